This is an optimization exercise on Yosys and OpenROAD, whose aim is small area, a short achievable clock period and few clock cycles per item, not a production implementation. RTL that was checked went through simulation tests only; none was proved equivalent to the original. The runs stand in the order in which they began. Some may have run side by side, so a run need not build on the results above it, and the first need not be the original design. Not every run is shown, and edits may drop behaviour that the tests do not exercise. No functional check of the RTL was part of runs 9 to 12, 16, 17, 21 to 23, 25, 26, 31, 32, 34, 37, 38, 41, 42 and 44. Power figures rest on the tool's default switching activity, not on a simulated workload.

===== flow/config.mk =====
export PLATFORM = sky130hd
export DESIGN_NAME = fpm
export DESIGN_NICKNAME = fpm
export VERILOG_FILES = /design/flow/design.v
export SDC_FILE = /design/flow/constraint.sdc
export NUM_CORES = 4
export LEC_CHECK = 0
export CAP_MARGIN = 20
export CORE_MARGIN = 2
export CORE_UTILIZATION = 40
export SLEW_MARGIN = 20

===== flow/constraint.sdc =====
create_clock -name core_clock -period 9.0 [get_ports {clk}]
set_input_delay 1.8000 -clock core_clock [delete_from_list [all_inputs] [get_ports {clk}]]
set_output_delay 1.8000 -clock core_clock [all_outputs]
set_load 0.01 [all_outputs]

===== flow/design.v =====
`timescale 1ns / 1ps
module fpm(
  input clk,
  input rst,
  input [31:0] number_in,
  input number_a_valid,
  output number_a_ready,
  input number_b_valid,
  output number_b_ready,
  output [31:0] number_out,
  output result_valid
);
  reg reg_a_ready, reg_b_ready;
  reg a_sign, b_sign, z_sign;
  reg signed [9:0] a_exp, b_exp, z_exp;
  reg [23:0] a_mant, b_mant, z_mant;
  reg [47:0] product;
  reg reg_done;
  reg [31:0] result;
  reg [2:0] state;
  parameter READ_A = 0,
            READ_B = 1,
            DECODE = 2,
            MULTIPLY = 3,
            NORMALIZE = 4,
            ROUND = 5,
            PACK = 6,
            OUTPUT = 7;
  assign number_a_ready = reg_a_ready;
  assign number_b_ready = reg_b_ready;
  assign result_valid = reg_done;
  assign number_out = result;
  always@(posedge clk)
  begin
    case (state)
      READ_A: begin
        reg_a_ready <= 1;
        if (number_a_valid && reg_a_ready) begin
          reg_done <= 0;
          result <= 0;
          a_sign <= number_in[31];
          a_exp <= number_in[30:23] - 127;
          a_mant <= {1'b0, number_in[22:0]};
          reg_a_ready <= 0;
          state <= READ_B;
        end
      end
      READ_B: begin
        reg_b_ready <= 1;
        if (number_b_valid && reg_b_ready) begin
          b_sign <= number_in[31];
          b_exp <= number_in[30:23] - 127;
          b_mant <= {1'b0, number_in[22:0]};
          reg_b_ready <= 0;
          state <= DECODE;
        end
      end
      DECODE: begin
        if ((a_exp == 128 && a_mant != 0) || (b_exp == 128 && b_mant != 0)) begin
          z_sign <= 0;
          z_exp <= 255;
          z_mant[22] <= 1;
          z_mant[21:0] <= 0;
          state <= OUTPUT;
        end else if (a_exp == 128) begin
          z_sign <= a_sign ^ b_sign;
          z_exp <= 255;
          if ((b_exp == -127) && (b_mant == 0)) begin
            z_mant[22] <= 1;
            z_mant[21:0] <= 0;
          end else begin
            z_mant <= 0;
          end
          state <= OUTPUT;
        end else if (b_exp == 128) begin
          z_sign <= a_sign ^ b_sign;
          z_exp <= 255;
          if ((a_exp == -127) && (a_mant == 0)) begin
            z_mant[22] <= 1;
            z_mant[21:0] <= 0;
          end else begin
            z_mant <= 0;
          end
          state <= OUTPUT;
        end else if (((a_exp == -127) && (a_mant == 0)) || ((b_exp == -127) && (b_mant == 0))) begin
          z_sign <= a_sign ^ b_sign;
          z_exp <= 0;
          z_mant <= 0;
          state <= OUTPUT;
        end else begin
          if (a_exp == -127) begin
            a_exp <= -126;
          end else begin
            a_mant[23] <= 1;
          end
          if (b_exp == -127) begin
            b_exp <= -126;
          end else begin
            b_mant[23] <= 1;
          end
          state <= MULTIPLY;
        end
      end
      MULTIPLY: begin
        z_sign <= a_sign ^ b_sign;
        z_exp <= a_exp + b_exp + 1;
        product <= a_mant * b_mant;
        state <= NORMALIZE;
      end
      NORMALIZE: begin
        if (z_exp < -150) begin
          product <= {47'b0, |product};
          z_exp <= -126;
          state <= NORMALIZE;
        end else if (z_exp < -126) begin
          product <= {1'b0, product[47:2], product[1] | product[0]};
          z_exp <= z_exp + 1;
          state <= NORMALIZE;
        end else if (product[47] == 0 && z_exp > -126) begin
          product <= product << 1;
          z_exp <= z_exp - 1;
          state <= NORMALIZE;
        end else begin
          state <= ROUND;
        end
      end
      ROUND: begin
        if (product[23] && (product[24] | product[22:0] != 0)) begin
          z_mant <= product[47:24] + 1;  
          if (product[47:24] == 24'hffffff) begin
            z_exp <= z_exp + 1;
          end
        end else begin
          z_mant <= product[47:24];  
        end
        state <= PACK;
      end
      PACK: begin
        if (z_exp > 127) begin  
          z_mant <= 0;
          z_exp <= 255;
        end else if (z_exp < -126) begin  
          z_mant <= 0;
          z_exp <= 0;
        end else if (z_mant[23] == 0 && z_exp == -126) begin  
          z_exp <= 0;
        end else begin  
          z_exp <= z_exp + 127;
        end
        state <= OUTPUT;
      end
      OUTPUT: begin
        reg_done <= 1;
        result[31] <= z_sign;
        result[30:23] <= z_exp;
        result[22:0] <= z_mant[22:0];
        state <= READ_A;
      end
    endcase
    if (rst == 0) begin
      reg_a_ready <= 0;
      reg_b_ready <= 0;
      reg_done <= 0;
      result <= 0;
      state <= READ_A;
    end
  end
endmodule

===== flow/run.sh =====
#!/bin/bash
# synth_recipe.tcl (not shown) runs the flow's synth.tcl, then flattens the netlist and writes it again
# the make line also repeats each setting of config.mk as NAME=value (left out here)
make -C /OpenROAD-flow-scripts/flow DESIGN_CONFIG=/design/flow/config.mk WORK_HOME=/design/flow/orfs CLKGATE_MAP_FILE= SYNTH_SCRIPT=/design/flow/synth_recipe.tcl finish

==> run notes, run 1 <==
- Worst r2r path cells: 23
- Setup tns final: 0 ns
- Gr ovfl total: 0
- Final #Nets: ~3700
- First-pass GRT wire length: roughly 120 mm
- Slew HR: 0.229
- I/O Buffers: 70
- Average wire per standard cell: 19.2 um
- # setup viols final: 0
- Worst Setup Path Type: flop to flop
- Minimum clock period: approximately 8 ns
- Initial antenna violation count: 1
- HP Class: flop to flop
- Startpoint type of the worst setup path: flop
- Hold depth: 1
- Fin. max-slew vios: 0
- CP Max Fanout: 25
- Hold-fix buffers, CTS: 0
- Area growth syn-to-layout: 8.14%
- Ys flop type: edfxtp_1
- Post-CTS setup buffers: 0
- Period utilization: 0.885
- Synth top cells by count: inv_1, fa_1, nand2_1, and2_1, ha_1
- Die Y: 269 um
- Vias in the first global route: roughly 21000
- Status: timing/DRC/antenna clean
- Mapped Cells: ~3000
- Final wirelength: 75.3 mm
- Crit-path most repeated cell: fa_1
- DRC Markers: 0
- WP depth: 23
- Final WS setup: a little over 1 ns
- Buffer and inverter count on the worst path: 5
- Diodes inserted: 0
- ANT nets after route: 0
- Arrival @ worst endpoint: 8.20 ns
- Synth Warn #: 1
- DR iter-0 viols: between 1000 and 1500
- Row count: 97
- CP delay by family, top: adder cells
- Critical Path RT: between 9 and 10 ns
- CP max stage delay: roughly 1.1 ns
- Post-synthesis cell area: ~0.028 mm^2
- TritonRoute pass-1 iters: 5
- Htree depth: 4
- Worst slew pin tran: around 1.2 ns
- Clk Latency, worst-skew pair: between 0.5 and 0.6 ns
- TritonCTS Buffers: 17
- Clock root buffer: clkbuf_16
- RSZ-0062 raised after global routing: no
- Max-cap violations: 0
- Finished Cell Area: slightly above 0.03 mm^2
- EDFF count, synth: between 150 and 200
- Post-Place Cell Area: 0.0296 mm^2
- Place WS: between 1 and 1.5 ns
- # resized after CTS: 0
- Register area share after synthesis: 0.189
- Die W: between 200 and 300 um
- Vias: 20575
- Final Wtd Congestion: approximately 0.89
- Top-area cell type share of the netlist area: 0.344
- Initial Util: 0.402
- Critical path cell sequence: nand2_1 -> fa_1 -> fa_1 -> inv_1 -> fa_1 -> inv_1 -> fa_1 -> inv_1 -> fa_1 -> fa_1 -> inv_1 -> fa_1 -> inv_1 -> ha_1 -> o21ai_0 -> nor2_1 -> a2111oi_2 -> o221ai_1 -> nor3_1 -> o21ai_0 -> a21oi_1 -> xor2_1 -> o22ai_1
- Distinct cells, synth: slightly above 70
- GRT Util Overall: 0.216
- Crit. End Element: flop
- Die area: roughly 0.072 mm^2
- Core Footprint: around 0.070 mm^2
- Share of layout cells above drive strength 1: 0.0311
- Fmax: approximately 130 MHz
- Pin count of the biggest net entering global routing: 49
- TritonCTS clock tree: built
- Synth async-reset ratio: 0
- Slowest cell on crit path: edfxtp_1
- Worst-path clk slew: around 0.10 ns
- #FFs+latches synth: 189
- Vias per inst: about 5.2
- Final setup skew: 0.0207 ns
- Post-synth top area cell: fa_1
- Synth area leaders: fa_1, edfxtp_1, ha_1
- Avg Inst Size Synth: between 9 and 10 um^2
- Post-DP HPWL: 58.1 mm
- I/O pin count: about 70
- Clock Tree Buf Depth: 2
- Final hold viol count: 0
- Clock sink count: between 150 and 200
- Top-count cell post-synth: inv_1
-- logic make-up after synthesis --
logic type	share of synthesized area
mux	0.0136
flops	0.189
xor+xnor	0.0246
simple gates	0.167
buf+inv	0.100
compound gates	0.0776
fa+ha+maj	0.428
-- layout by cell type, fill, tap and decap left out, types with 10 or more instances in the layout --
master	netlist	routed
a21oi_1	89	88
clkdlybuf4s50_1	0	70
nor2_1	93	93
nor4_1	29	29
a21o_1	21	21
buf_4	1	39
nand3_1	42	42
fa_1	483	483
nand2_1	412	412
and2_1	286	287
o21ai_0	58	56
inv_1	579	579
nand4_1	16	16
clkbuf_16	0	17
o31ai_1	10	10
nor3_1	16	16
and3_1	17	17
ha_1	188	188
a22o_1	25	25
xnor2_1	39	39
dfxtp_1	38	38
a21boi_0	11	11
mux2i_1	37	37
edfxtp_1	151	151
o22ai_1	31	31
xor2_1	40	40
-- state kept, by name, summed over array words and instances (netlist names) --
register	count
state	3
b_mant	24
reg_b_ready	1
a_sign	1
z_exp	10
product	48
a_exp	9
result	32
b_exp	9
b_sign	1
reg_done	1
z_mant	24
z_sign	1
a_mant	24
reg_a_ready	1
-- final timing paths --
| check | from | slack (ns) | endpoint |
|---|---|---|---|
| worst min register to register | z_mant[21] | 0.46 | result[21] |
| worst max register to register | b_mant[9] | 1.03 | product[35] |
| worst min-delay path | z_mant[21] | 0.46 | result[21] |
| worst max-delay path | b_mant[9] | 1.03 | product[35] |
-- worst register-to-register path: stages (launching register included) --
cell and delay [ns]:
edfxtp_1 1.12, nand2_1 0.20, fa_1 0.55, fa_1 0.55, inv_1 0.05, fa_1 0.51
inv_1 0.06, fa_1 0.54, inv_1 0.07, fa_1 0.45, fa_1 0.49, inv_1 0.05
fa_1 0.47, inv_1 0.04, ha_1 0.37, o21ai_0 0.27, nor2_1 0.10, a2111oi_2 0.42
o221ai_1 0.28, nor3_1 0.34, o21ai_0 0.24, a21oi_1 0.22, xor2_1 0.19, o22ai_1 0.11
-- final cells by class --
| class | instances | area [um^2] |
|---|---|---|
| fillers | 6783 | 39400 |
| multi-input cells | 2074 | 20000 |
| flip-flops and latches | 189 | 5300 |
| inverters | 579 | 2170 |
| well taps | 940 | 1180 |
| repair buffers | 112 | 1080 |
| clock buffers | 17 | 425 |
| clock inverters | 15 | 221 |
-- per-layer routing --
| layer | wire [um] | up-vias | share of wire | GRT usage |
|---|---|---|---|---|
| met4 | 1780 | 2 | 0.024 | 0.0563 |
| met1 | 33000 | 10552 | 0.44 | 0.289 |
| met2 | 36800 | 575 | 0.49 | 0.367 |
| met3 | 3730 | 112 | 0.050 | 0.0321 |
| li1 | - | 9334 | - | - |
| met5 | 9 | - | 0.00012 | 0 |
-- stage by stage --
stage	instances	util	hold WS, ns
after detailed placement	3891	0.425	0.441
final	3926	0.435	0.456
after floorplan	3005	-	0.436
after CTS	3923	0.434	0.462
after global routing	3926	0.435	0.477
after global placement	3891	0.425	0.439
Testbench counts, summed over its fixed seeds: cycles 33,241, items 3,200.
Power of run 1 is not shown: the default activity estimate is doubtful for this run.
==> run 2, diff against run 1 <==
==> flow/design.v (replaced) <==
`timescale 1ns / 1ps
module fpm(
  input clk,
  input rst,
  input [31:0] number_in,
  input number_a_valid,
  output number_a_ready,
  input number_b_valid,
  output number_b_ready,
  output [31:0] number_out,
  output result_valid
);
  reg phase;             
  reg v1;                
  reg v2;                
  reg [31:0] ra;
  reg [23:0] s1_hi;      
  reg [11:0] s1_lo;      
  reg [11:0] bhi;        
  reg [9:0]  s1_e;       
  reg        s1_s, s1_nan, s1_inf, s1_zero;
  reg [47:0] r;          
  reg [9:0]  e;          
  reg        s2_s, s2_nan, s2_inf, s2_zero, sub;
  wire a_fire = number_a_valid & ~phase;
  wire b_fire;
  wire [7:0]  ea = ra[30:23];
  wire [7:0]  eb = number_in[30:23];
  wire        ha = |ea;
  wire        hb = |eb;
  wire [23:0] ma = {ha, ra[22:0]};
  wire a_zero = ~ha & ~|ra[22:0];
  wire b_zero = ~hb & ~|number_in[22:0];
  wire a_infn = &ea;
  wire b_infn = &eb;
  wire a_nan  = a_infn & |ra[22:0];
  wire b_nan  = b_infn & |number_in[22:0];
  wire a_inf  = a_infn & ~|ra[22:0];
  wire b_inf  = b_infn & ~|number_in[22:0];
  wire [11:0] mm  = phase ? number_in[11:0] : bhi;
  wire [23:0] acc = phase ? 24'd0 : s1_hi;
  wire [35:0] x   = ma * mm + acc;
  wire fast_ok = r[47] ? (e != 10'd0 && !e[9]) : (r[46] && !e[9] && e > 10'd1);
  wire special = s2_nan | s2_inf | s2_zero;
  wire busy    = v2 & ~special & ~sub & ~fast_ok;
  assign b_fire = number_b_valid & phase & ~busy;
  assign number_a_ready = ~phase;
  assign number_b_ready = phase & ~busy;
  assign result_valid   = v2 & ~busy;
  always @(posedge clk) begin
    if (a_fire)
      ra <= number_in;
    if (b_fire) begin
      s1_hi <= x[35:12];
      s1_lo <= x[11:0];
      bhi <= {hb, number_in[22:12]};
      s1_e <= {2'b00, ea | {7'd0, ~ha}} + {2'b00, eb | {7'd0, ~hb}} - 10'd126;
      s1_nan <= a_nan | b_nan | (a_inf & b_zero) | (b_inf & a_zero);
      s1_s <= (ra[31] ^ number_in[31]) & ~(a_nan | b_nan);
      s1_inf <= a_inf | b_inf;
      s1_zero <= a_zero | b_zero;
    end
    if (v1) begin
      r <= {x, s1_lo};
      e <= s1_e;
      s2_s <= s1_s;
      s2_nan <= s1_nan;
      s2_inf <= s1_inf & ~s1_nan;
      s2_zero <= s1_zero & ~s1_nan & ~s1_inf;
      sub <= 1'b0;
    end else if (busy) begin
      if (e[9] || e == 10'd0) begin
        if (e[9] && e < 10'd994) begin  
          r <= {47'd0, |r};
          e <= 10'd1;
        end else begin
          r <= {1'b0, r[47:2], r[1] | r[0]};
          e <= e + 10'd1;
        end
      end else if (e == 10'd1) begin
        sub <= 1'b1;
      end else begin
        r <= {r[46:0], 1'b0};
        e <= e - 10'd1;
      end
    end
    if (rst == 0) begin
      phase <= 1'b0;
      v1 <= 1'b0;
      v2 <= 1'b0;
    end else begin
      if (a_fire) phase <= 1'b1;
      else if (b_fire) phase <= 1'b0;
      v1 <= b_fire;
      v2 <= v1 | busy;
    end
  end
  wire        hi   = r[47] | sub;
  wire [22:0] mant = hi ? r[46:24] : r[45:23];
  wire        g    = hi ? r[23] : r[22];
  wire        st   = hi ? |r[22:0] : |r[21:0];
  wire [9:0]  fe   = r[47] ? e : (sub ? 10'd0 : e - 10'd1);
  wire        inc  = g & (st | mant[0]);
  wire [32:0] rnd  = {fe, mant} + {32'd0, inc};
  wire        ovf  = rnd[32:23] >= 10'd255;
  assign number_out = s2_nan  ? {s2_s, 31'h7fc00000} :
                      s2_zero ? {s2_s, 31'd0} :
                      (s2_inf | ovf) ? {s2_s, 8'hff, 23'd0} :
                      {s2_s, rnd[30:0]};
endmodule
==> run 2 against run 1 <==
Against the previous run: hold slack lost 0.037 ns; count of clock-buffer cells in the layout is the same; clock skew shrank 0.011 ns; wire length shrank 34%; setup slack lost 0.19 ns; sequential cell count shrank 29; non-clock buffer count shrank 26; utilization grew 0.58 points; synthesized cell count shrank 29%; still clean; via count shrank 27%; final area shrank 30%; sequential share of layout area grew 5.1 points.
==> run notes, run 2 <==
- Top-area cell type share of the netlist area: 0.250
- Diodes inserted: 0
- Startpoint type of the worst setup path: input pin
- Synth Warn #: 1
- Place WS: 0.461 ns
- I/O pin count: a little over 70
- Die Y: 225 um
- Gr ovfl total: 0
- Worst hold slack: between 0.4 and 0.5 ns
- Synth async-reset ratio: 0
- Post-synthesis cell area: slightly below 0.02 mm^2
- Area growth syn-to-layout: 8.31%
- # fillers: between 4000 and 5000
- Final wirelength: ~50 mm
- Hold_sp: s1_s
- Max-cap violations: 0
- Largest registers: r x48, ra x32, s1_hi x24
- Post-CTS setup buffers: 0
- Register Area: around 0.0048 mm^2
- ANT nets after route: 0
- Mapped Cells: ~2100
- Minimum clock period: roughly 8.2 ns
- Biggest register: r
- Post-DP HPWL: approximately 38 mm
- RSZ-0062 raised after global routing: no
- Post-synth top area cell: fa_1
- Die W: around 220 um
- Core Footprint: ~0.048 mm^2
- CP Max Fanout: 24
- Final setup skew: between 0.009 and 0.01 ns
- Clk Latency, worst-skew pair: around 0.45 ns
- TritonCTS Buffers: 17
- Critical path cell sequence: clkdlybuf4s50_1 -> mux2_2 -> nand2_1 -> fa_1 -> fa_1 -> fa_1 -> inv_1 -> fa_1 -> inv_1 -> fa_1 -> inv_1 -> ha_1 -> a21oi_1 -> o21ai_0 -> or3b_2 -> o21ai_0 -> nand4_1 -> a21oi_1 -> o21ai_0 -> a211oi_1
- TritonCTS clock tree: built
- Final #Nets: about 2500
- Ys flop type: edfxtp_1
- First-pass GRT wire length: around 81 mm
- Max reg flops: between 40 and 50
- Clock Tree Buf Depth: 2
- Vias per inst: roughly 5.5
- Worst slew pin tran: roughly 0.94 ns
- TritonRoute pass-1 iters: 5
- Synth top cells by count: inv_1, nand2_1, fa_1, edfxtp_1, and2_1
- EDFF count, synth: approximately 160
- Worst Setup Path Type: input pin to flop
- Htree depth: 4
- Slew HR: 0.370
- Clock root buffer: clkbuf_16
- Leading cell type in the layout, fill and taps excluded: inv_1
- Vias: roughly 15000
- Register area share after synthesis: 0.244
- Final hold viol count: 0
- Final WS setup: around 0.84 ns
- Top-count cell post-synth: inv_1
- Fin. max-slew vios: 0
- Fmax: 123 MHz
- CP max stage delay: between 0.6 and 0.7 ns
- GRT Util Overall: 0.203
- Initial Util: 0.407
- HP Class: flop to flop
- Crit. End Element: flop
- Area of the multi-input gates: around 0.013 mm^2
- DRC Markers: 0
- Arrival @ worst endpoint: roughly 8.4 ns
- Period utilization: 0.907
- Critical Path RT: slightly above 9 ns
- Row count: 80
- #FFs+latches synth: 160
- Slowest cell on crit path: clkdlybuf4s50_1
- Distinct cells, synth: 86
- # setup viols final: 0
- Final Wtd Congestion: about 0.87
- Setup tns final: 0 ns
- Clock sink count: 160
- Vias in the first global route: around 15000
- I/O Buffers: 70
- # resized after CTS: 0
- Die area: a little over 0.05 mm^2
- Avg Inst Size Synth: about 9.1 um^2
- CP startpoint: number_in[3]
- Share of layout cells above drive strength 1: 0.0411
- Crit-path most repeated cell: fa_1
- Status: timing/DRC/antenna clean
- DR iter-0 viols: ~1100
- Reg-to-Reg Start: phase
- Pin count of the biggest net entering global routing: 84
- Initial antenna violation count: 2
- Worst-path clk slew: ~0.070 ns
- Hold-fix buffers, CTS: 0
- Commonest non-fill, non-tap cells in the layout: inv_1, nand2_1, fa_1
- Average wire per standard cell: around 18 um
- Synth area leaders: fa_1, edfxtp_1, ha_1
[run 2: logic make-up after synthesis]
logic type	count (synthesis)	synth area share
and+or+nand+nor	727	0.191
muxes	14	0.00795
AOI/OAI and AO/OA	348	0.116
DFF	160	0.244
adders and majority gates	345	0.315
xor gates and xnor gates	74	0.0336
buffers and inverters	465	0.0928
[run 2: path summary, 6_finish.rpt]
path / endpoint / slack, ns / depth (start not counted)
worst min-delay path: s2_s / 0.42 / 0
worst max register to register: r[43] / 1.44 / 21
worst min register to register: s2_s / 0.42 / 0
worst max-delay path: r[43] / 0.84 / 20
[run 2: final cells by class]
type	instances	area share
clock buffers	17	0.0201
clock inverters	15	0.00604
inverters	331	0.0588
multi-input cells	1508	0.614
flip-flops and latches	160	0.226
well taps	615	0.0364
repair buffers	86	0.0394
[run 2: worst max-delay path: cells and delay by family]
family | cells | cell delay, ns
buffers and inverters | 4 | 0.78
AND/OR/NAND/NOR | 3 | 0.93
multiplexers | 1 | 0.53
adder cells (fa/ha/maj) | 6 | 2.90
AO/OA/AOI/OAI | 6 | 1.50
[run 2: per-layer routing]
metal / track usage / vias up / wire length (um)
li1: - / 6972 / -
met1: 0.261 / 7559 / 21200
met2: 0.351 / 357 / 25300
met3: 0.0307 / 87 / 2120
met4: 0.0617 / 2 / 1310
met5: 0 / - / 13
[run 2: stage by stage]
step                instance area [um^2]  utilization  cells
floorplan                          19500            -   2133
global placement                   20600        0.429   2699
detailed placement                 20600        0.429   2699
CTS                                21100        0.440   2731
global route                       21100        0.441   2732
finish                             21100        0.441   2732
Testbench counts for the RTL of run 2, summed over its fixed seeds: cycles 6,416, items 3,200.
Power of run 2 is not shown: the default activity estimate is doubtful for this run.
==> run 3, diff against run 2 <==
--- a/flow/config.mk
+++ b/flow/config.mk
@@ -9,3 +9,4 @@
 export CORE_MARGIN = 2
 export CORE_UTILIZATION = 40
+export SETUP_SLACK_MARGIN = 2
 export SLEW_MARGIN = 20
==> run 3 against run 2 <==
Against the previous run: hold slack got worse by 0.0026 ns; final area increased by 3.3%; utilization increased by 1.5 points.
==> run notes, run 3 <==
- Crit. End Element: flop
- Max reg flops: 48
- Final setup skew: around 0.014 ns
- # setup viols final: 0
- Period utilization: 0.765
- EDFF count, synth: 156
- Row count: 80
- DR iter-0 viols: around 1200
- Post-synthesis cell area: 0.0195 mm^2
- Top-area cell type share of the netlist area: 0.250
- Vias: 15573
- Largest registers: r x48, ra x32, s1_hi x24
- Clock root buffer: clkbuf_16
- Share of layout cells above drive strength 1: 0.0817
- Worst slew pin tran: approximately 0.98 ns
- Setup tns final: 0 ns
- ANT nets after route: 0
- TritonRoute pass-1 iters: 5
- CP startpoint: number_in[8]
- Hold depth: 0
- Post-synth top area cell: fa_1
- Critical Path RT: between 9 and 10 ns
- Biggest register: r
- Status: timing/DRC/antenna clean
- Worst-path clk slew: 0.07 ns
- Max-cap violations: 0
- Startpoint type of the worst setup path: input pin
- Minimum clock period: around 6.9 ns
- Die W: 225 um
- TritonCTS Buffers: 17
- Clk Latency, worst-skew pair: 0.46 ns
- Initial Util: 0.407
- CP Max Fanout: 7
- First-pass GRT wire length: approximately 87 mm
- CP Capture Point: s1_hi[23]
- Ys flop type: edfxtp_1
- Average wire per standard cell: between 15 and 20 um
- Clock sink count: 160
- GRT Util Overall: 0.221
- Pin count of the biggest net entering global routing: 64
- Die area: between 0.05 and 0.06 mm^2
- I/O Buffers: 70
- Synth Warn #: 1
- Register area share after synthesis: 0.244
- Fmax: approximately 150 MHz
- Fin. max-slew vios: 0
- Final Wtd Congestion: 0.888
- Synth top cells by count: inv_1, nand2_1, fa_1, edfxtp_1, and2_1
- Vias in the first global route: between 15000 and 20000
- RSZ-0062 raised after global routing: no
- Vias per inst: about 5.6
- Mapped Cells: between 2000 and 2500
- Leading cell type in the layout, fill and taps excluded: inv_1
- Area growth syn-to-layout: 11.9%
- TritonCTS clock tree: built
- Htree depth: 4
- HP Class: flop to flop
- Arrival @ worst endpoint: between 7 and 8 ns
- Gr ovfl total: 0
- Clock Tree Buf Depth: 2
- Top-count cell post-synth: inv_1
- Worst Setup Path Type: input pin to flop
- I/O pin count: between 70 and 80
- Avg Inst Size Synth: around 9.1 um^2
- Commonest non-fill, non-tap cells in the layout: inv_1, nand2_1, fa_1
- Post-DP HPWL: 38.0 mm
- #FFs+latches synth: 160
- Slew HR: 0.347
- Final hold viol count: 0
- Synth async-reset ratio: 0
- Worst r2r path cells: 21
- Distinct cells, synth: 86
- Die Y: between 200 and 250 um
- DRC Markers: 0
- Critical R2R Capture: s1_hi[23]
- Initial antenna violation count: 0
- Final #Nets: 2522
- Core Footprint: around 0.048 mm^2
- Synth area leaders: fa_1, edfxtp_1, ha_1
- Final wirelength: 55.1 mm
- R2R Setup Slk: approximately 2.6 ns
- Reg-to-Reg Start: phase
-- run 3: worst min-delay path by stage --
stage          slack, ns  startpoint   end
3_3_place_gp        0.41        s1_s  s2_s
3_5_place_dp        0.42        s1_s  s2_s
4_1_cts             0.42        s1_s  s2_s
2_1_floorplan       0.40        s1_s  s2_s
5_1_grt             0.42        s1_s  s2_s
6_report            0.42        s1_s  s2_s
-- run 3: what timing repair did --
item / CTS / global route
gates resized for setup: 62 / 62
pin swaps: 4 / 12
hold buffers: 0 / 0
setup endpoints to repair: 47 / 47
setup buffers: 14 / 3
cloned: 23 / 0
-- run 3: through the flow --
step / setup slack [ns] / utilization / area, um^2 / hold WS [ns] / std cells
5_1_grt: 1.98 / 0.456 / 21800 / 0.420 / 2768
2_1_floorplan: 1.98 / - / 19600 / 0.400 / 2133
6_report: 2.12 / 0.456 / 21800 / 0.417 / 2769
4_1_cts: 1.98 / 0.452 / 21700 / 0.419 / 2764
3_3_place_gp: 0.841 / 0.430 / 20600 / 0.406 / 2696
3_5_place_dp: 0.761 / 0.430 / 20600 / 0.421 / 2696
-- run 3: final cells by class --
type                       count  area, um^2
antenna                        1        2.50
clock buffer                  17         425
timing repair buffer         100         910
tap                          615         769
sequential                   160        4770
inverter                     331        1240
multi-input combinational   1531       13600
clock inverter                14         110
fill                        4559       26100
-- run 3: kinds of logic (layout without fill, tap and decap cells) --
kind of cell    count (synthesis)  count (layout)  synth area share
simple gates                  727             727             0.191
buf+inv                       465             462            0.0928
compound gates                348             348             0.116
fa+ha+maj                     345             345             0.315
flops                         160             160             0.244
xor+xnor                       74              74            0.0336
mux                            14              37           0.00795
other cells                     0               1                 0
-- run 3: routing by layer --
| metal | vias up | GRT usage | part of all wire |
|---|---|---|---|
| met5 | - | 0 | 0 |
| met4 | 0 | 0.0590 | 0.028 |
| met3 | 110 | 0.0504 | 0.066 |
| met2 | 490 | 0.366 | 0.48 |
| met1 | 7877 | 0.292 | 0.43 |
| li1 | 7096 | - | - |
-- run 3: worst max-delay path: stages --
cell and delay [ns]:
clkbuf_4 0.16, mux2_4 0.27, buf_4 0.17, nand2_1 0.08
fa_1 0.52, inv_1 0.05, fa_1 0.56, fa_1 0.44
fa_1 0.55, inv_1 0.05, fa_1 0.47, inv_1 0.06
ha_4 0.23, a21o_1 0.20, a21oi_2 0.15, or3b_4 0.40
o21ai_4 0.17, nand4_1 0.11, buf_6 0.16, a21o_1 0.20
a31oi_1 0.17, xor2_1 0.08
Power of run 3 is not shown: the default activity estimate is doubtful for this run.
==> run 4, diff against run 3 <==
--- a/flow/config.mk
+++ b/flow/config.mk
@@ -9,4 +9,4 @@
 export CORE_MARGIN = 2
 export CORE_UTILIZATION = 40
-export SETUP_SLACK_MARGIN = 2
+export SETUP_SLACK_MARGIN = 4
 export SLEW_MARGIN = 20
==> run 4 against run 3 <==
Against the previous run: register-to-register slack lost 0.13 ns; cell count up 4.7%; sequential cell count is the same; hold slack improved by 0.011 ns; die area stayed put; wire length rose by 8.5%; global-route usage rose by 1.6 points; setup slack improved by 0.061 ns; sequential share of layout area decreased by 2.2 points; utilization up 5.0 points; area after synthesis stayed put; critical endpoint unchanged; largest cell class unchanged.
==> run notes, run 4 <==
- Clock sink count: 160
- Die W: around 220 um
- Worst Setup Path Type: input pin to flop
- GRT Util Overall: 0.237
- Synth Warn #: 1
- Place WS: 0.959 ns
- Status: timing/DRC/antenna clean
- Setup tns final: 0 ns
- Pin count of the biggest net entering global routing: 98
- Die Y: 225 um
- Clock Tree Buf Depth: 2
- EDFF count, synth: ~160
- DR iter-0 viols: about 1300
- GRT busiest layer: met2
- Htree depth: 4
- Largest registers: r x48, ra x32, s1_hi x24
- TritonRoute pass-1 iters: 6
- TritonCTS clock tree: built
- Critical Path RT: roughly 9.2 ns
- Vias: around 16000
- Biggest register: r
- First-pass GRT wire length: approximately 93 mm
- Synth async-reset ratio: 0
- Gr ovfl total: 0
- TritonCTS Buffers: 17
- Clk Latency, worst-skew pair: 0.45 ns
- Share of layout cells above drive strength 1: 0.218
- #FFs+latches synth: 160
- Arrival @ worst endpoint: around 7 ns
- Die area: roughly 0.05 mm^2
- Final hold viol count: 0
- # setup viols final: 0
- I/O pin count: 71
- Fmax: around 150 MHz
- Vias per inst: approximately 5.6
- Commonest non-fill, non-tap cells in the layout: inv_1, nand2_1, fa_1
- Slew HR: 0.366
- Final wirelength: between 50 and 60 mm
- Final WS setup: approximately 2.2 ns
- Top-area cell type share of the netlist area: 0.250
- Average wire per standard cell: between 20 and 25 um
- I/O Buffers: 70
- RSZ-0062 raised after global routing: yes
- Startpoint type of the worst setup path: input pin
- Top-count cell post-synth: inv_1
- Register area share after synthesis: 0.244
- Worst slew pin tran: 0.951 ns
- Crit. End Element: flop
- Hold-fix buffers, CTS: 0
- Avg Inst Size Synth: approximately 9.1 um^2
- HP Class: flop to flop
- Final setup skew: 0.0121 ns
- Final Wtd Congestion: 0.871
- Max reg flops: 48
- Final #Nets: 2653
- Initial antenna violation count: 1
- Max-cap violations: 0
- Minimum clock period: between 6 and 7 ns
- CP Max Fanout: 4
- Mapped Cells: about 2100
- Synth area leaders: fa_1, edfxtp_1, ha_1
- Distinct cells, synth: 86
- Synth top cells by count: inv_1, nand2_1, fa_1, edfxtp_1, and2_1
- Met2 Usage GRT: 0.389
- Grt met1 use: 0.314
- Met3 Usage GRT: 0.0512
- Ys flop type: edfxtp_1
- Fin. max-slew vios: 0
- Clock root buffer: clkbuf_16
- Core Footprint: about 0.048 mm^2
- Post-synthesis cell area: slightly below 0.02 mm^2
- Area growth syn-to-layout: 24.3%
- Row count: 80
- Period utilization: 0.758
- Post-DP HPWL: 38.5 mm
- Initial Util: 0.407
- ANT nets after route: 0
- Post-synth top area cell: fa_1
- Vias in the first global route: between 15000 and 20000
- DRC Markers: 0
- Worst-path clk slew: approximately 0.07 ns
- Leading cell type in the layout, fill and taps excluded: inv_1
[run 4: changes by cell type in the layout (fill, tap and decap cells not counted), moves of 15 or more]
cell / delta
and3_1: -17
buf_6: +70
buf_2: +16
a21oi_1: -21
a21oi_2: +15
xnor2_1: -18
and3_4: +17
clkdlybuf4s50_1: -32
buf_4: +71
ha_1: -16
o21ai_0: -18
[run 4: layout make-up]
cell class | instances | area (um^2)
Fill cell | 4272 | 23700
Antenna cell | 2 | 5.00
Timing Repair Buffer | 233 | 2220
Clock inverter | 12 | 163
Multi-Input combinational cell | 1529 | 14700
Inverter | 331 | 1240
Tap cell | 615 | 769
Sequential cell | 160 | 4770
Clock buffer | 17 | 425
[run 4: through the flow]
step / cells / utilization / cell area, um^2 / hold WS (ns)
final: 2899 / 0.506 / 24300 / 0.428
after detailed placement: 2696 / 0.437 / 20900 / 0.426
after floorplan: 2133 / - / 20100 / 0.400
after global placement: 2696 / 0.437 / 20900 / 0.411
after CTS: 2842 / 0.486 / 23300 / 0.436
after global routing: 2897 / 0.506 / 24200 / 0.446
[run 4: repair_timing]
item | 4_1_cts | 5_1_grt
cloned | 21 | 0
buffers inserted | 96 | 54
setup endpoints to repair | 98 | 95
pin swaps | 75 | 61
resized for setup | 391 | 113
[run 4: worst max-delay path, stage by stage]
cell and delay, ns:
buf_8 0.11, mux2_4 0.27, buf_12 0.15, buf_4 0.14, nand2_1 0.07, fa_1 0.44
inv_2 0.08, fa_1 0.40, fa_1 0.47, fa_1 0.54, inv_1 0.05, fa_1 0.51
inv_2 0.05, ha_4 0.21, a21o_1 0.18, a21oi_2 0.16, or3b_4 0.40, o21ai_4 0.16
nand4_1 0.14, buf_6 0.18, a21o_1 0.22, a31oi_1 0.17, xor2_1 0.10
[run 4: path summary, 6_finish.rpt]
path / startpoint / to / slack [ns] / cells after the start
max: number_in[8] / s1_hi[23] / 2.18 / 23
max reg2reg: phase / s1_hi[23] / 2.43 / 23
min reg2reg: s1_s / s2_s / 0.43 / 0
min: s1_s / s2_s / 0.43 / 0
[run 4: cell families after synthesis]
kind of cell,after synthesis,synth area share
simple gates,727,0.191
buf+inv,465,0.0928
compound gates,348,0.116
fa+ha+maj,345,0.315
flops,160,0.244
xor+xnor,74,0.0336
mux,14,0.00795
[run 4: layer usage]
metal  vias to the layer above  wire length [um]  share of wire
met5                         -                 0              0
met1                      8274             24700           0.41
met4                         0              1780          0.030
met2                       597             28500           0.48
met3                       134              4690          0.078
li1                       7348                 -              -
Power of run 4 is left out: the tool's default activity adds up to more than one toggle a clock period on the data nets, which glitch-free logic cannot reach.
==> run 5: too many edits to list; what changed since run 4 <==
flow/design.v: 110 -> 619 lines; modules unchanged: 0
  fpm: edited, 109 -> 610 lines, shown in part
  fpm_fa: new, 4 lines
  fpm_ha: new, 4 lines
==> module fpm, changes in run 5, first 27 of 601 lines <==
@@ -21,5 +21,5 @@
   reg [47:0] r;          
   reg [9:0]  e;          
-  reg        s2_s, s2_nan, s2_inf, s2_zero, sub;
+  reg        s2_s, s2_nan, s2_inf, s2_zero;
   wire a_fire = number_a_valid & ~phase;
   wire b_fire;
@@ -39,8 +39,521 @@
   wire [11:0] mm  = phase ? number_in[11:0] : bhi;
   wire [23:0] acc = phase ? 24'd0 : s1_hi;
-  wire [35:0] x   = ma * mm + acc;
-  wire fast_ok = r[47] ? (e != 10'd0 && !e[9]) : (r[46] && !e[9] && e > 10'd1);
+  wire [287:0] pp = {ma & {24{mm[11]}}, ma & {24{mm[10]}}, ma & {24{mm[9]}},
+                     ma & {24{mm[8]}}, ma & {24{mm[7]}}, ma & {24{mm[6]}},
+                     ma & {24{mm[5]}}, ma & {24{mm[4]}}, ma & {24{mm[3]}},
+                     ma & {24{mm[2]}}, ma & {24{mm[1]}}, ma & {24{mm[0]}}};
+  wire t1, t2;
+  fpm_ha u_t1 (.a(pp[8]), .b(pp[31]), .s(t1), .co(t2));
+  wire t3, t4;
+  fpm_fa u_t3 (.a(pp[9]), .b(pp[32]), .c(pp[55]), .s(t3), .co(t4));
+  wire t5, t6;
+  fpm_ha u_t5 (.a(pp[78]), .b(pp[101]), .s(t5), .co(t6));
+  wire t7, t8;
+  fpm_fa u_t7 (.a(pp[10]), .b(pp[33]), .c(pp[56]), .s(t7), .co(t8));
+  wire t9, t10;
+  fpm_fa u_t9 (.a(pp[79]), .b(pp[102]), .c(pp[125]), .s(t9), .co(t10));
+  wire t11, t12;
==> module fpm_fa as of run 5 <==
module fpm_fa(input a, input b, input c, output s, output co);
  assign s = a ^ b ^ c;
  assign co = (a & b) | (a & c) | (b & c);
endmodule
==> module fpm_ha as of run 5 <==
module fpm_ha(input a, input b, output s, output co);
  assign s = a ^ b;
  assign co = a & b;
endmodule
--- a/flow/config.mk
+++ b/flow/config.mk
@@ -9,4 +9,5 @@
 export CORE_MARGIN = 2
 export CORE_UTILIZATION = 40
-export SETUP_SLACK_MARGIN = 4
+export SETUP_SLACK_MARGIN = 2
 export SLEW_MARGIN = 20
+export SYNTH_HIERARCHICAL = 1
==> run 5 against run 4 <==
Against the previous run: sequential share of layout area is 1.6 points lower; largest cell class unchanged; critical path depth shrank 3; wire length down 19%; clock skew rose by 0.0020 ns; critical path type unchanged.
==> run notes, run 5 <==
- Max reg flops: 48
- Clk Latency, worst-skew pair: approximately 0.45 ns
- Final setup skew: ~0.014 ns
- Post-synth top area cell: fa_1
- Hold_sp: s1_s
- Share of layout cells above drive strength 1: 0.115
- Vias in the first global route: 13584
- TritonCTS clock tree: built
- Ys flop type: dfxtp_1
- Core Footprint: approximately 0.041 mm^2
- Simple-Gate Fraction of Synth Area: 0.241
- Die area: 0.0433 mm^2
- Critical Path RT: a little over 9 ns
- Final #Nets: 2127
- Largest family of logic cells by synthesized area: adder cells
- XOR/XNOR Fraction of Synth Area: 0.0389
- Minimum clock period: 6.86 ns
- Fmax: about 150 MHz
- DR iter-0 viols: between 900 and 1000
- GRT Util Overall: 0.223
- EDFF count, synth: 33
- Final hold viol count: 0
- Final cell count without fillers: 2326
- Area growth syn-to-layout: 17.2%
- Synth Warn #: 7
- Commonest non-fill, non-tap cells in the layout: nor2b_1, fa_1, nand2_1
- Initial Util: 0.407
- Post-Place Cell Area: approximately 0.018 mm^2
- Period utilization: 0.762
- Slew HR: 0.420
- Vias per inst: ~5.6
- CP startpoint: number_in[0]
- Status: timing/DRC/antenna clean
- Arrival @ worst endpoint: between 7 and 8 ns
- Clock root buffer: clkbuf_16
- Pin count of the biggest net entering global routing: 53
- CP Max Fanout: 12
- Htree depth: 4
- Critical R2R Capture: r[40]
- Finished Cell Area: 0.0195 mm^2
- Fin. max-slew vios: 0
- Post-synthesis cell area: about 0.017 mm^2
- Startpoint type of the worst setup path: input pin
- Worst r2r path cells: 19
- Compound-Gate Fraction of Synth Area: 0.112
- TritonCTS Buffers: 17
- Die W: ~210 um
- Crit. End Element: flop
- Synth area leaders: fa_1, dfxtp_1, nor2b_1
- R2R Setup Slk: approximately 2.5 ns
- Inst Count DP: around 2300
- HP Class: flop to flop
- First-pass GRT wire length: about 76 mm
- Worst-path clk slew: 0.07 ns
- Die Y: roughly 210 um
- Hold depth: 0
- Setup tns final: 0 ns
- Top-area cell type share of the netlist area: 0.293
- Row count: 74
- Biggest register: r
- I/O pin count: 71
- Register area share after synthesis: 0.211
- Initial antenna violation count: 0
- #FFs+latches synth: 159
- RSZ-0062 raised after global routing: yes
- ANT nets after route: 0
- Hold Path End: s2_s
- Gr ovfl total: 0
- Final wirelength: 48.4 mm
- Vias: around 13000
- Clock sink count: approximately 160
- Hold-fix buffers, CTS: 0
- Synth async-reset ratio: 0
- TritonRoute pass-1 iters: 5
- Reg-to-Reg Start: phase
- Average wire per standard cell: roughly 21 um
- Post-DP HPWL: around 36 mm
- Leading cell type in the layout, fill and taps excluded: nor2b_1
- Largest registers: r x48, ra x32, s1_hi x24
- Top-count cell post-synth: nor2b_1
- Post-synthesis adder-cell area fraction: 0.343
- # setup viols final: 0
- Worst Setup Path Type: input pin to flop
- Layout Utilization: 0.477
- Post-synthesis mux area share: 0.0155
- Distinct cells, synth: between 70 and 80
- Clock Tree Buf Depth: 2
- I/O Buffers: 70
- Synth top cells by count: nor2b_1, fa_1, nand2_1, dfxtp_1, nor2_1
- Max-cap violations: 0
- Mapped Cells: around 1700
- Worst slew pin tran: slightly below 0.9 ns
- Final Wtd Congestion: 0.873
- Avg Inst Size Synth: 9.53 um^2
- DRC Markers: 0
- Diodes inserted: 0
==> run 5: cell types whose count changed after synthesis, sizes merged, moves of 20 or more <==
cell	change
a21oi	-60
and3	-39
nor2	+47
nor2b	+283
dfxtp	+122
nand2	-137
and2	-126
inv	-289
edfxtp	-123
ha	-35
a31oi	+34
mux2i	+20
o21ai	-26
==> run 5: metal layers <==
layer / GRT usage / up-vias / part of all wire
li1: - / 5948 / -
met1: 0.300 / 6651 / 0.44
met2: 0.366 / 425 / 0.47
met3: 0.0448 / 65 / 0.056
met4: 0.0626 / 0 / 0.026
met5: 0 / - / 0
==> run 5: layout make-up <==
type / count / area [um^2]
fill: 3833 / 21400
multi-input combinational: 1431 / 13100
sequential: 159 / 3520
timing repair buffer: 132 / 1490
tap: 532 / 666
clock buffer: 19 / 464
clock inverter: 13 / 165
inverter: 40 / 150
==> run 5: worst max-delay path, stage by stage <==
cell and delay [ns]:
dlygate4sd2_1 0.29, mux2i_4 0.27, buf_12 0.15, buf_16 0.15, nor2b_1 0.08, fa_1 0.48
fa_1 0.53, fa_1 0.46, fa_1 0.50, fa_1 0.54, ha_2 0.31, and2_1 0.17
o21a_1 0.14, a221oi_4 0.30, o211a_1 0.26, nand3_4 0.12, a31oi_4 0.20, o21ai_0 0.12
xor2_1 0.17, a21o_1 0.16
==> run 5: repair_timing <==
item / CTS / global route
endpoints found under the hold margin: 0 / 0
gates cloned: 5 / 2
endpoints found under the setup margin: 65 / 53
pin swaps: 7 / 24
resized for setup: 63 / 75
setup buffers: 21 / 12
==> run 5: cell families after synthesis <==
family	count (synthesis)
AND/OR/NAND/NOR	745
adder cells (fa/ha/maj)	310
AO/OA/AOI/OAI	275
buffers and inverters	159
flip-flops	159
XOR/XNOR	74
multiplexers	25
==> run 5: worst max-delay path by stage <==
stage / end / slack [ns] / cells past startpoint
floorplan: r[45] / 2.01 / 19
global placement: r[44] / 0.94 / 19
detailed placement: r[44] / 0.81 / 19
CTS: r[47] / 2.00 / 20
global route: number_out[15] / 1.95 / 18
finish: r[40] / 2.14 / 20
==> run 5: through the flow <==
stage / worst slack (ns) / hold slack (ns)
4_1_cts: 2.00 / 0.413
2_1_floorplan: 2.01 / 0.386
5_1_grt: 1.95 / 0.433
3_5_place_dp: 0.806 / 0.398
6_report: 2.14 / 0.417
3_3_place_gp: 0.940 / 0.400
==> run 5: modules after synthesis (local to each module, per instance) <==
| module | copies in the design | flip-flops and latches | cell area [um^2] | cells |
|---|---|---|---|---|
| fpm | 1 | 159 | 11700 | 1494 |
| fpm_fa | 242 | 0 | 20.0 | 1 |
| fpm_ha | 11 | 0 | 12.5 | 1 |
Testbench counts for the RTL of run 5, summed over its fixed seeds: cycles 6,416, items 3,200.
Power of run 5 is left out for the same reason.
==> run 6: too many edits to list; what changed since run 5 <==
flow/design.v: 619 -> 749 lines; modules unchanged: 2
  fpm: edited, 610 -> 740 lines, shown in part
==> module fpm, changes in run 6, first 53 of 1055 lines <==
@@ -11,600 +11,730 @@
 );
   reg phase;             
-  reg v1;                
-  reg v2;                
-  reg [31:0] ra;
-  reg [23:0] s1_hi;      
-  reg [11:0] s1_lo;      
-  reg [11:0] bhi;        
+  reg nrm_a, nrm_b;      
+  reg vx, vy, vz, vw;    
+  reg slow;              
+  reg rv;
+  reg [31:0] ra, rb;
+  reg [4:0]  k;          
+  reg [11:0] ahi;        
+  reg [35:0] ts, tc;     
+  reg        c12, stlo;  
   reg [9:0]  s1_e;       
-  reg        s1_s, s1_nan, s1_inf, s1_zero;
-  reg [47:0] r;          
-  reg [9:0]  e;          
+  reg        s1_s, s1_nan, s1_inf, s1_zero, s1_slow;
+  reg [26:0] r;          
+  reg [9:0]  e;
   reg        s2_s, s2_nan, s2_inf, s2_zero;
-  wire a_fire = number_a_valid & ~phase;
-  wire b_fire;
-  wire [7:0]  ea = ra[30:23];
-  wire [7:0]  eb = number_in[30:23];
-  wire        ha = |ea;
-  wire        hb = |eb;
+  reg [31:0] out;
+  wire [7:0] ea = ra[30:23];
+  wire [7:0] eb = rb[30:23];
+  wire ha = |ea;
+  wire hb = |eb;
   wire [23:0] ma = {ha, ra[22:0]};
-  wire a_zero = ~ha & ~|ra[22:0];
-  wire b_zero = ~hb & ~|number_in[22:0];
-  wire a_infn = &ea;
-  wire b_infn = &eb;
-  wire a_nan  = a_infn & |ra[22:0];
-  wire b_nan  = b_infn & |number_in[22:0];
-  wire a_inf  = a_infn & ~|ra[22:0];
-  wire b_inf  = b_infn & ~|number_in[22:0];
-  wire [11:0] mm  = phase ? number_in[11:0] : bhi;
-  wire [23:0] acc = phase ? 24'd0 : s1_hi;
-  wire [287:0] pp = {ma & {24{mm[11]}}, ma & {24{mm[10]}}, ma & {24{mm[9]}},
-                     ma & {24{mm[8]}}, ma & {24{mm[7]}}, ma & {24{mm[6]}},
-                     ma & {24{mm[5]}}, ma & {24{mm[4]}}, ma & {24{mm[3]}},
-                     ma & {24{mm[2]}}, ma & {24{mm[1]}}, ma & {24{mm[0]}}};
+  wire [23:0] mb = {hb, rb[22:0]};
==> run 6 against run 5 <==
Against the previous run: critical path type is now flop to flop; non-clock buffer count decreased by 48; register-to-register slack improved by 0.95 ns; first-iteration DRC count increased by 5.7%; wire length increased by 11%; maximum frequency increased by 25%; still clean on timing, DRC and antenna; area after synthesis increased by 22%; cell count increased by 15%.
==> run notes, run 6 <==
- Status: timing/DRC/antenna clean
- Setup tns final: 0 ns
- I/O Buffers: 70
- Place WS: 3.44 ns
- Vias in the first global route: ~15000
- Hold-fix buffers, CTS: 0
- Compound-Gate Fraction of Synth Area: 0.0870
- Mapped Cells: about 2000
- Slew HR: 0.246
- Max-cap violations: 0
- Largest registers: ts x36, tc x35
- Final WS setup: ~3.5 ns
- Clock Tree Buf Depth: 3
- Fin. max-slew vios: 0
- Pleak: between 9 and 10 nW
- Commonest non-fill, non-tap cells in the layout: nor2b_1, fa_1, dfxtp_1
- I/O pin count: 71
- Top-area cell type share of the netlist area: 0.270
- GRT Util Overall: 0.207
- Row count: approximately 80
- Final setup skew: approximately 0.014 ns
- DR iter-0 viols: just over 1000
- Core Footprint: about 0.050 mm^2
- Diodes inserted: 0
- Fmax: 182 MHz
- Initial antenna violation count: 0
- DRC Markers: 0
- Area growth syn-to-layout: 12.2%
- TritonRoute pass-1 iters: 5
- Synth Warn #: 7
- Die Y: 229 um
- Die W: between 200 and 250 um
- Distinct cells, synth: 75
- CP Max Fanout: 29
- First-pass GRT wire length: between 80 and 90 mm
- # fillers: approximately 4800
- Clock sink count: 250
- Post-synthesis adder-cell area fraction: 0.320
- Critical Path RT: about 9.4 ns
- Vias: roughly 14000
- Final hold viol count: 0
- Synth async-reset ratio: 0
- Period utilization: 0.612
- Post-synthesis cell area: around 0.020 mm^2
- #FFs+latches synth: 250
- Minimum clock period: ~5.5 ns
- Post-synthesis mux area share: 0.0221
- Crit. End Element: flop
- Leading cell type in the layout, fill and taps excluded: nor2b_1
- TritonCTS Buffers: 34
- XOR/XNOR Fraction of Synth Area: 0.0337
- Worst vdd ir: around 0.14 mV
- Power per cell area: around 350 mW/mm^2
- Worst-path clk slew: roughly 0.06 ns
- ANT nets after route: 0
- TritonCTS clock tree: built
- RSZ-0062 raised after global routing: no
- Die area: 0.0525 mm^2
- Clk Latency, worst-skew pair: about 0.54 ns
- Arrival @ worst endpoint: slightly below 6 ns
- Startpoint type of the worst setup path: flop
- Avg Inst Size Synth: 10.3 um^2
- Synth area leaders: fa_1, dfxtp_1, edfxtp_1
- Ys flop type: dfxtp_1
- Synth top cells by count: nor2b_1, fa_1, dfxtp_1, nand2_1, clkbuf_1
- Final #Nets: about 2400
- Initial Util: 0.405
- Post-synth top area cell: fa_1
- # setup viols final: 0
- Biggest register: ts
- # resized after CTS: 0
- Average wire per standard cell: 20.2 um
- Register area share after synthesis: 0.286
- Clock root buffer: clkbuf_16
- Final wirelength: roughly 54 mm
- HP Class: flop to flop
- Max reg flops: 36
- Gr ovfl total: 0
- Pin count of the biggest net entering global routing: between 50 and 60
- Worst Setup Path Type: flop to flop
- EDFF count, synth: between 70 and 80
- Post-CTS setup buffers: 0
- Share of layout cells above drive strength 1: 0.0665
- Htree depth: 2
- Post-DP HPWL: a little under 40 mm
- Vias per inst: ~5.4
- Top-count cell post-synth: nor2b_1
- Largest family of logic cells by synthesized area: adder cells
- Simple-Gate Fraction of Synth Area: 0.214
- Final Wtd Congestion: approximately 0.86
- Worst slew pin tran: between 1 and 1.5 ns
run 6: cell types whose count changed after synthesis, moves of 18 or more:
cell,before,now
a31oi_1,41,13
and3_1,20,38
dfxtp_1,126,171
edfxtp_1,33,79
fa_1,244,274
inv_1,40,67
mux2_2,2,23
nor2b_1,303,331
o21ai_0,50,68
run 6: per-module statistics from Yosys, one instance, submodules excluded:
module / flops+latches / cells inside
fpm: 250 / 1688
fpm_fa: 0 / 1
fpm_ha: 0 / 1
run 6: path summary, 6_finish.rpt:
path | startpoint | to | slack, ns | depth (start not counted)
min | s2_s | out[31] | 0.34 | 0
max reg2reg | e[0] | out[20] | 3.49 | 16
max | e[0] | out[20] | 3.49 | 16
min reg2reg | s2_s | out[31] | 0.34 | 0
run 6: worst max-delay path, stage by stage (launching register included):
cell      delay (ns)
dfxtp_1         0.56
ha_1            0.23
or4b_4          0.53
o31ai_4         0.23
buf_4           0.35
nand2_1         0.13
a21boi_0        0.21
ha_1            0.32
nand2_1         0.11
nor4_1          0.55
nand3_1         0.35
o41ai_1         0.42
a221oi_1        0.13
and3_1          0.17
a211o_1         0.32
or3_4           0.48
a311oi_1        0.29
run 6: layer usage:
metal | part of all wire | vias up | track usage | wire length [um]
met2 | 0.47 | 420 | 0.340 | 25100
met4 | 0.035 | 0 | 0.0832 | 1880
met1 | 0.45 | 7131 | 0.274 | 24000
li1 | - | 6626 | - | -
met3 | 0.053 | 120 | 0.0340 | 2850
met5 | 0 | - | 0 | 0
run 6: cell families (layout without fill, tap and decap cells):
logic type,Yosys count,count (layout)
buffers and inverters,189,212
flip-flops,250,250
AND/OR/NAND/NOR,797,797
other,1,1
AO/OA/AOI/OAI,264,264
adder cells (fa/ha/maj),355,355
XOR/XNOR,78,78
multiplexers,42,42
run 6: cell type report:
type                            instances  area [um^2]  share of cell area
Multi-Input combinational cell       1537        13900               0.611
Sequential cell                       250         5800               0.255
Clock buffer                           44          950              0.0417
Timing Repair Buffer                   84          841              0.0369
Tap cell                              672          841              0.0369
Inverter                               67          251              0.0111
Clock inverter                         17          178             0.00781
run 6: where the power goes:
group | switching (mW) | internal (mW) | leakage (nW)
combinational | 2.58 | 2.15 | 6.40
clock | 0.527 | 0.833 | 0.551
sequential | 0.354 | 1.58 | 2.17
total | 3.46 | 4.57 | 9.12
run 6: per-stage QoR:
stage | total power [mW] | util | hold WS [ns] | instances | instance area, um^2
global route | 8.78 | 0.455 | 0.343 | 2671 | 22800
global placement | 6.47 | 0.431 | 0.335 | 2607 | 21600
floorplan | 5.30 | - | 0.323 | 1976 | 20300
detailed placement | 6.65 | 0.431 | 0.330 | 2608 | 21600
finish | 8.02 | 0.455 | 0.340 | 2671 | 22800
CTS | 8.04 | 0.453 | 0.343 | 2669 | 22700
Testbench counts for the RTL of run 6, summed over its fixed seeds: cycles 6,440, items 3,200.
## Run 7: large edit since run 6, in outline
flow/design.v: 749 -> 1060 lines; modules unchanged: 1
  fpm: edited, 740 -> 1051 lines, shown in part
  fpm_han: new, 4 lines
  removed: fpm_ha
==> module fpm, changes in run 7, first 44 of 1587 lines <==
@@ -17,11 +17,12 @@
   reg [31:0] ra, rb;
   reg [4:0]  k;          
-  reg [11:0] ahi;        
-  reg [35:0] ts, tc;     
-  reg        c12, stlo;  
+  reg [12:0] mm;         
+  reg [36:0] tsn, tcn;   
+  reg        c13, stlo;  
   reg [9:0]  s1_e;       
   reg        s1_s, s1_nan, s1_inf, s1_zero, s1_slow;
-  reg [26:0] r;          
-  reg [9:0]  e;
+  reg [25:0] sig;        
+  reg [9:0]  e;          
+  reg        le0;        
   reg        s2_s, s2_nan, s2_inf, s2_zero;
   reg [31:0] out;
@@ -51,4 +52,5 @@
   wire go_b = in_sub & ~a_sub & ~a_spec;
   wire normalising = nrm_a | nrm_b;
+  wire vx_next;
   wire a_fire = number_a_valid & ~phase & ~normalising;
   wire b_fire = number_b_valid & phase & ~slow;
@@ -57,613 +59,917 @@
   assign result_valid = rv;
   assign number_out = out;
-  wire [11:0] mm    = vx ? ma[11:0] : ahi;
-  wire [23:0] acc_s = vx ? 24'd0 : ts[35:12];
-  wire [23:0] acc_c = vx ? 24'd0 : tc[35:12];
-  wire [35:0] tree_s, tree_c;
-  wire [287:0] pp;
-  genvar gj;
-  generate
-    for (gj = 0; gj < 12; gj = gj + 1) begin : g_pp
-      assign pp[24*gj +: 24] = mb & {24{mm[gj]}};
-    end
-  endgenerate
-  wire t1, t2;
-  fpm_ha u_t1 (.a(pp[11]), .b(pp[34]), .s(t1), .co(t2));
-  wire t3, t4;
-  fpm_fa u_t3 (.a(pp[12]), .b(pp[35]), .c(pp[58]), .s(t3), .co(t4));
-  wire t5, t6;
-  fpm_fa u_t5 (.a(pp[13]), .b(pp[36]), .c(pp[59]), .s(t5), .co(t6));
==> module fpm_han as of run 7 <==
module fpm_han(input an, input bn, output sn, output con);
  assign sn = ~(an ^ bn);
  assign con = an | bn;
endmodule
--- a/flow/config.mk
+++ b/flow/config.mk
@@ -9,5 +9,5 @@
 export CORE_MARGIN = 2
 export CORE_UTILIZATION = 40
-export SETUP_SLACK_MARGIN = 2
+export SETUP_SLACK_MARGIN = 4
 export SLEW_MARGIN = 20
 export SYNTH_HIERARCHICAL = 1
==> run 7 against run 6 <==
Against the previous run: first-iteration DRC count fell by 2.0%; final area fell by 3.8%; highest routed layer unchanged; die area fell by 3.1%; setup slack improved by 0.99 ns; critical endpoint is now number_a_ready; wire length fell by 4.6%; sequential cell count rose by 2; sequential power barely moved; clock skew rose by 0.020 ns; maximum frequency rose by 22%; utilization fell by 0.56 points.
==> run notes, run 7 <==
- Worst Setup Path Type: flop to output port
- Startpoint type of the worst setup path: flop
- CP startpoint: nrm_a
- Minimum clock period: between 4 and 5 ns
- Synth top cells by count: nand2_1, fa_1, dfxtp_1, inv_1, nor2_1
- Vias per inst: ~5.4
- ANT nets after route: 0
- TritonRoute pass-1 iters: 5
- Distinct cells, synth: about 70
- Hold-fix buffers, CTS: 0
- Gr ovfl total: 0
- #FFs+latches synth: 252
- Final wirelength: 51.4 mm
- Switching part of the total: 0.447
- Clk network pwr share: 0.151
- EDFF count, synth: between 70 and 80
- Post-DP HPWL: about 37 mm
- Die Y: roughly 230 um
- CP delay by family, top: simple AND/OR/NAND/NOR gates
- Vias in the first global route: between 15000 and 20000
- Synth async-reset ratio: 0
- TritonCTS Buffers: 31
- First-pass GRT wire length: just over 80 mm
- Post-route total power: 8.27 mW
- TritonCTS clock tree: built
- I/O Buffers: 70
- Commonest non-fill, non-tap cells in the layout: nand2_1, fa_1, dfxtp_1
- Gate power share: 0.616
- Arrival @ worst endpoint: about 2.7 ns
- Htree depth: 1
- Setup tns final: 0 ns
- CP max stage delay: around 0.64 ns
- Status: timing/DRC/antenna clean
- Area of the multi-input gates: 0.0129 mm^2
- Pin count of the biggest net entering global routing: 62
- Hold_sp: s2_s
- Fmax: ~220 MHz
- Final hold viol count: 0
- # fillers: ~4600
- Register Area: just under 0.006 mm^2
- DR iter-0 viols: 987
- # setup viols final: 0
- Average wire per standard cell: between 15 and 20 um
- Critical Path RT: around 7.2 ns
- Initial antenna violation count: 0
- Largest registers: tcn x36, tsn x36
- Diodes inserted: 0
- Mapped Cells: around 2000
- Initial Util: 0.403
- Internal power: around 4.6 mW
- # resized after CTS: 0
- Share of layout cells above drive strength 1: 0.0780
- Final Wtd Congestion: 0.836
- Pleak: roughly 8.6 nW
- Die W: 226 um
- Clk Latency, worst-skew pair: roughly 0.60 ns
- Avg Inst Size Synth: 9.68 um^2
- Final setup skew: 0.0335 ns
- Synth Warn #: 7
- Vias: approximately 15000
- Post-CTS setup buffers: 0
- GRT Util Overall: 0.207
- CP Max Fanout: 16
- Reg-to-Reg Start: rb[26]
- Worst-path clk slew: roughly 0.06 ns
- HP Class: flop to flop
- RSZ-0062 raised after global routing: no
- Synth area leaders: fa_1, dfxtp_1, edfxtp_1
- Buffer and inverter count on the worst path: 1
- Post-synth top area cell: fa_1
- Sequential Power Share: 0.233
- Die area: between 0.05 and 0.06 mm^2
- Slew HR: 0.250
- Row count: 81
- Fin. max-slew vios: 0
- Inst Count DP: approximately 2700
- Post-synthesis cell area: 0.0196 mm^2
- Period utilization: 0.502
- I/O pin count: 71
- Final cell count without fillers: around 2700
- Max-cap violations: 0
- Top-area cell type share of the netlist area: 0.277
- Clock Tree Buf Depth: 3
- Register area share after synthesis: 0.297
- Psw: 3.70 mW
- Worst slew pin tran: 1.12 ns
- Ys flop type: dfxtp_1
- DRC Markers: 0
- Core Footprint: ~0.049 mm^2
- Crit. End Element: output port
- Leading cell type in the layout, fill and taps excluded: nand2_1
- Area growth syn-to-layout: 11.4%
- Critical path cell sequence: or2_2 -> nor2_1 -> clkdlybuf4s50_1
- Clock root buffer: clkbuf_16
- Worst vdd ir: 0.213 mV
- Power per cell area: ~380 mW/mm^2
- Slowest cell on crit path: clkdlybuf4s50_1
- Top-count cell post-synth: nand2_1
- Final #Nets: 2426
- Clock sink count: 252
run 7: final timing paths:
| check | end | slack [ns] | depth (start not counted) |
|---|---|---|---|
| setup / recovery | number_a_ready | 4.48 | 3 |
| hold / removal | out[31] | 0.34 | 0 |
| setup reg to reg | tcn[27] | 4.91 | 8 |
| hold reg to reg | out[31] | 0.34 | 0 |
run 7: layer usage:
layer | global-route usage | up-vias | share of wire
met4 | 0.0560 | 0 | 0.025
met3 | 0.0376 | 92 | 0.072
met5 | 0 | - | 0
met1 | 0.275 | 7323 | 0.43
met2 | 0.349 | 554 | 0.47
li1 | - | 6707 | -
run 7: Yosys stat by module (local to each module, per instance):
module | cells inside | flip-flops and latches | times used | cell area, um^2
fpm | 1706 | 252 | 1 | 14000
fpm_fa | 1 | 0 | 263 | 20.0
fpm_han | 5 | 0 | 12 | 27.5
run 7: cell families (layout without fill, tap and decap cells):
group	after synthesis	count (layout)	synth area share
compound gates	264	264	0.0831
simple gates	799	799	0.183
fa+ha+maj	352	352	0.328
flops	252	252	0.297
mux	37	37	0.0203
buf+inv	232	266	0.0459
xor+xnor	93	93	0.0419
run 7: final cells by class:
class	instances	share of cell area
Timing Repair Buffer	85	0.0372
Sequential cell	252	0.267
Multi-Input combinational cell	1545	0.590
Tap cell	664	0.0380
Inverter	123	0.0211
Clock inverter	20	0.00789
Clock buffer	38	0.0394
run 7: power groups by stage:
stage | Sequential [mW] | Clock (mW) | Combinational, mW
2_1_floorplan | 1.78 | 0 | 3.88
3_3_place_gp | 1.94 | 0 | 4.94
3_5_place_dp | 1.94 | 0 | 5.10
4_1_cts | 1.92 | 1.28 | 5.12
5_1_grt | 1.96 | 1.31 | 5.84
6_report | 1.93 | 1.25 | 5.10
run 7: per-stage QoR:
stage | area [um^2] | hold slack [ns] | worst slack, ns | util
after CTS | 21900 | 0.345 | 4.47 | 0.449
after floorplan | 19600 | 0.323 | 5.17 | -
final | 21900 | 0.343 | 4.48 | 0.449
after detailed placement | 20800 | 0.329 | 4.51 | 0.428
after global routing | 21900 | 0.362 | 4.34 | 0.449
after global placement | 20800 | 0.334 | 4.62 | 0.428
Testbench counts for the RTL of run 7, summed over its fixed seeds: cycles 6,440, items 3,200.
==> run 8, diff against run 7 <==
--- a/flow/config.mk
+++ b/flow/config.mk
@@ -9,5 +9,5 @@
 export CORE_MARGIN = 2
 export CORE_UTILIZATION = 40
-export SETUP_SLACK_MARGIN = 4
+export SETUP_SLACK_MARGIN = 5
 export SLEW_MARGIN = 20
 export SYNTH_HIERARCHICAL = 1
==> run 8 against run 7 <==
Against the previous run: still clean on timing, DRC and antenna; clock skew decreased by 0.0047 ns; critical path depth fell by 1; total power is essentially flat; largest cell class unchanged.
==> run notes, run 8 <==
- Buffer and inverter count on the worst path: 1
- Post-synthesis cell area: 0.0196 mm^2
- Worst slew pin tran: about 1.0 ns
- Fin. max-slew vios: 0
- Register area share after synthesis: 0.297
- Clock Tree Buf Depth: 3
- Distinct cells, synth: slightly below 70
- Clock root buffer: clkbuf_16
- CP max stage delay: 0.65 ns
- Die area: a little over 0.05 mm^2
- Setup tns final: 0 ns
- Finished Cell Area: between 0.02 and 0.025 mm^2
- Post-DP HPWL: approximately 37 mm
- Mapped Cells: approximately 2000
- Slew HR: 0.328
- Synth Warn #: 7
- Final wirelength: 51.3 mm
- Clock sink count: roughly 250
- DR iter-0 viols: about 1000
- R2R Setup Slk: a little over 5 ns
- Final setup skew: approximately 0.029 ns
- Final hold viol count: 0
- #FFs+latches synth: 252
- Pleak: 8.59 nW
- First-pass GRT wire length: roughly 83 mm
- Synth top cells by count: nand2_1, fa_1, dfxtp_1, inv_1, nor2_1
- Minimum clock period: about 4.0 ns
- TritonCTS Buffers: 31
- EDFF count, synth: between 70 and 80
- Post-synth top area cell: fa_1
- Initial antenna violation count: 0
- I/O Buffers: 70
- Diodes inserted: 0
- Synth async-reset ratio: 0
- Worst Setup Path Type: flop to output port
- Crit. End Element: output port
- Area growth syn-to-layout: 11.7%
- Max-cap violations: 0
- TritonCTS clock tree: built
- Top-count cell post-synth: nand2_1
- CP Max Fanout: 10
- Htree depth: 1
- Post-Place Cell Area: 0.0208 mm^2
- Power per cell area: roughly 380 mW/mm^2
- HP Class: flop to flop
- I/O pin count: about 70
- ANT nets after route: 0
- Gr ovfl total: 0
- Top-area cell type share of the netlist area: 0.277
- Average wire per standard cell: roughly 19 um
- Pin count of the biggest net entering global routing: 62
- Largest registers: tcn x36, tsn x36
- Hold-fix buffers, CTS: 0
- # setup viols final: 0
- Commonest non-fill, non-tap cells in the layout: nand2_1, fa_1, dfxtp_1
- TritonRoute pass-1 iters: 6
- Vias per inst: 5.37
- Critical Path RT: slightly above 7 ns
- Core Footprint: between 0.04 and 0.05 mm^2
- Worst-path clk slew: 0.06 ns
- Worst vdd ir: around 0.21 mV
- Status: timing/DRC/antenna clean
- Initial Util: 0.403
- Row count: a little over 80
- Leading cell type in the layout, fill and taps excluded: nand2_1
- Clk Latency, worst-skew pair: about 0.59 ns
- Fmax: 253 MHz
- Final Wtd Congestion: around 0.84
- Arrival @ worst endpoint: around 2.2 ns
- Critical path cell sequence: nor2b_1 -> clkdlybuf4s50_1
- Synth area leaders: fa_1, dfxtp_1, edfxtp_1
- RSZ-0062 raised after global routing: yes
- Period utilization: 0.440
- Die Y: roughly 230 um
- Vias: ~15000
- Vias in the first global route: approximately 15000
- Slowest cell on crit path: clkdlybuf4s50_1
- Avg Inst Size Synth: 9.68 um^2
- CP delay by family, top: buffers and inverters
- Die W: roughly 230 um
- Final #Nets: ~2400
- Startpoint type of the worst setup path: flop
- Ys flop type: dfxtp_1
- GRT Util Overall: 0.207
- Share of layout cells above drive strength 1: 0.0819
- DRC Markers: 0
- Worst hold slack: between 0.3 and 0.4 ns
==> run 8: cell types whose count changed in the layout (fill, tap and decap cells not counted), moves of 2 or more <==
cell and change:
nor4_4 +2, dfxtp_2 +2, nor4_1 -2, nand2_1 -2, dfxtp_1 -3
==> run 8: modules after synthesis, one instance, submodules excluded <==
module | times used | flops+latches | cells inside | cell area, um^2
fpm_han | 12 | 0 | 5 | 27.5
fpm | 1 | 252 | 1706 | 14000
fpm_fa | 263 | 0 | 1 | 20.0
==> run 8: area by class of cell <==
class	instances	area (um^2)
fillers	4620	26800
multi-input cells	1545	13000
flip-flops and latches	252	5850
clock buffers	38	862
well taps	664	831
repair buffers	85	813
inverters	123	462
clock inverters	20	173
==> run 8: repair_timing <==
| action | 4_1_cts | 5_1_grt |
|---|---|---|
| gates resized for setup | 5 | 10 |
| setup endpoints to repair | 18 | 73 |
| gates cloned | 0 | 0 |
| buffers inserted | 0 | 0 |
==> run 8: logic make-up (layout without fill, tap and decap cells) <==
kind of cell               count (synthesis)  count (layout)  synth area share
adders and majority gates                352             352             0.328
AOI/OAI and AO/OA                        264             264            0.0831
DFF                                      252             252             0.297
and+or+nand+nor                          799             799             0.183
buffers and inverters                    232             266            0.0459
xor gates and xnor gates                  93              93            0.0419
muxes                                     37              37            0.0203
==> run 8: power by group <==
group,leakage [nW],switching (mW),internal (mW),total [mW]
Combinational,5.90,2.84,2.26,5.10
Clock,0.497,0.528,0.716,1.24
Sequential,2.19,0.329,1.60,1.93
==> run 8: layer usage <==
| metal | up-vias | global-route usage | part of all wire |
|---|---|---|---|
| li1 | 6711 | - | - |
| met1 | 7283 | 0.275 | 0.43 |
| met2 | 565 | 0.349 | 0.47 |
| met3 | 91 | 0.0376 | 0.073 |
| met4 | 0 | 0.0560 | 0.025 |
| met5 | - | 0 | 0 |
==> run 8: worst paths after layout <==
path                              from  cells past startpoint        endpoint
worst max-delay path             phase                      2  number_b_ready
worst min-delay path              s2_s                      0         out[31]
worst max register to register  rb[11]                      6         tcn[24]
worst min register to register    s2_s                      0         out[31]
==> run 8: through the flow <==
stage	setup slack [ns]	power [mW]	util	cells
after global routing	4.97	9.12	0.450	2727
after CTS	4.92	8.31	0.449	2727
final	5.04	8.27	0.450	2727
after floorplan	5.17	5.66	-	2029
after global placement	4.62	6.88	0.428	2669
after detailed placement	4.51	7.04	0.428	2669
==> run 9, diff against run 8 <==
--- a/flow/design.v
+++ b/flow/design.v
@@ -16,4 +16,5 @@
   reg slow;              
   reg rv;
+  reg ar_q, br_q;        
   reg [31:0] ra, rb;
   reg [4:0]  k;          
@@ -54,10 +55,15 @@
   wire normalising = nrm_a | nrm_b;
   wire vx_next;
-  wire a_fire = number_a_valid & ~phase & ~normalising;
-  wire b_fire = number_b_valid & phase & ~slow;
-  assign number_a_ready = ~phase & ~normalising;
-  assign number_b_ready = phase & ~slow;
+  wire a_fire = number_a_valid & ar_q;
+  wire b_fire = number_b_valid & br_q;
+  assign number_a_ready = ar_q;
+  assign number_b_ready = br_q;
   assign result_valid = rv;
   assign number_out = out;
+  wire phase_n = a_fire | (phase & ~b_fire);
+  wire nrm_a_n = b_fire ? go_a : (nrm_a & ~ra[22]);
+  wire nrm_b_n = b_fire ? go_b : (nrm_b & ~rb[22]);
+  wire slow_set = vx & ~x_nan & ~x_inf & ~x_zero & (ex[9] | (ex[9:1] == 9'd0));
+  wire slow_n = slow_set | (slow & ~(vw & ~busy & ~vy & ~vz));
   assign vx_next = rst & ((b_fire & ~go_a & ~go_b) | (nrm_a & ra[22]) | (nrm_b & rb[22]));
   wire [23:0] acc_s = ~tsn[36:13] & {24{~vx}};
@@ -1001,8 +1007,12 @@
     c13 <= lo[13];
     stlo <= |lo[12:0];
-    if (vx_next)
-      mm <= nrm_a ? {ra[11:0], 1'b0} : ra[12:0];
-    else
+    if (b_fire)
+      mm <= ra[12:0];
+    else if (vx)
       mm <= {2'b00, ma[23:13]};
+    else if (nrm_a)
+      mm <= {ra[11:0], 1'b0};
+    else
+      mm <= ra[12:0];
     if (!busy) begin
       sig <= sig_z;
@@ -1029,14 +1039,10 @@
       slow <= 1'b0;
       rv <= 1'b0;
+      ar_q <= 1'b1;      
+      br_q <= 1'b0;
     end else begin
-      if (a_fire) phase <= 1'b1;
-      else if (b_fire) phase <= 1'b0;
-      if (b_fire) begin
-        nrm_a <= go_a;
-        nrm_b <= go_b;
-      end else begin
-        if (nrm_a & ra[22]) nrm_a <= 1'b0;
-        if (nrm_b & rb[22]) nrm_b <= 1'b0;
-      end
+      phase <= phase_n;
+      nrm_a <= nrm_a_n;
+      nrm_b <= nrm_b_n;
       vx <= vx_next;
       vy <= vx;
@@ -1044,8 +1050,7 @@
       vw <= vz | busy;
       rv <= vw & ~busy;
-      if (vx & ~x_nan & ~x_inf & ~x_zero & (ex[9] | (ex[9:1] == 9'd0)))
-        slow <= 1'b1;
-      else if (vw & ~busy & ~vy & ~vz)
-        slow <= 1'b0;        
+      slow <= slow_n;
+      ar_q <= ~phase_n & ~nrm_a_n & ~nrm_b_n;
+      br_q <= phase_n & ~slow_n;
     end
   end
==> flow/flow/run.sh (new file) <==
#!/bin/bash
set -euo pipefail
bash standard.sh SETUP_SLACK_MARGIN=6 finish > standard.log 2>&1
==> flow/standard.sh (new file) <==
#!/bin/bash
# synth_recipe.tcl (not shown) runs the flow's synth.tcl, then flattens the netlist and writes it again
# the make line also repeats each setting of config.mk as NAME=value (left out here)
make -C /OpenROAD-flow-scripts/flow DESIGN_CONFIG=/design/flow/config.mk WORK_HOME=/design/flow/orfs CLKGATE_MAP_FILE= SYNTH_SCRIPT=/design/flow/synth_recipe.tcl "${@:-finish}"
removed: flow/run.sh
==> run 9 against run 8 <==
Against the previous run: wire length is 20% higher; critical path depth is 7 higher; sequential share of layout area is 3.8 points lower; register-to-register slack better by 0.19 ns; count of clock-buffer cells in the layout is 1 higher; critical path type is now flop to flop; synthesized cell count is 0.74% lower; utilization is 8.0 points higher; sequential cell count is 2 higher; final area is 18% higher; still clean; combinational power is 42% higher.
==> run notes, run 9 <==
- Setup tns final: 0 ns
- DRC Markers: 0
- Fin. max-slew vios: 0
- Vias per inst: 5.46
- Post-synthesis cell area: 0.0198 mm^2
- Reg-to-Reg Start: rb[25]
- Final wirelength: between 60 and 70 mm
- #FFs+latches synth: 254
- Clk Latency, worst-skew pair: 0.58 ns
- Switching part of the total: 0.427
- Grt met1 use: 0.294
- Pin count of the biggest net entering global routing: 54
- Top-area cell type share of the netlist area: 0.275
- Place WS: approximately 5 ns
- Clock sink count: ~250
- First-pass GRT wire length: between 90 and 100 mm
- Register area share after synthesis: 0.297
- Hold-fix buffers, CTS: 0
- Worst Setup Path Type: flop to flop
- Initial antenna violation count: 0
- Core Footprint: about 0.049 mm^2
- Die Y: roughly 230 um
- Status: timing/DRC/antenna clean
- Area growth syn-to-layout: 30.9%
- Post-DP HPWL: 38.0 mm
- Clock Tree Buf Depth: 3
- Sequential Power Share: 0.188
- Post-route total power: slightly above 10 mW
- Worst hold slack: 0.354 ns
- Mapped Cells: ~2000
- Initial Util: 0.405
- Synth area leaders: fa_1, dfxtp_1, edfxtp_1
- Hold depth: 0
- Synth Warn #: 7
- Gate power share: 0.696
- Period utilization: 0.404
- CP Max Fanout: 8
- Worst r2r path cells: 9
- I/O Buffers: 70
- Finished Cell Area: roughly 0.026 mm^2
- Critical Path RT: around 9.5 ns
- Share of layout cells above drive strength 1: 0.307
- Post-Place Cell Area: about 0.021 mm^2
- ANT nets after route: 0
- I/O pin count: about 70
- Startpoint type of the worst setup path: flop
- Final setup skew: slightly below 0.03 ns
- Final Wtd Congestion: approximately 0.86
- Max-cap violations: 0
- Worst-path clk slew: around 0.060 ns
- R2R Setup Slk: about 5.4 ns
- Leading cell type in the layout, fill and taps excluded: nand2_1
- Vias in the first global route: 16436
- Row count: 81
- Fmax: between 200 and 300 MHz
- Synth top cells by count: nand2_1, fa_1, dfxtp_1, inv_1, nor2_1
- Htree depth: 1
- Met2 Usage GRT: 0.398
- TritonRoute pass-1 iters: 6
- Gr ovfl total: 0
- Internal power: between 5 and 6 mW
- Top-count cell post-synth: nand2_1
- CP startpoint: rb[25]
- Pleak: a little over 10 nW
- Largest registers: tcn x36, tsn x36
- Diodes inserted: 0
- Distinct cells, synth: just under 80
- GRT Util Overall: 0.237
- Post-synth top area cell: fa_1
- Worst vdd ir: roughly 0.27 mV
- Commonest non-fill, non-tap cells in the layout: nand2_1, fa_2, dfxtp_1
- RSZ-0062 raised after global routing: yes
- Vias: around 16000
- Crit. End Element: flop
- Average wire per standard cell: 21.2 um
- Clk network pwr share: 0.116
- Synth async-reset ratio: 0
- TritonCTS Buffers: 29
- HP Class: flop to flop
- Final hold viol count: 0
- Met3 Usage GRT: 0.0486
- DR iter-0 viols: 1246
- Slew HR: 0.408
- Avg Inst Size Synth: between 9 and 10 um^2
- Worst slew pin tran: 0.886 ns
- Power per cell area: around 400 mW/mm^2
- Minimum clock period: roughly 3.6 ns
- Psw: 4.42 mW
- Die area: 0.0512 mm^2
- GRT busiest layer: met2
- Arrival @ worst endpoint: 4.14 ns
- Hold_sp: s2_s
- EDFF count, synth: 79
- Final #Nets: between 2000 and 3000
- Ys flop type: dfxtp_1
- # setup viols final: 0
- Die W: between 200 and 250 um
- Final WS setup: around 5.4 ns
- TritonCTS clock tree: built
- Clock root buffer: clkbuf_16
## run 9: kinds of logic (layout without fill, tap and decap cells)
group | Yosys count | in the layout | share of synthesized area
muxes | 48 | 48 | 0.0288
buffers and inverters | 229 | 444 | 0.0459
adders and majority gates | 352 | 352 | 0.326
and+or+nand+nor | 780 | 786 | 0.176
DFF | 254 | 254 | 0.297
xor gates and xnor gates | 91 | 91 | 0.0403
AOI/OAI and AO/OA | 260 | 260 | 0.0861
## run 9: what timing repair did
action | in CTS | in global routing
endpoints found under the setup margin | 249 | 145
setup buffers | 126 | 26
resized for setup | 328 | 120
pin swaps | 179 | 96
cloned | 19 | 4
## run 9: modules after synthesis, one instance, submodules excluded
module	copies in the design	area, um^2
fpm_han	12	27.5
fpm	1	14200
fpm_fa	263	20.0
## run 9: area by class of cell
cell class                 count  area (um^2)
tap                          664          831
inverter                     130          494
multi-input combinational   1537        14400
sequential                   254         5920
fill                        4129        22900
clock buffer                  39          795
clock inverter                15          155
timing repair buffer         260         3310
## run 9: routing by layer
| layer | up-vias | share of wire |
|---|---|---|
| met2 | 691 | 0.47 |
| met4 | 0 | 0.050 |
| met5 | - | 0 |
| li1 | 7058 | - |
| met3 | 196 | 0.076 |
| met1 | 7890 | 0.40 |
## run 9: power groups by stage
stage	Sequential [mW]	Clock, mW	Combinational [mW]
2_1_floorplan	1.82	0	4.60
3_3_place_gp	1.97	0	5.72
3_5_place_dp	1.97	0	5.88
4_1_cts	1.93	1.21	6.91
5_1_grt	1.98	1.26	7.89
6_report	1.95	1.20	7.22
## run 9: final timing paths
kind              to
max reg2reg  tcn[24]
min reg2reg  out[31]
min          out[31]
max          tcn[24]
## run 9: worst max-delay path, stage by stage (launching register included)
cell and delay, ns:
edfxtp_1 0.45, nor4_4 0.37, nand2_1 0.14, buf_12 0.18, nand2_4 0.07, fa_1 0.44, fa_2 0.36, fa_2 0.53
fa_1 0.45, fa_2 0.55
## run 9: metrics by stage
stage                     utilization  std cells
after floorplan                     -       2014
after global placement          0.438       2669
after detailed placement        0.439       2670
after CTS                       0.515       2869
after global routing            0.530       2899
final                           0.530       2899
==> run 10, diff against run 9 <==
==> flow/run.sh (new file) <==
#!/bin/bash
# synth_recipe.tcl (not shown) runs the flow's synth.tcl, then flattens the netlist and writes it again
# the make line also repeats each setting of config.mk as NAME=value (left out here)
make -C /OpenROAD-flow-scripts/flow DESIGN_CONFIG=/design/flow/config.mk WORK_HOME=/design/flow/orfs CLKGATE_MAP_FILE= SYNTH_SCRIPT=/design/flow/synth_recipe.tcl finish
removed: flow/flow/run.sh
removed: flow/standard.sh
==> run 10 against run 9 <==
Against the previous run: clock power barely moved; cell count fell by 6.1%; maximum frequency down 4.5%; combinational power down 22%; clock skew down 0.011 ns; total power is 15% lower; non-clock buffer count decreased by 170; global-route usage fell by 3.0 points; area after synthesis stayed put; die area did not move; first-iteration DRC count shrank 21%; count of clock-buffer cells in the layout did not move.
==> run notes, run 10 <==
- First-pass GRT wire length: ~83 mm
- Slew HR: 0.308
- Top-area cell type share of the netlist area: 0.275
- Setup tns final: 0 ns
- Htree depth: 1
- Synth top cells by count: nand2_1, fa_1, dfxtp_1, inv_1, nor2_1
- Share of layout cells above drive strength 1: 0.0841
- Internal power: around 5.0 mW
- Clock root buffer: clkbuf_16
- Die W: approximately 230 um
- Status: timing/DRC/antenna clean
- Fmax: 263 MHz
- Synth async-reset ratio: 0
- Synth area leaders: fa_1, dfxtp_1, edfxtp_1
- Power per cell area: 400 mW/mm^2
- Pleak: ~8.7 nW
- Gr ovfl total: 0
- Area growth syn-to-layout: 11.6%
- GRT busiest layer: met2
- Worst-path clk slew: about 0.060 ns
- Sequential Power Share: 0.221
- Period utilization: 0.423
- Crit. End Element: flop
- Commonest non-fill, non-tap cells in the layout: nand2_1, fa_1, dfxtp_1
- Ys flop type: dfxtp_1
- Met3 Usage GRT: 0.0373
- Met2 Usage GRT: 0.352
- Vias in the first global route: roughly 15000
- Initial Util: 0.405
- Die Y: about 230 um
- I/O Buffers: 70
- Switching part of the total: 0.434
- Initial antenna violation count: 0
- TritonRoute pass-1 iters: 5
- Post-DP HPWL: between 30 and 40 mm
- Critical Path RT: 9.44 ns
- TritonCTS clock tree: built
- HP Class: flop to flop
- Final cell count without fillers: approximately 2700
- GRT Util Overall: 0.207
- #FFs+latches synth: about 250
- Top-count cell post-synth: nand2_1
- RSZ-0062 raised after global routing: yes
- Crit-path most repeated cell: fa_1
- Max-cap violations: 0
- Final wirelength: 52.3 mm
- Area of the multi-input gates: about 0.013 mm^2
- Vias per inst: 5.33
- Arrival @ worst endpoint: about 4.3 ns
- Clk Latency, worst-skew pair: 0.58 ns
- Clk network pwr share: 0.139
- Final hold viol count: 0
- DRC Markers: 0
- Largest registers: tcn x36, tsn x36
- Post-route total power: roughly 9 mW
- Worst Setup Path Type: flop to flop
- # setup viols final: 0
- Slowest cell on crit path: fa_1
- TritonCTS Buffers: 29
- Fin. max-slew vios: 0
- ANT nets after route: 0
- Grt met1 use: 0.270
- Vias: 14507
- Final Wtd Congestion: between 0.8 and 0.9
- Row count: 81
- Register area share after synthesis: 0.297
- Post-synthesis cell area: roughly 0.020 mm^2
- Critical path cell sequence: nor4_2 -> nand2_2 -> nand2_1 -> fa_1 -> fa_1 -> fa_1 -> fa_1 -> fa_1
- Inst Count DP: between 2000 and 3000
- Worst vdd ir: 0.296 mV
- Clock Tree Buf Depth: 3
- Avg Inst Size Synth: 9.82 um^2
- Startpoint type of the worst setup path: flop
- Leading cell type in the layout, fill and taps excluded: nand2_1
- Core Footprint: between 0.04 and 0.05 mm^2
- Register Area: a little under 0.006 mm^2
- CP Max Fanout: 14
- I/O pin count: 71
- EDFF count, synth: 79
- Pin count of the biggest net entering global routing: 76
- Distinct cells, synth: approximately 80
- Die area: a little over 0.05 mm^2
- Mapped Cells: about 2000
- # fillers: approximately 4700
- Minimum clock period: around 3.8 ns
- CP max stage delay: ~0.52 ns
- DR iter-0 viols: between 900 and 1000
- Final #Nets: roughly 2400
- Final setup skew: approximately 0.018 ns
- Post-synth top area cell: fa_1
- Psw: ~3.8 mW
- Average wire per standard cell: 19.2 um
- Gate power share: 0.639
- Diodes inserted: 0
- Synth Warn #: 7
- Clock sink count: between 200 and 300
- Worst slew pin tran: a little over 1 ns
==> run 10: cell counts after synthesis <==
No cell type changed its count.
==> run 10: power by group through the flow <==
stage,Combinational (mW),Sequential [mW],Clock [mW]
after floorplan,4.38,1.81,0
after global placement,5.44,1.96,0
after detailed placement,5.66,1.97,0
after CTS,5.68,1.94,1.26
after global routing,6.40,1.99,1.29
final,5.64,1.95,1.23
==> run 10: stage by stage <==
step	instance area (um^2)	setup slack, ns	hold WS, ns	utilization
2_1_floorplan	19800	5.07	0.323	-
3_3_place_gp	21000	4.56	0.332	0.431
3_5_place_dp	21000	4.51	0.330	0.431
4_1_cts	22000	4.99	0.352	0.451
5_1_grt	22100	4.90	0.360	0.452
6_report	22100	5.19	0.350	0.452
==> run 10: final cells by class <==
cell class / instances / share of cell area
clock inverter: 14 / 0.00737
timing repair buffer: 90 / 0.0387
inverter: 130 / 0.0221
sequential: 254 / 0.266
tap: 664 / 0.0376
multi-input combinational: 1531 / 0.590
clock buffer: 39 / 0.0378
==> run 10: final timing paths <==
| kind | from | cells past startpoint | slack (ns) | end |
|---|---|---|---|---|
| worst max-delay path | rb[26] | 8 | 5.19 | tcn[30] |
| worst min-delay path | s2_s | 0 | 0.35 | out[31] |
| worst max register to register | rb[26] | 8 | 5.19 | tcn[30] |
| worst min register to register | s2_s | 0 | 0.35 | out[31] |
==> run 10: routing by layer <==
layer | share of wire | wire length, um
met1 | 0.42 | 22000
met2 | 0.48 | 25200
met3 | 0.070 | 3650
met4 | 0.028 | 1470
met5 | 0 | 0
==> run 10: cell families after synthesis <==
| group | share of synthesized area |
|---|---|
| adder cells (fa/ha/maj) | 0.326 |
| AND/OR/NAND/NOR | 0.176 |
| buffers and inverters | 0.0459 |
| multiplexers | 0.0288 |
| flip-flops | 0.297 |
| XOR/XNOR | 0.0403 |
| AO/OA/AOI/OAI | 0.0861 |
==> run 10: Yosys stat by module (local to each module, per instance) <==
module | flops+latches | cells inside | times used
fpm_fa | 0 | 1 | 263
fpm | 254 | 1691 | 1
fpm_han | 0 | 5 | 12
==> run 10: repair_timing <==
action / 4_1_cts / 5_1_grt
setup buffers: 0 / 0
hold buffers: 0 / 0
gates resized for setup: 1 / 6
gates cloned: 0 / 0
endpoints found under the setup margin: 8 / 37
pin swaps: 0 / 1
==> run 10: critical path: cells and delay by family, from the launching register on <==
kind / cells / cell delay (ns)
adder cells (fa/ha/maj): 5 / 2.35
flip-flops: 1 / 0.43
AND/OR/NAND/NOR: 3 / 0.90
==> run 11, diff against run 10 <==
--- a/flow/design.v
+++ b/flow/design.v
@@ -18,4 +18,5 @@
   reg ar_q, br_q;        
   reg [31:0] ra, rb;
+  reg        hb;         
   reg [4:0]  k;          
   reg [12:0] mm;         
@@ -32,5 +33,5 @@
   wire [7:0] eb = rb[30:23];
   wire ha = |ea;
-  wire hb = |eb;
+  wire hb_e = |eb;
   wire [23:0] ma = {ha, ra[22:0]};
   wire [23:0] mb = {hb, rb[22:0]};
@@ -38,5 +39,5 @@
   wire fb0 = ~|rb[22:0];
   wire a_zero = ~ha & fa0;
-  wire b_zero = ~hb & fb0;
+  wire b_zero = ~hb_e & fb0;
   wire a_max = &ea;
   wire b_max = &eb;
@@ -64,6 +65,7 @@
   wire nrm_a_n = b_fire ? go_a : (nrm_a & ~ra[22]);
   wire nrm_b_n = b_fire ? go_b : (nrm_b & ~rb[22]);
-  wire slow_set = vx & ~x_nan & ~x_inf & ~x_zero & (ex[9] | (ex[9:1] == 9'd0));
-  wire slow_n = slow_set | (slow & ~(vw & ~busy & ~vy & ~vz));
+  wire [8:0] esum_in = {1'b0, ea | {7'd0, ~ha}} + {1'b0, ein | {7'd0, ~|ein}};
+  wire slow_set = b_fire & (go_a | go_b | (esum_in <= 9'd127));
+  wire slow_n = slow_set | (slow & ~(vw & ~busy & ~vx & ~vy & ~vz & ~normalising));
   assign vx_next = rst & ((b_fire & ~go_a & ~go_b) | (nrm_a & ra[22]) | (nrm_b & rb[22]));
   wire [23:0] acc_s = ~tsn[36:13] & {24{~vx}};
@@ -957,5 +959,5 @@
   assign tree_sn = {1'b1, t885, t883, t881, t879, t877, t875, t873, t871, t869, t867, t865, t863, t861, t859, t857, t855, t853, t851, t849, t847, t845, t843, t841, t839, t837, t835, t833, t831, t829, t827, t825, t823, t821, t819, t817, t816};
   assign tree_cn = {1'b1, t335, t884, t882, t880, t878, t876, t874, t872, t870, t868, t866, t864, t862, t860, t858, t856, t854, t852, t850, t848, t846, t844, t842, t840, t838, t836, t834, t832, t830, t828, t826, t824, t822, t820, t818, t3};
-  wire [9:0] ex = {2'b00, ea | {7'd0, ~ha}} + {2'b00, eb | {7'd0, ~hb}} - 10'd126 - {5'd0, k};
+  wire [9:0] ex = {2'b00, ea | {7'd0, ~ha}} + {2'b00, eb | {7'd0, ~hb_e}} - 10'd126 - {5'd0, k};
   wire x_nan = a_nan | b_nan | (a_inf & b_zero) | (b_inf & a_zero);
   wire x_inf = (a_inf | b_inf) & ~x_nan;
@@ -993,4 +995,8 @@
     end
     if (b_fire)
+      hb <= |ein;
+    else if (nrm_b & rb[22])
+      hb <= 1'b1;
+    if (b_fire)
       k <= 5'd0;
     else if (normalising)
==> run 11 against run 10 <==
Against the previous run: utilization shrank 0.20 points; die area grew 1.9%; hold slack gained 0.068 ns; via count grew 2.7%; total power shrank 4.3%; sequential cell count grew 1; sequential share of layout area shrank 0.34 points; global-route usage grew 0.075 points; synthesized cell count grew 2.9%; critical path depth shrank 2; critical endpoint is now tcn[19].
==> run notes, run 11 <==
- Fmax: 265 MHz
- Fin. max-slew vios: 0
- First-pass GRT wire length: between 80 and 90 mm
- Initial antenna violation count: 0
- Slew HR: 0.250
- Die W: about 230 um
- #FFs+latches synth: 255
- # setup viols final: 0
- GRT Util Overall: 0.208
- Startpoint type of the worst setup path: flop
- Final wirelength: 53.8 mm
- RSZ-0062 raised after global routing: no
- Die Y: between 200 and 250 um
- Leading cell type in the layout, fill and taps excluded: nand2_1
- ANT nets after route: 0
- Post-Place Cell Area: ~0.021 mm^2
- Final setup skew: between 0.015 and 0.02 ns
- Pleak: approximately 9 nW
- Clock sink count: 255
- TritonCTS clock tree: built
- Final WS setup: about 5.2 ns
- Area growth syn-to-layout: 11.5%
- CP Capture Point: tcn[19]
- Synth top cells by count: nand2_1, fa_1, dfxtp_1, inv_1, nor2_1
- Critical R2R Capture: tcn[19]
- Max-cap violations: 0
- Share of layout cells above drive strength 1: 0.0812
- Clock root buffer: clkbuf_16
- Worst Setup Path Type: flop to flop
- Final Wtd Congestion: roughly 0.85
- Vias in the first global route: about 16000
- Row count: roughly 80
- Gr ovfl total: 0
- TritonRoute pass-1 iters: 5
- Critical Path RT: about 9.5 ns
- Die area: around 0.052 mm^2
- DR iter-0 viols: around 980
- Average wire per standard cell: between 15 and 20 um
- Ys flop type: dfxtp_1
- Area of the multi-input gates: ~0.013 mm^2
- Largest registers: tcn x36, tsn x36
- CP Max Fanout: 15
- Pin count of the biggest net entering global routing: 64
- Mapped Cells: approximately 2100
- Distinct cells, synth: 84
- Register Area: 0.00591 mm^2
- EDFF count, synth: 80
- Final #Nets: roughly 2500
- Worst slew pin tran: ~1.1 ns
- Vias per inst: 5.37
- Clock Tree Buf Depth: 3
- Minimum clock period: ~3.8 ns
- Commonest non-fill, non-tap cells in the layout: nand2_1, fa_1, dfxtp_1
- Post-route total power: 8.44 mW
- Inst Count DP: 2722
- Avg Inst Size Synth: between 9 and 10 um^2
- Finished Cell Area: about 0.022 mm^2
- I/O pin count: 71
- Post-synth top area cell: fa_1
- Htree depth: 1
- Worst-path clk slew: about 0.060 ns
- Synth async-reset ratio: 0
- # fillers: around 4800
- Clk Latency, worst-skew pair: between 0.5 and 0.6 ns
- HP Class: flop to flop
- Synth Warn #: 7
- Core Footprint: ~0.05 mm^2
- CP startpoint: rb[7]
- DRC Markers: 0
- Final cell count without fillers: ~2800
- Final hold viol count: 0
- Top-count cell post-synth: nand2_1
- Diodes inserted: 0
- Reg-to-Reg Start: rb[7]
- Vias: roughly 15000
- Period utilization: 0.420
- TritonCTS Buffers: 30
- Crit. End Element: flop
- Initial Util: 0.404
- Power per cell area: ~380 mW/mm^2
- Synth area leaders: fa_1, dfxtp_1, edfxtp_1
- Top-area cell type share of the netlist area: 0.271
- Place WS: about 4.3 ns
- Status: timing/DRC/antenna clean
- I/O Buffers: 70
- Worst r2r path cells: 6
- Register area share after synthesis: 0.293
- Worst vdd ir: 0.234 mV
- Worst hold slack: 0.418 ns
- Setup tns final: 0 ns
- Arrival @ worst endpoint: between 4 and 5 ns
- R2R Setup Slk: ~5.2 ns
- Layout Utilization: 0.450
- Post-synthesis cell area: roughly 0.020 mm^2
- Post-DP HPWL: just under 40 mm
[run 11: cell types whose count changed in the layout (fill, tap and decap cells not counted), sizes merged, moves of 6 or more]
cell           before  now
o21a               11    3
xnor2              51   57
ha                 80   88
a211oi              3    9
clkdlybuf4s50      70   62
nor4               28   22
dlymetal6s2s        0    8
nor2              119  132
nand4              25   35
mux2               42   25
or2                28   36
o21ai              51   43
[run 11: logic make-up after synthesis]
kind of cell    after synthesis  share of synthesized area
simple gates                820                      0.186
compound gates              262                     0.0852
buf+inv                     244                     0.0485
mux                          35                     0.0189
fa+ha+maj                   361                      0.326
flops                       255                      0.293
xor+xnor                     96                     0.0430
[run 11: per-layer routing]
layer | share of wire | vias to the layer above | wire length, um | global-route usage
met2 | 0.46 | 492 | 25000 | 0.343
li1 | - | 6867 | - | -
met5 | 0 | - | 0 | 0
met1 | 0.44 | 7441 | 23600 | 0.278
met3 | 0.068 | 103 | 3680 | 0.0412
met4 | 0.027 | 0 | 1470 | 0.0598
[run 11: modules after synthesis, one instance, submodules excluded]
module,flip-flops and latches,copies in the design
fpm,255,1
fpm_fa,0,263
fpm_han,0,12
[run 11: what timing repair did]
item / CTS / global route
pin swaps: 1 / 0
endpoints found under the setup margin: 29 / 5
hold endpoints to repair: 0 / 0
setup buffers: 0 / 0
gates resized for setup: 3 / 13
gates cloned: 1 / 0
hold buffers: 0 / 0
[run 11: layout make-up]
cell class / count / area share
Multi-Input combinational cell: 1575 / 0.593
Sequential cell: 255 / 0.263
Clock buffer: 39 / 0.0385
Timing Repair Buffer: 88 / 0.0384
Tap cell: 672 / 0.0374
Inverter: 133 / 0.0222
Clock inverter: 15 / 0.00802
[run 11: where the power goes]
part           switching (mW)  internal [mW]
sequential              0.350           1.60
clock                   0.513          0.764
combinational            2.91           2.30
[run 11: how the worst min path moves through the flow]
| stage | start | end | slack, ns | cells past startpoint |
|---|---|---|---|---|
| floorplan | s2_s | out[31] | 0.32 | 0 |
| global placement | s2_s | out[31] | 0.39 | 0 |
| detailed placement | s2_s | out[31] | 0.40 | 0 |
| CTS | s2_s | out[31] | 0.42 | 0 |
| global route | s2_s | out[31] | 0.42 | 0 |
| finish | s2_s | out[31] | 0.42 | 0 |
[run 11: critical path, cell delays in order (launching register included)]
cell,delay [ns]
edfxtp_1,0.94
a21oi_1,0.20
fa_1,0.63
fa_1,0.46
fa_1,0.44
fa_1,0.56
fa_1,0.42
==> run 12, diff against run 11 <==
==> flow/flow/run.sh (new file) <==
#!/bin/bash
set -euo pipefail
bash standard.sh SETUP_SLACK_MARGIN=5.5 finish > standard.log 2>&1
==> flow/standard.sh (new file) <==
#!/bin/bash
# synth_recipe.tcl (not shown) runs the flow's synth.tcl, then flattens the netlist and writes it again
# the make line also repeats each setting of config.mk as NAME=value (left out here)
make -C /OpenROAD-flow-scripts/flow DESIGN_CONFIG=/design/flow/config.mk WORK_HOME=/design/flow/orfs CLKGATE_MAP_FILE= SYNTH_SCRIPT=/design/flow/synth_recipe.tcl "${@:-finish}"
removed: flow/run.sh
==> run 12 against run 11 <==
Against the previous run: die area stayed put; non-clock buffer count is 78 higher; total power is 3.4% higher; register-to-register slack improved by 0.32 ns; largest cell class unchanged; global-route usage fell by 0.072 points; final area increased by 4.3%; setup slack improved by 0.29 ns; critical endpoint is now slow; critical path type is now input pin to flop.
==> run notes, run 12 <==
- Status: timing/DRC/antenna clean
- Distinct cells, synth: 84
- Register area share after synthesis: 0.293
- Avg Inst Size Synth: approximately 9.7 um^2
- Die area: around 0.052 mm^2
- Mapped Cells: a little over 2000
- CP Max Fanout: 3
- Slowest cell on crit path: or4_4
- GRT busiest layer: met2
- GRT Util Overall: 0.207
- Diodes inserted: 0
- Crit. End Element: flop
- ANT nets after route: 0
- Post-synthesis cell area: slightly above 0.02 mm^2
- Worst-path clk slew: 0.06 ns
- Clock root buffer: clkbuf_16
- RSZ-0062 raised after global routing: yes
- DRC Markers: 0
- Sequential Power Share: 0.220
- Max-cap violations: 0
- Gate power share: 0.635
- Core Footprint: between 0.04 and 0.05 mm^2
- Initial antenna violation count: 0
- Fmax: between 200 and 300 MHz
- Internal power: 4.87 mW
- HP Class: flop to flop
- Critical Path RT: ~9.5 ns
- Top-area cell type share of the netlist area: 0.271
- Area growth syn-to-layout: 16.2%
- Hold depth: 0
- TritonRoute pass-1 iters: 5
- Gr ovfl total: 0
- Final setup skew: approximately 0.026 ns
- Hold Path End: out[31]
- Critical R2R Capture: tcn[23]
- I/O pin count: roughly 70
- Period utilization: 0.387
- Met2 Usage GRT: 0.345
- Vias in the first global route: around 16000
- Die W: approximately 230 um
- Clk Latency, worst-skew pair: around 0.58 ns
- Crit-path most repeated cell: o21ai_1
- Synth Warn #: 7
- Synth top cells by count: nand2_1, fa_1, dfxtp_1, inv_1, nor2_1
- Final hold viol count: 0
- DR iter-0 viols: about 1100
- Worst Setup Path Type: input pin to flop
- Startpoint type of the worst setup path: input pin
- Leading cell type in the layout, fill and taps excluded: nand2_1
- Hold_sp: s2_s
- Grt met1 use: 0.270
- Final Wtd Congestion: 0.887
- # setup viols final: 0
- CP startpoint: number_in[24]
- I/O Buffers: 70
- Final #Nets: 2558
- Post-DP HPWL: 38.8 mm
- Htree depth: 1
- TritonCTS Buffers: 30
- #FFs+latches synth: around 260
- Final wirelength: approximately 55 mm
- Die Y: between 200 and 250 um
- Clock Tree Buf Depth: 3
- Post-synth top area cell: fa_1
- Fin. max-slew vios: 0
- Arrival @ worst endpoint: roughly 4 ns
- Top-count cell post-synth: nand2_1
- Critical path cell sequence: buf_8 -> or4_4 -> nor2_4 -> or2_4 -> ha_4 -> a21o_1 -> nand2_1 -> nor2_1 -> o21ai_1 -> nand2b_1 -> a21oi_2 -> nor2b_1 -> o21ai_1 -> a221o_1 -> and2_1
- Worst vdd ir: roughly 0.22 mV
- Pin count of the biggest net entering global routing: 64
- Initial Util: 0.404
- First-pass GRT wire length: about 86 mm
- Ys flop type: dfxtp_1
- Minimum clock period: between 3 and 4 ns
- Reg-to-Reg Start: vx
- R2R Setup Slk: 5.54 ns
- Synth area leaders: fa_1, dfxtp_1, edfxtp_1
- Vias per inst: around 5.4
- Clock sink count: 255
- Switching part of the total: 0.442
- Hold-fix buffers, CTS: 0
- TritonCTS clock tree: built
- Worst slew pin tran: around 0.87 ns
- Row count: a little over 80
- Worst r2r path cells: 8
- Pleak: around 9.4 nW
- Met3 Usage GRT: 0.0429
- Setup tns final: 0 ns
- Synth async-reset ratio: 0
- Average wire per standard cell: ~19 um
- Largest registers: tcn x36, tsn x36
- Power per cell area: about 370 mW/mm^2
- Psw: about 3.9 mW
- Vias: roughly 15000
- Slew HR: 0.417
- CP max stage delay: ~0.53 ns
- Share of layout cells above drive strength 1: 0.132
- Commonest non-fill, non-tap cells in the layout: nand2_1, fa_1, dfxtp_1
- EDFF count, synth: 80
- Worst hold slack: just over 0.4 ns
- Clk network pwr share: 0.145
[run 12: repair_timing]
item / 4_1_cts / 5_1_grt
resized for setup: 35 / 54
endpoints found under the hold margin: 0 / 0
setup endpoints to repair: 75 / 58
gates cloned: 1 / 0
setup buffers: 69 / 13
pin swaps: 7 / 19
[run 12: routing by layer]
metal / vias to the layer above / part of all wire
li1: 7006 / -
met1: 7597 / 0.42
met2: 618 / 0.47
met3: 134 / 0.076
met4: 2 / 0.032
met5: - / 0.0012
[run 12: worst max path at each step]
stage	cells after the start	to	slack (ns)
2_1_floorplan	14	slow	5.16
3_3_place_gp	15	slow	4.41
3_5_place_dp	15	slow	4.46
4_1_cts	8	tcn[23]	5.50
5_1_grt	15	slow	5.42
6_report	15	slow	5.51
[run 12: through the flow]
| stage | std cells | worst slack [ns] | instance area (um^2) | power, mW | util |
|---|---|---|---|---|---|
| floorplan | 2073 | 5.16 | 20200 | 5.78 | - |
| global placement | 2718 | 4.41 | 21400 | 7.02 | 0.428 |
| detailed placement | 2718 | 4.46 | 21400 | 7.15 | 0.428 |
| CTS | 2844 | 5.50 | 23200 | 8.57 | 0.464 |
| global route | 2857 | 5.42 | 23400 | 9.47 | 0.469 |
| finish | 2857 | 5.51 | 23400 | 8.73 | 0.469 |
[run 12: modules after synthesis (local to each module, per instance)]
module | cells | cell area (um^2)
fpm | 1750 | 14600
fpm_han | 5 | 27.5
fpm_fa | 1 | 20.0
[run 12: critical path, delay by kind of cell]
family / cells / cell delay [ns]
AO/OA/AOI/OAI: 5 / 0.65
adder cells (fa/ha/maj): 1 / 0.12
buffers and inverters: 1 / 0.10
AND/OR/NAND/NOR: 8 / 1.28
[run 12: cell families (layout without fill, tap and decap cells)]
family	Yosys count	in the layout	share of synthesized area
DFF	255	255	0.293
xor gates and xnor gates	96	97	0.0430
buffers and inverters	244	355	0.0485
AOI/OAI and AO/OA	262	262	0.0852
muxes	35	35	0.0189
and+or+nand+nor	820	820	0.186
adders and majority gates	361	361	0.326
[run 12: layout make-up]
cell class                      instances  area, um^2
Clock buffer                           41         905
Clock inverter                         15         144
Fill cell                            4685       26500
Inverter                              133         499
Multi-Input combinational cell       1575       13500
Sequential cell                       255        5930
Tap cell                              672         841
Timing Repair Buffer                  166        1670
[run 12: power groups by stage]
stage                     logic [mW]  clock network, mW  registers [mW]
after floorplan                 3.99                  0            1.79
after global placement          5.07                  0            1.96
after detailed placement        5.19                  0            1.96
after CTS                       5.37               1.28            1.91
after global routing            6.18               1.33            1.96
final                           5.54               1.26            1.92
==> run 13, diff against run 12 <==
--- a/flow/design.v
+++ b/flow/design.v
@@ -65,6 +65,6 @@
   wire nrm_a_n = b_fire ? go_a : (nrm_a & ~ra[22]);
   wire nrm_b_n = b_fire ? go_b : (nrm_b & ~rb[22]);
-  wire [8:0] esum_in = {1'b0, ea | {7'd0, ~ha}} + {1'b0, ein | {7'd0, ~|ein}};
-  wire slow_set = b_fire & (go_a | go_b | (esum_in <= 9'd127));
+  wire [8:0] esum = {1'b0, ea | {7'd0, ~ha}} + {1'b0, eb | {7'd0, ~hb_e}};
+  wire slow_set = vx & ((k != 5'd0) | (esum <= 9'd127));
   wire slow_n = slow_set | (slow & ~(vw & ~busy & ~vx & ~vy & ~vz & ~normalising));
   assign vx_next = rst & ((b_fire & ~go_a & ~go_b) | (nrm_a & ra[22]) | (nrm_b & rb[22]));
@@ -982,5 +982,5 @@
                       {s2_s, rnd[30:0]};
   always @(posedge clk) begin
-    if (a_fire)
+    if (ar_q)
       ra <= number_in;
     else if (nrm_a) begin
@@ -988,5 +988,5 @@
       if (ra[22]) ra[30:23] <= 8'd1;
     end
-    if (b_fire)
+    if (phase)
       rb <= number_in;
     else if (nrm_b) begin
@@ -994,9 +994,9 @@
       if (rb[22]) rb[30:23] <= 8'd1;
     end
-    if (b_fire)
+    if (phase)
       hb <= |ein;
     else if (nrm_b & rb[22])
       hb <= 1'b1;
-    if (b_fire)
+    if (phase)
       k <= 5'd0;
     else if (normalising)
@@ -1013,7 +1013,5 @@
     c13 <= lo[13];
     stlo <= |lo[12:0];
-    if (b_fire)
-      mm <= ra[12:0];
-    else if (vx)
+    if (vx)
       mm <= {2'b00, ma[23:13]};
     else if (nrm_a)
==> flow/run.sh (new file) <==
#!/bin/bash
# synth_recipe.tcl (not shown) runs the flow's synth.tcl, then flattens the netlist and writes it again
# the make line also repeats each setting of config.mk as NAME=value (left out here)
make -C /OpenROAD-flow-scripts/flow DESIGN_CONFIG=/design/flow/config.mk WORK_HOME=/design/flow/orfs CLKGATE_MAP_FILE= SYNTH_SCRIPT=/design/flow/synth_recipe.tcl finish
--- a/flow/config.mk
+++ b/flow/config.mk
@@ -9,4 +9,5 @@
 export CORE_MARGIN = 2
 export CORE_UTILIZATION = 40
+export CTS_BUF_LIST = sky130_fd_sc_hd__clkbuf_4
 export SETUP_SLACK_MARGIN = 5
 export SLEW_MARGIN = 20
removed: flow/flow/run.sh
removed: flow/standard.sh
==> run 13 against run 12 <==
Against the previous run: still clean on timing, DRC and antenna; clock skew increased by 0.018 ns; count of clock-buffer cells in the layout rose by 69; cell count fell by 1.8%; maximum frequency is 9.4% lower; first-iteration DRC count shrank 6.5%; critical endpoint is now tcn[22]; largest cell class unchanged.
==> run notes, run 13 <==
- Crit-path most repeated cell: fa_1
- Worst slew pin tran: slightly below 1 ns
- Fmax: roughly 260 MHz
- Worst hold slack: between 0.3 and 0.4 ns
- Grt met1 use: 0.277
- Final setup skew: 0.0439 ns
- Met2 Usage GRT: 0.347
- Vias per inst: between 5 and 6
- Hold_sp: s2_s
- Ys flop type: dfxtp_1
- Hold depth: 0
- Compound-Gate Fraction of Synth Area: 0.0844
- CP Max Fanout: 15
- Clock root buffer: clkbuf_4
- Synth Warn #: 7
- Arrival @ worst endpoint: 4.50 ns
- I/O Buffers: 70
- Critical R2R Capture: tcn[22]
- RSZ-0062 raised after global routing: no
- Place WS: 4.73 ns
- Synth area leaders: fa_1, dfxtp_1, edfxtp_1
- Final wirelength: around 56 mm
- Initial Util: 0.402
- Vias in the first global route: roughly 16000
- Vias: 15100
- Pin count of the biggest net entering global routing: 49
- Slowest cell on crit path: edfxtp_1
- R2R Setup Slk: just over 5 ns
- Share of layout cells above drive strength 1: 0.115
- Reg-to-Reg Start: rb[10]
- EDFF count, synth: 80
- Post-Place Cell Area: 0.0213 mm^2
- GRT busiest layer: met2
- Synth top cells by count: nand2_1, fa_1, dfxtp_1, inv_1, nor2_1
- GRT Util Overall: 0.215
- Setup tns final: 0 ns
- ANT nets after route: 0
- TritonCTS clock tree: built
- Die W: 228 um
- Final #Nets: 2470
- Status: timing/DRC/antenna clean
- Core Footprint: 0.0499 mm^2
- Met3 Usage GRT: 0.0568
- Die area: 0.0520 mm^2
- Hold Path End: out[31]
- Distinct cells, synth: 69
- Final Wtd Congestion: ~0.9
- I/O pin count: a little over 70
- Crit. End Element: flop
- Synth async-reset ratio: 0
- Post-synth top area cell: fa_1
- Clock sink count: 255
- CP delay by family, top: adder cells
- TritonCTS Buffers: 72
- CP max stage delay: 0.93 ns
- Post-synthesis cell area: between 0.02 and 0.025 mm^2
- Die Y: 228 um
- Worst Setup Path Type: flop to flop
- Buffer and inverter count on the worst path: 0
- Worst r2r path cells: 6
- XOR/XNOR Fraction of Synth Area: 0.0428
- Commonest non-fill, non-tap cells in the layout: nand2_1, fa_1, dfxtp_1
- Max-cap violations: 0
- Clk Latency, worst-skew pair: around 0.80 ns
- Clock Tree Buf Depth: 3
- Startpoint type of the worst setup path: flop
- Avg Inst Size Synth: 9.97 um^2
- Final hold viol count: 0
- Worst-path clk slew: ~0.060 ns
- Period utilization: 0.427
- First-pass GRT wire length: roughly 90 mm
- Post-synthesis adder-cell area fraction: 0.328
- Mapped Cells: between 2000 and 2500
- Top-count cell post-synth: nand2_1
- Critical Path RT: 9.65 ns
- Row count: ~80
- Largest family of logic cells by synthesized area: adder cells
- DRC Markers: 0
- Critical path cell sequence: a21oi_1 -> fa_1 -> fa_1 -> fa_1 -> fa_1 -> fa_1
- Average wire per standard cell: roughly 20 um
- Largest registers: tcn x36, tsn x36
- Post-DP HPWL: 39.9 mm
- #FFs+latches synth: roughly 260
- Simple-Gate Fraction of Synth Area: 0.158
- Top-area cell type share of the netlist area: 0.272
- HP Class: flop to flop
- TritonRoute pass-1 iters: 6
- # setup viols final: 0
- Htree depth: 3
- Fin. max-slew vios: 0
- Register area share after synthesis: 0.294
- Minimum clock period: between 3 and 4 ns
- DR iter-0 viols: around 1100
- Gr ovfl total: 0
- Leading cell type in the layout, fill and taps excluded: nand2_1
- Final WS setup: approximately 5.2 ns
- Post-synthesis mux area share: 0.0446
- Slew HR: 0.359
- Initial antenna violation count: 2
- Area growth syn-to-layout: 11.3%
- Finished Cell Area: between 0.02 and 0.025 mm^2
run 13: changes by cell type in the layout (fill, tap and decap cells not counted), moves of 9 or more:
cell | before | now
buf_12 | 17 | 0
clkbuf_16 | 32 | 0
a21oi_2 | 22 | 1
mux2_2 | 24 | 59
a22oi_1 | 14 | 2
a21oi_1 | 82 | 106
clkbuf_4 | 0 | 110
nand2_1 | 444 | 373
o21ai_0 | 34 | 54
buf_4 | 67 | 18
buf_6 | 14 | 1
and3_1 | 23 | 10
and2_1 | 21 | 30
mux2i_1 | 10 | 23
run 13: worst max path at each step:
stage            from  slack [ns]  depth (start not counted)       to
2_1_floorplan      vx        5.14                          9  tcn[15]
3_3_place_gp       vx        4.88                          8  tcn[16]
3_5_place_dp       vx        4.73                          8  tcn[22]
4_1_cts        tcn[0]        5.02                         12     e[1]
5_1_grt        tcn[0]        4.99                         12   sig[9]
6_report       rb[10]        5.15                          6  tcn[22]
run 13: per-module statistics from Yosys (local to each module, per instance):
module / flip-flops and latches / copies in the design
fpm: 255 / 1
fpm_fa: 0 / 263
fpm_han: 0 / 12
run 13: routing by layer:
metal | wire (um) | vias to the layer above
li1 | - | 6821
met1 | 23600 | 7459
met2 | 25600 | 674
met3 | 4710 | 146
met4 | 1840 | 0
met5 | 0 | -
run 13: what timing repair did:
item                       in CTS  in global routing
setup endpoints to repair      28                 30
setup buffers                   0                  1
resized for setup               2                  2
hold buffers                    0                  0
run 13: cell families (layout without fill, tap and decap cells):
kind of cell,Yosys count,in the layout
buf+inv,239,355
flops,255,255
compound gates,270,270
other cells,0,6
mux,82,82
simple gates,706,706
fa+ha+maj,362,362
xor+xnor,98,98
run 13: cell type report:
cell class	count	area, um^2
fillers	4827	27500
multi-input cells	1518	13200
flip-flops and latches	255	5910
repair buffers	90	862
well taps	672	841
clock buffers	110	826
inverters	135	507
clock inverters	20	141
diodes	6	15.0
run 13: metrics by stage:
stage | util | cells
global placement | 0.427 | 2669
floorplan | - | 2012
CTS | 0.447 | 2799
global route | 0.448 | 2806
finish | 0.448 | 2806
detailed placement | 0.427 | 2669
run 13: worst reg2reg max path: cells and delay by family (launching register included):
family / cells / cell delay, ns
AO/OA/AOI/OAI: 1 / 0.26
adder cells (fa/ha/maj): 5 / 2.51
flip-flops: 1 / 0.93
Testbench counts for the RTL of run 13, summed over its fixed seeds: cycles 6,440, items 3,200.
Power of run 13 is not shown: the default activity estimate is doubtful for this run.
==> run 14, diff against run 13 <==
==> flow/flow/run.sh (new file) <==
#!/bin/bash
set -euo pipefail
bash standard.sh SETUP_SLACK_MARGIN=5.5 "BUFFER_PORTS_ARGS=-buffer_cell sky130_fd_sc_hd__buf_2" finish > standard.log 2>&1
==> flow/standard.sh (new file) <==
#!/bin/bash
# synth_recipe.tcl (not shown) runs the flow's synth.tcl, then flattens the netlist and writes it again
# the make line also repeats each setting of config.mk as NAME=value (left out here)
make -C /OpenROAD-flow-scripts/flow DESIGN_CONFIG=/design/flow/config.mk WORK_HOME=/design/flow/orfs CLKGATE_MAP_FILE= SYNTH_SCRIPT=/design/flow/synth_recipe.tcl "${@:-finish}"
--- a/flow/config.mk
+++ b/flow/config.mk
@@ -9,5 +9,4 @@
 export CORE_MARGIN = 2
 export CORE_UTILIZATION = 40
-export CTS_BUF_LIST = sky130_fd_sc_hd__clkbuf_4
 export SETUP_SLACK_MARGIN = 5
 export SLEW_MARGIN = 20
removed: flow/run.sh
==> run 14 against run 13 <==
Against the previous run: critical endpoint is now tcn[23]; utilization increased by 0.97 points; via count is 0.15% lower; sequential share of layout area is 0.55 points lower.
==> run notes, run 14 <==
- Status: timing/DRC/antenna clean
- Slowest cell on crit path: dfxtp_4
- Routed wl met3: roughly 4.3 mm
- CP startpoint: vx
- TritonCTS clock tree: built
- Reg-to-Reg Start: vx
- CP Capture Point: tcn[23]
- Period utilization: 0.378
- Max-cap violations: 0
- Area of the multi-input gates: roughly 0.013 mm^2
- Final setup skew: 0.0215 ns
- Synth top cells by count: nand2_1, fa_1, dfxtp_1, inv_1, nor2_1
- Vias in the first global route: roughly 16000
- Leading cell type in the layout, fill and taps excluded: nand2_1
- DR iter-0 viols: between 1000 and 1500
- Final Wtd Congestion: just under 0.9
- Share of layout cells above drive strength 1: 0.146
- ANT nets after route: 0
- Slew HR: 0.324
- Top-count cell post-synth: nand2_1
- Vias per inst: approximately 5.4
- Worst Setup Path Type: flop to flop
- M1 wire length: 23.3 mm
- Gr ovfl total: 0
- Clock Tree Buf Depth: 3
- Max layer used: met4
- Final cell count without fillers: around 2800
- Pin count of the biggest net entering global routing: 47
- Row count: between 80 and 90
- Crit. End Element: flop
- Core Footprint: roughly 0.05 mm^2
- Area growth syn-to-layout: 13.7%
- Fin. max-slew vios: 0
- EDFF count, synth: 80
- Commonest non-fill, non-tap cells in the layout: nand2_1, fa_1, dfxtp_1
- # setup viols final: 0
- Critical path cell sequence: nor2_1 -> a21oi_1 -> fa_1 -> fa_1 -> fa_1 -> fa_1 -> fa_1
- First-pass GRT wire length: ~90 mm
- Register area share after synthesis: 0.294
- Avg Inst Size Synth: 9.97 um^2
- RSZ-0062 raised after global routing: yes
- Post-DP HPWL: slightly below 40 mm
- Synth async-reset ratio: 0
- Distinct cells, synth: just under 70
- Die area: between 0.05 and 0.06 mm^2
- Ys flop type: dfxtp_1
- Critical R2R Capture: tcn[23]
- Inst Count DP: around 2700
- Post-synthesis cell area: between 0.02 and 0.025 mm^2
- Register Area: between 0.005 and 0.006 mm^2
- Diodes inserted: 0
- Die W: ~230 um
- Critical Path RT: between 9 and 10 ns
- Clk Latency, worst-skew pair: about 0.58 ns
- DRC Markers: 0
- Crit-path most repeated cell: fa_1
- HP Class: flop to flop
- CP max stage delay: ~0.56 ns
- Final hold viol count: 0
- CP Max Fanout: 24
- Arrival @ worst endpoint: about 3.8 ns
- Mapped Cells: between 2000 and 2500
- Top-area cell type share of the netlist area: 0.272
- Clock root buffer: clkbuf_16
- Finished Cell Area: approximately 0.023 mm^2
- GRT Util Overall: 0.213
- Synth area leaders: fa_1, dfxtp_1, edfxtp_1
- Minimum clock period: 3.40 ns
- Final wirelength: about 56 mm
- I/O Buffers: 70
- Largest registers: tcn x36, tsn x36
- Initial Util: 0.402
- Die Y: ~230 um
- R2R Setup Slk: between 5 and 6 ns
- TritonRoute pass-1 iters: 7
- Final #Nets: 2488
- Synth Warn #: 7
- Initial antenna violation count: 0
- Worst r2r path cells: 7
- Average wire per standard cell: 19.9 um
- # fillers: 4679
- Post-Place Cell Area: between 0.02 and 0.025 mm^2
- Clock sink count: ~260
- Worst slew pin tran: just over 1 ns
- Vias: 15077
- Setup tns final: 0 ns
- #FFs+latches synth: ~260
- Fmax: 294 MHz
- TritonCTS Buffers: 30
- Startpoint type of the worst setup path: flop
- I/O pin count: 71
- Met2 WL: between 20 and 30 mm
- Worst-path clk slew: about 0.060 ns
- Post-synth top area cell: fa_1
- Htree depth: 1
==> run 14: cell types whose count changed in the layout (fill, tap and decap cells not counted), moves of 7 or more <==
| cell | delta |
|---|---|
| clkbuf_4 | -110 |
| buf_2 | +70 |
| clkdlybuf4s50_1 | -70 |
| buf_4 | +36 |
| clkbuf_16 | +31 |
| buf_12 | +18 |
| clkinv_1 | -7 |
==> run 14: how the worst min path moves through the flow <==
stage / cells past startpoint / endpoint / startpoint
2_1_floorplan: 0 / out[31] / s2_s
3_3_place_gp: 0 / out[31] / s2_s
3_5_place_dp: 0 / out[31] / s2_s
4_1_cts: 0 / out[31] / s2_s
5_1_grt: 0 / out[31] / s2_s
6_report: 0 / out[31] / s2_s
==> run 14: final cells by class <==
cell class,count,share of cell area
multi-input combinational,1519,0.582
inverter,135,0.0222
timing repair buffer,149,0.0526
tap,672,0.0369
clock inverter,15,0.00862
clock buffer,41,0.0383
sequential,255,0.259
==> run 14: what timing repair did <==
item,CTS,global route
gates cloned,0,1
hold buffers,0,0
gates resized for setup,6,12
setup endpoints to repair,80,44
pin swaps,0,1
setup buffers,60,2
==> run 14: stage by stage <==
stage          hold WS (ns)  setup WS (ns)  utilization
2_1_floorplan         0.323           5.54            -
3_3_place_gp          0.330           5.17        0.420
3_5_place_dp          0.337           5.13        0.420
4_1_cts               0.351           5.52        0.456
5_1_grt               0.376           5.48        0.457
6_report              0.350           5.60        0.457
==> run 14: cells by family (layout without fill, tap and decap cells) <==
group,count (synthesis),count (layout),share of synthesized area
and+or+nand+nor,706,707,0.158
buffers and inverters,239,340,0.0477
muxes,82,82,0.0446
adders and majority gates,362,362,0.328
AOI/OAI and AO/OA,270,270,0.0844
xor gates and xnor gates,98,98,0.0428
DFF,255,255,0.294
==> run 14: modules after synthesis, one instance, submodules excluded <==
| module | cell area (um^2) | flip-flops and latches | times used |
|---|---|---|---|
| fpm | 14500 | 255 | 1 |
| fpm_han | 27.5 | 0 | 12 |
| fpm_fa | 20.0 | 0 | 263 |
==> run 14: critical path: cells and delay by family, from the launching register on <==
family          cells  cell delay, ns
flops               1            0.56
simple gates        1            0.11
fa+ha+maj           5            2.36
compound gates      1            0.22
==> run 14: layer usage <==
metal / up-vias / global-route usage
met3: 151 / 0.0419
met2: 651 / 0.355
li1: 6821 / -
met4: 0 / 0.0729
met1: 7454 / 0.278
met5: - / 0
Power of run 14 is not shown: the default activity estimate is doubtful for this run.
==> run 15, diff against run 14 <==
==> flow/flow/run.sh (replaced) <==
#!/bin/bash
set -euo pipefail
bash standard.sh SETUP_SLACK_MARGIN=5.5 "BUFFER_PORTS_ARGS=-buffer_cell sky130_fd_sc_hd__buf_2" "CTS_ARGS=-sink_clustering_enable -repair_clock_nets -dont_use_dummy_load" finish > standard.log 2>&1
==> run 15 against run 14 <==
Against the previous run: final area is 1.3% lower; register-to-register slack worse by 0.02 ns; critical path depth stayed put; global-route usage hardly changed; highest routed layer unchanged; die area stayed put.
==> run notes, run 15 <==
- Status: timing/DRC/antenna clean
- Initial Util: 0.402
- Crit. End Element: flop
- M1 wire length: about 24 mm
- # setup viols final: 0
- Worst slew pin tran: 1.02 ns
- Critical path cell sequence: nor2_1 -> a21oi_1 -> fa_1 -> fa_1 -> fa_1 -> fa_1 -> fa_1
- I/O Buffers: 70
- Vias: 15012
- RSZ-0062 raised after global routing: yes
- Final wirelength: approximately 55 mm
- Max layer used: met4
- TritonCTS clock tree: built
- Fmax: 292 MHz
- Final #Nets: roughly 2500
- Post-synth top area cell: fa_1
- Clk Latency, worst-skew pair: just under 0.6 ns
- Ys flop type: dfxtp_1
- Max-cap violations: 0
- Mapped Cells: slightly above 2000
- Vias in the first global route: around 16000
- I/O pin count: a little over 70
- Core Footprint: about 0.05 mm^2
- Gr ovfl total: 0
- DRC Markers: 0
- HP Class: flop to flop
- CP delay by family, top: adder cells
- Commonest non-fill, non-tap cells in the layout: nand2_1, fa_1, dfxtp_1
- Fin. max-slew vios: 0
- EDFF count, synth: 80
- Die Y: 228 um
- Hold-fix buffers, CTS: 0
- Avg Inst Size Synth: roughly 10 um^2
- Buffer and inverter count on the worst path: 0
- Synth Warn #: 7
- Leading cell type in the layout, fill and taps excluded: nand2_1
- Setup tns final: 0 ns
- ANT nets after route: 0
- Largest registers: tcn x36, tsn x36
- Arrival @ worst endpoint: between 3 and 4 ns
- First-pass GRT wire length: 87.9 mm
- Final setup skew: roughly 0.042 ns
- Crit-path most repeated cell: fa_1
- Synth area leaders: fa_1, dfxtp_1, edfxtp_1
- CP Max Fanout: 24
- Top-area cell type share of the netlist area: 0.272
- Area growth syn-to-layout: 12.2%
- TritonCTS Buffers: 30
- Minimum clock period: approximately 3.4 ns
- Htree depth: 1
- Register area share after synthesis: 0.294
- Met2 WL: 26.1 mm
- Final Wtd Congestion: a little under 0.9
- Average wire per standard cell: approximately 20 um
- Slew HR: 0.317
- Routed wl met3: approximately 3.8 mm
- #FFs+latches synth: 255
- Die W: 228 um
- Post-DP HPWL: roughly 40 mm
- Period utilization: 0.380
- Critical Path RT: approximately 9.4 ns
- Worst-path clk slew: around 0.060 ns
- TritonRoute pass-1 iters: 5
- Row count: 82
- Share of layout cells above drive strength 1: 0.138
- Synth async-reset ratio: 0
- CP max stage delay: about 0.57 ns
- Worst Setup Path Type: flop to flop
- Clock root buffer: clkbuf_16
- DR iter-0 viols: 1157
- Distinct cells, synth: 69
- GRT Util Overall: 0.213
- Die area: 0.0520 mm^2
- Final hold viol count: 0
- Vias per inst: between 5 and 6
- Initial antenna violation count: 0
- Startpoint type of the worst setup path: flop
- Top-count cell post-synth: nand2_1
- Post-synthesis cell area: between 0.02 and 0.025 mm^2
- Synth top cells by count: nand2_1, fa_1, dfxtp_1, inv_1, nor2_1
- Pin count of the biggest net entering global routing: between 40 and 50
- Slowest cell on crit path: dfxtp_4
- Layout Utilization: 0.451
- Diodes inserted: 0
- Clock Tree Buf Depth: 3
- Clock sink count: roughly 260
run 15: cell types whose count changed in the layout (fill, tap and decap cells not counted):
cell,before,now
clkbuf_1,4,0
clkbuf_16,31,30
buf_12,18,19
clkinv_1,1,0
buf_6,6,5
clkbuf_8,6,0
inv_6,2,0
bufinv_16,4,0
clkinvlp_4,1,0
clkinv_2,3,0
inv_4,1,0
buf_4,54,56
clkinv_4,3,0
run 15: cell families after synthesis:
family                     share of synthesized area
muxes                                         0.0446
xor gates and xnor gates                      0.0428
buffers and inverters                         0.0477
adders and majority gates                      0.328
and+or+nand+nor                                0.158
AOI/OAI and AO/OA                             0.0844
DFF                                            0.294
run 15: cell type report:
cell class              count  area, um^2
fillers                  4692       27400
multi-input cells        1519       13300
flip-flops and latches    255        5910
repair buffers            151        1220
well taps                 672         841
clock buffers              30         751
inverters                 135         507
run 15: what timing repair did:
action,in CTS,in global routing
cloned,0,1
gates resized for setup,6,11
buffers inserted,62,2
endpoints found under the setup margin,80,44
endpoints found under the hold margin,0,0
pin swaps,0,1
run 15: worst paths after layout:
path | start | end | slack [ns] | cells past startpoint
worst max-delay path | vx | tcn[20] | 5.58 | 7
worst min-delay path | s2_s | out[31] | 0.35 | 0
worst max register to register | vx | tcn[20] | 5.58 | 7
worst min register to register | s2_s | out[31] | 0.35 | 0
run 15: modules after synthesis, one instance, submodules excluded:
module	cells inside	flip-flops and latches	cell area, um^2	copies in the design
fpm_fa	1	0	20.0	263
fpm	1689	255	14500	1
fpm_han	5	0	27.5	12
run 15: metal layers:
metal / vias to the layer above / track usage
met5: - / 0
met1: 7486 / 0.278
met2: 594 / 0.357
met4: 0 / 0.0674
met3: 135 / 0.0413
li1: 6797 / -
run 15: stage by stage:
stage	std cells	instance area (um^2)	hold slack, ns	setup slack [ns]
final	2762	22500	0.348	5.58
after global routing	2762	22500	0.374	5.48
after CTS	2759	22400	0.349	5.52
after detailed placement	2667	20900	0.337	5.13
after global placement	2667	20900	0.330	5.17
after floorplan	2012	20100	0.323	5.54
Power of run 15 is not shown: the default activity estimate is doubtful for this run.
==> run 16, diff against run 15 <==
--- a/flow/design.v
+++ b/flow/design.v
@@ -12,5 +12,5 @@
 );
   reg phase;             
-  reg nrm_a, nrm_b;      
+  reg nrm_a;             
   reg vx, vy, vz, vw;    
   reg slow;              
@@ -54,19 +54,14 @@
   wire go_a = a_sub & ~in_sub & ~in_spec;
   wire go_b = in_sub & ~a_sub & ~a_spec;
-  wire normalising = nrm_a | nrm_b;
+  wire normalising = nrm_a;
   wire vx_next;
   wire a_fire = number_a_valid & ar_q;
   wire b_fire = number_b_valid & br_q;
+  wire swap = b_fire & go_b;
   assign number_a_ready = ar_q;
   assign number_b_ready = br_q;
   assign result_valid = rv;
   assign number_out = out;
-  wire phase_n = a_fire | (phase & ~b_fire);
-  wire nrm_a_n = b_fire ? go_a : (nrm_a & ~ra[22]);
-  wire nrm_b_n = b_fire ? go_b : (nrm_b & ~rb[22]);
-  wire [8:0] esum = {1'b0, ea | {7'd0, ~ha}} + {1'b0, eb | {7'd0, ~hb_e}};
-  wire slow_set = vx & ((k != 5'd0) | (esum <= 9'd127));
-  wire slow_n = slow_set | (slow & ~(vw & ~busy & ~vx & ~vy & ~vz & ~normalising));
-  assign vx_next = rst & ((b_fire & ~go_a & ~go_b) | (nrm_a & ra[22]) | (nrm_b & rb[22]));
+  assign vx_next = rst & ((b_fire & ~go_a & ~go_b) | (nrm_a & ra[22]));
   wire [23:0] acc_s = ~tsn[36:13] & {24{~vx}};
   wire [23:0] acc_c = ~tcn[36:13] & {24{~vx}};
@@ -981,6 +976,10 @@
                       (s2_inf | ovf) ? {s2_s, 8'hff, 23'd0} :
                       {s2_s, rnd[30:0]};
+  wire phase_n = a_fire | (phase & ~b_fire);
+  wire nrm_a_n = b_fire ? (go_a | go_b) : (nrm_a & ~ra[22]);
+  wire slow_set = vx & ((k != 5'd0) | ex[9] | (ex[9:1] == 9'd0));
+  wire slow_n = slow_set | (slow & ~(vw & ~busy & ~vx & ~vy & ~vz & ~normalising));
   always @(posedge clk) begin
-    if (ar_q)
+    if (ar_q | swap)
       ra <= number_in;
     else if (nrm_a) begin
@@ -988,14 +987,12 @@
       if (ra[22]) ra[30:23] <= 8'd1;
     end
-    if (phase)
+    if (swap)
+      rb <= ra;
+    else if (phase)
       rb <= number_in;
-    else if (nrm_b) begin
-      rb[22:0] <= {rb[21:0], 1'b0};
-      if (rb[22]) rb[30:23] <= 8'd1;
-    end
-    if (phase)
-      hb <= |ein;
-    else if (nrm_b & rb[22])
+    if (swap)
       hb <= 1'b1;
+    else if (phase)
+      hb <= |ein;
     if (phase)
       k <= 5'd0;
@@ -1036,5 +1033,4 @@
       phase <= 1'b0;
       nrm_a <= 1'b0;
-      nrm_b <= 1'b0;
       vx <= 1'b0;
       vy <= 1'b0;
@@ -1048,5 +1044,4 @@
       phase <= phase_n;
       nrm_a <= nrm_a_n;
-      nrm_b <= nrm_b_n;
       vx <= vx_next;
       vy <= vx;
@@ -1055,5 +1050,5 @@
       rv <= vw & ~busy;
       slow <= slow_n;
-      ar_q <= ~phase_n & ~nrm_a_n & ~nrm_b_n;
+      ar_q <= ~phase_n & ~nrm_a_n;
       br_q <= phase_n & ~slow_n;
     end
==> flow/flow/run.sh (replaced) <==
#!/bin/bash
set -euo pipefail
bash standard.sh SETUP_SLACK_MARGIN=5.5 "BUFFER_PORTS_ARGS=-buffer_cell sky130_fd_sc_hd__buf_2" "CTS_ARGS=-sink_clustering_enable -repair_clock_nets -dont_use_dummy_load -buf_list sky130_fd_sc_hd__clkbuf_8 -sink_clustering_size 25" finish > standard.log 2>&1
==> run 16 against run 15 <==
Against the previous run: die area is 1.1% higher; final area is 1.4% higher; sequential share of layout area is 0.48 points lower; synthesized cell count is 5.3% higher; critical path depth is 9 higher; hold slack better by 0.0026 ns; first-iteration DRC count is 5.4% lower; global-route usage is 0.076 points higher; setup slack worse by 0.28 ns.
==> run notes, run 16 <==
- Status: timing/DRC/antenna clean
- I/O pin count: between 70 and 80
- Arrival @ worst endpoint: around 4.2 ns
- Top-area cell type share of the netlist area: 0.268
- # setup viols final: 0
- Commonest non-fill, non-tap cells in the layout: nand2_1, fa_1, dfxtp_1
- CP Max Fanout: 2
- Slew HR: 0.266
- Post-synth top area cell: fa_1
- Clk Latency, worst-skew pair: roughly 0.63 ns
- Critical Path RT: around 9.5 ns
- Mapped Cells: 2119
- ANT nets after route: 0
- GRT Util Overall: 0.214
- Clock sink count: 254
- Post-Place Cell Area: between 0.02 and 0.025 mm^2
- Ys flop type: dfxtp_1
- Final #Nets: between 2000 and 3000
- Die W: ~230 um
- Fin. max-slew vios: 0
- Gr ovfl total: 0
- TritonCTS clock tree: built
- Die area: around 0.053 mm^2
- Final wirelength: between 50 and 60 mm
- Vias in the first global route: about 17000
- Synth top cells by count: nand2_1, fa_1, dfxtp_1, inv_1, nor2_1
- Worst Setup Path Type: flop to flop
- Distinct cells, synth: 75
- DR iter-0 viols: between 1000 and 1500
- Vias per inst: 5.46
- Period utilization: 0.411
- M1 wire length: between 20 and 25 mm
- #FFs+latches synth: roughly 250
- Fmax: roughly 270 MHz
- Htree depth: 2
- Worst slew pin tran: approximately 1.1 ns
- TritonCTS Buffers: 46
- Largest registers: tcn x36, tsn x36
- Average wire per standard cell: 19.4 um
- RSZ-0062 raised after global routing: yes
- Avg Inst Size Synth: about 9.6 um^2
- Setup tns final: 0 ns
- Final setup skew: between 0.07 and 0.08 ns
- Diodes inserted: 0
- DRC Markers: 0
- Final Wtd Congestion: approximately 0.87
- Area growth syn-to-layout: 12.5%
- Met2 WL: 26.3 mm
- Core Footprint: ~0.050 mm^2
- Vias: 15720
- Finished Cell Area: 0.0228 mm^2
- First-pass GRT wire length: 89.3 mm
- TritonRoute pass-1 iters: 7
- Post-synthesis cell area: approximately 0.020 mm^2
- Synth Warn #: 7
- Minimum clock period: approximately 3.7 ns
- Row count: around 80
- Leading cell type in the layout, fill and taps excluded: nand2_1
- Register area share after synthesis: 0.290
- Synth async-reset ratio: 0
- Initial antenna violation count: 0
- Max layer used: met4
- Pin count of the biggest net entering global routing: about 60
- Worst-path clk slew: around 0.06 ns
- Die Y: 229 um
- Startpoint type of the worst setup path: flop
- Clock root buffer: clkbuf_8
- Routed wl met3: between 4 and 5 mm
- Top-count cell post-synth: nand2_1
- HP Class: flop to flop
- Clock Tree Buf Depth: 3
- Max-cap violations: 0
- Post-DP HPWL: between 30 and 40 mm
- I/O Buffers: 70
- Final hold viol count: 0
- Initial Util: 0.405
- Crit. End Element: flop
- EDFF count, synth: 79
- Synth area leaders: fa_1, dfxtp_1, edfxtp_1
- Share of layout cells above drive strength 1: 0.148
==> run 16: cells by family (layout without fill, tap and decap cells) <==
family                   Yosys count  after routing  synth area share
AO/OA/AOI/OAI                    291            291            0.0936
XOR/XNOR                          91             91            0.0393
adder cells (fa/ha/maj)          353            353             0.318
buffers and inverters            247            334            0.0472
flip-flops                       254            254             0.290
multiplexers                      40             40            0.0212
AND/OR/NAND/NOR                  843            843             0.191
==> run 16: layout make-up <==
type / instances / area [um^2]
Tap cell: 672 / 841
Fill cell: 4799 / 27300
Sequential cell: 254 / 5880
Multi-Input combinational cell: 1618 / 13700
Timing Repair Buffer: 155 / 1300
Inverter: 133 / 499
Clock buffer: 46 / 633
==> run 16: per-layer routing <==
| metal | vias to the layer above | global-route usage |
|---|---|---|
| met5 | - | 0 |
| met4 | 0 | 0.0731 |
| met3 | 106 | 0.0418 |
| met2 | 568 | 0.352 |
| met1 | 7832 | 0.281 |
| li1 | 7214 | - |
==> run 16: final timing paths <==
check,to,start,slack [ns],cells past startpoint
setup / recovery,br_q,rb[23],5.30,16
hold reg to reg,out[31],s2_s,0.35,0
setup reg to reg,br_q,rb[23],5.30,16
hold / removal,out[31],s2_s,0.35,0
==> run 16: stage by stage <==
| step | util | instances | setup slack [ns] | hold slack, ns |
|---|---|---|---|---|
| floorplan | - | 2119 | 5.48 | 0.323 |
| global placement | 0.424 | 2765 | 4.68 | 0.334 |
| detailed placement | 0.424 | 2765 | 4.70 | 0.339 |
| CTS | 0.451 | 2870 | 5.32 | 0.352 |
| global route | 0.456 | 2878 | 5.13 | 0.367 |
| finish | 0.456 | 2878 | 5.30 | 0.350 |
==> run 16: repair_timing <==
| item | in CTS | in global routing |
|---|---|---|
| gates resized for setup | 13 | 36 |
| buffers inserted | 59 | 8 |
| hold buffers | 0 | 0 |
| pin swaps | 4 | 10 |
| endpoints found under the setup margin | 123 | 92 |
| endpoints found under the hold margin | 0 | 0 |
==> run 16: Yosys stat by module, one instance, submodules excluded <==
module	times used	cells inside	area (um^2)	flip-flops and latches
fpm_han	12	5	27.5	0
fpm_fa	263	1	20.0	0
fpm	1	1796	14700	254
==> run 16: worst max-delay path, cell delays in order, from the launching register on <==
cell and delay [ns]:
edfxtp_1 0.38, or4_4 0.55, nor2_2 0.09, nor2_1 0.05
ha_2 0.16, fa_1 0.48, inv_1 0.04, ha_2 0.18
fa_2 0.34, a21o_1 0.17, a21oi_2 0.15, o21bai_1 0.10
a21oi_2 0.20, xnor2_2 0.10, o41ai_2 0.27, a21oi_2 0.13
and2_1 0.17
Power of run 16 is not shown: the default activity estimate is doubtful for this run.
==> run 17, diff against run 16 <==
--- a/flow/design.v
+++ b/flow/design.v
@@ -978,5 +978,6 @@
   wire phase_n = a_fire | (phase & ~b_fire);
   wire nrm_a_n = b_fire ? (go_a | go_b) : (nrm_a & ~ra[22]);
-  wire slow_set = vx & ((k != 5'd0) | ex[9] | (ex[9:1] == 9'd0));
+  wire [8:0] esum = {1'b0, ea | {7'd0, ~ha}} + {1'b0, eb | {7'd0, ~hb_e}};
+  wire slow_set = vx & ((k != 5'd0) | (esum <= 9'd127));
   wire slow_n = slow_set | (slow & ~(vw & ~busy & ~vx & ~vy & ~vz & ~normalising));
   always @(posedge clk) begin
==> flow/flow/run.sh (replaced) <==
#!/bin/bash
set -euo pipefail
bash standard.sh SETUP_SLACK_MARGIN=5.5 BUFFER_PORTS_ARGS=-buffer_cell\ sky130_fd_sc_hd__buf_2 CTS_ARGS=-sink_clustering_enable\ -repair_clock_nets\ -dont_use_dummy_load\ -buf_list\ sky130_fd_sc_hd__clkbuf_8\ -sink_clustering_size\ 25 finish > standard.log 2>&1
==> run 17 against run 16 <==
Against the previous run: register-to-register slack better by 0.29 ns; via count down 0.93%; global-route usage down 0.28 points; still clean on timing, DRC and antenna.
==> run notes, run 17 <==
- Status: timing/DRC/antenna clean
- Setup tns final: 0 ns
- Hold-fix buffers, CTS: 0
- Largest registers: tcn x36, tsn x36
- Final wirelength: roughly 56 mm
- Top-area cell type share of the netlist area: 0.270
- Hold depth: 0
- Minimum clock period: 3.43 ns
- Gr ovfl total: 0
- Die Y: 229 um
- Fmax: about 290 MHz
- Top-count cell post-synth: nand2_1
- Vias in the first global route: 16197
- Synth Warn #: 7
- Final setup skew: about 0.047 ns
- Critical R2R Capture: sig[22]
- Clock sink count: 254
- Leading cell type in the layout, fill and taps excluded: nand2_1
- ANT nets after route: 0
- TritonCTS Buffers: 43
- Initial Util: 0.404
- Worst r2r path cells: 14
- First-pass GRT wire length: approximately 90 mm
- Inst Count DP: around 2800
- Diodes inserted: 0
- Die area: 0.0524 mm^2
- Htree depth: 2
- Final Wtd Congestion: 0.880
- Worst-path clk slew: ~0.060 ns
- Clock root buffer: clkbuf_8
- Worst hold slack: ~0.34 ns
- Synth area leaders: fa_1, dfxtp_1, edfxtp_1
- Final hold viol count: 0
- Reg-to-Reg Start: c13
- Startpoint type of the worst setup path: input pin
- TritonCTS clock tree: built
- Vias per inst: between 5 and 6
- Ys flop type: dfxtp_1
- I/O pin count: 71
- Hold Path End: out[31]
- Worst slew pin tran: between 1 and 1.5 ns
- TritonRoute pass-1 iters: 5
- Arrival @ worst endpoint: 3.64 ns
- GRT Util Overall: 0.211
- Fin. max-slew vios: 0
- Die W: about 230 um
- #FFs+latches synth: 254
- Clock Tree Buf Depth: 3
- Mapped Cells: about 2100
- Row count: 82
- Share of layout cells above drive strength 1: 0.148
- Final #Nets: between 2000 and 3000
- Period utilization: 0.382
- Final cell count without fillers: between 2000 and 3000
- Clk Latency, worst-skew pair: roughly 0.58 ns
- Critical Path RT: between 9 and 10 ns
- DRC Markers: 0
- Post-synthesis cell area: 0.0202 mm^2
- DR iter-0 viols: between 900 and 1000
- Hold_sp: s2_s
- HP Class: flop to flop
- # setup viols final: 0
- Crit. End Element: flop
- R2R Setup Slk: ~5.6 ns
- Area growth syn-to-layout: 13.4%
- Commonest non-fill, non-tap cells in the layout: nand2_1, fa_1, dfxtp_1
- Distinct cells, synth: between 60 and 70
- RSZ-0062 raised after global routing: yes
- Vias: roughly 16000
- Synth top cells by count: nand2_1, fa_1, dfxtp_1, inv_1, nor2_1
- Register area share after synthesis: 0.291
- Pin count of the biggest net entering global routing: 44
- Post-synth top area cell: fa_1
- CP Max Fanout: 27
- Worst Setup Path Type: input pin to flop
- Avg Inst Size Synth: roughly 9.5 um^2
- I/O Buffers: 70
- Average wire per standard cell: approximately 19 um
- Slew HR: 0.300
- Core Footprint: 0.0501 mm^2
- Synth async-reset ratio: 0
- Post-DP HPWL: between 30 and 40 mm
- EDFF count, synth: between 70 and 80
- Initial antenna violation count: 0
- Max-cap violations: 0
==> run 17: cell count changes in the layout (fill, tap and decap cells not counted), moves of 6 or more <==
| cell | change |
|---|---|
| a21o_1 | +8 |
| inv_1 | +14 |
| nor2_2 | -13 |
| fa_1 | +6 |
| nor2_1 | +18 |
| o21ai_0 | -10 |
| a211oi_2 | +6 |
| nor3_1 | -7 |
| xnor2_1 | -8 |
| a21oi_1 | +17 |
| nand2_1 | +9 |
| a31oi_1 | -10 |
==> run 17: cells by family (layout without fill, tap and decap cells) <==
kind of cell	count (synthesis)	after routing	synth area share
AOI/OAI and AO/OA	296	296	0.0943
buffers and inverters	252	347	0.0493
adders and majority gates	362	362	0.325
and+or+nand+nor	833	836	0.182
muxes	45	45	0.0238
DFF	254	254	0.291
xor gates and xnor gates	80	80	0.0347
==> run 17: cell type report <==
type	count	area [um^2]
Tap cell	672	841
Inverter	147	552
Fill cell	4807	27100
Multi-Input combinational cell	1619	13600
Clock buffer	43	592
Sequential cell	254	5890
Timing Repair Buffer	157	1410
==> run 17: through the flow <==
| step | utilization | worst slack, ns | instance area, um^2 |
|---|---|---|---|
| final | 0.458 | 5.57 | 22900 |
| after global routing | 0.458 | 5.46 | 22900 |
| after CTS | 0.449 | 5.50 | 22500 |
| after detailed placement | 0.422 | 4.40 | 21100 |
| after global placement | 0.422 | 4.45 | 21100 |
| after floorplan | - | 5.50 | 20300 |
==> run 17: repair_timing <==
item | 4_1_cts | 5_1_grt
cloned | 1 | 4
buffers inserted | 50 | 18
gates resized for setup | 22 | 59
setup endpoints to repair | 144 | 160
hold endpoints to repair | 0 | 0
pin swaps | 4 | 16
==> run 17: Yosys stat by module (local to each module, per instance) <==
module   flops+latches  area (um^2)  times used
fpm_han              0         27.5          12
fpm_fa               0         20.0         263
fpm                254        14600           1
==> run 17: worst max path at each step <==
stage	endpoint	start	slack, ns	cells after the start
final	rb[30]	number_in[23]	5.57	8
after global routing	sig[1]	c13	5.46	14
after CTS	sig[22]	tsn[0]	5.50	13
after detailed placement	ra[23]	number_in[17]	4.40	8
after global placement	ra[23]	number_in[17]	4.45	8
after floorplan	ra[10]	number_in[11]	5.50	7
==> run 17: critical path, cell delays in order <==
cell	delay [ns]
buf_2	0.13
nor4_2	0.34
nand2_1	0.14
nor2_1	0.13
o211ai_1	0.15
buf_4	0.18
or2_4	0.37
nand2b_2	0.40
==> run 17: layer usage <==
layer  part of all wire  up-vias  GRT usage
met5                  0        -          0
met4              0.029        0     0.0629
met3              0.063      109     0.0327
met1               0.42     7726      0.273
li1                   -     7217          -
met2               0.48      522      0.364
Power of run 17 is not shown: the default activity estimate is doubtful for this run.
==> run 18, diff against run 17 <==
==> flow/design.v: back to that of run 13 <==
--- a/flow/config.mk
+++ b/flow/config.mk
@@ -8,5 +8,6 @@
 export CAP_MARGIN = 20
 export CORE_MARGIN = 2
-export CORE_UTILIZATION = 40
+export CORE_UTILIZATION = 65
+export PLACE_DENSITY = 0.75
 export SETUP_SLACK_MARGIN = 5
 export SLEW_MARGIN = 20
==> run 18 against run 17 <==
Against the previous run: still clean on timing, DRC and antenna; via count decreased by 1.9%; global-route usage up 13 points; non-clock buffer count shrank 18; register-to-register slack got worse by 0.06 ns; clock skew grew 0.035 ns; sequential cell count up 1; die area decreased by 38%; critical endpoint is now tcn[12].
==> run notes, run 18 <==
- Status: timing/DRC/antenna clean
- Arrival @ worst endpoint: about 3.9 ns
- Distinct cells, synth: 69
- DRC Markers: 0
- Synth top cells by count: nand2_1, fa_1, dfxtp_1, inv_1, nor2_1
- Crit. End Element: flop
- Vias in the first global route: 16205
- Post-synthesis adder-cell area fraction: 0.328
- Worst r2r path cells: 7
- Critical R2R Capture: tcn[12]
- Fmax: 288 MHz
- Slowest cell on crit path: fa_1
- Worst hold slack: 0.339 ns
- GRT Util Overall: 0.336
- EDFF count, synth: 80
- Synth Warn #: 7
- Clock sink count: between 200 and 300
- Crit-path most repeated cell: fa_1
- Die area: roughly 0.032 mm^2
- CP Capture Point: tcn[12]
- ANT nets after route: 0
- Core Footprint: 0.0305 mm^2
- Post-synth top area cell: fa_1
- Hold-fix buffers, CTS: 0
- Critical Path RT: between 9 and 10 ns
- Hold depth: 0
- HP Class: flop to flop
- Period utilization: 0.386
- Clock Tree Buf Depth: 3
- Final wirelength: around 54 mm
- TritonCTS Buffers: 45
- Fin. max-slew vios: 0
- Final cell count without fillers: 2490
- Vias per inst: between 6 and 7
- Slew HR: 0.303
- Average wire per standard cell: 21.5 um
- Final hold viol count: 0
- Ys flop type: dfxtp_1
- First-pass GRT wire length: 85.7 mm
- Final setup skew: 0.0827 ns
- Top-area cell type share of the netlist area: 0.272
- I/O pin count: 71
- Critical path cell sequence: buf_4 -> a21oi_1 -> fa_1 -> fa_1 -> fa_1 -> fa_1 -> fa_1
- Initial Util: 0.657
- Mapped Cells: roughly 2000
- Area growth syn-to-layout: 9.33%
- Synth async-reset ratio: 0
- XOR/XNOR Fraction of Synth Area: 0.0428
- Compound-Gate Fraction of Synth Area: 0.0844
- Largest registers: tcn x36, tsn x36
- Gr ovfl total: 0
- Final #Nets: roughly 2500
- Die Y: ~180 um
- Post-DP HPWL: roughly 37 mm
- I/O Buffers: 70
- Largest family of logic cells by synthesized area: adder cells
- Simple-Gate Fraction of Synth Area: 0.158
- Worst-path clk slew: around 0.050 ns
- Register area share after synthesis: 0.294
- Max-cap violations: 0
- R2R Setup Slk: 5.53 ns
- Startpoint type of the worst setup path: flop
- Register Area: 0.00592 mm^2
- Vias: approximately 15000
- Pin count of the biggest net entering global routing: between 40 and 50
- Layout Utilization: 0.719
- Minimum clock period: 3.47 ns
- Inst Count DP: between 2000 and 2500
- Reg-to-Reg Start: mm[11]
- # fillers: approximately 2200
- CP max stage delay: between 0.6 and 0.7 ns
- Htree depth: 2
- Die W: ~180 um
- #FFs+latches synth: about 260
- Share of layout cells above drive strength 1: 0.141
- CP Max Fanout: 24
- Worst slew pin tran: between 1 and 1.5 ns
- Top-count cell post-synth: nand2_1
- Synth area leaders: fa_1, dfxtp_1, edfxtp_1
- TritonRoute pass-1 iters: 5
- Leading cell type in the layout, fill and taps excluded: nand2_1
- Row count: 64
- Final Wtd Congestion: a little over 0.9
- RSZ-0062 raised after global routing: yes
- Area of the multi-input gates: 0.0133 mm^2
- CP startpoint: mm[11]
- TritonCTS clock tree: built
- Post-synthesis mux area share: 0.0446
- Worst Setup Path Type: flop to flop
- Commonest non-fill, non-tap cells in the layout: nand2_1, fa_1, dfxtp_1
- DR iter-0 viols: 1388
- # setup viols final: 0
- Initial antenna violation count: 1
- Post-synthesis cell area: 0.0201 mm^2
- Clk Latency, worst-skew pair: about 0.59 ns
- Avg Inst Size Synth: 9.97 um^2
- Clock root buffer: clkbuf_8
- Setup tns final: 0 ns
## run 18: changes by cell type in the layout (fill, tap and decap cells not counted), moves of 7 or more
cell	previous run	this run
buf_12	24	17
a211oi_2	7	0
nor3_1	29	18
inv_1	145	135
mux2_2	23	59
xnor2_1	42	61
o22ai_1	11	1
nor2_1	137	121
nor2b_1	15	8
and2_1	9	30
a21oi_1	94	105
nand2_1	455	373
ha_1	82	89
a21o_1	32	24
## run 18: worst max-delay path: cells and delay by family (launching register included)
family / cells / cell delay (ns)
AO/OA/AOI/OAI: 1 / 0.18
adder cells (fa/ha/maj): 5 / 2.49
flip-flops: 1 / 0.31
buffers and inverters: 1 / 0.35
## run 18: worst min path at each step
stage	from	end	slack [ns]
after detailed placement	s2_s	out[31]	0.33
after floorplan	s2_s	out[31]	0.32
after global placement	s2_s	out[31]	0.33
after global routing	s2_s	out[31]	0.36
final	s2_s	out[31]	0.34
after CTS	s2_s	out[31]	0.34
## run 18: layout make-up
cell class	instances	area share
Tap cell	396	0.0226
Timing Repair Buffer	139	0.0505
Sequential cell	255	0.270
Clock buffer	45	0.0282
Antenna cell	1	0.000114
Inverter	135	0.0231
Multi-Input combinational cell	1519	0.605
## run 18: through the flow
step	worst slack, ns	cell area, um^2
detailed placement	5.09	20600
global placement	5.20	20600
floorplan	5.54	20100
CTS	5.50	21800
finish	5.53	21900
global route	5.47	21900
## run 18: modules after synthesis, one instance, submodules excluded
module   times used  cell area (um^2)  cells
fpm_han          12              27.5      5
fpm_fa          263              20.0      1
fpm               1             14500   1689
## run 18: kinds of logic (layout without fill, tap and decap cells)
kind of cell / count (synthesis) / in the layout
flops: 255 / 255
simple gates: 706 / 707
other cells: 0 / 1
compound gates: 270 / 270
fa+ha+maj: 362 / 362
xor+xnor: 98 / 98
mux: 82 / 82
buf+inv: 239 / 319
## run 18: what timing repair did
item,4_1_cts,5_1_grt
gates resized for setup,10,11
buffers inserted,48,4
pin swaps,0,1
gates cloned,0,1
endpoints found under the setup margin,78,87
## run 18: layer usage
| metal | up-vias | track usage | wire [um] |
|---|---|---|---|
| met1 | 7431 | 0.437 | 20900 |
| met3 | 216 | 0.0592 | 4820 |
| met2 | 843 | 0.549 | 25200 |
| met5 | - | 0.00296 | 0 |
| li1 | 6794 | - | - |
| met4 | 0 | 0.161 | 2770 |
Testbench counts for the RTL of run 18, summed over its fixed seeds: cycles 6,440, items 3,200.
Power of run 18 is not shown: the default activity estimate is doubtful for this run.
==> run 19, diff against run 18 <==
==> flow/flow/run.sh (replaced) <==
#!/bin/bash
set -euo pipefail
bash standard.sh SETUP_SLACK_MARGIN=5.5 "BUFFER_PORTS_ARGS=-buffer_cell sky130_fd_sc_hd__buf_2" "CTS_ARGS=-sink_clustering_enable -repair_clock_nets -dont_use_dummy_load -buf_list sky130_fd_sc_hd__clkbuf_8 -sink_clustering_size 25" finish > standard.log 2>&1
--- a/flow/config.mk
+++ b/flow/config.mk
@@ -8,6 +8,5 @@
 export CAP_MARGIN = 20
 export CORE_MARGIN = 2
-export CORE_UTILIZATION = 65
-export PLACE_DENSITY = 0.75
+export CORE_UTILIZATION = 40
 export SETUP_SLACK_MARGIN = 5
 export SLEW_MARGIN = 20
==> run 19 against run 18 <==
Against the previous run: register-to-register slack better by 0.06 ns; hold slack better by 0.0099 ns; setup slack better by 0.064 ns; maximum frequency up 1.9%; sequential share of layout area down 0.62 points; still clean; critical path depth unchanged; wire length up 3.3%; area after synthesis unchanged; final area up 2.2%.
==> run notes, run 19 <==
- Distinct cells, synth: 69
- Post-synth top area cell: fa_1
- Area growth syn-to-layout: 11.7%
- Final wirelength: approximately 55 mm
- Period utilization: 0.379
- Clock sink count: 255
- Hold-fix buffers, CTS: 0
- Worst Setup Path Type: flop to flop
- Slew HR: 0.331
- Critical Path RT: 9.38 ns
- Slowest cell on crit path: fa_1
- #FFs+latches synth: around 260
- DRC Markers: 0
- Average wire per standard cell: 20.0 um
- CP delay by family, top: adder cells
- RSZ-0062 raised after global routing: no
- Diodes inserted: 0
- Synth top cells by count: nand2_1, fa_1, dfxtp_1, inv_1, nor2_1
- Gr ovfl total: 0
- Leading cell type in the layout, fill and taps excluded: nand2_1
- Vias per inst: approximately 5.4
- Worst-path clk slew: 0.05 ns
- CP Max Fanout: 24
- DR iter-0 viols: roughly 1200
- Fin. max-slew vios: 0
- Final #Nets: about 2500
- Final Wtd Congestion: roughly 0.87
- I/O pin count: 71
- TritonRoute pass-1 iters: 8
- Post-DP HPWL: 38.8 mm
- Avg Inst Size Synth: around 10 um^2
- Largest registers: tcn x36, tsn x36
- TritonCTS Buffers: between 40 and 50
- Minimum clock period: 3.41 ns
- Arrival @ worst endpoint: roughly 3.8 ns
- Max-cap violations: 0
- Share of layout cells above drive strength 1: 0.144
- # setup viols final: 0
- Core Footprint: around 0.05 mm^2
- Register area share after synthesis: 0.294
- Vias in the first global route: roughly 16000
- Die Y: about 230 um
- Commonest non-fill, non-tap cells in the layout: nand2_1, fa_1, dfxtp_1
- Fmax: approximately 290 MHz
- Critical path cell sequence: buf_6 -> nand2_1 -> fa_1 -> fa_1 -> fa_1 -> fa_1 -> fa_1
- Clock Tree Buf Depth: 3
- GRT Util Overall: 0.214
- Clk Latency, worst-skew pair: 0.59 ns
- Crit. End Element: flop
- Initial antenna violation count: 0
- Htree depth: 2
- EDFF count, synth: 80
- HP Class: flop to flop
- Crit-path most repeated cell: fa_1
- Ys flop type: dfxtp_1
- I/O Buffers: 70
- Die W: ~230 um
- Mapped Cells: 2012
- Top-count cell post-synth: nand2_1
- CP max stage delay: slightly below 0.6 ns
- Die area: approximately 0.052 mm^2
- Final setup skew: around 0.074 ns
- # fillers: 4716
- Synth Warn #: 7
- Synth area leaders: fa_1, dfxtp_1, edfxtp_1
- Worst hold slack: between 0.3 and 0.4 ns
- Status: timing/DRC/antenna clean
- ANT nets after route: 0
- Top-area cell type share of the netlist area: 0.272
- Setup tns final: 0 ns
- First-pass GRT wire length: 88.1 mm
- Clock root buffer: clkbuf_8
- TritonCTS clock tree: built
- Synth async-reset ratio: 0
- Worst slew pin tran: between 1 and 1.5 ns
- Buffer and inverter count on the worst path: 1
- Startpoint type of the worst setup path: flop
- Initial Util: 0.402
- Vias: roughly 15000
- Row count: 82
- Post-synthesis cell area: 0.0201 mm^2
- Pin count of the biggest net entering global routing: between 40 and 50
- Final hold viol count: 0
[run 19: cell counts after synthesis]
Identical to the previous run, type by type.
[run 19: worst paths after layout]
kind	end	startpoint	slack, ns	depth (start not counted)
max	tcn[29]	mm[4]	5.59	7
min	out[31]	s2_s	0.35	0
max reg2reg	tcn[29]	mm[4]	5.59	7
min reg2reg	out[31]	s2_s	0.35	0
[run 19: modules after synthesis (local to each module, per instance)]
module / cells / times used / area (um^2)
fpm_fa: 1 / 263 / 20.0
fpm: 1689 / 1 / 14500
fpm_han: 5 / 12 / 27.5
[run 19: area by class of cell]
cell class	instances	area (um^2)	area share
Clock buffer	45	619	0.0276
Sequential cell	255	5910	0.264
Inverter	135	507	0.0226
Timing Repair Buffer	151	1260	0.0562
Multi-Input combinational cell	1519	13300	0.592
Tap cell	672	841	0.0375
[run 19: kinds of logic after synthesis]
| logic type | Yosys count | share of synthesized area |
|---|---|---|
| compound gates | 270 | 0.0844 |
| buf+inv | 239 | 0.0477 |
| simple gates | 706 | 0.158 |
| flops | 255 | 0.294 |
| xor+xnor | 98 | 0.0428 |
| mux | 82 | 0.0446 |
| fa+ha+maj | 362 | 0.328 |
[run 19: worst register-to-register path: cells and delay by family (launching register included)]
| family | cells | cell delay, ns |
|---|---|---|
| fa+ha+maj | 5 | 2.46 |
| flops | 1 | 0.32 |
| buf+inv | 1 | 0.27 |
| simple gates | 1 | 0.17 |
[run 19: stage by stage]
stage | utilization | instances | instance area [um^2] | setup WS (ns)
final | 0.449 | 2777 | 22400 | 5.59
after detailed placement | 0.420 | 2667 | 20900 | 5.13
after global placement | 0.420 | 2667 | 20900 | 5.17
after CTS | 0.447 | 2772 | 22300 | 5.51
after global routing | 0.449 | 2777 | 22400 | 5.49
after floorplan | - | 2012 | 20100 | 5.54
[run 19: metal layers]
metal,track usage,share of wire
met5,0,0
met4,0.0707,0.033
met3,0.0429,0.077
met2,0.356,0.47
met1,0.279,0.42
[run 19: repair_timing]
item / CTS / global route
gates resized for setup: 8 / 17
pin swaps: 0 / 1
buffers inserted: 60 / 4
setup endpoints to repair: 79 / 58
gates cloned: 0 / 1
Power of run 19 is not shown: the default activity estimate is doubtful for this run.
==> run 20, diff against run 19 <==
==> flow/flow/run.sh (replaced) <==
#!/bin/bash
set -euo pipefail
bash standard.sh SETUP_SLACK_MARGIN=5.8 BUFFER_PORTS_ARGS=-buffer_cell\ sky130_fd_sc_hd__buf_2 CTS_ARGS=-sink_clustering_enable\ -repair_clock_nets\ -dont_use_dummy_load\ -buf_list\ sky130_fd_sc_hd__clkbuf_8\ -sink_clustering_size\ 25 finish > standard.log 2>&1
==> run 20 against run 19 <==
Against the previous run: sequential share of layout area down 2.4 points; cell count up 4.0%; wire length up 11%; final area is 11% higher; die area unchanged; critical endpoint is now tcn[19]; maximum frequency rose by 2.4%; via count up 4.5%; critical path depth is 1 higher; setup slack better by 0.080 ns; largest cell class unchanged.
==> run notes, run 20 <==
- Vias in the first global route: ~16000
- Routed wl met3: 5.18 mm
- Row count: 82
- Critical Path RT: 9.47 ns
- Slowest cell on crit path: fa_2
- Fin. max-slew vios: 0
- Final Wtd Congestion: about 0.9
- Final hold viol count: 0
- Distinct cells, synth: between 60 and 70
- Register area share after synthesis: 0.294
- Area growth syn-to-layout: 24.2%
- Initial antenna violation count: 2
- Crit-path most repeated cell: fa_2
- Crit. End Element: flop
- Core Footprint: roughly 0.050 mm^2
- Clock sink count: 255
- Worst hold slack: around 0.36 ns
- I/O pin count: 71
- Worst slew pin tran: 0.699 ns
- #FFs+latches synth: about 260
- Synth Warn #: 7
- Hold depth: 0
- TritonCTS Buffers: 47
- First-pass GRT wire length: a little over 90 mm
- TritonRoute pass-1 iters: 7
- Worst r2r path cells: 8
- Clock Tree Buf Depth: 3
- Buffer and inverter count on the worst path: 2
- Mapped Cells: approximately 2000
- Final setup skew: 0.0695 ns
- Vias per inst: 5.46
- CP max stage delay: between 0.5 and 0.6 ns
- Fmax: between 300 and 400 MHz
- Period utilization: 0.370
- Die W: roughly 230 um
- Status: timing/DRC/antenna clean
- Max-cap violations: 0
- ANT nets after route: 0
- Hold-fix buffers, CTS: 0
- Synth top cells by count: nand2_1, fa_1, dfxtp_1, inv_1, nor2_1
- RSZ-0062 raised after global routing: yes
- GRT Util Overall: 0.225
- Htree depth: 2
- Post-synthesis cell area: approximately 0.020 mm^2
- Ys flop type: dfxtp_1
- I/O Buffers: 70
- Post-synth top area cell: fa_1
- Post-DP HPWL: a little under 40 mm
- Largest registers: tcn x36, tsn x36
- Worst Setup Path Type: flop to flop
- Slew HR: 0.530
- # setup viols final: 0
- CP delay by family, top: adder cells
- Leading cell type in the layout, fill and taps excluded: nand2_1
- Die area: between 0.05 and 0.06 mm^2
- Clk Latency, worst-skew pair: between 0.6 and 0.7 ns
- Startpoint type of the worst setup path: flop
- Worst-path clk slew: about 0.06 ns
- HP Class: flop to flop
- Inst Count DP: between 2000 and 3000
- Share of layout cells above drive strength 1: 0.299
- Final cell count without fillers: between 2000 and 3000
- # fillers: 4476
- M1 wire length: ~25 mm
- WP depth: 8
- Initial Util: 0.402
- Met2 WL: 28.6 mm
- Arrival @ worst endpoint: between 3 and 4 ns
- Average wire per standard cell: 21.3 um
- Avg Inst Size Synth: 9.97 um^2
- DR iter-0 viols: roughly 1200
- DRC Markers: 0
- CP Max Fanout: 13
- Max layer used: met4
- Top-count cell post-synth: nand2_1
- Final #Nets: between 2000 and 3000
- Pin count of the biggest net entering global routing: slightly below 50
- TritonCTS clock tree: built
- Minimum clock period: between 3 and 4 ns
- Gr ovfl total: 0
- Top-area cell type share of the netlist area: 0.272
- Setup tns final: 0 ns
- Vias: 15781
- EDFF count, synth: 80
- Final wirelength: between 60 and 70 mm
- Die Y: roughly 230 um
- Synth area leaders: fa_1, dfxtp_1, edfxtp_1
- Critical path cell sequence: buf_12 -> buf_4 -> a21oi_2 -> fa_1 -> fa_2 -> fa_2 -> fa_2 -> fa_1
- Layout Utilization: 0.500
- Synth async-reset ratio: 0
- Clock root buffer: clkbuf_8
- Commonest non-fill, non-tap cells in the layout: nand2_1, dfxtp_1, fa_2
==> run 20: worst paths after layout <==
path,from,to,slack [ns]
setup reg to reg,rb[6],tcn[19],5.67
hold reg to reg,s2_s,out[31],0.36
setup / recovery,rb[6],tcn[19],5.67
hold / removal,s2_s,out[31],0.36
==> run 20: layer usage <==
layer	GRT usage	vias up
li1	-	7042
met1	0.285	7740
met2	0.364	784
met3	0.0508	215
met4	0.108	0
met5	0	-
==> run 20: worst register-to-register path: cells and delay by family (launching register included) <==
kind | cells | cell delay [ns]
adders and majority gates | 5 | 2.28
DFF | 1 | 0.42
buffers and inverters | 2 | 0.33
AOI/OAI and AO/OA | 1 | 0.13
==> run 20: logic make-up (layout without fill, tap and decap cells) <==
family,Yosys count,after routing,synth area share
muxes,82,82,0.0446
buffers and inverters,239,440,0.0477
AOI/OAI and AO/OA,270,270,0.0844
and+or+nand+nor,706,707,0.158
other,0,2,0
xor gates and xnor gates,98,98,0.0428
DFF,255,255,0.294
adders and majority gates,362,362,0.328
==> run 20: stage by stage <==
| step | cell area (um^2) | setup WS, ns |
|---|---|---|
| 4_1_cts | 23500 | 5.67 |
| 3_5_place_dp | 21100 | 5.05 |
| 3_3_place_gp | 21100 | 5.00 |
| 6_report | 24900 | 5.67 |
| 5_1_grt | 24900 | 5.62 |
| 2_1_floorplan | 20400 | 5.76 |
==> run 20: Yosys stat by module (local to each module, per instance) <==
module | flip-flops and latches | area, um^2 | cells inside
fpm_fa | 0 | 20.0 | 1
fpm | 255 | 14500 | 1689
fpm_han | 0 | 27.5 | 5
==> run 20: timing repair <==
action / CTS / global route
setup buffers: 101 / 60
gates cloned: 7 / 8
setup endpoints to repair: 97 / 92
resized for setup: 106 / 180
pin swaps: 14 / 119
==> run 20: area by class of cell <==
cell class / count / area [um^2] / area share
clock buffer: 47 / 647 / 0.0260
multi-input combinational: 1519 / 14100 / 0.567
antenna: 2 / 5.00 / 0.000201
inverter: 135 / 507 / 0.0203
timing repair buffer: 258 / 2830 / 0.113
tap: 672 / 841 / 0.0338
sequential: 255 / 5960 / 0.239
Power of run 20 is not shown: the default activity estimate is doubtful for this run.
--- run 21: outline of the changes from run 20 ---
flow/design.v: 1069 -> 788 lines; modules unchanged: 2
  fpm: edited, 1060 -> 779 lines, shown in part
==> module fpm, changes in run 21, first 40 of 1480 lines <==
@@ -11,5 +11,5 @@
 );
   reg phase;             
-  reg nrm_a, nrm_b;      
+  reg nrm_a;             
   reg vx, vy, vz, vw;    
   reg slow;              
@@ -19,6 +19,6 @@
   reg        hb;         
   reg [4:0]  k;          
-  reg [12:0] mm;         
-  reg [36:0] tsn, tcn;   
+  reg [6:0]  bone, btwo, bneg;   
+  reg [38:0] tsn, tcn;   
   reg        c13, stlo;  
   reg [9:0]  s1_e;       
@@ -53,909 +53,630 @@
   wire go_a = a_sub & ~in_sub & ~in_spec;
   wire go_b = in_sub & ~a_sub & ~a_spec;
-  wire normalising = nrm_a | nrm_b;
+  wire normalising = nrm_a;
   wire vx_next;
   wire a_fire = number_a_valid & ar_q;
   wire b_fire = number_b_valid & br_q;
+  wire swap = b_fire & go_b;
   assign number_a_ready = ar_q;
   assign number_b_ready = br_q;
   assign result_valid = rv;
   assign number_out = out;
-  wire phase_n = a_fire | (phase & ~b_fire);
-  wire nrm_a_n = b_fire ? go_a : (nrm_a & ~ra[22]);
-  wire nrm_b_n = b_fire ? go_b : (nrm_b & ~rb[22]);
-  wire [8:0] esum = {1'b0, ea | {7'd0, ~ha}} + {1'b0, eb | {7'd0, ~hb_e}};
-  wire slow_set = vx & ((k != 5'd0) | (esum <= 9'd127));
-  wire slow_n = slow_set | (slow & ~(vw & ~busy & ~vx & ~vy & ~vz & ~normalising));
-  assign vx_next = rst & ((b_fire & ~go_a & ~go_b) | (nrm_a & ra[22]) | (nrm_b & rb[22]));
-  wire [23:0] acc_s = ~tsn[36:13] & {24{~vx}};
-  wire [23:0] acc_c = ~tcn[36:13] & {24{~vx}};
-  wire [36:0] tree_sn, tree_cn;
-  wire t1 = ~(mb[0] & mm[0]);
==> flow/flow/run.sh (replaced) <==
#!/bin/bash
set -euo pipefail
bash standard.sh SETUP_SLACK_MARGIN=5.5 BUFFER_PORTS_ARGS=-buffer_cell\ sky130_fd_sc_hd__buf_2 CTS_ARGS=-sink_clustering_enable\ -repair_clock_nets\ -dont_use_dummy_load\ -buf_list\ sky130_fd_sc_hd__clkbuf_8\ -sink_clustering_size\ 25 finish > standard.log 2>&1
==> run 21 against run 20 <==
Against the previous run: clock skew up 0.0041 ns; synthesized cell count rose by 2.8%; setup slack worse by 0.16 ns; still clean on timing, DRC and antenna; register-to-register slack got worse by 0.16 ns; area after synthesis is 0.53% higher; final area decreased by 10%; global-route usage is 1.4 points lower; first-iteration DRC count rose by 8.8%; non-clock buffer count down 135; critical endpoint is now tcn[12].
==> run notes, run 21 <==
- Status: timing/DRC/antenna clean
- Average wire per standard cell: slightly above 20 um
- Minimum clock period: between 3 and 4 ns
- EDFF count, synth: 79
- R2R Setup Slk: roughly 5.5 ns
- Buffer and inverter count on the worst path: 0
- TritonCTS clock tree: built
- Vias: between 15000 and 20000
- Register area share after synthesis: 0.300
- Die Y: roughly 230 um
- Htree depth: 2
- #FFs+latches synth: ~260
- Arrival @ worst endpoint: 3.92 ns
- HP Class: flop to flop
- Period utilization: 0.387
- Ys flop type: dfxtp_1
- Clock root buffer: clkbuf_8
- Crit. End Element: flop
- Post-synth top area cell: dfxtp_1
- Row count: between 80 and 90
- Vias per inst: between 5 and 6
- Worst Setup Path Type: flop to flop
- Leading cell type in the layout, fill and taps excluded: xnor2_1
- Gr ovfl total: 0
- RSZ-0062 raised after global routing: yes
- Layout Utilization: 0.448
- Share of layout cells above drive strength 1: 0.154
- Critical path cell sequence: a22oi_1 -> xnor2_1 -> fa_1 -> fa_1 -> fa_1 -> fa_1
- TritonRoute pass-1 iters: 8
- GRT Util Overall: 0.211
- Synth async-reset ratio: 0
- # setup viols final: 0
- Synth Warn #: 7
- Final hold viol count: 0
- Final #Nets: approximately 2400
- Synth area leaders: dfxtp_1, fa_1, edfxtp_1
- Commonest non-fill, non-tap cells in the layout: xnor2_1, inv_1, dfxtp_1
- Post-synthesis cell area: 0.0202 mm^2
- Top-area cell type share of the netlist area: 0.183
- First-pass GRT wire length: a little under 90 mm
- Synth top cells by count: xnor2_1, inv_1, dfxtp_1, fa_1, a22oi_1
- Worst slew pin tran: 1.12 ns
- Top-count cell post-synth: xnor2_1
- Pin count of the biggest net entering global routing: 67
- I/O Buffers: 70
- Final setup skew: around 0.074 ns
- Mapped Cells: 2068
- Slowest cell on crit path: edfxtp_1
- Largest registers: tcn x37, tsn x37
- CP delay by family, top: adder cells
- Setup tns final: 0 ns
- Slew HR: 0.249
- Clk Latency, worst-skew pair: between 0.6 and 0.7 ns
- Fin. max-slew vios: 0
- Area growth syn-to-layout: 11.1%
- CP max stage delay: ~0.9 ns
- Avg Inst Size Synth: between 9 and 10 um^2
- Clock sink count: roughly 260
- Critical Path RT: approximately 9.4 ns
- Crit-path most repeated cell: fa_1
- TritonCTS Buffers: 47
- CP Max Fanout: 15
- Worst-path clk slew: ~0.06 ns
- I/O pin count: 71
- DRC Markers: 0
- Clock Tree Buf Depth: 3
- Max-cap violations: 0
- Fmax: 287 MHz
- Final wirelength: 56.2 mm
- Initial antenna violation count: 2
- ANT nets after route: 0
- DR iter-0 viols: around 1300
- Vias in the first global route: ~16000
- Initial Util: 0.404
- Core Footprint: 0.0500 mm^2
- Post-DP HPWL: between 30 and 40 mm
- Final Wtd Congestion: ~0.86
- Die W: about 230 um
- Startpoint type of the worst setup path: flop
- Distinct cells, synth: 69
- Die area: 0.0522 mm^2
-- run 21: area by class of cell --
cell class,count,area (um^2)
diodes,2,5.00
clock buffers,47,647
fillers,4712,27600
inverters,197,742
multi-input cells,1491,13100
flip-flops and latches,263,6080
well taps,672,841
repair buffers,123,1020
-- run 21: Yosys stat by module, one instance, submodules excluded --
module   area, um^2  cells
fpm_fa         20.0      1
fpm_han        27.5      5
fpm           16300   1785
-- run 21: per-layer routing --
metal | GRT usage | vias to the layer above | part of all wire
li1 | - | 7196 | -
met1 | 0.283 | 7656 | 0.43
met2 | 0.342 | 600 | 0.46
met3 | 0.0356 | 149 | 0.071
met4 | 0.0770 | 0 | 0.034
met5 | 0 | - | 0
-- run 21: what timing repair did --
item,4_1_cts,5_1_grt
cloned,3,1
buffers inserted,31,13
hold buffers,0,0
endpoints found under the setup margin,172,122
gates resized for setup,21,23
pin swaps,4,1
-- run 21: cell families after synthesis --
group                    after synthesis  share of synthesized area
flip-flops                           263                      0.300
buffers and inverters                319                     0.0601
other                                  1                   0.000186
AND/OR/NAND/NOR                      482                      0.121
XOR/XNOR                             253                      0.110
AO/OA/AOI/OAI                        414                      0.142
adder cells (fa/ha/maj)              271                      0.231
multiplexers                          65                     0.0357
-- run 21: path summary, 6_finish.rpt --
kind | end | start | depth (start not counted)
setup / recovery | tcn[12] | rb[0] | 6
setup reg to reg | tcn[12] | rb[0] | 6
hold / removal | out[31] | s2_s | 0
hold reg to reg | out[31] | s2_s | 0
-- run 21: per-stage QoR --
step                instance area, um^2  hold WS [ns]  cells  setup WS [ns]
finish                            22400         0.365   2795           5.51
global placement                  21000         0.326   2698           4.29
detailed placement                21000         0.329   2698           4.14
CTS                               22100         0.370   2779           5.50
global route                      22400         0.371   2795           5.39
floorplan                         20300         0.323   2069           5.46
-- run 21: worst reg2reg max path, cell delays in order (launching register included) --
cell      delay (ns)
edfxtp_1        0.89
a22oi_1         0.21
xnor2_1         0.24
fa_1            0.48
fa_1            0.44
fa_1            0.51
fa_1            0.53
Power of run 21 is left out: the tool's default activity adds up to more than one toggle a clock period on the data nets, which glitch-free logic cannot reach.
==> run 22, diff against run 21 <==
--- a/flow/design.v
+++ b/flow/design.v
@@ -313,15 +313,15 @@
   wire t233 = ~(~bneg[6]);
   wire t234, t235;
-  fpm_han u_t234 (.an(t28), .bn(t29), .sn(t234), .con(t235));
+  fpm_fa u_t234 (.a(t28), .b(t29), .c(1'b1), .s(t234), .co(t235));
   wire t236, t237;
-  fpm_han u_t236 (.an(t35), .bn(t36), .sn(t236), .con(t237));
+  fpm_fa u_t236 (.a(t35), .b(t36), .c(1'b1), .s(t236), .co(t237));
   wire t238, t239;
   fpm_fa u_t238 (.a(t41), .b(t42), .c(t43), .s(t238), .co(t239));
   wire t240, t241;
-  fpm_han u_t240 (.an(t44), .bn(t45), .sn(t240), .con(t241));
+  fpm_fa u_t240 (.a(t44), .b(t45), .c(1'b1), .s(t240), .co(t241));
   wire t242, t243;
   fpm_fa u_t242 (.a(t49), .b(t50), .c(t51), .s(t242), .co(t243));
   wire t244, t245;
-  fpm_han u_t244 (.an(t52), .bn(t53), .sn(t244), .con(t245));
+  fpm_fa u_t244 (.a(t52), .b(t53), .c(1'b1), .s(t244), .co(t245));
   wire t246, t247;
   fpm_fa u_t246 (.a(t56), .b(t57), .c(t58), .s(t246), .co(t247));
@@ -329,5 +329,5 @@
   fpm_fa u_t248 (.a(t59), .b(t60), .c(t61), .s(t248), .co(t249));
   wire t250, t251;
-  fpm_han u_t250 (.an(t62), .bn(t63), .sn(t250), .con(t251));
+  fpm_fa u_t250 (.a(t62), .b(t63), .c(1'b1), .s(t250), .co(t251));
   wire t252, t253;
   fpm_fa u_t252 (.a(t65), .b(t66), .c(t67), .s(t252), .co(t253));
@@ -335,5 +335,5 @@
   fpm_fa u_t254 (.a(t68), .b(t69), .c(t70), .s(t254), .co(t255));
   wire t256, t257;
-  fpm_han u_t256 (.an(t71), .bn(t72), .sn(t256), .con(t257));
+  fpm_fa u_t256 (.a(t71), .b(t72), .c(1'b1), .s(t256), .co(t257));
   wire t258, t259;
   fpm_fa u_t258 (.a(t73), .b(t74), .c(t75), .s(t258), .co(t259));
@@ -353,5 +353,5 @@
   fpm_fa u_t272 (.a(t94), .b(t95), .c(t96), .s(t272), .co(t273));
   wire t274, t275;
-  fpm_han u_t274 (.an(t97), .bn(t98), .sn(t274), .con(t275));
+  fpm_fa u_t274 (.a(t97), .b(t98), .c(1'b1), .s(t274), .co(t275));
   wire t276, t277;
   fpm_fa u_t276 (.a(t99), .b(t100), .c(t101), .s(t276), .co(t277));
@@ -365,5 +365,5 @@
   fpm_fa u_t284 (.a(t111), .b(t112), .c(t113), .s(t284), .co(t285));
   wire t286, t287;
-  fpm_han u_t286 (.an(t114), .bn(t115), .sn(t286), .con(t287));
+  fpm_fa u_t286 (.a(t114), .b(t115), .c(1'b1), .s(t286), .co(t287));
   wire t288, t289;
   fpm_fa u_t288 (.a(t116), .b(t117), .c(t118), .s(t288), .co(t289));
@@ -377,5 +377,5 @@
   fpm_fa u_t296 (.a(t128), .b(t129), .c(t130), .s(t296), .co(t297));
   wire t298, t299;
-  fpm_han u_t298 (.an(t131), .bn(t132), .sn(t298), .con(t299));
+  fpm_fa u_t298 (.a(t131), .b(t132), .c(1'b1), .s(t298), .co(t299));
   wire t300, t301;
   fpm_fa u_t300 (.a(t133), .b(t134), .c(t135), .s(t300), .co(t301));
@@ -389,5 +389,5 @@
   fpm_fa u_t308 (.a(t145), .b(t146), .c(t147), .s(t308), .co(t309));
   wire t310, t311;
-  fpm_han u_t310 (.an(t148), .bn(t149), .sn(t310), .con(t311));
+  fpm_fa u_t310 (.a(t148), .b(t149), .c(1'b1), .s(t310), .co(t311));
   wire t312, t313;
   fpm_fa u_t312 (.a(t150), .b(t151), .c(t152), .s(t312), .co(t313));
@@ -401,5 +401,5 @@
   fpm_fa u_t320 (.a(t162), .b(t163), .c(t164), .s(t320), .co(t321));
   wire t322, t323;
-  fpm_han u_t322 (.an(t165), .bn(t166), .sn(t322), .con(t323));
+  fpm_fa u_t322 (.a(t165), .b(t166), .c(1'b1), .s(t322), .co(t323));
   wire t324, t325;
   fpm_fa u_t324 (.a(t167), .b(t168), .c(t169), .s(t324), .co(t325));
@@ -413,5 +413,5 @@
   fpm_fa u_t332 (.a(t179), .b(t180), .c(t181), .s(t332), .co(t333));
   wire t334, t335;
-  fpm_han u_t334 (.an(t182), .bn(t183), .sn(t334), .con(t335));
+  fpm_fa u_t334 (.a(t182), .b(t183), .c(1'b1), .s(t334), .co(t335));
   wire t336, t337;
   fpm_fa u_t336 (.a(t184), .b(t185), .c(t186), .s(t336), .co(t337));
@@ -419,23 +419,23 @@
   fpm_fa u_t338 (.a(t187), .b(t188), .c(t189), .s(t338), .co(t339));
   wire t340, t341;
-  fpm_han u_t340 (.an(t190), .bn(t191), .sn(t340), .con(t341));
+  fpm_fa u_t340 (.a(t190), .b(t191), .c(1'b1), .s(t340), .co(t341));
   wire t342, t343;
   fpm_fa u_t342 (.a(t192), .b(t193), .c(t194), .s(t342), .co(t343));
   wire t344, t345;
-  fpm_han u_t344 (.an(t195), .bn(t196), .sn(t344), .con(t345));
+  fpm_fa u_t344 (.a(t195), .b(t196), .c(1'b1), .s(t344), .co(t345));
   wire t346, t347;
   fpm_fa u_t346 (.a(t198), .b(t199), .c(t200), .s(t346), .co(t347));
   wire t348, t349;
-  fpm_han u_t348 (.an(t8), .bn(t9), .sn(t348), .con(t349));
+  fpm_fa u_t348 (.a(t8), .b(t9), .c(1'b1), .s(t348), .co(t349));
   wire t350, t351;
-  fpm_han u_t350 (.an(t13), .bn(t14), .sn(t350), .con(t351));
+  fpm_fa u_t350 (.a(t13), .b(t14), .c(1'b1), .s(t350), .co(t351));
   wire t352, t353;
   fpm_fa u_t352 (.a(t17), .b(t18), .c(t19), .s(t352), .co(t353));
   wire t354, t355;
-  fpm_han u_t354 (.an(t20), .bn(t21), .sn(t354), .con(t355));
+  fpm_fa u_t354 (.a(t20), .b(t21), .c(1'b1), .s(t354), .co(t355));
   wire t356, t357;
   fpm_fa u_t356 (.a(t23), .b(t24), .c(t25), .s(t356), .co(t357));
   wire t358, t359;
-  fpm_han u_t358 (.an(t26), .bn(t27), .sn(t358), .con(t359));
+  fpm_fa u_t358 (.a(t26), .b(t27), .c(1'b1), .s(t358), .co(t359));
   wire t360, t361;
   fpm_fa u_t360 (.a(t234), .b(t30), .c(t31), .s(t360), .co(t361));
@@ -533,13 +533,13 @@
   fpm_fa u_t452 (.a(t209), .b(t210), .c(t211), .s(t452), .co(t453));
   wire t454, t455;
-  fpm_han u_t454 (.an(t212), .bn(t213), .sn(t454), .con(t455));
+  fpm_fa u_t454 (.a(t212), .b(t213), .c(1'b1), .s(t454), .co(t455));
   wire t456, t457;
   fpm_fa u_t456 (.a(t214), .b(t215), .c(t216), .s(t456), .co(t457));
   wire t458, t459;
-  fpm_han u_t458 (.an(t218), .bn(t219), .sn(t458), .con(t459));
+  fpm_fa u_t458 (.a(t218), .b(t219), .c(1'b1), .s(t458), .co(t459));
   wire t460, t461;
-  fpm_han u_t460 (.an(t1), .bn(t2), .sn(t460), .con(t461));
+  fpm_fa u_t460 (.a(t1), .b(t2), .c(1'b1), .s(t460), .co(t461));
   wire t462, t463;
-  fpm_han u_t462 (.an(t5), .bn(t6), .sn(t462), .con(t463));
+  fpm_fa u_t462 (.a(t5), .b(t6), .c(1'b1), .s(t462), .co(t463));
   wire t464, t465;
   fpm_fa u_t464 (.a(t348), .b(t10), .c(t11), .s(t464), .co(t465));
@@ -605,7 +605,7 @@
   fpm_fa u_t524 (.a(t459), .b(t222), .c(t223), .s(t524), .co(t525));
   wire t526, t527;
-  fpm_han u_t526 (.an(t225), .bn(t226), .sn(t526), .con(t527));
+  fpm_fa u_t526 (.a(t225), .b(t226), .c(1'b1), .s(t526), .co(t527));
   wire t528, t529;
-  fpm_han u_t528 (.an(t460), .bn(t3), .sn(t528), .con(t529));
+  fpm_fa u_t528 (.a(t460), .b(t3), .c(1'b1), .s(t528), .co(t529));
   wire t530, t531;
   fpm_fa u_t530 (.a(t461), .b(t462), .c(t7), .s(t530), .co(t531));
@@ -677,5 +677,5 @@
   fpm_fa u_t596 (.a(t527), .b(t228), .c(t229), .s(t596), .co(t597));
   wire t598, t599;
-  fpm_han u_t598 (.an(t230), .bn(t231), .sn(t598), .con(t599));
+  fpm_fa u_t598 (.a(t230), .b(t231), .c(1'b1), .s(t598), .co(t599));
   assign tree_sn = {1'b1, t233, t599, t597, t595, t593, t591, t589, t587, t585, t583, t581, t579, t577, t575, t573, t571, t569, t567, t565, t563, t561, t559, t557, t555, t553, t551, t549, t547, t545, t543, t541, t539, t537, t535, t533, t531, t529, t528};
   assign tree_cn = {1'b1, 1'b1, t232, t598, t596, t594, t592, t590, t588, t586, t584, t582, t580, t578, t576, t574, t572, t570, t568, t566, t564, t562, t560, t558, t556, t554, t552, t550, t548, t546, t544, t542, t540, t538, t536, t534, t532, t530, t4};
@@ -783,6 +783,2 @@
   assign co = (a & b) | (a & c) | (b & c);
 endmodule
-module fpm_han(input an, input bn, output sn, output con);
-  assign sn = ~(an ^ bn);
-  assign con = an | bn;
-endmodule
==> run 22 against run 21 <==
Against the previous run: still clean on timing, DRC and antenna; die area shrank 0.20%; via count shrank 0.73%; register-to-register slack gained 0.06 ns; cell count shrank 1.8%; wire length shrank 0.29%; area after synthesis shrank 0.20%; hold slack lost 0.016 ns; utilization grew 0.12 points; critical path type unchanged; critical endpoint unchanged.
==> run notes, run 22 <==
- Initial Util: 0.404
- # setup viols final: 0
- Die Y: about 230 um
- Pin count of the biggest net entering global routing: between 80 and 90
- I/O Buffers: 70
- Largest family of logic cells by synthesized area: adder cells
- GRT Util Overall: 0.212
- CP Max Fanout: 24
- Post-synthesis cell area: 0.0201 mm^2
- TritonCTS Buffers: 47
- Worst-path clk slew: ~0.060 ns
- Core Footprint: 0.0499 mm^2
- DRC Markers: 0
- Fmax: ~290 MHz
- Compound-Gate Fraction of Synth Area: 0.145
- I/O pin count: just over 70
- Distinct cells, synth: 69
- Max-cap violations: 0
- Mapped Cells: between 1500 and 2000
- Post-DP HPWL: 38.7 mm
- Average wire per standard cell: 20.4 um
- Period utilization: 0.381
- Share of layout cells above drive strength 1: 0.163
- Largest registers: tcn x37, tsn x37
- Fin. max-slew vios: 0
- Minimum clock period: approximately 3.4 ns
- Worst slew pin tran: ~0.98 ns
- Clock Tree Buf Depth: 3
- Simple-Gate Fraction of Synth Area: 0.126
- Row count: 82
- Status: timing/DRC/antenna clean
- Worst Setup Path Type: flop to flop
- First-pass GRT wire length: approximately 88 mm
- Top-area cell type share of the netlist area: 0.192
- Startpoint type of the worst setup path: flop
- Diodes inserted: 0
- Ys flop type: dfxtp_1
- Synth area leaders: fa_1, dfxtp_1, edfxtp_1
- Vias in the first global route: ~16000
- Clk Latency, worst-skew pair: about 0.65 ns
- Post-synth top area cell: fa_1
- Setup tns final: 0 ns
- Synth top cells by count: fa_1, xnor2_1, dfxtp_1, a22oi_1, nor2_1
- Commonest non-fill, non-tap cells in the layout: xnor2_1, fa_1, dfxtp_1
- Post-synthesis mux area share: 0.0387
- Slew HR: 0.345
- Die area: between 0.05 and 0.06 mm^2
- Arrival @ worst endpoint: 3.87 ns
- Clock sink count: 263
- HP Class: flop to flop
- #FFs+latches synth: 263
- TritonRoute pass-1 iters: 6
- Synth Warn #: 7
- Avg Inst Size Synth: between 10 and 15 um^2
- Synth async-reset ratio: 0
- Final Wtd Congestion: 0.867
- Die W: between 200 and 250 um
- Final setup skew: 0.0917 ns
- EDFF count, synth: 79
- Final #Nets: 2383
- DR iter-0 viols: 1182
- Crit. End Element: flop
- Final wirelength: 56.1 mm
- Clock root buffer: clkbuf_8
- XOR/XNOR Fraction of Synth Area: 0.105
- Register area share after synthesis: 0.301
- RSZ-0062 raised after global routing: yes
- Post-synthesis adder-cell area fraction: 0.240
- Htree depth: 2
- Vias per inst: 5.64
- Vias: 15487
- Area growth syn-to-layout: 11.4%
- Gr ovfl total: 0
- Critical Path RT: around 9.5 ns
- ANT nets after route: 0
- Initial antenna violation count: 0
- Final hold viol count: 0
- TritonCTS clock tree: built
==> run 22: per-module statistics from Yosys, one instance, submodules excluded <==
module | area (um^2) | flip-flops and latches | times used | cells
fpm | 16500 | 263 | 1 | 1810
fpm_fa | 20.0 | 0 | 183 | 1
==> run 22: layer usage <==
metal  GRT usage  vias up  part of all wire
li1            -     7121                 -
met1       0.268     7641              0.42
met2       0.351      574              0.47
met3      0.0373      151             0.068
met4       0.101        0             0.046
met5           0        -                 0
==> run 22: kinds of logic (layout without fill, tap and decap cells) <==
kind of cell | after synthesis | in the layout
AOI/OAI and AO/OA | 432 | 432
xor gates and xnor gates | 241 | 241
adders and majority gates | 271 | 271
buffers and inverters | 222 | 275
DFF | 263 | 263
muxes | 71 | 71
other | 1 | 27
and+or+nand+nor | 492 | 494
==> run 22: through the flow <==
| step | hold WS (ns) | setup WS (ns) | std cells | instance area, um^2 | util |
|---|---|---|---|---|---|
| 4_1_cts | 0.351 | 5.47 | 2717 | 22000 | 0.441 |
| 2_1_floorplan | 0.323 | 5.46 | 2019 | 20300 | - |
| 5_1_grt | 0.362 | 5.46 | 2746 | 22400 | 0.450 |
| 6_report | 0.349 | 5.57 | 2746 | 22400 | 0.450 |
| 3_5_place_dp | 0.343 | 4.69 | 2647 | 21000 | 0.422 |
| 3_3_place_gp | 0.333 | 4.78 | 2647 | 21000 | 0.422 |
==> run 22: layout make-up <==
type	count	area, um^2
clock buffers	47	647
fillers	4824	27400
inverters	98	378
multi-input cells	1536	13400
flip-flops and latches	263	6070
well taps	672	841
repair buffers	130	1050
==> run 22: final timing paths <==
| path | start | endpoint | slack, ns | depth (start not counted) |
|---|---|---|---|---|
| max | bone[1] | tcn[12] | 5.57 | 6 |
| min | s2_s | out[31] | 0.35 | 0 |
| max reg2reg | bone[1] | tcn[12] | 5.57 | 6 |
| min reg2reg | s2_s | out[31] | 0.35 | 0 |
==> run 22: what timing repair did <==
item                                    4_1_cts  5_1_grt
pin swaps                                     2        3
resized for setup                            21       28
hold buffers                                  0        0
gates cloned                                  1        2
endpoints found under the setup margin      108      155
setup buffers                                22       27
==> run 22: critical path, stage by stage (launching register included) <==
cell and delay (ns):
dfxtp_2 0.74, a22oi_1 0.22, xnor2_1 0.20, fa_1 0.47
fa_1 0.52, fa_1 0.64, fa_1 0.43
Power of run 22 is not shown: the default activity estimate is doubtful for this run.
--- run 23: outline of the changes from run 22 ---
flow/design.v: 784 -> 1061 lines; modules unchanged: 1
  fpm: edited, 779 -> 1056 lines, shown in part
==> module fpm as of run 23, first 63 of 1056 lines <==
module fpm(
  input clk,
  input rst,
  input [31:0] number_in,
  input number_a_valid,
  output number_a_ready,
  input number_b_valid,
  output number_b_ready,
  output [31:0] number_out,
  output result_valid
);
  reg phase;             
  reg nrm_a;             
  reg vx, vy, vz, vw;    
  reg slow;              
  reg rv;
  reg ar_q, br_q;        
  reg [31:0] ra, rb;
  reg        hb;         
  reg [4:0]  k;          
  reg [12:0] mm;         
  reg [36:0] tsn, tcn;   
  reg        c13, stlo;  
  reg [9:0]  s1_e;       
  reg        s1_s, s1_nan, s1_inf, s1_zero, s1_slow;
  reg [25:0] sig;        
  reg [9:0]  e;          
  reg        le0;        
  reg        s2_s, s2_nan, s2_inf, s2_zero;
  reg [31:0] out;
  wire [7:0] ea = ra[30:23];
  wire [7:0] eb = rb[30:23];
  wire ha = |ea;
  wire hb_e = |eb;
  wire [23:0] ma = {ha, ra[22:0]};
  wire [23:0] mb = {hb, rb[22:0]};
  wire fa0 = ~|ra[22:0];
  wire fb0 = ~|rb[22:0];
  wire a_zero = ~ha & fa0;
  wire b_zero = ~hb_e & fb0;
  wire a_max = &ea;
  wire b_max = &eb;
  wire a_nan = a_max & ~fa0;
  wire b_nan = b_max & ~fb0;
  wire a_inf = a_max & fa0;
  wire b_inf = b_max & fb0;
  wire [7:0] ein = number_in[30:23];
  wire in_f0 = ~|number_in[22:0];
  wire in_sub = ~|ein & ~in_f0;
  wire in_spec = (~|ein & in_f0) | &ein;
  wire a_sub = ~ha & ~fa0;
  wire a_spec = a_zero | a_max;
  wire go_a = a_sub & ~in_sub & ~in_spec;
  wire go_b = in_sub & ~a_sub & ~a_spec;
  wire normalising = nrm_a;
  wire vx_next;
  wire a_fire = number_a_valid & ar_q;
  wire b_fire = number_b_valid & br_q;
  wire swap = b_fire & go_b;
  assign number_a_ready = ar_q;
  assign number_b_ready = br_q;
  assign result_valid = rv;
  assign number_out = out;
==> run 23 against run 22 <==
Against the previous run: global-route usage increased by 0.44 points; synthesized cell count increased by 4.1%; die area about the same; sequential cell count decreased by 9; count of clock-buffer cells in the layout decreased by 1; largest cell class unchanged; cell count increased by 4.2%; final area increased by 2.3%; critical path type is now input pin to flop; still clean.
==> run notes, run 23 <==
- Status: timing/DRC/antenna clean
- First-pass GRT wire length: between 80 and 90 mm
- Final wirelength: between 50 and 60 mm
- Row count: 82
- Vias per inst: approximately 5.4
- Synth top cells by count: nand2_1, fa_1, dfxtp_1, nor2_1
- Hold_sp: s2_s
- Largest family of logic cells by synthesized area: adder cells
- Pin count of the biggest net entering global routing: 44
- Die area: roughly 0.052 mm^2
- Max-cap violations: 0
- HP Class: flop to flop
- Htree depth: 2
- Final hold viol count: 0
- Final setup skew: around 0.046 ns
- Fin. max-slew vios: 0
- Commonest non-fill, non-tap cells in the layout: nand2_1, fa_1, dfxtp_1
- Critical Path RT: roughly 9.3 ns
- Gr ovfl total: 0
- EDFF count, synth: slightly below 80
- Post-synthesis adder-cell area fraction: 0.331
- Synth Warn #: 7
- Startpoint type of the worst setup path: input pin
- Post-synth top area cell: fa_1
- Average wire per standard cell: roughly 20 um
- CP startpoint: number_in[17]
- CP Max Fanout: 34
- Leading cell type in the layout, fill and taps excluded: nand2_1
- Critical path cell sequence: buf_2 -> nor4_1 -> nand4_1 -> o211ai_1 -> nor2_2 -> buf_8 -> nor2_4 -> buf_12 -> mux2_2
- Share of layout cells above drive strength 1: 0.151
- Setup tns final: 0 ns
- Post-synthesis cell area: roughly 0.020 mm^2
- Initial antenna violation count: 1
- R2R Setup Slk: ~5.5 ns
- Post-synthesis mux area share: 0.0239
- Arrival @ worst endpoint: approximately 3.8 ns
- Die W: between 200 and 250 um
- Clk Latency, worst-skew pair: slightly below 0.6 ns
- Minimum clock period: 3.46 ns
- CP max stage delay: ~0.35 ns
- I/O Buffers: 70
- TritonRoute pass-1 iters: 7
- CP Capture Point: ra[11]
- Compound-Gate Fraction of Synth Area: 0.0947
- WP depth: 9
- Slew HR: 0.239
- Critical R2R Capture: tcn[23]
- ANT nets after route: 0
- Clock root buffer: clkbuf_8
- Worst hold slack: around 0.35 ns
- Vias: 15563
- Top-area cell type share of the netlist area: 0.283
- Core Footprint: around 0.05 mm^2
- I/O pin count: 71
- Area growth syn-to-layout: 13.9%
- Largest registers: tcn x36, tsn x36
- Avg Inst Size Synth: roughly 9.7 um^2
- Synth async-reset ratio: 0
- Simple-Gate Fraction of Synth Area: 0.183
- Period utilization: 0.384
- Finished Cell Area: around 0.023 mm^2
- Worst r2r path cells: 7
- Top-count cell post-synth: nand2_1
- Worst Setup Path Type: input pin to flop
- GRT Util Overall: 0.216
- Register area share after synthesis: 0.292
- DRC Markers: 0
- Synth area leaders: fa_1, dfxtp_1, edfxtp_1
- Worst-path clk slew: approximately 0.050 ns
- RSZ-0062 raised after global routing: yes
- CP delay by family, top: simple AND/OR/NAND/NOR gates
- Reg-to-Reg Start: mm[11]
- Slowest cell on crit path: o211ai_1
- XOR/XNOR Fraction of Synth Area: 0.0348
- Ys flop type: dfxtp_1
- # setup viols final: 0
- Vias in the first global route: roughly 17000
- Die Y: approximately 230 um
- Clock Tree Buf Depth: 3
- Distinct cells, synth: 69
- DR iter-0 viols: 980
- Initial Util: 0.403
- Worst slew pin tran: ~1.1 ns
- Post-Place Cell Area: between 0.02 and 0.025 mm^2
- Mapped Cells: around 2100
- Final Wtd Congestion: roughly 0.88
- Crit. End Element: flop
- Final #Nets: ~2600
- TritonCTS clock tree: built
- TritonCTS Buffers: 46
- Post-DP HPWL: slightly below 40 mm
- Buffer and inverter count on the worst path: 3
- Fmax: 289 MHz
- Diodes inserted: 0
- #FFs+latches synth: ~250
- Clock sink count: between 200 and 300
## run 23: layer usage
metal | share of wire | vias to the layer above | GRT usage
li1 | - | 7144 | -
met1 | 0.42 | 7699 | 0.278
met2 | 0.48 | 564 | 0.370
met3 | 0.064 | 156 | 0.0351
met4 | 0.036 | 0 | 0.0741
met5 | 0 | - | 0
## run 23: cell type report
| type | instances | area (um^2) |
|---|---|---|
| Timing Repair Buffer | 157 | 1390 |
| Sequential cell | 254 | 5900 |
| Fill cell | 4727 | 27000 |
| Inverter | 99 | 372 |
| Multi-Input combinational cell | 1633 | 13800 |
| Tap cell | 672 | 841 |
| Clock buffer | 46 | 633 |
## run 23: cell families after synthesis
| kind of cell | Yosys count |
|---|---|
| buffers and inverters | 204 |
| AND/OR/NAND/NOR | 833 |
| multiplexers | 45 |
| AO/OA/AOI/OAI | 296 |
| adder cells (fa/ha/maj) | 362 |
| other | 1 |
| XOR/XNOR | 80 |
| flip-flops | 254 |
## run 23: worst min path at each step
stage               endpoint  slack, ns  cells past startpoint
floorplan            out[31]       0.32                      0
global placement     out[31]       0.33                      0
detailed placement   out[31]       0.34                      0
CTS                  out[31]       0.35                      0
global route         out[31]       0.35                      0
finish               out[31]       0.35                      0
## run 23: Yosys stat by module, one instance, submodules excluded
module | times used | cell area [um^2] | cells inside | flip-flops and latches
fpm_fa | 275 | 20.0 | 1 | 0
fpm | 1 | 14600 | 1800 | 254
## run 23: what timing repair did
| item | 4_1_cts | 5_1_grt |
|---|---|---|
| gates cloned | 3 | 3 |
| setup buffers | 58 | 15 |
| gates resized for setup | 26 | 54 |
| pin swaps | 7 | 14 |
| setup endpoints to repair | 165 | 142 |
| hold buffers | 0 | 0 |
## run 23: metrics by stage
stage               worst slack (ns)  utilization  instances
finish                          5.54        0.459       2861
global route                    5.46        0.459       2861
CTS                             5.48        0.451       2843
detailed placement              4.37        0.422       2736
global placement                4.45        0.422       2736
floorplan                       5.50            -       2086
Power of run 23 is not shown: the default activity estimate is doubtful for this run.
==> run 24, diff against run 23 <==
--- a/flow/design.v
+++ b/flow/design.v
@@ -12,5 +12,5 @@
 );
   reg phase;             
-  reg nrm_a;             
+  reg nrm_a, nrm_b;      
   reg vx, vy, vz, vw;    
   reg slow;              
@@ -54,14 +54,13 @@
   wire go_a = a_sub & ~in_sub & ~in_spec;
   wire go_b = in_sub & ~a_sub & ~a_spec;
-  wire normalising = nrm_a;
+  wire normalising = nrm_a | nrm_b;
   wire vx_next;
   wire a_fire = number_a_valid & ar_q;
   wire b_fire = number_b_valid & br_q;
-  wire swap = b_fire & go_b;
   assign number_a_ready = ar_q;
   assign number_b_ready = br_q;
   assign result_valid = rv;
   assign number_out = out;
-  assign vx_next = rst & ((b_fire & ~go_a & ~go_b) | (nrm_a & ra[22]));
+  assign vx_next = rst & ((b_fire & ~go_a & ~go_b) | (nrm_a & ra[22]) | (nrm_b & rb[22]));
   wire [23:0] acc_s = ~tsn[36:13] & {24{~vx}};
   wire [23:0] acc_c = ~tcn[36:13] & {24{~vx}};
@@ -977,10 +976,11 @@
                       {s2_s, rnd[30:0]};
   wire phase_n = a_fire | (phase & ~b_fire);
-  wire nrm_a_n = b_fire ? (go_a | go_b) : (nrm_a & ~ra[22]);
+  wire nrm_a_n = b_fire ? go_a : (nrm_a & ~ra[22]);
+  wire nrm_b_n = b_fire ? go_b : (nrm_b & ~rb[22]);
   wire [8:0] esum = {1'b0, ea | {7'd0, ~ha}} + {1'b0, eb | {7'd0, ~hb_e}};
   wire slow_set = vx & ((k != 5'd0) | (esum <= 9'd127));
   wire slow_n = slow_set | (slow & ~(vw & ~busy & ~vx & ~vy & ~vz & ~normalising));
   always @(posedge clk) begin
-    if (ar_q | swap)
+    if (ar_q)
       ra <= number_in;
     else if (nrm_a) begin
@@ -988,12 +988,14 @@
       if (ra[22]) ra[30:23] <= 8'd1;
     end
-    if (swap)
-      rb <= ra;
-    else if (phase)
+    if (phase)
       rb <= number_in;
-    if (swap)
-      hb <= 1'b1;
-    else if (phase)
+    else if (nrm_b) begin
+      rb[22:0] <= {rb[21:0], 1'b0};
+      if (rb[22]) rb[30:23] <= 8'd1;
+    end
+    if (phase)
       hb <= |ein;
+    else if (nrm_b & rb[22])
+      hb <= 1'b1;
     if (phase)
       k <= 5'd0;
@@ -1034,4 +1036,5 @@
       phase <= 1'b0;
       nrm_a <= 1'b0;
+      nrm_b <= 1'b0;
       vx <= 1'b0;
       vy <= 1'b0;
@@ -1045,4 +1048,5 @@
       phase <= phase_n;
       nrm_a <= nrm_a_n;
+      nrm_b <= nrm_b_n;
       vx <= vx_next;
       vy <= vx;
@@ -1051,5 +1055,5 @@
       rv <= vw & ~busy;
       slow <= slow_n;
-      ar_q <= ~phase_n & ~nrm_a_n;
+      ar_q <= ~phase_n & ~nrm_a_n & ~nrm_b_n;
       br_q <= phase_n & ~slow_n;
     end
==> run 24 against run 23 <==
Against the previous run: still clean; global-route usage rose by 0.31 points; critical path depth fell by 2; clock skew fell by 0.0016 ns; setup slack improved by 0.038 ns; die area fell by 0.95%; non-clock buffer count rose by 5; utilization fell by 0.084 points; first-iteration DRC count fell by 5.6%; count of clock-buffer cells in the layout did not move; area after synthesis fell by 0.97%; wire length fell by 2.3%; critical endpoint is now tcn[11]; largest cell class unchanged.
==> run notes, run 24 <==
- Slew HR: 0.427
- Hold-fix buffers, CTS: 0
- Final hold viol count: 0
- Finished Cell Area: roughly 0.022 mm^2
- Slowest cell on crit path: fa_1
- #FFs+latches synth: around 260
- I/O pin count: 71
- Share of layout cells above drive strength 1: 0.157
- Row count: 81
- Buffer and inverter count on the worst path: 1
- Period utilization: 0.380
- Clock root buffer: clkbuf_8
- Crit-path most repeated cell: fa_1
- Worst slew pin tran: roughly 0.86 ns
- Startpoint type of the worst setup path: flop
- Pin count of the biggest net entering global routing: 54
- Clk Latency, worst-skew pair: just over 0.6 ns
- TritonCTS Buffers: between 40 and 50
- CP delay by family, top: adder cells
- Critical Path RT: around 9.5 ns
- Diodes inserted: 0
- Synth top cells by count: nand2_1, fa_1, dfxtp_1, nor2_1, a21oi_1
- Die area: slightly above 0.05 mm^2
- Synth Warn #: 7
- Max-cap violations: 0
- Minimum clock period: 3.42 ns
- Synth async-reset ratio: 0
- Die Y: between 200 and 250 um
- Gr ovfl total: 0
- DR iter-0 viols: between 900 and 1000
- EDFF count, synth: 80
- CP Max Fanout: 24
- GRT Util Overall: 0.219
- TritonRoute pass-1 iters: 5
- Avg Inst Size Synth: 10.2 um^2
- Post-DP HPWL: ~39 mm
- Leading cell type in the layout, fill and taps excluded: nand2_1
- Arrival @ worst endpoint: 3.87 ns
- ANT nets after route: 0
- Ys flop type: dfxtp_1
- Fin. max-slew vios: 0
- Initial antenna violation count: 0
- Post-synth top area cell: fa_1
- Final Wtd Congestion: 0.851
- Top-count cell post-synth: nand2_1
- Htree depth: 2
- Final wirelength: about 55 mm
- Synth area leaders: fa_1, dfxtp_1, edfxtp_1
- HP Class: flop to flop
- Area growth syn-to-layout: 12.7%
- Distinct cells, synth: between 60 and 70
- Post-Place Cell Area: ~0.021 mm^2
- DRC Markers: 0
- CP max stage delay: around 0.53 ns
- Setup tns final: 0 ns
- Vias: 14902
- Crit. End Element: flop
- Post-synthesis cell area: around 0.020 mm^2
- Initial Util: 0.406
- Vias in the first global route: roughly 16000
- Clock sink count: around 260
- Largest registers: tcn x36, tsn x36
- Top-area cell type share of the netlist area: 0.286
- Final #Nets: between 2000 and 2500
- TritonCTS clock tree: built
- Commonest non-fill, non-tap cells in the layout: nand2_1, fa_1, dfxtp_1
- I/O Buffers: 70
- Worst-path clk slew: about 0.060 ns
- Status: timing/DRC/antenna clean
- Average wire per standard cell: 20.1 um
- Vias per inst: about 5.4
- Clock Tree Buf Depth: 3
- # setup viols final: 0
- Final setup skew: approximately 0.045 ns
- Mapped Cells: about 2000
- Fmax: approximately 290 MHz
- First-pass GRT wire length: 87.1 mm
- Die W: 227 um
- Critical path cell sequence: buf_6 -> nand2_1 -> fa_1 -> fa_1 -> fa_1 -> fa_1 -> fa_1
- Register area share after synthesis: 0.296
- RSZ-0062 raised after global routing: no
- Core Footprint: roughly 0.049 mm^2
- Worst Setup Path Type: flop to flop
-- run 24: changes by cell type after synthesis, sizes merged, moves of 14 or more --
cell | before | now
nor2 | 141 | 117
a211oi | 16 | 1
mux2 | 24 | 66
xnor2 | 42 | 56
clkbuf | 96 | 80
and2 | 9 | 28
nand2 | 456 | 370
-- run 24: cell type report --
| type | instances | area, um^2 |
|---|---|---|
| clock buffer | 46 | 633 |
| sequential | 255 | 5910 |
| multi-input combinational | 1528 | 13400 |
| timing repair buffer | 162 | 1390 |
| inverter | 91 | 342 |
| fill | 4633 | 26600 |
| tap | 664 | 831 |
-- run 24: timing repair --
action	4_1_cts	5_1_grt
resized for setup	2	24
hold endpoints to repair	0	0
gates cloned	1	0
pin swaps	2	0
endpoints found under the setup margin	75	53
buffers inserted	65	10
-- run 24: cells by family (layout without fill, tap and decap cells) --
group | after synthesis | after routing | synth area share
AND/OR/NAND/NOR | 720 | 721 | 0.165
adder cells (fa/ha/maj) | 362 | 362 | 0.335
AO/OA/AOI/OAI | 255 | 255 | 0.0780
flip-flops | 255 | 255 | 0.296
buffers and inverters | 191 | 299 | 0.0384
XOR/XNOR | 91 | 91 | 0.0400
multiplexers | 87 | 87 | 0.0478
other | 1 | 12 | 0.000188
-- run 24: per-module statistics from Yosys (local to each module, per instance) --
module,times used,area [um^2]
fpm,1,14400
fpm_fa,275,20.0
-- run 24: per-stage QoR --
stage	setup WS [ns]	hold WS, ns	std cells	utilization
finish	5.58	0.420	2746	0.458
global route	5.50	0.439	2746	0.458
global placement	5.17	0.409	2624	0.425
floorplan	5.53	0.323	1973	-
detailed placement	5.10	0.407	2624	0.425
CTS	5.50	0.420	2736	0.454
-- run 24: worst paths after layout --
path | start | to | slack [ns] | depth (start not counted)
min reg2reg | s1_s | s2_s | 0.42 | 0
max | mm[9] | tcn[11] | 5.58 | 7
max reg2reg | mm[9] | tcn[11] | 5.58 | 7
min | s1_s | s2_s | 0.42 | 0
-- run 24: routing by layer --
metal / up-vias / routed length, um / GRT usage
met5: - / 0 / 0
met4: 0 / 1660 / 0.0799
met3: 148 / 3980 / 0.0435
met2: 558 / 26100 / 0.365
met1: 7446 / 23400 / 0.283
li1: 6750 / - / -
Testbench counts for the RTL of run 24, summed over its fixed seeds: cycles 6,440, items 3,200.
Power of run 24 is not shown: the default activity estimate is doubtful for this run.
==> run 25: too many edits to list; what changed since run 24 <==
flow/design.v: 1065 -> 792 lines; modules unchanged: 1
  fpm: edited, 1060 -> 787 lines, not shown
==> run 25 against run 24 <==
Against the previous run: cell count grew 0.11%; utilization shrank 1.9 points; critical endpoint unchanged; non-clock buffer count shrank 77; critical path type unchanged; largest cell class unchanged; still clean; register-to-register slack is essentially flat.
==> run notes, run 25 <==
- Area growth syn-to-layout: 8.35%
- TritonCTS clock tree: built
- Commonest non-fill, non-tap cells in the layout: xnor2_1, fa_1, dfxtp_1
- Synth top cells by count: xnor2_1, dfxtp_1, fa_1, a22oi_1, nor2_1
- Hold depth: 0
- Hold-fix buffers, CTS: 0
- I/O Buffers: 70
- Crit. End Element: flop
- Clk Latency, worst-skew pair: 0.63 ns
- EDFF count, synth: around 80
- Synth area leaders: dfxtp_1, fa_1, edfxtp_1
- Distinct cells, synth: 78
- Clock Tree Buf Depth: 3
- Worst-path clk slew: roughly 0.050 ns
- DRC Markers: 0
- Final Wtd Congestion: 0.902
- Place WS: ~4.9 ns
- Critical path cell sequence: inv_2 -> xnor2_1 -> fa_1 -> fa_1 -> fa_1 -> fa_1
- Synth Warn #: 7
- Initial Util: 0.405
- Fmax: ~290 MHz
- Status: timing/DRC/antenna clean
- DR iter-0 viols: roughly 1100
- First-pass GRT wire length: 89.2 mm
- Reg-to-Reg Start: bneg[2]
- Slowest cell on crit path: inv_2
- RSZ-0062 raised after global routing: yes
- Worst slew pin tran: roughly 0.96 ns
- Die area: ~0.054 mm^2
- Leading cell type in the layout, fill and taps excluded: xnor2_1
- Avg Inst Size Synth: 10.3 um^2
- Hold Path End: out[31]
- Startpoint type of the worst setup path: flop
- Vias in the first global route: between 15000 and 20000
- Clock root buffer: clkbuf_8
- Share of layout cells above drive strength 1: 0.133
- Inst Count DP: between 2000 and 3000
- TritonCTS Buffers: 50
- Arrival @ worst endpoint: 3.86 ns
- Vias per inst: approximately 5.6
- Die W: roughly 230 um
- Crit-path most repeated cell: fa_1
- # setup viols final: 0
- Post-DP HPWL: 40.4 mm
- Initial antenna violation count: 0
- CP Max Fanout: 26
- Pin count of the biggest net entering global routing: between 60 and 70
- Row count: 83
- Clock sink count: roughly 290
- R2R Setup Slk: 5.59 ns
- Final setup skew: 0.0649 ns
- Core Footprint: roughly 0.051 mm^2
- Final cell count without fillers: between 2000 and 3000
- Top-area cell type share of the netlist area: 0.201
- Synth async-reset ratio: 0
- Worst r2r path cells: 6
- Final hold viol count: 0
- Final WS setup: about 5.6 ns
- Post-synthesis cell area: between 0.02 and 0.025 mm^2
- #FFs+latches synth: about 290
- ANT nets after route: 0
- Diodes inserted: 0
- Period utilization: 0.379
- Average wire per standard cell: ~21 um
- GRT Util Overall: 0.211
- Worst Setup Path Type: flop to flop
- Gr ovfl total: 0
- Hold_sp: s2_s
- CP max stage delay: approximately 0.66 ns
- Critical R2R Capture: tcn[11]
- Final #Nets: 2378
- TritonRoute pass-1 iters: 7
- Setup tns final: 0 ns
- Htree depth: 2
- Fin. max-slew vios: 0
- Final wirelength: about 57 mm
- Register area share after synthesis: 0.315
- # fillers: about 5000
- Post-synth top area cell: dfxtp_1
- Die Y: ~230 um
- Max-cap violations: 0
- Ys flop type: dfxtp_1
- Vias: ~15000
- Minimum clock period: ~3.4 ns
- Largest registers: tcn x37, tsn x37
- Slew HR: 0.363
- Critical Path RT: about 9.5 ns
- HP Class: flop to flop
- Mapped Cells: 2029
- Top-count cell post-synth: xnor2_1
- I/O pin count: between 70 and 80
## run 25: logic make-up (layout without fill, tap and decap cells)
logic type / after synthesis / after routing / synth area share
adder cells (fa/ha/maj): 271 / 271 / 0.232
XOR/XNOR: 252 / 252 / 0.106
buffers and inverters: 226 / 239 / 0.0425
flip-flops: 288 / 288 / 0.315
AO/OA/AOI/OAI: 436 / 436 / 0.146
AND/OR/NAND/NOR: 473 / 474 / 0.114
multiplexers: 82 / 82 / 0.0440
other: 1 / 27 / 0.000180
## run 25: layout make-up
type | count | area [um^2] | area share
multi-input combinational | 1542 | 13500 | 0.600
sequential | 288 | 6580 | 0.292
tap | 680 | 851 | 0.0377
clock buffer | 50 | 688 | 0.0305
timing repair buffer | 85 | 495 | 0.0220
inverter | 104 | 400 | 0.0178
## run 25: how the worst max path moves through the flow
stage / startpoint / cells past startpoint / endpoint / slack [ns]
after global placement: tsn[0] / 12 / e[9] / 5.01
final: bneg[2] / 6 / tcn[11] / 5.59
after CTS: tsn[0] / 12 / e[8] / 5.50
after global routing: tcn[0] / 13 / e[9] / 5.47
after floorplan: vx / 9 / tcn[14] / 5.57
after detailed placement: tsn[0] / 12 / e[8] / 4.93
## run 25: through the flow
stage	utilization	area, um^2	hold slack (ns)
global route	0.439	22600	0.349
global placement	0.422	21700	0.335
finish	0.439	22600	0.340
CTS	0.437	22500	0.346
detailed placement	0.422	21700	0.351
floorplan	-	20900	0.323
## run 25: worst max-delay path, delay by kind of cell, from the launching register on
kind,cells,cell delay [ns]
XOR/XNOR,1,0.22
adder cells (fa/ha/maj),4,2.00
buffers and inverters,1,0.66
flip-flops,1,0.33
## run 25: modules after synthesis (local to each module, per instance)
module	cell area [um^2]	times used	cells
fpm	17200	1	1846
fpm_fa	20.0	183	1
## run 25: per-layer routing
| layer | vias up | GRT usage | wire [um] |
|---|---|---|---|
| li1 | 7116 | - | - |
| met1 | 7560 | 0.268 | 23700 |
| met2 | 613 | 0.347 | 26600 |
| met3 | 155 | 0.0390 | 3900 |
| met4 | 0 | 0.101 | 2350 |
| met5 | - | 0 | 0 |
## run 25: what timing repair did
| action | in CTS | in global routing |
|---|---|---|
| cloned | 1 | 0 |
| pin swaps | 1 | 4 |
| endpoints found under the setup margin | 85 | 77 |
| resized for setup | 12 | 29 |
| setup buffers | 1 | 3 |
Power of run 25 is not shown: the default activity estimate is doubtful for this run.
==> run 26, diff against run 25 <==
==> flow/flow/run.sh (replaced) <==
#!/bin/bash
set -euo pipefail
bash standard.sh SETUP_SLACK_MARGIN=5.75 BUFFER_PORTS_ARGS=-buffer_cell\ sky130_fd_sc_hd__buf_2 CTS_ARGS=-sink_clustering_enable\ -repair_clock_nets\ -dont_use_dummy_load\ -buf_list\ sky130_fd_sc_hd__clkbuf_8\ -sink_clustering_size\ 25 finish > standard.log 2>&1
==> run 26 against run 25 <==
Against the previous run: final area increased by 3.3%; global-route usage is 0.35 points higher; first-iteration DRC count up 4.9%; sequential share of layout area is 0.62 points lower; clock skew up 0.023 ns; setup slack improved by 0.11 ns; critical endpoint is now sig[13].
==> run notes, run 26 <==
- Vias: about 16000
- Gr ovfl total: 0
- Final Wtd Congestion: 0.902
- # fillers: a little under 5000
- ANT nets after route: 0
- Vias in the first global route: approximately 16000
- Worst Setup Path Type: flop to flop
- Worst slew pin tran: between 0.9 and 1 ns
- TritonCTS clock tree: built
- Die W: approximately 230 um
- Register Area: between 0.006 and 0.007 mm^2
- GRT Util Overall: 0.215
- EDFF count, synth: around 80
- Arrival @ worst endpoint: 3.85 ns
- Clk Latency, worst-skew pair: ~0.65 ns
- First-pass GRT wire length: 90.3 mm
- Post-synthesis cell area: 0.0208 mm^2
- Setup tns final: 0 ns
- Post-synthesis mux area share: 0.0440
- Post-synthesis adder-cell area fraction: 0.232
- #FFs+latches synth: around 290
- Synth area leaders: dfxtp_1, fa_1, edfxtp_1
- Register area share after synthesis: 0.315
- Initial antenna violation count: 1
- Htree depth: 2
- Critical Path RT: 9.55 ns
- Routed wl met3: 4.55 mm
- Distinct cells, synth: slightly below 80
- Commonest non-fill, non-tap cells in the layout: xnor2_1, fa_1, dfxtp_1
- Final setup skew: ~0.09 ns
- Average wire per standard cell: ~21 um
- Pin count of the biggest net entering global routing: just over 60
- Top-area cell type share of the netlist area: 0.201
- Top-count cell post-synth: xnor2_1
- I/O Buffers: 70
- Worst-path clk slew: ~0.06 ns
- # setup viols final: 0
- Crit. End Element: flop
- Status: timing/DRC/antenna clean
- Die Y: 232 um
- Max layer used: met4
- Synth top cells by count: xnor2_1, dfxtp_1, fa_1, a22oi_1, nor2_1
- Clock Tree Buf Depth: 3
- Initial Util: 0.405
- Leading cell type in the layout, fill and taps excluded: xnor2_1
- Minimum clock period: about 3.3 ns
- Post-synth top area cell: dfxtp_1
- Compound-Gate Fraction of Synth Area: 0.146
- Hold_sp: s2_s
- M1 wire length: around 24 mm
- Reg-to-Reg Start: tsn[0]
- Synth async-reset ratio: 0
- RSZ-0062 raised after global routing: yes
- Final wirelength: between 50 and 60 mm
- Final hold viol count: 0
- Final #Nets: 2412
- Avg Inst Size Synth: around 10 um^2
- CP startpoint: tsn[0]
- Largest family of logic cells by synthesized area: adder cells
- Fin. max-slew vios: 0
- Simple-Gate Fraction of Synth Area: 0.114
- Area of the multi-input gates: about 0.014 mm^2
- Period utilization: 0.367
- Core Footprint: approximately 0.051 mm^2
- I/O pin count: 71
- Clock root buffer: clkbuf_8
- Ys flop type: dfxtp_1
- TritonRoute pass-1 iters: 5
- Max-cap violations: 0
- Clock sink count: ~290
- TritonCTS Buffers: 52
- Die area: about 0.054 mm^2
- Vias per inst: 5.67
- Synth Warn #: 7
- Area growth syn-to-layout: 11.9%
- DRC Markers: 0
- Slew HR: 0.348
- Mapped Cells: a little over 2000
- Post-DP HPWL: ~40 mm
- Share of layout cells above drive strength 1: 0.175
- Fmax: slightly above 300 MHz
- Met2 WL: 27.5 mm
- DR iter-0 viols: about 1200
- CP Max Fanout: 8
- Startpoint type of the worst setup path: flop
- HP Class: flop to flop
- Row count: 83
- XOR/XNOR Fraction of Synth Area: 0.106
- Largest registers: tcn x37, tsn x37
## run 26: cells by family (layout without fill, tap and decap cells)
family | after synthesis | after routing
DFF | 288 | 288
adders and majority gates | 271 | 271
xor gates and xnor gates | 252 | 252
AOI/OAI and AO/OA | 436 | 436
other | 1 | 28
buffers and inverters | 226 | 272
muxes | 82 | 82
and+or+nand+nor | 473 | 475
## run 26: cell type report
cell class / count / area share
sequential: 288 / 0.286
tap: 680 / 0.0365
antenna: 1 / 0.000107
inverter: 104 / 0.0182
multi-input combinational: 1543 / 0.590
clock buffer: 52 / 0.0307
timing repair buffer: 116 / 0.0383
## run 26: final timing paths
kind | endpoint | slack (ns) | cells after the start
min | out[31] | 0.35 | 0
min reg2reg | out[31] | 0.35 | 0
max | sig[13] | 5.70 | 14
max reg2reg | sig[13] | 5.70 | 14
## run 26: stage by stage
step / setup slack [ns] / instance area [um^2] / cells / hold slack [ns] / utilization
2_1_floorplan: 5.76 / 21000 / 2055 / 0.323 / -
5_1_grt: 5.60 / 23300 / 2784 / 0.358 / 0.453
6_report: 5.70 / 23300 / 2784 / 0.348 / 0.453
4_1_cts: 5.67 / 22800 / 2763 / 0.355 / 0.443
3_5_place_dp: 4.93 / 21700 / 2694 / 0.341 / 0.423
3_3_place_gp: 5.00 / 21700 / 2694 / 0.340 / 0.423
## run 26: what timing repair did
action,CTS,global route
setup buffers,13,19
hold buffers,0,0
endpoints found under the setup margin,110,94
gates resized for setup,61,79
pin swaps,6,29
gates cloned,4,1
## run 26: modules after synthesis, one instance, submodules excluded
module / cells / times used / area (um^2)
fpm_fa: 1 / 183 / 20.0
fpm: 1846 / 1 / 17200
## run 26: routing by layer
layer,global-route usage,vias up
li1,-,7181
met1,0.284,7746
met2,0.348,713
met3,0.0344,155
met4,0.0913,0
met5,0,-
## run 26: critical path, stage by stage (launching register included)
cell and delay, ns:
dfxtp_2 0.33, fa_2 0.40, inv_2 0.07, fa_2 0.18
and2b_2 0.24, o31a_1 0.31, o211ai_2 0.29, a2111oi_4 0.11
buf_4 0.17, or3_4 0.35, nand3_4 0.12, buf_6 0.11
buf_12 0.12, mux2_1 0.32, a21oi_1 0.14
Power of run 26 is not shown: the default activity estimate is doubtful for this run.
==> run 27, diff against run 26 <==
==> flow/design.v: back to that of run 24 <==
==> flow/flow/run.sh (replaced) <==
#!/bin/bash
set -euo pipefail
bash standard.sh SETUP_SLACK_MARGIN=5.5 BUFFER_PORTS_ARGS=-buffer_cell\ sky130_fd_sc_hd__buf_2 CTS_ARGS=-sink_clustering_enable\ -repair_clock_nets\ -dont_use_dummy_load\ -buf_list\ sky130_fd_sc_hd__clkbuf_8\ -sink_clustering_size\ 25 finish > standard.log 2>&1
--- a/flow/config.mk
+++ b/flow/config.mk
@@ -12,2 +12,3 @@
 export SLEW_MARGIN = 20
 export SYNTH_HIERARCHICAL = 1
+export TNS_END_PERCENT = 5
==> run 27 against run 26 <==
Against the previous run: still clean; non-clock buffer count up 33; area after synthesis fell by 4.2%; critical path depth shrank 8; die area is 4.2% lower; hold slack improved by 0.073 ns; sequential cell count shrank 33; synthesized cell count decreased by 3.3%; largest cell class unchanged.
==> run notes, run 27 <==
- HP Class: flop to flop
- Clock root buffer: clkbuf_8
- Slowest cell on crit path: edfxtp_1
- Final Wtd Congestion: ~0.85
- Avg Inst Size Synth: a little over 10 um^2
- Met2 WL: 25.9 mm
- Synth area leaders: fa_1, dfxtp_1, edfxtp_1
- Top-count cell post-synth: nand2_1
- Synth async-reset ratio: 0
- Critical path cell sequence: nand2_1 -> fa_1 -> fa_1 -> fa_1 -> fa_1 -> fa_1
- #FFs+latches synth: 255
- CP max stage delay: a little under 0.8 ns
- Crit. End Element: flop
- Startpoint type of the worst setup path: flop
- Gr ovfl total: 0
- ANT nets after route: 0
- Post-DP HPWL: approximately 39 mm
- Final hold viol count: 0
- Row count: between 80 and 90
- Slew HR: 0.428
- Final setup skew: 0.0511 ns
- Status: timing/DRC/antenna clean
- Fin. max-slew vios: 0
- Htree depth: 2
- Pin count of the biggest net entering global routing: 54
- Hold-fix buffers, CTS: 0
- Share of layout cells above drive strength 1: 0.149
- Initial Util: 0.406
- Routed wl met3: 4.26 mm
- # setup viols final: 0
- Clock sink count: between 200 and 300
- Die W: ~230 um
- EDFF count, synth: 80
- I/O Buffers: 70
- Die area: between 0.05 and 0.06 mm^2
- Core Footprint: 0.0491 mm^2
- First-pass GRT wire length: between 80 and 90 mm
- Vias in the first global route: about 16000
- Leading cell type in the layout, fill and taps excluded: nand2_1
- Synth Warn #: 7
- Die Y: 227 um
- Initial antenna violation count: 0
- Final #Nets: roughly 2500
- Commonest non-fill, non-tap cells in the layout: nand2_1, fa_1, dfxtp_1
- TritonRoute pass-1 iters: 5
- Top-area cell type share of the netlist area: 0.286
- Mapped Cells: roughly 2000
- Clk Latency, worst-skew pair: slightly above 0.6 ns
- DR iter-0 viols: about 900
- Setup tns final: 0 ns
- Area growth syn-to-layout: 11.6%
- Clock Tree Buf Depth: 3
- Worst Setup Path Type: flop to flop
- Max-cap violations: 0
- Largest registers: tcn x36, tsn x36
- TritonCTS Buffers: 46
- Worst-path clk slew: around 0.07 ns
- Synth top cells by count: nand2_1, fa_1, dfxtp_1, nor2_1, a21oi_1
- Diodes inserted: 0
- Minimum clock period: ~3.5 ns
- RSZ-0062 raised after global routing: yes
- CP Max Fanout: 15
- TritonCTS clock tree: built
- Vias per inst: between 5 and 6
- DRC Markers: 0
- Register area share after synthesis: 0.296
- Fmax: about 280 MHz
- Worst slew pin tran: 0.856 ns
- M1 wire length: ~23 mm
- I/O pin count: around 70
- GRT Util Overall: 0.219
- Max layer used: met4
- Post-synth top area cell: fa_1
- Final wirelength: ~55 mm
- Arrival @ worst endpoint: 4.01 ns
- Average wire per standard cell: between 20 and 25 um
- Crit-path most repeated cell: fa_1
- Period utilization: 0.394
- Post-synthesis cell area: between 0.015 and 0.02 mm^2
- Distinct cells, synth: 66
- Critical Path RT: 9.47 ns
- Vias: between 10000 and 15000
- Ys flop type: dfxtp_1
run 27: changes by cell type in the layout (fill, tap and decap cells not counted), sizes merged, moves of 21 or more:
cell | before | now
nand2 | 102 | 370
a22o | 24 | 3
dfxtp | 209 | 175
fa | 193 | 285
buf | 114 | 149
a22oi | 147 | 1
nor2 | 138 | 117
xnor2 | 217 | 56
run 27: repair_timing:
action,4_1_cts,5_1_grt
buffers inserted,59,3
resized for setup,1,3
gates cloned,1,0
pin swaps,1,1
endpoints found under the setup margin,75,66
run 27: stage by stage:
step	instance area (um^2)	std cells	util	hold WS [ns]	setup slack [ns]
after floorplan	20000	1973	-	0.323	5.53
after global placement	20900	2624	0.425	0.409	5.17
after detailed placement	20900	2624	0.425	0.407	5.10
after CTS	22200	2730	0.453	0.420	5.42
after global routing	22300	2733	0.454	0.439	5.31
final	22300	2733	0.454	0.420	5.46
run 27: worst max-delay path, delay by kind of cell (launching register included):
kind / cells / cell delay [ns]
AND/OR/NAND/NOR: 1 / 0.17
adder cells (fa/ha/maj): 5 / 2.45
flip-flops: 1 / 0.77
run 27: final timing paths:
check	to	slack, ns	startpoint	depth (start not counted)
max reg2reg	tcn[24]	5.46	rb[21]	6
min	s2_s	0.42	s1_s	0
min reg2reg	s2_s	0.42	s1_s	0
max	tcn[24]	5.46	rb[21]	6
run 27: layout make-up:
class	instances	area [um^2]
Tap cell	664	831
Clock buffer	46	633
Fill cell	4657	26800
Multi-Input combinational cell	1528	13300
Sequential cell	255	5910
Timing Repair Buffer	149	1200
Inverter	91	342
run 27: logic make-up (layout without fill, tap and decap cells):
logic type / Yosys count / after routing / synth area share
simple gates: 720 / 721 / 0.165
fa+ha+maj: 362 / 362 / 0.335
compound gates: 255 / 255 / 0.0780
flops: 255 / 255 / 0.296
buf+inv: 191 / 286 / 0.0384
xor+xnor: 91 / 91 / 0.0400
mux: 87 / 87 / 0.0478
other cells: 1 / 12 / 0.000188
run 27: Yosys stat by module (local to each module, per instance):
| module | cell area [um^2] | times used | cells inside | flip-flops and latches |
|---|---|---|---|---|
| fpm_fa | 20.0 | 275 | 1 | 0 |
| fpm | 14400 | 1 | 1687 | 255 |
run 27: per-layer routing:
metal | track usage | vias to the layer above
met2 | 0.365 | 573
met5 | 0 | -
met3 | 0.0428 | 142
met4 | 0.0795 | 0
li1 | - | 6727
met1 | 0.284 | 7389
Testbench counts for the RTL of run 27, summed over its fixed seeds: cycles 6,440, items 3,200.
Power of run 27 is not shown: the default activity estimate is doubtful for this run.
==> run 28, diff against run 27 <==
==> flow/flow/run.sh (replaced) <==
#!/bin/bash
set -euo pipefail
bash standard.sh SETUP_SLACK_MARGIN=5.5 BUFFER_PORTS_ARGS=-buffer_cell\ sky130_fd_sc_hd__buf_1 CTS_ARGS=-sink_clustering_enable\ -repair_clock_nets\ -dont_use_dummy_load\ -buf_list\ \{sky130_fd_sc_hd__clkbuf_16\ sky130_fd_sc_hd__clkbuf_8\}\ -sink_clustering_size\ 30 finish > standard.log 2>&1
--- a/flow/config.mk
+++ b/flow/config.mk
@@ -12,3 +12,2 @@
 export SLEW_MARGIN = 20
 export SYNTH_HIERARCHICAL = 1
-export TNS_END_PERCENT = 5
==> run 28 against run 27 <==
Against the previous run: area after synthesis unchanged; critical path depth up 1; sequential cell count unchanged; final area up 0.36%; highest routed layer unchanged; synthesized cell count unchanged; via count down 0.51%; die area unchanged; maximum frequency up 4.0%; hold slack worse by 0.0062 ns; non-clock buffer count up 5; setup slack better by 0.14 ns.
==> run notes, run 28 <==
- DR iter-0 viols: 942
- CP delay by family, top: adder cells
- Largest registers: tcn x36, tsn x36
- TritonCTS Buffers: 30
- Clk Latency, worst-skew pair: slightly below 0.6 ns
- Startpoint type of the worst setup path: flop
- Status: timing/DRC/antenna clean
- CP max stage delay: a little under 0.6 ns
- Worst r2r path cells: 7
- Die W: 227 um
- Die area: slightly above 0.05 mm^2
- Synth Warn #: 7
- Top-area cell type share of the netlist area: 0.286
- CP Max Fanout: 24
- Ys flop type: dfxtp_1
- Initial antenna violation count: 2
- Final #Nets: ~2500
- ANT nets after route: 0
- Top-count cell post-synth: nand2_1
- Slowest cell on crit path: fa_1
- GRT Util Overall: 0.214
- Synth area leaders: fa_1, dfxtp_1, edfxtp_1
- Post-synthesis cell area: between 0.015 and 0.02 mm^2
- Vias in the first global route: approximately 16000
- DRC Markers: 0
- Vias per inst: 5.42
- # setup viols final: 0
- CP startpoint: mm[11]
- Gr ovfl total: 0
- Reg-to-Reg Start: mm[11]
- Vias: 14755
- Final setup skew: about 0.035 ns
- Fmax: 294 MHz
- Leading cell type in the layout, fill and taps excluded: nand2_1
- Worst Setup Path Type: flop to flop
- Critical Path RT: between 9 and 10 ns
- Synth top cells by count: nand2_1, fa_1, dfxtp_1, nor2_1, a21oi_1
- Critical R2R Capture: tcn[18]
- Arrival @ worst endpoint: about 3.9 ns
- Final Wtd Congestion: 0.864
- Max-cap violations: 0
- Worst slew pin tran: between 0.7 and 0.8 ns
- I/O Buffers: 70
- # fillers: around 4600
- Clock sink count: approximately 260
- Critical path cell sequence: buf_4 -> a21oi_1 -> fa_1 -> fa_1 -> fa_1 -> fa_1 -> fa_1
- Hold_sp: s1_s
- Avg Inst Size Synth: between 10 and 15 um^2
- Clock root buffer: clkbuf_16
- Die Y: 227 um
- TritonCTS clock tree: built
- RSZ-0062 raised after global routing: no
- WP depth: 7
- R2R Setup Slk: roughly 5.6 ns
- Worst-path clk slew: 0.06 ns
- Htree depth: 1
- Clock Tree Buf Depth: 3
- Crit-path most repeated cell: fa_1
- Period utilization: 0.378
- Post-synth top area cell: fa_1
- Inst Count DP: between 2000 and 3000
- Core Footprint: between 0.04 and 0.05 mm^2
- Initial Util: 0.406
- Slew HR: 0.482
- Hold depth: 0
- First-pass GRT wire length: 85.2 mm
- Buffer and inverter count on the worst path: 1
- Final wirelength: about 54 mm
- EDFF count, synth: 80
- HP Class: flop to flop
- TritonRoute pass-1 iters: 5
- Minimum clock period: 3.41 ns
- Final hold viol count: 0
- Share of layout cells above drive strength 1: 0.110
- Area growth syn-to-layout: 12.0%
- Register area share after synthesis: 0.296
- Synth async-reset ratio: 0
- Final cell count without fillers: ~2700
- #FFs+latches synth: approximately 260
- Post-DP HPWL: 38.5 mm
- Mapped Cells: just under 2000
- Pin count of the biggest net entering global routing: 52
- Commonest non-fill, non-tap cells in the layout: nand2_1, fa_1, dfxtp_1
- Distinct cells, synth: between 60 and 70
- I/O pin count: 71
- Setup tns final: 0 ns
- Row count: 81
- Crit. End Element: flop
- Average wire per standard cell: 19.8 um
- CP Capture Point: tcn[18]
- Fin. max-slew vios: 0
==> run 28: cell counts after synthesis <==
Identical to the previous run, type by type.
==> run 28: logic make-up (layout without fill, tap and decap cells) <==
logic type,after synthesis,in the layout,share of synthesized area
AO/OA/AOI/OAI,255,255,0.0780
XOR/XNOR,91,91,0.0400
adder cells (fa/ha/maj),362,362,0.335
buffers and inverters,191,275,0.0384
flip-flops,255,255,0.296
multiplexers,87,87,0.0478
other,1,14,0.000188
AND/OR/NAND/NOR,720,720,0.165
==> run 28: metal layers <==
| metal | track usage | up-vias | routed length (um) |
|---|---|---|---|
| li1 | - | 6698 | - |
| met1 | 0.273 | 7361 | 22300 |
| met2 | 0.359 | 566 | 25500 |
| met3 | 0.0480 | 130 | 4320 |
| met4 | 0.0744 | 0 | 1780 |
| met5 | 0 | - | 0 |
==> run 28: how the worst min path moves through the flow <==
| stage | endpoint | slack [ns] |
|---|---|---|
| final | s2_s | 0.41 |
| after global routing | out[31] | 0.43 |
| after CTS | s2_s | 0.42 |
| after detailed placement | s2_s | 0.40 |
| after global placement | s2_s | 0.42 |
| after floorplan | out[31] | 0.32 |
==> run 28: through the flow <==
step | cell area, um^2 | setup slack [ns] | hold WS (ns) | utilization
after CTS | 22300 | 5.53 | 0.416 | 0.454
after detailed placement | 20800 | 5.13 | 0.405 | 0.424
final | 22300 | 5.59 | 0.414 | 0.455
after global placement | 20800 | 5.16 | 0.416 | 0.424
after global routing | 22300 | 5.45 | 0.435 | 0.455
after floorplan | 20000 | 5.53 | 0.323 | -
==> run 28: cell type report <==
type                            count  area [um^2]  area share
Antenna cell                        2         5.00    0.000224
Clock buffer                       30          751      0.0336
Inverter                           91          342      0.0153
Multi-Input combinational cell   1527        13300       0.597
Sequential cell                   255         5910       0.265
Tap cell                          664          831      0.0372
Timing Repair Buffer              154         1160      0.0521
==> run 28: per-module statistics from Yosys (local to each module, per instance) <==
module  copies in the design  cells
fpm_fa                   275      1
fpm                        1   1687
==> run 28: timing repair <==
item | in CTS | in global routing
resized for setup | 1 | 11
hold endpoints to repair | 0 | 0
setup endpoints to repair | 65 | 25
hold buffers | 0 | 0
pin swaps | 1 | 0
setup buffers | 62 | 3
Power of run 28 is not shown: the default activity estimate is doubtful for this run.
==> run 29, diff against run 28 <==
==> flow/flow/run.sh (replaced) <==
#!/bin/bash
set -euo pipefail
bash standard.sh SETUP_SLACK_MARGIN=5.5 BUFFER_PORTS_ARGS=-buffer_cell\ sky130_fd_sc_hd__buf_1 CTS_ARGS=-sink_clustering_enable\ -repair_clock_nets\ -dont_use_dummy_load\ -buf_list\ sky130_fd_sc_hd__clkbuf_16\ -sink_clustering_size\ 35\ -sink_clustering_max_diameter\ 80 finish > standard.log 2>&1
==> run 29 against run 28 <==
Against the previous run: register-to-register slack hardly changed; critical endpoint is now tcn[21]; sequential cell count unchanged; area after synthesis unchanged; count of clock-buffer cells in the layout fell by 12; setup slack worse by 0.0048 ns; non-clock buffer count up 3; hold slack got worse by 0.055 ns; wire length about the same; via count fell by 0.47%; first-iteration DRC count grew 3.9%; clock skew is 0.030 ns higher; sequential share of layout area increased by 0.26 points; critical path type unchanged.
==> run notes, run 29 <==
- Avg Inst Size Synth: slightly above 10 um^2
- HP Class: flop to flop
- Startpoint type of the worst setup path: flop
- Inst Count DP: approximately 2600
- DRC Markers: 0
- Minimum clock period: ~3.4 ns
- Layout Utilization: 0.451
- Share of layout cells above drive strength 1: 0.106
- Clk Latency, worst-skew pair: 0.55 ns
- Slew HR: 0.404
- Top-area cell type share of the netlist area: 0.286
- Period utilization: 0.379
- Clock Tree Buf Depth: 3
- Post-DP HPWL: ~39 mm
- Final cell count without fillers: 2713
- Synth area leaders: fa_1, dfxtp_1, edfxtp_1
- I/O pin count: slightly above 70
- Final hold viol count: 0
- Vias per inst: 5.41
- Worst slew pin tran: slightly below 0.9 ns
- Slowest cell on crit path: fa_1
- EDFF count, synth: 80
- Critical path cell sequence: buf_6 -> nand2_1 -> fa_1 -> fa_1 -> fa_1 -> fa_1 -> fa_1
- CP max stage delay: ~0.6 ns
- TritonRoute pass-1 iters: 6
- Die W: 227 um
- Post-synthesis cell area: roughly 0.02 mm^2
- Final #Nets: ~2400
- Register area share after synthesis: 0.296
- Area of the multi-input gates: roughly 0.013 mm^2
- Max-cap violations: 0
- Setup tns final: 0 ns
- Vias in the first global route: approximately 16000
- RSZ-0062 raised after global routing: no
- Met2 WL: roughly 25 mm
- Synth top cells by count: nand2_1, fa_1, dfxtp_1, nor2_1, a21oi_1
- # setup viols final: 0
- TritonCTS Buffers: 18
- Clock root buffer: clkbuf_16
- Pin count of the biggest net entering global routing: 52
- Worst hold slack: between 0.3 and 0.4 ns
- Crit-path most repeated cell: fa_1
- Max layer used: met5
- Mapped Cells: slightly below 2000
- Htree depth: 1
- First-pass GRT wire length: 84.9 mm
- I/O Buffers: 70
- # fillers: 4641
- Final wirelength: between 50 and 60 mm
- Final Wtd Congestion: 0.864
- Gr ovfl total: 0
- CP Max Fanout: 24
- Average wire per standard cell: 19.9 um
- Largest registers: tcn x36, tsn x36
- Vias: ~15000
- Area growth syn-to-layout: 11.0%
- Status: timing/DRC/antenna clean
- CP delay by family, top: adder cells
- Initial antenna violation count: 1
- DR iter-0 viols: 979
- Buffer and inverter count on the worst path: 1
- Post-synth top area cell: fa_1
- Clock sink count: 255
- Leading cell type in the layout, fill and taps excluded: nand2_1
- Top-count cell post-synth: nand2_1
- M1 wire length: 22.4 mm
- Hold-fix buffers, CTS: 0
- Core Footprint: 0.0491 mm^2
- TritonCTS clock tree: built
- #FFs+latches synth: ~260
- Synth async-reset ratio: 0
- Initial Util: 0.406
- Die area: approximately 0.052 mm^2
- Crit. End Element: flop
- Fmax: 293 MHz
- GRT Util Overall: 0.214
- Synth Warn #: 7
- Worst Setup Path Type: flop to flop
- Critical Path RT: 9.37 ns
- Commonest non-fill, non-tap cells in the layout: nand2_1, fa_1, dfxtp_1
- ANT nets after route: 0
- Row count: between 80 and 90
- Arrival @ worst endpoint: ~3.8 ns
- Distinct cells, synth: 66
- Ys flop type: dfxtp_1
- Fin. max-slew vios: 0
- Final setup skew: approximately 0.066 ns
- Register Area: around 0.0059 mm^2
- Die Y: between 200 and 250 um
- Worst-path clk slew: 0.11 ns
- Routed wl met3: roughly 4.3 mm
==> run 29: cell counts after synthesis <==
Identical to the previous run, type by type.
==> run 29: through the flow <==
| stage | area [um^2] | setup slack (ns) |
|---|---|---|
| 3_3_place_gp | 20800 | 5.16 |
| 6_report | 22100 | 5.59 |
| 2_1_floorplan | 20000 | 5.53 |
| 5_1_grt | 22100 | 5.48 |
| 3_5_place_dp | 20800 | 5.13 |
| 4_1_cts | 22000 | 5.52 |
==> run 29: logic make-up after synthesis <==
group,count (synthesis),share of synthesized area
xor gates and xnor gates,91,0.0400
muxes,87,0.0478
buffers and inverters,191,0.0384
adders and majority gates,362,0.335
AOI/OAI and AO/OA,255,0.0780
and+or+nand+nor,720,0.165
other,1,0.000188
DFF,255,0.296
==> run 29: worst paths after layout <==
kind | cells after the start | endpoint | slack, ns | start
worst max-delay path | 7 | tcn[21] | 5.59 | mm[7]
worst min-delay path | 0 | out[31] | 0.36 | s2_s
worst max register to register | 7 | tcn[21] | 5.59 | mm[7]
worst min register to register | 0 | out[31] | 0.36 | s2_s
==> run 29: per-module statistics from Yosys (local to each module, per instance) <==
module | flip-flops and latches | times used | cell area [um^2] | cells
fpm | 255 | 1 | 14400 | 1687
fpm_fa | 0 | 275 | 20.0 | 1
==> run 29: area by class of cell <==
type | count | area share
inverter | 91 | 0.0154
timing repair buffer | 157 | 0.0565
multi-input combinational | 1527 | 0.603
antenna | 1 | 0.000113
clock buffer | 18 | 0.0204
tap | 664 | 0.0376
sequential | 255 | 0.267
==> run 29: what timing repair did <==
| action | 4_1_cts | 5_1_grt |
|---|---|---|
| buffers inserted | 64 | 4 |
| gates resized for setup | 2 | 18 |
| pin swaps | 1 | 0 |
| hold endpoints to repair | 0 | 0 |
| endpoints found under the setup margin | 69 | 35 |
==> run 29: layer usage <==
layer  up-vias  track usage
met3       135       0.0427
li1       6684            -
met5         -       0.0104
met2       574        0.357
met4         2       0.0753
met1      7290        0.275
Power of run 29 is not shown: the default activity estimate is doubtful for this run.
==> run 30, diff against run 29 <==
==> flow/flow/run.sh (replaced) <==
#!/bin/bash
set -euo pipefail
bash standard.sh SETUP_SLACK_MARGIN=5.5 BUFFER_PORTS_ARGS=-buffer_cell\ sky130_fd_sc_hd__buf_1 CTS_ARGS=-sink_clustering_enable\ -repair_clock_nets\ -dont_use_dummy_load\ -buf_list\ sky130_fd_sc_hd__clkbuf_16\ -sink_clustering_size\ 40\ -sink_clustering_max_diameter\ 80 finish > standard.log 2>&1
==> run 30 against run 29 <==
Against the previous run: still clean; clock skew did not move; utilization unchanged; non-clock buffer count stayed put; global-route usage unchanged; wire length is the same; cell count is the same; register-to-register slack barely moved; area after synthesis unchanged; critical path type unchanged.
==> run notes, run 30 <==
- Reg-to-Reg Start: mm[7]
- Arrival @ worst endpoint: approximately 3.8 ns
- Initial Util: 0.406
- Post-synthesis adder-cell area fraction: 0.335
- TritonRoute pass-1 iters: 6
- Worst Setup Path Type: flop to flop
- CP startpoint: mm[7]
- Area growth syn-to-layout: 11.0%
- CP max stage delay: just under 0.6 ns
- Fmax: a little under 300 MHz
- HP Class: flop to flop
- Gr ovfl total: 0
- Worst slew pin tran: about 0.89 ns
- Row count: 81
- Synth Warn #: 7
- Post-synthesis cell area: roughly 0.02 mm^2
- DR iter-0 viols: between 900 and 1000
- GRT Util Overall: 0.214
- Clock sink count: 255
- Buffer and inverter count on the worst path: 1
- RSZ-0062 raised after global routing: no
- Final WS setup: 5.59 ns
- Period utilization: 0.379
- DRC Markers: 0
- Final #Nets: 2448
- Final wirelength: roughly 54 mm
- Clock root buffer: clkbuf_16
- Vias: roughly 15000
- Largest family of logic cells by synthesized area: adder cells
- I/O Buffers: 70
- Synth area leaders: fa_1, dfxtp_1, edfxtp_1
- Commonest non-fill, non-tap cells in the layout: nand2_1, fa_1, dfxtp_1
- Die W: approximately 230 um
- Startpoint type of the worst setup path: flop
- Synth top cells by count: nand2_1, fa_1, dfxtp_1, nor2_1, a21oi_1
- Final setup skew: roughly 0.066 ns
- # fillers: 4641
- Post-Place Cell Area: between 0.02 and 0.025 mm^2
- Htree depth: 1
- Crit-path most repeated cell: fa_1
- Register area share after synthesis: 0.296
- Vias per inst: 5.41
- Setup tns final: 0 ns
- Simple-Gate Fraction of Synth Area: 0.165
- XOR/XNOR Fraction of Synth Area: 0.0400
- Die area: 0.0516 mm^2
- Max-cap violations: 0
- Slowest cell on crit path: fa_1
- Top-count cell post-synth: nand2_1
- # setup viols final: 0
- Hold-fix buffers, CTS: 0
- TritonCTS Buffers: 18
- CP delay by family, top: adder cells
- Status: timing/DRC/antenna clean
- Crit. End Element: flop
- Final hold viol count: 0
- Register Area: around 0.0059 mm^2
- TritonCTS clock tree: built
- Top-area cell type share of the netlist area: 0.286
- Post-synth top area cell: fa_1
- Clock Tree Buf Depth: 3
- CP Max Fanout: 24
- Post-synthesis mux area share: 0.0478
- ANT nets after route: 0
- I/O pin count: between 70 and 80
- Final Wtd Congestion: about 0.86
- Place WS: 5.13 ns
- Finished Cell Area: between 0.02 and 0.025 mm^2
- Vias in the first global route: 15531
- Critical path cell sequence: buf_6 -> nand2_1 -> fa_1 -> fa_1 -> fa_1 -> fa_1 -> fa_1
- Minimum clock period: 3.41 ns
- Leading cell type in the layout, fill and taps excluded: nand2_1
- Clk Latency, worst-skew pair: ~0.55 ns
- Fin. max-slew vios: 0
- Core Footprint: 0.0491 mm^2
- Inst Count DP: 2626
- First-pass GRT wire length: between 80 and 90 mm
- Mapped Cells: 1962
- #FFs+latches synth: about 260
- Pin count of the biggest net entering global routing: 52
- Final cell count without fillers: around 2700
- Worst-path clk slew: around 0.11 ns
- Largest registers: tcn x36, tsn x36
- Die Y: between 200 and 250 um
- Distinct cells, synth: between 60 and 70
- Hold_sp: s2_s
- Post-DP HPWL: approximately 39 mm
- Area of the multi-input gates: 0.0133 mm^2
- Share of layout cells above drive strength 1: 0.106
- Avg Inst Size Synth: 10.2 um^2
- Synth async-reset ratio: 0
- EDFF count, synth: 80
- Compound-Gate Fraction of Synth Area: 0.0780
- Critical Path RT: between 9 and 10 ns
- Ys flop type: dfxtp_1
- Slew HR: 0.404
- Average wire per standard cell: 19.9 um
- Initial antenna violation count: 1
[run 30: cell counts after synthesis]
No cell type changed its count.
[run 30: area by class of cell]
type	instances	area share
diodes	1	0.000113
clock buffers	18	0.0204
inverters	91	0.0154
multi-input cells	1527	0.603
flip-flops and latches	255	0.267
well taps	664	0.0376
repair buffers	157	0.0565
[run 30: cells by family after synthesis]
logic type	after synthesis
and+or+nand+nor	720
adders and majority gates	362
AOI/OAI and AO/OA	255
DFF	255
buffers and inverters	191
xor gates and xnor gates	91
muxes	87
other	1
[run 30: metal layers]
metal,up-vias,GRT usage,wire [um]
li1,6684,-,-
met1,7290,0.275,22400
met2,574,0.357,25300
met3,135,0.0427,4310
met4,2,0.0753,1800
met5,-,0.0104,63
[run 30: worst register-to-register path, cell delays in order (launching register included)]
cell and delay [ns]:
dfxtp_1 0.35, buf_6 0.27, nand2_1 0.15, fa_1 0.59
fa_1 0.46, fa_1 0.43, fa_1 0.57, fa_1 0.43
[run 30: path summary, 6_finish.rpt]
check / to / slack (ns) / cells after the start
setup / recovery: tcn[21] / 5.59 / 7
setup reg to reg: tcn[21] / 5.59 / 7
hold / removal: out[31] / 0.36 / 0
hold reg to reg: out[31] / 0.36 / 0
[run 30: timing repair]
item / in CTS / in global routing
pin swaps: 1 / 0
gates cloned: 0 / 0
setup buffers: 64 / 4
setup endpoints to repair: 69 / 35
resized for setup: 2 / 18
[run 30: stage by stage]
| stage | util | hold slack [ns] |
|---|---|---|
| 3_3_place_gp | 0.424 | 0.416 |
| 3_5_place_dp | 0.424 | 0.405 |
| 6_report | 0.451 | 0.359 |
| 5_1_grt | 0.451 | 0.373 |
| 2_1_floorplan | - | 0.323 |
| 4_1_cts | 0.448 | 0.373 |
[run 30: modules after synthesis, one instance, submodules excluded]
module,copies in the design,cells,flip-flops and latches
fpm,1,1687,255
fpm_fa,275,1,0
Power of run 30 is not shown: the default activity estimate is doubtful for this run.
==> run 31, diff against run 30 <==
--- a/flow/design.v
+++ b/flow/design.v
@@ -957,27 +957,74 @@
   wire x_inf = (a_inf | b_inf) & ~x_nan;
   wire x_zero = (a_zero | b_zero) & ~x_nan & ~x_inf;
-  wire [13:0] lo = {1'b0, ~tsn[12:0]} + {1'b0, ~tcn[12:0]};
+  wire [12:0] lo_a = ~tsn[12:0];
+  wire [12:0] lo_b = ~tcn[12:0];
+  wire [12:0] lo_p = lo_a ^ lo_b;
+  wire [12:0] lo_g = lo_a & lo_b;
+  wire [12:0] lo_k = lo_a | lo_b;
+  wire [13:0] lo_c;
+  assign lo_c[0] = 1'b0;
+  genvar gl;
+  generate
+    for (gl = 0; gl < 13; gl = gl + 1) begin : g_lo
+      assign lo_c[gl+1] = lo_g[gl] | (lo_p[gl] & lo_c[gl]);
+    end
+  endgenerate
+  wire lo_nz = |(lo_p ^ {lo_k[11:0], 1'b0});
   wire [34:0] phn = tsn[34:0] + tcn[34:0] + {34'd0, ~c13};
   wire [34:0] ph = ~phn;   
   wire        p47 = ph[34];
   wire [25:0] sig_z = p47 ? {ph[34:10], stlo | |ph[9:0]} : {ph[33:9], stlo | |ph[8:0]};
-  wire [9:0]  s1_em1 = s1_e - 10'd1;
+  wire [10:0] em1_b;
+  wire [9:0]  s1_em1;
+  assign em1_b[0] = 1'b1;
+  generate
+    for (gl = 0; gl < 10; gl = gl + 1) begin : g_em1
+      assign s1_em1[gl] = s1_e[gl] ^ em1_b[gl];
+      assign em1_b[gl+1] = em1_b[gl] & ~s1_e[gl];
+    end
+  endgenerate
   wire [9:0]  e_z = p47 ? s1_e : s1_em1;
-  wire        le0_z = p47 ? (s1_e[9] | (s1_e == 10'd0)) : (s1_em1[9] | (s1_em1 == 10'd0));
+  wire        le0_z = s1_e[9] | (~|s1_e[8:1] & (~s1_e[0] | ~p47));
   wire busy = vw & ~s2_nan & ~s2_inf & ~s2_zero & le0;
   wire [22:0] mant = sig[24:2];
   wire        inc  = sig[1] & (sig[0] | mant[0]);
   wire [9:0]  fe   = e & {10{sig[25]}};
-  wire [32:0] rnd  = {fe, mant} + {32'd0, inc};
-  wire        ovf  = rnd[32:23] >= 10'd255;
+  wire [32:0] rnd_x = {fe, mant};
+  wire [33:0] rnd_c;
+  wire [32:0] rnd;
+  assign rnd_c[0] = inc;
+  generate
+    for (gl = 0; gl < 33; gl = gl + 1) begin : g_rnd
+      assign rnd[gl] = rnd_x[gl] ^ rnd_c[gl];
+      assign rnd_c[gl+1] = rnd_c[gl] & rnd_x[gl];
+    end
+  endgenerate
+  wire        ovf  = rnd[32] | rnd[31] | &rnd[30:23];
   wire [31:0] res_w = s2_nan  ? {s2_s, 31'h7fc00000} :
                       s2_zero ? {s2_s, 31'd0} :
                       (s2_inf | ovf) ? {s2_s, 8'hff, 23'd0} :
                       {s2_s, rnd[30:0]};
+  wire [10:0] einc_c;
+  wire [9:0]  e_inc;
+  assign einc_c[0] = 1'b1;
+  generate
+    for (gl = 0; gl < 10; gl = gl + 1) begin : g_einc
+      assign e_inc[gl] = e[gl] ^ einc_c[gl];
+      assign einc_c[gl+1] = einc_c[gl] & e[gl];
+    end
+  endgenerate
   wire phase_n = a_fire | (phase & ~b_fire);
   wire nrm_a_n = b_fire ? go_a : (nrm_a & ~ra[22]);
   wire nrm_b_n = b_fire ? go_b : (nrm_b & ~rb[22]);
-  wire [8:0] esum = {1'b0, ea | {7'd0, ~ha}} + {1'b0, eb | {7'd0, ~hb_e}};
-  wire slow_set = vx & ((k != 5'd0) | (esum <= 9'd127));
+  wire [7:0] ea1 = ea | {7'd0, ~ha};
+  wire [7:0] eb1 = eb | {7'd0, ~hb_e};
+  wire [7:0] es_c;
+  assign es_c[0] = 1'b0;
+  generate
+    for (gl = 0; gl < 7; gl = gl + 1) begin : g_es
+      assign es_c[gl+1] = (ea1[gl] & eb1[gl]) | ((ea1[gl] | eb1[gl]) & es_c[gl]);
+    end
+  endgenerate
+  wire slow_set = vx & ((k != 5'd0) | (~ea1[7] & ~eb1[7] & ~es_c[7]));
   wire slow_n = slow_set | (slow & ~(vw & ~busy & ~vx & ~vy & ~vz & ~normalising));
   always @(posedge clk) begin
@@ -1001,5 +1048,5 @@
       k <= 5'd0;
     else if (normalising)
-      k <= k + 5'd1;
+      k <= {k[4] ^ &k[3:0], k[3] ^ &k[2:0], k[2] ^ &k[1:0], k[1] ^ k[0], ~k[0]};
     if (vx) begin
       s1_e <= ex;
@@ -1011,6 +1058,6 @@
     tsn <= tree_sn;
     tcn <= tree_cn;
-    c13 <= lo[13];
-    stlo <= |lo[12:0];
+    c13 <= lo_c[13];
+    stlo <= lo_nz;
     if (vx)
       mm <= {2'b00, ma[23:13]};
@@ -1026,5 +1073,5 @@
     end else begin
       sig <= {1'b0, sig[25:2], sig[1] | sig[0]};
-      e <= e + 10'd1;
+      e <= e_inc;
       le0 <= e[9];
     end
==> flow/flow/run.sh (replaced) <==
#!/bin/bash
set -euo pipefail
bash standard.sh SETUP_SLACK_MARGIN=5.5 BUFFER_PORTS_ARGS=-buffer_cell\ sky130_fd_sc_hd__buf_1 CTS_ARGS=-sink_clustering_enable\ -repair_clock_nets\ -dont_use_dummy_load\ -buf_list\ sky130_fd_sc_hd__clkbuf_16\ -sink_clustering_size\ 35\ -sink_clustering_max_diameter\ 80 finish > standard.log 2>&1
==> run 31 against run 30 <==
Against the previous run: final area grew 0.81%; largest cell class unchanged; utilization up 1.5 points; first-iteration DRC count grew 2.7%; still clean; global-route usage is 0.49 points lower; cell count decreased by 6.7%; area after synthesis fell by 2.6%; critical endpoint is now out[5]; sequential share of layout area decreased by 0.11 points; synthesized cell count down 7.9%; setup slack worse by 2.7 ns; die area decreased by 2.6%; register-to-register slack got worse by 2.7 ns; count of clock-buffer cells in the layout grew 2.
==> run notes, run 31 <==
- Status: timing/DRC/antenna clean
- Vias per inst: between 5 and 6
- Arrival @ worst endpoint: 6.61 ns
- Mapped Cells: between 1500 and 2000
- Worst Setup Path Type: flop to flop
- I/O pin count: roughly 70
- Vias: roughly 14000
- HP Class: flop to flop
- Die area: just over 0.05 mm^2
- Worst-path clk slew: around 0.1 ns
- Vias in the first global route: between 10000 and 15000
- Final wirelength: around 52 mm
- Worst slew pin tran: roughly 1.1 ns
- Fin. max-slew vios: 0
- Crit. End Element: flop
- Initial Util: 0.406
- Post-synth top area cell: fa_1
- Post-Place Cell Area: approximately 0.021 mm^2
- Fmax: between 150 and 200 MHz
- Average wire per standard cell: between 20 and 25 um
- TritonCTS Buffers: 20
- Clock root buffer: clkbuf_16
- Row count: 80
- Hold_sp: s2_s
- Share of layout cells above drive strength 1: 0.139
- GRT Util Overall: 0.209
- Place WS: 2.24 ns
- Crit-path most repeated cell: ha_4
- Setup tns final: 0 ns
- DRC Markers: 0
- Synth top cells by count: nand2_1, fa_1, dfxtp_1, ha_1, nor2_1
- TritonCTS clock tree: built
- Slowest cell on crit path: dfxtp_2
- Post-synthesis cell area: slightly below 0.02 mm^2
- Top-count cell post-synth: nand2_1
- Leading cell type in the layout, fill and taps excluded: nand2_1
- Clock Tree Buf Depth: 3
- Final WS setup: roughly 2.9 ns
- Gr ovfl total: 0
- Post-DP HPWL: approximately 36 mm
- Synth area leaders: fa_1, dfxtp_1, edfxtp_1
- Die Y: roughly 220 um
- Initial antenna violation count: 0
- Avg Inst Size Synth: roughly 11 um^2
- Area growth syn-to-layout: 14.9%
- Startpoint type of the worst setup path: flop
- TritonRoute pass-1 iters: 5
- CP Max Fanout: 12
- Largest registers: tcn x36, tsn x36
- # fillers: 4435
- Critical Path RT: between 9 and 10 ns
- Htree depth: 1
- Final #Nets: 2364
- #FFs+latches synth: 255
- Final hold viol count: 0
- Core Footprint: about 0.048 mm^2
- Ys flop type: dfxtp_1
- Minimum clock period: 6.13 ns
- Commonest non-fill, non-tap cells in the layout: nand2_1, fa_1, dfxtp_1
- DR iter-0 viols: between 1000 and 1500
- ANT nets after route: 0
- Slew HR: 0.251
- Reg-to-Reg Start: sig[2]
- Inst Count DP: approximately 2400
- Final setup skew: ~0.066 ns
- Hold depth: 0
- Hold-fix buffers, CTS: 0
- # setup viols final: 0
- EDFF count, synth: 80
- Top-area cell type share of the netlist area: 0.303
- First-pass GRT wire length: between 80 and 90 mm
- R2R Setup Slk: ~2.9 ns
- Synth async-reset ratio: 0
- Register area share after synthesis: 0.304
- Max-cap violations: 0
- RSZ-0062 raised after global routing: yes
- Clk Latency, worst-skew pair: 0.55 ns
- CP max stage delay: ~0.31 ns
- Period utilization: 0.681
- Finished Cell Area: between 0.02 and 0.025 mm^2
- Hold Path End: out[31]
- Final cell count without fillers: roughly 2500
- Die W: 224 um
- Pin count of the biggest net entering global routing: 65
- Final Wtd Congestion: 0.856
- Worst r2r path cells: 38
- Critical R2R Capture: out[5]
- I/O Buffers: 70
- Synth Warn #: 7
- Clock sink count: between 200 and 300
- Distinct cells, synth: 73
## run 31: critical path: cells and delay by family (launching register included)
family,cells,cell delay [ns]
adder cells (fa/ha/maj),31,4.67
AND/OR/NAND/NOR,4,0.61
flip-flops,1,0.31
AO/OA/AOI/OAI,1,0.15
buffers and inverters,1,0.14
XOR/XNOR,1,0.13
## run 31: stage by stage
stage          hold slack [ns]   util
4_1_cts                  0.369  0.461
3_5_place_dp             0.408  0.431
6_report                 0.371  0.466
5_1_grt                  0.377  0.466
2_1_floorplan            0.323      -
3_3_place_gp             0.407  0.431
## run 31: cells by family (layout without fill, tap and decap cells)
group,Yosys count,after routing,synth area share
AO/OA/AOI/OAI,202,202,0.0703
XOR/XNOR,47,49,0.0216
adder cells (fa/ha/maj),416,416,0.382
buffers and inverters,179,270,0.0359
flip-flops,255,255,0.304
multiplexers,61,61,0.0346
other,1,14,0.000193
AND/OR/NAND/NOR,646,648,0.152
## run 31: how the worst max path moves through the flow
stage               startpoint      end  slack, ns  cells after the start
floorplan               sig[2]   out[0]       2.85                     38
global placement        sig[2]   out[2]       2.35                     37
detailed placement      sig[2]  out[16]       2.24                     37
CTS                     sig[2]   out[5]       2.84                     38
global route            sig[2]  out[10]       2.70                     38
finish                  sig[2]   out[5]       2.87                     38
## run 31: Yosys stat by module (local to each module, per instance)
module	times used	flip-flops and latches
fpm_fa	275	0
fpm	1	255
## run 31: what timing repair did
action / 4_1_cts / 5_1_grt
resized for setup: 15 / 26
gates cloned: 4 / 0
buffers inserted: 70 / 12
hold endpoints to repair: 0 / 0
endpoints found under the setup margin: 115 / 91
pin swaps: 12 / 13
## run 31: metal layers
layer  GRT usage  vias up  wire length (um)  share of wire
li1            -     6189                 -              -
met1       0.284     6779             22600           0.44
met2       0.337      540             23600           0.46
met3      0.0405      118              3780          0.073
met4      0.0664        0              1720          0.033
met5           0        -                 0              0
## run 31: final cells by class
type | instances | area, um^2 | share of cell area
tap | 615 | 769 | 0.0345
antenna | 2 | 5.00 | 0.000224
timing repair buffer | 164 | 1350 | 0.0607
sequential | 255 | 5930 | 0.266
multi-input combinational | 1388 | 13400 | 0.601
inverter | 86 | 328 | 0.0147
clock buffer | 20 | 500 | 0.0224
Power of run 31 is not shown: the default activity estimate is doubtful for this run.
==> run 32, diff against run 31 <==
--- a/flow/design.v
+++ b/flow/design.v
@@ -971,5 +971,16 @@
   endgenerate
   wire lo_nz = |(lo_p ^ {lo_k[11:0], 1'b0});
-  wire [34:0] phn = tsn[34:0] + tcn[34:0] + {34'd0, ~c13};
+  wire [34:0] ph_p = tsn[34:0] ^ tcn[34:0];
+  wire [34:0] ph_g = tsn[34:0] & tcn[34:0];
+  wire [35:0] ph_c;
+  wire [34:0] phn;
+  assign ph_c[0] = ~c13;
+  genvar gp;
+  generate
+    for (gp = 0; gp < 35; gp = gp + 1) begin : g_ph
+      assign phn[gp] = ph_p[gp] ^ ph_c[gp];
+      assign ph_c[gp+1] = ph_g[gp] | (ph_p[gp] & ph_c[gp]);
+    end
+  endgenerate
   wire [34:0] ph = ~phn;   
   wire        p47 = ph[34];
==> run 32 against run 31 <==
Against the previous run: the layout now fails its checks (setup timing); count of clock-buffer cells in the layout is 2 lower; wire length shrank 4.9%; synthesized cell count decreased by 6.7%; sequential cell count did not move; maximum frequency decreased by 54%; die area decreased by 3.4%; final area is essentially flat; clock skew grew 0.013 ns; register-to-register slack worse by 7.3 ns; via count shrank 5.6%; global-route usage is 0.22 points lower; critical endpoint is now le0; highest routed layer unchanged.
==> run notes, run 32 <==
- Period utilization: 1.49
- Diodes inserted: 0
- Post-route total power: around 8.4 mW
- Initial antenna violation count: 0
- Average wire per standard cell: between 20 and 25 um
- I/O Buffers: 70
- HP Class: flop to flop
- Clk network pwr share: 0.089
- Worst Setup Path Type: flop to flop
- Psw: approximately 3.5 mW
- EDFF count, synth: 80
- Share of layout cells above drive strength 1: 0.211
- R2R Setup Slk: -4.40 ns
- Clock root buffer: clkbuf_16
- CP max stage delay: around 0.38 ns
- Top-area cell type share of the netlist area: 0.336
- Synth Warn #: 7
- First-pass GRT wire length: 77.2 mm
- Clock Tree Buf Depth: 3
- Reg-to-Reg Start: tsn[0]
- Setup tns final: -160.65 ns
- Area growth syn-to-layout: 19.1%
- Violated Checks: setup timing
- Final Wtd Congestion: roughly 0.84
- Fmax: between 70 and 80 MHz
- GRT Util Overall: 0.206
- Die W: around 220 um
- Largest registers: tcn x36, tsn x36
- Startpoint type of the worst setup path: flop
- Worst hold slack: approximately 0.35 ns
- Critical R2R Capture: le0
- Vias: between 10000 and 15000
- Row count: a little under 80
- Avg Inst Size Synth: roughly 11 um^2
- Pin count of the biggest net entering global routing: 52
- Status: complete, but fails checks
- Worst r2r path cells: 42
- Pleak: approximately 8.6 nW
- Power per cell area: 375 mW/mm^2
- DRC Markers: 0
- Worst slew pin tran: 0.751 ns
- Crit-path most repeated cell: fa_2
- Minimum clock period: between 10 and 15 ns
- DR iter-0 viols: roughly 840
- Synth area leaders: fa_1, dfxtp_1, edfxtp_1
- Vias in the first global route: 14174
- Sequential Power Share: 0.234
- Internal power: between 4 and 5 mW
- Leading cell type in the layout, fill and taps excluded: nand2_1
- CP startpoint: tsn[0]
- Final #Nets: 2286
- Post-synth top area cell: fa_1
- Hold-fix buffers, CTS: 0
- Die area: approximately 0.049 mm^2
- Register area share after synthesis: 0.315
- TritonCTS Buffers: 18
- I/O pin count: between 70 and 80
- Post-synthesis cell area: 0.0187 mm^2
- Critical Path RT: between 9 and 10 ns
- RSZ-0062 raised after global routing: yes
- Top-count cell post-synth: nand2_1
- Ys flop type: dfxtp_1
- Clock sink count: roughly 260
- Vias per inst: around 5.3
- Worst vdd ir: ~0.21 mV
- Arrival @ worst endpoint: 13.77 ns
- Slowest cell on crit path: fa_2
- CP Capture Point: le0
- # setup viols final: 37
- Slew HR: 0.496
- Final setup skew: approximately 0.08 ns
- Core Footprint: about 0.046 mm^2
- Switching part of the total: 0.423
- #FFs+latches synth: between 200 and 300
- CP Max Fanout: 21
- Final WS setup: -4.40 ns
- Htree depth: 1
- Max-cap violations: 0
- Clk Latency, worst-skew pair: 0.55 ns
- Gate power share: 0.677
- Gr ovfl total: 0
- Mapped Cells: 1686
- Worst-path clk slew: about 0.090 ns
- ANT nets after route: 0
- Final hold viol count: 0
- Commonest non-fill, non-tap cells in the layout: nand2_1, fa_1, dfxtp_1
- Synth async-reset ratio: 0
- Fin. max-slew vios: 0
- TritonCTS clock tree: built
- Crit. End Element: flop
- Synth top cells by count: nand2_1, fa_1, dfxtp_1, inv_1, ha_1
- Die Y: 220 um
- Distinct cells, synth: 59
- TritonRoute pass-1 iters: 5
- Post-DP HPWL: between 30 and 40 mm
- Initial Util: 0.404
- Final wirelength: approximately 49 mm
-- run 32: modules after synthesis, one instance, submodules excluded --
| module | flip-flops and latches | cell area, um^2 | cells inside | times used |
|---|---|---|---|---|
| fpm | 255 | 13200 | 1411 | 1 |
| fpm_fa | 0 | 20.0 | 1 | 275 |
-- run 32: layout make-up --
| cell class | instances | area, um^2 |
|---|---|---|
| fillers | 4177 | 24000 |
| clock buffers | 18 | 450 |
| multi-input cells | 1237 | 12900 |
| flip-flops and latches | 255 | 5930 |
| well taps | 607 | 759 |
| repair buffers | 208 | 1830 |
| inverters | 118 | 443 |
-- run 32: per-layer routing --
layer  track usage  wire length, um
met1         0.272            20700
met2         0.342            22900
met3        0.0452             3840
met4        0.0626             1740
met5             0                0
-- run 32: stage by stage --
| step | setup WS (ns) | utilization | instances | area (um^2) |
|---|---|---|---|---|
| finish | -4.40 | 0.481 | 2443 | 22300 |
| global route | -4.73 | 0.481 | 2443 | 22300 |
| CTS | -4.43 | 0.469 | 2421 | 21800 |
| detailed placement | -4.52 | 0.438 | 2325 | 20300 |
| global placement | -4.29 | 0.438 | 2325 | 20300 |
| floorplan | -4.01 | - | 1697 | 19400 |
-- run 32: repair_timing --
item	4_1_cts	5_1_grt
resized for setup	56	78
cloned	3	3
hold endpoints to repair	0	0
pin swaps	5	9
setup buffers	75	18
endpoints found under the setup margin	118	106
-- run 32: kinds of logic after synthesis --
logic type               count (synthesis)  synth area share
adder cells (fa/ha/maj)                412             0.401
AND/OR/NAND/NOR                        565             0.136
buffers and inverters                  206            0.0417
other                                    1          0.000200
multiplexers                            79            0.0451
AO/OA/AOI/OAI                          143            0.0483
XOR/XNOR                                25            0.0121
flip-flops                             255             0.315
-- run 32: critical path: cells and delay by family (launching register included) --
family                     cells  cell delay, ns
AOI/OAI and AO/OA              2            0.19
xor gates and xnor gates       2            0.32
adders and majority gates     34           11.90
buffers and inverters          3            0.36
DFF                            1            0.33
and+or+nand+nor                1            0.15
-- run 32: power by group through the flow --
stage	Clock, mW	Combinational (mW)	Sequential, mW
floorplan	0	3.47	1.88
global placement	0	4.85	2.02
CTS	0.768	5.35	1.96
global route	0.802	6.35	1.99
finish	0.748	5.66	1.95
detailed placement	0	5.00	2.02
-- run 32: how the worst min path moves through the flow --
stage / from / to / slack, ns / depth (start not counted)
floorplan: s2_s / out[31] / 0.32 / 0
finish: s2_s / out[31] / 0.35 / 0
detailed placement: s2_s / out[31] / 0.34 / 0
global route: s2_s / out[31] / 0.37 / 0
CTS: s2_s / out[31] / 0.36 / 0
global placement: s2_s / out[31] / 0.32 / 0
==> run 33, diff against run 32 <==
--- a/flow/design.v
+++ b/flow/design.v
@@ -971,58 +971,148 @@
   endgenerate
   wire lo_nz = |(lo_p ^ {lo_k[11:0], 1'b0});
-  wire [34:0] ph_p = tsn[34:0] ^ tcn[34:0];
-  wire [34:0] ph_g = tsn[34:0] & tcn[34:0];
-  wire [35:0] ph_c;
-  wire [34:0] phn;
-  assign ph_c[0] = ~c13;
-  genvar gp;
-  generate
-    for (gp = 0; gp < 35; gp = gp + 1) begin : g_ph
-      assign phn[gp] = ph_p[gp] ^ ph_c[gp];
-      assign ph_c[gp+1] = ph_g[gp] | (ph_p[gp] & ph_c[gp]);
-    end
-  endgenerate
+  wire [34:0] phn = tsn[34:0] + tcn[34:0] + {34'd0, ~c13};
   wire [34:0] ph = ~phn;   
   wire        p47 = ph[34];
   wire [25:0] sig_z = p47 ? {ph[34:10], stlo | |ph[9:0]} : {ph[33:9], stlo | |ph[8:0]};
-  wire [10:0] em1_b;
-  wire [9:0]  s1_em1;
-  assign em1_b[0] = 1'b1;
-  generate
-    for (gl = 0; gl < 10; gl = gl + 1) begin : g_em1
-      assign s1_em1[gl] = s1_e[gl] ^ em1_b[gl];
-      assign em1_b[gl+1] = em1_b[gl] & ~s1_e[gl];
-    end
-  endgenerate
+  wire [9:0]  s1_ez;   
+  wire s1_ez_0_1 = ~s1_e[1] & ~s1_e[0];
+  wire s1_ez_0_3 = ~s1_e[3] & ~s1_e[2];
+  wire s1_ez_0_5 = ~s1_e[5] & ~s1_e[4];
+  wire s1_ez_0_7 = ~s1_e[7] & ~s1_e[6];
+  wire s1_ez_0_9 = ~s1_e[9] & ~s1_e[8];
+  wire s1_ez_1_2 = ~s1_e[2] & s1_ez_0_1;
+  wire s1_ez_1_3 = s1_ez_0_3 & s1_ez_0_1;
+  wire s1_ez_1_6 = ~s1_e[6] & s1_ez_0_5;
+  wire s1_ez_1_7 = s1_ez_0_7 & s1_ez_0_5;
+  wire s1_ez_2_4 = ~s1_e[4] & s1_ez_1_3;
+  wire s1_ez_2_5 = s1_ez_0_5 & s1_ez_1_3;
+  wire s1_ez_2_6 = s1_ez_1_6 & s1_ez_1_3;
+  wire s1_ez_2_7 = s1_ez_1_7 & s1_ez_1_3;
+  wire s1_ez_3_8 = ~s1_e[8] & s1_ez_2_7;
+  wire s1_ez_3_9 = s1_ez_0_9 & s1_ez_2_7;
+  assign s1_ez[0] = ~s1_e[0];
+  assign s1_ez[1] = s1_ez_0_1;
+  assign s1_ez[2] = s1_ez_1_2;
+  assign s1_ez[3] = s1_ez_1_3;
+  assign s1_ez[4] = s1_ez_2_4;
+  assign s1_ez[5] = s1_ez_2_5;
+  assign s1_ez[6] = s1_ez_2_6;
+  assign s1_ez[7] = s1_ez_2_7;
+  assign s1_ez[8] = s1_ez_3_8;
+  assign s1_ez[9] = s1_ez_3_9;
+  wire [9:0]  s1_em1 = s1_e ^ {s1_ez[8:0], 1'b1};
   wire [9:0]  e_z = p47 ? s1_e : s1_em1;
   wire        le0_z = s1_e[9] | (~|s1_e[8:1] & (~s1_e[0] | ~p47));
+  wire [9:0]  e_ones;   
+  wire e_ones_0_1 = e[1] & e[0];
+  wire e_ones_0_3 = e[3] & e[2];
+  wire e_ones_0_5 = e[5] & e[4];
+  wire e_ones_0_7 = e[7] & e[6];
+  wire e_ones_0_9 = e[9] & e[8];
+  wire e_ones_1_2 = e[2] & e_ones_0_1;
+  wire e_ones_1_3 = e_ones_0_3 & e_ones_0_1;
+  wire e_ones_1_6 = e[6] & e_ones_0_5;
+  wire e_ones_1_7 = e_ones_0_7 & e_ones_0_5;
+  wire e_ones_2_4 = e[4] & e_ones_1_3;
+  wire e_ones_2_5 = e_ones_0_5 & e_ones_1_3;
+  wire e_ones_2_6 = e_ones_1_6 & e_ones_1_3;
+  wire e_ones_2_7 = e_ones_1_7 & e_ones_1_3;
+  wire e_ones_3_8 = e[8] & e_ones_2_7;
+  wire e_ones_3_9 = e_ones_0_9 & e_ones_2_7;
+  assign e_ones[0] = e[0];
+  assign e_ones[1] = e_ones_0_1;
+  assign e_ones[2] = e_ones_1_2;
+  assign e_ones[3] = e_ones_1_3;
+  assign e_ones[4] = e_ones_2_4;
+  assign e_ones[5] = e_ones_2_5;
+  assign e_ones[6] = e_ones_2_6;
+  assign e_ones[7] = e_ones_2_7;
+  assign e_ones[8] = e_ones_3_8;
+  assign e_ones[9] = e_ones_3_9;
+  wire [9:0]  e_inc = e ^ {e_ones[8:0], 1'b1};
   wire busy = vw & ~s2_nan & ~s2_inf & ~s2_zero & le0;
   wire [22:0] mant = sig[24:2];
   wire        inc  = sig[1] & (sig[0] | mant[0]);
   wire [9:0]  fe   = e & {10{sig[25]}};
-  wire [32:0] rnd_x = {fe, mant};
-  wire [33:0] rnd_c;
-  wire [32:0] rnd;
-  assign rnd_c[0] = inc;
-  generate
-    for (gl = 0; gl < 33; gl = gl + 1) begin : g_rnd
-      assign rnd[gl] = rnd_x[gl] ^ rnd_c[gl];
-      assign rnd_c[gl+1] = rnd_c[gl] & rnd_x[gl];
-    end
-  endgenerate
-  wire        ovf  = rnd[32] | rnd[31] | &rnd[30:23];
+  wire [22:0] mant_ones;   
+  wire mant_ones_0_1 = mant[1] & mant[0];
+  wire mant_ones_0_3 = mant[3] & mant[2];
+  wire mant_ones_0_5 = mant[5] & mant[4];
+  wire mant_ones_0_7 = mant[7] & mant[6];
+  wire mant_ones_0_9 = mant[9] & mant[8];
+  wire mant_ones_0_11 = mant[11] & mant[10];
+  wire mant_ones_0_13 = mant[13] & mant[12];
+  wire mant_ones_0_15 = mant[15] & mant[14];
+  wire mant_ones_0_17 = mant[17] & mant[16];
+  wire mant_ones_0_19 = mant[19] & mant[18];
+  wire mant_ones_0_21 = mant[21] & mant[20];
+  wire mant_ones_1_2 = mant[2] & mant_ones_0_1;
+  wire mant_ones_1_3 = mant_ones_0_3 & mant_ones_0_1;
+  wire mant_ones_1_6 = mant[6] & mant_ones_0_5;
+  wire mant_ones_1_7 = mant_ones_0_7 & mant_ones_0_5;
+  wire mant_ones_1_10 = mant[10] & mant_ones_0_9;
+  wire mant_ones_1_11 = mant_ones_0_11 & mant_ones_0_9;
+  wire mant_ones_1_14 = mant[14] & mant_ones_0_13;
+  wire mant_ones_1_15 = mant_ones_0_15 & mant_ones_0_13;
+  wire mant_ones_1_18 = mant[18] & mant_ones_0_17;
+  wire mant_ones_1_19 = mant_ones_0_19 & mant_ones_0_17;
+  wire mant_ones_1_22 = mant[22] & mant_ones_0_21;
+  wire mant_ones_2_4 = mant[4] & mant_ones_1_3;
+  wire mant_ones_2_5 = mant_ones_0_5 & mant_ones_1_3;
+  wire mant_ones_2_6 = mant_ones_1_6 & mant_ones_1_3;
+  wire mant_ones_2_7 = mant_ones_1_7 & mant_ones_1_3;
+  wire mant_ones_2_12 = mant[12] & mant_ones_1_11;
+  wire mant_ones_2_13 = mant_ones_0_13 & mant_ones_1_11;
+  wire mant_ones_2_14 = mant_ones_1_14 & mant_ones_1_11;
+  wire mant_ones_2_15 = mant_ones_1_15 & mant_ones_1_11;
+  wire mant_ones_2_20 = mant[20] & mant_ones_1_19;
+  wire mant_ones_2_21 = mant_ones_0_21 & mant_ones_1_19;
+  wire mant_ones_2_22 = mant_ones_1_22 & mant_ones_1_19;
+  wire mant_ones_3_8 = mant[8] & mant_ones_2_7;
+  wire mant_ones_3_9 = mant_ones_0_9 & mant_ones_2_7;
+  wire mant_ones_3_10 = mant_ones_1_10 & mant_ones_2_7;
+  wire mant_ones_3_11 = mant_ones_1_11 & mant_ones_2_7;
+  wire mant_ones_3_12 = mant_ones_2_12 & mant_ones_2_7;
+  wire mant_ones_3_13 = mant_ones_2_13 & mant_ones_2_7;
+  wire mant_ones_3_14 = mant_ones_2_14 & mant_ones_2_7;
+  wire mant_ones_3_15 = mant_ones_2_15 & mant_ones_2_7;
+  wire mant_ones_4_16 = mant[16] & mant_ones_3_15;
+  wire mant_ones_4_17 = mant_ones_0_17 & mant_ones_3_15;
+  wire mant_ones_4_18 = mant_ones_1_18 & mant_ones_3_15;
+  wire mant_ones_4_19 = mant_ones_1_19 & mant_ones_3_15;
+  wire mant_ones_4_20 = mant_ones_2_20 & mant_ones_3_15;
+  wire mant_ones_4_21 = mant_ones_2_21 & mant_ones_3_15;
+  wire mant_ones_4_22 = mant_ones_2_22 & mant_ones_3_15;
+  assign mant_ones[0] = mant[0];
+  assign mant_ones[1] = mant_ones_0_1;
+  assign mant_ones[2] = mant_ones_1_2;
+  assign mant_ones[3] = mant_ones_1_3;
+  assign mant_ones[4] = mant_ones_2_4;
+  assign mant_ones[5] = mant_ones_2_5;
+  assign mant_ones[6] = mant_ones_2_6;
+  assign mant_ones[7] = mant_ones_2_7;
+  assign mant_ones[8] = mant_ones_3_8;
+  assign mant_ones[9] = mant_ones_3_9;
+  assign mant_ones[10] = mant_ones_3_10;
+  assign mant_ones[11] = mant_ones_3_11;
+  assign mant_ones[12] = mant_ones_3_12;
+  assign mant_ones[13] = mant_ones_3_13;
+  assign mant_ones[14] = mant_ones_3_14;
+  assign mant_ones[15] = mant_ones_3_15;
+  assign mant_ones[16] = mant_ones_4_16;
+  assign mant_ones[17] = mant_ones_4_17;
+  assign mant_ones[18] = mant_ones_4_18;
+  assign mant_ones[19] = mant_ones_4_19;
+  assign mant_ones[20] = mant_ones_4_20;
+  assign mant_ones[21] = mant_ones_4_21;
+  assign mant_ones[22] = mant_ones_4_22;
+  wire [22:0] mant_r = mant ^ {mant_ones[21:0] & {22{inc}}, inc};
+  wire        mant_co = inc & mant_ones[22];
+  wire [9:0]  fe_r = mant_co ? (sig[25] ? e_inc : 10'd1) : fe;
+  wire        ovf  = fe_r[9] | fe_r[8] | &fe_r[7:0];
   wire [31:0] res_w = s2_nan  ? {s2_s, 31'h7fc00000} :
                       s2_zero ? {s2_s, 31'd0} :
                       (s2_inf | ovf) ? {s2_s, 8'hff, 23'd0} :
-                      {s2_s, rnd[30:0]};
-  wire [10:0] einc_c;
-  wire [9:0]  e_inc;
-  assign einc_c[0] = 1'b1;
-  generate
-    for (gl = 0; gl < 10; gl = gl + 1) begin : g_einc
-      assign e_inc[gl] = e[gl] ^ einc_c[gl];
-      assign einc_c[gl+1] = einc_c[gl] & e[gl];
-    end
-  endgenerate
+                      {s2_s, fe_r[7:0], mant_r};
   wire phase_n = a_fire | (phase & ~b_fire);
   wire nrm_a_n = b_fire ? go_a : (nrm_a & ~ra[22]);
==> run 33 against run 32 <==
Against the previous run: the run now finishes clean; critical path depth down 35; clock skew down 0.0051 ns; sequential cell count is the same; global-route usage is 0.77 points higher; cell count rose by 5.0%; critical path type unchanged.
==> run notes, run 33 <==
- Status: timing/DRC/antenna clean
- Simple-Gate Fraction of Synth Area: 0.153
- DRC Markers: 0
- I/O Buffers: 70
- Final wirelength: ~53 mm
- Register area share after synthesis: 0.304
- Area growth syn-to-layout: 12.2%
- Ys flop type: dfxtp_1
- Final #Nets: about 2400
- CP startpoint: mm[11]
- Post-synth top area cell: fa_1
- Avg Inst Size Synth: approximately 11 um^2
- Row count: 80
- Top-area cell type share of the netlist area: 0.303
- # fillers: around 4400
- Critical Path RT: approximately 9.4 ns
- Clock root buffer: clkbuf_16
- Reg-to-Reg Start: mm[11]
- TritonCTS Buffers: 17
- Max-cap violations: 0
- Clock sink count: 255
- Clock Tree Buf Depth: 3
- Post-synthesis cell area: approximately 0.019 mm^2
- Inst Count DP: around 2500
- Fin. max-slew vios: 0
- Period utilization: 0.382
- Post-synthesis mux area share: 0.0471
- Largest family of logic cells by synthesized area: adder cells
- Mapped Cells: ~1800
- Diodes inserted: 0
- Final hold viol count: 0
- Post-synthesis adder-cell area fraction: 0.355
- Pin count of the biggest net entering global routing: a little over 60
- DR iter-0 viols: around 1300
- Die W: 224 um
- Critical R2R Capture: tcn[21]
- Leading cell type in the layout, fill and taps excluded: nand2_1
- TritonCTS clock tree: built
- Largest registers: tcn x36, tsn x36
- Share of layout cells above drive strength 1: 0.123
- HP Class: flop to flop
- Arrival @ worst endpoint: 3.80 ns
- I/O pin count: 71
- Worst slew pin tran: between 0.9 and 1 ns
- EDFF count, synth: 80
- Worst r2r path cells: 7
- Setup tns final: 0 ns
- R2R Setup Slk: roughly 5.6 ns
- Vias in the first global route: ~15000
- Vias: 14081
- Worst hold slack: approximately 0.35 ns
- Synth Warn #: 7
- Vias per inst: roughly 5.5
- RSZ-0062 raised after global routing: yes
- Core Footprint: around 0.048 mm^2
- Synth area leaders: fa_1, dfxtp_1, edfxtp_1
- Die area: 0.0503 mm^2
- Synth top cells by count: nand2_1, fa_1, dfxtp_1, nor2_1, a21oi_1
- Slew HR: 0.369
- Htree depth: 1
- Startpoint type of the worst setup path: flop
- First-pass GRT wire length: 83.6 mm
- Average wire per standard cell: approximately 21 um
- CP Max Fanout: 24
- Worst-path clk slew: roughly 0.11 ns
- Worst Setup Path Type: flop to flop
- # setup viols final: 0
- XOR/XNOR Fraction of Synth Area: 0.0356
- Gr ovfl total: 0
- ANT nets after route: 0
- Clk Latency, worst-skew pair: approximately 0.55 ns
- Initial Util: 0.406
- Die Y: between 200 and 250 um
- Crit. End Element: flop
- Final cell count without fillers: roughly 2600
- Initial antenna violation count: 0
- GRT Util Overall: 0.214
- Synth async-reset ratio: 0
- Compound-Gate Fraction of Synth Area: 0.0681
- Top-count cell post-synth: nand2_1
- TritonRoute pass-1 iters: 5
- Commonest non-fill, non-tap cells in the layout: nand2_1, fa_1, dfxtp_1
- Final setup skew: 0.0743 ns
- #FFs+latches synth: roughly 260
- Distinct cells, synth: between 70 and 80
- Fmax: between 200 and 300 MHz
- Final Wtd Congestion: 0.898
- Hold-fix buffers, CTS: 0
- Post-DP HPWL: approximately 37 mm
- Minimum clock period: approximately 3.4 ns
- CP Capture Point: tcn[21]
## run 33: cells by family after synthesis
| group | Yosys count |
|---|---|
| multiplexers | 83 |
| AND/OR/NAND/NOR | 664 |
| adder cells (fa/ha/maj) | 375 |
| AO/OA/AOI/OAI | 211 |
| XOR/XNOR | 78 |
| buffers and inverters | 178 |
| flip-flops | 255 |
| other | 1 |
## run 33: layout make-up
class | count | area [um^2] | share of cell area
clock buffers | 17 | 425 | 0.0195
inverters | 86 | 323 | 0.0148
multi-input cells | 1423 | 12900 | 0.594
flip-flops and latches | 255 | 5910 | 0.272
well taps | 615 | 769 | 0.0353
repair buffers | 169 | 1420 | 0.0652
## run 33: worst max-delay path, cell delays in order (launching register included)
cell	delay [ns]
dfxtp_1	0.34
buf_6	0.27
a21oi_1	0.15
fa_1	0.58
fa_1	0.47
fa_1	0.46
fa_1	0.57
fa_1	0.43
## run 33: worst min path at each step
stage          depth (start not counted)  slack, ns  endpoint  from
2_1_floorplan                          0       0.32   out[31]  s2_s
3_3_place_gp                           0       0.33   out[31]  s2_s
3_5_place_dp                           0       0.33   out[31]  s2_s
4_1_cts                                0       0.36   out[31]  s2_s
5_1_grt                                0       0.37   out[31]  s2_s
6_report                               0       0.35   out[31]  s2_s
## run 33: timing repair
action / in CTS / in global routing
cloned: 0 / 2
buffers inserted: 57 / 21
pin swaps: 3 / 9
endpoints found under the hold margin: 0 / 0
resized for setup: 8 / 34
endpoints found under the setup margin: 84 / 69
## run 33: layer usage
layer / track usage / vias to the layer above / part of all wire
met5: 0 / - / 0
met4: 0.0662 / 0 / 0.031
met3: 0.0359 / 106 / 0.075
met2: 0.360 / 615 / 0.48
met1: 0.284 / 7075 / 0.42
li1: - / 6285 / -
## run 33: modules after synthesis, one instance, submodules excluded
module	flip-flops and latches	cell area (um^2)	copies in the design	cells
fpm	255	13900	1	1570
fpm_fa	0	20.0	275	1
## run 33: stage by stage
| step | worst slack (ns) | utilization | instance area, um^2 |
|---|---|---|---|
| 2_1_floorplan | 5.54 | - | 19500 |
| 3_3_place_gp | 5.09 | 0.423 | 20300 |
| 3_5_place_dp | 5.00 | 0.423 | 20300 |
| 4_1_cts | 5.47 | 0.448 | 21400 |
| 5_1_grt | 5.35 | 0.455 | 21800 |
| 6_report | 5.56 | 0.455 | 21800 |
Testbench counts for the RTL of run 33, summed over its fixed seeds: cycles 6,440, items 3,200.
Power of run 33 is not shown: the default activity estimate is doubtful for this run.
==> run 34, diff against run 33 <==
--- a/flow/design.v
+++ b/flow/design.v
@@ -12,5 +12,5 @@
 );
   reg phase;             
-  reg nrm_a, nrm_b;      
+  reg nrm_b;             
   reg vx, vy, vz, vw;    
   reg slow;              
@@ -54,13 +54,14 @@
   wire go_a = a_sub & ~in_sub & ~in_spec;
   wire go_b = in_sub & ~a_sub & ~a_spec;
-  wire normalising = nrm_a | nrm_b;
+  wire normalising = nrm_b;
   wire vx_next;
   wire a_fire = number_a_valid & ar_q;
   wire b_fire = number_b_valid & br_q;
+  wire swap = b_fire & a_sub;
   assign number_a_ready = ar_q;
   assign number_b_ready = br_q;
   assign result_valid = rv;
   assign number_out = out;
-  assign vx_next = rst & ((b_fire & ~go_a & ~go_b) | (nrm_a & ra[22]) | (nrm_b & rb[22]));
+  assign vx_next = rst & ((b_fire & ~go_a & ~go_b) | (nrm_b & rb[22]));
   wire [23:0] acc_s = ~tsn[36:13] & {24{~vx}};
   wire [23:0] acc_c = ~tcn[36:13] & {24{~vx}};
@@ -1116,6 +1117,5 @@
                       {s2_s, fe_r[7:0], mant_r};
   wire phase_n = a_fire | (phase & ~b_fire);
-  wire nrm_a_n = b_fire ? go_a : (nrm_a & ~ra[22]);
-  wire nrm_b_n = b_fire ? go_b : (nrm_b & ~rb[22]);
+  wire nrm_b_n = b_fire ? (go_a | go_b) : (nrm_b & ~rb[22]);
   wire [7:0] ea1 = ea | {7'd0, ~ha};
   wire [7:0] eb1 = eb | {7'd0, ~hb_e};
@@ -1130,11 +1130,9 @@
   wire slow_n = slow_set | (slow & ~(vw & ~busy & ~vx & ~vy & ~vz & ~normalising));
   always @(posedge clk) begin
-    if (ar_q)
+    if (ar_q | swap)
       ra <= number_in;
-    else if (nrm_a) begin
-      ra[22:0] <= {ra[21:0], 1'b0};
-      if (ra[22]) ra[30:23] <= 8'd1;
-    end
-    if (phase)
+    if (swap)
+      rb <= ra;
+    else if (phase)
       rb <= number_in;
     else if (nrm_b) begin
@@ -1142,5 +1140,7 @@
       if (rb[22]) rb[30:23] <= 8'd1;
     end
-    if (phase)
+    if (swap)
+      hb <= 1'b0;
+    else if (phase)
       hb <= |ein;
     else if (nrm_b & rb[22])
@@ -1163,6 +1163,4 @@
     if (vx)
       mm <= {2'b00, ma[23:13]};
-    else if (nrm_a)
-      mm <= {ra[11:0], 1'b0};
     else
       mm <= ra[12:0];
@@ -1183,5 +1181,4 @@
     if (rst == 0) begin
       phase <= 1'b0;
-      nrm_a <= 1'b0;
       nrm_b <= 1'b0;
       vx <= 1'b0;
@@ -1195,5 +1192,4 @@
     end else begin
       phase <= phase_n;
-      nrm_a <= nrm_a_n;
       nrm_b <= nrm_b_n;
       vx <= vx_next;
@@ -1203,5 +1199,5 @@
       rv <= vw & ~busy;
       slow <= slow_n;
-      ar_q <= ~phase_n & ~nrm_a_n & ~nrm_b_n;
+      ar_q <= ~phase_n & ~nrm_b_n;
       br_q <= phase_n & ~slow_n;
     end
==> flow/flow/run.sh (replaced) <==
#!/bin/bash
set -euo pipefail
bash standard.sh SETUP_SLACK_MARGIN=5.5 BUFFER_PORTS_ARGS=-buffer_cell\ sky130_fd_sc_hd__buf_1 CTS_ARGS=-sink_clustering_enable\ -repair_clock_nets\ -dont_use_dummy_load\ -buf_list\ sky130_fd_sc_hd__clkbuf_16\ -sink_clustering_size\ 30\ -sink_clustering_max_diameter\ 70 finish > standard.log 2>&1
==> run 34 against run 33 <==
Against the previous run: wire length is 3.8% higher; via count is 2.5% higher; still clean; critical path type unchanged; sequential share of layout area is 0.11 points lower; cell count is 1.0% higher; register-to-register slack worse by 0.03 ns.
==> run notes, run 34 <==
- Avg Inst Size Synth: between 10 and 15 um^2
- Synth async-reset ratio: 0
- Compound-Gate Fraction of Synth Area: 0.0780
- Final setup skew: between 0.04 and 0.05 ns
- CP max stage delay: 0.60 ns
- Row count: 80
- Status: timing/DRC/antenna clean
- Clock Tree Buf Depth: 3
- Gr ovfl total: 0
- Max-cap violations: 0
- Critical path cell sequence: buf_8 -> nand2_1 -> fa_1 -> fa_1 -> fa_1 -> fa_1 -> fa_1
- Register area share after synthesis: 0.305
- CP Max Fanout: 24
- Synth top cells by count: nand2_1, fa_1, dfxtp_1, nor2_1, a21oi_1
- I/O Buffers: 70
- Htree depth: 1
- ANT nets after route: 0
- Top-count cell post-synth: nand2_1
- Startpoint type of the worst setup path: flop
- Final hold viol count: 0
- TritonCTS Buffers: 21
- DRC Markers: 0
- Ys flop type: dfxtp_1
- Top-area cell type share of the netlist area: 0.306
- Simple-Gate Fraction of Synth Area: 0.161
- Critical Path RT: 9.35 ns
- Core Footprint: 0.0476 mm^2
- Largest registers: tcn x36, tsn x36
- Crit-path most repeated cell: fa_1
- Die W: 223 um
- Period utilization: 0.385
- Post-synthesis cell area: between 0.015 and 0.02 mm^2
- Clk Latency, worst-skew pair: around 0.54 ns
- Average wire per standard cell: approximately 21 um
- Worst-path clk slew: approximately 0.08 ns
- Arrival @ worst endpoint: around 3.8 ns
- GRT Util Overall: 0.223
- Fin. max-slew vios: 0
- Clock sink count: between 200 and 300
- Vias per inst: approximately 5.6
- #FFs+latches synth: 254
- Pin count of the biggest net entering global routing: 59
- Slowest cell on crit path: fa_1
- Worst Setup Path Type: flop to flop
- Synth area leaders: fa_1, dfxtp_1, edfxtp_1
- Post-synth top area cell: fa_1
- Distinct cells, synth: 73
- Post-DP HPWL: roughly 38 mm
- Worst slew pin tran: 0.995 ns
- Largest family of logic cells by synthesized area: adder cells
- Crit. End Element: flop
- TritonCTS clock tree: built
- Synth Warn #: 7
- Initial antenna violation count: 0
- Post-synthesis adder-cell area fraction: 0.358
- XOR/XNOR Fraction of Synth Area: 0.0331
- Die area: ~0.050 mm^2
- RSZ-0062 raised after global routing: yes
- Final #Nets: 2388
- Area growth syn-to-layout: 13.2%
- Vias: 14429
- Commonest non-fill, non-tap cells in the layout: nand2_1, fa_1, dfxtp_1
- Fmax: ~290 MHz
- Clock root buffer: clkbuf_16
- Place WS: approximately 4.6 ns
- DR iter-0 viols: between 1000 and 1500
- I/O pin count: 71
- Final wirelength: around 55 mm
- Vias in the first global route: 15104
- Final Wtd Congestion: 0.870
- Final WS setup: 5.53 ns
- First-pass GRT wire length: between 80 and 90 mm
- Slew HR: 0.336
- EDFF count, synth: 79
- TritonRoute pass-1 iters: 5
- Post-synthesis mux area share: 0.0269
- Diodes inserted: 0
- Minimum clock period: between 3 and 4 ns
- Buffer and inverter count on the worst path: 1
- HP Class: flop to flop
- Leading cell type in the layout, fill and taps excluded: nand2_1
- Mapped Cells: ~1900
- Setup tns final: 0 ns
- Share of layout cells above drive strength 1: 0.0997
- CP delay by family, top: adder cells
- # setup viols final: 0
- Initial Util: 0.404
- Die Y: between 200 and 250 um
run 34: final timing paths:
kind | from | endpoint | slack [ns] | cells past startpoint
setup / recovery | mm[3] | tcn[28] | 5.53 | 7
hold / removal | s2_s | out[31] | 0.34 | 0
setup reg to reg | mm[3] | tcn[28] | 5.53 | 7
hold reg to reg | s2_s | out[31] | 0.34 | 0
run 34: worst reg2reg max path, cell delays in order, from the launching register on:
cell	delay, ns
dfxtp_1	0.35
buf_8	0.26
nand2_1	0.13
fa_1	0.53
fa_1	0.48
fa_1	0.48
fa_1	0.60
fa_1	0.47
run 34: Yosys stat by module, one instance, submodules excluded:
module  cells inside  area, um^2
fpm             1603       13800
fpm_fa             1        20.0
run 34: final cells by class:
| cell class | instances | area, um^2 |
|---|---|---|
| clock buffers | 21 | 526 |
| fillers | 4490 | 25800 |
| inverters | 92 | 358 |
| repair buffers | 161 | 1420 |
| multi-input cells | 1448 | 12800 |
| flip-flops and latches | 254 | 5890 |
| well taps | 615 | 769 |
run 34: metrics by stage:
stage	std cells	util	cell area, um^2	hold slack (ns)
2_1_floorplan	1889	-	19300	0.323
3_3_place_gp	2495	0.422	20100	0.329
3_5_place_dp	2495	0.422	20100	0.329
4_1_cts	2580	0.451	21500	0.348
5_1_grt	2591	0.458	21800	0.352
6_report	2591	0.458	21800	0.345
run 34: cells by family after synthesis:
group           after synthesis
compound gates              240
xor+xnor                     72
fa+ha+maj                   374
buf+inv                     187
flops                       254
mux                          49
other cells                   1
simple gates                701
run 34: routing by layer:
layer / track usage / wire [um] / up-vias
li1: - / - / 6401
met3: 0.0404 / 4250 / 125
met4: 0.0710 / 1940 / 0
met5: 0 / 0 / -
met2: 0.369 / 26300 / 631
met1: 0.297 / 23000 / 7272
run 34: repair_timing:
| item | in CTS | in global routing |
|---|---|---|
| hold buffers | 0 | 0 |
| resized for setup | 11 | 51 |
| endpoints found under the hold margin | 0 | 0 |
| pin swaps | 3 | 10 |
| setup buffers | 63 | 10 |
| endpoints found under the setup margin | 123 | 97 |
| gates cloned | 1 | 1 |
Power of run 34 is not shown: the default activity estimate is doubtful for this run.
==> run 35, diff against run 34 <==
--- a/flow/design.v
+++ b/flow/design.v
@@ -12,5 +12,5 @@
 );
   reg phase;             
-  reg nrm_b;             
+  reg nrm_a, nrm_b;      
   reg vx, vy, vz, vw;    
   reg slow;              
@@ -24,5 +24,5 @@
   reg        c13, stlo;  
   reg [9:0]  s1_e;       
-  reg        s1_s, s1_nan, s1_inf, s1_zero, s1_slow;
+  reg        s1_s, s1_nan, s1_inf, s1_zero;
   reg [25:0] sig;        
   reg [9:0]  e;          
@@ -54,14 +54,13 @@
   wire go_a = a_sub & ~in_sub & ~in_spec;
   wire go_b = in_sub & ~a_sub & ~a_spec;
-  wire normalising = nrm_b;
+  wire normalising = nrm_a | nrm_b;
   wire vx_next;
   wire a_fire = number_a_valid & ar_q;
   wire b_fire = number_b_valid & br_q;
-  wire swap = b_fire & a_sub;
   assign number_a_ready = ar_q;
   assign number_b_ready = br_q;
   assign result_valid = rv;
   assign number_out = out;
-  assign vx_next = rst & ((b_fire & ~go_a & ~go_b) | (nrm_b & rb[22]));
+  assign vx_next = rst & ((b_fire & ~go_a & ~go_b) | (nrm_a & ra[22]) | (nrm_b & rb[22]));
   wire [23:0] acc_s = ~tsn[36:13] & {24{~vx}};
   wire [23:0] acc_c = ~tcn[36:13] & {24{~vx}};
@@ -1117,5 +1116,6 @@
                       {s2_s, fe_r[7:0], mant_r};
   wire phase_n = a_fire | (phase & ~b_fire);
-  wire nrm_b_n = b_fire ? (go_a | go_b) : (nrm_b & ~rb[22]);
+  wire nrm_a_n = b_fire ? go_a : (nrm_a & ~ra[22]);
+  wire nrm_b_n = b_fire ? go_b : (nrm_b & ~rb[22]);
   wire [7:0] ea1 = ea | {7'd0, ~ha};
   wire [7:0] eb1 = eb | {7'd0, ~hb_e};
@@ -1130,9 +1130,11 @@
   wire slow_n = slow_set | (slow & ~(vw & ~busy & ~vx & ~vy & ~vz & ~normalising));
   always @(posedge clk) begin
-    if (ar_q | swap)
+    if (ar_q)
       ra <= number_in;
-    if (swap)
-      rb <= ra;
-    else if (phase)
+    else if (nrm_a) begin
+      ra[22:0] <= {ra[21:0], 1'b0};
+      if (ra[22]) ra[30:23] <= 8'd1;
+    end
+    if (phase)
       rb <= number_in;
     else if (nrm_b) begin
@@ -1140,7 +1142,5 @@
       if (rb[22]) rb[30:23] <= 8'd1;
     end
-    if (swap)
-      hb <= 1'b0;
-    else if (phase)
+    if (phase)
       hb <= |ein;
     else if (nrm_b & rb[22])
@@ -1163,4 +1163,6 @@
     if (vx)
       mm <= {2'b00, ma[23:13]};
+    else if (nrm_a)
+      mm <= {ra[11:0], 1'b0};
     else
       mm <= ra[12:0];
@@ -1181,4 +1183,5 @@
     if (rst == 0) begin
       phase <= 1'b0;
+      nrm_a <= 1'b0;
       nrm_b <= 1'b0;
       vx <= 1'b0;
@@ -1192,4 +1195,5 @@
     end else begin
       phase <= phase_n;
+      nrm_a <= nrm_a_n;
       nrm_b <= nrm_b_n;
       vx <= vx_next;
@@ -1199,5 +1203,5 @@
       rv <= vw & ~busy;
       slow <= slow_n;
-      ar_q <= ~phase_n & ~nrm_b_n;
+      ar_q <= ~phase_n & ~nrm_a_n & ~nrm_b_n;
       br_q <= phase_n & ~slow_n;
     end
--- a/flow/config.mk
+++ b/flow/config.mk
@@ -8,5 +8,5 @@
 export CAP_MARGIN = 20
 export CORE_MARGIN = 2
-export CORE_UTILIZATION = 40
+export CORE_UTILIZATION = 55
 export SETUP_SLACK_MARGIN = 5
 export SLEW_MARGIN = 20
==> run 35 against run 34 <==
Against the previous run: register-to-register slack improved by 0.04 ns; global-route usage rose by 7.1 points; hold slack improved by 0.0026 ns; maximum frequency rose by 1.2%; wire length fell by 4.5%; critical path type unchanged.
==> run notes, run 35 <==
- CP Max Fanout: 24
- Final wirelength: between 50 and 60 mm
- Ys flop type: dfxtp_1
- Worst slew pin tran: 0.905 ns
- Final setup skew: ~0.057 ns
- I/O pin count: 71
- Worst-path clk slew: about 0.070 ns
- Clock sink count: around 260
- GRT Util Overall: 0.294
- Arrival @ worst endpoint: 3.80 ns
- Diodes inserted: 0
- Top-count cell post-synth: nand2_1
- Hold Path End: out[31]
- Register area share after synthesis: 0.304
- Avg Inst Size Synth: 10.5 um^2
- Critical Path RT: between 9 and 10 ns
- I/O Buffers: 70
- Setup tns final: 0 ns
- EDFF count, synth: 80
- Initial antenna violation count: 0
- Mapped Cells: 1845
- Area growth syn-to-layout: 11.6%
- Critical path cell sequence: buf_4 -> nand2_1 -> fa_1 -> fa_1 -> fa_1 -> fa_1 -> fa_1
- CP startpoint: mm[6]
- Hold depth: 0
- # setup viols final: 0
- Routed wl met3: about 3.4 mm
- HP Class: flop to flop
- DRC Markers: 0
- Worst r2r path cells: 7
- Row count: between 60 and 70
- Clock Tree Buf Depth: 3
- Pin count of the biggest net entering global routing: 48
- Core Footprint: 0.0346 mm^2
- Top-area cell type share of the netlist area: 0.303
- Critical R2R Capture: tcn[11]
- Minimum clock period: 3.43 ns
- Largest family of logic cells by synthesized area: adder cells
- Final hold viol count: 0
- Slew HR: 0.396
- XOR/XNOR Fraction of Synth Area: 0.0356
- Met2 WL: approximately 26 mm
- Clock root buffer: clkbuf_16
- Post-synth top area cell: fa_1
- Status: timing/DRC/antenna clean
- Commonest non-fill, non-tap cells in the layout: nand2_1, fa_1, dfxtp_1
- Max-cap violations: 0
- Synth async-reset ratio: 0
- Vias in the first global route: about 14000
- #FFs+latches synth: 255
- Htree depth: 1
- Share of layout cells above drive strength 1: 0.126
- # fillers: around 2900
- TritonCTS Buffers: 22
- Hold_sp: s2_s
- Clk Latency, worst-skew pair: roughly 0.55 ns
- Distinct cells, synth: 74
- TritonRoute pass-1 iters: 6
- Reg-to-Reg Start: mm[6]
- CP delay by family, top: adder cells
- Startpoint type of the worst setup path: flop
- Largest registers: tcn x36, tsn x36
- Compound-Gate Fraction of Synth Area: 0.0681
- Slowest cell on crit path: fa_1
- Average wire per standard cell: roughly 22 um
- Final Wtd Congestion: ~0.9
- Fin. max-slew vios: 0
- Max layer used: met4
- Post-synthesis adder-cell area fraction: 0.355
- Worst Setup Path Type: flop to flop
- Simple-Gate Fraction of Synth Area: 0.153
- Vias: about 14000
- Gr ovfl total: 0
- Post-synthesis cell area: 0.0194 mm^2
- Die W: ~190 um
- Synth area leaders: fa_1, dfxtp_1, edfxtp_1
- Crit. End Element: flop
- Leading cell type in the layout, fill and taps excluded: nand2_1
- Die Y: around 190 um
- TritonCTS clock tree: built
- CP max stage delay: around 0.58 ns
- R2R Setup Slk: around 5.6 ns
- Hold-fix buffers, CTS: 0
- M1 wire length: 22.2 mm
- Synth Warn #: 7
- Die area: 0.0368 mm^2
- Synth top cells by count: nand2_1, fa_1, dfxtp_1, nor2_1, a21oi_1
- DR iter-0 viols: 905
- Period utilization: 0.381
- Fmax: between 200 and 300 MHz
- First-pass GRT wire length: a little over 80 mm
- Vias per inst: approximately 5.8
- ANT nets after route: 0
- Buffer and inverter count on the worst path: 1
- Final #Nets: 2364
- Crit-path most repeated cell: fa_1
- Post-DP HPWL: 36.8 mm
- Post-synthesis mux area share: 0.0471
- RSZ-0062 raised after global routing: yes
- Initial Util: 0.561
## run 35: cell types whose count changed after synthesis, moves of 11 or more
cell	previous run	this run
a21oi_1	111	87
and2_1	12	27
nand2_1	379	361
o21ai_0	22	38
xnor2_1	34	45
mux2i_1	27	16
mux2_2	20	67
## run 35: modules after synthesis, one instance, submodules excluded
module  copies in the design  area, um^2  cells inside  flops+latches
fpm                        1       13900          1570            255
fpm_fa                   275        20.0             1              0
## run 35: worst max path at each step
stage | end | slack (ns) | cells past startpoint
floorplan | tcn[15] | 5.54 | 9
global placement | le0 | 4.99 | 16
detailed placement | e[6] | 4.93 | 14
CTS | le0 | 5.40 | 16
global route | le0 | 5.47 | 18
finish | tcn[11] | 5.57 | 7
## run 35: what timing repair did
action | 4_1_cts | 5_1_grt
pin swaps | 2 | 10
resized for setup | 11 | 27
buffers inserted | 56 | 20
endpoints found under the setup margin | 88 | 67
endpoints found under the hold margin | 0 | 0
gates cloned | 0 | 2
## run 35: final cells by class
type / count / area (um^2) / area share
timing repair buffer: 166 / 1340 / 0.0620
sequential: 255 / 5920 / 0.273
clock buffer: 22 / 551 / 0.0254
inverter: 86 / 323 / 0.0149
multi-input combinational: 1423 / 13000 / 0.598
tap: 455 / 569 / 0.0263
## run 35: cells by family (layout without fill, tap and decap cells)
kind of cell | count (synthesis) | in the layout
muxes | 83 | 83
AOI/OAI and AO/OA | 211 | 211
DFF | 255 | 255
xor gates and xnor gates | 78 | 78
buffers and inverters | 178 | 274
adders and majority gates | 375 | 375
other | 1 | 12
and+or+nand+nor | 664 | 664
## run 35: through the flow
| step | worst slack (ns) | hold WS [ns] | area, um^2 | instances | utilization |
|---|---|---|---|---|---|
| 5_1_grt | 5.47 | 0.348 | 21700 | 2407 | 0.625 |
| 3_5_place_dp | 4.93 | 0.328 | 20000 | 2307 | 0.579 |
| 6_report | 5.57 | 0.347 | 21700 | 2407 | 0.625 |
| 3_3_place_gp | 4.99 | 0.325 | 20000 | 2307 | 0.579 |
| 4_1_cts | 5.40 | 0.350 | 21300 | 2385 | 0.616 |
| 2_1_floorplan | 5.54 | 0.323 | 19500 | 1856 | - |
## run 35: metal layers
layer	vias up	GRT usage
met5	-	0
met4	0	0.101
met3	118	0.0431
met2	521	0.493
met1	6926	0.391
li1	6277	-
Testbench counts for the RTL of run 35, summed over its fixed seeds: cycles 6,440, items 3,200.
Power of run 35 is not shown: the default activity estimate is doubtful for this run.
==> run 36, diff against run 35 <==
--- a/flow/config.mk
+++ b/flow/config.mk
@@ -8,5 +8,5 @@
 export CAP_MARGIN = 20
 export CORE_MARGIN = 2
-export CORE_UTILIZATION = 55
+export CORE_UTILIZATION = 40
 export SETUP_SLACK_MARGIN = 5
 export SLEW_MARGIN = 20
==> run 36 against run 35 <==
Against the previous run: count of clock-buffer cells in the layout increased by 1; area after synthesis unchanged; synthesized cell count unchanged; sequential cell count unchanged; global-route usage decreased by 7.8 points; die area increased by 37%; largest cell class unchanged; highest routed layer unchanged.
==> run notes, run 36 <==
- Average wire per standard cell: 20.9 um
- Max-cap violations: 0
- EDFF count, synth: 80
- Mapped Cells: between 1500 and 2000
- Worst r2r path cells: 7
- I/O Buffers: 70
- Hold depth: 0
- Initial Util: 0.406
- Share of layout cells above drive strength 1: 0.126
- Core Footprint: between 0.04 and 0.05 mm^2
- Post-DP HPWL: between 30 and 40 mm
- Die W: between 200 and 250 um
- I/O pin count: 71
- Fin. max-slew vios: 0
- DR iter-0 viols: between 1000 and 1500
- Htree depth: 1
- Period utilization: 0.380
- Startpoint type of the worst setup path: flop
- TritonCTS clock tree: built
- Vias per inst: about 5.5
- RSZ-0062 raised after global routing: yes
- Row count: 80
- Commonest non-fill, non-tap cells in the layout: nand2_1, fa_1, dfxtp_1
- Die Y: 224 um
- Clk Latency, worst-skew pair: 0.55 ns
- # fillers: approximately 4400
- ANT nets after route: 0
- Crit-path most repeated cell: fa_1
- Met2 Usage GRT: 0.361
- Minimum clock period: around 3.4 ns
- HP Class: flop to flop
- Reg-to-Reg Start: mm[5]
- Synth async-reset ratio: 0
- Critical Path RT: around 9.4 ns
- Final #Nets: about 2400
- Grt met1 use: 0.286
- Avg Inst Size Synth: between 10 and 15 um^2
- Top-count cell post-synth: nand2_1
- Synth area leaders: fa_1, dfxtp_1, edfxtp_1
- Vias: ~14000
- GRT Util Overall: 0.215
- Clock Tree Buf Depth: 3
- First-pass GRT wire length: approximately 84 mm
- Post-synthesis cell area: roughly 0.019 mm^2
- Worst-path clk slew: approximately 0.08 ns
- Synth Warn #: 7
- Die area: between 0.05 and 0.06 mm^2
- Area growth syn-to-layout: 12.9%
- Worst slew pin tran: 0.958 ns
- R2R Setup Slk: approximately 5.6 ns
- Fmax: ~290 MHz
- Critical path cell sequence: buf_4 -> nand2_1 -> fa_1 -> fa_1 -> fa_1 -> fa_1 -> fa_1
- Initial antenna violation count: 0
- Ys flop type: dfxtp_1
- Post-Place Cell Area: 0.0203 mm^2
- Leading cell type in the layout, fill and taps excluded: nand2_1
- Distinct cells, synth: 74
- Hold-fix buffers, CTS: 0
- Status: timing/DRC/antenna clean
- GRT busiest layer: met2
- #FFs+latches synth: ~260
- Slowest cell on crit path: fa_1
- Hold Path End: out[31]
- Pin count of the biggest net entering global routing: 61
- TritonCTS Buffers: 23
- Gr ovfl total: 0
- Finished Cell Area: between 0.02 and 0.025 mm^2
- Post-synth top area cell: fa_1
- Vias in the first global route: approximately 15000
- Layout Utilization: 0.458
- Crit. End Element: flop
- Final wirelength: 53.7 mm
- Final hold viol count: 0
- Synth top cells by count: nand2_1, fa_1, dfxtp_1, nor2_1, a21oi_1
- DRC Markers: 0
- # setup viols final: 0
- TritonRoute pass-1 iters: 5
- Diodes inserted: 0
- Clock sink count: roughly 260
- Met3 Usage GRT: 0.0362
- Final setup skew: just over 0.04 ns
- Largest registers: tcn x36, tsn x36
- Top-area cell type share of the netlist area: 0.303
- Arrival @ worst endpoint: around 3.8 ns
- Final Wtd Congestion: 0.898
- Setup tns final: 0 ns
- Critical R2R Capture: tcn[29]
- Hold_sp: s2_s
- Buffer and inverter count on the worst path: 1
- Register area share after synthesis: 0.304
- CP max stage delay: roughly 0.66 ns
- CP delay by family, top: adder cells
- Slew HR: 0.360
- CP Max Fanout: 24
- Worst Setup Path Type: flop to flop
- Clock root buffer: clkbuf_16
[run 36: final cells by class]
| class | count | area [um^2] | area share |
|---|---|---|---|
| inverter | 86 | 323 | 0.0147 |
| sequential | 255 | 5910 | 0.270 |
| multi-input combinational | 1423 | 12900 | 0.591 |
| timing repair buffer | 165 | 1390 | 0.0635 |
| clock buffer | 23 | 576 | 0.0263 |
| tap | 615 | 769 | 0.0351 |
[run 36: metal layers]
layer | part of all wire | vias to the layer above
li1 | - | 6289
met4 | 0.036 | 0
met3 | 0.075 | 138
met2 | 0.47 | 565
met1 | 0.41 | 7108
met5 | 0 | -
[run 36: per-module statistics from Yosys (local to each module, per instance)]
| module | times used | cells inside | flip-flops and latches |
|---|---|---|---|
| fpm | 1 | 1570 | 255 |
| fpm_fa | 275 | 1 | 0 |
[run 36: repair_timing]
action,CTS,global route
setup buffers,56,18
gates resized for setup,8,31
pin swaps,5,10
setup endpoints to repair,86,67
gates cloned,1,1
[run 36: how the worst max path moves through the flow]
stage	from	to	slack [ns]	depth (start not counted)
2_1_floorplan	vx	tcn[15]	5.54	9
3_3_place_gp	tsn[0]	le0	5.09	16
3_5_place_dp	tsn[0]	le0	5.00	16
4_1_cts	tsn[0]	le0	5.44	17
5_1_grt	tsn[0]	le0	5.39	17
6_report	mm[5]	tcn[29]	5.58	7
[run 36: cells by family (layout without fill, tap and decap cells)]
logic type,after synthesis,after routing,synth area share
AO/OA/AOI/OAI,211,211,0.0681
XOR/XNOR,78,78,0.0356
adder cells (fa/ha/maj),375,375,0.355
buffers and inverters,178,274,0.0369
flip-flops,255,255,0.304
multiplexers,83,83,0.0471
other,1,12,0.000193
AND/OR/NAND/NOR,664,664,0.153
[run 36: through the flow]
step / cells / hold WS (ns) / worst slack [ns]
2_1_floorplan: 1856 / 0.323 / 5.54
3_3_place_gp: 2468 / 0.330 / 5.09
3_5_place_dp: 2468 / 0.332 / 5.00
4_1_cts: 2548 / 0.351 / 5.44
5_1_grt: 2567 / 0.365 / 5.39
6_report: 2567 / 0.350 / 5.58
Power of run 36 is not shown: the default activity estimate is doubtful for this run.
==> run 37, diff against run 36 <==
--- a/flow/design.v
+++ b/flow/design.v
@@ -12,5 +12,5 @@
 );
   reg phase;             
-  reg nrm_a, nrm_b;      
+  reg nrm_b;             
   reg vx, vy, vz, vw;    
   reg slow;              
@@ -54,13 +54,14 @@
   wire go_a = a_sub & ~in_sub & ~in_spec;
   wire go_b = in_sub & ~a_sub & ~a_spec;
-  wire normalising = nrm_a | nrm_b;
+  wire normalising = nrm_b;
   wire vx_next;
   wire a_fire = number_a_valid & ar_q;
   wire b_fire = number_b_valid & br_q;
+  wire swap = b_fire & a_sub;
   assign number_a_ready = ar_q;
   assign number_b_ready = br_q;
   assign result_valid = rv;
   assign number_out = out;
-  assign vx_next = rst & ((b_fire & ~go_a & ~go_b) | (nrm_a & ra[22]) | (nrm_b & rb[22]));
+  assign vx_next = rst & ((b_fire & ~go_a & ~go_b) | (nrm_b & rb[22]));
   wire [23:0] acc_s = ~tsn[36:13] & {24{~vx}};
   wire [23:0] acc_c = ~tcn[36:13] & {24{~vx}};
@@ -953,5 +954,62 @@
   assign tree_sn = {1'b1, t885, t883, t881, t879, t877, t875, t873, t871, t869, t867, t865, t863, t861, t859, t857, t855, t853, t851, t849, t847, t845, t843, t841, t839, t837, t835, t833, t831, t829, t827, t825, t823, t821, t819, t817, t816};
   assign tree_cn = {1'b1, t335, t884, t882, t880, t878, t876, t874, t872, t870, t868, t866, t864, t862, t860, t858, t856, t854, t852, t850, t848, t846, t844, t842, t840, t838, t836, t834, t832, t830, t828, t826, t824, t822, t820, t818, t3};
-  wire [9:0] ex = {2'b00, ea | {7'd0, ~ha}} + {2'b00, eb | {7'd0, ~hb_e}} - 10'd126 - {5'd0, k};
+  wire [9:0] ex_a = {2'b00, ea | {7'd0, ~ha}};
+  wire [9:0] ex_b = {2'b00, eb | {7'd0, ~hb_e}};
+  wire [9:0] ex_k = ~(10'd125 + {5'd0, k});
+  wire       ex_0 = 1'b0;
+  wire [9:0] ex_ab_p = ex_a ^ ex_b;
+  wire [9:0] ex_ab_g0 = ex_a & ex_b;
+  wire ex_ab_g1_1 = ex_ab_g0[0] | (ex_ab_p[0] & ex_0);
+  wire ex_ab_g1_3 = ex_ab_g0[2] | (ex_ab_p[2] & ex_ab_g0[1]);
+  wire ex_ab_q1_3 = ex_ab_p[2] & ex_ab_p[1];
+  wire ex_ab_g1_5 = ex_ab_g0[4] | (ex_ab_p[4] & ex_ab_g0[3]);
+  wire ex_ab_q1_5 = ex_ab_p[4] & ex_ab_p[3];
+  wire ex_ab_g1_7 = ex_ab_g0[6] | (ex_ab_p[6] & ex_ab_g0[5]);
+  wire ex_ab_q1_7 = ex_ab_p[6] & ex_ab_p[5];
+  wire ex_ab_g1_9 = ex_ab_g0[8] | (ex_ab_p[8] & ex_ab_g0[7]);
+  wire ex_ab_q1_9 = ex_ab_p[8] & ex_ab_p[7];
+  wire ex_ab_g2_2 = ex_ab_g0[1] | (ex_ab_p[1] & ex_ab_g1_1);
+  wire ex_ab_g2_3 = ex_ab_g1_3 | (ex_ab_q1_3 & ex_ab_g1_1);
+  wire ex_ab_g2_6 = ex_ab_g0[5] | (ex_ab_p[5] & ex_ab_g1_5);
+  wire ex_ab_q2_6 = ex_ab_p[5] & ex_ab_q1_5;
+  wire ex_ab_g2_7 = ex_ab_g1_7 | (ex_ab_q1_7 & ex_ab_g1_5);
+  wire ex_ab_q2_7 = ex_ab_q1_7 & ex_ab_q1_5;
+  wire ex_ab_g2_10 = ex_ab_g0[9] | (ex_ab_p[9] & ex_ab_g1_9);
+  wire ex_ab_q2_10 = ex_ab_p[9] & ex_ab_q1_9;
+  wire ex_ab_g3_4 = ex_ab_g0[3] | (ex_ab_p[3] & ex_ab_g2_3);
+  wire ex_ab_g3_5 = ex_ab_g1_5 | (ex_ab_q1_5 & ex_ab_g2_3);
+  wire ex_ab_g3_6 = ex_ab_g2_6 | (ex_ab_q2_6 & ex_ab_g2_3);
+  wire ex_ab_g3_7 = ex_ab_g2_7 | (ex_ab_q2_7 & ex_ab_g2_3);
+  wire ex_ab_g4_8 = ex_ab_g0[7] | (ex_ab_p[7] & ex_ab_g3_7);
+  wire ex_ab_g4_9 = ex_ab_g1_9 | (ex_ab_q1_9 & ex_ab_g3_7);
+  wire ex_ab_g4_10 = ex_ab_g2_10 | (ex_ab_q2_10 & ex_ab_g3_7);
+  wire [9:0] ex_ab = ex_ab_p ^ {ex_ab_g4_9, ex_ab_g4_8, ex_ab_g3_7, ex_ab_g3_6, ex_ab_g3_5, ex_ab_g3_4, ex_ab_g2_3, ex_ab_g2_2, ex_ab_g1_1, ex_0};
+  wire [9:0] ex_p = ex_ab ^ ex_k;
+  wire [9:0] ex_g0 = ex_ab & ex_k;
+  wire ex_g1_1 = ex_g0[0] | (ex_p[0] & ex_0);
+  wire ex_g1_3 = ex_g0[2] | (ex_p[2] & ex_g0[1]);
+  wire ex_q1_3 = ex_p[2] & ex_p[1];
+  wire ex_g1_5 = ex_g0[4] | (ex_p[4] & ex_g0[3]);
+  wire ex_q1_5 = ex_p[4] & ex_p[3];
+  wire ex_g1_7 = ex_g0[6] | (ex_p[6] & ex_g0[5]);
+  wire ex_q1_7 = ex_p[6] & ex_p[5];
+  wire ex_g1_9 = ex_g0[8] | (ex_p[8] & ex_g0[7]);
+  wire ex_q1_9 = ex_p[8] & ex_p[7];
+  wire ex_g2_2 = ex_g0[1] | (ex_p[1] & ex_g1_1);
+  wire ex_g2_3 = ex_g1_3 | (ex_q1_3 & ex_g1_1);
+  wire ex_g2_6 = ex_g0[5] | (ex_p[5] & ex_g1_5);
+  wire ex_q2_6 = ex_p[5] & ex_q1_5;
+  wire ex_g2_7 = ex_g1_7 | (ex_q1_7 & ex_g1_5);
+  wire ex_q2_7 = ex_q1_7 & ex_q1_5;
+  wire ex_g2_10 = ex_g0[9] | (ex_p[9] & ex_g1_9);
+  wire ex_q2_10 = ex_p[9] & ex_q1_9;
+  wire ex_g3_4 = ex_g0[3] | (ex_p[3] & ex_g2_3);
+  wire ex_g3_5 = ex_g1_5 | (ex_q1_5 & ex_g2_3);
+  wire ex_g3_6 = ex_g2_6 | (ex_q2_6 & ex_g2_3);
+  wire ex_g3_7 = ex_g2_7 | (ex_q2_7 & ex_g2_3);
+  wire ex_g4_8 = ex_g0[7] | (ex_p[7] & ex_g3_7);
+  wire ex_g4_9 = ex_g1_9 | (ex_q1_9 & ex_g3_7);
+  wire ex_g4_10 = ex_g2_10 | (ex_q2_10 & ex_g3_7);
+  wire [9:0] ex = ex_p ^ {ex_g4_9, ex_g4_8, ex_g3_7, ex_g3_6, ex_g3_5, ex_g3_4, ex_g2_3, ex_g2_2, ex_g1_1, ex_0};
   wire x_nan = a_nan | b_nan | (a_inf & b_zero) | (b_inf & a_zero);
   wire x_inf = (a_inf | b_inf) & ~x_nan;
@@ -971,5 +1029,149 @@
   endgenerate
   wire lo_nz = |(lo_p ^ {lo_k[11:0], 1'b0});
-  wire [34:0] phn = tsn[34:0] + tcn[34:0] + {34'd0, ~c13};
+  wire c13n = ~c13;
+  wire [34:0] phn_p = tsn[34:0] ^ tcn[34:0];
+  wire [34:0] phn_g0 = tsn[34:0] & tcn[34:0];
+  wire phn_g1_1 = phn_g0[0] | (phn_p[0] & c13n);
+  wire phn_g1_3 = phn_g0[2] | (phn_p[2] & phn_g0[1]);
+  wire phn_q1_3 = phn_p[2] & phn_p[1];
+  wire phn_g1_5 = phn_g0[4] | (phn_p[4] & phn_g0[3]);
+  wire phn_q1_5 = phn_p[4] & phn_p[3];
+  wire phn_g1_7 = phn_g0[6] | (phn_p[6] & phn_g0[5]);
+  wire phn_q1_7 = phn_p[6] & phn_p[5];
+  wire phn_g1_9 = phn_g0[8] | (phn_p[8] & phn_g0[7]);
+  wire phn_q1_9 = phn_p[8] & phn_p[7];
+  wire phn_g1_11 = phn_g0[10] | (phn_p[10] & phn_g0[9]);
+  wire phn_q1_11 = phn_p[10] & phn_p[9];
+  wire phn_g1_13 = phn_g0[12] | (phn_p[12] & phn_g0[11]);
+  wire phn_q1_13 = phn_p[12] & phn_p[11];
+  wire phn_g1_15 = phn_g0[14] | (phn_p[14] & phn_g0[13]);
+  wire phn_q1_15 = phn_p[14] & phn_p[13];
+  wire phn_g1_17 = phn_g0[16] | (phn_p[16] & phn_g0[15]);
+  wire phn_q1_17 = phn_p[16] & phn_p[15];
+  wire phn_g1_19 = phn_g0[18] | (phn_p[18] & phn_g0[17]);
+  wire phn_q1_19 = phn_p[18] & phn_p[17];
+  wire phn_g1_21 = phn_g0[20] | (phn_p[20] & phn_g0[19]);
+  wire phn_q1_21 = phn_p[20] & phn_p[19];
+  wire phn_g1_23 = phn_g0[22] | (phn_p[22] & phn_g0[21]);
+  wire phn_q1_23 = phn_p[22] & phn_p[21];
+  wire phn_g1_25 = phn_g0[24] | (phn_p[24] & phn_g0[23]);
+  wire phn_q1_25 = phn_p[24] & phn_p[23];
+  wire phn_g1_27 = phn_g0[26] | (phn_p[26] & phn_g0[25]);
+  wire phn_q1_27 = phn_p[26] & phn_p[25];
+  wire phn_g1_29 = phn_g0[28] | (phn_p[28] & phn_g0[27]);
+  wire phn_q1_29 = phn_p[28] & phn_p[27];
+  wire phn_g1_31 = phn_g0[30] | (phn_p[30] & phn_g0[29]);
+  wire phn_q1_31 = phn_p[30] & phn_p[29];
+  wire phn_g1_33 = phn_g0[32] | (phn_p[32] & phn_g0[31]);
+  wire phn_q1_33 = phn_p[32] & phn_p[31];
+  wire phn_g1_35 = phn_g0[34] | (phn_p[34] & phn_g0[33]);
+  wire phn_q1_35 = phn_p[34] & phn_p[33];
+  wire phn_g2_2 = phn_g0[1] | (phn_p[1] & phn_g1_1);
+  wire phn_g2_3 = phn_g1_3 | (phn_q1_3 & phn_g1_1);
+  wire phn_g2_6 = phn_g0[5] | (phn_p[5] & phn_g1_5);
+  wire phn_q2_6 = phn_p[5] & phn_q1_5;
+  wire phn_g2_7 = phn_g1_7 | (phn_q1_7 & phn_g1_5);
+  wire phn_q2_7 = phn_q1_7 & phn_q1_5;
+  wire phn_g2_10 = phn_g0[9] | (phn_p[9] & phn_g1_9);
+  wire phn_q2_10 = phn_p[9] & phn_q1_9;
+  wire phn_g2_11 = phn_g1_11 | (phn_q1_11 & phn_g1_9);
+  wire phn_q2_11 = phn_q1_11 & phn_q1_9;
+  wire phn_g2_14 = phn_g0[13] | (phn_p[13] & phn_g1_13);
+  wire phn_q2_14 = phn_p[13] & phn_q1_13;
+  wire phn_g2_15 = phn_g1_15 | (phn_q1_15 & phn_g1_13);
+  wire phn_q2_15 = phn_q1_15 & phn_q1_13;
+  wire phn_g2_18 = phn_g0[17] | (phn_p[17] & phn_g1_17);
+  wire phn_q2_18 = phn_p[17] & phn_q1_17;
+  wire phn_g2_19 = phn_g1_19 | (phn_q1_19 & phn_g1_17);
+  wire phn_q2_19 = phn_q1_19 & phn_q1_17;
+  wire phn_g2_22 = phn_g0[21] | (phn_p[21] & phn_g1_21);
+  wire phn_q2_22 = phn_p[21] & phn_q1_21;
+  wire phn_g2_23 = phn_g1_23 | (phn_q1_23 & phn_g1_21);
+  wire phn_q2_23 = phn_q1_23 & phn_q1_21;
+  wire phn_g2_26 = phn_g0[25] | (phn_p[25] & phn_g1_25);
+  wire phn_q2_26 = phn_p[25] & phn_q1_25;
+  wire phn_g2_27 = phn_g1_27 | (phn_q1_27 & phn_g1_25);
+  wire phn_q2_27 = phn_q1_27 & phn_q1_25;
+  wire phn_g2_30 = phn_g0[29] | (phn_p[29] & phn_g1_29);
+  wire phn_q2_30 = phn_p[29] & phn_q1_29;
+  wire phn_g2_31 = phn_g1_31 | (phn_q1_31 & phn_g1_29);
+  wire phn_q2_31 = phn_q1_31 & phn_q1_29;
+  wire phn_g2_34 = phn_g0[33] | (phn_p[33] & phn_g1_33);
+  wire phn_q2_34 = phn_p[33] & phn_q1_33;
+  wire phn_g2_35 = phn_g1_35 | (phn_q1_35 & phn_g1_33);
+  wire phn_q2_35 = phn_q1_35 & phn_q1_33;
+  wire phn_g3_4 = phn_g0[3] | (phn_p[3] & phn_g2_3);
+  wire phn_g3_5 = phn_g1_5 | (phn_q1_5 & phn_g2_3);
+  wire phn_g3_6 = phn_g2_6 | (phn_q2_6 & phn_g2_3);
+  wire phn_g3_7 = phn_g2_7 | (phn_q2_7 & phn_g2_3);
+  wire phn_g3_12 = phn_g0[11] | (phn_p[11] & phn_g2_11);
+  wire phn_q3_12 = phn_p[11] & phn_q2_11;
+  wire phn_g3_13 = phn_g1_13 | (phn_q1_13 & phn_g2_11);
+  wire phn_q3_13 = phn_q1_13 & phn_q2_11;
+  wire phn_g3_14 = phn_g2_14 | (phn_q2_14 & phn_g2_11);
+  wire phn_q3_14 = phn_q2_14 & phn_q2_11;
+  wire phn_g3_15 = phn_g2_15 | (phn_q2_15 & phn_g2_11);
+  wire phn_q3_15 = phn_q2_15 & phn_q2_11;
+  wire phn_g3_20 = phn_g0[19] | (phn_p[19] & phn_g2_19);
+  wire phn_q3_20 = phn_p[19] & phn_q2_19;
+  wire phn_g3_21 = phn_g1_21 | (phn_q1_21 & phn_g2_19);
+  wire phn_q3_21 = phn_q1_21 & phn_q2_19;
+  wire phn_g3_22 = phn_g2_22 | (phn_q2_22 & phn_g2_19);
+  wire phn_q3_22 = phn_q2_22 & phn_q2_19;
+  wire phn_g3_23 = phn_g2_23 | (phn_q2_23 & phn_g2_19);
+  wire phn_q3_23 = phn_q2_23 & phn_q2_19;
+  wire phn_g3_28 = phn_g0[27] | (phn_p[27] & phn_g2_27);
+  wire phn_q3_28 = phn_p[27] & phn_q2_27;
+  wire phn_g3_29 = phn_g1_29 | (phn_q1_29 & phn_g2_27);
+  wire phn_q3_29 = phn_q1_29 & phn_q2_27;
+  wire phn_g3_30 = phn_g2_30 | (phn_q2_30 & phn_g2_27);
+  wire phn_q3_30 = phn_q2_30 & phn_q2_27;
+  wire phn_g3_31 = phn_g2_31 | (phn_q2_31 & phn_g2_27);
+  wire phn_q3_31 = phn_q2_31 & phn_q2_27;
+  wire phn_g4_8 = phn_g0[7] | (phn_p[7] & phn_g3_7);
+  wire phn_g4_9 = phn_g1_9 | (phn_q1_9 & phn_g3_7);
+  wire phn_g4_10 = phn_g2_10 | (phn_q2_10 & phn_g3_7);
+  wire phn_g4_11 = phn_g2_11 | (phn_q2_11 & phn_g3_7);
+  wire phn_g4_12 = phn_g3_12 | (phn_q3_12 & phn_g3_7);
+  wire phn_g4_13 = phn_g3_13 | (phn_q3_13 & phn_g3_7);
+  wire phn_g4_14 = phn_g3_14 | (phn_q3_14 & phn_g3_7);
+  wire phn_g4_15 = phn_g3_15 | (phn_q3_15 & phn_g3_7);
+  wire phn_g4_24 = phn_g0[23] | (phn_p[23] & phn_g3_23);
+  wire phn_q4_24 = phn_p[23] & phn_q3_23;
+  wire phn_g4_25 = phn_g1_25 | (phn_q1_25 & phn_g3_23);
+  wire phn_q4_25 = phn_q1_25 & phn_q3_23;
+  wire phn_g4_26 = phn_g2_26 | (phn_q2_26 & phn_g3_23);
+  wire phn_q4_26 = phn_q2_26 & phn_q3_23;
+  wire phn_g4_27 = phn_g2_27 | (phn_q2_27 & phn_g3_23);
+  wire phn_q4_27 = phn_q2_27 & phn_q3_23;
+  wire phn_g4_28 = phn_g3_28 | (phn_q3_28 & phn_g3_23);
+  wire phn_q4_28 = phn_q3_28 & phn_q3_23;
+  wire phn_g4_29 = phn_g3_29 | (phn_q3_29 & phn_g3_23);
+  wire phn_q4_29 = phn_q3_29 & phn_q3_23;
+  wire phn_g4_30 = phn_g3_30 | (phn_q3_30 & phn_g3_23);
+  wire phn_q4_30 = phn_q3_30 & phn_q3_23;
+  wire phn_g4_31 = phn_g3_31 | (phn_q3_31 & phn_g3_23);
+  wire phn_q4_31 = phn_q3_31 & phn_q3_23;
+  wire phn_g5_16 = phn_g0[15] | (phn_p[15] & phn_g4_15);
+  wire phn_g5_17 = phn_g1_17 | (phn_q1_17 & phn_g4_15);
+  wire phn_g5_18 = phn_g2_18 | (phn_q2_18 & phn_g4_15);
+  wire phn_g5_19 = phn_g2_19 | (phn_q2_19 & phn_g4_15);
+  wire phn_g5_20 = phn_g3_20 | (phn_q3_20 & phn_g4_15);
+  wire phn_g5_21 = phn_g3_21 | (phn_q3_21 & phn_g4_15);
+  wire phn_g5_22 = phn_g3_22 | (phn_q3_22 & phn_g4_15);
+  wire phn_g5_23 = phn_g3_23 | (phn_q3_23 & phn_g4_15);
+  wire phn_g5_24 = phn_g4_24 | (phn_q4_24 & phn_g4_15);
+  wire phn_g5_25 = phn_g4_25 | (phn_q4_25 & phn_g4_15);
+  wire phn_g5_26 = phn_g4_26 | (phn_q4_26 & phn_g4_15);
+  wire phn_g5_27 = phn_g4_27 | (phn_q4_27 & phn_g4_15);
+  wire phn_g5_28 = phn_g4_28 | (phn_q4_28 & phn_g4_15);
+  wire phn_g5_29 = phn_g4_29 | (phn_q4_29 & phn_g4_15);
+  wire phn_g5_30 = phn_g4_30 | (phn_q4_30 & phn_g4_15);
+  wire phn_g5_31 = phn_g4_31 | (phn_q4_31 & phn_g4_15);
+  wire phn_g6_32 = phn_g0[31] | (phn_p[31] & phn_g5_31);
+  wire phn_g6_33 = phn_g1_33 | (phn_q1_33 & phn_g5_31);
+  wire phn_g6_34 = phn_g2_34 | (phn_q2_34 & phn_g5_31);
+  wire phn_g6_35 = phn_g2_35 | (phn_q2_35 & phn_g5_31);
+  wire [34:0] phn = phn_p ^ {phn_g6_34, phn_g6_33, phn_g6_32, phn_g5_31, phn_g5_30, phn_g5_29, phn_g5_28, phn_g5_27, phn_g5_26, phn_g5_25, phn_g5_24, phn_g5_23, phn_g5_22, phn_g5_21, phn_g5_20, phn_g5_19, phn_g5_18, phn_g5_17, phn_g5_16, phn_g4_15, phn_g4_14, phn_g4_13, phn_g4_12, phn_g4_11, phn_g4_10, phn_g4_9, phn_g4_8, phn_g3_7, phn_g3_6, phn_g3_5, phn_g3_4, phn_g2_3, phn_g2_2, phn_g1_1, c13n};
   wire [34:0] ph = ~phn;   
   wire        p47 = ph[34];
@@ -1116,6 +1318,5 @@
                       {s2_s, fe_r[7:0], mant_r};
   wire phase_n = a_fire | (phase & ~b_fire);
-  wire nrm_a_n = b_fire ? go_a : (nrm_a & ~ra[22]);
-  wire nrm_b_n = b_fire ? go_b : (nrm_b & ~rb[22]);
+  wire nrm_b_n = b_fire ? (go_a | go_b) : (nrm_b & ~rb[22]);
   wire [7:0] ea1 = ea | {7'd0, ~ha};
   wire [7:0] eb1 = eb | {7'd0, ~hb_e};
@@ -1130,11 +1331,9 @@
   wire slow_n = slow_set | (slow & ~(vw & ~busy & ~vx & ~vy & ~vz & ~normalising));
   always @(posedge clk) begin
-    if (ar_q)
+    if (ar_q | swap)
       ra <= number_in;
-    else if (nrm_a) begin
-      ra[22:0] <= {ra[21:0], 1'b0};
-      if (ra[22]) ra[30:23] <= 8'd1;
-    end
-    if (phase)
+    if (swap)
+      rb <= ra;
+    else if (phase)
       rb <= number_in;
     else if (nrm_b) begin
@@ -1142,5 +1341,7 @@
       if (rb[22]) rb[30:23] <= 8'd1;
     end
-    if (phase)
+    if (swap)
+      hb <= 1'b0;
+    else if (phase)
       hb <= |ein;
     else if (nrm_b & rb[22])
@@ -1163,6 +1364,4 @@
     if (vx)
       mm <= {2'b00, ma[23:13]};
-    else if (nrm_a)
-      mm <= {ra[11:0], 1'b0};
     else
       mm <= ra[12:0];
@@ -1183,5 +1382,4 @@
     if (rst == 0) begin
       phase <= 1'b0;
-      nrm_a <= 1'b0;
       nrm_b <= 1'b0;
       vx <= 1'b0;
@@ -1195,5 +1393,4 @@
     end else begin
       phase <= phase_n;
-      nrm_a <= nrm_a_n;
       nrm_b <= nrm_b_n;
       vx <= vx_next;
@@ -1203,5 +1400,5 @@
       rv <= vw & ~busy;
       slow <= slow_n;
-      ar_q <= ~phase_n & ~nrm_a_n & ~nrm_b_n;
+      ar_q <= ~phase_n & ~nrm_b_n;
       br_q <= phase_n & ~slow_n;
     end
==> run 37 against run 36 <==
Against the previous run: global-route usage shrank 0.25 points; cell count shrank 0.39%; register-to-register slack lost 0.13 ns; wire length shrank 2.7%; first-iteration DRC count shrank 21%; maximum frequency shrank 3.7%; utilization grew 0.81 points; critical path depth grew 8; sequential share of layout area grew 0.063 points; critical endpoint is now s1_e[8].
==> run notes, run 37 <==
- Status: timing/DRC/antenna clean
- Post-synth top area cell: fa_1
- Synth Warn #: 7
- Row count: 79
- TritonCTS Buffers: 23
- Avg Inst Size Synth: between 10 and 15 um^2
- Register area share after synthesis: 0.309
- Final #Nets: 2361
- ANT nets after route: 0
- EDFF count, synth: between 70 and 80
- Average wire per standard cell: between 20 and 25 um
- First-pass GRT wire length: between 80 and 90 mm
- Commonest non-fill, non-tap cells in the layout: nand2_1, fa_1, dfxtp_1
- Post-DP HPWL: approximately 37 mm
- Leading cell type in the layout, fill and taps excluded: nand2_1
- Critical path cell sequence: nor4_4 -> nand2_1 -> nand2b_1 -> ha_2 -> fa_1 -> ha_1 -> a21o_1 -> a21oi_2 -> o21bai_1 -> a21oi_2 -> nor2b_2 -> o21ai_1 -> nand2b_1 -> fa_2 -> xor2_1
- Largest registers: tcn x36, tsn x36
- Final setup skew: 0.0544 ns
- Hold-fix buffers, CTS: 0
- Vias: around 14000
- Startpoint type of the worst setup path: flop
- Ys flop type: dfxtp_1
- Mapped Cells: 1817
- Die Y: between 200 and 250 um
- Final Wtd Congestion: 0.847
- Critical Path RT: 9.30 ns
- Worst Setup Path Type: flop to flop
- Synth async-reset ratio: 0
- Synth area leaders: fa_1, dfxtp_1, edfxtp_1
- Gr ovfl total: 0
- Slowest cell on crit path: edfxtp_1
- #FFs+latches synth: between 200 and 300
- Setup tns final: 0 ns
- # setup viols final: 0
- Fmax: 281 MHz
- Htree depth: 1
- Share of layout cells above drive strength 1: 0.127
- Vias per inst: roughly 5.4
- Post-synthesis cell area: about 0.019 mm^2
- CP Max Fanout: 3
- Slew HR: 0.275
- Pin count of the biggest net entering global routing: 51
- Period utilization: 0.395
- Top-count cell post-synth: nand2_1
- Core Footprint: roughly 0.047 mm^2
- TritonCTS clock tree: built
- DRC Markers: 0
- DR iter-0 viols: roughly 910
- GRT Util Overall: 0.213
- Minimum clock period: 3.55 ns
- Area growth syn-to-layout: 14.6%
- Vias in the first global route: 14582
- Initial Util: 0.407
- Die area: 0.0493 mm^2
- Final hold viol count: 0
- Distinct cells, synth: 62
- Clk Latency, worst-skew pair: ~0.56 ns
- Clock sink count: approximately 250
- # fillers: ~4300
- HP Class: flop to flop
- Final wirelength: 52.3 mm
- Initial antenna violation count: 0
- Max-cap violations: 0
- Worst slew pin tran: 1.09 ns
- RSZ-0062 raised after global routing: yes
- Synth top cells by count: nand2_1, fa_1, dfxtp_1, nor2_1
- I/O pin count: roughly 70
- Clock root buffer: clkbuf_16
- Clock Tree Buf Depth: 3
- Top-area cell type share of the netlist area: 0.308
- CP max stage delay: between 0.4 and 0.5 ns
- Fin. max-slew vios: 0
- Diodes inserted: 0
- I/O Buffers: 70
- Crit. End Element: flop
- Worst-path clk slew: 0.07 ns
- Arrival @ worst endpoint: slightly below 4 ns
- TritonRoute pass-1 iters: 5
- Die W: ~220 um
## run 37: worst paths after layout
path               start       to  slack [ns]  depth (start not counted)
hold reg to reg     s2_s  out[31]        0.34                          0
setup / recovery  rb[23]  s1_e[8]        5.45                         15
setup reg to reg  rb[23]  s1_e[8]        5.45                         15
hold / removal      s2_s  out[31]        0.34                          0
## run 37: per-module statistics from Yosys, one instance, submodules excluded
module  copies in the design  cells
fpm                        1   1542
fpm_fa                   275      1
## run 37: worst max-delay path: cells and delay by family, from the launching register on
family	cells	cell delay, ns
adder cells (fa/ha/maj)	4	1.31
AND/OR/NAND/NOR	5	0.68
AO/OA/AOI/OAI	5	0.71
flip-flops	1	0.46
XOR/XNOR	1	0.16
## run 37: what timing repair did
item / CTS / global route
buffers inserted: 88 / 12
pin swaps: 17 / 29
endpoints found under the setup margin: 102 / 85
cloned: 1 / 0
gates resized for setup: 26 / 44
## run 37: layout make-up
| cell class | instances | area (um^2) | share of cell area |
|---|---|---|---|
| well taps | 607 | 759 | 0.0348 |
| clock buffers | 23 | 576 | 0.0264 |
| multi-input cells | 1408 | 12800 | 0.587 |
| flip-flops and latches | 254 | 5890 | 0.270 |
| inverters | 79 | 300 | 0.0138 |
| repair buffers | 186 | 1470 | 0.0676 |
## run 37: stage by stage
stage | hold slack, ns | utilization | cells | setup WS (ns) | instance area (um^2)
finish | 0.337 | 0.466 | 2557 | 5.45 | 21800
global route | 0.341 | 0.466 | 2557 | 5.24 | 21800
CTS | 0.339 | 0.460 | 2544 | 5.43 | 21500
floorplan | 0.323 | - | 1828 | 5.50 | 19100
detailed placement | 0.329 | 0.425 | 2432 | 4.95 | 19900
global placement | 0.328 | 0.425 | 2432 | 4.99 | 19900
## run 37: cells by family (layout without fill, tap and decap cells)
kind of cell | count (synthesis) | after routing | share of synthesized area
compound gates | 208 | 208 | 0.0702
buf+inv | 167 | 288 | 0.0345
other cells | 1 | 12 | 0.000197
xor+xnor | 82 | 82 | 0.0377
mux | 52 | 52 | 0.0302
fa+ha+maj | 373 | 373 | 0.361
flops | 254 | 254 | 0.309
simple gates | 680 | 681 | 0.157
## run 37: layer usage
metal	vias to the layer above	part of all wire	global-route usage
met2	548	0.47	0.349
met1	6857	0.42	0.280
met3	116	0.079	0.0473
met5	-	0	0
li1	6248	-	-
met4	0	0.036	0.0704
Power of run 37 is not shown: the default activity estimate is doubtful for this run.
==> run 38, diff against run 37 <==
--- a/flow/design.v
+++ b/flow/design.v
@@ -12,5 +12,5 @@
 );
   reg phase;             
-  reg nrm_b;             
+  reg nrm_a, nrm_b;      
   reg vx, vy, vz, vw;    
   reg slow;              
@@ -54,14 +54,13 @@
   wire go_a = a_sub & ~in_sub & ~in_spec;
   wire go_b = in_sub & ~a_sub & ~a_spec;
-  wire normalising = nrm_b;
+  wire normalising = nrm_a | nrm_b;
   wire vx_next;
   wire a_fire = number_a_valid & ar_q;
   wire b_fire = number_b_valid & br_q;
-  wire swap = b_fire & a_sub;
   assign number_a_ready = ar_q;
   assign number_b_ready = br_q;
   assign result_valid = rv;
   assign number_out = out;
-  assign vx_next = rst & ((b_fire & ~go_a & ~go_b) | (nrm_b & rb[22]));
+  assign vx_next = rst & ((b_fire & ~go_a & ~go_b) | (nrm_a & ra[22]) | (nrm_b & rb[22]));
   wire [23:0] acc_s = ~tsn[36:13] & {24{~vx}};
   wire [23:0] acc_c = ~tcn[36:13] & {24{~vx}};
@@ -1318,5 +1317,6 @@
                       {s2_s, fe_r[7:0], mant_r};
   wire phase_n = a_fire | (phase & ~b_fire);
-  wire nrm_b_n = b_fire ? (go_a | go_b) : (nrm_b & ~rb[22]);
+  wire nrm_a_n = b_fire ? go_a : (nrm_a & ~ra[22]);
+  wire nrm_b_n = b_fire ? go_b : (nrm_b & ~rb[22]);
   wire [7:0] ea1 = ea | {7'd0, ~ha};
   wire [7:0] eb1 = eb | {7'd0, ~hb_e};
@@ -1331,9 +1331,11 @@
   wire slow_n = slow_set | (slow & ~(vw & ~busy & ~vx & ~vy & ~vz & ~normalising));
   always @(posedge clk) begin
-    if (ar_q | swap)
+    if (ar_q)
       ra <= number_in;
-    if (swap)
-      rb <= ra;
-    else if (phase)
+    else if (nrm_a) begin
+      ra[22:0] <= {ra[21:0], 1'b0};
+      if (ra[22]) ra[30:23] <= 8'd1;
+    end
+    if (phase)
       rb <= number_in;
     else if (nrm_b) begin
@@ -1341,7 +1343,5 @@
       if (rb[22]) rb[30:23] <= 8'd1;
     end
-    if (swap)
-      hb <= 1'b0;
-    else if (phase)
+    if (phase)
       hb <= |ein;
     else if (nrm_b & rb[22])
@@ -1364,4 +1364,6 @@
     if (vx)
       mm <= {2'b00, ma[23:13]};
+    else if (nrm_a)
+      mm <= {ra[11:0], 1'b0};
     else
       mm <= ra[12:0];
@@ -1382,4 +1384,5 @@
     if (rst == 0) begin
       phase <= 1'b0;
+      nrm_a <= 1'b0;
       nrm_b <= 1'b0;
       vx <= 1'b0;
@@ -1393,4 +1396,5 @@
     end else begin
       phase <= phase_n;
+      nrm_a <= nrm_a_n;
       nrm_b <= nrm_b_n;
       vx <= vx_next;
@@ -1400,5 +1404,5 @@
       rv <= vw & ~busy;
       slow <= slow_n;
-      ar_q <= ~phase_n & ~nrm_b_n;
+      ar_q <= ~phase_n & ~nrm_a_n & ~nrm_b_n;
       br_q <= phase_n & ~slow_n;
     end
==> run 38 against run 37 <==
Against the previous run: final area down 1.4%; critical endpoint unchanged; synthesized cell count shrank 1.1%; via count fell by 0.82%; sequential cell count up 1; critical path depth unchanged; maximum frequency grew 1.7%.
==> run notes, run 38 <==
- Arrival @ worst endpoint: between 3 and 4 ns
- Htree depth: 1
- I/O Buffers: 70
- Worst slew pin tran: approximately 1 ns
- Slew HR: 0.314
- Hold-fix buffers, CTS: 0
- Worst-path clk slew: 0.08 ns
- Vias: around 14000
- Post-synthesis cell area: 0.0191 mm^2
- Final WS setup: 5.50 ns
- Minimum clock period: approximately 3.5 ns
- DRC Markers: 0
- Clock Tree Buf Depth: 3
- Largest family of logic cells by synthesized area: adder cells
- TritonCTS Buffers: 20
- I/O pin count: 71
- Mapped Cells: around 1800
- Final wirelength: roughly 52 mm
- ANT nets after route: 0
- Top-area cell type share of the netlist area: 0.307
- Initial Util: 0.403
- Ys flop type: dfxtp_1
- Register area share after synthesis: 0.309
- Final #Nets: about 2300
- Synth area leaders: fa_1, dfxtp_1, edfxtp_1
- Distinct cells, synth: 71
- Register Area: 0.00591 mm^2
- Synth async-reset ratio: 0
- Status: timing/DRC/antenna clean
- Diodes inserted: 0
- Hold depth: 0
- Die Y: approximately 220 um
- Area growth syn-to-layout: 12.4%
- Initial antenna violation count: 0
- Row count: 80
- Max-cap violations: 0
- Final Wtd Congestion: around 0.88
- HP Class: flop to flop
- Average wire per standard cell: 20.4 um
- Final hold viol count: 0
- CP Max Fanout: 3
- Fmax: 286 MHz
- Synth top cells by count: nand2_1, fa_1, dfxtp_1, nor2_1
- Core Footprint: 0.0474 mm^2
- Vias in the first global route: roughly 15000
- Critical Path RT: around 9.3 ns
- Top-count cell post-synth: nand2_1
- Vias per inst: ~5.4
- Fin. max-slew vios: 0
- First-pass GRT wire length: about 80 mm
- Crit. End Element: flop
- GRT Util Overall: 0.208
- TritonRoute pass-1 iters: 5
- Post-DP HPWL: 36.0 mm
- Post-synth top area cell: fa_1
- Pin count of the biggest net entering global routing: 66
- Largest registers: tcn x36, tsn x36
- Synth Warn #: 7
- Gr ovfl total: 0
- Worst Setup Path Type: flop to flop
- Post-synthesis mux area share: 0.0405
- Setup tns final: 0 ns
- Clk Latency, worst-skew pair: between 0.5 and 0.6 ns
- CP startpoint: ra[30]
- Period utilization: 0.388
- Die area: approximately 0.050 mm^2
- # setup viols final: 0
- Simple-Gate Fraction of Synth Area: 0.155
- Reg-to-Reg Start: ra[30]
- TritonCTS clock tree: built
- #FFs+latches synth: 255
- Place WS: roughly 5.1 ns
- Clock sink count: between 200 and 300
- Post-synthesis adder-cell area fraction: 0.359
- Area of the multi-input gates: between 0.01 and 0.015 mm^2
- Share of layout cells above drive strength 1: 0.118
- R2R Setup Slk: approximately 5.5 ns
- Final setup skew: 0.0658 ns
- # fillers: around 4500
- Commonest non-fill, non-tap cells in the layout: nand2_1, fa_1, dfxtp_1
- Hold_sp: s2_s
- Clock root buffer: clkbuf_16
- Layout Utilization: 0.453
- Leading cell type in the layout, fill and taps excluded: nand2_1
- Avg Inst Size Synth: around 11 um^2
- RSZ-0062 raised after global routing: yes
- Worst r2r path cells: 15
- Die W: approximately 220 um
- DR iter-0 viols: 956
- Compound-Gate Fraction of Synth Area: 0.0668
- Startpoint type of the worst setup path: flop
- EDFF count, synth: 80
- XOR/XNOR Fraction of Synth Area: 0.0362
==> run 38: worst paths after layout <==
check            end
max reg2reg  s1_e[8]
min          out[31]
min reg2reg  out[31]
max          s1_e[8]
==> run 38: cell families after synthesis <==
family                   after synthesis
AO/OA/AOI/OAI                        201
multiplexers                          71
flip-flops                           255
XOR/XNOR                              79
AND/OR/NAND/NOR                      654
buffers and inverters                163
adder cells (fa/ha/maj)              373
other                                  1
==> run 38: Yosys stat by module, one instance, submodules excluded <==
module / times used / cells / flops+latches / area [um^2]
fpm_fa: 275 / 1 / 0 / 20.0
fpm: 1 / 1522 / 255 / 13600
==> run 38: routing by layer <==
layer | up-vias | part of all wire | GRT usage
met2 | 513 | 0.47 | 0.345
met3 | 116 | 0.078 | 0.0438
met1 | 6881 | 0.42 | 0.276
met4 | 0 | 0.029 | 0.0567
li1 | 6146 | - | -
met5 | - | 0 | 0
==> run 38: final cells by class <==
type,instances,share of cell area
clock buffers,20,0.0233
inverters,73,0.0131
multi-input cells,1391,0.591
flip-flops and latches,255,0.275
well taps,615,0.0358
repair buffers,168,0.0622
==> run 38: metrics by stage <==
stage                     hold WS, ns  cell area, um^2  cells
after global routing            0.361            21500   2522
after detailed placement        0.336            20000   2419
final                           0.349            21500   2522
after floorplan                 0.323            19200   1808
after global placement          0.330            20000   2419
after CTS                       0.349            21200   2508
==> run 38: repair_timing <==
item,in CTS,in global routing
pin swaps,1,12
endpoints found under the setup margin,61,73
hold endpoints to repair,0,0
gates resized for setup,5,33
cloned,1,0
buffers inserted,68,14
==> run 38: worst max-delay path: stages (launching register included) <==
cell and delay [ns]:
edfxtp_1 0.44, nor4_2 0.31, nand2_1 0.12, nand2b_1 0.12, ha_2 0.20, fa_1 0.44
ha_1 0.29, a21o_1 0.17, a21oi_2 0.15, o21bai_1 0.11, a21oi_2 0.16, nor2b_1 0.07
o21ai_1 0.11, nand2b_1 0.10, fa_2 0.35, xor2_1 0.16
Power of run 38 is not shown: the default activity estimate is doubtful for this run.
==> run 39, diff against run 38 <==
--- a/flow/design.v
+++ b/flow/design.v
@@ -953,62 +953,5 @@
   assign tree_sn = {1'b1, t885, t883, t881, t879, t877, t875, t873, t871, t869, t867, t865, t863, t861, t859, t857, t855, t853, t851, t849, t847, t845, t843, t841, t839, t837, t835, t833, t831, t829, t827, t825, t823, t821, t819, t817, t816};
   assign tree_cn = {1'b1, t335, t884, t882, t880, t878, t876, t874, t872, t870, t868, t866, t864, t862, t860, t858, t856, t854, t852, t850, t848, t846, t844, t842, t840, t838, t836, t834, t832, t830, t828, t826, t824, t822, t820, t818, t3};
-  wire [9:0] ex_a = {2'b00, ea | {7'd0, ~ha}};
-  wire [9:0] ex_b = {2'b00, eb | {7'd0, ~hb_e}};
-  wire [9:0] ex_k = ~(10'd125 + {5'd0, k});
-  wire       ex_0 = 1'b0;
-  wire [9:0] ex_ab_p = ex_a ^ ex_b;
-  wire [9:0] ex_ab_g0 = ex_a & ex_b;
-  wire ex_ab_g1_1 = ex_ab_g0[0] | (ex_ab_p[0] & ex_0);
-  wire ex_ab_g1_3 = ex_ab_g0[2] | (ex_ab_p[2] & ex_ab_g0[1]);
-  wire ex_ab_q1_3 = ex_ab_p[2] & ex_ab_p[1];
-  wire ex_ab_g1_5 = ex_ab_g0[4] | (ex_ab_p[4] & ex_ab_g0[3]);
-  wire ex_ab_q1_5 = ex_ab_p[4] & ex_ab_p[3];
-  wire ex_ab_g1_7 = ex_ab_g0[6] | (ex_ab_p[6] & ex_ab_g0[5]);
-  wire ex_ab_q1_7 = ex_ab_p[6] & ex_ab_p[5];
-  wire ex_ab_g1_9 = ex_ab_g0[8] | (ex_ab_p[8] & ex_ab_g0[7]);
-  wire ex_ab_q1_9 = ex_ab_p[8] & ex_ab_p[7];
-  wire ex_ab_g2_2 = ex_ab_g0[1] | (ex_ab_p[1] & ex_ab_g1_1);
-  wire ex_ab_g2_3 = ex_ab_g1_3 | (ex_ab_q1_3 & ex_ab_g1_1);
-  wire ex_ab_g2_6 = ex_ab_g0[5] | (ex_ab_p[5] & ex_ab_g1_5);
-  wire ex_ab_q2_6 = ex_ab_p[5] & ex_ab_q1_5;
-  wire ex_ab_g2_7 = ex_ab_g1_7 | (ex_ab_q1_7 & ex_ab_g1_5);
-  wire ex_ab_q2_7 = ex_ab_q1_7 & ex_ab_q1_5;
-  wire ex_ab_g2_10 = ex_ab_g0[9] | (ex_ab_p[9] & ex_ab_g1_9);
-  wire ex_ab_q2_10 = ex_ab_p[9] & ex_ab_q1_9;
-  wire ex_ab_g3_4 = ex_ab_g0[3] | (ex_ab_p[3] & ex_ab_g2_3);
-  wire ex_ab_g3_5 = ex_ab_g1_5 | (ex_ab_q1_5 & ex_ab_g2_3);
-  wire ex_ab_g3_6 = ex_ab_g2_6 | (ex_ab_q2_6 & ex_ab_g2_3);
-  wire ex_ab_g3_7 = ex_ab_g2_7 | (ex_ab_q2_7 & ex_ab_g2_3);
-  wire ex_ab_g4_8 = ex_ab_g0[7] | (ex_ab_p[7] & ex_ab_g3_7);
-  wire ex_ab_g4_9 = ex_ab_g1_9 | (ex_ab_q1_9 & ex_ab_g3_7);
-  wire ex_ab_g4_10 = ex_ab_g2_10 | (ex_ab_q2_10 & ex_ab_g3_7);
-  wire [9:0] ex_ab = ex_ab_p ^ {ex_ab_g4_9, ex_ab_g4_8, ex_ab_g3_7, ex_ab_g3_6, ex_ab_g3_5, ex_ab_g3_4, ex_ab_g2_3, ex_ab_g2_2, ex_ab_g1_1, ex_0};
-  wire [9:0] ex_p = ex_ab ^ ex_k;
-  wire [9:0] ex_g0 = ex_ab & ex_k;
-  wire ex_g1_1 = ex_g0[0] | (ex_p[0] & ex_0);
-  wire ex_g1_3 = ex_g0[2] | (ex_p[2] & ex_g0[1]);
-  wire ex_q1_3 = ex_p[2] & ex_p[1];
-  wire ex_g1_5 = ex_g0[4] | (ex_p[4] & ex_g0[3]);
-  wire ex_q1_5 = ex_p[4] & ex_p[3];
-  wire ex_g1_7 = ex_g0[6] | (ex_p[6] & ex_g0[5]);
-  wire ex_q1_7 = ex_p[6] & ex_p[5];
-  wire ex_g1_9 = ex_g0[8] | (ex_p[8] & ex_g0[7]);
-  wire ex_q1_9 = ex_p[8] & ex_p[7];
-  wire ex_g2_2 = ex_g0[1] | (ex_p[1] & ex_g1_1);
-  wire ex_g2_3 = ex_g1_3 | (ex_q1_3 & ex_g1_1);
-  wire ex_g2_6 = ex_g0[5] | (ex_p[5] & ex_g1_5);
-  wire ex_q2_6 = ex_p[5] & ex_q1_5;
-  wire ex_g2_7 = ex_g1_7 | (ex_q1_7 & ex_g1_5);
-  wire ex_q2_7 = ex_q1_7 & ex_q1_5;
-  wire ex_g2_10 = ex_g0[9] | (ex_p[9] & ex_g1_9);
-  wire ex_q2_10 = ex_p[9] & ex_q1_9;
-  wire ex_g3_4 = ex_g0[3] | (ex_p[3] & ex_g2_3);
-  wire ex_g3_5 = ex_g1_5 | (ex_q1_5 & ex_g2_3);
-  wire ex_g3_6 = ex_g2_6 | (ex_q2_6 & ex_g2_3);
-  wire ex_g3_7 = ex_g2_7 | (ex_q2_7 & ex_g2_3);
-  wire ex_g4_8 = ex_g0[7] | (ex_p[7] & ex_g3_7);
-  wire ex_g4_9 = ex_g1_9 | (ex_q1_9 & ex_g3_7);
-  wire ex_g4_10 = ex_g2_10 | (ex_q2_10 & ex_g3_7);
-  wire [9:0] ex = ex_p ^ {ex_g4_9, ex_g4_8, ex_g3_7, ex_g3_6, ex_g3_5, ex_g3_4, ex_g2_3, ex_g2_2, ex_g1_1, ex_0};
+  wire [9:0] ex = {2'b00, ea | {7'd0, ~ha}} + {2'b00, eb | {7'd0, ~hb_e}} - 10'd126 - {5'd0, k};
   wire x_nan = a_nan | b_nan | (a_inf & b_zero) | (b_inf & a_zero);
   wire x_inf = (a_inf | b_inf) & ~x_nan;
==> run 39 against run 38 <==
Against the previous run: critical endpoint is now tcn[11]; synthesized cell count is 1.8% higher; first-iteration DRC count is 8.3% higher; clock skew is 0.013 ns lower; maximum frequency is 2.8% higher; largest cell class unchanged.
==> run notes, run 39 <==
- CP Max Fanout: 24
- CP max stage delay: between 0.5 and 0.6 ns
- Fmax: between 200 and 300 MHz
- Core Footprint: 0.0476 mm^2
- Gr ovfl total: 0
- Finished Cell Area: ~0.022 mm^2
- Hold-fix buffers, CTS: 0
- Max layer used: met4
- Mapped Cells: approximately 1800
- Max-cap violations: 0
- Initial Util: 0.405
- Htree depth: 1
- Final hold viol count: 0
- Die area: 0.0500 mm^2
- CP delay by family, top: adder cells
- Synth top cells by count: nand2_1, fa_1, dfxtp_1, nor2_1, inv_1
- Post-DP HPWL: 36.2 mm
- Crit-path most repeated cell: fa_1
- Arrival @ worst endpoint: ~3.8 ns
- Setup tns final: 0 ns
- Met2 WL: roughly 24 mm
- Die Y: about 220 um
- Synth async-reset ratio: 0
- Distinct cells, synth: 73
- Buffer and inverter count on the worst path: 1
- Die W: approximately 220 um
- Clock Tree Buf Depth: 3
- Minimum clock period: between 3 and 4 ns
- Register Area: just under 0.006 mm^2
- DR iter-0 viols: around 1000
- Period utilization: 0.378
- Critical path cell sequence: buf_6 -> nand2_1 -> fa_1 -> fa_1 -> fa_1 -> fa_1 -> fa_1
- Vias: between 10000 and 15000
- Inst Count DP: 2452
- # fillers: approximately 4500
- Layout Utilization: 0.455
- HP Class: flop to flop
- Final setup skew: 0.0524 ns
- #FFs+latches synth: approximately 260
- Average wire per standard cell: between 20 and 25 um
- ANT nets after route: 0
- Clk Latency, worst-skew pair: around 0.56 ns
- Clock root buffer: clkbuf_16
- Clock sink count: 255
- Final Wtd Congestion: roughly 0.9
- Post-Place Cell Area: about 0.02 mm^2
- Row count: 80
- Final cell count without fillers: around 2600
- Commonest non-fill, non-tap cells in the layout: nand2_1, fa_1, dfxtp_1
- Initial antenna violation count: 0
- Slew HR: 0.381
- Status: timing/DRC/antenna clean
- Routed wl met3: 4.42 mm
- RSZ-0062 raised after global routing: yes
- EDFF count, synth: 80
- Vias per inst: around 5.4
- Share of layout cells above drive strength 1: 0.116
- Critical Path RT: 9.39 ns
- Startpoint type of the worst setup path: flop
- First-pass GRT wire length: 81.6 mm
- Area of the multi-input gates: 0.0128 mm^2
- DRC Markers: 0
- Synth Warn #: 7
- Fin. max-slew vios: 0
- M1 wire length: roughly 22 mm
- Worst slew pin tran: 0.928 ns
- Avg Inst Size Synth: approximately 11 um^2
- Ys flop type: dfxtp_1
- TritonRoute pass-1 iters: 5
- Diodes inserted: 0
- Top-count cell post-synth: nand2_1
- I/O Buffers: 70
- TritonCTS clock tree: built
- Leading cell type in the layout, fill and taps excluded: nand2_1
- Final wirelength: roughly 52 mm
- Post-synth top area cell: fa_1
- Area growth syn-to-layout: 12.3%
- Synth area leaders: fa_1, dfxtp_1, edfxtp_1
- Worst-path clk slew: 0.09 ns
- Vias in the first global route: around 15000
- Top-area cell type share of the netlist area: 0.304
- Crit. End Element: flop
- Post-synthesis cell area: 0.0193 mm^2
- Largest registers: tcn x36, tsn x36
- # setup viols final: 0
- TritonCTS Buffers: 22
- Final #Nets: around 2300
- GRT Util Overall: 0.209
- I/O pin count: approximately 70
- Slowest cell on crit path: fa_1
- Register area share after synthesis: 0.306
- Worst Setup Path Type: flop to flop
- Pin count of the biggest net entering global routing: just under 60
run 39: cells by family (layout without fill, tap and decap cells):
group                    Yosys count  count (layout)  synth area share
AO/OA/AOI/OAI                    207             207            0.0717
XOR/XNOR                          76              76            0.0345
adder cells (fa/ha/maj)          375             375             0.357
buffers and inverters            179             273            0.0364
flip-flops                       255             255             0.306
multiplexers                      62              62            0.0354
other                              1              12          0.000195
AND/OR/NAND/NOR                  675             675             0.158
run 39: modules after synthesis (local to each module, per instance):
module	flops+latches	copies in the design	cells	cell area, um^2
fpm_fa	0	275	1	20.0
fpm	255	1	1555	13800
run 39: path summary, 6_finish.rpt:
| check | startpoint | to | slack (ns) | cells past startpoint |
|---|---|---|---|---|
| max | mm[6] | tcn[11] | 5.60 | 7 |
| min | s2_s | out[31] | 0.35 | 0 |
| max reg2reg | mm[6] | tcn[11] | 5.60 | 7 |
| min reg2reg | s2_s | out[31] | 0.35 | 0 |
run 39: metrics by stage:
stage | hold WS (ns) | setup WS [ns]
final | 0.348 | 5.60
after global routing | 0.355 | 5.48
after CTS | 0.354 | 5.51
after detailed placement | 0.337 | 5.12
after global placement | 0.327 | 5.16
after floorplan | 0.323 | 5.54
run 39: worst register-to-register path: stages, from the launching register on:
cell	delay, ns
dfxtp_1	0.33
buf_6	0.29
nand2_1	0.14
fa_1	0.58
fa_1	0.45
fa_1	0.44
fa_1	0.56
fa_1	0.43
run 39: layout make-up:
| type | count | share of cell area |
|---|---|---|
| repair buffers | 163 | 0.0607 |
| inverters | 88 | 0.0156 |
| flip-flops and latches | 255 | 0.273 |
| multi-input cells | 1407 | 0.590 |
| well taps | 615 | 0.0355 |
| clock buffers | 22 | 0.0254 |
run 39: layer usage:
metal  global-route usage  vias up
met3               0.0470       98
met1                0.277     6950
li1                     -     6233
met5                    0        -
met2                0.346      565
met4               0.0617        0
run 39: timing repair:
action                                  CTS  global route
endpoints found under the setup margin   64            44
pin swaps                                 1             5
setup buffers                            63            12
gates cloned                              0             1
resized for setup                        15            23
Testbench counts for the RTL of run 39, summed over its fixed seeds: cycles 6,440, items 3,200.
Power of run 39 is not shown: the default activity estimate is doubtful for this run.
==> run 40, diff against run 39 <==
==> flow/flow/run.sh (replaced) <==
#!/bin/bash
set -euo pipefail
bash standard.sh SETUP_SLACK_MARGIN=5.6 BUFFER_PORTS_ARGS=-buffer_cell\ sky130_fd_sc_hd__buf_1 CTS_ARGS=-sink_clustering_enable\ -repair_clock_nets\ -dont_use_dummy_load\ -buf_list\ sky130_fd_sc_hd__clkbuf_16\ -sink_clustering_size\ 30\ -sink_clustering_max_diameter\ 70 finish > standard.log 2>&1
==> run 40 against run 39 <==
Against the previous run: setup slack better by 0.033 ns; die area is the same; sequential share of layout area fell by 0.31 points; hold slack lost 0.016 ns; largest cell class unchanged.
==> run notes, run 40 <==
- Initial antenna violation count: 0
- Final hold viol count: 0
- Fin. max-slew vios: 0
- TritonCTS clock tree: built
- Slew HR: 0.516
- Synth Warn #: 7
- Met2 Usage GRT: 0.354
- Largest registers: tcn x36, tsn x36
- Clock sink count: between 200 and 300
- CP Max Fanout: 26
- Top-area cell type share of the netlist area: 0.304
- I/O pin count: 71
- GRT busiest layer: met2
- Final #Nets: roughly 2400
- Grt met1 use: 0.272
- Compound-Gate Fraction of Synth Area: 0.0717
- Startpoint type of the worst setup path: flop
- Post-synthesis cell area: 0.0193 mm^2
- XOR/XNOR Fraction of Synth Area: 0.0345
- Mapped Cells: roughly 1800
- Simple-Gate Fraction of Synth Area: 0.158
- Gr ovfl total: 0
- EDFF count, synth: 80
- Final Wtd Congestion: a little under 0.9
- Clock Tree Buf Depth: 3
- Post-synthesis mux area share: 0.0354
- DRC Markers: 0
- Post-synth top area cell: fa_1
- Vias: 13939
- Largest family of logic cells by synthesized area: adder cells
- Synth top cells by count: nand2_1, fa_1, dfxtp_1, nor2_1, inv_1
- Core Footprint: around 0.048 mm^2
- Synth async-reset ratio: 0
- Distinct cells, synth: 73
- Final setup skew: around 0.064 ns
- Share of layout cells above drive strength 1: 0.127
- Ys flop type: dfxtp_1
- Finished Cell Area: 0.0219 mm^2
- Crit. End Element: flop
- First-pass GRT wire length: a little over 80 mm
- Average wire per standard cell: 20.6 um
- Clock root buffer: clkbuf_16
- Die Y: between 200 and 250 um
- Avg Inst Size Synth: approximately 11 um^2
- DR iter-0 viols: slightly below 1000
- Fmax: slightly below 300 MHz
- Status: timing/DRC/antenna clean
- Post-Place Cell Area: 0.0201 mm^2
- Leading cell type in the layout, fill and taps excluded: nand2_1
- Worst slew pin tran: between 0.7 and 0.8 ns
- Initial Util: 0.405
- Diodes inserted: 0
- TritonCTS Buffers: 23
- Max-cap violations: 0
- Setup tns final: 0 ns
- Worst hold slack: around 0.33 ns
- Pin count of the biggest net entering global routing: between 50 and 60
- Die W: approximately 220 um
- Die area: between 0.04 and 0.05 mm^2
- ANT nets after route: 0
- #FFs+latches synth: about 260
- Worst Setup Path Type: flop to flop
- Vias per inst: 5.44
- TritonRoute pass-1 iters: 5
- Htree depth: 1
- Vias in the first global route: 14940
- Post-synthesis adder-cell area fraction: 0.357
- RSZ-0062 raised after global routing: yes
- Critical Path RT: between 9 and 10 ns
- Synth area leaders: fa_1, dfxtp_1, edfxtp_1
- # setup viols final: 0
- GRT Util Overall: 0.210
- Minimum clock period: around 3.4 ns
- Arrival @ worst endpoint: 3.84 ns
- I/O Buffers: 70
- Area growth syn-to-layout: 13.9%
- Met3 Usage GRT: 0.0443
- HP Class: flop to flop
- Worst-path clk slew: 0.08 ns
- Clk Latency, worst-skew pair: about 0.56 ns
- Final wirelength: ~53 mm
- R2R Setup Slk: 5.63 ns
- Period utilization: 0.374
- Commonest non-fill, non-tap cells in the layout: nand2_1, fa_1, dfxtp_1
- Register area share after synthesis: 0.306
- Row count: 80
- Post-DP HPWL: around 36 mm
- Top-count cell post-synth: nand2_1
[run 40: cell counts after synthesis]
No cell type changed its count.
[run 40: path summary, 6_finish.rpt]
path	from	to	cells after the start
setup / recovery	tcn[0]	le0	14
hold / removal	s2_s	out[31]	0
setup reg to reg	tcn[0]	le0	14
hold reg to reg	s2_s	out[31]	0
[run 40: through the flow]
stage                      util  cells  setup WS [ns]
after floorplan               -   1841           5.61
after global placement    0.422   2452           5.17
after detailed placement  0.422   2452           5.10
after CTS                 0.453   2548           5.53
after global routing      0.461   2562           5.47
final                     0.461   2562           5.63
[run 40: modules after synthesis (local to each module, per instance)]
module | cells | times used | flip-flops and latches | area (um^2)
fpm_fa | 1 | 275 | 0 | 20.0
fpm | 1555 | 1 | 255 | 13800
[run 40: worst max-delay path: stages (launching register included)]
cell      delay, ns
dfxtp_1        0.37
inv_1          0.09
fa_2           0.37
nand3b_1       0.21
a211oi_2       0.36
o21ai_4        0.14
a211oi_4       0.35
o21ai_2        0.12
a211oi_4       0.31
buf_12         0.16
inv_6          0.08
ha_1           0.21
nor3_2         0.20
a31oi_1        0.13
a21oi_1        0.15
[run 40: layout make-up]
| cell class | instances | area (um^2) |
|---|---|---|
| Clock buffer | 23 | 576 |
| Fill cell | 4441 | 25700 |
| Inverter | 88 | 335 |
| Multi-Input combinational cell | 1407 | 12800 |
| Sequential cell | 255 | 5930 |
| Tap cell | 615 | 769 |
| Timing Repair Buffer | 174 | 1550 |
[run 40: timing repair]
action	4_1_cts	5_1_grt
setup endpoints to repair	76	49
gates resized for setup	23	46
pin swaps	3	11
cloned	0	4
hold buffers	0	0
setup buffers	73	10
[run 40: metal layers]
layer  up-vias  routed length (um)
met5         -                   0
met1      6931               21800
met4         0                1900
met2       598               24600
met3       142                4410
li1       6268                   -
[run 40: logic make-up after synthesis]
logic type,count (synthesis)
and+or+nand+nor,675
adders and majority gates,375
DFF,255
AOI/OAI and AO/OA,207
buffers and inverters,179
xor gates and xnor gates,76
muxes,62
other,1
Power of run 40 is not shown: the default activity estimate is doubtful for this run.
## Run 41: large edit since run 40, in outline
flow/design.v: 1357 -> 1357 lines; modules unchanged: 1
  fpm: edited, 1352 -> 1352 lines, shown in part
==> module fpm, changes in run 41, first 28 of 479 lines <==
@@ -421,11 +421,11 @@
   fpm_fa u_t354 (.a(t85), .b(t86), .c(1'b1), .s(t354), .co(t355));
   wire t356, t357;
-  fpm_fa u_t356 (.a(t89), .b(t90), .c(t91), .s(t356), .co(t357));
+  fpm_fa u_t356 (.a(t100), .b(t101), .c(t89), .s(t356), .co(t357));
   wire t358, t359;
-  fpm_fa u_t358 (.a(t92), .b(t93), .c(t94), .s(t358), .co(t359));
+  fpm_fa u_t358 (.a(t90), .b(t91), .c(t92), .s(t358), .co(t359));
   wire t360, t361;
-  fpm_fa u_t360 (.a(t95), .b(t96), .c(t97), .s(t360), .co(t361));
+  fpm_fa u_t360 (.a(t93), .b(t94), .c(t95), .s(t360), .co(t361));
   wire t362, t363;
-  fpm_fa u_t362 (.a(t98), .b(t99), .c(t100), .s(t362), .co(t363));
+  fpm_fa u_t362 (.a(t96), .b(t97), .c(t98), .s(t362), .co(t363));
   wire t364, t365;
   fpm_fa u_t364 (.a(t102), .b(t103), .c(t104), .s(t364), .co(t365));
@@ -557,135 +557,135 @@
   fpm_fa u_t490 (.a(t40), .b(t41), .c(1'b1), .s(t490), .co(t491));
   wire t492, t493;
-  fpm_fa u_t492 (.a(t336), .b(t45), .c(t46), .s(t492), .co(t493));
+  fpm_fa u_t492 (.a(t45), .b(t46), .c(t47), .s(t492), .co(t493));
   wire t494, t495;
-  fpm_fa u_t494 (.a(t47), .b(t48), .c(t49), .s(t494), .co(t495));
+  fpm_fa u_t494 (.a(t48), .b(t49), .c(t50), .s(t494), .co(t495));
   wire t496, t497;
-  fpm_fa u_t496 (.a(t50), .b(t51), .c(t52), .s(t496), .co(t497));
+  fpm_fa u_t496 (.a(t51), .b(t52), .c(t336), .s(t496), .co(t497));
   wire t498, t499;
==> flow/flow/run.sh (replaced) <==
#!/bin/bash
set -euo pipefail
bash standard.sh SETUP_SLACK_MARGIN=5.5 BUFFER_PORTS_ARGS=-buffer_cell\ sky130_fd_sc_hd__buf_1 CTS_ARGS=-sink_clustering_enable\ -repair_clock_nets\ -dont_use_dummy_load\ -buf_list\ sky130_fd_sc_hd__clkbuf_16\ -sink_clustering_size\ 30\ -sink_clustering_max_diameter\ 70 finish > standard.log 2>&1
==> run 41 against run 40 <==
Against the previous run: still clean on timing, DRC and antenna; maximum frequency is 1.9% lower; final area decreased by 1.5%; wire length decreased by 0.68%; count of clock-buffer cells in the layout decreased by 1; clock skew shrank 0.0066 ns; first-iteration DRC count is 22% higher; non-clock buffer count down 12; via count fell by 0.42%; synthesized cell count unchanged; die area unchanged; sequential share of layout area grew 0.35 points; critical path type unchanged.
==> run notes, run 41 <==
- Ys flop type: dfxtp_1
- Clock root buffer: clkbuf_16
- CP max stage delay: between 0.5 and 0.6 ns
- Worst slew pin tran: about 0.98 ns
- Die W: 224 um
- Period utilization: 0.381
- CP delay by family, top: adder cells
- Commonest non-fill, non-tap cells in the layout: nand2_1, fa_1, dfxtp_1
- Reg-to-Reg Start: vx
- Post-DP HPWL: between 30 and 40 mm
- Final #Nets: ~2300
- Slew HR: 0.348
- Simple-Gate Fraction of Synth Area: 0.158
- Minimum clock period: roughly 3.4 ns
- Top-count cell post-synth: nand2_1
- Vias per inst: about 5.4
- Clock sink count: roughly 260
- Final hold viol count: 0
- Hold depth: 0
- I/O pin count: 71
- R2R Setup Slk: 5.57 ns
- Critical R2R Capture: tcn[18]
- Critical path cell sequence: buf_4 -> nor2_1 -> a21oi_1 -> fa_1 -> fa_1 -> fa_1 -> fa_1 -> fa_1
- Register area share after synthesis: 0.306
- Core Footprint: 0.0476 mm^2
- Hold-fix buffers, CTS: 0
- Final setup skew: ~0.057 ns
- Setup tns final: 0 ns
- Worst hold slack: around 0.37 ns
- Distinct cells, synth: 73
- EDFF count, synth: 80
- Crit. End Element: flop
- First-pass GRT wire length: 82.7 mm
- Mapped Cells: ~1800
- DRC Markers: 0
- Synth async-reset ratio: 0
- Post-synthesis cell area: a little under 0.02 mm^2
- HP Class: flop to flop
- Crit-path most repeated cell: fa_1
- Hold_sp: s2_s
- Critical Path RT: between 9 and 10 ns
- Pin count of the biggest net entering global routing: 53
- Synth top cells by count: nand2_1, fa_1, dfxtp_1, nor2_1, inv_1
- Post-synthesis mux area share: 0.0354
- Post-synthesis adder-cell area fraction: 0.357
- Diodes inserted: 0
- Gr ovfl total: 0
- Initial antenna violation count: 0
- Die area: 0.0500 mm^2
- Fin. max-slew vios: 0
- ANT nets after route: 0
- Vias: around 14000
- Avg Inst Size Synth: around 11 um^2
- Worst r2r path cells: 8
- CP Max Fanout: 12
- Status: timing/DRC/antenna clean
- Average wire per standard cell: about 20 um
- GRT Util Overall: 0.212
- Synth area leaders: fa_1, dfxtp_1, edfxtp_1
- Share of layout cells above drive strength 1: 0.116
- Arrival @ worst endpoint: 3.83 ns
- RSZ-0062 raised after global routing: yes
- Final wirelength: between 50 and 60 mm
- Layout Utilization: 0.454
- # setup viols final: 0
- Final cell count without fillers: approximately 2500
- Area growth syn-to-layout: 12.1%
- Synth Warn #: 7
- Htree depth: 1
- Final Wtd Congestion: roughly 0.87
- Slowest cell on crit path: fa_1
- Inst Count DP: 2453
- Die Y: 224 um
- Worst Setup Path Type: flop to flop
- TritonCTS Buffers: 22
- DR iter-0 viols: about 1200
- Vias in the first global route: ~15000
- Post-synth top area cell: fa_1
- Top-area cell type share of the netlist area: 0.304
- Row count: 80
- I/O Buffers: 70
- Max-cap violations: 0
- XOR/XNOR Fraction of Synth Area: 0.0345
- CP startpoint: vx
- Buffer and inverter count on the worst path: 1
- Largest registers: tcn x36, tsn x36
- TritonCTS clock tree: built
- TritonRoute pass-1 iters: 6
- Clk Latency, worst-skew pair: about 0.56 ns
- Largest family of logic cells by synthesized area: adder cells
- Hold Path End: out[31]
- Compound-Gate Fraction of Synth Area: 0.0717
- Startpoint type of the worst setup path: flop
- Worst-path clk slew: approximately 0.11 ns
- Leading cell type in the layout, fill and taps excluded: nand2_1
- Clock Tree Buf Depth: 3
- Initial Util: 0.405
- Fmax: 291 MHz
- #FFs+latches synth: about 260
-- run 41: metal layers --
layer	wire, um	track usage
met4	1920	0.0727
met1	22500	0.285
met3	3700	0.0371
met2	24200	0.349
met5	0	0
-- run 41: cell type report --
cell class / instances / area (um^2)
flip-flops and latches: 255 / 5910
fillers: 4449 / 26000
clock buffers: 22 / 551
repair buffers: 162 / 1260
well taps: 615 / 769
multi-input cells: 1407 / 12800
inverters: 88 / 333
-- run 41: Yosys stat by module, one instance, submodules excluded --
module  times used  flip-flops and latches  cells inside  cell area, um^2
fpm              1                     255          1555            13800
fpm_fa         275                       0             1             20.0
-- run 41: worst max path at each step --
| stage | end | slack, ns | cells past startpoint |
|---|---|---|---|
| detailed placement | tcn[21] | 5.17 | 7 |
| global placement | s1_e[9] | 5.23 | 15 |
| CTS | tcn[23] | 5.51 | 6 |
| finish | tcn[18] | 5.57 | 8 |
| floorplan | tcn[15] | 5.52 | 9 |
| global route | le0 | 5.40 | 14 |
-- run 41: logic make-up (layout without fill, tap and decap cells) --
family	count (synthesis)	count (layout)
adder cells (fa/ha/maj)	375	375
flip-flops	255	255
buffers and inverters	179	272
multiplexers	62	62
AO/OA/AOI/OAI	207	207
XOR/XNOR	76	76
AND/OR/NAND/NOR	675	675
other	1	12
-- run 41: timing repair --
item,CTS,global route
pin swaps,2,11
setup buffers,58,15
setup endpoints to repair,59,32
resized for setup,9,21
cloned,0,1
-- run 41: metrics by stage --
| stage | cell area (um^2) | worst slack (ns) |
|---|---|---|
| after detailed placement | 20100 | 5.17 |
| after global placement | 20100 | 5.23 |
| after global routing | 21600 | 5.40 |
| final | 21600 | 5.57 |
| after CTS | 21400 | 5.51 |
| after floorplan | 19300 | 5.52 |
Power of run 41 is not shown: the default activity estimate is doubtful for this run.
## Run 42: large edit since run 41, in outline
flow/design.v: 1357 -> 1324 lines; modules unchanged: 1
  fpm: edited, 1352 -> 1319 lines, shown in part
==> module fpm as of run 42, first 62 of 1319 lines <==
module fpm(
  input clk,
  input rst,
  input [31:0] number_in,
  input number_a_valid,
  output number_a_ready,
  input number_b_valid,
  output number_b_ready,
  output [31:0] number_out,
  output result_valid
);
  reg phase;             
  reg nrm_a, nrm_b;      
  reg vx, vy, vz, vw;    
  reg slow;              
  reg rv;
  reg ar_q, br_q;        
  reg [31:0] ra, rb;
  reg        hb;         
  reg [4:0]  k;          
  reg [12:0] mm;         
  reg [36:0] tsn, tcn;   
  reg        c11, stlo;  
  reg [9:0]  s1_e;       
  reg        s1_s, s1_nan, s1_inf, s1_zero;
  reg [25:0] sig;        
  reg [9:0]  e;          
  reg        le0;        
  reg        s2_s, s2_nan, s2_inf, s2_zero;
  reg [31:0] out;
  wire [7:0] ea = ra[30:23];
  wire [7:0] eb = rb[30:23];
  wire ha = |ea;
  wire hb_e = |eb;
  wire [23:0] ma = {ha, ra[22:0]};
  wire [23:0] mb = {hb, rb[22:0]};
  wire fa0 = ~|ra[22:0];
  wire fb0 = ~|rb[22:0];
  wire a_zero = ~ha & fa0;
  wire b_zero = ~hb_e & fb0;
  wire a_max = &ea;
  wire b_max = &eb;
  wire a_nan = a_max & ~fa0;
  wire b_nan = b_max & ~fb0;
  wire a_inf = a_max & fa0;
  wire b_inf = b_max & fb0;
  wire [7:0] ein = number_in[30:23];
  wire in_f0 = ~|number_in[22:0];
  wire in_sub = ~|ein & ~in_f0;
  wire in_spec = (~|ein & in_f0) | &ein;
  wire a_sub = ~ha & ~fa0;
  wire a_spec = a_zero | a_max;
  wire go_a = a_sub & ~in_sub & ~in_spec;
  wire go_b = in_sub & ~a_sub & ~a_spec;
  wire normalising = nrm_a | nrm_b;
  wire vx_next;
  wire a_fire = number_a_valid & ar_q;
  wire b_fire = number_b_valid & br_q;
  assign number_a_ready = ar_q;
  assign number_b_ready = br_q;
  assign result_valid = rv;
  assign number_out = out;
==> run 42 against run 41 <==
Against the previous run: wire length is 1.3% higher; clock skew rose by 0.021 ns; critical path depth decreased by 1; non-clock buffer count fell by 3; register-to-register slack worse by 0.03 ns; setup slack got worse by 0.030 ns; critical path type unchanged; critical endpoint is now tcn[28]; highest routed layer unchanged.
==> run notes, run 42 <==
- Share of layout cells above drive strength 1: 0.122
- Diodes inserted: 0
- Gr ovfl total: 0
- I/O Buffers: 70
- Post-DP HPWL: between 30 and 40 mm
- Distinct cells, synth: 87
- Clk Latency, worst-skew pair: roughly 0.57 ns
- Crit. End Element: flop
- Slowest cell on crit path: fa_1
- Synth top cells by count: nand2_1, fa_1, dfxtp_1, a21oi_1, nor2_1
- DR iter-0 viols: about 1200
- Commonest non-fill, non-tap cells in the layout: nand2_1, fa_1, dfxtp_1
- Max reg flops: 37
- Final wirelength: 53.0 mm
- Row count: 80
- Critical path cell sequence: buf_16 -> or2_2 -> fa_1 -> fa_1 -> fa_1 -> fa_1 -> fa_1
- Final #Nets: approximately 2300
- # setup viols final: 0
- Worst slew pin tran: between 0.8 and 0.9 ns
- Crit-path most repeated cell: fa_1
- Final hold viol count: 0
- Die W: approximately 220 um
- Critical Path RT: roughly 9.4 ns
- GRT Util Overall: 0.215
- Pin count of the biggest net entering global routing: 54
- Synth area leaders: fa_1, dfxtp_1, edfxtp_1
- Clock root buffer: clkbuf_16
- Largest registers: tsn x37, tcn x36
- Synth Warn #: 7
- Period utilization: 0.385
- Worst-path clk slew: 0.06 ns
- Clock Tree Buf Depth: 3
- Ys flop type: dfxtp_1
- First-pass GRT wire length: about 84 mm
- Htree depth: 1
- Final Wtd Congestion: roughly 0.86
- GRT busiest layer: met2
- Core Footprint: ~0.048 mm^2
- Arrival @ worst endpoint: ~3.9 ns
- Clock sink count: about 260
- Average wire per standard cell: 20.8 um
- Buffer and inverter count on the worst path: 1
- Vias in the first global route: between 10000 and 15000
- Top-count cell post-synth: nand2_1
- Area growth syn-to-layout: 12.7%
- EDFF count, synth: 80
- Leading cell type in the layout, fill and taps excluded: nand2_1
- Initial Util: 0.404
- Grt met1 use: 0.288
- Vias: approximately 14000
- Post-synthesis cell area: around 0.019 mm^2
- Vias per inst: ~5.5
- Met2 Usage GRT: 0.343
- Setup tns final: 0 ns
- Avg Inst Size Synth: between 10 and 15 um^2
- ANT nets after route: 0
- Initial antenna violation count: 0
- TritonCTS clock tree: built
- Post-synth top area cell: fa_1
- #FFs+latches synth: 256
- Slew HR: 0.404
- Met3 Usage GRT: 0.0450
- Mapped Cells: 1822
- Top-area cell type share of the netlist area: 0.293
- Worst Setup Path Type: flop to flop
- TritonRoute pass-1 iters: 5
- Synth async-reset ratio: 0
- Final setup skew: roughly 0.078 ns
- TritonCTS Buffers: 23
- CP delay by family, top: adder cells
- Fin. max-slew vios: 0
- RSZ-0062 raised after global routing: no
- CP max stage delay: 0.54 ns
- Die area: about 0.05 mm^2
- HP Class: flop to flop
- Status: timing/DRC/antenna clean
- CP Max Fanout: 23
- Max-cap violations: 0
- DRC Markers: 0
- Biggest register: tsn
- Minimum clock period: around 3.5 ns
- Fmax: 289 MHz
- I/O pin count: between 70 and 80
- Die Y: 223 um
- Register area share after synthesis: 0.308
- Startpoint type of the worst setup path: flop
## run 42: path summary, 6_finish.rpt
kind / startpoint / slack [ns] / end / depth (start not counted)
max: vx / 5.54 / tcn[28] / 7
min: s2_s / 0.37 / out[31] / 0
max reg2reg: vx / 5.54 / tcn[28] / 7
min reg2reg: s2_s / 0.37 / out[31] / 0
## run 42: final cells by class
type                            instances  area (um^2)
Clock buffer                           23          576
Fill cell                            4408        25900
Inverter                               88          338
Multi-Input combinational cell       1411        12800
Sequential cell                       256         5940
Tap cell                              615          769
Timing Repair Buffer                  159         1280
## run 42: worst register-to-register path, delay by kind of cell, from the launching register on
| kind | cells | cell delay (ns) |
|---|---|---|
| adders and majority gates | 5 | 2.40 |
| buffers and inverters | 1 | 0.18 |
| DFF | 1 | 0.39 |
| and+or+nand+nor | 1 | 0.39 |
## run 42: logic make-up (layout without fill, tap and decap cells)
family | count (synthesis) | count (layout) | share of synthesized area
flops | 256 | 256 | 0.308
simple gates | 642 | 642 | 0.156
mux | 75 | 75 | 0.0429
fa+ha+maj | 361 | 361 | 0.345
xor+xnor | 68 | 68 | 0.0320
compound gates | 243 | 243 | 0.0780
buf+inv | 176 | 270 | 0.0380
other cells | 1 | 22 | 0.000195
## run 42: per-layer routing
layer / vias up / share of wire
met2: 609 / 0.45
met5: - / 0
met4: 0 / 0.043
li1: 6306 / -
met1: 6985 / 0.43
met3: 130 / 0.081
## run 42: modules after synthesis, one instance, submodules excluded
module | cells | times used | flip-flops and latches | cell area, um^2
fpm | 1558 | 1 | 256 | 13900
fpm_fa | 1 | 264 | 0 | 20.0
## run 42: metrics by stage
stage / setup slack (ns) / std cells / hold WS (ns) / area (um^2) / utilization
after CTS: 5.49 / 2545 / 0.375 / 21400 / 0.451
after global placement: 5.11 / 2462 / 0.362 / 20100 / 0.423
final: 5.54 / 2552 / 0.371 / 21700 / 0.456
after global routing: 5.49 / 2552 / 0.380 / 21700 / 0.456
after detailed placement: 5.04 / 2462 / 0.359 / 20100 / 0.423
after floorplan: 5.52 / 1843 / 0.323 / 19300 / -
## run 42: timing repair
action	4_1_cts	5_1_grt
pin swaps	0	4
endpoints found under the setup margin	56	40
cloned	0	1
gates resized for setup	11	43
hold buffers	0	0
buffers inserted	60	6
Power of run 42 is not shown: the default activity estimate is doubtful for this run.
==> run 43, diff against run 42 <==
==> flow/design.v: back to that of run 39 <==
==> flow/flow/run.sh (replaced) <==
#!/bin/bash
set -euo pipefail
bash standard.sh SETUP_SLACK_MARGIN=5.5 RECOVER_POWER=100 BUFFER_PORTS_ARGS=-buffer_cell\ sky130_fd_sc_hd__buf_1 CTS_ARGS=-sink_clustering_enable\ -repair_clock_nets\ -dont_use_dummy_load\ -buf_list\ sky130_fd_sc_hd__clkbuf_16\ -sink_clustering_size\ 30\ -sink_clustering_max_diameter\ 70 finish > standard.log 2>&1
==> run 43 against run 42 <==
Against the previous run: now fails the layout checks on capacitance limit, slew limit; sequential share of layout area up 0.20 points; synthesized cell count up 0.44%; die area up 0.26%; non-clock buffer count up 4; critical path depth up 6; largest cell class unchanged.
==> run notes, run 43 <==
- Status: complete, but fails checks
- Mapped Cells: around 1800
- Final wirelength: 51.9 mm
- Critical Path RT: 9.32 ns
- Distinct cells, synth: between 70 and 80
- Clock Tree Buf Depth: 3
- TritonCTS Buffers: 22
- Startpoint type of the worst setup path: flop
- Max-cap violations: 6
- Met2 WL: about 24 mm
- Clock sink count: between 200 and 300
- Average wire per standard cell: 20.4 um
- Violated Checks: capacitance limit, slew limit
- Initial antenna violation count: 0
- RSZ-0062 raised after global routing: yes
- ANT nets after route: 0
- Post-synth top area cell: fa_1
- GRT Util Overall: 0.209
- Final Wtd Congestion: 0.879
- Reg-to-Reg Start: tsn[0]
- Htree depth: 1
- Routed wl met3: about 4.5 mm
- Register Area: ~0.0059 mm^2
- DR iter-0 viols: roughly 1000
- Die Y: ~220 um
- Worst r2r path cells: 13
- Hold depth: 0
- Critical R2R Capture: e[6]
- Synth top cells by count: nand2_1, fa_1, dfxtp_1, nor2_1, inv_1
- Diodes inserted: 0
- Row count: 80
- Gr ovfl total: 0
- Hold-fix buffers, CTS: 0
- Clock root buffer: clkbuf_16
- M1 wire length: ~22 mm
- R2R Setup Slk: 3.98 ns
- Synth area leaders: fa_1, dfxtp_1, edfxtp_1
- Post-DP HPWL: around 36 mm
- Setup tns final: 0 ns
- Arrival @ worst endpoint: between 5 and 6 ns
- Final WS setup: 3.98 ns
- Core Footprint: 0.0476 mm^2
- I/O pin count: 71
- Crit. End Element: flop
- Fmax: around 200 MHz
- Top-area cell type share of the netlist area: 0.304
- CP Max Fanout: 26
- Vias in the first global route: roughly 15000
- Register area share after synthesis: 0.306
- Worst slew pin tran: 2.41 ns
- Avg Inst Size Synth: 10.5 um^2
- Synth async-reset ratio: 0
- Final setup skew: 0.0523 ns
- Worst-path clk slew: around 0.08 ns
- Synth Warn #: 7
- Fin. max-slew vios: 212
- First-pass GRT wire length: about 82 mm
- Hold Path End: out[31]
- Pin count of the biggest net entering global routing: just under 60
- HP Class: flop to flop
- # fillers: 4495
- Max layer used: met4
- Place WS: ~5 ns
- Minimum clock period: roughly 5 ns
- Leading cell type in the layout, fill and taps excluded: nand2_1
- Area of the multi-input gates: 0.0127 mm^2
- Final #Nets: about 2300
- Die W: 224 um
- Die area: around 0.050 mm^2
- Vias per inst: ~5.4
- EDFF count, synth: 80
- Initial Util: 0.405
- Commonest non-fill, non-tap cells in the layout: nand2_1, fa_1, dfxtp_1
- TritonCTS clock tree: built
- DRC Markers: 0
- #FFs+latches synth: around 260
- Worst Setup Path Type: flop to flop
- Clk Latency, worst-skew pair: approximately 0.56 ns
- Final hold viol count: 0
- Ys flop type: dfxtp_1
- Hold_sp: s2_s
- Largest registers: tcn x36, tsn x36
- Area growth syn-to-layout: 11.1%
- Post-synthesis cell area: 0.0193 mm^2
- Slew HR: -0.604
- Vias: 13837
- Period utilization: 0.557
- Share of layout cells above drive strength 1: 0.0987
- I/O Buffers: 70
- TritonRoute pass-1 iters: 5
- Top-count cell post-synth: nand2_1
- # setup viols final: 0
run 43: cell types whose count changed after synthesis, sizes merged, moves of 7 or more:
cell and delta:
a31oi -7, mux2 -7, nor2 -13, a21oi -33, fa +12, or2 +19, o21ai -13, xnor2 +8
nand4 -10, a211oi +9, nand2 +38, nor3 +7
run 43: how the worst max path moves through the flow:
stage	depth (start not counted)	to	start
after floorplan	9	tcn[15]	vx
after global placement	13	sig[9]	tsn[0]
after detailed placement	13	sig[9]	tsn[0]
after CTS	7	tcn[11]	mm[3]
after global routing	14	le0	tsn[0]
final	13	e[6]	tsn[0]
run 43: metrics by stage:
stage          hold WS, ns   util  std cells  cell area, um^2
2_1_floorplan        0.323      -       1841            19300
3_3_place_gp         0.327  0.422       2452            20100
3_5_place_dp         0.337  0.422       2452            20100
5_1_grt              0.355  0.450       2550            21400
4_1_cts              0.354  0.450       2537            21500
6_report             0.348  0.450       2550            21400
run 43: cells by family (layout without fill, tap and decap cells):
logic type                 after synthesis  count (layout)  synth area share
buffers and inverters                  179             273            0.0364
other                                    1              12          0.000195
and+or+nand+nor                        675             675             0.158
DFF                                    255             255             0.306
AOI/OAI and AO/OA                      207             207            0.0717
muxes                                   62              62            0.0354
adders and majority gates              375             375             0.357
xor gates and xnor gates                76              76            0.0345
run 43: metal layers:
layer	GRT usage	vias to the layer above
met1	0.277	6949
met4	0.0617	0
met5	0	-
met3	0.0470	105
met2	0.346	552
li1	-	6231
run 43: per-module statistics from Yosys (local to each module, per instance):
module / times used / flops+latches / cells inside / cell area (um^2)
fpm_fa: 275 / 0 / 1 / 20.0
fpm: 1 / 255 / 1555 / 13800
run 43: area by class of cell:
cell class | count | share of cell area
tap | 615 | 0.0359
sequential | 255 | 0.276
inverter | 88 | 0.0155
multi-input combinational | 1407 | 0.591
clock buffer | 22 | 0.0257
timing repair buffer | 163 | 0.0561
run 43: worst max-delay path: stages, from the launching register on:
cell             delay [ns]
dfxtp_1                0.36
inv_1                  0.08
fa_1                   0.47
nand3b_1               0.21
a211oi_1               0.33
o21ai_0                0.32
a211oi_1               0.52
o21ai_0                0.28
a211oi_4               0.30
clkdlybuf4s25_1        0.34
clkinvlp_2             0.70
nor4_1                 0.60
xnor2_1                0.19
a21oi_1                0.09
run 43: timing repair:
item                                    4_1_cts  5_1_grt
endpoints found under the hold margin         0        0
endpoints found under the setup margin       64       44
buffers inserted                             63       12
gates resized for setup                      15       23
gates cloned                                  0        1
pin swaps                                     1        5
Testbench counts for the RTL of run 43, summed over its fixed seeds: cycles 6,440, items 3,200.
Power of run 43 is not shown: the default activity estimate is doubtful for this run.
==> run 44, diff against run 43 <==
==> flow/design.v: back to that of run 42 <==
==> flow/flow/run.sh (replaced) <==
#!/bin/bash
set -euo pipefail
bash standard.sh SETUP_SLACK_MARGIN=5.5 BUFFER_PORTS_ARGS=-buffer_cell\ sky130_fd_sc_hd__buf_1 CTS_ARGS=-sink_clustering_enable\ -repair_clock_nets\ -dont_use_dummy_load\ -buf_list\ sky130_fd_sc_hd__clkbuf_16\ -sink_clustering_size\ 35\ -sink_clustering_max_diameter\ 80 finish > standard.log 2>&1
==> run 44 against run 43 <==
Against the previous run: the run now finishes clean; global-route usage is 0.46 points higher; sequential share of layout area about the same; maximum frequency grew 46%; die area decreased by 0.26%; synthesized cell count fell by 0.44%; final area grew 0.30%; count of clock-buffer cells in the layout fell by 2; non-clock buffer count down 15; clock skew increased by 0.0042 ns.
==> run notes, run 44 <==
- Status: timing/DRC/antenna clean
- Post-synth top area cell: fa_1
- Commonest non-fill, non-tap cells in the layout: nand2_1, fa_1, dfxtp_1
- First-pass GRT wire length: a little over 80 mm
- DRC Markers: 0
- Final setup skew: 0.0565 ns
- Top-count cell post-synth: nand2_1
- Slowest cell on crit path: fa_2
- Fin. max-slew vios: 0
- Minimum clock period: around 3.4 ns
- R2R Setup Slk: ~5.6 ns
- TritonCTS Buffers: 20
- Buffer and inverter count on the worst path: 1
- # setup viols final: 0
- Pin count of the biggest net entering global routing: 54
- Fmax: between 200 and 300 MHz
- Vias per inst: about 5.5
- Synth area leaders: fa_1, dfxtp_1, edfxtp_1
- Period utilization: 0.382
- Critical Path RT: roughly 9.4 ns
- Slew HR: 0.427
- Distinct cells, synth: 87
- Worst r2r path cells: 7
- Post-synthesis cell area: a little under 0.02 mm^2
- CP Max Fanout: 23
- Post-DP HPWL: approximately 37 mm
- Clock sink count: approximately 260
- Startpoint type of the worst setup path: flop
- Reg-to-Reg Start: vx
- Hold Path End: out[31]
- DR iter-0 viols: roughly 950
- TritonRoute pass-1 iters: 6
- Critical R2R Capture: tcn[26]
- HP Class: flop to flop
- Largest registers: tsn x37, tcn x36
- Max reg flops: 37
- Die area: approximately 0.05 mm^2
- Initial antenna violation count: 0
- Worst Setup Path Type: flop to flop
- Row count: 80
- CP delay by family, top: adder cells
- Register area share after synthesis: 0.308
- Leading cell type in the layout, fill and taps excluded: nand2_1
- Die Y: 223 um
- GRT Util Overall: 0.214
- Mapped Cells: ~1800
- Hold depth: 0
- Hold_sp: s2_s
- CP max stage delay: 0.57 ns
- Htree depth: 1
- Crit-path most repeated cell: fa_1
- Max-cap violations: 0
- Clock Tree Buf Depth: 3
- Final Wtd Congestion: ~0.86
- Crit. End Element: flop
- Final wirelength: between 50 and 60 mm
- RSZ-0062 raised after global routing: yes
- Initial Util: 0.404
- Arrival @ worst endpoint: between 3 and 4 ns
- Area growth syn-to-layout: 11.7%
- Average wire per standard cell: about 21 um
- Diodes inserted: 0
- Core Footprint: between 0.04 and 0.05 mm^2
- Clk Latency, worst-skew pair: 0.55 ns
- Share of layout cells above drive strength 1: 0.114
- Synth top cells by count: nand2_1, fa_1, dfxtp_1, a21oi_1, nor2_1
- Top-area cell type share of the netlist area: 0.293
- Worst slew pin tran: approximately 0.86 ns
- Die W: 223 um
- Clock root buffer: clkbuf_16
- # fillers: around 4400
- Synth async-reset ratio: 0
- Worst-path clk slew: ~0.08 ns
- Ys flop type: dfxtp_1
- Synth Warn #: 7
- Hold-fix buffers, CTS: 0
- Final hold viol count: 0
- EDFF count, synth: 80
- Final #Nets: around 2300
- Avg Inst Size Synth: between 10 and 15 um^2
- I/O pin count: 71
- ANT nets after route: 0
- Gr ovfl total: 0
- TritonCTS clock tree: built
- Area of the multi-input gates: roughly 0.013 mm^2
- Setup tns final: 0 ns
- Critical path cell sequence: buf_16 -> or2_2 -> fa_2 -> fa_1 -> fa_1 -> fa_1 -> fa_1
- Vias: approximately 14000
- Vias in the first global route: 14858
- Register Area: ~0.0059 mm^2
- I/O Buffers: 70
- #FFs+latches synth: around 260
- Biggest register: tsn
==> run 44: cell types whose count changed in the layout (fill, tap and decap cells not counted), moves of 8 or more <==
| cell | before | now |
|---|---|---|
| nand2_1 | 372 | 332 |
| a21oi_1 | 68 | 98 |
| nor2_2 | 0 | 20 |
| fa_1 | 293 | 278 |
| or2_2 | 24 | 9 |
| and2_0 | 14 | 0 |
| and2_1 | 11 | 25 |
| clkbuf_1 | 14 | 0 |
| conb_1 | 12 | 22 |
| xnor2_1 | 42 | 32 |
| nand4_1 | 13 | 21 |
==> run 44: through the flow <==
| step | std cells | util | setup slack (ns) | hold WS (ns) | area [um^2] |
|---|---|---|---|---|---|
| global placement | 2462 | 0.423 | 5.11 | 0.362 | 20100 |
| CTS | 2534 | 0.448 | 5.50 | 0.373 | 21300 |
| finish | 2538 | 0.452 | 5.56 | 0.369 | 21500 |
| floorplan | 1843 | - | 5.52 | 0.323 | 19300 |
| global route | 2538 | 0.452 | 5.47 | 0.378 | 21500 |
| detailed placement | 2462 | 0.423 | 5.04 | 0.359 | 20100 |
==> run 44: how the worst max path moves through the flow <==
stage	start	end	slack (ns)	cells past startpoint
6_report	vx	tcn[26]	5.56	7
3_3_place_gp	vx	tcn[10]	5.11	7
2_1_floorplan	vx	tcn[10]	5.52	9
3_5_place_dp	vx	tcn[13]	5.04	7
4_1_cts	mm[4]	tcn[28]	5.50	7
5_1_grt	tsn[1]	sig[21]	5.47	13
==> run 44: cell type report <==
cell class,instances,share of cell area
repair buffers,148,0.0552
flip-flops and latches,256,0.276
inverters,88,0.0157
well taps,615,0.0358
clock buffers,20,0.0233
multi-input cells,1411,0.594
==> run 44: what timing repair did <==
| action | 4_1_cts | 5_1_grt |
|---|---|---|
| gates resized for setup | 10 | 40 |
| buffers inserted | 52 | 3 |
| cloned | 0 | 1 |
| setup endpoints to repair | 56 | 66 |
| pin swaps | 0 | 1 |
==> run 44: logic make-up (layout without fill, tap and decap cells) <==
group / after synthesis / in the layout / synth area share
compound gates: 243 / 243 / 0.0780
xor+xnor: 68 / 68 / 0.0320
fa+ha+maj: 361 / 361 / 0.345
buf+inv: 176 / 256 / 0.0380
flops: 256 / 256 / 0.308
mux: 75 / 75 / 0.0429
other cells: 1 / 22 / 0.000195
simple gates: 642 / 642 / 0.156
==> run 44: layer usage <==
layer,global-route usage,wire (um),up-vias,part of all wire
met5,0,0,-,0
met4,0.0745,2140,0,0.041
met2,0.347,23700,542,0.45
met1,0.286,22400,7017,0.43
met3,0.0444,4150,120,0.079
li1,-,-,6274,-
==> run 44: modules after synthesis, one instance, submodules excluded <==
module / flops+latches / cells / copies in the design
fpm: 256 / 1558 / 1
fpm_fa: 0 / 1 / 264
Power of run 44 is not shown: the default activity estimate is doubtful for this run.
==> run 45, diff against run 44 <==
==> flow/design.v: back to that of run 39 <==
==> run 45 against run 44 <==
Against the previous run: register-to-register slack is essentially flat; global-route usage decreased by 0.43 points; critical path depth is the same; maximum frequency increased by 0.17%; count of clock-buffer cells in the layout down 1; cell count grew 0.35%; synthesized cell count grew 0.44%; clock skew increased by 0.017 ns; via count shrank 0.28%; area after synthesis rose by 0.27%; die area up 0.26%.
==> run notes, run 45 <==
- Synth Warn #: 7
- Vias: about 14000
- Layout Utilization: 0.454
- Simple-Gate Fraction of Synth Area: 0.158
- I/O Buffers: 70
- First-pass GRT wire length: 81.8 mm
- Startpoint type of the worst setup path: flop
- Worst-path clk slew: 0.12 ns
- Setup tns final: 0 ns
- Max-cap violations: 0
- Final #Nets: 2342
- Final setup skew: between 0.07 and 0.08 ns
- Fin. max-slew vios: 0
- Post-synth top area cell: fa_1
- Vias in the first global route: 14741
- I/O pin count: 71
- TritonCTS Buffers: 19
- Hold-fix buffers, CTS: 0
- Hold depth: 0
- Average wire per standard cell: 20.3 um
- Die W: approximately 220 um
- Post-DP HPWL: ~36 mm
- Clock sink count: approximately 260
- Die area: 0.0500 mm^2
- # setup viols final: 0
- Post-synthesis mux area share: 0.0354
- Final WS setup: 5.57 ns
- Post-synthesis cell area: around 0.019 mm^2
- GRT Util Overall: 0.210
- Register area share after synthesis: 0.306
- Largest registers: tcn x36, tsn x36
- Hold_sp: s2_s
- Synth top cells by count: nand2_1, fa_1, dfxtp_1, nor2_1, inv_1
- Htree depth: 1
- Hold Path End: out[31]
- Worst slew pin tran: 0.924 ns
- DR iter-0 viols: between 1000 and 1500
- Gr ovfl total: 0
- TritonCTS clock tree: built
- Commonest non-fill, non-tap cells in the layout: nand2_1, fa_1, dfxtp_1
- Post-synthesis adder-cell area fraction: 0.357
- Critical Path RT: approximately 9.4 ns
- Distinct cells, synth: between 70 and 80
- Ys flop type: dfxtp_1
- Avg Inst Size Synth: 10.5 um^2
- Slew HR: 0.383
- Synth area leaders: fa_1, dfxtp_1, edfxtp_1
- Compound-Gate Fraction of Synth Area: 0.0717
- Core Footprint: 0.0476 mm^2
- Vias per inst: 5.46
- Worst r2r path cells: 7
- Clk Latency, worst-skew pair: between 0.5 and 0.6 ns
- DRC Markers: 0
- Critical R2R Capture: tcn[15]
- Period utilization: 0.381
- Share of layout cells above drive strength 1: 0.117
- Clock root buffer: clkbuf_16
- EDFF count, synth: 80
- Area growth syn-to-layout: 12.2%
- ANT nets after route: 0
- Top-area cell type share of the netlist area: 0.304
- Leading cell type in the layout, fill and taps excluded: nand2_1
- Row count: 80
- CP Max Fanout: 7
- Crit. End Element: flop
- Status: timing/DRC/antenna clean
- Final Wtd Congestion: slightly below 0.9
- Die Y: between 200 and 250 um
- Initial Util: 0.405
- Fmax: around 300 MHz
- Top-count cell post-synth: nand2_1
- Worst Setup Path Type: flop to flop
- Reg-to-Reg Start: rb[2]
- Final wirelength: roughly 52 mm
- Place WS: a little over 5 ns
- HP Class: flop to flop
- Largest family of logic cells by synthesized area: adder cells
- #FFs+latches synth: 255
- Synth async-reset ratio: 0
- Minimum clock period: ~3.4 ns
- Final hold viol count: 0
- R2R Setup Slk: between 5 and 6 ns
- Pin count of the biggest net entering global routing: between 50 and 60
- Clock Tree Buf Depth: 3
- Initial antenna violation count: 0
- XOR/XNOR Fraction of Synth Area: 0.0345
- Mapped Cells: roughly 1800
- TritonRoute pass-1 iters: 6
- RSZ-0062 raised after global routing: no
- Arrival @ worst endpoint: between 3 and 4 ns
- Diodes inserted: 0
==> run 45: changes by cell type after synthesis, moves of 11 or more <==
| cell | delta |
|---|---|
| nand2_1 | +40 |
| fa_1 | +12 |
| a21oi_1 | -32 |
| o21ai_0 | -11 |
| nor2_2 | -20 |
| or2_2 | +18 |
==> run 45: how the worst max path moves through the flow <==
stage,start,slack [ns],end,depth (start not counted)
detailed placement,tsn[0],5.12,sig[9],13
finish,rb[2],5.57,tcn[15],7
floorplan,vx,5.54,tcn[15],9
global placement,tsn[0],5.16,sig[9],13
CTS,mm[0],5.50,tcn[11],6
global route,ra[30],5.48,s1_e[7],15
==> run 45: final cells by class <==
class / instances / area [um^2]
fill: 4462 / 26000
tap: 615 / 769
inverter: 88 / 338
sequential: 255 / 5920
timing repair buffer: 163 / 1340
multi-input combinational: 1407 / 12800
clock buffer: 19 / 475
==> run 45: logic make-up after synthesis <==
| kind of cell | after synthesis |
|---|---|
| xor gates and xnor gates | 76 |
| adders and majority gates | 375 |
| AOI/OAI and AO/OA | 207 |
| buffers and inverters | 179 |
| and+or+nand+nor | 675 |
| DFF | 255 |
| other | 1 |
| muxes | 62 |
==> run 45: per-module statistics from Yosys (local to each module, per instance) <==
| module | flip-flops and latches | area, um^2 | cells inside |
|---|---|---|---|
| fpm | 255 | 13800 | 1555 |
| fpm_fa | 0 | 20.0 | 1 |
==> run 45: per-layer routing <==
layer / part of all wire / wire length (um) / track usage
met1: 0.43 / 22100 / 0.280
met2: 0.47 / 24100 / 0.348
met3: 0.077 / 4000 / 0.0411
met4: 0.030 / 1540 / 0.0613
met5: 0 / 0 / 0
==> run 45: what timing repair did <==
item / in CTS / in global routing
resized for setup: 13 / 32
pin swaps: 2 / 8
gates cloned: 0 / 1
endpoints found under the setup margin: 67 / 47
buffers inserted: 68 / 7
==> run 45: stage by stage <==
step           area, um^2  instances  hold WS (ns)
3_3_place_gp        20100       2452         0.327
2_1_floorplan       19300       1841         0.323
3_5_place_dp        20100       2452         0.337
5_1_grt             21600       2547         0.358
6_report            21600       2547         0.351
4_1_cts             21400       2539         0.357
==> run 45: worst max-delay path, stage by stage, from the launching register on <==
cell and delay [ns]:
edfxtp_1 0.46, buf_12 0.18, a21oi_1 0.21, fa_1 0.50, fa_1 0.50, fa_1 0.43
fa_1 0.55, fa_1 0.41
Testbench counts for the RTL of run 45, summed over its fixed seeds: cycles 6,440, items 3,200.
Power of run 45 is not shown: the default activity estimate is doubtful for this run.

what the ideal ports hide:
Ports are ideal in the flow. The routed layouts listed here were re-timed in OpenROAD. Step 1 sets driving cells, clkbuf_16 on the clock port and buf_2 on the other inputs (assumed; they add their load-dependent delay and slew). Step 2 moves the port delays by t, midway between the first and last clock arrival at a register: inputs arrive t later, outputs are due t later. That takes back most of the time a late clock gives input paths. Three values: no drivers, after step 1, after step 2; two values: the first two.
run	t, ns	setup slack, ns	worst setup path after step 2	clock arrival spread, ns
run 1	0.562	1.031 / 1.031 / 1.031	register to register	0.021 / 0.021
run 2	0.495	0.839 / 0.853 / 0.358	input to register	0.009 / 0.009
run 3	0.497	2.117 / 2.131 / 1.633	input to register	0.014 / 0.013
run 4	0.497	2.177 / 2.128 / 1.631	input to register	0.012 / 0.012
run 5	0.498	2.141 / 2.178 / 1.680	input to register	0.014 / 0.014
run 6	0.593	3.491 / 3.491 / 3.491	register to register	0.016 / 0.017
run 7	0.639	4.483 / 4.425 / 4.523	input to register	0.037 / 0.037
run 8	0.635	5.040 / 4.982 / 4.814	input to register	0.033 / 0.033
run 9	0.629	5.364 / 5.364 / 5.364	register to register	0.030 / 0.030
run 10	0.619	5.192 / 5.192 / 4.833	input to register	0.019 / 0.019
run 11	0.631	5.220 / 5.220 / 4.696	input to register	0.017 / 0.017
run 12	0.630	5.514 / 5.537 / 4.907	input to register	0.027 / 0.026
run 13	0.828	5.154 / 5.154 / 5.110	input to register	0.044 / 0.044
run 14	0.618	5.602 / 5.602 / 5.527	input to register	0.021 / 0.022
run 15	0.609	5.579 / 5.579 / 5.483	input to register	0.042 / 0.042
run 16	0.643	5.303 / 5.303 / 5.004	input to register	0.072 / 0.073
run 17	0.607	5.565 / 5.592 / 4.990	input to register	0.047 / 0.047
run 18	0.598	5.526 / 5.526 / 5.525	input to register	0.085 / 0.085
run 19	0.599	5.590 / 5.590 / 5.555	input to register	0.074 / 0.074
run 20	0.657	5.671 / 5.671 / 5.372	input to register	0.069 / 0.070
run 21	0.643	5.514 / 5.514 / 5.032	input to register	0.074 / 0.075
run 22	0.655	5.573 / 5.573 / 5.004	input to register	0.091 / 0.092
run 23	0.611	5.543 / 5.543 / 4.964	input to register	0.046 / 0.047
run 24	0.641	5.581 / 5.581 / 5.496	input to register	0.050 / 0.050
run 25	0.646	5.593 / 5.593 / 5.467	input to register	0.065 / 0.066
run 26	0.654	5.699 / 5.699 / 5.482	input to register	0.088 / 0.087
run 27	0.643	5.458 / 5.458 / 5.458	register to register	0.052 / 0.051
run 28	0.619	5.594 / 5.594 / 5.504	input to register	0.036 / 0.036
run 29	0.571	5.590 / 5.590 / 5.463	input to register	0.066 / 0.065
run 30	0.571	5.590 / 5.590 / 5.463	input to register	0.066 / 0.065
run 31	0.567	2.871 / 2.871 / 2.871	register to register	0.067 / 0.066
run 32	0.567	-4.399 / -4.399 / -4.399	register to register	0.080 / 0.080
run 33	0.563	5.562 / 5.562 / 5.482	input to register	0.076 / 0.076
run 34	0.567	5.533 / 5.533 / 5.143	input to register	0.049 / 0.049
run 35	0.575	5.574 / 5.574 / 5.529	input to register	0.057 / 0.057
run 36	0.583	5.580 / 5.580 / 5.471	input to register	0.042 / 0.041
run 37	0.590	5.446 / 5.446 / 5.232	input to register	0.057 / 0.057
run 38	0.573	5.505 / 5.505 / 5.475	input to register	0.067 / 0.067
run 39	0.589	5.600 / 5.600 / 5.481	input to register	0.053 / 0.053
run 40	0.581	5.633 / 5.633 / 5.477	input to register	0.063 / 0.064
run 41	0.584	5.567 / 5.567 / 5.503	input to register	0.059 / 0.059
run 42	0.584	5.537 / 5.537 / 5.537	register to register	0.079 / 0.078
run 43	0.588	3.985 / 3.985 / 3.985	register to register	0.053 / 0.053
run 44	0.577	5.563 / 5.563 / 5.563	register to register	0.057 / 0.056
run 45	0.586	5.568 / 5.568 / 5.509	input to register	0.076 / 0.076
For run 12, which loses most, drivers alone change the setup slack by +0.023 ns; drivers and shift together by -0.607 ns.
